What follows belongs to an exercise in optimizing a design on an open flow for small area, a short achievable clock period and few clock cycles; a production flow would make more cautious choices. At most, simulation tests tie the RTL to the original design; equivalence was not proved. Order is by start time. A run may have started before the one above it ended, and the first run may already hold edits. Not every run is shown, and edits may drop behaviour that the tests do not exercise. Only the layout flow was run in runs 3 to 7, 10 and 11; the RTL was not checked for function there.

==> design.v <==
module cost_min (
    input CLK,
    input RST,
    input Last,
    input [6:0] cost,
    output reg [9:0] MinCost,
    output reg [3:0] MatchCount,
    output reg Valid
);
    reg [9:0] Accumulator;
    reg [2:0] CheckCounter;
    reg RST_delay_0;
    reg RST_delay_1;
    reg RST_delay_2;
    reg RST_delay_3;
    wire Period_1;
    wire Period_5;
    assign Period_1 = (CheckCounter == 1);
    assign Period_5 = (CheckCounter == 5);
    always @(posedge CLK) begin
        RST_delay_0 <= RST;
        RST_delay_1 <= RST_delay_0;
        RST_delay_2 <= RST_delay_1;
        RST_delay_3 <= RST_delay_2;
    end
    always @(posedge CLK) begin
        if (RST_delay_1) begin
            Accumulator <= 0;
        end else begin
            if (Period_1) Accumulator <= cost;
            else Accumulator <= Accumulator + cost;
        end
    end
    always @(posedge CLK) begin
        if (RST_delay_1) begin
            CheckCounter <= 0;
        end else begin
            if (CheckCounter == 7) CheckCounter <= 0;
            else begin
                CheckCounter <= CheckCounter + 1;
            end
        end
    end
    reg [7:0] last_propagate;
    integer i;
    always @(posedge CLK) begin
        if (RST_delay_1) begin
            for (i = 0; i < 8; i = i + 1) last_propagate[i] <= 0;
            Valid <= 0;
        end else begin
            last_propagate[0] <= Last;
            for (i = 0; i < 7; i = i + 1) last_propagate[i+1] <= last_propagate[i];
            Valid <= last_propagate[7];
        end
    end
    reg [9:0] PreviousAcc;
    always @(posedge CLK) begin
        if (RST_delay_3)
            PreviousAcc <= {10{1'b1}}; 
        else begin
            if (Period_1) PreviousAcc <= Accumulator;
            else;   
        end
    end
    always @(posedge CLK) begin
        if (RST_delay_1) MinCost <= {10{1'b1}};
        else begin
            if (Period_1) begin
                MinCost <= (PreviousAcc < MinCost) ? PreviousAcc : MinCost;
            end else begin
                MinCost <= MinCost;   
            end
        end
    end
    always @(posedge CLK) begin
        if (RST) MatchCount <= 0;
        else begin
            if ((Period_5)) begin
                case ({
                    PreviousAcc < MinCost, PreviousAcc == MinCost
                })
                    2'b10:   MatchCount <= 1;
                    2'b01:   MatchCount <= MatchCount + 1;
                    default: MatchCount <= MatchCount;
                endcase
            end else begin
                MatchCount <= MatchCount;   
            end
        end
    end
endmodule
module order_output (
    input CLK,
    input RST,
    input [3*8-1:0] list,
    input enable,
    output reg [2:0] job,
    output reg [2:0] work,
    output reg last
);
    reg [2:0] worker_counter;
    reg [2:0] sequential_list[0:7];
    reg RST_delay;
    always @(posedge CLK) RST_delay <= RST;
    integer i;
    always @(posedge CLK) begin
        if (RST_delay) begin
            for (i = 0; i < 8; i = i + 1) sequential_list[i] <= i;
        end else if (enable) begin
            for (i = 0; i < 8; i = i + 1) sequential_list[i] <= list[i*3+:3];
        end else begin
            sequential_list[7] <= 3'd0;
            for (i = 0; i < 7; i = i + 1) sequential_list[i] <= sequential_list[i+1];
        end
    end
    always @(posedge CLK) begin
        if (RST_delay) begin
            job  <= 0;
            work <= 0;
        end else begin
            job  <= sequential_list[0];
            work <= worker_counter;
        end
    end
    always @(posedge CLK) begin
        if (RST_delay) begin
            worker_counter <= 0;
        end else begin
            if (enable) worker_counter <= 0;
            else worker_counter <= worker_counter + 1;
        end
    end
    wire last_one;
    assign last_one = (  (sequential_list[0]==7)&(sequential_list[1]==6)
                        &(sequential_list[2]==5)&(sequential_list[3]==4)
                        &(sequential_list[4]==3)&(sequential_list[5]==2)
                        &(sequential_list[6]==1)&(sequential_list[7]==0)
        &(worker_counter ==0) 
        ) ? 1'b1 : 1'b0;
    reg [2:0] last_one_propagte[0:7];
    always @(posedge CLK) begin   
        if (RST_delay) begin
            for (i = 0; i < 8; i = i + 1) last_one_propagte[i] <= 0;
            last <= 0;
        end else begin
            last_one_propagte[0] <= last_one;
            last <= last_one_propagte[7];
            for (i = 0; i < 7; i = i + 1) begin
                last_one_propagte[i+1] <= last_one_propagte[i];
            end
        end
    end
endmodule
module all_sort (
    input CLK,
    input RST,
    output [2:0] work,
    output [2:0] job,
    output all_sort_last
);
    localparam NUMBER_OF_WORK = 8;
    localparam COST_BIT = 7;
    localparam INDEX_BIT = 3;
    localparam COM_0 = 4;
    localparam COM_1 = 2;
    localparam ENABLE_CNT_NUM = 7;
    wire grt[0:NUMBER_OF_WORK-2];
    wire [2:0] switch_number_index;
    wire [COST_BIT-1:0] switch_value;
    wire [2:0] switch_point;
    reg [3*8-1:0] order_list;
    reg [2:0] list[0:NUMBER_OF_WORK-1];
    reg [2:0] list_0[0:NUMBER_OF_WORK-1];
    reg [2:0] list_1[0:NUMBER_OF_WORK-1];
    reg [2:0] list_2[0:NUMBER_OF_WORK-1];
    reg [2:0] list_3[0:NUMBER_OF_WORK-1];
    reg [2:0] switch_number_index_propagate[0:4];
    reg enable;
    reg [3:0] enable_cnt;
    reg [COST_BIT-1:0] list_switch_value[0:NUMBER_OF_WORK-1];
    reg [INDEX_BIT+COST_BIT-1:0] list_find_small_0[0:COM_0-1];
    reg [INDEX_BIT+COST_BIT-1:0] list_find_small_1[0:COM_1-1];
    reg [INDEX_BIT+COST_BIT-1:0] list_find_small_2;
    reg [2:0] list_switch[0:NUMBER_OF_WORK-1];
    reg [2:0] list_out[0:NUMBER_OF_WORK-1];
    reg [2:0] list_out_delay_0[0:NUMBER_OF_WORK-1];
    integer j;
    assign switch_value = list[(switch_number_index-1)];
    always @(posedge CLK) begin
        if (RST) begin
            for (j = 0; j < NUMBER_OF_WORK; j = j + 1) begin
                list[j]   <= 7 - j;
                list_0[j] <= 7 - j;
                list_1[j] <= 7 - j;
                list_2[j] <= 7 - j;
                list_3[j] <= 7 - j;
            end
        end else begin
            for (j = 0; j < NUMBER_OF_WORK; j = j + 1) begin
                list_0[j] <= list[j];
                list_1[j] <= list_0[j];
                list_2[j] <= list_1[j];
                list_3[j] <= list_2[j];
                if (enable) list[j] <= list_out_delay_0[j];
                else list[j] <= j;   
            end
        end
    end
    always @(posedge CLK) begin
        if (RST) begin
            for (j = 0; j < NUMBER_OF_WORK; j = j + 1) list_switch_value[j] <= j;
        end else begin
            for (j = 0; j < NUMBER_OF_WORK; j = j + 1)
            list_switch_value[j] <= (j > (switch_number_index - 1)) ? list[j] - switch_value : 7;  
        end
    end
    genvar t;
    generate
        for (t = 0; t < NUMBER_OF_WORK - 1; t = t + 1)
        begin : Greater_Than_Right
            assign grt[t] = list[t] < list[t+1];
        end
    endgenerate
    assign switch_number_index = 
                            grt[6] ? 4'd7   :
                            grt[5] ? 4'd6   :
                            grt[4] ? 4'd5   :
                            grt[3] ? 4'd4   :
                            grt[2] ? 4'd3   :
                            grt[1] ? 4'd2   :
                            grt[0] ? 4'd1   :   4'd0;
    always @(posedge CLK) begin
        if (RST) begin
            for (j = 0; j < COM_0; j = j + 1) list_find_small_0[j] <= 0;
        end else begin
            list_find_small_0[0] <= (list_switch_value[0] < list_switch_value[1]) ?  {{3'd0},{list_switch_value[0]}} : {{3'd1},{list_switch_value[1]}} ;
            list_find_small_0[1] <= (list_switch_value[2] < list_switch_value[3]) ?  {{3'd2},{list_switch_value[2]}} : {{3'd3},{list_switch_value[3]}} ;
            list_find_small_0[2] <= (list_switch_value[4] < list_switch_value[5]) ?  {{3'd4},{list_switch_value[4]}} : {{3'd5},{list_switch_value[5]}} ;
            list_find_small_0[3] <= (list_switch_value[6] < list_switch_value[7]) ?  {{3'd6},{list_switch_value[6]}} : {{3'd7},{list_switch_value[7]}} ;
        end
    end
    always @(posedge CLK) begin
        if (RST) begin
            for (j = 0; j < COM_1; j = j + 1) list_find_small_1[j] <= 0;
        end else begin
            list_find_small_1[0] <= list_find_small_0[0][COST_BIT-1:0] < list_find_small_0[1][COST_BIT-1:0] ? list_find_small_0[0]:list_find_small_0[1];
            list_find_small_1[1] <= list_find_small_0[2][COST_BIT-1:0] < list_find_small_0[3][COST_BIT-1:0] ? list_find_small_0[2]:list_find_small_0[3];
        end
    end
    always @(posedge CLK) begin
        if (RST) list_find_small_2 <= 0;
        else
            list_find_small_2 <=  list_find_small_1[0][COST_BIT-1:0]<list_find_small_1[1][COST_BIT-1:0] ? list_find_small_1[0]:list_find_small_1[1];
    end
    assign switch_point = list_find_small_2[INDEX_BIT+COST_BIT-1:INDEX_BIT+COST_BIT-3];
    always @(posedge CLK) begin
        if (RST) begin
            for (j = 0; j < 5; j = j + 1) switch_number_index_propagate[j] <= 7;
        end else begin
            switch_number_index_propagate[0] <= switch_number_index - 1;
            switch_number_index_propagate[1] <= switch_number_index_propagate[0];
            switch_number_index_propagate[2] <= switch_number_index_propagate[1];
            switch_number_index_propagate[3] <= switch_number_index_propagate[2];
            switch_number_index_propagate[4] <= switch_number_index_propagate[3];
        end
    end
    wire [2:0] reversed_point_switch;
    wire [2:0] reversed_point_reversed;
    assign reversed_point_switch = switch_number_index_propagate[3];
    assign reversed_point_reversed = (switch_number_index_propagate[3] == 7 ) ? 3'd6:switch_number_index_propagate[4];
    generate
        genvar k;
        for (k = 0; k < 8; k = k + 1) begin : SWITCH_TWO_NUMBER
            always @(posedge CLK) begin
                if (RST) begin
                    list_switch[k] <= k;
                end else begin   
                    if (reversed_point_switch == 7) begin   
                        list_switch[k] <= list_3[k];
                    end else begin
                        if (switch_point == k) list_switch[k] <= list_3[reversed_point_switch];
                        else if (reversed_point_switch == k) list_switch[k] <= list_3[switch_point];
                        else list_switch[k] <= list_3[k];
                    end
                end
            end
        end
    endgenerate
    always @(posedge CLK) begin
        if (RST) begin
            for (j = 0; j < NUMBER_OF_WORK; j = j + 1) begin
                list_out[j] <= j;
            end
        end else begin
            case (reversed_point_reversed)
                3'd0: begin
                    list_out[0] <= list_switch[0];
                    list_out[1] <= list_switch[7];
                    list_out[2] <= list_switch[6];
                    list_out[3] <= list_switch[5];
                    list_out[4] <= list_switch[4];
                    list_out[5] <= list_switch[3];
                    list_out[6] <= list_switch[2];
                    list_out[7] <= list_switch[1];
                end
                3'd1: begin
                    list_out[0] <= list_switch[0];
                    list_out[1] <= list_switch[1];
                    list_out[2] <= list_switch[7];
                    list_out[3] <= list_switch[6];
                    list_out[4] <= list_switch[5];
                    list_out[5] <= list_switch[4];
                    list_out[6] <= list_switch[3];
                    list_out[7] <= list_switch[2];
                end
                3'd2: begin
                    list_out[0] <= list_switch[0];
                    list_out[1] <= list_switch[1];
                    list_out[2] <= list_switch[2];
                    list_out[3] <= list_switch[7];
                    list_out[4] <= list_switch[6];
                    list_out[5] <= list_switch[5];
                    list_out[6] <= list_switch[4];
                    list_out[7] <= list_switch[3];
                end
                3'd3: begin
                    list_out[0] <= list_switch[0];
                    list_out[1] <= list_switch[1];
                    list_out[2] <= list_switch[2];
                    list_out[3] <= list_switch[3];
                    list_out[4] <= list_switch[7];
                    list_out[5] <= list_switch[6];
                    list_out[6] <= list_switch[5];
                    list_out[7] <= list_switch[4];
                end
                3'd4: begin
                    list_out[0] <= list_switch[0];
                    list_out[1] <= list_switch[1];
                    list_out[2] <= list_switch[2];
                    list_out[3] <= list_switch[3];
                    list_out[4] <= list_switch[4];
                    list_out[5] <= list_switch[7];
                    list_out[6] <= list_switch[6];
                    list_out[7] <= list_switch[5];
                end
                3'd5: begin
                    list_out[0] <= list_switch[0];
                    list_out[1] <= list_switch[1];
                    list_out[2] <= list_switch[2];
                    list_out[3] <= list_switch[3];
                    list_out[4] <= list_switch[4];
                    list_out[5] <= list_switch[5];
                    list_out[6] <= list_switch[7];
                    list_out[7] <= list_switch[6];
                end
                default: begin
                    list_out[0] <= list_switch[0];
                    list_out[1] <= list_switch[1];
                    list_out[2] <= list_switch[2];
                    list_out[3] <= list_switch[3];
                    list_out[4] <= list_switch[4];
                    list_out[5] <= list_switch[5];
                    list_out[6] <= list_switch[6];
                    list_out[7] <= list_switch[7];
                end
            endcase
        end
    end
    always @(posedge CLK) begin
        if (RST) begin
            for (j = 0; j < NUMBER_OF_WORK; j = j + 1) begin
                list_out_delay_0[j] <= 0;
            end
        end else begin
            for (j = 0; j < NUMBER_OF_WORK; j = j + 1) begin
                list_out_delay_0[j] <= list_out[j];
            end
        end
    end
    always @(posedge CLK) begin
        if (RST) begin
            enable_cnt <= 0;
        end else begin
            if (enable_cnt == ENABLE_CNT_NUM) begin
                enable_cnt <= 0;
            end else begin
                enable_cnt <= enable_cnt + 1'b1;
            end
        end
    end
    always @(posedge CLK) begin
        if (RST) begin
            enable <= 0;
        end else begin
            if (enable_cnt == ENABLE_CNT_NUM) begin
                enable <= 1;
            end else begin
                enable <= 0;
            end
        end
    end
    wire all_sort_enable;
    assign all_sort_enable = enable;
    always @(*) begin
        if (enable)
            order_list <= {
                list_out_delay_0[7],
                list_out_delay_0[6],
                list_out_delay_0[5],
                list_out_delay_0[4],
                list_out_delay_0[3],
                list_out_delay_0[2],
                list_out_delay_0[1],
                list_out_delay_0[0]
            };
        else order_list <= 24'b0;
    end
    wire ORDER_OUTPUT_last;
    order_output order_output_dut (
        .CLK(CLK),
        .RST(RST),
        .list(order_list),
        .enable(enable),
        .job(job),
        .work(work),
        .last(ORDER_OUTPUT_last)
    );
    assign all_sort_last = ORDER_OUTPUT_last;
endmodule
module JAM (
    input CLK,
    input RST,
    output [2:0] W,
    output [2:0] J,
    input [6:0] Cost,
    output [3:0] MatchCount,
    output [9:0] MinCost,
    output Valid
);
    wire Last_signal;
    cost_min cost_min_dut (
        .CLK(CLK),
        .RST(RST),
        .Last(Last_signal),
        .cost(Cost),
        .MinCost(MinCost),
        .MatchCount(MatchCount),
        .Valid(Valid)
    );
    all_sort all_sort_dut (
        .CLK(CLK),
        .RST(RST),
        .work(W),
        .job(J),
        .all_sort_last(Last_signal)
    );
endmodule
==> run.sh <==
#!/bin/bash
# synth_recipe.tcl (not shown) runs the flow's synth.tcl, then flattens the netlist and writes it again
# the make line also repeats each setting of config.mk as NAME=value (left out here)
make -C /OpenROAD-flow-scripts/flow DESIGN_CONFIG=/design/flow/config.mk WORK_HOME=/design/flow/orfs CLKGATE_MAP_FILE= SYNTH_SCRIPT=/design/flow/synth_recipe.tcl finish
==> config.mk <==
export PLATFORM = sky130hd
export DESIGN_NAME = JAM
export DESIGN_NICKNAME = JAM
export VERILOG_FILES = /design/flow/design.v
export SDC_FILE = /design/flow/constraint.sdc
export NUM_CORES = 4
export LEC_CHECK = 0
export CAP_MARGIN = 20
export CORE_MARGIN = 2
export CORE_UTILIZATION = 40
export SLEW_MARGIN = 20
==> constraint.sdc <==
create_clock -name core_clock -period 10.0 [get_ports {CLK}]
set_input_delay 2.0000 -clock core_clock [delete_from_list [all_inputs] [get_ports {CLK}]]
set_output_delay 2.0000 -clock core_clock [all_outputs]
set_load 0.01 [all_outputs]
==> flow_results.org, run 1 <==
** Job
- # Max-Cap Violations :: 0

** Critical path
- Number of buffers and inverters on the critical path :: 2
- STA puts the critical path data required time at between 10 and 15 ns.
- Slowest cell on crit path :: sky130_fd_sc_hd__xnor2_1
- Max incr delay on CP :: between 0.5 and 0.6 ns
- Critical path type :: reg -> reg
- Critical Path End Type :: flip-flop
- Data on the critical path arrives at its endpoint at 4.94 ns.
- Of all nets on the critical path, the largest fanout is 11.
- Cell breakdown of the critical path :: inv_1 > ha_1 > a21o_1 > o21ba_2 > a211oi_1 > o21ai_1 > inv_2 > ha_1 > xnor2_1 > a21oi_1 > or3_1 > ha_1 > fa_1 > nor3b_1 > a211oi_1
- Launching element type of the critical path :: flip-flop
- Cell seen most often among critical-path stages :: sky130_fd_sc_hd__ha_1
- Largest delay contributor family on the critical path :: adder cells

** Yosys
- Yosys printed 17 warnings.
- The number of nets handed over by synthesis was 1709.
- Synthesis produced a netlist whose cell count is approximately 1600.
- Synthesis inferred between 300 and 400 register bits.
- Avg Synthesized Cell Area :: roughly 9.4 um2
- The mapped netlist covers 0.0152 mm2.
- Yosys mapped a number of flops with a built-in enable equal to 0.
- In the post-synthesis netlist, the biggest area contributors are sky130_fd_sc_hd__dfxtp_1, sky130_fd_sc_hd__ha_1, sky130_fd_sc_hd__nor2b_1, sky130_fd_sc_hd__a21oi_1, sky130_fd_sc_hd__nor2_1.
- Largest area contributor in the netlist :: sky130_fd_sc_hd__dfxtp_1
- Post-synthesis cell type count :: 74
- Fraction of post-synthesis cell area in the top cell type by area :: 0.484
- Counting flops with an async set or reset pin after synthesis yields a share of 0.
- Sequential cell area fraction in the yosys report :: 0.484
- Among all flip-flop cells after synthesis, the most frequent one is sky130_fd_sc_hd__dfxtp_1.

** Clock network
- Total number of H-tree levels :: 2
- Clock-pin slew was measured on the worst setup and hold paths at 0.06 ns.
- In this run, CTS created clock tree buffers numbering 39.
- TritonCTS built the clock tree.
- Number of buffers on the longest clock path :: 3
- Number of buffers inserted to repair setup after CTS :: 0
- Gates resized during post-CTS repair numbered 0.
- Clock latency on the worst-skew pair :: around 0.54 ns
- CTS saw between 300 and 400 sinks.
- CTS hold repair buffers :: 0
- Buffer type at the clock tree root :: sky130_fd_sc_hd__clkbuf_16

** Outcome
- Result of the run :: no timing/DRC/antenna violations

** Routing
- In this run the remaining antenna-violating nets after routing total 0.
- The routed design has between 30000 and 40000 um of wire.
- The final route contains roughly 11000 vias.
- Detailed-route DRC error count :: 0
- Average detailed-routed wire length per instance :: 17.7 um
- Dividing the detail-routed via count by the number of cells gives 5.20.
- Detailed Route Iter0 Violations :: 860
- The pre-antenna-repair detailed-routing pass consisted of 7 iterations.

** STA
- Headroom to the max-slew limit came out at 0.331.
- Static timing analysis puts the maximum clock frequency at about 0.22 GHz.
- Total Negative Setup Slacks :: 0 ns
- Setup repair after global routing left no endpoint under its margin.
- Worst Skew :: ~0.021 ns
- Hold violation count in the final report :: 0
- The total count of max-transition violations in the final report came to 0.
- At the pin with the least slew margin, the transition time is between 1 and 1.5 ns.
- The worst path in the final design needs a cycle of between 4 and 5 ns, including I/O delays and setup.
- Fin crit share :: 0.457
- Setup violation total in the final timing report :: 0
- Post-route setup slack :: around 5.4 ns

** Finish
- In the layout the commonest cells are sky130_fd_sc_hd__dfxtp_1, sky130_fd_sc_hd__nor2_1, sky130_fd_sc_hd__nor2b_1, sky130_fd_sc_hd__nand2_1, sky130_fd_sc_hd__a21oi_1.
- Proportion of layout cells with a drive suffix above 1 :: 0.0912
- From synthesis to final layout, the design area changed by 13.3%.
- The final layout contains approximately 1700 nets.
- Number of fill cells :: roughly 3600
- The repair_antennas step left the layout with diodes totalling 0.
- Most frequent standard cell in the layout excluding fill and tap cells :: sky130_fd_sc_hd__dfxtp_1

** GRT
- Sum of overflow across all layers after global routing :: 0
- The first global-routing pass estimated 60100 um of wire.
- Number of antenna violations at the first check in global routing :: 1
- Via count of the first global-routing pass :: roughly 11000
- Entering global routing, the biggest net connects 120 pins.
- Gr usage total :: 0.193

** Floorplan
- Chip Width :: approximately 200 um
- Number of core rows :: between 70 and 80
- Number of top-level pins :: 30
- For this configuration, the core starts out at a cell density of 0.405.
- Die H :: 199 um
- Placeable core region :: roughly 0.037 mm2
- Die area :: between 0.03 and 0.04 mm2

** Placement
- Input and output buffers added on the ports amount to 29.
- OpenSTA, run right after detailed placement, puts the worst setup slack at between 5 and 6 ns.
- Global placer's final weighted congestion :: about 0.95
- Sum of net half-perimeters after detailed placement :: between 20000 and 30000 um

** Min path
- In this run the worst hold path is classified as reg -> reg.
-- path summary, 6_finish.rpt --
path	start	endpoint	slack [ns]	cells after the start
max	all_sort_dut.list[3][2]$_SDFF_PP1_	all_sort_dut.list_switch_value[5][1]$_SDFF_PP0_	5.43	15
min	cost_min_dut.RST_delay_2$_DFF_P_	cost_min_dut.RST_delay_3$_DFF_P_	0.33	0
max reg2reg	all_sort_dut.list[3][2]$_SDFF_PP1_	all_sort_dut.list_switch_value[5][1]$_SDFF_PP0_	5.43	15
min reg2reg	cost_min_dut.RST_delay_2$_DFF_P_	cost_min_dut.RST_delay_3$_DFF_P_	0.33	0
-- synth_stat cells (all sizes together) (4+ instances only) --
cell,instances
and4b,4
and2,4
clkbuf,55
a22o,8
o211ai,16
a311oi,4
nand2,117
mux2i,36
o21a,5
a22oi,9
nand3,32
mux2,6
and3,11
nor2,129
dfxtp,367
nand3b,5
xor2,8
o21ai,59
xnor2,9
nor2b,123
a221oi,8
ha,87
nor3,38
fa,8
a221o,6
nand2b,35
buf,29
a211oi,21
o21bai,11
a21o,29
or2,52
o22ai,6
or3,4
a32oi,5
a21oi,98
mux4,7
nor3b,7
inv,79
and3b,5
a31oi,21
nand4,10
-- kinds of logic after synthesis --
family | after synthesis | share of synthesized area
simple gates | 583 | 0.199
flops | 367 | 0.484
mux | 49 | 0.0404
compound gates | 329 | 0.141
xor+xnor | 17 | 0.0103
buf+inv | 165 | 0.0427
fa+ha+maj | 95 | 0.0823
-- flip-flops by register name (all words and copies together) (netlist names), 12 cells and up --
signal	flops
all_sort_dut.list_find_small_0	19
all_sort_dut.list_3	24
all_sort_dut.list_1	24
all_sort_dut.order_output_dut.sequential_list	24
all_sort_dut.list_out_delay_0	24
all_sort_dut.list_switch_value	29
all_sort_dut.list_find_small_1	12
all_sort_dut.list_2	24
all_sort_dut.switch_number_index_propagate	15
all_sort_dut.list	24
all_sort_dut.list_0	24
all_sort_dut.list_out	24
all_sort_dut.list_switch	24
-- through the flow --
| step | instances | hold WS [ns] | util | area [um2] |
|---|---|---|---|---|
| final | 2145 | 0.330 | 0.458 | 17200 |
| after global routing | 2145 | 0.343 | 0.458 | 17200 |
| after CTS | 2145 | 0.334 | 0.458 | 17200 |
| after detailed placement | 2075 | 0.319 | 0.423 | 15900 |
| after global placement | 2075 | 0.312 | 0.423 | 15900 |
| after floorplan | 1605 | 0.310 | - | 15200 |
-- metal layers --
| metal | global-route usage | vias to the layer above | routed length (um) |
|---|---|---|---|
| li1 | - | 5515 | - |
| met2 | 0.310 | 330 | 17200 |
| met3 | 0.0324 | 90 | 2030 |
| met1 | 0.262 | 5212 | 17500 |
| met4 | 0.0708 | 0 | 1210 |
| met5 | 0 | - | 0 |
-- final cells by class --
cell class | count | area [um2] | area share
clock buffer | 53 | 1110 | 0.0646
timing repair buffer | 43 | 397 | 0.0231
sequential | 367 | 7350 | 0.428
multi-input combinational | 1073 | 7170 | 0.418
inverter | 81 | 304 | 0.0177
clock inverter | 17 | 209 | 0.0122
tap | 511 | 639 | 0.0372
-- worst reg2reg max path, cell delays in order (launching register included) --
cell	delay (ns)
sky130_fd_sc_hd__dfxtp_1	0.41
sky130_fd_sc_hd__inv_1	0.08
sky130_fd_sc_hd__ha_1	0.31
sky130_fd_sc_hd__a21o_1	0.19
sky130_fd_sc_hd__o21ba_2	0.22
sky130_fd_sc_hd__a211oi_1	0.05
sky130_fd_sc_hd__o21ai_1	0.33
sky130_fd_sc_hd__inv_2	0.19
sky130_fd_sc_hd__ha_1	0.34
sky130_fd_sc_hd__xnor2_1	0.57
sky130_fd_sc_hd__a21oi_1	0.07
sky130_fd_sc_hd__or3_1	0.57
sky130_fd_sc_hd__ha_1	0.31
sky130_fd_sc_hd__fa_1	0.50
sky130_fd_sc_hd__nor3b_1	0.20
sky130_fd_sc_hd__a211oi_1	0.07
Testbench counts, summed over its fixed seeds: cycles 5,806,278.
Power of run 1 is not shown: the default activity estimate is doubtful for this run.
==> run 2: changes to the inputs <==
==> design.v (replaced) <==
module jam_cmb (
    input  [13:0] a,
    input  [13:0] b,
    output [13:0] y
);
    wire lt = a[9:0] < b[9:0];
    wire eq = a[9:0] == b[9:0];
    assign y[9:0] = lt ? a[9:0] : b[9:0];
    assign y[13:10] = eq ? a[13:10] + b[13:10] : (lt ? a[13:10] : b[13:10]);
endmodule
module jam_order (
    input  [5:0] k,
    output reg [5:0] a
);
    always @(*) begin
        case (k)
            6'd0: a = 6'd0;
            6'd1: a = 6'd1;
            6'd2: a = 6'd2;
            6'd3: a = 6'd6;
            6'd4: a = 6'd7;
            6'd5: a = 6'd9;
            6'd6: a = 6'd10;
            6'd7: a = 6'd14;
            6'd8: a = 6'd15;
            6'd9: a = 6'd8;
            6'd10: a = 6'd18;
            6'd11: a = 6'd22;
            6'd12: a = 6'd23;
            6'd13: a = 6'd3;
            6'd14: a = 6'd11;
            6'd15: a = 6'd17;
            6'd16: a = 6'd16;
            6'd17: a = 6'd19;
            6'd18: a = 6'd26;
            6'd19: a = 6'd30;
            6'd20: a = 6'd31;
            6'd21: a = 6'd25;
            6'd22: a = 6'd24;
            6'd23: a = 6'd27;
            6'd24: a = 6'd34;
            6'd25: a = 6'd38;
            6'd26: a = 6'd39;
            6'd27: a = 6'd4;
            6'd28: a = 6'd12;
            6'd29: a = 6'd33;
            6'd30: a = 6'd32;
            6'd31: a = 6'd20;
            6'd32: a = 6'd35;
            6'd33: a = 6'd28;
            6'd34: a = 6'd42;
            6'd35: a = 6'd43;
            6'd36: a = 6'd46;
            6'd37: a = 6'd47;
            6'd38: a = 6'd41;
            6'd39: a = 6'd40;
            6'd40: a = 6'd36;
            6'd41: a = 6'd44;
            6'd42: a = 6'd5;
            6'd43: a = 6'd13;
            6'd44: a = 6'd21;
            6'd45: a = 6'd29;
            6'd46: a = 6'd50;
            6'd47: a = 6'd51;
            6'd48: a = 6'd52;
            6'd49: a = 6'd54;
            6'd50: a = 6'd55;
            6'd51: a = 6'd49;
            6'd52: a = 6'd48;
            6'd53: a = 6'd37;
            6'd54: a = 6'd45;
            6'd55: a = 6'd53;
            6'd56: a = 6'd58;
            6'd57: a = 6'd59;
            6'd58: a = 6'd60;
            6'd59: a = 6'd61;
            6'd60: a = 6'd62;
            6'd61: a = 6'd63;
            6'd62: a = 6'd57;
            6'd63: a = 6'd56;
            default: a = 6'd0;
        endcase
    end
endmodule
module jam_cand (
    input  [13:0] v,
    input  [6:0]  c,
    input         ok,
    output [13:0] y
);
    wire [9:0] s = v[9:0] + {3'd0, c};
    assign y[9:0] = s | {10{~ok}};
    assign y[13:10] = v[13:10] & {4{ok}};
endmodule
module JAM (
    input CLK,
    input RST,
    output [2:0] W,
    output [2:0] J,
    input [6:0] Cost,
    output reg [3:0] MatchCount,
    output reg [9:0] MinCost,
    output reg Valid
);
    reg [5:0] rk;
    reg [5:0] wj;
    wire [5:0] rk_inc = (rk == 6'd63) ? 6'd63 : rk + 6'd1;
    wire [5:0] nxt_addr;
    jam_order u_ord (.k(RST ? 6'd0 : rk_inc), .a(nxt_addr));
    assign W = wj[5:3];
    assign J = wj[2:0];
    reg [5:0] a1, a2;
    reg [6:0] cin;
    always @(posedge CLK) begin
        if (RST) rk <= 6'd0; else rk <= rk_inc;
        wj <= nxt_addr;
        a1 <= wj;
        a2 <= a1;
        cin <= Cost;
    end
    reg [6:0] tab [0:63];
    integer ti;
    always @(posedge CLK) begin
        for (ti = 0; ti < 64; ti = ti + 1) if (a2 == ti) tab[ti] <= cin;
    end
    reg [7:0] g0_um2, g0_um1, g0_u0, g0_u1, g0_u2, g0_u3;
    reg [2:0] g0_rm1, g0_r0, g0_r1, g0_r2;
    wire [2:0] g0_pc = {2'd0, g0_um2[0]} + {2'd0, g0_um2[1]} + {2'd0, g0_um2[2]} + {2'd0, g0_um2[3]} + {2'd0, g0_um2[4]} + {2'd0, g0_um2[5]} + 3'd7;
    always @(posedge CLK) begin
        if (RST) g0_um2 <= 8'd240; else g0_um2 <= g0_um2 + 8'd1;
        g0_um1 <= g0_um2; g0_u0 <= g0_um1; g0_u1 <= g0_u0; g0_u2 <= g0_u1; g0_u3 <= g0_u2;
        g0_rm1 <= g0_pc; g0_r0 <= g0_rm1; g0_r1 <= g0_r0; g0_r2 <= g0_r1;
    end
    reg [6:0] g0_c0;
    always @(posedge CLK) g0_c0 <= tab[{g0_r2, 3'd0}];
    reg [6:0] g0_c1;
    always @(posedge CLK) g0_c1 <= tab[{g0_r1, 3'd1}];
    reg [6:0] g0_c2;
    always @(posedge CLK) g0_c2 <= tab[{g0_rm1, 3'd2}];
    reg [6:0] g0_c3;
    always @(posedge CLK) g0_c3 <= tab[{g0_rm1, 3'd3}];
    reg [6:0] g0_c4;
    always @(posedge CLK) g0_c4 <= tab[{g0_rm1, 3'd4}];
    reg [6:0] g0_c5;
    always @(posedge CLK) g0_c5 <= tab[{g0_rm1, 3'd5}];
    reg [7:0] g1_um2, g1_um1, g1_u0, g1_u1, g1_u2, g1_u3;
    reg [2:0] g1_rm1, g1_r0, g1_r1, g1_r2;
    wire [2:0] g1_pc = {2'd0, g1_um2[0]} + {2'd0, g1_um2[1]} + {2'd0, g1_um2[2]} + {2'd0, g1_um2[3]} + {2'd0, g1_um2[4]} + {2'd0, g1_um2[5]} + 3'd0;
    always @(posedge CLK) begin
        if (RST) g1_um2 <= 8'd236; else g1_um2 <= g1_um2 + 8'd1;
        g1_um1 <= g1_um2; g1_u0 <= g1_um1; g1_u1 <= g1_u0; g1_u2 <= g1_u1; g1_u3 <= g1_u2;
        g1_rm1 <= g1_pc; g1_r0 <= g1_rm1; g1_r1 <= g1_r0; g1_r2 <= g1_r1;
    end
    reg [6:0] g1_c0;
    always @(posedge CLK) g1_c0 <= tab[{g1_r2, 3'd0}];
    reg [6:0] g1_c1;
    always @(posedge CLK) g1_c1 <= tab[{g1_r1, 3'd1}];
    reg [6:0] g1_c2;
    always @(posedge CLK) g1_c2 <= tab[{g1_rm1, 3'd2}];
    reg [6:0] g1_c3;
    always @(posedge CLK) g1_c3 <= tab[{g1_rm1, 3'd3}];
    reg [6:0] g1_c4;
    always @(posedge CLK) g1_c4 <= tab[{g1_rm1, 3'd4}];
    reg [6:0] g1_c5;
    always @(posedge CLK) g1_c5 <= tab[{g1_rm1, 3'd5}];
    reg [6:0] g1_c6;
    always @(posedge CLK) g1_c6 <= tab[{g1_rm1, 3'd6}];
    reg [6:0] g1_c7;
    always @(posedge CLK) g1_c7 <= tab[{g1_rm1, 3'd7}];
    reg [7:0] g2_um2, g2_um1, g2_u0, g2_u1, g2_u2, g2_u3;
    reg [2:0] g2_rm1, g2_r0, g2_r1, g2_r2;
    wire [2:0] g2_pc = {2'd0, g2_um2[0]} + {2'd0, g2_um2[1]} + {2'd0, g2_um2[2]} + {2'd0, g2_um2[3]} + {2'd0, g2_um2[4]} + {2'd0, g2_um2[5]} + 3'd1;
    always @(posedge CLK) begin
        if (RST) g2_um2 <= 8'd232; else g2_um2 <= g2_um2 + 8'd1;
        g2_um1 <= g2_um2; g2_u0 <= g2_um1; g2_u1 <= g2_u0; g2_u2 <= g2_u1; g2_u3 <= g2_u2;
        g2_rm1 <= g2_pc; g2_r0 <= g2_rm1; g2_r1 <= g2_r0; g2_r2 <= g2_r1;
    end
    reg [6:0] g2_c0;
    always @(posedge CLK) g2_c0 <= tab[{g2_r2, 3'd0}];
    reg [6:0] g2_c1;
    always @(posedge CLK) g2_c1 <= tab[{g2_r1, 3'd1}];
    reg [6:0] g2_c2;
    always @(posedge CLK) g2_c2 <= tab[{g2_rm1, 3'd2}];
    reg [6:0] g2_c3;
    always @(posedge CLK) g2_c3 <= tab[{g2_rm1, 3'd3}];
    reg [6:0] g2_c4;
    always @(posedge CLK) g2_c4 <= tab[{g2_rm1, 3'd4}];
    reg [6:0] g2_c5;
    always @(posedge CLK) g2_c5 <= tab[{g2_rm1, 3'd5}];
    reg [6:0] g2_c6;
    always @(posedge CLK) g2_c6 <= tab[{g2_rm1, 3'd6}];
    reg [6:0] g2_c7;
    always @(posedge CLK) g2_c7 <= tab[{g2_rm1, 3'd7}];
    reg [13:0] q0 [0:28];
    wire [13:0] l0_x0;
    jam_cand l0_cx0 (.v(q0[0]), .c(g0_c2), .ok(g0_u0[2]), .y(l0_x0));
    wire [13:0] l0_x1;
    jam_cand l0_cx1 (.v(q0[4]), .c(g0_c3), .ok(g0_u0[3]), .y(l0_x1));
    wire [13:0] l0_x2;
    jam_cand l0_cx2 (.v(q0[12]), .c(g0_c4), .ok(g0_u0[4]), .y(l0_x2));
    wire [13:0] l0_x3;
    jam_cand l0_cx3 (.v(q0[28]), .c(g0_c5), .ok(g0_u0[5]), .y(l0_x3));
    wire [13:0] l0_y0;
    jam_cmb l0_cy0 (.a(l0_x0), .b(l0_x1), .y(l0_y0));
    wire [13:0] l0_y1;
    jam_cmb l0_cy1 (.a(l0_x2), .b(l0_x3), .y(l0_y1));
    reg [13:0] l0_p0 [0:1];
    always @(posedge CLK) begin
        l0_p0[0] <= l0_y0;
        l0_p0[1] <= l0_y1;
    end
    wire [13:0] l0_z0_0;
    jam_cmb l0_cz0_0 (.a(l0_p0[0]), .b(l0_p0[1]), .y(l0_z0_0));
    reg [13:0] l0_p1, l0_p2;
    always @(posedge CLK) l0_p1 <= l0_z0_0;
    wire [13:0] l0_t2, l0_s2;
    jam_cand l0_ct2 (.v(q0[0]), .c(g0_c1), .ok(g0_u2[1]), .y(l0_t2));
    jam_cmb l0_cs2 (.a(l0_t2), .b(l0_p1), .y(l0_s2));
    always @(posedge CLK) l0_p2 <= l0_s2;
    wire [13:0] l0_t1, l0_s3, l0_r;
    jam_cand l0_ct1 (.v(q0[0]), .c(g0_c0), .ok(g0_u3[0]), .y(l0_t1));
    jam_cmb l0_cs3 (.a(l0_t1), .b(l0_p2), .y(l0_s3));
    assign l0_r = (g0_u3 == 8'd0) ? 14'h0400 : l0_s3;
    integer qi0;
    always @(posedge CLK) begin
        q0[0] <= l0_r;
        for (qi0 = 1; qi0 < 29; qi0 = qi0 + 1) q0[qi0] <= q0[qi0-1];
    end
    reg [13:0] q1 [0:28];
    wire [13:0] l1_x0;
    jam_cand l1_cx0 (.v(q1[0]), .c(g1_c2), .ok(g1_u0[2]), .y(l1_x0));
    wire [13:0] l1_x1;
    jam_cand l1_cx1 (.v(q1[4]), .c(g1_c3), .ok(g1_u0[3]), .y(l1_x1));
    wire [13:0] l1_x2;
    jam_cand l1_cx2 (.v(q1[12]), .c(g1_c4), .ok(g1_u0[4]), .y(l1_x2));
    wire [13:0] l1_x3;
    jam_cand l1_cx3 (.v(q1[28]), .c(g1_c5), .ok(g1_u0[5]), .y(l1_x3));
    wire [13:0] l1_x4;
    jam_cand l1_cx4 (.v(q0[0]), .c(g1_c6), .ok(1'b1), .y(l1_x4));
    wire [13:0] l1_y0;
    jam_cmb l1_cy0 (.a(l1_x0), .b(l1_x1), .y(l1_y0));
    wire [13:0] l1_y1;
    jam_cmb l1_cy1 (.a(l1_x2), .b(l1_x3), .y(l1_y1));
    reg [13:0] l1_p0 [0:2];
    always @(posedge CLK) begin
        l1_p0[0] <= l1_y0;
        l1_p0[1] <= l1_y1;
        l1_p0[2] <= l1_x4;
    end
    wire [13:0] l1_z0_0;
    jam_cmb l1_cz0_0 (.a(l1_p0[0]), .b(l1_p0[1]), .y(l1_z0_0));
    wire [13:0] l1_z1_0;
    jam_cmb l1_cz1_0 (.a(l1_z0_0), .b(l1_p0[2]), .y(l1_z1_0));
    reg [13:0] l1_p1, l1_p2;
    always @(posedge CLK) l1_p1 <= l1_z1_0;
    wire [13:0] l1_t2, l1_s2;
    jam_cand l1_ct2 (.v(q1[0]), .c(g1_c1), .ok(g1_u2[1]), .y(l1_t2));
    jam_cmb l1_cs2 (.a(l1_t2), .b(l1_p1), .y(l1_s2));
    always @(posedge CLK) l1_p2 <= l1_s2;
    wire [13:0] l1_t1, l1_s3, l1_r;
    jam_cand l1_ct1 (.v(q1[0]), .c(g1_c0), .ok(g1_u3[0]), .y(l1_t1));
    jam_cmb l1_cs3 (.a(l1_t1), .b(l1_p2), .y(l1_s3));
    assign l1_r = l1_s3;
    integer qi1;
    always @(posedge CLK) begin
        q1[0] <= l1_r;
        for (qi1 = 1; qi1 < 29; qi1 = qi1 + 1) q1[qi1] <= q1[qi1-1];
    end
    reg [13:0] q2 [0:28];
    wire [13:0] l2_x0;
    jam_cand l2_cx0 (.v(q2[0]), .c(g1_c2), .ok(g1_u0[2]), .y(l2_x0));
    wire [13:0] l2_x1;
    jam_cand l2_cx1 (.v(q2[4]), .c(g1_c3), .ok(g1_u0[3]), .y(l2_x1));
    wire [13:0] l2_x2;
    jam_cand l2_cx2 (.v(q2[12]), .c(g1_c4), .ok(g1_u0[4]), .y(l2_x2));
    wire [13:0] l2_x3;
    jam_cand l2_cx3 (.v(q2[28]), .c(g1_c5), .ok(g1_u0[5]), .y(l2_x3));
    wire [13:0] l2_x4;
    jam_cand l2_cx4 (.v(q0[0]), .c(g1_c7), .ok(1'b1), .y(l2_x4));
    wire [13:0] l2_y0;
    jam_cmb l2_cy0 (.a(l2_x0), .b(l2_x1), .y(l2_y0));
    wire [13:0] l2_y1;
    jam_cmb l2_cy1 (.a(l2_x2), .b(l2_x3), .y(l2_y1));
    reg [13:0] l2_p0 [0:2];
    always @(posedge CLK) begin
        l2_p0[0] <= l2_y0;
        l2_p0[1] <= l2_y1;
        l2_p0[2] <= l2_x4;
    end
    wire [13:0] l2_z0_0;
    jam_cmb l2_cz0_0 (.a(l2_p0[0]), .b(l2_p0[1]), .y(l2_z0_0));
    wire [13:0] l2_z1_0;
    jam_cmb l2_cz1_0 (.a(l2_z0_0), .b(l2_p0[2]), .y(l2_z1_0));
    reg [13:0] l2_p1, l2_p2;
    always @(posedge CLK) l2_p1 <= l2_z1_0;
    wire [13:0] l2_t2, l2_s2;
    jam_cand l2_ct2 (.v(q2[0]), .c(g1_c1), .ok(g1_u2[1]), .y(l2_t2));
    jam_cmb l2_cs2 (.a(l2_t2), .b(l2_p1), .y(l2_s2));
    always @(posedge CLK) l2_p2 <= l2_s2;
    wire [13:0] l2_t1, l2_s3, l2_r;
    jam_cand l2_ct1 (.v(q2[0]), .c(g1_c0), .ok(g1_u3[0]), .y(l2_t1));
    jam_cmb l2_cs3 (.a(l2_t1), .b(l2_p2), .y(l2_s3));
    assign l2_r = l2_s3;
    integer qi2;
    always @(posedge CLK) begin
        q2[0] <= l2_r;
        for (qi2 = 1; qi2 < 29; qi2 = qi2 + 1) q2[qi2] <= q2[qi2-1];
    end
    reg [13:0] q3 [0:28];
    wire [13:0] l3_x0;
    jam_cand l3_cx0 (.v(q3[0]), .c(g2_c2), .ok(g2_u0[2]), .y(l3_x0));
    wire [13:0] l3_x1;
    jam_cand l3_cx1 (.v(q3[4]), .c(g2_c3), .ok(g2_u0[3]), .y(l3_x1));
    wire [13:0] l3_x2;
    jam_cand l3_cx2 (.v(q3[12]), .c(g2_c4), .ok(g2_u0[4]), .y(l3_x2));
    wire [13:0] l3_x3;
    jam_cand l3_cx3 (.v(q3[28]), .c(g2_c5), .ok(g2_u0[5]), .y(l3_x3));
    wire [13:0] l3_x4;
    jam_cand l3_cx4 (.v(q2[0]), .c(g2_c6), .ok(1'b1), .y(l3_x4));
    wire [13:0] l3_x5;
    jam_cand l3_cx5 (.v(q1[0]), .c(g2_c7), .ok(1'b1), .y(l3_x5));
    wire [13:0] l3_y0;
    jam_cmb l3_cy0 (.a(l3_x0), .b(l3_x1), .y(l3_y0));
    wire [13:0] l3_y1;
    jam_cmb l3_cy1 (.a(l3_x2), .b(l3_x3), .y(l3_y1));
    wire [13:0] l3_y2;
    jam_cmb l3_cy2 (.a(l3_x4), .b(l3_x5), .y(l3_y2));
    reg [13:0] l3_p0 [0:2];
    always @(posedge CLK) begin
        l3_p0[0] <= l3_y0;
        l3_p0[1] <= l3_y1;
        l3_p0[2] <= l3_y2;
    end
    wire [13:0] l3_z0_0;
    jam_cmb l3_cz0_0 (.a(l3_p0[0]), .b(l3_p0[1]), .y(l3_z0_0));
    wire [13:0] l3_z1_0;
    jam_cmb l3_cz1_0 (.a(l3_z0_0), .b(l3_p0[2]), .y(l3_z1_0));
    reg [13:0] l3_p1, l3_p2;
    always @(posedge CLK) l3_p1 <= l3_z1_0;
    wire [13:0] l3_t2, l3_s2;
    jam_cand l3_ct2 (.v(q3[0]), .c(g2_c1), .ok(g2_u2[1]), .y(l3_t2));
    jam_cmb l3_cs2 (.a(l3_t2), .b(l3_p1), .y(l3_s2));
    always @(posedge CLK) l3_p2 <= l3_s2;
    wire [13:0] l3_t1, l3_s3, l3_r;
    jam_cand l3_ct1 (.v(q3[0]), .c(g2_c0), .ok(g2_u3[0]), .y(l3_t1));
    jam_cmb l3_cs3 (.a(l3_t1), .b(l3_p2), .y(l3_s3));
    assign l3_r = l3_s3;
    integer qi3;
    always @(posedge CLK) begin
        q3[0] <= l3_r;
        for (qi3 = 1; qi3 < 29; qi3 = qi3 + 1) q3[qi3] <= q3[qi3-1];
    end
    always @(posedge CLK) begin
        if (RST) Valid <= 1'b0;
        else if (g2_u3 == 8'd63) begin
            Valid <= 1'b1;
            MinCost <= l3_r[9:0];
            MatchCount <= l3_r[13:10];
        end
    end
endmodule
==> flow_results.org, run 2 <==
** Min path
- Type of the most critical hold path :: reg -> reg

** STA
- The clock tree skew after final layout was 0.0818 ns (+0.0609 ns).
- Setup violation total in the final timing report :: 0 (unchanged)
- Least-Margin Pin Slew :: 1.23 ns (+0.227 ns)
- The minimum period implied by the final worst setup slack came to 4.62 ns (+0.0448 ns).
- The final-layout worst hold slack came to 0.274 ns (-0.0563 ns).
- Fin crit share :: 0.462 (+0.00448)
- Unrepaired setup endpoints after global routing :: false
- The headroom to the max-slew limit is 0.171 (-0.160).
- Max-slew violations :: 0 (unchanged)
- Total Negative Setup Slacks :: 0 ns (unchanged)
- The number of hold violations in the final report is 0 (unchanged).
- The top achievable clock speed came to 0.216 GHz (-0.97%).

** GRT
- Via count of the first global-routing pass :: 56500 (+420%)
- The total congestion overflow after global routing was 0 (unchanged).
- First-pass GRT wire length :: 350000 um (+480%)
- Gr usage total :: 0.195 (+0.00205)
- Number of antenna violations at the first check in global routing :: 34 (+33)
- The pin count of the biggest net entering global routing came to 65 (-46%).

** Finish
- The area growth from synthesis to layout is 14.5%.
- Highest-count cells in the layout ignoring fill and taps :: sky130_fd_sc_hd__dfxtp_1, sky130_fd_sc_hd__nor2_1, sky130_fd_sc_hd__ha_1, sky130_fd_sc_hd__a21oi_1, sky130_fd_sc_hd__nand2_1
- Proportion of layout cells with a drive suffix above 1 :: 0.0934 (+0.00219)
- Leaving out fill and tap cells, the most frequent cell in the layout is sky130_fd_sc_hd__dfxtp_1.
- The final net count came to 8414 (+390%).
- Flip-flop count of the largest register after layout :: 448 (+1400%)
- Ranked by flip-flop count, first place goes to tab.

** Critical path
- The arrival time reported for the critical path endpoint is 5.40 ns (+0.46 ns).
- Reg2Reg Setup Slack :: 5.38 ns (-0.04 ns)
- STA classifies the critical path startpoint as a flip-flop.
- By startpoint and endpoint, the worst setup path is classified as reg -> reg.
- The slowest stage of the critical path is the sky130_fd_sc_hd__a211oi_2 cell.
- Max incr delay on CP :: 0.62 ns (+0.05 ns)
- The peak fanout along the critical path is 19 (+8).
- The sum of buffers and inverters on the critical path was 3 (+1).
- Walking the worst path, the cells encountered are inv_1 > ha_1 > and3_1 > o21ai_0 > a21boi_0 > nor2_1 > buf_4 > nand2_1 > o21ai_0 > ha_1 > and3b_1 > o21a_1 > o21ai_0 > a21oi_1 > a211oi_2 > buf_4 > a2bb2oi_1 > o21ai_0 > a21oi_1.
- Cell seen most often among critical-path stages :: sky130_fd_sc_hd__o21ai_0
- Grouping stages by cell kind, the critical path spends the most delay in compound AO/OA/AOI/OAI gates.
- Critical Path End Type :: flip-flop
- The critical path required time came to 10.79 ns (+0.42 ns).

** Routing
- Average detailed-routed wire length per instance :: 21.3 um (+21%)
- Routed vias/inst :: 5.19 (-0.16%)
- Post-detailed-route count of antenna-violating nets :: 0 (unchanged)
- The overall via count from detail_route came to 57400 (+420%).
- Final routed wirelength across all metal layers :: 236000 um (+520%)
- The remaining routing DRC violations was 0 (unchanged).
- The number of detailed-routing iterations run before antenna repair came to 6 (-1).
- The initial detailed-routing violation count came to 5186 (+500%).

** Job
- The max capacitance violation total was 0 (unchanged).

** Clock network
- CTS hold repair buffers :: 0 (unchanged)
- Number of buffers on the longest clock path :: 4 (+1)
- The number of clock sinks was 2685 (+630%).
- Clock latency on the worst-skew pair :: 0.95 ns (+0.41 ns)
- The number of levels the H-tree was split into came to 5 (+3).
- Number of buffers inserted to repair setup after CTS :: 0 (unchanged)
- Buffer type at the clock tree root :: sky130_fd_sc_hd__clkbuf_16
- Quantity of gates resized following cts :: 0 (unchanged)
- Clock slew at reported path FFs :: 0.06 ns (about the same)
- The number of buffers created by CTS was 288 (+640%).
- TritonCTS clock tree :: done

** Outcome
- Result of the run :: no timing/DRC/antenna violations

** Floorplan
- The horizontal die dimension came to 486 um (+140%).
- The starting density of the core is 0.403 (-0.00152).
- The I/O pin count was 30 (unchanged).
- The area of the die was 0.236 mm2 (+500%).
- Die H :: 486 um (+140%)
- Number of core rows :: 176 (+150%)
- Placeable core region :: 0.231 mm2 (+520%)

** Yosys
- Counting instances in the post-synthesis netlist gives the leading cell types as sky130_fd_sc_hd__dfxtp_1, sky130_fd_sc_hd__nor2_1, sky130_fd_sc_hd__ha_1.
- Syn Std Cell Area :: 0.0929 mm2 (+510%)
- Dominant cell by count in the synthesized netlist :: sky130_fd_sc_hd__dfxtp_1
- Gate count after technology mapping :: 7681 (+380%)
- The most used flip-flop cell after synthesis is sky130_fd_sc_hd__dfxtp_1.
- The number of distinct library cell variants in the gate-level netlist after synthesis is 76 (+2.7%).
- Fraction of post-synthesis cell area in the top cell type by area :: 0.479 (-0.00552)
- The post-synthesis async set-or-reset flop share came to 0 (unchanged).
- The number of nets in the synthesized netlist is 8278 (+380%).
- The largest total area in the synthesized netlist belongs to sky130_fd_sc_hd__dfxtp_1.
- Sequential cell area fraction in the yosys report :: 0.628 (+0.144)
- Avg Synthesized Cell Area :: 12.1 um2 (+28%)
- Post-synthesis register bit count :: 2685 (+630%)
- The warning count from the yosys run is 20 (+3).
- Area contributors post-synth :: sky130_fd_sc_hd__dfxtp_1, sky130_fd_sc_hd__edfxtp_1, sky130_fd_sc_hd__ha_1, sky130_fd_sc_hd__a21oi_1, sky130_fd_sc_hd__mux4_2
- Number of flops mapped to enable cells by yosys :: 462 (+462)

** Placement
- Sum of net half-perimeters after detailed placement :: 165000 um (+530%)
- Global placer's final weighted congestion :: 0.925 (-2.8%)
- The count of buffers inserted at the top-level ports is 29 (unchanged).
[run 2: logic make-up after synthesis]
logic type               Yosys count  synth area share
adder cells (fa/ha/maj)          588            0.0841
AO/OA/AOI/OAI                   1527             0.103
multiplexers                     366            0.0541
AND/OR/NAND/NOR                 1617            0.0801
buffers and inverters            646            0.0264
flip-flops                      2685             0.628
XOR/XNOR                         252            0.0238
[run 2: worst paths after layout]
check / from / end / depth (start not counted)
max: l1_p0[1][4]$_DFF_P_ / l1_p1[13]$_DFF_P_ / 19
min: q0[6][5]$_DFF_P_ / q0[7][5]$_DFF_P_ / 0
max reg2reg: l1_p0[1][4]$_DFF_P_ / l1_p1[13]$_DFF_P_ / 19
min reg2reg: q0[6][5]$_DFF_P_ / q0[7][5]$_DFF_P_ / 0
[run 2: layer usage]
metal / share of wire / wire length [um] / GRT usage / up-vias
li1: - / - / - / 27100
met1: 0.43 / 102000 / 0.260 / 27500
met2: 0.44 / 103000 / 0.302 / 2198
met3: 0.077 / 18000 / 0.0388 / 585
met4: 0.054 / 12800 / 0.101 / 12
met5: 0.00032 / 76 / 0 / -
[run 2: worst reg2reg max path, stage by stage (launching register included)]
cell and delay [ns]:
sky130_fd_sc_hd__dfxtp_1 0.31, sky130_fd_sc_hd__inv_1 0.06, sky130_fd_sc_hd__ha_1 0.32, sky130_fd_sc_hd__and3_1 0.17
sky130_fd_sc_hd__o21ai_0 0.20, sky130_fd_sc_hd__a21boi_0 0.18, sky130_fd_sc_hd__nor2_1 0.47, sky130_fd_sc_hd__buf_4 0.31
sky130_fd_sc_hd__nand2_1 0.07, sky130_fd_sc_hd__o21ai_0 0.14, sky130_fd_sc_hd__ha_1 0.30, sky130_fd_sc_hd__and3b_1 0.17
sky130_fd_sc_hd__o21a_1 0.16, sky130_fd_sc_hd__o21ai_0 0.19, sky130_fd_sc_hd__a21oi_1 0.12, sky130_fd_sc_hd__a211oi_2 0.62
sky130_fd_sc_hd__buf_4 0.33, sky130_fd_sc_hd__a2bb2oi_1 0.18, sky130_fd_sc_hd__o21ai_0 0.09, sky130_fd_sc_hd__a21oi_1 0.14
[run 2: final cells by class]
| class | count | area [um2] |
|---|---|---|
| fillers | 20400 | 124000 |
| repair buffers | 106 | 868 |
| well taps | 3026 | 3790 |
| flip-flops and latches | 2685 | 58400 |
| clock inverters | 113 | 1460 |
| clock buffers | 381 | 8250 |
| multi-input cells | 4350 | 32100 |
| inverters | 386 | 1450 |
| diodes | 24 | 60.1 |
[run 2: stage by stage]
step,util,instances,setup slack (ns),area [um2]
floorplan,-,7681,5.77,92900
global placement,0.419,10600,4.57,96600
CTS,0.461,11000,5.38,106000
finish,0.462,11100,5.38,106000
detailed placement,0.419,10600,4.59,96600
global route,0.461,11100,4.98,106000
Testbench counts for the RTL of run 2, summed over its fixed seeds: cycles 1,674.
Power of run 2 is not shown: the default activity estimate is doubtful for this run.
==> run 3: changes to the inputs <==
--- a/design.v
+++ b/design.v
@@ -4,6 +4,44 @@
     output [13:0] y
 );
-    wire lt = a[9:0] < b[9:0];
-    wire eq = a[9:0] == b[9:0];
+    wire l0_0 = ~a[0] & b[0];
+    wire e0_0 = ~(a[0] ^ b[0]);
+    wire l0_1 = ~a[1] & b[1];
+    wire e0_1 = ~(a[1] ^ b[1]);
+    wire l0_2 = ~a[2] & b[2];
+    wire e0_2 = ~(a[2] ^ b[2]);
+    wire l0_3 = ~a[3] & b[3];
+    wire e0_3 = ~(a[3] ^ b[3]);
+    wire l0_4 = ~a[4] & b[4];
+    wire e0_4 = ~(a[4] ^ b[4]);
+    wire l0_5 = ~a[5] & b[5];
+    wire e0_5 = ~(a[5] ^ b[5]);
+    wire l0_6 = ~a[6] & b[6];
+    wire e0_6 = ~(a[6] ^ b[6]);
+    wire l0_7 = ~a[7] & b[7];
+    wire e0_7 = ~(a[7] ^ b[7]);
+    wire l0_8 = ~a[8] & b[8];
+    wire e0_8 = ~(a[8] ^ b[8]);
+    wire l0_9 = ~a[9] & b[9];
+    wire e0_9 = ~(a[9] ^ b[9]);
+    wire l1_0 = l0_1 | (e0_1 & l0_0);
+    wire e1_0 = e0_1 & e0_0;
+    wire l1_1 = l0_3 | (e0_3 & l0_2);
+    wire e1_1 = e0_3 & e0_2;
+    wire l1_2 = l0_5 | (e0_5 & l0_4);
+    wire e1_2 = e0_5 & e0_4;
+    wire l1_3 = l0_7 | (e0_7 & l0_6);
+    wire e1_3 = e0_7 & e0_6;
+    wire l1_4 = l0_9 | (e0_9 & l0_8);
+    wire e1_4 = e0_9 & e0_8;
+    wire l2_0 = l1_1 | (e1_1 & l1_0);
+    wire e2_0 = e1_1 & e1_0;
+    wire l2_1 = l1_3 | (e1_3 & l1_2);
+    wire e2_1 = e1_3 & e1_2;
+    wire l3_0 = l2_1 | (e2_1 & l2_0);
+    wire e3_0 = e2_1 & e2_0;
+    wire l4_0 = l1_4 | (e1_4 & l3_0);
+    wire e4_0 = e1_4 & e3_0;
+    wire lt = l4_0;
+    wire eq = e4_0;
     assign y[9:0] = lt ? a[9:0] : b[9:0];
     assign y[13:10] = eq ? a[13:10] + b[13:10] : (lt ? a[13:10] : b[13:10]);
@@ -20,9 +58,9 @@
             6'd3: a = 6'd6;
             6'd4: a = 6'd7;
-            6'd5: a = 6'd9;
-            6'd6: a = 6'd10;
-            6'd7: a = 6'd14;
-            6'd8: a = 6'd15;
-            6'd9: a = 6'd8;
+            6'd5: a = 6'd8;
+            6'd6: a = 6'd9;
+            6'd7: a = 6'd10;
+            6'd8: a = 6'd14;
+            6'd9: a = 6'd15;
             6'd10: a = 6'd18;
             6'd11: a = 6'd22;
@@ -30,12 +68,12 @@
             6'd13: a = 6'd3;
             6'd14: a = 6'd11;
-            6'd15: a = 6'd17;
-            6'd16: a = 6'd16;
+            6'd15: a = 6'd16;
+            6'd16: a = 6'd17;
             6'd17: a = 6'd19;
             6'd18: a = 6'd26;
             6'd19: a = 6'd30;
             6'd20: a = 6'd31;
-            6'd21: a = 6'd25;
-            6'd22: a = 6'd24;
+            6'd21: a = 6'd24;
+            6'd22: a = 6'd25;
             6'd23: a = 6'd27;
             6'd24: a = 6'd34;
@@ -44,6 +82,6 @@
             6'd27: a = 6'd4;
             6'd28: a = 6'd12;
-            6'd29: a = 6'd33;
-            6'd30: a = 6'd32;
+            6'd29: a = 6'd32;
+            6'd30: a = 6'd33;
             6'd31: a = 6'd20;
             6'd32: a = 6'd35;
@@ -53,6 +91,6 @@
             6'd36: a = 6'd46;
             6'd37: a = 6'd47;
-            6'd38: a = 6'd41;
-            6'd39: a = 6'd40;
+            6'd38: a = 6'd40;
+            6'd39: a = 6'd41;
             6'd40: a = 6'd36;
             6'd41: a = 6'd44;
@@ -66,6 +104,6 @@
             6'd49: a = 6'd54;
             6'd50: a = 6'd55;
-            6'd51: a = 6'd49;
-            6'd52: a = 6'd48;
+            6'd51: a = 6'd48;
+            6'd52: a = 6'd49;
             6'd53: a = 6'd37;
             6'd54: a = 6'd45;
@@ -77,6 +115,6 @@
             6'd60: a = 6'd62;
             6'd61: a = 6'd63;
-            6'd62: a = 6'd57;
-            6'd63: a = 6'd56;
+            6'd62: a = 6'd56;
+            6'd63: a = 6'd57;
             default: a = 6'd0;
         endcase
@@ -89,5 +127,115 @@
     output [13:0] y
 );
-    wire [9:0] s = v[9:0] + {3'd0, c};
+    wire g0_0 = v[0] & c[0];
+    wire p0_0 = v[0] ^ c[0];
+    wire g0_1 = v[1] & c[1];
+    wire p0_1 = v[1] ^ c[1];
+    wire g0_2 = v[2] & c[2];
+    wire p0_2 = v[2] ^ c[2];
+    wire g0_3 = v[3] & c[3];
+    wire p0_3 = v[3] ^ c[3];
+    wire g0_4 = v[4] & c[4];
+    wire p0_4 = v[4] ^ c[4];
+    wire g0_5 = v[5] & c[5];
+    wire p0_5 = v[5] ^ c[5];
+    wire g0_6 = v[6] & c[6];
+    wire p0_6 = v[6] ^ c[6];
+    wire g0_7 = 1'b0;
+    wire p0_7 = v[7];
+    wire g0_8 = 1'b0;
+    wire p0_8 = v[8];
+    wire g0_9 = 1'b0;
+    wire p0_9 = v[9];
+    wire g1_0 = g0_0;
+    wire p1_0 = p0_0;
+    wire g1_1 = g0_1 | (p0_1 & g0_0);
+    wire p1_1 = p0_1 & p0_0;
+    wire g1_2 = g0_2 | (p0_2 & g0_1);
+    wire p1_2 = p0_2 & p0_1;
+    wire g1_3 = g0_3 | (p0_3 & g0_2);
+    wire p1_3 = p0_3 & p0_2;
+    wire g1_4 = g0_4 | (p0_4 & g0_3);
+    wire p1_4 = p0_4 & p0_3;
+    wire g1_5 = g0_5 | (p0_5 & g0_4);
+    wire p1_5 = p0_5 & p0_4;
+    wire g1_6 = g0_6 | (p0_6 & g0_5);
+    wire p1_6 = p0_6 & p0_5;
+    wire g1_7 = g0_7 | (p0_7 & g0_6);
+    wire p1_7 = p0_7 & p0_6;
+    wire g1_8 = g0_8 | (p0_8 & g0_7);
+    wire p1_8 = p0_8 & p0_7;
+    wire g1_9 = g0_9 | (p0_9 & g0_8);
+    wire p1_9 = p0_9 & p0_8;
+    wire g2_0 = g1_0;
+    wire p2_0 = p1_0;
+    wire g2_1 = g1_1;
+    wire p2_1 = p1_1;
+    wire g2_2 = g1_2 | (p1_2 & g1_0);
+    wire p2_2 = p1_2 & p1_0;
+    wire g2_3 = g1_3 | (p1_3 & g1_1);
+    wire p2_3 = p1_3 & p1_1;
+    wire g2_4 = g1_4 | (p1_4 & g1_2);
+    wire p2_4 = p1_4 & p1_2;
+    wire g2_5 = g1_5 | (p1_5 & g1_3);
+    wire p2_5 = p1_5 & p1_3;
+    wire g2_6 = g1_6 | (p1_6 & g1_4);
+    wire p2_6 = p1_6 & p1_4;
+    wire g2_7 = g1_7 | (p1_7 & g1_5);
+    wire p2_7 = p1_7 & p1_5;
+    wire g2_8 = g1_8 | (p1_8 & g1_6);
+    wire p2_8 = p1_8 & p1_6;
+    wire g2_9 = g1_9 | (p1_9 & g1_7);
+    wire p2_9 = p1_9 & p1_7;
+    wire g3_0 = g2_0;
+    wire p3_0 = p2_0;
+    wire g3_1 = g2_1;
+    wire p3_1 = p2_1;
+    wire g3_2 = g2_2;
+    wire p3_2 = p2_2;
+    wire g3_3 = g2_3;
+    wire p3_3 = p2_3;
+    wire g3_4 = g2_4 | (p2_4 & g2_0);
+    wire p3_4 = p2_4 & p2_0;
+    wire g3_5 = g2_5 | (p2_5 & g2_1);
+    wire p3_5 = p2_5 & p2_1;
+    wire g3_6 = g2_6 | (p2_6 & g2_2);
+    wire p3_6 = p2_6 & p2_2;
+    wire g3_7 = g2_7 | (p2_7 & g2_3);
+    wire p3_7 = p2_7 & p2_3;
+    wire g3_8 = g2_8 | (p2_8 & g2_4);
+    wire p3_8 = p2_8 & p2_4;
+    wire g3_9 = g2_9 | (p2_9 & g2_5);
+    wire p3_9 = p2_9 & p2_5;
+    wire g4_0 = g3_0;
+    wire p4_0 = p3_0;
+    wire g4_1 = g3_1;
+    wire p4_1 = p3_1;
+    wire g4_2 = g3_2;
+    wire p4_2 = p3_2;
+    wire g4_3 = g3_3;
+    wire p4_3 = p3_3;
+    wire g4_4 = g3_4;
+    wire p4_4 = p3_4;
+    wire g4_5 = g3_5;
+    wire p4_5 = p3_5;
+    wire g4_6 = g3_6;
+    wire p4_6 = p3_6;
+    wire g4_7 = g3_7;
+    wire p4_7 = p3_7;
+    wire g4_8 = g3_8 | (p3_8 & g3_0);
+    wire p4_8 = p3_8 & p3_0;
+    wire g4_9 = g3_9 | (p3_9 & g3_1);
+    wire p4_9 = p3_9 & p3_1;
+    wire [9:0] s;
+    assign s[0] = p0_0;
+    assign s[1] = p0_1 ^ g4_0;
+    assign s[2] = p0_2 ^ g4_1;
+    assign s[3] = p0_3 ^ g4_2;
+    assign s[4] = p0_4 ^ g4_3;
+    assign s[5] = p0_5 ^ g4_4;
+    assign s[6] = p0_6 ^ g4_5;
+    assign s[7] = p0_7 ^ g4_6;
+    assign s[8] = p0_8 ^ g4_7;
+    assign s[9] = p0_9 ^ g4_8;
     assign y[9:0] = s | {10{~ok}};
     assign y[13:10] = v[13:10] & {4{ok}};
@@ -107,5 +255,5 @@
     wire [5:0] rk_inc = (rk == 6'd63) ? 6'd63 : rk + 6'd1;
     wire [5:0] nxt_addr;
-    jam_order u_ord (.k(RST ? 6'd0 : rk_inc), .a(nxt_addr));
+    jam_order u_ord (.k(rk_inc), .a(nxt_addr));
     assign W = wj[5:3];
     assign J = wj[2:0];
@@ -114,5 +262,5 @@
     always @(posedge CLK) begin
         if (RST) rk <= 6'd0; else rk <= rk_inc;
-        wj <= nxt_addr;
+        wj <= RST ? 6'd0 : nxt_addr;
         a1 <= wj;
         a2 <= a1;
@@ -133,5 +281,5 @@
     end
     reg [6:0] g0_c0;
-    always @(posedge CLK) g0_c0 <= tab[{g0_r2, 3'd0}];
+    always @(posedge CLK) g0_c0 <= tab[{g0_r1, 3'd0}];
     reg [6:0] g0_c1;
     always @(posedge CLK) g0_c1 <= tab[{g0_r1, 3'd1}];
@@ -153,5 +301,5 @@
     end
     reg [6:0] g1_c0;
-    always @(posedge CLK) g1_c0 <= tab[{g1_r2, 3'd0}];
+    always @(posedge CLK) g1_c0 <= tab[{g1_r1, 3'd0}];
     reg [6:0] g1_c1;
     always @(posedge CLK) g1_c1 <= tab[{g1_r1, 3'd1}];
@@ -177,5 +325,5 @@
     end
     reg [6:0] g2_c0;
-    always @(posedge CLK) g2_c0 <= tab[{g2_r2, 3'd0}];
+    always @(posedge CLK) g2_c0 <= tab[{g2_r1, 3'd0}];
     reg [6:0] g2_c1;
     always @(posedge CLK) g2_c1 <= tab[{g2_r1, 3'd1}];
@@ -210,16 +358,21 @@
         l0_p0[1] <= l0_y1;
     end
-    wire [13:0] l0_z0_0;
-    jam_cmb l0_cz0_0 (.a(l0_p0[0]), .b(l0_p0[1]), .y(l0_z0_0));
-    reg [13:0] l0_p1, l0_p2;
-    always @(posedge CLK) l0_p1 <= l0_z0_0;
-    wire [13:0] l0_t2, l0_s2;
-    jam_cand l0_ct2 (.v(q0[0]), .c(g0_c1), .ok(g0_u2[1]), .y(l0_t2));
-    jam_cmb l0_cs2 (.a(l0_t2), .b(l0_p1), .y(l0_s2));
-    always @(posedge CLK) l0_p2 <= l0_s2;
-    wire [13:0] l0_t1, l0_s3, l0_r;
-    jam_cand l0_ct1 (.v(q0[0]), .c(g0_c0), .ok(g0_u3[0]), .y(l0_t1));
-    jam_cmb l0_cs3 (.a(l0_t1), .b(l0_p2), .y(l0_s3));
-    assign l0_r = (g0_u3 == 8'd0) ? 14'h0400 : l0_s3;
+    reg [13:0] l0_a1, l0_b1;
+    wire [13:0] l0_z1;
+    jam_cmb l0_cz1 (.a(l0_p0[0]), .b(l0_p0[1]), .y(l0_z1));
+    always @(posedge CLK) l0_a1 <= l0_z1;
+    reg [13:0] l0_pr, l0_t2, l0_t1;
+    wire [13:0] l0_t2s, l0_prv, l0_t1s;
+    jam_cand l0_ct2 (.v(q0[0]), .c(g0_c1), .ok(g0_u2[1]), .y(l0_t2s));
+    jam_cmb l0_cpv (.a(l0_pr), .b(l0_t2), .y(l0_prv));
+    jam_cand l0_ct1 (.v(l0_prv), .c(g0_c0), .ok(g0_u2[0]), .y(l0_t1s));
+    always @(posedge CLK) begin
+        l0_pr <= ((g0_u2 == 8'd0) ? 14'h0400 : l0_a1);
+        l0_t2 <= l0_t2s;
+        l0_t1 <= l0_t1s;
+    end
+    wire [13:0] l0_m3, l0_r;
+    jam_cmb l0_cm3 (.a(l0_t1), .b(l0_t2), .y(l0_m3));
+    jam_cmb l0_cr3 (.a(l0_m3), .b(l0_pr), .y(l0_r));
     integer qi0;
     always @(posedge CLK) begin
@@ -248,18 +401,24 @@
         l1_p0[2] <= l1_x4;
     end
-    wire [13:0] l1_z0_0;
-    jam_cmb l1_cz0_0 (.a(l1_p0[0]), .b(l1_p0[1]), .y(l1_z0_0));
-    wire [13:0] l1_z1_0;
-    jam_cmb l1_cz1_0 (.a(l1_z0_0), .b(l1_p0[2]), .y(l1_z1_0));
-    reg [13:0] l1_p1, l1_p2;
-    always @(posedge CLK) l1_p1 <= l1_z1_0;
-    wire [13:0] l1_t2, l1_s2;
-    jam_cand l1_ct2 (.v(q1[0]), .c(g1_c1), .ok(g1_u2[1]), .y(l1_t2));
-    jam_cmb l1_cs2 (.a(l1_t2), .b(l1_p1), .y(l1_s2));
-    always @(posedge CLK) l1_p2 <= l1_s2;
-    wire [13:0] l1_t1, l1_s3, l1_r;
-    jam_cand l1_ct1 (.v(q1[0]), .c(g1_c0), .ok(g1_u3[0]), .y(l1_t1));
-    jam_cmb l1_cs3 (.a(l1_t1), .b(l1_p2), .y(l1_s3));
-    assign l1_r = l1_s3;
+    reg [13:0] l1_a1, l1_b1;
+    wire [13:0] l1_z1;
+    jam_cmb l1_cz1 (.a(l1_p0[0]), .b(l1_p0[1]), .y(l1_z1));
+    always @(posedge CLK) l1_a1 <= l1_z1;
+    reg [13:0] l1_pr, l1_t2, l1_t1;
+    always @(posedge CLK) l1_b1 <= l1_p0[2];
+    wire [13:0] l1_z2;
+    jam_cmb l1_cz2 (.a(l1_a1), .b(l1_b1), .y(l1_z2));
+    wire [13:0] l1_t2s, l1_prv, l1_t1s;
+    jam_cand l1_ct2 (.v(q1[0]), .c(g1_c1), .ok(g1_u2[1]), .y(l1_t2s));
+    jam_cmb l1_cpv (.a(l1_pr), .b(l1_t2), .y(l1_prv));
+    jam_cand l1_ct1 (.v(l1_prv), .c(g1_c0), .ok(g1_u2[0]), .y(l1_t1s));
+    always @(posedge CLK) begin
+        l1_pr <= l1_z2;
+        l1_t2 <= l1_t2s;
+        l1_t1 <= l1_t1s;
+    end
+    wire [13:0] l1_m3, l1_r;
+    jam_cmb l1_cm3 (.a(l1_t1), .b(l1_t2), .y(l1_m3));
+    jam_cmb l1_cr3 (.a(l1_m3), .b(l1_pr), .y(l1_r));
     integer qi1;
     always @(posedge CLK) begin
@@ -288,18 +447,24 @@
         l2_p0[2] <= l2_x4;
     end
-    wire [13:0] l2_z0_0;
-    jam_cmb l2_cz0_0 (.a(l2_p0[0]), .b(l2_p0[1]), .y(l2_z0_0));
-    wire [13:0] l2_z1_0;
-    jam_cmb l2_cz1_0 (.a(l2_z0_0), .b(l2_p0[2]), .y(l2_z1_0));
-    reg [13:0] l2_p1, l2_p2;
-    always @(posedge CLK) l2_p1 <= l2_z1_0;
-    wire [13:0] l2_t2, l2_s2;
-    jam_cand l2_ct2 (.v(q2[0]), .c(g1_c1), .ok(g1_u2[1]), .y(l2_t2));
-    jam_cmb l2_cs2 (.a(l2_t2), .b(l2_p1), .y(l2_s2));
-    always @(posedge CLK) l2_p2 <= l2_s2;
-    wire [13:0] l2_t1, l2_s3, l2_r;
-    jam_cand l2_ct1 (.v(q2[0]), .c(g1_c0), .ok(g1_u3[0]), .y(l2_t1));
-    jam_cmb l2_cs3 (.a(l2_t1), .b(l2_p2), .y(l2_s3));
-    assign l2_r = l2_s3;
+    reg [13:0] l2_a1, l2_b1;
+    wire [13:0] l2_z1;
+    jam_cmb l2_cz1 (.a(l2_p0[0]), .b(l2_p0[1]), .y(l2_z1));
+    always @(posedge CLK) l2_a1 <= l2_z1;
+    reg [13:0] l2_pr, l2_t2, l2_t1;
+    always @(posedge CLK) l2_b1 <= l2_p0[2];
+    wire [13:0] l2_z2;
+    jam_cmb l2_cz2 (.a(l2_a1), .b(l2_b1), .y(l2_z2));
+    wire [13:0] l2_t2s, l2_prv, l2_t1s;
+    jam_cand l2_ct2 (.v(q2[0]), .c(g1_c1), .ok(g1_u2[1]), .y(l2_t2s));
+    jam_cmb l2_cpv (.a(l2_pr), .b(l2_t2), .y(l2_prv));
+    jam_cand l2_ct1 (.v(l2_prv), .c(g1_c0), .ok(g1_u2[0]), .y(l2_t1s));
+    always @(posedge CLK) begin
+        l2_pr <= l2_z2;
+        l2_t2 <= l2_t2s;
+        l2_t1 <= l2_t1s;
+    end
+    wire [13:0] l2_m3, l2_r;
+    jam_cmb l2_cm3 (.a(l2_t1), .b(l2_t2), .y(l2_m3));
+    jam_cmb l2_cr3 (.a(l2_m3), .b(l2_pr), .y(l2_r));
     integer qi2;
     always @(posedge CLK) begin
@@ -332,18 +497,24 @@
         l3_p0[2] <= l3_y2;
     end
-    wire [13:0] l3_z0_0;
-    jam_cmb l3_cz0_0 (.a(l3_p0[0]), .b(l3_p0[1]), .y(l3_z0_0));
-    wire [13:0] l3_z1_0;
-    jam_cmb l3_cz1_0 (.a(l3_z0_0), .b(l3_p0[2]), .y(l3_z1_0));
-    reg [13:0] l3_p1, l3_p2;
-    always @(posedge CLK) l3_p1 <= l3_z1_0;
-    wire [13:0] l3_t2, l3_s2;
-    jam_cand l3_ct2 (.v(q3[0]), .c(g2_c1), .ok(g2_u2[1]), .y(l3_t2));
-    jam_cmb l3_cs2 (.a(l3_t2), .b(l3_p1), .y(l3_s2));
-    always @(posedge CLK) l3_p2 <= l3_s2;
-    wire [13:0] l3_t1, l3_s3, l3_r;
-    jam_cand l3_ct1 (.v(q3[0]), .c(g2_c0), .ok(g2_u3[0]), .y(l3_t1));
-    jam_cmb l3_cs3 (.a(l3_t1), .b(l3_p2), .y(l3_s3));
-    assign l3_r = l3_s3;
+    reg [13:0] l3_a1, l3_b1;
+    wire [13:0] l3_z1;
+    jam_cmb l3_cz1 (.a(l3_p0[0]), .b(l3_p0[1]), .y(l3_z1));
+    always @(posedge CLK) l3_a1 <= l3_z1;
+    reg [13:0] l3_pr, l3_t2, l3_t1;
+    always @(posedge CLK) l3_b1 <= l3_p0[2];
+    wire [13:0] l3_z2;
+    jam_cmb l3_cz2 (.a(l3_a1), .b(l3_b1), .y(l3_z2));
+    wire [13:0] l3_t2s, l3_prv, l3_t1s;
+    jam_cand l3_ct2 (.v(q3[0]), .c(g2_c1), .ok(g2_u2[1]), .y(l3_t2s));
+    jam_cmb l3_cpv (.a(l3_pr), .b(l3_t2), .y(l3_prv));
+    jam_cand l3_ct1 (.v(l3_prv), .c(g2_c0), .ok(g2_u2[0]), .y(l3_t1s));
+    always @(posedge CLK) begin
+        l3_pr <= l3_z2;
+        l3_t2 <= l3_t2s;
+        l3_t1 <= l3_t1s;
+    end
+    wire [13:0] l3_m3, l3_r;
+    jam_cmb l3_cm3 (.a(l3_t1), .b(l3_t2), .y(l3_m3));
+    jam_cmb l3_cr3 (.a(l3_m3), .b(l3_pr), .y(l3_r));
     integer qi3;
     always @(posedge CLK) begin
==> flow_results.org, run 3 <==
** Critical path
- Launching element type of the critical path :: flip-flop
- Slowest cell on crit path :: sky130_fd_sc_hd__nand2_1
- Worst setup path start :: l3_t1[5]$_DFF_P_
- Worst-path fanout max :: 17 (-2)
- The sum of buffers and inverters on the critical path came to 1 (-2).
- The depth of the most critical reg-to-reg path is 15 (-4).
- The most critical setup path has its endpoint at MatchCount[3]$_DFFE_PP_.
- Largest delay contributor family on the critical path :: simple AND/OR/NAND/NOR gates
- The startpoint identified for the worst register-to-register timing path is l3_t1[5]$_DFF_P_.
- The critical path required time came to 10.69 ns (-0.10 ns).
- The maximum cell stage delay along the critical path is 0.72 ns (+0.10 ns).
- Number of logic stages on the critical path including buffering :: 15 (-4)
- The arrival time reported for the critical path endpoint was 5.20 ns (-0.20 ns).
- Reg-to-Reg End :: MatchCount[3]$_DFFE_PP_
- Reg2Reg Setup Slack :: 5.48 ns (+0.10 ns)
- The setup path with the least slack is of type reg -> reg.
- Cell breakdown of the critical path :: inv_1 > ha_1 > a211o_1 > o211ai_1 > o21ai_0 > or2_2 > mux2i_1 > ha_1 > a21o_1 > a21o_1 > a21oi_1 > o21ai_0 > nand2_1 > nor3b_1 > nor4_1
- STA classifies the critical path endpoint as a flip-flop.

** Yosys
- Number of flops mapped to enable cells by yosys :: 462 (unchanged)
- By instance count, the leading cell after synthesis is sky130_fd_sc_hd__dfxtp_1.
- In the synthesized netlist the dominant register cell turns out to be sky130_fd_sc_hd__dfxtp_1.
- The synthesized instance count was 8314 (+8.2%).
- After synthesis, the largest family of logic cells by area is compound AO/OA/AOI/OAI gates.
- The fraction of the mapped netlist area in compound gates is 0.106 (+0.00259).
- The area share of the largest cell type after synthesis came to 0.478 (-0.000620).
- The number of distinct library cell variants in the gate-level netlist after synthesis is 76 (unchanged).
- Of all cell types, the one taking the most synthesized area is sky130_fd_sc_hd__dfxtp_1.
- Area contributors post-synth :: sky130_fd_sc_hd__dfxtp_1, sky130_fd_sc_hd__edfxtp_1, sky130_fd_sc_hd__ha_1, sky130_fd_sc_hd__mux2i_1, sky130_fd_sc_hd__a21oi_1
- Sequential cell area fraction in the yosys report :: 0.619 (-0.00893)
- The area fraction in and, or, nand and nor cells after synthesis came to 0.0854 (+0.00531).
- The number of nets in the synthesized netlist was 8967 (+8.3%).
- Proportion of synthesized flip-flops having asynchronous set or reset :: 0 (unchanged)
- Post-Synth XOR/XNOR Area :: 0.0192 (-0.00453)
- Top cells by count, synth :: sky130_fd_sc_hd__dfxtp_1, sky130_fd_sc_hd__nor2_1, sky130_fd_sc_hd__nand2_1
- Avg Synthesized Cell Area :: 11.8 um2 (-2.2%)
- The warning count from the yosys run came to 20 (unchanged).
- Adder-cell area share of the yosys netlist :: 0.0868 (+0.00274)
- Post-synthesis register bit count :: 2813 (+4.8%)
- The area of the mapped netlist was 0.0984 mm2 (+5.9%).
- Fraction of synthesized area in multiplexers :: 0.0549 (+0.000804)

** Placement
- The count of buffers inserted at the top-level ports came to 29 (unchanged).
- Placed standard-cell area :: 0.102 mm2 (+6.0%)
- The final RePlAce weighted congestion came to 0.932 (+0.71%).
- The post-detailed-placement half-perimeter wirelength came to 177000 um (+7.5%).

** Floorplan
- Die H :: 500 um (+2.9%)
- Chip Width :: 500 um (+2.9%)
- The core region area came to 0.245 mm2 (+6.4%).
- Initial Utilization :: 0.401 (-0.00181)
- Number of core rows :: 182 (+3.4%)
- Die area :: 0.250 mm2 (+5.8%)
- Number of top-level pins :: 30 (unchanged)

** GRT
- First-pass GRT wire length :: 377000 um (+7.8%)
- The total congestion overflow after global routing came to 0 (unchanged).
- The pin count of the biggest net entering global routing was 65 (unchanged).
- Gr usage total :: 0.199 (+0.00344)
- Via count of the first global-routing pass :: 60600 (+7.1%)
- The initial antenna violation count came to 33 (-2.9%).

** Clock network
- TritonCTS built the clock tree.
- The number of gates resized after CTS came to 0 (unchanged).
- Num Clock Sinks :: 2813 (+4.8%)
- Clock tree synthesis selected as its root buffer the cell sky130_fd_sc_hd__clkbuf_16.
- Clock slew at reported path FFs :: 0.06 ns (about the same)
- The number of buffers inserted for hold repair after clock tree synthesis came to 0 (unchanged).
- The number of buffers created by CTS is 301 (+4.5%).
- Total number of H-tree levels :: 5 (unchanged)
- Number of buffers inserted to repair setup after CTS :: 0 (unchanged)
- Clock latency on the worst-skew pair :: 0.94 ns (about the same)
- Number of buffers on the longest clock path :: 4 (unchanged)

** STA
- Shortest clock period the worst path allows after layout :: 4.52 ns (-0.104 ns)
- The final number of setup-violating endpoints was 0 (unchanged).
- Max-Slew Margin vs Limit :: 0.178 (+0.00702)
- Hold violation count in the final report :: 0 (unchanged)
- Unrepaired setup endpoints after global routing :: false
- The actual transition at the worst max-transition pin is 1.23 ns (-0.00207 ns).
- Fmax :: 0.221 GHz (+2.3%)
- The clock tree skew after final layout came to 0.0672 ns (-0.0146 ns).
- Total Negative Setup Slacks :: 0 ns (unchanged)
- Max-slew violations :: 0 (unchanged)
- The final clock period utilization by the worst path was 0.452 (-0.0104).

** Finish
- The design area is 0.112 mm2 (+5.6%).
- The number of flip-flops under the largest register name came to 448 (unchanged).
- Highest-count cells in the layout ignoring fill and taps :: sky130_fd_sc_hd__dfxtp_1, sky130_fd_sc_hd__nor2_1, sky130_fd_sc_hd__nand2_1, sky130_fd_sc_hd__ha_1, sky130_fd_sc_hd__a21oi_1
- Nets :: 9114 (+8.3%)
- The register with the most flip-flops in the final layout is tab.
- Proportion of layout cells with a drive suffix above 1 :: 0.0888 (-0.00462)
- Most frequent standard cell in the layout excluding fill and tap cells :: sky130_fd_sc_hd__dfxtp_1
- The area growth from synthesis to layout is 14.2%.

** Routing
- The mean routed wirelength per cell came to 21.3 um (about the same).
- The initial detailed-routing violation count came to 5257 (+1.4%).
- Post-detailed-route count of antenna-violating nets :: 0 (unchanged)
- Final routed wirelength across all metal layers :: 253000 um (+7.5%)
- Routed vias/inst :: 5.19 (about the same)
- Vias post-DR :: 61800 (+7.6%)
- The number of detailed-routing iterations run before antenna repair is 7 (+1).
- Detailed-route DRC error count :: 0 (unchanged)

** Outcome
- Result of the run :: no timing/DRC/antenna violations

** Min path
- The tightest min-delay check is of the reg -> reg type.

** Job
- The max capacitance violation total came to 0 (unchanged).
run 3: changes by cell type after synthesis, moves of 30 or more:
cell	change
sky130_fd_sc_hd__nand3_1	-30
sky130_fd_sc_hd__dfxtp_1	+128
sky130_fd_sc_hd__nand2_1	+128
sky130_fd_sc_hd__mux2i_1	+78
sky130_fd_sc_hd__inv_1	+83
sky130_fd_sc_hd__nand2b_1	+39
sky130_fd_sc_hd__ha_1	+52
sky130_fd_sc_hd__nor2_1	+86
sky130_fd_sc_hd__nor2b_1	-75
sky130_fd_sc_hd__o21ai_0	+79
run 3: worst min-delay path by stage:
stage	from	to	slack (ns)	cells past startpoint
after floorplan	a1[0]$_DFF_P_	a2[0]$_DFF_P_	0.31	0
after global placement	q1[19][2]$_DFF_P_	q1[20][2]$_DFF_P_	0.31	0
after CTS	q1[3][6]$_DFF_P_	q1[4][6]$_DFF_P_	0.28	0
final	q1[3][6]$_DFF_P_	q1[4][6]$_DFF_P_	0.29	0
after global routing	q3[8][5]$_DFF_P_	q3[9][5]$_DFF_P_	0.29	0
after detailed placement	g1_r0[2]$_DFF_P_	g1_r1[2]$_DFF_P_	0.31	0
run 3: cells by family (layout without fill, tap and decap cells):
logic type      after synthesis  count (layout)
compound gates             1639            1639
xor+xnor                    216             216
fa+ha+maj                   644             644
buf+inv                     737            1098
flops                      2813            2813
mux                         414             414
other cells                   0              16
simple gates               1851            1851
run 3: final cells by class:
class / count / area (um2)
Fill cell: 21900 / 133000
Sequential cell: 2813 / 61000
Clock buffer: 401 / 8550
Timing Repair Buffer: 114 / 928
Clock inverter: 116 / 1300
Antenna cell: 16 / 40.0
Inverter: 467 / 1750
Multi-Input combinational cell: 4764 / 34800
Tap cell: 3220 / 4030
run 3: through the flow:
stage / instances / util / worst slack (ns) / hold WS [ns]
after floorplan: 8314 / - / 5.99 / 0.310
after global placement: 11400 / 0.418 / 5.68 / 0.310
after detailed placement: 11400 / 0.418 / 5.63 / 0.312
after CTS: 11900 / 0.458 / 5.55 / 0.280
after global routing: 11900 / 0.458 / 5.11 / 0.289
final: 11900 / 0.458 / 5.48 / 0.287
run 3: worst reg2reg max path: cells and delay by family (launching register included):
kind	cells	cell delay [ns]
AO/OA/AOI/OAI	7	1.30
adder cells (fa/ha/maj)	2	0.56
buffers and inverters	1	0.05
flip-flops	1	0.33
multiplexers	1	0.29
AND/OR/NAND/NOR	4	1.77
run 3: layer usage:
metal	share of wire	GRT usage	vias up
met3	0.070	0.0360	632
met4	0.053	0.100	12
met5	0.00038	0	-
met2	0.44	0.312	2225
met1	0.43	0.263	29700
li1	-	-	29300
Power of run 3 is not shown: the default activity estimate is doubtful for this run.
==> run 4: changes to the inputs <==
==> flow/run.sh (new file) <==
#!/bin/bash
# Standard layout, but the port buffers use a normal buffer cell (buf_4) instead of
# the default pick, so the output ports are driven with a normal buffer.
set -euo pipefail
export BUFFER_PORTS_ARGS="-buffer_cell sky130_fd_sc_hd__buf_4"
bash standard.sh finish > standard_flow.log 2>&1
==> standard.sh (new file) <==
#!/bin/bash
# synth_recipe.tcl (not shown) runs the flow's synth.tcl, then flattens the netlist and writes it again
# the make line also repeats each setting of config.mk as NAME=value (left out here)
make -C /OpenROAD-flow-scripts/flow DESIGN_CONFIG=/design/flow/config.mk WORK_HOME=/design/flow/orfs CLKGATE_MAP_FILE= SYNTH_SCRIPT=/design/flow/synth_recipe.tcl "${@:-finish}"
removed: run.sh
==> flow_results.org, run 4 <==
** Outcome
- The flow ran to the end and the layout has no timing, DRC or antenna violations.

** GRT
- The global-route wire length before repair is 376000 um (-0.14%).
- The overall fraction of global-route tracks in use is 0.198 (-0.000633).
- Number of antenna violations at the first check in global routing :: 28 (-15%)
- The pin count of the biggest net entering global routing is 65 (unchanged).
- The total congestion overflow after global routing came to 0 (unchanged).
- Via count of the first global-routing pass :: 61000 (+0.78%)

** Min path
- Type of the most critical hold path :: reg -> reg

** Yosys
- The post-synthesis async set-or-reset flop share is 0 (unchanged).
- Area contributors post-synth :: sky130_fd_sc_hd__dfxtp_1, sky130_fd_sc_hd__edfxtp_1, sky130_fd_sc_hd__ha_1, sky130_fd_sc_hd__mux2i_1, sky130_fd_sc_hd__a21oi_1
- Fraction of post-synthesis cell area in the top cell type by area :: 0.478 (unchanged)
- The register bit total from synthesis came to 2813 (unchanged).
- Number of flops mapped to enable cells by yosys :: 462 (unchanged)
- Ranked by instance count, the synthesized netlist is headed by sky130_fd_sc_hd__dfxtp_1, sky130_fd_sc_hd__nor2_1, sky130_fd_sc_hd__nand2_1.
- Largest area contributor in the netlist :: sky130_fd_sc_hd__dfxtp_1
- Among all flip-flop cells after synthesis, the most frequent one is sky130_fd_sc_hd__dfxtp_1.
- The warning count from the yosys run was 20 (unchanged).
- The mean instance size in the synthesized netlist is 11.8 um2 (unchanged).
- The number of nets in the synthesized netlist was 8967 (unchanged).
- Post-synthesis cell type count :: 76 (unchanged)
- The area of the mapped netlist is 0.0984 mm2 (unchanged).
- The synthesized instance count came to 8314 (unchanged).
- The portion of the post-synthesis area used by sequential elements is 0.619 (unchanged).
- sky130_fd_sc_hd__dfxtp_1 is the most common cell in the netlist.

** Placement
- Placed standard-cell area :: 0.102 mm2 (about the same)
- IO buf count :: 29 (unchanged)
- The final RePlAce weighted congestion was 0.928 (-0.36%).
- The post-detailed-placement half-perimeter wirelength came to 177000 um (+0.28%).

** STA
- The top achievable clock speed is 0.219 GHz (-0.89%).
- Hold violation count in the final report :: 0 (unchanged)
- Setup repair after global routing left no endpoint under its margin.
- The total count of max-transition violations in the final report is 0 (unchanged).
- The final number of setup-violating endpoints came to 0 (unchanged).
- The headroom to the max-slew limit was 0.222 (+0.0434).
- The final sum of negative setup slack is 0 ns (unchanged).
- Final hold slack :: 0.271 ns (-0.0160 ns)
- The clock tree skew after final layout is 0.0993 ns (+0.0321 ns).
- Least-Margin Pin Slew :: 1.16 ns (-0.0649 ns)
- Shortest clock period the worst path allows after layout :: 4.56 ns (+0.0404 ns)
- The final clock period utilization by the worst path came to 0.456 (+0.00404).

** Finish
- The final-layout fill cell count was 21900 (-0.10%).
- Leaving out fill and tap cells, the most frequent cells in the layout are sky130_fd_sc_hd__dfxtp_1, sky130_fd_sc_hd__nor2_1, sky130_fd_sc_hd__nand2_1, sky130_fd_sc_hd__ha_1, sky130_fd_sc_hd__a21oi_1.
- The number of flip-flops under the largest register name was 448 (unchanged).
- Relative to the synthesized area, the layout overhead comes to 14.3%.
- Multi-input logic area :: 0.0348 mm2 (about the same)
- Cell area after layout :: 0.112 mm2 (+0.10%)
- The library cell used most frequently in the layout, excluding fill and tap cells, is sky130_fd_sc_hd__dfxtp_1.
- Nets :: 9118 (+0.044%)
- Register with the most flip-flops :: tab
- The flip-flop and latch area came to 0.0610 mm2 (about the same).
- Proportion of layout cells with a drive suffix above 1 :: 0.0946 (+0.00589)

** Critical path
- Launching element type of the critical path :: flip-flop
- The peak fanout along the critical path was 17 (unchanged).
- Critical Path End Type :: flip-flop
- Critical path type :: reg -> reg
- The critical path required time was 10.71 ns (+0.02 ns).
- Endpoint arrival time on the critical path :: 5.26 ns (+0.06 ns)

** Floorplan
- The area of the die came to 0.250 mm2 (unchanged).
- The horizontal die dimension is 500 um (unchanged).
- Number of core rows :: 182 (unchanged)
- Die H :: 500 um (unchanged)
- Initial Utilization :: 0.401 (unchanged)
- The I/O pin count is 30 (unchanged).
- The core region area is 0.245 mm2 (unchanged).

** Clock network
- The number of setup buffers added after CTS came to 0 (unchanged).
- The number of levels the H-tree was split into is 5 (unchanged).
- Num Clock Sinks :: 2813 (unchanged)
- The root buffer cell chosen for the clock tree is sky130_fd_sc_hd__clkbuf_16.
- Num CTS Buffers :: 302 (+0.33%)
- Number of buffers on the longest clock path :: 4 (unchanged)
- The clock latency on the worst-skew pair came to 0.95 ns (about the same).
- The clock-pin slew on the worst setup and hold paths is 0.06 ns (about the same).
- The number of buffers inserted for hold repair after clock tree synthesis was 0 (unchanged).
- TritonCTS clock tree :: done
- The number of gates resized after CTS is 0 (unchanged).

** Routing
- Post-detailed-route count of antenna-violating nets :: 0 (unchanged)
- Vias post-DR :: 61500 (-0.56%)
- The remaining routing DRC violations came to 0 (unchanged).
- Final routed wirelength across all metal layers :: 253000 um (-0.37%)
- Average detailed-routed wire length per instance :: 21.2 um (-0.45%)
- The number of vias per cell came to 5.16 (-0.64%).
- The number of detailed-routing iterations run before antenna repair was 5 (-2).
- Detailed Route Iter0 Violations :: 4899 (-6.8%)

** Job
- The max capacitance violation total is 0 (unchanged).
[run 4: changes by cell type in the layout (fill, tap and decap cells not counted), moves of 3 or more]
| cell | change |
|---|---|
| sky130_fd_sc_hd__buf_4 | +31 |
| sky130_fd_sc_hd__clkdlybuf4s50_1 | -29 |
| sky130_fd_sc_hd__clkinvlp_4 | +9 |
| sky130_fd_sc_hd__clkbuf_16 | +8 |
| sky130_fd_sc_hd__clkbuf_8 | -8 |
| sky130_fd_sc_hd__clkinv_2 | +8 |
| sky130_fd_sc_hd__clkbuf_1 | -7 |
| sky130_fd_sc_hd__inv_6 | -6 |
| sky130_fd_sc_hd__clkinv_4 | +3 |
| sky130_fd_sc_hd__inv_4 | +3 |
[run 4: worst paths after layout]
path	startpoint	to	slack, ns	cells after the start
worst max-delay path	l3_t2[5]$_DFF_P_	MatchCount[3]$_DFFE_PP_	5.44	14
worst max register to register	l3_t2[5]$_DFF_P_	MatchCount[3]$_DFFE_PP_	5.44	14
worst min register to register	q1[18][5]$_DFF_P_	q1[19][5]$_DFF_P_	0.27	0
worst min-delay path	q1[18][5]$_DFF_P_	q1[19][5]$_DFF_P_	0.27	0
[run 4: kinds of logic after synthesis]
family,count (synthesis),synth area share
compound gates,1639,0.106
xor+xnor,216,0.0192
fa+ha+maj,644,0.0868
buf+inv,737,0.0284
flops,2813,0.619
mux,414,0.0549
simple gates,1851,0.0854
[run 4: cell type report]
class / instances / area share
Clock inverter: 129 / 0.0123
Inverter: 467 / 0.0156
Timing Repair Buffer: 117 / 0.00788
Multi-Input combinational cell: 4764 / 0.309
Antenna cell: 16 / 0.000356
Clock buffer: 395 / 0.0766
Tap cell: 3220 / 0.0358
Sequential cell: 2813 / 0.542
[run 4: critical path, cell delays in order (launching register included)]
cell	delay, ns
sky130_fd_sc_hd__dfxtp_1	0.34
sky130_fd_sc_hd__ha_1	0.32
sky130_fd_sc_hd__a211o_1	0.27
sky130_fd_sc_hd__o211ai_1	0.13
sky130_fd_sc_hd__o21ai_0	0.19
sky130_fd_sc_hd__or2_2	0.51
sky130_fd_sc_hd__mux2i_1	0.29
sky130_fd_sc_hd__ha_1	0.29
sky130_fd_sc_hd__a21o_1	0.19
sky130_fd_sc_hd__a21o_1	0.17
sky130_fd_sc_hd__a21oi_1	0.22
sky130_fd_sc_hd__o21ai_0	0.14
sky130_fd_sc_hd__nand2_1	0.72
sky130_fd_sc_hd__nor3b_1	0.12
sky130_fd_sc_hd__nor4_1	0.41
[run 4: routing by layer]
| metal | vias to the layer above | wire, um | track usage |
|---|---|---|---|
| li1 | 29300 | - | - |
| met1 | 29400 | 109000 | 0.259 |
| met2 | 2140 | 113000 | 0.312 |
| met3 | 621 | 16900 | 0.0378 |
| met4 | 10 | 13500 | 0.105 |
| met5 | - | 66 | 0 |
[run 4: stage by stage]
stage	std cells	utilization	setup WS (ns)
floorplan	8314	-	5.99
global placement	11400	0.417	5.58
detailed placement	11400	0.417	5.55
CTS	11900	0.458	5.47
global route	11900	0.458	5.12
finish	11900	0.458	5.44
Power of run 4 is not shown: the default activity estimate is doubtful for this run.
==> run 5: changes to the inputs <==
--- a/design.v
+++ b/design.v
@@ -1,6 +1,7 @@
-module jam_cmb (
-    input  [13:0] a,
-    input  [13:0] b,
-    output [13:0] y
+module jam_cmp (
+    input  [9:0] a,
+    input  [9:0] b,
+    output lt,
+    output eq
 );
     wire l0_0 = ~a[0] & b[0];
@@ -42,9 +43,53 @@
     wire l4_0 = l1_4 | (e1_4 & l3_0);
     wire e4_0 = e1_4 & e3_0;
-    wire lt = l4_0;
-    wire eq = e4_0;
+    assign lt = l4_0;
+    assign eq = e4_0;
+endmodule
+module jam_cmb (
+    input  [13:0] a,
+    input  [13:0] b,
+    output [13:0] y
+);
+    wire lt, eq;
+    jam_cmp u_c (.a(a[9:0]), .b(b[9:0]), .lt(lt), .eq(eq));
     assign y[9:0] = lt ? a[9:0] : b[9:0];
     assign y[13:10] = eq ? a[13:10] + b[13:10] : (lt ? a[13:10] : b[13:10]);
 endmodule
+module jam_min3 (
+    input  [13:0] a,
+    input  [13:0] b,
+    input  [13:0] c,
+    output [13:0] y
+);
+    wire lab, eab, lac, eac, lbc, ebc;
+    jam_cmp u_ab (.a(a[9:0]), .b(b[9:0]), .lt(lab), .eq(eab));
+    jam_cmp u_ac (.a(a[9:0]), .b(c[9:0]), .lt(lac), .eq(eac));
+    jam_cmp u_bc (.a(b[9:0]), .b(c[9:0]), .lt(lbc), .eq(ebc));
+    wire am = (lab | eab) & (lac | eac);
+    wire bm = ~lab & (lbc | ebc);
+    wire cm = ~lac & ~lbc;
+    assign y[9:0] = am ? a[9:0] : (bm ? b[9:0] : c[9:0]);
+    wire [3:0] sab = a[13:10] + b[13:10];
+    wire [3:0] sac = a[13:10] + c[13:10];
+    wire [3:0] sbc = b[13:10] + c[13:10];
+    wire [3:0] sabc = sab + c[13:10];
+    assign y[13:10] = am ? (bm ? (cm ? sabc : sab) : (cm ? sac : a[13:10]))
+                         : (bm ? (cm ? sbc : b[13:10]) : c[13:10]);
+endmodule
+module jam_cand2 (
+    input  [13:0] a,
+    input  [13:0] b,
+    input  [6:0]  c,
+    input         ok,
+    output [13:0] y
+);
+    wire lt, eq;
+    jam_cmp u_c (.a(a[9:0]), .b(b[9:0]), .lt(lt), .eq(eq));
+    wire [13:0] sa, sb;
+    jam_cand u_a (.v(a), .c(c), .ok(ok), .y(sa));
+    jam_cand u_b (.v(b), .c(c), .ok(ok), .y(sb));
+    assign y[9:0] = lt ? sa[9:0] : sb[9:0];
+    assign y[13:10] = {4{ok}} & (eq ? a[13:10] + b[13:10] : (lt ? a[13:10] : b[13:10]));
+endmodule
 module jam_order (
     input  [5:0] k,
@@ -251,4 +296,5 @@
     output reg Valid
 );
+    reg rst_q;   
     reg [5:0] rk;
     reg [5:0] wj;
@@ -258,17 +304,15 @@
     assign W = wj[5:3];
     assign J = wj[2:0];
-    reg [5:0] a1, a2;
-    reg [6:0] cin;
+    reg [5:0] a1;
     always @(posedge CLK) begin
+        rst_q <= RST;
         if (RST) rk <= 6'd0; else rk <= rk_inc;
         wj <= RST ? 6'd0 : nxt_addr;
         a1 <= wj;
-        a2 <= a1;
-        cin <= Cost;
     end
     reg [6:0] tab [0:63];
     integer ti;
     always @(posedge CLK) begin
-        for (ti = 0; ti < 64; ti = ti + 1) if (a2 == ti) tab[ti] <= cin;
+        for (ti = 0; ti < 64; ti = ti + 1) if (a1 == ti) tab[ti] <= Cost;
     end
     reg [7:0] g0_um2, g0_um1, g0_u0, g0_u1, g0_u2, g0_u3;
@@ -276,5 +320,5 @@
     wire [2:0] g0_pc = {2'd0, g0_um2[0]} + {2'd0, g0_um2[1]} + {2'd0, g0_um2[2]} + {2'd0, g0_um2[3]} + {2'd0, g0_um2[4]} + {2'd0, g0_um2[5]} + 3'd7;
     always @(posedge CLK) begin
-        if (RST) g0_um2 <= 8'd240; else g0_um2 <= g0_um2 + 8'd1;
+        if (rst_q) g0_um2 <= 8'd242; else g0_um2 <= g0_um2 + 8'd1;
         g0_um1 <= g0_um2; g0_u0 <= g0_um1; g0_u1 <= g0_u0; g0_u2 <= g0_u1; g0_u3 <= g0_u2;
         g0_rm1 <= g0_pc; g0_r0 <= g0_rm1; g0_r1 <= g0_r0; g0_r2 <= g0_r1;
@@ -296,5 +340,5 @@
     wire [2:0] g1_pc = {2'd0, g1_um2[0]} + {2'd0, g1_um2[1]} + {2'd0, g1_um2[2]} + {2'd0, g1_um2[3]} + {2'd0, g1_um2[4]} + {2'd0, g1_um2[5]} + 3'd0;
     always @(posedge CLK) begin
-        if (RST) g1_um2 <= 8'd236; else g1_um2 <= g1_um2 + 8'd1;
+        if (rst_q) g1_um2 <= 8'd238; else g1_um2 <= g1_um2 + 8'd1;
         g1_um1 <= g1_um2; g1_u0 <= g1_um1; g1_u1 <= g1_u0; g1_u2 <= g1_u1; g1_u3 <= g1_u2;
         g1_rm1 <= g1_pc; g1_r0 <= g1_rm1; g1_r1 <= g1_r0; g1_r2 <= g1_r1;
@@ -320,5 +364,5 @@
     wire [2:0] g2_pc = {2'd0, g2_um2[0]} + {2'd0, g2_um2[1]} + {2'd0, g2_um2[2]} + {2'd0, g2_um2[3]} + {2'd0, g2_um2[4]} + {2'd0, g2_um2[5]} + 3'd1;
     always @(posedge CLK) begin
-        if (RST) g2_um2 <= 8'd232; else g2_um2 <= g2_um2 + 8'd1;
+        if (rst_q) g2_um2 <= 8'd234; else g2_um2 <= g2_um2 + 8'd1;
         g2_um1 <= g2_um2; g2_u0 <= g2_um1; g2_u1 <= g2_u0; g2_u2 <= g2_u1; g2_u3 <= g2_u2;
         g2_rm1 <= g2_pc; g2_r0 <= g2_rm1; g2_r1 <= g2_r0; g2_r2 <= g2_r1;
@@ -341,4 +385,5 @@
     always @(posedge CLK) g2_c7 <= tab[{g2_rm1, 3'd7}];
     reg [13:0] q0 [0:28];
+    reg [13:0] l0_e [0:3];
     wire [13:0] l0_x0;
     jam_cand l0_cx0 (.v(q0[0]), .c(g0_c2), .ok(g0_u0[2]), .y(l0_x0));
@@ -349,30 +394,32 @@
     wire [13:0] l0_x3;
     jam_cand l0_cx3 (.v(q0[28]), .c(g0_c5), .ok(g0_u0[5]), .y(l0_x3));
-    wire [13:0] l0_y0;
-    jam_cmb l0_cy0 (.a(l0_x0), .b(l0_x1), .y(l0_y0));
-    wire [13:0] l0_y1;
-    jam_cmb l0_cy1 (.a(l0_x2), .b(l0_x3), .y(l0_y1));
-    reg [13:0] l0_p0 [0:1];
     always @(posedge CLK) begin
-        l0_p0[0] <= l0_y0;
-        l0_p0[1] <= l0_y1;
-    end
+        l0_e[0] <= l0_x0;
+        l0_e[1] <= l0_x1;
+        l0_e[2] <= l0_x2;
+        l0_e[3] <= l0_x3;
+    end
+    wire [13:0] l0_g0;
+    jam_min3 l0_cg0 (.a(l0_e[0]), .b(l0_e[1]), .c(l0_e[2]), .y(l0_g0));
+    wire [13:0] l0_g1;
+    assign l0_g1 = l0_e[3];
     reg [13:0] l0_a1, l0_b1;
-    wire [13:0] l0_z1;
-    jam_cmb l0_cz1 (.a(l0_p0[0]), .b(l0_p0[1]), .y(l0_z1));
-    always @(posedge CLK) l0_a1 <= l0_z1;
+    always @(posedge CLK) begin
+        l0_a1 <= l0_g0;
+        l0_b1 <= l0_g1;
+    end
     reg [13:0] l0_pr, l0_t2, l0_t1;
-    wire [13:0] l0_t2s, l0_prv, l0_t1s;
+    wire [13:0] l0_z2;
+    jam_cmb l0_cz2 (.a(l0_a1), .b(l0_b1), .y(l0_z2));
+    wire [13:0] l0_t2s, l0_t1s;
     jam_cand l0_ct2 (.v(q0[0]), .c(g0_c1), .ok(g0_u2[1]), .y(l0_t2s));
-    jam_cmb l0_cpv (.a(l0_pr), .b(l0_t2), .y(l0_prv));
-    jam_cand l0_ct1 (.v(l0_prv), .c(g0_c0), .ok(g0_u2[0]), .y(l0_t1s));
+    jam_cand2 l0_ct1 (.a(l0_pr), .b(l0_t2), .c(g0_c0), .ok(g0_u2[0]), .y(l0_t1s));
     always @(posedge CLK) begin
-        l0_pr <= ((g0_u2 == 8'd0) ? 14'h0400 : l0_a1);
+        l0_pr <= ((g0_u2 == 8'd0) ? 14'h0400 : l0_z2);
         l0_t2 <= l0_t2s;
         l0_t1 <= l0_t1s;
     end
-    wire [13:0] l0_m3, l0_r;
-    jam_cmb l0_cm3 (.a(l0_t1), .b(l0_t2), .y(l0_m3));
-    jam_cmb l0_cr3 (.a(l0_m3), .b(l0_pr), .y(l0_r));
+    wire [13:0] l0_r;
+    jam_min3 l0_cr3 (.a(l0_t1), .b(l0_t2), .c(l0_pr), .y(l0_r));
     integer qi0;
     always @(posedge CLK) begin
@@ -381,4 +428,5 @@
     end
     reg [13:0] q1 [0:28];
+    reg [13:0] l1_e [0:4];
     wire [13:0] l1_x0;
     jam_cand l1_cx0 (.v(q1[0]), .c(g1_c2), .ok(g1_u0[2]), .y(l1_x0));
@@ -391,26 +439,26 @@
     wire [13:0] l1_x4;
     jam_cand l1_cx4 (.v(q0[0]), .c(g1_c6), .ok(1'b1), .y(l1_x4));
-    wire [13:0] l1_y0;
-    jam_cmb l1_cy0 (.a(l1_x0), .b(l1_x1), .y(l1_y0));
-    wire [13:0] l1_y1;
-    jam_cmb l1_cy1 (.a(l1_x2), .b(l1_x3), .y(l1_y1));
-    reg [13:0] l1_p0 [0:2];
-    always @(posedge CLK) begin
-        l1_p0[0] <= l1_y0;
-        l1_p0[1] <= l1_y1;
-        l1_p0[2] <= l1_x4;
-    end
+    always @(posedge CLK) begin
+        l1_e[0] <= l1_x0;
+        l1_e[1] <= l1_x1;
+        l1_e[2] <= l1_x2;
+        l1_e[3] <= l1_x3;
+        l1_e[4] <= l1_x4;
+    end
+    wire [13:0] l1_g0;
+    jam_min3 l1_cg0 (.a(l1_e[0]), .b(l1_e[1]), .c(l1_e[2]), .y(l1_g0));
+    wire [13:0] l1_g1;
+    jam_cmb l1_cg1 (.a(l1_e[3]), .b(l1_e[4]), .y(l1_g1));
     reg [13:0] l1_a1, l1_b1;
-    wire [13:0] l1_z1;
-    jam_cmb l1_cz1 (.a(l1_p0[0]), .b(l1_p0[1]), .y(l1_z1));
-    always @(posedge CLK) l1_a1 <= l1_z1;
+    always @(posedge CLK) begin
+        l1_a1 <= l1_g0;
+        l1_b1 <= l1_g1;
+    end
     reg [13:0] l1_pr, l1_t2, l1_t1;
-    always @(posedge CLK) l1_b1 <= l1_p0[2];
     wire [13:0] l1_z2;
     jam_cmb l1_cz2 (.a(l1_a1), .b(l1_b1), .y(l1_z2));
-    wire [13:0] l1_t2s, l1_prv, l1_t1s;
+    wire [13:0] l1_t2s, l1_t1s;
     jam_cand l1_ct2 (.v(q1[0]), .c(g1_c1), .ok(g1_u2[1]), .y(l1_t2s));
-    jam_cmb l1_cpv (.a(l1_pr), .b(l1_t2), .y(l1_prv));
-    jam_cand l1_ct1 (.v(l1_prv), .c(g1_c0), .ok(g1_u2[0]), .y(l1_t1s));
+    jam_cand2 l1_ct1 (.a(l1_pr), .b(l1_t2), .c(g1_c0), .ok(g1_u2[0]), .y(l1_t1s));
     always @(posedge CLK) begin
         l1_pr <= l1_z2;
@@ -418,7 +466,6 @@
         l1_t1 <= l1_t1s;
     end
-    wire [13:0] l1_m3, l1_r;
-    jam_cmb l1_cm3 (.a(l1_t1), .b(l1_t2), .y(l1_m3));
-    jam_cmb l1_cr3 (.a(l1_m3), .b(l1_pr), .y(l1_r));
+    wire [13:0] l1_r;
+    jam_min3 l1_cr3 (.a(l1_t1), .b(l1_t2), .c(l1_pr), .y(l1_r));
     integer qi1;
     always @(posedge CLK) begin
@@ -427,4 +474,5 @@
     end
     reg [13:0] q2 [0:28];
+    reg [13:0] l2_e [0:4];
     wire [13:0] l2_x0;
     jam_cand l2_cx0 (.v(q2[0]), .c(g1_c2), .ok(g1_u0[2]), .y(l2_x0));
@@ -437,26 +485,26 @@
     wire [13:0] l2_x4;
     jam_cand l2_cx4 (.v(q0[0]), .c(g1_c7), .ok(1'b1), .y(l2_x4));
-    wire [13:0] l2_y0;
-    jam_cmb l2_cy0 (.a(l2_x0), .b(l2_x1), .y(l2_y0));
-    wire [13:0] l2_y1;
-    jam_cmb l2_cy1 (.a(l2_x2), .b(l2_x3), .y(l2_y1));
-    reg [13:0] l2_p0 [0:2];
-    always @(posedge CLK) begin
-        l2_p0[0] <= l2_y0;
-        l2_p0[1] <= l2_y1;
-        l2_p0[2] <= l2_x4;
-    end
+    always @(posedge CLK) begin
+        l2_e[0] <= l2_x0;
+        l2_e[1] <= l2_x1;
+        l2_e[2] <= l2_x2;
+        l2_e[3] <= l2_x3;
+        l2_e[4] <= l2_x4;
+    end
+    wire [13:0] l2_g0;
+    jam_min3 l2_cg0 (.a(l2_e[0]), .b(l2_e[1]), .c(l2_e[2]), .y(l2_g0));
+    wire [13:0] l2_g1;
+    jam_cmb l2_cg1 (.a(l2_e[3]), .b(l2_e[4]), .y(l2_g1));
     reg [13:0] l2_a1, l2_b1;
-    wire [13:0] l2_z1;
-    jam_cmb l2_cz1 (.a(l2_p0[0]), .b(l2_p0[1]), .y(l2_z1));
-    always @(posedge CLK) l2_a1 <= l2_z1;
+    always @(posedge CLK) begin
+        l2_a1 <= l2_g0;
+        l2_b1 <= l2_g1;
+    end
     reg [13:0] l2_pr, l2_t2, l2_t1;
-    always @(posedge CLK) l2_b1 <= l2_p0[2];
     wire [13:0] l2_z2;
     jam_cmb l2_cz2 (.a(l2_a1), .b(l2_b1), .y(l2_z2));
-    wire [13:0] l2_t2s, l2_prv, l2_t1s;
+    wire [13:0] l2_t2s, l2_t1s;
     jam_cand l2_ct2 (.v(q2[0]), .c(g1_c1), .ok(g1_u2[1]), .y(l2_t2s));
-    jam_cmb l2_cpv (.a(l2_pr), .b(l2_t2), .y(l2_prv));
-    jam_cand l2_ct1 (.v(l2_prv), .c(g1_c0), .ok(g1_u2[0]), .y(l2_t1s));
+    jam_cand2 l2_ct1 (.a(l2_pr), .b(l2_t2), .c(g1_c0), .ok(g1_u2[0]), .y(l2_t1s));
     always @(posedge CLK) begin
         l2_pr <= l2_z2;
@@ -464,7 +512,6 @@
         l2_t1 <= l2_t1s;
     end
-    wire [13:0] l2_m3, l2_r;
-    jam_cmb l2_cm3 (.a(l2_t1), .b(l2_t2), .y(l2_m3));
-    jam_cmb l2_cr3 (.a(l2_m3), .b(l2_pr), .y(l2_r));
+    wire [13:0] l2_r;
+    jam_min3 l2_cr3 (.a(l2_t1), .b(l2_t2), .c(l2_pr), .y(l2_r));
     integer qi2;
     always @(posedge CLK) begin
@@ -473,4 +520,5 @@
     end
     reg [13:0] q3 [0:28];
+    reg [13:0] l3_e [0:5];
     wire [13:0] l3_x0;
     jam_cand l3_cx0 (.v(q3[0]), .c(g2_c2), .ok(g2_u0[2]), .y(l3_x0));
@@ -485,28 +533,27 @@
     wire [13:0] l3_x5;
     jam_cand l3_cx5 (.v(q1[0]), .c(g2_c7), .ok(1'b1), .y(l3_x5));
-    wire [13:0] l3_y0;
-    jam_cmb l3_cy0 (.a(l3_x0), .b(l3_x1), .y(l3_y0));
-    wire [13:0] l3_y1;
-    jam_cmb l3_cy1 (.a(l3_x2), .b(l3_x3), .y(l3_y1));
-    wire [13:0] l3_y2;
-    jam_cmb l3_cy2 (.a(l3_x4), .b(l3_x5), .y(l3_y2));
-    reg [13:0] l3_p0 [0:2];
-    always @(posedge CLK) begin
-        l3_p0[0] <= l3_y0;
-        l3_p0[1] <= l3_y1;
-        l3_p0[2] <= l3_y2;
-    end
+    always @(posedge CLK) begin
+        l3_e[0] <= l3_x0;
+        l3_e[1] <= l3_x1;
+        l3_e[2] <= l3_x2;
+        l3_e[3] <= l3_x3;
+        l3_e[4] <= l3_x4;
+        l3_e[5] <= l3_x5;
+    end
+    wire [13:0] l3_g0;
+    jam_min3 l3_cg0 (.a(l3_e[0]), .b(l3_e[1]), .c(l3_e[2]), .y(l3_g0));
+    wire [13:0] l3_g1;
+    jam_min3 l3_cg1 (.a(l3_e[3]), .b(l3_e[4]), .c(l3_e[5]), .y(l3_g1));
     reg [13:0] l3_a1, l3_b1;
-    wire [13:0] l3_z1;
-    jam_cmb l3_cz1 (.a(l3_p0[0]), .b(l3_p0[1]), .y(l3_z1));
-    always @(posedge CLK) l3_a1 <= l3_z1;
+    always @(posedge CLK) begin
+        l3_a1 <= l3_g0;
+        l3_b1 <= l3_g1;
+    end
     reg [13:0] l3_pr, l3_t2, l3_t1;
-    always @(posedge CLK) l3_b1 <= l3_p0[2];
     wire [13:0] l3_z2;
     jam_cmb l3_cz2 (.a(l3_a1), .b(l3_b1), .y(l3_z2));
-    wire [13:0] l3_t2s, l3_prv, l3_t1s;
+    wire [13:0] l3_t2s, l3_t1s;
     jam_cand l3_ct2 (.v(q3[0]), .c(g2_c1), .ok(g2_u2[1]), .y(l3_t2s));
-    jam_cmb l3_cpv (.a(l3_pr), .b(l3_t2), .y(l3_prv));
-    jam_cand l3_ct1 (.v(l3_prv), .c(g2_c0), .ok(g2_u2[0]), .y(l3_t1s));
+    jam_cand2 l3_ct1 (.a(l3_pr), .b(l3_t2), .c(g2_c0), .ok(g2_u2[0]), .y(l3_t1s));
     always @(posedge CLK) begin
         l3_pr <= l3_z2;
@@ -514,7 +561,6 @@
         l3_t1 <= l3_t1s;
     end
-    wire [13:0] l3_m3, l3_r;
-    jam_cmb l3_cm3 (.a(l3_t1), .b(l3_t2), .y(l3_m3));
-    jam_cmb l3_cr3 (.a(l3_m3), .b(l3_pr), .y(l3_r));
+    wire [13:0] l3_r;
+    jam_min3 l3_cr3 (.a(l3_t1), .b(l3_t2), .c(l3_pr), .y(l3_r));
     integer qi3;
     always @(posedge CLK) begin
@@ -523,7 +569,9 @@
     end
     always @(posedge CLK) begin
-        if (RST) Valid <= 1'b0;
-        else if (g2_u3 == 8'd63) begin
-            Valid <= 1'b1;
+        if (rst_q) Valid <= 1'b0;
+        else if (g2_u3 == 8'd63) Valid <= 1'b1;
+    end
+    always @(posedge CLK) begin
+        if (g2_u3 == 8'd63) begin
             MinCost <= l3_r[9:0];
             MatchCount <= l3_r[13:10];
==> flow_results.org, run 5 <==
** STA
- The total count of max-transition violations in the final report is 0 (unchanged).
- Fin crit share :: 0.350 (-0.106)
- The number of hold violations in the final report is 0 (unchanged).
- Least-Margin Pin Slew :: 1.20 ns (+0.0406 ns)
- Setup repair after global routing left no endpoint under its margin.
- The final number of setup-violating endpoints was 0 (unchanged).
- The setup slack after layout came to 6.50 ns (+1.06 ns).
- The final sum of negative setup slack was 0 ns (unchanged).
- Worst Skew :: 0.0905 ns (-0.00875 ns)
- Final hold slack :: 0.264 ns (-0.00696 ns)
- Shortest clock period the worst path allows after layout :: 3.50 ns (-1.06 ns)
- The top achievable clock speed is 0.286 GHz (+30%).
- The headroom to the max-slew limit is 0.195 (-0.0272).

** GRT
- The overall fraction of global-route tracks in use came to 0.197 (-0.00169).
- First-pass GRT wire length :: 400000 um (+6.3%)
- The pin count of the biggest net entering global routing came to 65 (unchanged).
- The number of global-route vias before repair came to 64900 (+6.3%).
- The total congestion overflow after global routing is 0 (unchanged).
- The initial antenna violation count was 22 (-21%).

** Floorplan
- The starting density of the core was 0.401 (about the same).
- Number of core rows :: 188 (+3.3%)
- Number of top-level pins :: 30 (unchanged)
- Die H :: 517 um (+3.3%)
- Die area :: 0.267 mm2 (+6.7%)
- Chip Width :: 517 um (+3.3%)
- Placeable core region :: 0.262 mm2 (+6.7%)

** Critical path
- Largest delay contributor family on the critical path :: flip-flops
- Launching element type of the critical path :: flip-flop
- The maximum cell stage delay along the critical path is 0.46 ns (-0.26 ns).
- Launch instance of the worst register-to-register path :: l3_pr[7]$_DFF_P_
- The critical path required time was 8.00 ns (-2.71 ns).
- Critical path type :: reg -> out
- The worst reg-to-reg setup slack was 6.75 ns (+1.31 ns).
- Number of buffers and inverters on the critical path :: 1 (+1)
- The endpoint identified for the worst register-to-register timing path is MatchCount[3]$_DFFE_PN_.
- The signal on the critical path passes through buf_4.
- Critical Path End Type :: output pin
- The depth of the most critical reg-to-reg path is 9 (-5).
- The arrival time reported for the critical path endpoint came to 1.50 ns (-3.76 ns).
- Slowest cell on crit path :: sky130_fd_sc_hd__edfxtp_1
- The peak fanout along the critical path came to 1 (-16).

** Routing
- The number of nets still failing antenna checks after routing was 0 (unchanged).
- Final routed wirelength across all metal layers :: 266000 um (+5.2%)
- Vias post-DR :: 65100 (+6.0%)
- The initial detailed-routing violation count is 5367 (+9.6%).
- The number of detailed-routing iterations run before antenna repair was 7 (+2).
- The remaining routing DRC violations was 0 (unchanged).
- The mean routed wirelength per cell was 21.0 um (-0.99%).
- The number of vias per cell was 5.14 (-0.31%).

** Clock network
- The number of buffers created by CTS was 303 (+0.33%).
- Clock latency on the worst-skew pair :: 0.87 ns (-0.08 ns)
- CTS hold repair buffers :: 0 (unchanged)
- Buffer type at the clock tree root :: sky130_fd_sc_hd__clkbuf_16
- The clock-pin slew on the worst setup and hold paths is 0.06 ns (about the same).
- Total number of H-tree levels :: 5 (unchanged)
- Number of buffers inserted to repair setup after CTS :: 0 (unchanged)
- Number of buffers on the longest clock path :: 4 (unchanged)
- TritonCTS clock tree :: done
- The number of gates resized after CTS came to 0 (unchanged).
- The number of clock sinks is 2941 (+4.6%).

** Placement
- The post-detailed-placement half-perimeter wirelength is 189000 um (+6.4%).
- The count of buffers inserted at the top-level ports came to 29 (unchanged).
- Pre-CTS setup slack :: 6.76 ns (+1.21 ns)
- Global placer's final weighted congestion :: 0.902 (-2.8%)

** Yosys
- The portion of the post-synthesis area used by sequential elements is 0.604 (-0.0150).
- Avg Synthesized Cell Area :: 12.0 um2 (+1.0%)
- The area share of the largest cell type after synthesis is 0.472 (-0.00604).
- Syn Std Cell Area :: 0.105 mm2 (+6.8%)
- The synthesized design spends more area on one cell type than any other, namely sky130_fd_sc_hd__dfxtp_1.
- Gate count after technology mapping :: 8789 (+5.7%)
- Dominant cell by count in the synthesized netlist :: sky130_fd_sc_hd__dfxtp_1
- Post-synthesis cell type count :: 84 (+11%)
- Number of warnings issued by yosys :: 20 (unchanged)
- Number of flops mapped to enable cells by yosys :: 462 (unchanged)
- For this run, the leading register cell type out of synthesis is sky130_fd_sc_hd__dfxtp_1.
- The commonest cells after synthesis are sky130_fd_sc_hd__dfxtp_1, sky130_fd_sc_hd__ha_1, sky130_fd_sc_hd__nor2_1.
- Area contributors post-synth :: sky130_fd_sc_hd__dfxtp_1, sky130_fd_sc_hd__edfxtp_1, sky130_fd_sc_hd__ha_1, sky130_fd_sc_hd__a21oi_1, sky130_fd_sc_hd__mux4_2
- The register bit total from synthesis came to 2941 (+4.6%).
- Post-Synthesis Net Count :: 9613 (+7.2%)
- The post-synthesis async set-or-reset flop share was 0 (unchanged).

** Min path
- Worst Hold End :: q1[16][4]$_DFF_P_
- The worst hold path depth came to 0 (unchanged).
- Type of the most critical hold path :: reg -> reg
- In this run the most critical hold path is launched from q1[15][4]$_DFF_P_.

** Finish
- Counting flops per register, the top entry is tab.
- The final design utilization came to 0.456 (-0.00266).
- The largest registers in the layout are tab x448, q3 x406.
- Highest-count cells in the layout ignoring fill and taps :: sky130_fd_sc_hd__dfxtp_1, sky130_fd_sc_hd__ha_1, sky130_fd_sc_hd__nor2_1, sky130_fd_sc_hd__a21oi_1, sky130_fd_sc_hd__inv_1
- The library cell used most frequently in the layout, excluding fill and tap cells, is sky130_fd_sc_hd__dfxtp_1.
- Proportion of layout cells with a drive suffix above 1 :: 0.0989 (+0.00421)
- Flip-flop count of the largest register after layout :: 448 (unchanged)
- Nets :: 9731 (+6.7%)
- Layout overhead on the synthesized area :: 13.6%

** Job
- The max capacitance violation total is 0 (unchanged).

** Outcome
- Result of the run :: no timing/DRC/antenna violations
-- run 5: how the worst max path moves through the flow --
stage | end | cells after the start | from | slack, ns
floorplan | MatchCount[3]$_DFFE_PN_ | 10 | l3_pr[7]$_DFF_P_ | 7.33
global placement | q2[0][13]$_DFF_P_ | 10 | l2_pr[5]$_DFF_P_ | 6.59
finish | MinCost[6] | 1 | MinCost[6]$_DFFE_PN_ | 6.50
global route | MinCost[6] | 1 | MinCost[6]$_DFFE_PN_ | 6.41
CTS | MinCost[6] | 1 | MinCost[6]$_DFFE_PN_ | 6.41
detailed placement | MatchCount[3]$_DFFE_PN_ | 9 | l3_pr[7]$_DFF_P_ | 6.76
-- run 5: logic make-up after synthesis --
group / Yosys count / synth area share
AOI/OAI and AO/OA: 1774 / 0.107
buffers and inverters: 835 / 0.0305
and+or+nand+nor: 1651 / 0.0716
DFF: 2941 / 0.604
xor gates and xnor gates: 313 / 0.0261
muxes: 460 / 0.0580
adders and majority gates: 815 / 0.103
-- run 5: layer usage --
metal  routed length, um  share of wire  up-vias  global-route usage
met5                 108        0.00041        -             0.00198
met3               18900          0.071      579              0.0384
met4               12400          0.047        8              0.0898
met1              116000           0.44    31400               0.261
met2              118000           0.45     2233               0.309
li1                    -              -    31000                   -
-- run 5: per-stage QoR --
stage          cells  cell area, um2
2_1_floorplan   8789          105000
3_3_place_gp   12100          109000
3_5_place_dp   12100          109000
4_1_cts        12700          119000
5_1_grt        12700          119000
6_report       12700          119000
-- run 5: area by class of cell --
cell class	count	area (um2)
fill	23600	142000
clock buffer	405	8600
sequential	2941	63500
timing repair buffer	97	743
multi-input combinational	5013	38500
clock inverter	138	1480
antenna	10	25.0
tap	3515	4400
inverter	551	2070
Power of run 5 is not shown: the default activity estimate is doubtful for this run.
==> run 6: changes to the inputs <==
--- a/design.v
+++ b/design.v
@@ -572,9 +572,7 @@
         else if (g2_u3 == 8'd63) Valid <= 1'b1;
     end
-    always @(posedge CLK) begin
-        if (g2_u3 == 8'd63) begin
-            MinCost <= l3_r[9:0];
-            MatchCount <= l3_r[13:10];
-        end
+    always @(*) begin
+        MinCost = q3[0][9:0];
+        MatchCount = q3[0][13:10];
     end
 endmodule
==> flow_results.org, run 6 <==
** Yosys
- Ys flop type :: sky130_fd_sc_hd__dfxtp_1
- The post-synthesis async set-or-reset flop share came to 0 (unchanged).
- Fraction of post-synthesis cell area in the top cell type by area :: 0.474 (+0.00191)
- The register bit total from synthesis was 2927 (-0.48%).
- The largest total area in the synthesized netlist belongs to sky130_fd_sc_hd__dfxtp_1.
- In the synthesized netlist, the cells that appear most often are sky130_fd_sc_hd__dfxtp_1, sky130_fd_sc_hd__ha_1, sky130_fd_sc_hd__nor2_1.
- The synthesized instance count is 8832 (+0.49%).
- The portion of the post-synthesis area used by sequential elements was 0.603 (-0.00158).
- Number of flops mapped to enable cells by yosys :: 448 (-3.0%)
- The area of the mapped netlist was 0.105 mm2 (-0.40%).
- Dominant cell by count in the synthesized netlist :: sky130_fd_sc_hd__dfxtp_1
- The warning count from the yosys run was 20 (unchanged).
- Post-Synthesis Net Count :: 9655 (+0.44%)
- Post-synthesis cell type count :: 83 (-1.2%)
- The mean instance size in the synthesized netlist came to 11.9 um2 (-0.89%).
- Area contributors post-synth :: sky130_fd_sc_hd__dfxtp_1, sky130_fd_sc_hd__edfxtp_1, sky130_fd_sc_hd__ha_1, sky130_fd_sc_hd__a21oi_1, sky130_fd_sc_hd__mux2i_1

** STA
- The total count of max-transition violations in the final report came to 0 (unchanged).
- The final clock period utilization by the worst path came to 0.375 (+0.0258).
- Shortest clock period the worst path allows after layout :: 3.75 ns (+0.258 ns)
- Least-Margin Pin Slew :: 1.15 ns (-0.0545 ns)
- Fmax :: 0.266 GHz (-6.9%)
- The final sum of negative setup slack is 0 ns (unchanged).
- Post-route setup slack :: 6.25 ns (-0.258 ns)
- Max-Slew Margin vs Limit :: 0.231 (+0.0365)
- Setup repair after global routing left no endpoint under its margin.
- Hold violation count in the final report :: 0 (unchanged)
- Setup violation total in the final timing report :: 0 (unchanged)
- Worst Skew :: 0.0681 ns (-0.0225 ns)

** Routing
- First-pass iteration count of the detailed router :: 6 (-1)
- Vias post-DR :: 65600 (+0.67%)
- Average detailed-routed wire length per instance :: 21.2 um (+0.99%)
- Detailed Route Iter0 Violations :: 5594 (+4.2%)
- The number of nets still failing antenna checks after routing came to 0 (unchanged).
- The final wirelength is 269000 um (+1.2%).
- Detailed-route DRC error count :: 0 (unchanged)
- The number of vias per cell was 5.16 (+0.42%).

** GRT
- The global-route wire length before repair came to 402000 um (+0.54%).
- Gr usage total :: 0.199 (+0.00227)
- Number of antenna violations at the first check in global routing :: 21 (-4.5%)
- The pin count of the biggest net entering global routing is 65 (unchanged).
- The number of global-route vias before repair was 64900 (+0.077%).
- The total congestion overflow after global routing came to 0 (unchanged).

** Finish
- The synthesis-to-layout area growth is 13.6% (about the same).
- Register with the most flip-flops :: tab
- The share of post-route cells with drive strength above 1 is 0.0940 (-0.00484).
- Highest-count cells in the layout ignoring fill and taps :: sky130_fd_sc_hd__dfxtp_1, sky130_fd_sc_hd__ha_1, sky130_fd_sc_hd__nor2_1, sky130_fd_sc_hd__a21oi_1, sky130_fd_sc_hd__inv_1
- The number of flip-flops under the largest register name was 448 (unchanged).
- The final design utilization was 0.458 (+0.00177).
- Biggest regs :: tab x448, q3 x406
- Most frequent standard cell in the layout excluding fill and tap cells :: sky130_fd_sc_hd__dfxtp_1
- The final net count was 9769 (+0.39%).
- Number of fill cells :: 23300 (-1.1%)

** Clock network
- The maximum count of clock buffers along a single path is 4 (unchanged).
- CTS placed an instance of sky130_fd_sc_hd__clkbuf_16 at the clock tree root.
- Clock slew at reported path FFs :: 0.06 ns (about the same)
- The number of gates resized after CTS came to 0 (unchanged).
- The clock latency on the worst-skew pair is 0.88 ns (about the same).
- Num Clock Sinks :: 2927 (-0.48%)
- Total number of H-tree levels :: 5 (unchanged)
- The number of buffers inserted for hold repair after clock tree synthesis came to 0 (unchanged).
- Number of buffers inserted to repair setup after CTS :: 0 (unchanged)
- The number of buffers created by CTS is 305 (+0.66%).
- TritonCTS clock tree :: done

** Floorplan
- The area of the die was 0.266 mm2 (-0.40%).
- Number of top-level pins :: 30 (unchanged)
- Number of core rows :: 187 (-0.53%)
- Placeable core region :: 0.260 mm2 (-0.71%)
- Chip Width :: 516 um (-0.20%)
- Initial Utilization :: 0.403 (+0.00125)
- The vertical extent of the die is 516 um (-0.20%).

** Critical path
- The worst setup path is launched from a flip-flop.
- Launch instance of the worst register-to-register path :: g1_rm1[1]$_DFF_P_
- The peak fanout along the critical path was 6 (+5).
- The most critical setup path has its endpoint at MinCost[1].
- Tracing the worst setup path back leads to its startpoint at q3[0][1]$_DFF_P_.
- The sum of buffers and inverters on the critical path is 1 (unchanged).
- The cell family contributing the most delay on the critical path is flip-flops.
- The maximum cell stage delay along the critical path is 0.67 ns (+0.21 ns).
- Critical path type :: reg -> out
- The depth of the most critical reg-to-reg path was 8 (-1).
- Cell breakdown of the critical path :: buf_4
- The critical path required time was 8.00 ns (about the same).
- The worst reg-to-reg setup slack was 6.71 ns (-0.04 ns).
- Reg-to-Reg End :: g1_c7[3]$_DFF_P_
- The arrival time reported for the critical path endpoint is 1.75 ns (+0.25 ns).
- Critical Path End Type :: output pin
- Slowest cell on crit path :: sky130_fd_sc_hd__dfxtp_1
- Number of logic stages on the critical path including buffering :: 1 (unchanged)

** Outcome
- The flow ran to the end and the layout has no timing, DRC or antenna violations.

** Placement
- The count of buffers inserted at the top-level ports came to 29 (unchanged).
- The post-detailed-placement half-perimeter wirelength is 191000 um (+1.1%).
- Pre-CTS setup slack :: 6.68 ns (-0.0821 ns)
- Global placer's final weighted congestion :: 0.909 (+0.79%)

** Min path
- Cell depth of the worst min-delay path :: 0 (unchanged)
- Type of the most critical hold path :: reg -> reg

** Job
- # Max-Cap Violations :: 0 (unchanged)
run 6: cell count changes after synthesis, moves of 20 or more:
cell,delta
sky130_fd_sc_hd__mux4_2,-24
sky130_fd_sc_hd__a221oi_1,+21
sky130_fd_sc_hd__mux2_2,-20
sky130_fd_sc_hd__mux2i_1,+20
sky130_fd_sc_hd__buf_2,+20
run 6: cell families after synthesis:
| logic type | after synthesis | share of synthesized area |
|---|---|---|
| compound gates | 1838 | 0.112 |
| xor+xnor | 313 | 0.0262 |
| fa+ha+maj | 814 | 0.103 |
| buf+inv | 840 | 0.0309 |
| flops | 2927 | 0.603 |
| mux | 436 | 0.0528 |
| simple gates | 1664 | 0.0723 |
run 6: worst min path at each step:
stage / end / from / slack, ns
5_1_grt: q1[9][5]$_DFF_P_ / q1[8][5]$_DFF_P_ / 0.27
6_report: q1[21][3]$_DFF_P_ / q1[20][3]$_DFF_P_ / 0.27
3_5_place_dp: q0[25][11]$_DFF_P_ / q0[24][11]$_DFF_P_ / 0.31
4_1_cts: q2[9][3]$_DFF_P_ / q2[8][3]$_DFF_P_ / 0.26
3_3_place_gp: q3[7][13]$_DFF_P_ / q3[6][13]$_DFF_P_ / 0.31
2_1_floorplan: g0_r1[0]$_DFF_P_ / g0_r0[0]$_DFF_P_ / 0.31
run 6: through the flow:
step | instances | cell area (um2) | hold slack, ns
after CTS | 12700 | 119000 | 0.260
final | 12700 | 119000 | 0.272
after floorplan | 8832 | 105000 | 0.310
after global routing | 12700 | 119000 | 0.265
after global placement | 12100 | 109000 | 0.310
after detailed placement | 12100 | 109000 | 0.312
run 6: cell type report:
class	count	area (um2)	area share
tap	3496	4370	0.0368
inverter	548	2060	0.0173
antenna	16	40.0	0.000337
clock inverter	150	1740	0.0146
sequential	2927	63100	0.531
clock buffer	401	8400	0.0707
multi-input combinational	5065	38500	0.323
timing repair buffer	99	752	0.00632
run 6: routing by layer:
| layer | track usage | vias to the layer above | part of all wire | wire (um) |
|---|---|---|---|---|
| li1 | - | 31100 | - | - |
| met1 | 0.267 | 31600 | 0.44 | 119000 |
| met3 | 0.0357 | 603 | 0.067 | 18100 |
| met2 | 0.313 | 2273 | 0.44 | 119000 |
| met4 | 0.0870 | 6 | 0.045 | 12200 |
| met5 | 0 | - | 0.00014 | 37 |
Power of run 6 is not shown: the default activity estimate is doubtful for this run.
==> run 7: changes to the inputs <==
==> flow/run.sh (replaced) <==
#!/bin/bash
# Standard layout with two changes: the port buffers use a normal buffer cell (buf_4)
# instead of the default pick, and clock tree synthesis builds its tree from clkbuf_8
# without dummy loads.
set -euo pipefail
export BUFFER_PORTS_ARGS="-buffer_cell sky130_fd_sc_hd__buf_4"
export CTS_ARGS="-sink_clustering_enable -repair_clock_nets -dont_use_dummy_load -buf_list sky130_fd_sc_hd__clkbuf_8"
bash standard.sh finish > standard_flow.log 2>&1
==> flow_results.org, run 7 <==
** Routing
- Final routed wirelength across all metal layers :: 268000 um (-0.27%)
- Detailed Route Iter0 Violations :: 5331 (-4.7%)
- Vias post-DR :: 65300 (-0.46%)
- Routed vias/inst :: 5.18 (+0.41%)
- The remaining routing DRC violations came to 0 (unchanged).
- The number of detailed-routing iterations run before antenna repair is 6 (unchanged).
- Average detailed-routed wire length per instance :: 21.3 um (+0.61%)
- The number of nets still failing antenna checks after routing came to 0 (unchanged).

** Clock network
- The number of buffers inserted for hold repair after clock tree synthesis was 0 (unchanged).
- Clock latency on the worst-skew pair :: 1.04 ns (+0.16 ns)
- Number of buffers inserted to repair setup after CTS :: 0 (unchanged)
- Clock slew at reported path FFs :: 0.06 ns (about the same)
- Clock tree synthesis selected as its root buffer the cell sky130_fd_sc_hd__clkbuf_8.
- Num Clock Sinks :: 2927 (unchanged)
- The number of buffers created by CTS is 447 (+47%).
- The maximum count of clock buffers along a single path was 4 (unchanged).
- TritonCTS clock tree :: done
- Total number of H-tree levels :: 5 (unchanged)
- The number of gates resized after CTS is 0 (unchanged).

** Finish
- Nets :: 9909 (+1.4%)
- The largest registers in the layout are tab x448, q3 x406.
- The top cell types in the final layout, fill and taps aside, are sky130_fd_sc_hd__dfxtp_1, sky130_fd_sc_hd__ha_1, sky130_fd_sc_hd__nor2_1, sky130_fd_sc_hd__a21oi_1, sky130_fd_sc_hd__inv_1.
- The final design utilization came to 0.442 (-0.0155).
- Number of fill cells :: 23700 (+1.7%)
- Register with the most flip-flops :: tab
- Proportion of layout cells with a drive suffix above 1 :: 0.0908 (-0.00320)
- The number of flip-flops under the largest register name came to 448 (unchanged).
- Relative to the synthesized area, the layout overhead comes to 9.79%.
- Most frequent standard cell in the layout excluding fill and tap cells :: sky130_fd_sc_hd__dfxtp_1

** Critical path
- The number of logic stages on the critical path including buffering was 1 (unchanged).
- Worst-path fanout max :: 6 (unchanged)
- Walking the worst path, the cells encountered are buf_4.
- Max incr delay on CP :: 0.69 ns (+0.02 ns)
- The arrival time reported for the critical path endpoint came to 1.90 ns (+0.15 ns).
- Number of buffers and inverters on the critical path :: 1 (unchanged)
- Critical Path End Type :: output pin
- Critical path type :: reg -> out
- The largest individual stage delay along the critical path comes from the cell sky130_fd_sc_hd__dfxtp_1.
- The worst setup path is launched from a flip-flop.
- The critical path required time is 8.00 ns (about the same).
- The depth of the most critical reg-to-reg path is 7 (-1).
- Largest delay contributor family on the critical path :: flip-flops

** STA
- Fmax :: 0.256 GHz (-3.7%)
- Max-slew violations :: 0 (unchanged)
- The headroom to the max-slew limit came to 0.170 (-0.0613).
- The final number of setup-violating endpoints was 0 (unchanged).
- The actual transition at the worst max-transition pin is 1.24 ns (+0.0916 ns).
- Worst Skew :: 0.142 ns (+0.0742 ns)
- Hold violation count in the final report :: 0 (unchanged)
- Final hold slack :: 0.198 ns (-0.0746 ns)
- The final clock period utilization by the worst path came to 0.390 (+0.0144).
- Setup repair after global routing left no endpoint under its margin.
- Shortest clock period the worst path allows after layout :: 3.90 ns (+0.144 ns)
- The final sum of negative setup slack came to 0 ns (unchanged).

** Floorplan
- The I/O pin count was 30 (unchanged).
- Die area :: 0.266 mm2 (unchanged)
- Placeable core region :: 0.260 mm2 (unchanged)
- The vertical extent of the die is 516 um (unchanged).
- Initial Utilization :: 0.403 (unchanged)
- The horizontal die dimension is 516 um (unchanged).
- The count of standard-cell rows came to 187 (unchanged).

** Yosys
- Proportion of synthesized flip-flops having asynchronous set or reset :: 0 (unchanged)
- Sequential cell area fraction in the yosys report :: 0.603 (unchanged)
- Dominant cell by count in the synthesized netlist :: sky130_fd_sc_hd__dfxtp_1
- The number of nets in the synthesized netlist came to 9655 (unchanged).
- Syn Std Cell Area :: 0.105 mm2 (unchanged)
- The area share of the largest cell type after synthesis was 0.474 (unchanged).
- Area contributors post-synth :: sky130_fd_sc_hd__dfxtp_1, sky130_fd_sc_hd__edfxtp_1, sky130_fd_sc_hd__ha_1, sky130_fd_sc_hd__a21oi_1, sky130_fd_sc_hd__mux2i_1
- The mean instance size in the synthesized netlist came to 11.9 um2 (unchanged).
- Ys flop type :: sky130_fd_sc_hd__dfxtp_1
- Number of warnings issued by yosys :: 20 (unchanged)
- Gate count after technology mapping :: 8832 (unchanged)
- The number of synthesized flops with an enable pin was 448 (unchanged).
- sky130_fd_sc_hd__dfxtp_1 takes more of the synthesized area than any other cell.
- The register bit total from synthesis is 2927 (unchanged).
- The number of distinct library cell variants in the gate-level netlist after synthesis came to 83 (unchanged).
- Top cells by count, synth :: sky130_fd_sc_hd__dfxtp_1, sky130_fd_sc_hd__ha_1, sky130_fd_sc_hd__nor2_1

** GRT
- The overall fraction of global-route tracks in use was 0.198 (-0.000636).
- The global-route wire length before repair is 401000 um (-0.22%).
- Number of antenna violations at the first check in global routing :: 26 (+24%)
- Maximum number of pins on one net before global-route repair :: 65 (unchanged)
- The total congestion overflow after global routing came to 0 (unchanged).
- The number of global-route vias before repair came to 65500 (+0.87%).

** Min path
- In this run the worst hold path is classified as reg -> reg.
- Cell depth of the worst min-delay path :: 0 (unchanged)

** Job
- # Max-Cap Violations :: 0 (unchanged)

** Placement
- The post-detailed-placement half-perimeter wirelength is 191000 um (unchanged).
- IO buf count :: 29 (unchanged)
- Global placer's final weighted congestion :: 0.909 (unchanged)

** Outcome
- Result of the run :: no timing/DRC/antenna violations
[run 7: cell counts after synthesis]
No cell type changed its count.
[run 7: area by class of cell]
cell class,instances,area [um2],area share
clock buffer,447,6150,0.0535
multi-input combinational,5065,38500,0.335
timing repair buffer,97,726,0.00632
antenna,12,30.0,0.000261
inverter,548,2060,0.0179
tap,3496,4370,0.0381
sequential,2927,63100,0.549
[run 7: logic make-up after synthesis]
| family | synth area share |
|---|---|
| and+or+nand+nor | 0.0723 |
| adders and majority gates | 0.103 |
| buffers and inverters | 0.0309 |
| DFF | 0.603 |
| muxes | 0.0528 |
| xor gates and xnor gates | 0.0262 |
| AOI/OAI and AO/OA | 0.112 |
[run 7: path summary, 6_finish.rpt]
path | endpoint | slack (ns) | from
max | MinCost[1] | 6.10 | q3[0][1]$_DFF_P_
min | q1[24][3]$_DFF_P_ | 0.20 | q1[23][3]$_DFF_P_
max reg2reg | g2_c7[1]$_DFF_P_ | 6.76 | g2_rm1[1]$_DFF_P_
min reg2reg | q1[24][3]$_DFF_P_ | 0.20 | q1[23][3]$_DFF_P_
[run 7: layer usage]
layer	GRT usage	vias to the layer above	routed length [um]
li1	-	31100	-
met2	0.311	2294	119000
met4	0.0894	16	12300
met3	0.0429	612	19400
met5	0	-	116
met1	0.262	31300	118000
[run 7: stage by stage]
| step | instance area, um2 | setup WS (ns) | std cells |
|---|---|---|---|
| final | 115000 | 6.10 | 12600 |
| after detailed placement | 109000 | 6.68 | 12100 |
| after floorplan | 105000 | 7.42 | 8832 |
| after CTS | 115000 | 5.99 | 12600 |
| after global routing | 115000 | 6.01 | 12600 |
| after global placement | 109000 | 6.73 | 12100 |
Power of run 7 is not shown: the default activity estimate is doubtful for this run.
==> run 8: changes to the inputs <==
--- a/design.v
+++ b/design.v
@@ -316,10 +316,16 @@
         for (ti = 0; ti < 64; ti = ti + 1) if (a1 == ti) tab[ti] <= Cost;
     end
-    reg [7:0] g0_um2, g0_um1, g0_u0, g0_u1, g0_u2, g0_u3;
+    reg [7:0] g0_um2;
+    reg [5:0] g0_um1, g0_u0;
+    reg [1:0] g0_u1, g0_u2;
+    reg g0_zm1, g0_z0, g0_z1, g0_z2;       
+    reg g0_lm1, g0_l0, g0_l1, g0_l2, g0_l3;   
     reg [2:0] g0_rm1, g0_r0, g0_r1, g0_r2;
     wire [2:0] g0_pc = {2'd0, g0_um2[0]} + {2'd0, g0_um2[1]} + {2'd0, g0_um2[2]} + {2'd0, g0_um2[3]} + {2'd0, g0_um2[4]} + {2'd0, g0_um2[5]} + 3'd7;
     always @(posedge CLK) begin
         if (rst_q) g0_um2 <= 8'd242; else g0_um2 <= g0_um2 + 8'd1;
-        g0_um1 <= g0_um2; g0_u0 <= g0_um1; g0_u1 <= g0_u0; g0_u2 <= g0_u1; g0_u3 <= g0_u2;
+        g0_um1 <= g0_um2[5:0]; g0_u0 <= g0_um1; g0_u1 <= g0_u0[1:0]; g0_u2 <= g0_u1;
+        g0_zm1 <= (g0_um2 == 8'd0); g0_z0 <= g0_zm1; g0_z1 <= g0_z0; g0_z2 <= g0_z1;
+        g0_lm1 <= (g0_um2 == 8'd63); g0_l0 <= g0_lm1; g0_l1 <= g0_l0; g0_l2 <= g0_l1; g0_l3 <= g0_l2;
         g0_rm1 <= g0_pc; g0_r0 <= g0_rm1; g0_r1 <= g0_r0; g0_r2 <= g0_r1;
     end
@@ -336,10 +342,16 @@
     reg [6:0] g0_c5;
     always @(posedge CLK) g0_c5 <= tab[{g0_rm1, 3'd5}];
-    reg [7:0] g1_um2, g1_um1, g1_u0, g1_u1, g1_u2, g1_u3;
+    reg [7:0] g1_um2;
+    reg [5:0] g1_um1, g1_u0;
+    reg [1:0] g1_u1, g1_u2;
+    reg g1_zm1, g1_z0, g1_z1, g1_z2;       
+    reg g1_lm1, g1_l0, g1_l1, g1_l2, g1_l3;   
     reg [2:0] g1_rm1, g1_r0, g1_r1, g1_r2;
     wire [2:0] g1_pc = {2'd0, g1_um2[0]} + {2'd0, g1_um2[1]} + {2'd0, g1_um2[2]} + {2'd0, g1_um2[3]} + {2'd0, g1_um2[4]} + {2'd0, g1_um2[5]} + 3'd0;
     always @(posedge CLK) begin
         if (rst_q) g1_um2 <= 8'd238; else g1_um2 <= g1_um2 + 8'd1;
-        g1_um1 <= g1_um2; g1_u0 <= g1_um1; g1_u1 <= g1_u0; g1_u2 <= g1_u1; g1_u3 <= g1_u2;
+        g1_um1 <= g1_um2[5:0]; g1_u0 <= g1_um1; g1_u1 <= g1_u0[1:0]; g1_u2 <= g1_u1;
+        g1_zm1 <= (g1_um2 == 8'd0); g1_z0 <= g1_zm1; g1_z1 <= g1_z0; g1_z2 <= g1_z1;
+        g1_lm1 <= (g1_um2 == 8'd63); g1_l0 <= g1_lm1; g1_l1 <= g1_l0; g1_l2 <= g1_l1; g1_l3 <= g1_l2;
         g1_rm1 <= g1_pc; g1_r0 <= g1_rm1; g1_r1 <= g1_r0; g1_r2 <= g1_r1;
     end
@@ -360,10 +372,16 @@
     reg [6:0] g1_c7;
     always @(posedge CLK) g1_c7 <= tab[{g1_rm1, 3'd7}];
-    reg [7:0] g2_um2, g2_um1, g2_u0, g2_u1, g2_u2, g2_u3;
+    reg [7:0] g2_um2;
+    reg [5:0] g2_um1, g2_u0;
+    reg [1:0] g2_u1, g2_u2;
+    reg g2_zm1, g2_z0, g2_z1, g2_z2;       
+    reg g2_lm1, g2_l0, g2_l1, g2_l2, g2_l3;   
     reg [2:0] g2_rm1, g2_r0, g2_r1, g2_r2;
     wire [2:0] g2_pc = {2'd0, g2_um2[0]} + {2'd0, g2_um2[1]} + {2'd0, g2_um2[2]} + {2'd0, g2_um2[3]} + {2'd0, g2_um2[4]} + {2'd0, g2_um2[5]} + 3'd1;
     always @(posedge CLK) begin
         if (rst_q) g2_um2 <= 8'd234; else g2_um2 <= g2_um2 + 8'd1;
-        g2_um1 <= g2_um2; g2_u0 <= g2_um1; g2_u1 <= g2_u0; g2_u2 <= g2_u1; g2_u3 <= g2_u2;
+        g2_um1 <= g2_um2[5:0]; g2_u0 <= g2_um1; g2_u1 <= g2_u0[1:0]; g2_u2 <= g2_u1;
+        g2_zm1 <= (g2_um2 == 8'd0); g2_z0 <= g2_zm1; g2_z1 <= g2_z0; g2_z2 <= g2_z1;
+        g2_lm1 <= (g2_um2 == 8'd63); g2_l0 <= g2_lm1; g2_l1 <= g2_l0; g2_l2 <= g2_l1; g2_l3 <= g2_l2;
         g2_rm1 <= g2_pc; g2_r0 <= g2_rm1; g2_r1 <= g2_r0; g2_r2 <= g2_r1;
     end
@@ -416,5 +434,5 @@
     jam_cand2 l0_ct1 (.a(l0_pr), .b(l0_t2), .c(g0_c0), .ok(g0_u2[0]), .y(l0_t1s));
     always @(posedge CLK) begin
-        l0_pr <= ((g0_u2 == 8'd0) ? 14'h0400 : l0_z2);
+        l0_pr <= (g0_z2 ? 14'h0400 : l0_z2);
         l0_t2 <= l0_t2s;
         l0_t1 <= l0_t1s;
@@ -570,9 +588,9 @@
     always @(posedge CLK) begin
         if (rst_q) Valid <= 1'b0;
-        else if (g2_u3 == 8'd63) Valid <= 1'b1;
+        else if (g2_l3) Valid <= 1'b1;
     end
-    always @(*) begin
-        MinCost = q3[0][9:0];
-        MatchCount = q3[0][13:10];
+    always @(posedge CLK) begin
+        MinCost <= l3_r[9:0];
+        MatchCount <= l3_r[13:10];
     end
 endmodule
==> flow_results.org, run 8 <==
** Outcome
- The flow ran to the end and the layout has no timing, DRC or antenna violations.

** Floorplan
- The horizontal die dimension came to 514 um (-0.27%).
- Number of core rows :: 187 (unchanged)
- Placeable core region :: 0.259 mm2 (-0.27%)
- The starting density of the core was 0.401 (-0.00113).
- Die H :: 514 um (-0.27%)
- Die area :: 0.264 mm2 (-0.55%)
- Number of top-level pins :: 30 (unchanged)

** Yosys
- The post-synthesis async set-or-reset flop share came to 0 (unchanged).
- Area contributors post-synth :: sky130_fd_sc_hd__dfxtp_1, sky130_fd_sc_hd__edfxtp_1, sky130_fd_sc_hd__ha_1, sky130_fd_sc_hd__a21oi_1, sky130_fd_sc_hd__mux2i_1
- The number of distinct library cell variants in the gate-level netlist after synthesis was 84 (+1.2%).
- The area of the mapped netlist was 0.104 mm2 (-0.55%).
- Dominant cell by count in the synthesized netlist :: sky130_fd_sc_hd__dfxtp_1
- The warning count from the yosys run is 20 (unchanged).
- Number of flops mapped to enable cells by yosys :: 448 (unchanged)
- Post-synthesis register bit count :: 2896 (-1.1%)
- The portion of the post-synthesis area used by sequential elements is 0.600 (-0.00263).
- The area share of the largest cell type after synthesis came to 0.471 (-0.00334).
- The synthesized design spends more area on one cell type than any other, namely sky130_fd_sc_hd__dfxtp_1.
- The synthesized instance count was 8775 (-0.65%).
- Avg Synthesized Cell Area :: 11.9 um2 (about the same)
- In the synthesized netlist the dominant register cell turns out to be sky130_fd_sc_hd__dfxtp_1.
- The number of nets in the synthesized netlist was 9600 (-0.57%).
- After synthesis, the most frequently instantiated cells are sky130_fd_sc_hd__dfxtp_1, sky130_fd_sc_hd__ha_1, sky130_fd_sc_hd__a21oi_1.

** Critical path
- Critical Path End Type :: output pin
- Cell depth of the worst flop-to-flop path :: 6 (-1)
- The slowest stage of the critical path is the sky130_fd_sc_hd__dfxtp_1 cell.
- The critical path required time was 8.00 ns (about the same).
- Number of buffers and inverters on the critical path :: 1 (unchanged)
- Launching element type of the critical path :: flip-flop
- The worst reg-to-reg setup slack came to 6.66 ns (-0.10 ns).
- Reg-to-Reg End :: g2_c3[0]$_DFF_P_
- Endpoint arrival time on the critical path :: 1.84 ns (-0.06 ns)
- The worst register-to-register path begins at g2_rm1[2]$_DFF_P_.
- The signal on the critical path passes through buf_4.
- The maximum cell stage delay along the critical path is 0.66 ns (-0.03 ns).
- The peak fanout along the critical path came to 6 (unchanged).
- The setup path with the least slack is of type reg -> out.
- Among cell families on the critical path, the largest total delay comes from flip-flops.

** Min path
- Type of the most critical hold path :: reg -> reg
- The worst hold path depth was 0 (unchanged).
- In this run the most critical hold path is launched from q1[9][7]$_DFF_P_.
- Worst Hold End :: q1[10][7]$_DFF_P_

** Finish
- Most frequent standard cell in the layout excluding fill and tap cells :: sky130_fd_sc_hd__dfxtp_1
- Ranked by flip-flop count, first place goes to tab.
- Layout overhead on the synthesized area :: 9.81% (about the same)
- The number of flip-flops under the largest register name came to 448 (unchanged).
- Proportion of layout cells with a drive suffix above 1 :: 0.0946 (+0.00379)
- The final net count was 9864 (-0.45%).
- In the layout the commonest cells are sky130_fd_sc_hd__dfxtp_1, sky130_fd_sc_hd__ha_1, sky130_fd_sc_hd__a21oi_1, sky130_fd_sc_hd__nor2_1, sky130_fd_sc_hd__inv_1.
- Core Util, Final :: 0.441 (-0.00114)
- The count of non-filler cells in the finished layout came to 12500 (-1.1%).

** Placement
- The post-detailed-placement half-perimeter wirelength was 188000 um (-1.5%).
- Global placer's final weighted congestion :: 0.912 (+0.33%)
- Cell total after placement :: 12000 (-1.2%)
- IO buf count :: 29 (unchanged)

** STA
- The final clock period utilization by the worst path was 0.384 (-0.00573).
- Total Negative Setup Slacks :: 0 ns (unchanged)
- The clock tree skew after final layout came to 0.140 ns (-0.00273 ns).
- The top achievable clock speed was 0.260 GHz (+1.5%).
- Max-Slew Margin vs Limit :: 0.155 (-0.0149)
- The minimum period implied by the final worst setup slack came to 3.84 ns (-0.0573 ns).
- Max-slew violations :: 0 (unchanged)
- Least-Margin Pin Slew :: 1.27 ns (+0.0243 ns)
- Hold violation count in the final report :: 0 (unchanged)
- Setup violation total in the final timing report :: 0 (unchanged)
- The final-layout worst hold slack was 0.241 ns (+0.0434 ns).
- Unrepaired setup endpoints after global routing :: false

** Clock network
- Buffer type at the clock tree root :: sky130_fd_sc_hd__clkbuf_8
- The number of levels the H-tree was split into was 5 (unchanged).
- The clock latency on the worst-skew pair was 1.03 ns (about the same).
- The number of gates resized after CTS was 0 (unchanged).
- CTS hold repair buffers :: 0 (unchanged)
- The number of buffers created by CTS is 453 (+1.3%).
- The number of setup buffers added after CTS was 0 (unchanged).
- Clock slew at reported path FFs :: 0.05 ns (about the same)
- Num Clock Sinks :: 2896 (-1.1%)
- Number of buffers on the longest clock path :: 4 (unchanged)
- TritonCTS clock tree :: done

** Routing
- Final routed wirelength across all metal layers :: 266000 um (-0.98%)
- Average detailed-routed wire length per instance :: 21.3 um (+0.11%)
- Detailed Route Iter0 Violations :: 5289 (-0.79%)
- Vias post-DR :: 65600 (+0.46%)
- The number of nets still failing antenna checks after routing was 0 (unchanged).
- The number of detailed-routing iterations run before antenna repair was 6 (unchanged).
- Detailed-route DRC error count :: 0 (unchanged)
- Routed vias/inst :: 5.26 (+1.6%)

** GRT
- The number of global-route vias before repair is 65600 (+0.073%).
- Sum of overflow across all layers after global routing :: 0 (unchanged)
- Gr usage total :: 0.197 (-0.00140)
- Maximum number of pins on one net before global-route repair :: 65 (unchanged)
- The global-route wire length before repair came to 398000 um (-0.90%).
- The initial antenna violation count was 26 (unchanged).

** Job
- # Max-Cap Violations :: 0 (unchanged)
run 8: area by class of cell:
| class | count | area (um2) |
|---|---|---|
| Fill cell | 23900 | 145000 |
| Clock buffer | 453 | 6230 |
| Sequential cell | 2896 | 62500 |
| Multi-Input combinational cell | 5028 | 38400 |
| Antenna cell | 16 | 40.0 |
| Inverter | 559 | 2100 |
| Timing Repair Buffer | 101 | 758 |
| Tap cell | 3402 | 4260 |
run 8: routing by layer:
layer / track usage / share of wire / vias to the layer above
met1: 0.262 / 0.44 / 31400
li1: - / - / 31000
met5: 0 / 0.000094 / -
met3: 0.0399 / 0.073 / 668
met4: 0.0888 / 0.046 / 6
met2: 0.309 / 0.44 / 2496
run 8: worst max path at each step:
stage                     startpoint                end  slack, ns  cells past startpoint
detailed placement  l3_pr[1]$_DFF_P_   l3_t1[0]$_DFF_P_       6.73                     11
global route        q3[0][1]$_DFF_P_         MinCost[1]       6.04                      1
CTS                 q3[0][1]$_DFF_P_         MinCost[1]       6.02                      1
global placement    l2_t2[7]$_DFF_P_  q2[0][13]$_DFF_P_       6.64                     10
finish              q3[0][1]$_DFF_P_         MinCost[1]       6.16                      1
floorplan                        RST   wj[5]$_SDFF_PP0_       7.34                      4
run 8: cells by family after synthesis:
logic type | synth area share
compound gates | 0.113
xor+xnor | 0.0261
fa+ha+maj | 0.104
buf+inv | 0.0314
flops | 0.600
mux | 0.0541
simple gates | 0.0708
run 8: metrics by stage:
stage                     setup WS [ns]  instance area [um2]
after floorplan                    7.34               104000
after global placement             6.64               108000
after detailed placement           6.73               108000
after CTS                          6.02               114000
after global routing               6.04               114000
final                              6.16               114000
Testbench counts for the RTL of run 8, summed over its fixed seeds: cycles 1,656.
Power of run 8 is not shown: the default activity estimate is doubtful for this run.
==> run 9: changes to the inputs <==
--- a/config.mk
+++ b/config.mk
@@ -8,4 +8,4 @@
 export CAP_MARGIN = 20
 export CORE_MARGIN = 2
-export CORE_UTILIZATION = 40
+export CORE_UTILIZATION = 60
 export SLEW_MARGIN = 20
==> flow_results.org, run 9 <==
** Finish
- Number of fill cells :: 13200 (-45%)
- Highest-count cells in the layout ignoring fill and taps :: sky130_fd_sc_hd__dfxtp_1, sky130_fd_sc_hd__ha_1, sky130_fd_sc_hd__a21oi_1, sky130_fd_sc_hd__inv_1, sky130_fd_sc_hd__nor2_1
- The final net count is 9843 (-0.21%).
- Core Util, Final :: 0.655 (+0.214)
- Flip-flop count of the largest register after layout :: 448 (unchanged)
- Register with the most flip-flops :: tab
- The count of non-filler cells in the finished layout is 11300 (-9.0%).
- The share of post-route cells with drive strength above 1 came to 0.0925 (-0.00211).
- Layout overhead on the synthesized area :: 8.24%
- Leaving out fill and tap cells, the most frequent cell in the layout is sky130_fd_sc_hd__dfxtp_1.

** GRT
- The overall fraction of global-route tracks in use is 0.297 (+0.0999).
- Met1 track demand over resource in global routing :: 0.399 (+0.137)
- Via count of the first global-routing pass :: 64700 (-1.3%)
- Met3 track utilization from global routing :: 0.0762 (+0.0364)
- Met2 track demand over resource in global routing :: 0.449 (+0.140)
- Maximum number of pins on one net before global-route repair :: 65 (unchanged)
- The initial antenna violation count is 23 (-12%).
- The global-route wire length before repair is 393000 um (-1.2%).
- Most Crowded Layer GR :: met2
- Sum of overflow across all layers after global routing :: 0 (unchanged)

** Floorplan
- The I/O pin count is 30 (unchanged).
- The area of the die was 0.177 mm2 (-33%).
- Number of core rows :: 152 (-19%)
- Die H :: 421 um (-18%)
- The starting density of the core was 0.605 (+0.204).
- The core region area is 0.172 mm2 (-34%).
- The horizontal die dimension came to 421 um (-18%).

** STA
- The final number of setup-violating endpoints is 0 (unchanged).
- Post-route setup slack :: 6.08 ns (-0.0830 ns)
- Fmax :: 0.255 GHz (-2.1%)
- Shortest clock period the worst path allows after layout :: 3.92 ns (+0.0830 ns)
- The headroom to the max-slew limit is 0.159 (+0.00434).
- The clock tree skew after final layout is 0.0942 ns (-0.0453 ns).
- Setup repair after global routing left no endpoint under its margin.
- Total Negative Setup Slacks :: 0 ns (unchanged)
- The number of hold violations in the final report was 0 (unchanged).
- Least-Margin Pin Slew :: 1.26 ns (-0.00391 ns)
- The total count of max-transition violations in the final report is 0 (unchanged).
- The final clock period utilization by the worst path came to 0.392 (+0.00830).

** Yosys
- The area of the mapped netlist is 0.104 mm2 (unchanged).
- Sorting the synthesized cells by how often they occur yields sky130_fd_sc_hd__dfxtp_1, sky130_fd_sc_hd__ha_1, sky130_fd_sc_hd__a21oi_1.
- The number of distinct library cell variants in the gate-level netlist after synthesis came to 84 (unchanged).
- sky130_fd_sc_hd__dfxtp_1 is the most common cell in the netlist.
- Area contributors post-synth :: sky130_fd_sc_hd__dfxtp_1, sky130_fd_sc_hd__edfxtp_1, sky130_fd_sc_hd__ha_1, sky130_fd_sc_hd__a21oi_1, sky130_fd_sc_hd__mux2i_1
- Number of warnings issued by yosys :: 20 (unchanged)
- Post-synthesis register bit count :: 2896 (unchanged)
- The post-synthesis async set-or-reset flop share was 0 (unchanged).
- The area share of the largest cell type after synthesis is 0.471 (unchanged).
- Avg Synthesized Cell Area :: 11.9 um2 (unchanged)
- Largest area contributor in the netlist :: sky130_fd_sc_hd__dfxtp_1
- Post-Synthesis Net Count :: 9600 (unchanged)
- Sequential cell area fraction in the yosys report :: 0.600 (unchanged)
- The number of synthesized flops with an enable pin came to 448 (unchanged).
- Gate count after technology mapping :: 8775 (unchanged)
- Ys flop type :: sky130_fd_sc_hd__dfxtp_1

** Critical path
- The peak fanout along the critical path was 4 (-2).
- Cell breakdown of the critical path :: buf_4
- STA classifies the critical path startpoint as a flip-flop.
- In this run the critical register-to-register path is captured at q1[0][3]$_DFF_P_.
- The arrival time reported for the critical path endpoint was 1.92 ns (+0.08 ns).
- In this run the critical register-to-register path is launched from l1_pr[5]$_DFF_P_.
- Data required time of the worst path :: 8.00 ns (about the same)
- Critical path type :: reg -> out
- Destination of the critical timing path :: MinCost[0]
- The worst setup path is captured at an output pin.
- On the critical path, the stage with the largest delay is an instance of sky130_fd_sc_hd__dfxtp_1.
- Max incr delay on CP :: 0.67 ns (about the same)
- On the critical path the largest part of the delay comes from flip-flops.
- The number of logic stages on the critical path including buffering is 1 (unchanged).
- Tracing the worst setup path back leads to its startpoint at q3[0][0]$_DFF_P_.
- Number of buffers and inverters on the critical path :: 1 (unchanged)
- The depth of the most critical reg-to-reg path was 10 (+4).
- Reg2Reg Setup Slack :: 6.66 ns (about the same)

** Routing
- Vias post-DR :: 65800 (+0.41%)
- The number of detailed-routing iterations run before antenna repair was 8 (+2).
- Final routed wirelength across all metal layers :: 263000 um (-1.1%)
- The initial detailed-routing violation count is 6327 (+20%).
- Post-detailed-route count of antenna-violating nets :: 0 (unchanged)
- Average detailed-routed wire length per instance :: 23.2 um (+8.7%)
- The remaining routing DRC violations came to 0 (unchanged).
- Routed vias/inst :: 5.81 (+10%)

** Clock network
- The clock-pin slew on the worst setup and hold paths is 0.06 ns (about the same).
- The number of buffers created by CTS is 437 (-3.5%).
- The number of levels the H-tree was split into came to 5 (unchanged).
- Clock latency on the worst-skew pair :: 1.06 ns (+0.03 ns)
- The number of setup buffers added after CTS is 0 (unchanged).
- Number of buffers on the longest clock path :: 4 (unchanged)
- The number of gates resized after CTS came to 0 (unchanged).
- Num Clock Sinks :: 2896 (unchanged)
- TritonCTS clock tree :: done
- Buffer type at the clock tree root :: sky130_fd_sc_hd__clkbuf_8
- CTS hold repair buffers :: 0 (unchanged)

** Placement
- The post-detailed-placement half-perimeter wirelength was 188000 um (about the same).
- Global placer's final weighted congestion :: 0.948 (+3.9%)
- Cell total after placement :: 10900 (-9.2%)
- The count of buffers inserted at the top-level ports is 29 (unchanged).
- The pre-CTS setup slack is 6.75 ns (+0.0149 ns).

** Outcome
- Result of the run :: no timing/DRC/antenna violations

** Job
- The max capacitance violation total is 0 (unchanged).

** Min path
- Type of the most critical hold path :: reg -> reg
[run 9: worst min-delay path by stage]
stage / cells after the start / end / slack (ns) / from
4_1_cts: 0 / q2[16][10]$_DFF_P_ / 0.26 / q2[15][10]$_DFF_P_
3_3_place_gp: 0 / q3[9][10]$_DFF_P_ / 0.31 / q3[8][10]$_DFF_P_
3_5_place_dp: 0 / q1[12][9]$_DFF_P_ / 0.31 / q1[11][9]$_DFF_P_
6_report: 0 / q1[2][7]$_DFF_P_ / 0.26 / q1[1][7]$_DFF_P_
2_1_floorplan: 0 / g0_r1[0]$_DFF_P_ / 0.31 / g0_r0[0]$_DFF_P_
5_1_grt: 0 / q1[2][7]$_DFF_P_ / 0.25 / q1[1][7]$_DFF_P_
[run 9: logic make-up after synthesis]
kind of cell,after synthesis,synth area share
AOI/OAI and AO/OA,1850,0.113
xor gates and xnor gates,310,0.0261
adders and majority gates,816,0.104
buffers and inverters,851,0.0314
DFF,2896,0.600
muxes,438,0.0541
and+or+nand+nor,1614,0.0708
[run 9: per-stage QoR]
stage	area (um2)	hold WS, ns
floorplan	104000	0.310
global placement	107000	0.310
detailed placement	107000	0.312
CTS	113000	0.263
global route	113000	0.250
finish	113000	0.257
[run 9: cell type report]
cell class | count | area [um2] | share of cell area
timing repair buffer | 96 | 721 | 0.00640
antenna | 10 | 25.0 | 0.000222
tap | 2310 | 2890 | 0.0257
clock buffer | 437 | 6010 | 0.0534
inverter | 559 | 2100 | 0.0186
sequential | 2896 | 62500 | 0.555
multi-input combinational | 5028 | 38400 | 0.341
[run 9: layer usage]
layer / vias to the layer above / routed length (um)
met4: 12 / 12400
li1: 31000 / -
met3: 634 / 23800
met2: 2798 / 114000
met5: - / 129
met1: 31400 / 113000
Power of run 9 is not shown: the default activity estimate is doubtful for this run.
==> run 10: changes to the inputs <==
--- a/design.v
+++ b/design.v
@@ -192,95 +192,37 @@
     wire g0_9 = 1'b0;
     wire p0_9 = v[9];
-    wire g1_0 = g0_0;
-    wire p1_0 = p0_0;
-    wire g1_1 = g0_1 | (p0_1 & g0_0);
-    wire p1_1 = p0_1 & p0_0;
-    wire g1_2 = g0_2 | (p0_2 & g0_1);
-    wire p1_2 = p0_2 & p0_1;
-    wire g1_3 = g0_3 | (p0_3 & g0_2);
-    wire p1_3 = p0_3 & p0_2;
-    wire g1_4 = g0_4 | (p0_4 & g0_3);
-    wire p1_4 = p0_4 & p0_3;
-    wire g1_5 = g0_5 | (p0_5 & g0_4);
-    wire p1_5 = p0_5 & p0_4;
-    wire g1_6 = g0_6 | (p0_6 & g0_5);
-    wire p1_6 = p0_6 & p0_5;
-    wire g1_7 = g0_7 | (p0_7 & g0_6);
-    wire p1_7 = p0_7 & p0_6;
-    wire g1_8 = g0_8 | (p0_8 & g0_7);
-    wire p1_8 = p0_8 & p0_7;
-    wire g1_9 = g0_9 | (p0_9 & g0_8);
-    wire p1_9 = p0_9 & p0_8;
-    wire g2_0 = g1_0;
-    wire p2_0 = p1_0;
-    wire g2_1 = g1_1;
-    wire p2_1 = p1_1;
-    wire g2_2 = g1_2 | (p1_2 & g1_0);
-    wire p2_2 = p1_2 & p1_0;
-    wire g2_3 = g1_3 | (p1_3 & g1_1);
-    wire p2_3 = p1_3 & p1_1;
-    wire g2_4 = g1_4 | (p1_4 & g1_2);
-    wire p2_4 = p1_4 & p1_2;
-    wire g2_5 = g1_5 | (p1_5 & g1_3);
-    wire p2_5 = p1_5 & p1_3;
-    wire g2_6 = g1_6 | (p1_6 & g1_4);
-    wire p2_6 = p1_6 & p1_4;
-    wire g2_7 = g1_7 | (p1_7 & g1_5);
-    wire p2_7 = p1_7 & p1_5;
-    wire g2_8 = g1_8 | (p1_8 & g1_6);
-    wire p2_8 = p1_8 & p1_6;
-    wire g2_9 = g1_9 | (p1_9 & g1_7);
-    wire p2_9 = p1_9 & p1_7;
-    wire g3_0 = g2_0;
-    wire p3_0 = p2_0;
-    wire g3_1 = g2_1;
-    wire p3_1 = p2_1;
-    wire g3_2 = g2_2;
-    wire p3_2 = p2_2;
-    wire g3_3 = g2_3;
-    wire p3_3 = p2_3;
-    wire g3_4 = g2_4 | (p2_4 & g2_0);
-    wire p3_4 = p2_4 & p2_0;
-    wire g3_5 = g2_5 | (p2_5 & g2_1);
-    wire p3_5 = p2_5 & p2_1;
-    wire g3_6 = g2_6 | (p2_6 & g2_2);
-    wire p3_6 = p2_6 & p2_2;
-    wire g3_7 = g2_7 | (p2_7 & g2_3);
-    wire p3_7 = p2_7 & p2_3;
-    wire g3_8 = g2_8 | (p2_8 & g2_4);
-    wire p3_8 = p2_8 & p2_4;
-    wire g3_9 = g2_9 | (p2_9 & g2_5);
-    wire p3_9 = p2_9 & p2_5;
-    wire g4_0 = g3_0;
-    wire p4_0 = p3_0;
-    wire g4_1 = g3_1;
-    wire p4_1 = p3_1;
-    wire g4_2 = g3_2;
-    wire p4_2 = p3_2;
-    wire g4_3 = g3_3;
-    wire p4_3 = p3_3;
-    wire g4_4 = g3_4;
-    wire p4_4 = p3_4;
-    wire g4_5 = g3_5;
-    wire p4_5 = p3_5;
-    wire g4_6 = g3_6;
-    wire p4_6 = p3_6;
-    wire g4_7 = g3_7;
-    wire p4_7 = p3_7;
-    wire g4_8 = g3_8 | (p3_8 & g3_0);
-    wire p4_8 = p3_8 & p3_0;
-    wire g4_9 = g3_9 | (p3_9 & g3_1);
-    wire p4_9 = p3_9 & p3_1;
+    wire gx1 = g0_1 | (p0_1 & g0_0);
+    wire px1 = p0_1 & p0_0;
+    wire gx2 = g0_3 | (p0_3 & g0_2);
+    wire px2 = p0_3 & p0_2;
+    wire gx3 = g0_5 | (p0_5 & g0_4);
+    wire px3 = p0_5 & p0_4;
+    wire gx4 = g0_7 | (p0_7 & g0_6);
+    wire px4 = p0_7 & p0_6;
+    wire gx5 = g0_9 | (p0_9 & g0_8);
+    wire px5 = p0_9 & p0_8;
+    wire gx6 = gx2 | (px2 & gx1);
+    wire px6 = px2 & px1;
+    wire gx7 = gx4 | (px4 & gx3);
+    wire px7 = px4 & px3;
+    wire gx8 = gx7 | (px7 & gx6);
+    wire px8 = px7 & px6;
+    wire gx9 = gx3 | (px3 & gx6);
+    wire gx10 = gx5 | (px5 & gx8);
+    wire gx11 = g0_2 | (p0_2 & gx1);
+    wire gx12 = g0_4 | (p0_4 & gx6);
+    wire gx13 = g0_6 | (p0_6 & gx9);
+    wire gx14 = g0_8 | (p0_8 & gx8);
     wire [9:0] s;
     assign s[0] = p0_0;
-    assign s[1] = p0_1 ^ g4_0;
-    assign s[2] = p0_2 ^ g4_1;
-    assign s[3] = p0_3 ^ g4_2;
-    assign s[4] = p0_4 ^ g4_3;
-    assign s[5] = p0_5 ^ g4_4;
-    assign s[6] = p0_6 ^ g4_5;
-    assign s[7] = p0_7 ^ g4_6;
-    assign s[8] = p0_8 ^ g4_7;
-    assign s[9] = p0_9 ^ g4_8;
+    assign s[1] = p0_1 ^ g0_0;
+    assign s[2] = p0_2 ^ gx1;
+    assign s[3] = p0_3 ^ gx11;
+    assign s[4] = p0_4 ^ gx6;
+    assign s[5] = p0_5 ^ gx12;
+    assign s[6] = p0_6 ^ gx9;
+    assign s[7] = p0_7 ^ gx13;
+    assign s[8] = p0_8 ^ gx8;
+    assign s[9] = p0_9 ^ gx14;
     assign y[9:0] = s | {10{~ok}};
     assign y[13:10] = v[13:10] & {4{ok}};
@@ -321,25 +263,21 @@
     reg g0_zm1, g0_z0, g0_z1, g0_z2;       
     reg g0_lm1, g0_l0, g0_l1, g0_l2, g0_l3;   
-    reg [2:0] g0_rm1, g0_r0, g0_r1, g0_r2;
-    wire [2:0] g0_pc = {2'd0, g0_um2[0]} + {2'd0, g0_um2[1]} + {2'd0, g0_um2[2]} + {2'd0, g0_um2[3]} + {2'd0, g0_um2[4]} + {2'd0, g0_um2[5]} + 3'd7;
+    reg [2:0] g0_r0, g0_r1;
+    reg [7:0] g0_oh0, g0_oh2;   
+    wire [2:0] g0_pc = {2'd0, g0_um1[0]} + {2'd0, g0_um1[1]} + {2'd0, g0_um1[2]} + {2'd0, g0_um1[3]} + {2'd0, g0_um1[4]} + {2'd0, g0_um1[5]} + 3'd7;
     always @(posedge CLK) begin
-        if (rst_q) g0_um2 <= 8'd242; else g0_um2 <= g0_um2 + 8'd1;
+        if (rst_q) g0_um2 <= 8'd243; else g0_um2 <= g0_um2 + 8'd1;
         g0_um1 <= g0_um2[5:0]; g0_u0 <= g0_um1; g0_u1 <= g0_u0[1:0]; g0_u2 <= g0_u1;
         g0_zm1 <= (g0_um2 == 8'd0); g0_z0 <= g0_zm1; g0_z1 <= g0_z0; g0_z2 <= g0_z1;
         g0_lm1 <= (g0_um2 == 8'd63); g0_l0 <= g0_lm1; g0_l1 <= g0_l0; g0_l2 <= g0_l1; g0_l3 <= g0_l2;
-        g0_rm1 <= g0_pc; g0_r0 <= g0_rm1; g0_r1 <= g0_r0; g0_r2 <= g0_r1;
+        g0_r0 <= g0_pc; g0_r1 <= g0_r0;
+        g0_oh0 <= 8'd1 << g0_pc; g0_oh2 <= 8'd1 << g0_r1;
     end
-    reg [6:0] g0_c0;
-    always @(posedge CLK) g0_c0 <= tab[{g0_r1, 3'd0}];
-    reg [6:0] g0_c1;
-    always @(posedge CLK) g0_c1 <= tab[{g0_r1, 3'd1}];
-    reg [6:0] g0_c2;
-    always @(posedge CLK) g0_c2 <= tab[{g0_rm1, 3'd2}];
-    reg [6:0] g0_c3;
-    always @(posedge CLK) g0_c3 <= tab[{g0_rm1, 3'd3}];
-    reg [6:0] g0_c4;
-    always @(posedge CLK) g0_c4 <= tab[{g0_rm1, 3'd4}];
-    reg [6:0] g0_c5;
-    always @(posedge CLK) g0_c5 <= tab[{g0_rm1, 3'd5}];
+    wire [6:0] g0_c0 = ({7{g0_oh2[0]}} & tab[0]) | ({7{g0_oh2[1]}} & tab[8]) | ({7{g0_oh2[2]}} & tab[16]) | ({7{g0_oh2[3]}} & tab[24]) | ({7{g0_oh2[4]}} & tab[32]) | ({7{g0_oh2[5]}} & tab[40]);
+    wire [6:0] g0_c1 = ({7{g0_oh2[0]}} & tab[1]) | ({7{g0_oh2[1]}} & tab[9]) | ({7{g0_oh2[2]}} & tab[17]) | ({7{g0_oh2[3]}} & tab[25]) | ({7{g0_oh2[4]}} & tab[33]) | ({7{g0_oh2[5]}} & tab[41]);
+    wire [6:0] g0_c2 = ({7{g0_oh0[0]}} & tab[2]) | ({7{g0_oh0[1]}} & tab[10]) | ({7{g0_oh0[2]}} & tab[18]) | ({7{g0_oh0[3]}} & tab[26]) | ({7{g0_oh0[4]}} & tab[34]) | ({7{g0_oh0[5]}} & tab[42]);
+    wire [6:0] g0_c3 = ({7{g0_oh0[0]}} & tab[3]) | ({7{g0_oh0[1]}} & tab[11]) | ({7{g0_oh0[2]}} & tab[19]) | ({7{g0_oh0[3]}} & tab[27]) | ({7{g0_oh0[4]}} & tab[35]) | ({7{g0_oh0[5]}} & tab[43]);
+    wire [6:0] g0_c4 = ({7{g0_oh0[0]}} & tab[4]) | ({7{g0_oh0[1]}} & tab[12]) | ({7{g0_oh0[2]}} & tab[20]) | ({7{g0_oh0[3]}} & tab[28]) | ({7{g0_oh0[4]}} & tab[36]) | ({7{g0_oh0[5]}} & tab[44]);
+    wire [6:0] g0_c5 = ({7{g0_oh0[0]}} & tab[5]) | ({7{g0_oh0[1]}} & tab[13]) | ({7{g0_oh0[2]}} & tab[21]) | ({7{g0_oh0[3]}} & tab[29]) | ({7{g0_oh0[4]}} & tab[37]) | ({7{g0_oh0[5]}} & tab[45]);
     reg [7:0] g1_um2;
     reg [5:0] g1_um1, g1_u0;
@@ -347,29 +285,23 @@
     reg g1_zm1, g1_z0, g1_z1, g1_z2;       
     reg g1_lm1, g1_l0, g1_l1, g1_l2, g1_l3;   
-    reg [2:0] g1_rm1, g1_r0, g1_r1, g1_r2;
-    wire [2:0] g1_pc = {2'd0, g1_um2[0]} + {2'd0, g1_um2[1]} + {2'd0, g1_um2[2]} + {2'd0, g1_um2[3]} + {2'd0, g1_um2[4]} + {2'd0, g1_um2[5]} + 3'd0;
+    reg [2:0] g1_r0, g1_r1;
+    reg [7:0] g1_oh0, g1_oh2;   
+    wire [2:0] g1_pc = {2'd0, g1_um1[0]} + {2'd0, g1_um1[1]} + {2'd0, g1_um1[2]} + {2'd0, g1_um1[3]} + {2'd0, g1_um1[4]} + {2'd0, g1_um1[5]} + 3'd0;
     always @(posedge CLK) begin
-        if (rst_q) g1_um2 <= 8'd238; else g1_um2 <= g1_um2 + 8'd1;
+        if (rst_q) g1_um2 <= 8'd239; else g1_um2 <= g1_um2 + 8'd1;
         g1_um1 <= g1_um2[5:0]; g1_u0 <= g1_um1; g1_u1 <= g1_u0[1:0]; g1_u2 <= g1_u1;
         g1_zm1 <= (g1_um2 == 8'd0); g1_z0 <= g1_zm1; g1_z1 <= g1_z0; g1_z2 <= g1_z1;
         g1_lm1 <= (g1_um2 == 8'd63); g1_l0 <= g1_lm1; g1_l1 <= g1_l0; g1_l2 <= g1_l1; g1_l3 <= g1_l2;
-        g1_rm1 <= g1_pc; g1_r0 <= g1_rm1; g1_r1 <= g1_r0; g1_r2 <= g1_r1;
+        g1_r0 <= g1_pc; g1_r1 <= g1_r0;
+        g1_oh0 <= 8'd1 << g1_pc; g1_oh2 <= 8'd1 << g1_r1;
     end
-    reg [6:0] g1_c0;
-    always @(posedge CLK) g1_c0 <= tab[{g1_r1, 3'd0}];
-    reg [6:0] g1_c1;
-    always @(posedge CLK) g1_c1 <= tab[{g1_r1, 3'd1}];
-    reg [6:0] g1_c2;
-    always @(posedge CLK) g1_c2 <= tab[{g1_rm1, 3'd2}];
-    reg [6:0] g1_c3;
-    always @(posedge CLK) g1_c3 <= tab[{g1_rm1, 3'd3}];
-    reg [6:0] g1_c4;
-    always @(posedge CLK) g1_c4 <= tab[{g1_rm1, 3'd4}];
-    reg [6:0] g1_c5;
-    always @(posedge CLK) g1_c5 <= tab[{g1_rm1, 3'd5}];
-    reg [6:0] g1_c6;
-    always @(posedge CLK) g1_c6 <= tab[{g1_rm1, 3'd6}];
-    reg [6:0] g1_c7;
-    always @(posedge CLK) g1_c7 <= tab[{g1_rm1, 3'd7}];
+    wire [6:0] g1_c0 = ({7{g1_oh2[1]}} & tab[8]) | ({7{g1_oh2[2]}} & tab[16]) | ({7{g1_oh2[3]}} & tab[24]) | ({7{g1_oh2[4]}} & tab[32]) | ({7{g1_oh2[5]}} & tab[40]) | ({7{g1_oh2[6]}} & tab[48]);
+    wire [6:0] g1_c1 = ({7{g1_oh2[1]}} & tab[9]) | ({7{g1_oh2[2]}} & tab[17]) | ({7{g1_oh2[3]}} & tab[25]) | ({7{g1_oh2[4]}} & tab[33]) | ({7{g1_oh2[5]}} & tab[41]) | ({7{g1_oh2[6]}} & tab[49]);
+    wire [6:0] g1_c2 = ({7{g1_oh0[1]}} & tab[10]) | ({7{g1_oh0[2]}} & tab[18]) | ({7{g1_oh0[3]}} & tab[26]) | ({7{g1_oh0[4]}} & tab[34]) | ({7{g1_oh0[5]}} & tab[42]) | ({7{g1_oh0[6]}} & tab[50]);
+    wire [6:0] g1_c3 = ({7{g1_oh0[1]}} & tab[11]) | ({7{g1_oh0[2]}} & tab[19]) | ({7{g1_oh0[3]}} & tab[27]) | ({7{g1_oh0[4]}} & tab[35]) | ({7{g1_oh0[5]}} & tab[43]) | ({7{g1_oh0[6]}} & tab[51]);
+    wire [6:0] g1_c4 = ({7{g1_oh0[1]}} & tab[12]) | ({7{g1_oh0[2]}} & tab[20]) | ({7{g1_oh0[3]}} & tab[28]) | ({7{g1_oh0[4]}} & tab[36]) | ({7{g1_oh0[5]}} & tab[44]) | ({7{g1_oh0[6]}} & tab[52]);
+    wire [6:0] g1_c5 = ({7{g1_oh0[1]}} & tab[13]) | ({7{g1_oh0[2]}} & tab[21]) | ({7{g1_oh0[3]}} & tab[29]) | ({7{g1_oh0[4]}} & tab[37]) | ({7{g1_oh0[5]}} & tab[45]) | ({7{g1_oh0[6]}} & tab[53]);
+    wire [6:0] g1_c6 = ({7{g1_oh0[0]}} & tab[6]) | ({7{g1_oh0[1]}} & tab[14]) | ({7{g1_oh0[2]}} & tab[22]) | ({7{g1_oh0[3]}} & tab[30]) | ({7{g1_oh0[4]}} & tab[38]) | ({7{g1_oh0[5]}} & tab[46]) | ({7{g1_oh0[6]}} & tab[54]);
+    wire [6:0] g1_c7 = ({7{g1_oh0[0]}} & tab[7]) | ({7{g1_oh0[1]}} & tab[15]) | ({7{g1_oh0[2]}} & tab[23]) | ({7{g1_oh0[3]}} & tab[31]) | ({7{g1_oh0[4]}} & tab[39]) | ({7{g1_oh0[5]}} & tab[47]) | ({7{g1_oh0[6]}} & tab[55]);
     reg [7:0] g2_um2;
     reg [5:0] g2_um1, g2_u0;
@@ -377,29 +309,23 @@
     reg g2_zm1, g2_z0, g2_z1, g2_z2;       
     reg g2_lm1, g2_l0, g2_l1, g2_l2, g2_l3;   
-    reg [2:0] g2_rm1, g2_r0, g2_r1, g2_r2;
-    wire [2:0] g2_pc = {2'd0, g2_um2[0]} + {2'd0, g2_um2[1]} + {2'd0, g2_um2[2]} + {2'd0, g2_um2[3]} + {2'd0, g2_um2[4]} + {2'd0, g2_um2[5]} + 3'd1;
+    reg [2:0] g2_r0, g2_r1;
+    reg [7:0] g2_oh0, g2_oh2;   
+    wire [2:0] g2_pc = {2'd0, g2_um1[0]} + {2'd0, g2_um1[1]} + {2'd0, g2_um1[2]} + {2'd0, g2_um1[3]} + {2'd0, g2_um1[4]} + {2'd0, g2_um1[5]} + 3'd1;
     always @(posedge CLK) begin
-        if (rst_q) g2_um2 <= 8'd234; else g2_um2 <= g2_um2 + 8'd1;
+        if (rst_q) g2_um2 <= 8'd235; else g2_um2 <= g2_um2 + 8'd1;
         g2_um1 <= g2_um2[5:0]; g2_u0 <= g2_um1; g2_u1 <= g2_u0[1:0]; g2_u2 <= g2_u1;
         g2_zm1 <= (g2_um2 == 8'd0); g2_z0 <= g2_zm1; g2_z1 <= g2_z0; g2_z2 <= g2_z1;
         g2_lm1 <= (g2_um2 == 8'd63); g2_l0 <= g2_lm1; g2_l1 <= g2_l0; g2_l2 <= g2_l1; g2_l3 <= g2_l2;
-        g2_rm1 <= g2_pc; g2_r0 <= g2_rm1; g2_r1 <= g2_r0; g2_r2 <= g2_r1;
+        g2_r0 <= g2_pc; g2_r1 <= g2_r0;
+        g2_oh0 <= 8'd1 << g2_pc; g2_oh2 <= 8'd1 << g2_r1;
     end
-    reg [6:0] g2_c0;
-    always @(posedge CLK) g2_c0 <= tab[{g2_r1, 3'd0}];
-    reg [6:0] g2_c1;
-    always @(posedge CLK) g2_c1 <= tab[{g2_r1, 3'd1}];
-    reg [6:0] g2_c2;
-    always @(posedge CLK) g2_c2 <= tab[{g2_rm1, 3'd2}];
-    reg [6:0] g2_c3;
-    always @(posedge CLK) g2_c3 <= tab[{g2_rm1, 3'd3}];
-    reg [6:0] g2_c4;
-    always @(posedge CLK) g2_c4 <= tab[{g2_rm1, 3'd4}];
-    reg [6:0] g2_c5;
-    always @(posedge CLK) g2_c5 <= tab[{g2_rm1, 3'd5}];
-    reg [6:0] g2_c6;
-    always @(posedge CLK) g2_c6 <= tab[{g2_rm1, 3'd6}];
-    reg [6:0] g2_c7;
-    always @(posedge CLK) g2_c7 <= tab[{g2_rm1, 3'd7}];
+    wire [6:0] g2_c0 = ({7{g2_oh2[2]}} & tab[16]) | ({7{g2_oh2[3]}} & tab[24]) | ({7{g2_oh2[4]}} & tab[32]) | ({7{g2_oh2[5]}} & tab[40]) | ({7{g2_oh2[6]}} & tab[48]) | ({7{g2_oh2[7]}} & tab[56]);
+    wire [6:0] g2_c1 = ({7{g2_oh2[2]}} & tab[17]) | ({7{g2_oh2[3]}} & tab[25]) | ({7{g2_oh2[4]}} & tab[33]) | ({7{g2_oh2[5]}} & tab[41]) | ({7{g2_oh2[6]}} & tab[49]) | ({7{g2_oh2[7]}} & tab[57]);
+    wire [6:0] g2_c2 = ({7{g2_oh0[2]}} & tab[18]) | ({7{g2_oh0[3]}} & tab[26]) | ({7{g2_oh0[4]}} & tab[34]) | ({7{g2_oh0[5]}} & tab[42]) | ({7{g2_oh0[6]}} & tab[50]) | ({7{g2_oh0[7]}} & tab[58]);
+    wire [6:0] g2_c3 = ({7{g2_oh0[2]}} & tab[19]) | ({7{g2_oh0[3]}} & tab[27]) | ({7{g2_oh0[4]}} & tab[35]) | ({7{g2_oh0[5]}} & tab[43]) | ({7{g2_oh0[6]}} & tab[51]) | ({7{g2_oh0[7]}} & tab[59]);
+    wire [6:0] g2_c4 = ({7{g2_oh0[2]}} & tab[20]) | ({7{g2_oh0[3]}} & tab[28]) | ({7{g2_oh0[4]}} & tab[36]) | ({7{g2_oh0[5]}} & tab[44]) | ({7{g2_oh0[6]}} & tab[52]) | ({7{g2_oh0[7]}} & tab[60]);
+    wire [6:0] g2_c5 = ({7{g2_oh0[2]}} & tab[21]) | ({7{g2_oh0[3]}} & tab[29]) | ({7{g2_oh0[4]}} & tab[37]) | ({7{g2_oh0[5]}} & tab[45]) | ({7{g2_oh0[6]}} & tab[53]) | ({7{g2_oh0[7]}} & tab[61]);
+    wire [6:0] g2_c6 = ({7{g2_oh0[1]}} & tab[14]) | ({7{g2_oh0[2]}} & tab[22]) | ({7{g2_oh0[3]}} & tab[30]) | ({7{g2_oh0[4]}} & tab[38]) | ({7{g2_oh0[5]}} & tab[46]) | ({7{g2_oh0[6]}} & tab[54]) | ({7{g2_oh0[7]}} & tab[62]);
+    wire [6:0] g2_c7 = ({7{g2_oh0[1]}} & tab[15]) | ({7{g2_oh0[2]}} & tab[23]) | ({7{g2_oh0[3]}} & tab[31]) | ({7{g2_oh0[4]}} & tab[39]) | ({7{g2_oh0[5]}} & tab[47]) | ({7{g2_oh0[6]}} & tab[55]) | ({7{g2_oh0[7]}} & tab[63]);
     reg [13:0] q0 [0:28];
     reg [13:0] l0_e [0:3];
==> flow/run.sh (replaced) <==
#!/bin/bash
# Standard layout with two changes: the port buffers use a normal buffer cell (buf_4)
# instead of the default pick, and clock tree synthesis builds its tree from clkbuf_16,
# without dummy loads, in clusters of up to 20 flip-flops.
set -euo pipefail
export BUFFER_PORTS_ARGS="-buffer_cell sky130_fd_sc_hd__buf_4"
export CTS_ARGS="-sink_clustering_enable -repair_clock_nets -dont_use_dummy_load -buf_list sky130_fd_sc_hd__clkbuf_16 -sink_clustering_size 20 -sink_clustering_max_diameter 150"
bash standard.sh finish > standard_flow.log 2>&1
--- a/config.mk
+++ b/config.mk
@@ -8,4 +8,4 @@
 export CAP_MARGIN = 20
 export CORE_MARGIN = 2
-export CORE_UTILIZATION = 60
+export CORE_UTILIZATION = 40
 export SLEW_MARGIN = 20
==> flow_results.org, run 10 <==
** Clock network
- The number of setup buffers added after CTS is 0 (unchanged).
- Quantity of gates resized following cts :: 0 (unchanged)
- Total number of H-tree levels :: 4 (-1)
- CTS hold repair buffers :: 0 (unchanged)
- The number of buffers created by CTS came to 157 (-64%).
- The number of clock sinks is 2771 (-4.3%).
- The maximum count of clock buffers along a single path came to 3 (-1).
- TritonCTS built the clock tree.
- The clock-pin slew on the worst setup and hold paths is 0.08 ns (+0.02 ns).
- Clock latency on the worst-skew pair :: 0.83 ns (-0.23 ns)
- In this run the clock root is driven by a sky130_fd_sc_hd__clkbuf_16.

** GRT
- The initial antenna violation count was 13 (-43%).
- Sum of overflow across all layers after global routing :: 0 (unchanged)
- The global-route wire length before repair was 347000 um (-12%).
- The pin count of the biggest net entering global routing came to 65 (unchanged).
- Via count of the first global-routing pass :: 56300 (-13%)
- The overall fraction of global-route tracks in use was 0.186 (-0.110).

** Routing
- Routed vias/inst :: 5.11 (-12%)
- The mean routed wirelength per cell is 20.9 um (-9.7%).
- The initial detailed-routing violation count is 4935 (-22%).
- First-pass iteration count of the detailed router :: 9 (+1)
- Vias post-DR :: 55700 (-15%)
- Post-detailed-route count of antenna-violating nets :: 0 (unchanged)
- Final routed wirelength across all metal layers :: 229000 um (-13%)
- The remaining routing DRC violations was 0 (unchanged).

** Yosys
- By count the netlist is led by sky130_fd_sc_hd__dfxtp_1, sky130_fd_sc_hd__ha_1, sky130_fd_sc_hd__inv_1.
- Post-synthesis register bit count :: 2771 (-4.3%)
- Avg Synthesized Cell Area :: 12.5 um2 (+5.2%)
- The post-synthesis async set-or-reset flop share came to 0 (unchanged).
- The number of synthesized flops with an enable pin was 448 (unchanged).
- Largest area contributor in the netlist :: sky130_fd_sc_hd__dfxtp_1
- Post-Synthesis Net Count :: 8631 (-10%)
- Dominant cell by count in the synthesized netlist :: sky130_fd_sc_hd__dfxtp_1
- The portion of the post-synthesis area used by sequential elements is 0.623 (+0.0227).
- The area of the mapped netlist came to 0.0963 mm2 (-7.5%).
- The area share of the largest cell type after synthesis came to 0.483 (+0.0122).
- The number of distinct library cell variants in the gate-level netlist after synthesis is 74 (-12%).
- In the synthesized netlist the dominant register cell turns out to be sky130_fd_sc_hd__dfxtp_1.
- Number of warnings issued by yosys :: 20 (unchanged)
- In the post-synthesis netlist, the biggest area contributors are sky130_fd_sc_hd__dfxtp_1, sky130_fd_sc_hd__edfxtp_1, sky130_fd_sc_hd__ha_1, sky130_fd_sc_hd__fa_1, sky130_fd_sc_hd__a22oi_1.
- The synthesized instance count came to 7713 (-12%).

** Finish
- Most frequent standard cell in the layout excluding fill and tap cells :: sky130_fd_sc_hd__dfxtp_1
- The share of post-route cells with drive strength above 1 is 0.0486 (-0.0439).
- Flip-flop count of the largest register after layout :: 448 (unchanged)
- In the layout the commonest cells are sky130_fd_sc_hd__dfxtp_1, sky130_fd_sc_hd__ha_1, sky130_fd_sc_hd__inv_1, sky130_fd_sc_hd__edfxtp_1, sky130_fd_sc_hd__a22oi_1.
- Nets :: 8639 (-12%)
- tab holds more flip-flops than any other register.
- Layout overhead on the synthesized area :: 8.05%
- Number of fill cells :: 21900 (+66%)

** Critical path
- The worst setup path is captured at a flip-flop.
- Reg-to-Reg End :: l2_e[2][7]$_DFF_P_
- The peak fanout along the critical path was 42 (+38).
- Cell depth of the worst flop-to-flop path :: 15 (+5)
- Reg2Reg Setup Slack :: 6.17 ns (-0.49 ns)
- Data required time of the worst path :: 10.65 ns (+2.65 ns)
- Launch instance of the worst register-to-register path :: g1_oh0[1]$_SDFF_PP0_
- In this run the worst setup path begins at g1_oh0[1]$_SDFF_PP0_.
- STA classifies the critical path startpoint as a flip-flop.
- Critical path type :: reg -> reg
- Endpoint arrival time on the critical path :: 4.49 ns (+2.57 ns)

** Min path
- For hold timing, the worst endpoint is q2[27][12]$_DFF_P_.
- Cell depth of the worst min-delay path :: 0 (unchanged)
- Type of the most critical hold path :: reg -> reg
- In this run the most critical hold path is launched from q2[26][12]$_DFF_P_.

** Floorplan
- Chip Width :: 495 um (+18%)
- The count of standard-cell rows was 180 (+18%).
- The vertical extent of the die came to 495 um (+18%).
- Number of top-level pins :: 30 (unchanged)
- The starting density of the core was 0.401 (-0.204).
- Die area :: 0.245 mm2 (+38%)
- The core region area came to 0.240 mm2 (+40%).

** STA
- Total Negative Setup Slacks :: 0 ns (unchanged)
- The final number of setup-violating endpoints was 0 (unchanged).
- Worst Skew :: 0.0833 ns (-0.0109 ns)
- The top achievable clock speed is 0.261 GHz (+2.3%).
- Max-Slew Margin vs Limit :: 0.253 (+0.0940)
- The minimum period implied by the final worst setup slack was 3.83 ns (-0.0899 ns).
- The actual transition at the worst max-transition pin came to 1.12 ns (-0.141 ns).
- Fin crit share :: 0.383 (-0.00899)
- The total count of max-transition violations in the final report was 0 (unchanged).
- Hold violation count in the final report :: 0 (unchanged)
- Setup repair after global routing left no endpoint under its margin.

** Placement
- Global placer's final weighted congestion :: 0.915 (-3.5%)
- The count of buffers inserted at the top-level ports came to 29 (unchanged).
- The post-detailed-placement half-perimeter wirelength came to 167000 um (-11%).

** Job
- # Max-Cap Violations :: 0 (unchanged)

** Outcome
- Result of the run :: no timing/DRC/antenna violations
-- run 10: cell types whose count changed after synthesis, moves of 96 or more --
cell	change
sky130_fd_sc_hd__mux2i_1	-104
sky130_fd_sc_hd__a21oi_1	-246
sky130_fd_sc_hd__a221oi_1	-98
sky130_fd_sc_hd__fa_1	+96
sky130_fd_sc_hd__o21ai_0	-176
sky130_fd_sc_hd__a22oi_1	+394
sky130_fd_sc_hd__dfxtp_1	-125
sky130_fd_sc_hd__nor2_1	-259
-- run 10: worst max-delay path by stage --
stage                                    end  cells after the start
after global routing        l2_t1[9]$_DFF_P_                     17
after floorplan           l3_e[5][9]$_DFF_P_                     14
after detailed placement  l2_e[2][7]$_DFF_P_                     15
after CTS                   l1_t1[9]$_DFF_P_                     16
after global placement      l2_t1[9]$_DFF_P_                     18
final                     l2_e[2][7]$_DFF_P_                     15
-- run 10: area by class of cell --
type | instances | area, um2 | share of cell area
inverter | 540 | 2030 | 0.0195
timing repair buffer | 81 | 616 | 0.00592
antenna | 9 | 22.5 | 0.000217
multi-input combinational | 4170 | 33500 | 0.322
tap | 3185 | 3990 | 0.0383
clock buffer | 157 | 3930 | 0.0378
sequential | 2771 | 60000 | 0.576
-- run 10: cells by family after synthesis --
kind of cell / synth area share
xor+xnor: 0.0212
buf+inv: 0.0304
simple gates: 0.0690
flops: 0.623
mux: 0.0249
fa+ha+maj: 0.132
compound gates: 0.0996
-- run 10: per-layer routing --
layer,vias up,share of wire,routed length [um],global-route usage
met5,-,0,0,0
met1,27000,0.44,102000,0.250
met4,0,0.035,8010,0.0655
met2,1671,0.46,104000,0.299
met3,374,0.064,14600,0.0376
li1,26700,-,-,-
-- run 10: through the flow --
step | hold slack, ns | area [um2] | worst slack, ns | cells | utilization
after detailed placement | 0.312 | 100000 | 6.30 | 10700 | 0.417
after global placement | 0.310 | 100000 | 6.31 | 10700 | 0.417
final | 0.273 | 104000 | 6.17 | 10900 | 0.434
after floorplan | 0.310 | 96300 | 6.96 | 7713 | -
after CTS | 0.273 | 104000 | 6.25 | 10900 | 0.434
after global routing | 0.281 | 104000 | 5.92 | 10900 | 0.434
-- run 10: critical path: stages (launching register included) --
cell	delay, ns
sky130_fd_sc_hd__dfxtp_1	0.32
sky130_fd_sc_hd__buf_4	0.51
sky130_fd_sc_hd__a22oi_1	0.19
sky130_fd_sc_hd__nand3_1	0.52
sky130_fd_sc_hd__ha_1	0.26
sky130_fd_sc_hd__inv_1	0.06
sky130_fd_sc_hd__fa_1	0.37
sky130_fd_sc_hd__inv_1	0.11
sky130_fd_sc_hd__a21o_1	0.12
sky130_fd_sc_hd__a21o_1	0.17
sky130_fd_sc_hd__a21o_1	0.13
sky130_fd_sc_hd__a21o_1	0.18
sky130_fd_sc_hd__inv_1	0.07
sky130_fd_sc_hd__fa_1	0.41
sky130_fd_sc_hd__xor2_1	0.16
sky130_fd_sc_hd__nand2_1	0.07
Power of run 10 is not shown: the default activity estimate is doubtful for this run.
==> run 11: changes to the inputs <==
==> flow/run.sh (replaced) <==
#!/bin/bash
# Standard layout with two changes: the port buffers use a normal buffer cell (buf_4)
# instead of the default pick, and clock tree synthesis builds its tree from clkbuf_8,
# without dummy loads, in clusters of up to 15 flip-flops.
set -euo pipefail
export BUFFER_PORTS_ARGS="-buffer_cell sky130_fd_sc_hd__buf_4"
export CTS_ARGS="-sink_clustering_enable -repair_clock_nets -dont_use_dummy_load -buf_list sky130_fd_sc_hd__clkbuf_8 -sink_clustering_size 15 -sink_clustering_max_diameter 100"
bash standard.sh finish > standard_flow.log 2>&1
==> flow_results.org, run 11 <==
** Job
- The max capacitance violation total is 0 (unchanged).

** Yosys
- Fraction of post-synthesis cell area in the top cell type by area :: 0.483 (unchanged)
- Avg Synthesized Cell Area :: 12.5 um2 (unchanged)
- Number of warnings issued by yosys :: 20 (unchanged)
- The register bit total from synthesis is 2771 (unchanged).
- Number of flops mapped to enable cells by yosys :: 448 (unchanged)
- Summed over all instances, the cell type with the most area after synthesis is sky130_fd_sc_hd__dfxtp_1.
- The portion of the post-synthesis area used by sequential elements came to 0.623 (unchanged).
- For this run, the leading register cell type out of synthesis is sky130_fd_sc_hd__dfxtp_1.
- The number of nets in the synthesized netlist came to 8631 (unchanged).
- Gate count after technology mapping :: 7713 (unchanged)
- The number of distinct library cell variants in the gate-level netlist after synthesis came to 74 (unchanged).
- Proportion of synthesized flip-flops having asynchronous set or reset :: 0 (unchanged)
- The area of the mapped netlist came to 0.0963 mm2 (unchanged).
- In the synthesized netlist, the cells that appear most often are sky130_fd_sc_hd__dfxtp_1, sky130_fd_sc_hd__ha_1, sky130_fd_sc_hd__inv_1.
- Yosys attributes the largest share of cell area to sky130_fd_sc_hd__dfxtp_1, sky130_fd_sc_hd__edfxtp_1, sky130_fd_sc_hd__ha_1, sky130_fd_sc_hd__fa_1, sky130_fd_sc_hd__a22oi_1.
- Among all cell types in the netlist, the one instantiated most often is sky130_fd_sc_hd__dfxtp_1.

** Clock network
- CTS hold repair buffers :: 0 (unchanged)
- TritonCTS clock tree :: done
- Total number of H-tree levels :: 4 (unchanged)
- The maximum count of clock buffers along a single path came to 3 (unchanged).
- The number of clock sinks is 2771 (unchanged).
- Number of buffers inserted to repair setup after CTS :: 0 (unchanged)
- Buffer type at the clock tree root :: sky130_fd_sc_hd__clkbuf_8
- The clock latency on the worst-skew pair came to 0.99 ns (+0.16 ns).
- Clock slew at reported path FFs :: 0.10 ns (+0.02 ns)
- The number of buffers created by CTS is 205 (+31%).
- The number of gates resized after CTS came to 0 (unchanged).

** GRT
- The initial antenna violation count came to 12 (-1).
- The number of global-route vias before repair was 56700 (+0.69%).
- The total congestion overflow after global routing was 0 (unchanged).
- Maximum number of pins on one net before global-route repair :: 65 (unchanged)
- The overall fraction of global-route tracks in use is 0.187 (+0.000602).
- First-pass GRT wire length :: 349000 um (+0.38%)

** Routing
- The remaining routing DRC violations was 0 (unchanged).
- The initial detailed-routing violation count came to 4866 (-1.4%).
- The mean routed wirelength per cell was 20.9 um (about the same).
- The number of detailed-routing iterations run before antenna repair was 9 (unchanged).
- Vias post-DR :: 55900 (+0.32%)
- The number of nets still failing antenna checks after routing came to 0 (unchanged).
- The final wirelength was 229000 um (+0.36%).
- The number of vias per cell is 5.10 (-0.11%).

** STA
- Total Negative Setup Slacks :: 0 ns (unchanged)
- The actual transition at the worst max-transition pin was 1.12 ns (-0.00214 ns).
- The final clock period utilization by the worst path came to 0.383 (-0.000750).
- Worst Skew :: 0.130 ns (+0.0463 ns)
- Unrepaired setup endpoints after global routing :: false
- Fmax :: 0.261 GHz (+0.20%)
- The minimum period implied by the final worst setup slack is 3.83 ns (-0.00750 ns).
- Max-Slew Margin vs Limit :: 0.255 (+0.00142)
- The number of hold violations in the final report came to 0 (unchanged).
- The final number of setup-violating endpoints was 0 (unchanged).
- The total count of max-transition violations in the final report is 0 (unchanged).

** Critical path
- Launching element type of the critical path :: flip-flop
- The critical path is of the reg -> reg type.
- Critical Path End Type :: flip-flop
- The worst reg-to-reg setup slack was 6.17 ns (about the same).
- Reg-to-Reg End :: l1_t1[9]$_DFF_P_
- The critical path required time was 10.74 ns (+0.09 ns).
- The arrival time reported for the critical path endpoint was 4.57 ns (+0.08 ns).
- In this run the critical register-to-register path is launched from g1_oh2[2]$_SDFF_PP0_.
- Worst-path fanout max :: 14 (-67%)
- Cell depth of the worst flop-to-flop path :: 16 (+1)

** Finish
- Nets :: 8687 (+0.56%)
- Flip-flop count of the largest register after layout :: 448 (unchanged)
- Highest-count cells in the layout ignoring fill and taps :: sky130_fd_sc_hd__dfxtp_1, sky130_fd_sc_hd__ha_1, sky130_fd_sc_hd__inv_1, sky130_fd_sc_hd__edfxtp_1, sky130_fd_sc_hd__a22oi_1
- Proportion of layout cells with a drive suffix above 1 :: 0.0545 (+0.00588)
- Register with the most flip-flops :: tab
- Compared with the post-synthesis result, the final layout area differs by 6.90%.
- The library cell used most frequently in the layout, excluding fill and tap cells, is sky130_fd_sc_hd__dfxtp_1.

** Floorplan
- Placeable core region :: 0.240 mm2 (unchanged)
- The vertical extent of the die is 495 um (unchanged).
- Initial Utilization :: 0.401 (unchanged)
- The count of standard-cell rows came to 180 (unchanged).
- Die area :: 0.245 mm2 (unchanged)
- The I/O pin count came to 30 (unchanged).
- Chip Width :: 495 um (unchanged)

** Placement
- Global placer's final weighted congestion :: 0.915 (unchanged)
- IO buf count :: 29 (unchanged)
- The post-detailed-placement half-perimeter wirelength was 167000 um (unchanged).

** Min path
- The min-delay analysis places its worst path in the category reg -> reg.
- In this run the most critical hold path is launched from q1[3][9]$_DFF_P_.
- Cell depth of the worst min-delay path :: 0 (unchanged)
- The path with the worst hold slack has its endpoint at q1[4][9]$_DFF_P_.

** Outcome
- The run finished with no timing, DRC or antenna violations.
## run 11: cell families after synthesis
group	Yosys count	share of synthesized area
compound gates	1434	0.0996
xor+xnor	233	0.0212
mux	214	0.0249
fa+ha+maj	909	0.132
simple gates	1380	0.0690
flops	2771	0.623
buf+inv	772	0.0304
## run 11: critical path, cell delays in order, from the launching register on
cell and delay [ns]:
sky130_fd_sc_hd__dfxtp_1 0.54, sky130_fd_sc_hd__a22oi_1 0.25, sky130_fd_sc_hd__nand2_1 0.07, sky130_fd_sc_hd__a221oi_1 0.61, sky130_fd_sc_hd__buf_4 0.28, sky130_fd_sc_hd__fa_1 0.17, sky130_fd_sc_hd__inv_1 0.06, sky130_fd_sc_hd__a21o_1 0.16
sky130_fd_sc_hd__a21o_1 0.21, sky130_fd_sc_hd__a21o_1 0.19, sky130_fd_sc_hd__a21o_1 0.22, sky130_fd_sc_hd__a21oi_1 0.18, sky130_fd_sc_hd__nor2_1 0.07, sky130_fd_sc_hd__ha_1 0.19, sky130_fd_sc_hd__xor2_1 0.13, sky130_fd_sc_hd__o21ai_0 0.15
sky130_fd_sc_hd__nand2_1 0.07
## run 11: worst max-delay path by stage
| stage | start | end | slack, ns | cells past startpoint |
|---|---|---|---|---|
| after detailed placement | g1_oh0[1]$_SDFF_PP0_ | l2_e[2][7]$_DFF_P_ | 6.30 | 15 |
| final | g1_oh2[2]$_SDFF_PP0_ | l1_t1[9]$_DFF_P_ | 6.17 | 16 |
| after global routing | g1_oh2[2]$_SDFF_PP0_ | l2_t1[9]$_DFF_P_ | 5.90 | 17 |
| after global placement | g1_oh2[5]$_SDFF_PN0_ | l2_t1[9]$_DFF_P_ | 6.31 | 18 |
| after floorplan | g2_oh0[4]$_SDFF_PP0_ | l3_e[5][9]$_DFF_P_ | 6.96 | 14 |
| after CTS | q3[0][7]$_DFF_P_ | MinCost[7] | 6.08 | 1 |
## run 11: per-layer routing
metal | track usage | part of all wire
met2 | 0.298 | 0.45
met5 | 0 | 0
met4 | 0.0714 | 0.039
met1 | 0.250 | 0.44
met3 | 0.0386 | 0.067
## run 11: final cells by class
type,instances,area (um2)
Fill cell,22100,137000
Sequential cell,2771,60000
Multi-Input combinational cell,4170,33500
Tap cell,3185,3990
Clock buffer,205,2820
Inverter,540,2030
Timing Repair Buffer,81,616
Antenna cell,8,20.0
## run 11: per-stage QoR
step           utilization  std cells  area (um2)  hold slack [ns]  setup slack, ns
4_1_cts              0.429      11000      103000            0.235             6.08
5_1_grt              0.429      11000      103000            0.247             5.90
6_report             0.429      11000      103000            0.245             6.17
3_3_place_gp         0.417      10700      100000            0.310             6.31
3_5_place_dp         0.417      10700      100000            0.312             6.30
2_1_floorplan            -       7713       96300            0.310             6.96
Power of run 11 is not shown: the default activity estimate is doubtful for this run.
==> run 12: changes to the inputs <==
--- a/design.v
+++ b/design.v
@@ -263,21 +263,27 @@
     reg g0_zm1, g0_z0, g0_z1, g0_z2;       
     reg g0_lm1, g0_l0, g0_l1, g0_l2, g0_l3;   
-    reg [2:0] g0_r0, g0_r1;
-    reg [7:0] g0_oh0, g0_oh2;   
-    wire [2:0] g0_pc = {2'd0, g0_um1[0]} + {2'd0, g0_um1[1]} + {2'd0, g0_um1[2]} + {2'd0, g0_um1[3]} + {2'd0, g0_um1[4]} + {2'd0, g0_um1[5]} + 3'd7;
+    reg [2:0] g0_rm1, g0_r0;
+    reg [7:0] g0_ohm1, g0_oh1;   
+    wire [2:0] g0_pc = {2'd0, g0_um2[0]} + {2'd0, g0_um2[1]} + {2'd0, g0_um2[2]} + {2'd0, g0_um2[3]} + {2'd0, g0_um2[4]} + {2'd0, g0_um2[5]} + 3'd7;
     always @(posedge CLK) begin
-        if (rst_q) g0_um2 <= 8'd243; else g0_um2 <= g0_um2 + 8'd1;
+        if (rst_q) g0_um2 <= 8'd242; else g0_um2 <= g0_um2 + 8'd1;
         g0_um1 <= g0_um2[5:0]; g0_u0 <= g0_um1; g0_u1 <= g0_u0[1:0]; g0_u2 <= g0_u1;
         g0_zm1 <= (g0_um2 == 8'd0); g0_z0 <= g0_zm1; g0_z1 <= g0_z0; g0_z2 <= g0_z1;
         g0_lm1 <= (g0_um2 == 8'd63); g0_l0 <= g0_lm1; g0_l1 <= g0_l0; g0_l2 <= g0_l1; g0_l3 <= g0_l2;
-        g0_r0 <= g0_pc; g0_r1 <= g0_r0;
-        g0_oh0 <= 8'd1 << g0_pc; g0_oh2 <= 8'd1 << g0_r1;
+        g0_rm1 <= g0_pc; g0_r0 <= g0_rm1;
+        g0_ohm1 <= 8'd1 << g0_pc; g0_oh1 <= 8'd1 << g0_r0;
     end
-    wire [6:0] g0_c0 = ({7{g0_oh2[0]}} & tab[0]) | ({7{g0_oh2[1]}} & tab[8]) | ({7{g0_oh2[2]}} & tab[16]) | ({7{g0_oh2[3]}} & tab[24]) | ({7{g0_oh2[4]}} & tab[32]) | ({7{g0_oh2[5]}} & tab[40]);
-    wire [6:0] g0_c1 = ({7{g0_oh2[0]}} & tab[1]) | ({7{g0_oh2[1]}} & tab[9]) | ({7{g0_oh2[2]}} & tab[17]) | ({7{g0_oh2[3]}} & tab[25]) | ({7{g0_oh2[4]}} & tab[33]) | ({7{g0_oh2[5]}} & tab[41]);
-    wire [6:0] g0_c2 = ({7{g0_oh0[0]}} & tab[2]) | ({7{g0_oh0[1]}} & tab[10]) | ({7{g0_oh0[2]}} & tab[18]) | ({7{g0_oh0[3]}} & tab[26]) | ({7{g0_oh0[4]}} & tab[34]) | ({7{g0_oh0[5]}} & tab[42]);
-    wire [6:0] g0_c3 = ({7{g0_oh0[0]}} & tab[3]) | ({7{g0_oh0[1]}} & tab[11]) | ({7{g0_oh0[2]}} & tab[19]) | ({7{g0_oh0[3]}} & tab[27]) | ({7{g0_oh0[4]}} & tab[35]) | ({7{g0_oh0[5]}} & tab[43]);
-    wire [6:0] g0_c4 = ({7{g0_oh0[0]}} & tab[4]) | ({7{g0_oh0[1]}} & tab[12]) | ({7{g0_oh0[2]}} & tab[20]) | ({7{g0_oh0[3]}} & tab[28]) | ({7{g0_oh0[4]}} & tab[36]) | ({7{g0_oh0[5]}} & tab[44]);
-    wire [6:0] g0_c5 = ({7{g0_oh0[0]}} & tab[5]) | ({7{g0_oh0[1]}} & tab[13]) | ({7{g0_oh0[2]}} & tab[21]) | ({7{g0_oh0[3]}} & tab[29]) | ({7{g0_oh0[4]}} & tab[37]) | ({7{g0_oh0[5]}} & tab[45]);
+    reg [6:0] g0_c0;
+    always @(posedge CLK) g0_c0 <= ({7{g0_oh1[0]}} & tab[0]) | ({7{g0_oh1[1]}} & tab[8]) | ({7{g0_oh1[2]}} & tab[16]) | ({7{g0_oh1[3]}} & tab[24]) | ({7{g0_oh1[4]}} & tab[32]) | ({7{g0_oh1[5]}} & tab[40]);
+    reg [6:0] g0_c1;
+    always @(posedge CLK) g0_c1 <= ({7{g0_oh1[0]}} & tab[1]) | ({7{g0_oh1[1]}} & tab[9]) | ({7{g0_oh1[2]}} & tab[17]) | ({7{g0_oh1[3]}} & tab[25]) | ({7{g0_oh1[4]}} & tab[33]) | ({7{g0_oh1[5]}} & tab[41]);
+    reg [6:0] g0_c2;
+    always @(posedge CLK) g0_c2 <= ({7{g0_ohm1[0]}} & tab[2]) | ({7{g0_ohm1[1]}} & tab[10]) | ({7{g0_ohm1[2]}} & tab[18]) | ({7{g0_ohm1[3]}} & tab[26]) | ({7{g0_ohm1[4]}} & tab[34]) | ({7{g0_ohm1[5]}} & tab[42]);
+    reg [6:0] g0_c3;
+    always @(posedge CLK) g0_c3 <= ({7{g0_ohm1[0]}} & tab[3]) | ({7{g0_ohm1[1]}} & tab[11]) | ({7{g0_ohm1[2]}} & tab[19]) | ({7{g0_ohm1[3]}} & tab[27]) | ({7{g0_ohm1[4]}} & tab[35]) | ({7{g0_ohm1[5]}} & tab[43]);
+    reg [6:0] g0_c4;
+    always @(posedge CLK) g0_c4 <= ({7{g0_ohm1[0]}} & tab[4]) | ({7{g0_ohm1[1]}} & tab[12]) | ({7{g0_ohm1[2]}} & tab[20]) | ({7{g0_ohm1[3]}} & tab[28]) | ({7{g0_ohm1[4]}} & tab[36]) | ({7{g0_ohm1[5]}} & tab[44]);
+    reg [6:0] g0_c5;
+    always @(posedge CLK) g0_c5 <= ({7{g0_ohm1[0]}} & tab[5]) | ({7{g0_ohm1[1]}} & tab[13]) | ({7{g0_ohm1[2]}} & tab[21]) | ({7{g0_ohm1[3]}} & tab[29]) | ({7{g0_ohm1[4]}} & tab[37]) | ({7{g0_ohm1[5]}} & tab[45]);
     reg [7:0] g1_um2;
     reg [5:0] g1_um1, g1_u0;
@@ -285,23 +291,31 @@
     reg g1_zm1, g1_z0, g1_z1, g1_z2;       
     reg g1_lm1, g1_l0, g1_l1, g1_l2, g1_l3;   
-    reg [2:0] g1_r0, g1_r1;
-    reg [7:0] g1_oh0, g1_oh2;   
-    wire [2:0] g1_pc = {2'd0, g1_um1[0]} + {2'd0, g1_um1[1]} + {2'd0, g1_um1[2]} + {2'd0, g1_um1[3]} + {2'd0, g1_um1[4]} + {2'd0, g1_um1[5]} + 3'd0;
+    reg [2:0] g1_rm1, g1_r0;
+    reg [7:0] g1_ohm1, g1_oh1;   
+    wire [2:0] g1_pc = {2'd0, g1_um2[0]} + {2'd0, g1_um2[1]} + {2'd0, g1_um2[2]} + {2'd0, g1_um2[3]} + {2'd0, g1_um2[4]} + {2'd0, g1_um2[5]} + 3'd0;
     always @(posedge CLK) begin
-        if (rst_q) g1_um2 <= 8'd239; else g1_um2 <= g1_um2 + 8'd1;
+        if (rst_q) g1_um2 <= 8'd238; else g1_um2 <= g1_um2 + 8'd1;
         g1_um1 <= g1_um2[5:0]; g1_u0 <= g1_um1; g1_u1 <= g1_u0[1:0]; g1_u2 <= g1_u1;
         g1_zm1 <= (g1_um2 == 8'd0); g1_z0 <= g1_zm1; g1_z1 <= g1_z0; g1_z2 <= g1_z1;
         g1_lm1 <= (g1_um2 == 8'd63); g1_l0 <= g1_lm1; g1_l1 <= g1_l0; g1_l2 <= g1_l1; g1_l3 <= g1_l2;
-        g1_r0 <= g1_pc; g1_r1 <= g1_r0;
-        g1_oh0 <= 8'd1 << g1_pc; g1_oh2 <= 8'd1 << g1_r1;
+        g1_rm1 <= g1_pc; g1_r0 <= g1_rm1;
+        g1_ohm1 <= 8'd1 << g1_pc; g1_oh1 <= 8'd1 << g1_r0;
     end
-    wire [6:0] g1_c0 = ({7{g1_oh2[1]}} & tab[8]) | ({7{g1_oh2[2]}} & tab[16]) | ({7{g1_oh2[3]}} & tab[24]) | ({7{g1_oh2[4]}} & tab[32]) | ({7{g1_oh2[5]}} & tab[40]) | ({7{g1_oh2[6]}} & tab[48]);
-    wire [6:0] g1_c1 = ({7{g1_oh2[1]}} & tab[9]) | ({7{g1_oh2[2]}} & tab[17]) | ({7{g1_oh2[3]}} & tab[25]) | ({7{g1_oh2[4]}} & tab[33]) | ({7{g1_oh2[5]}} & tab[41]) | ({7{g1_oh2[6]}} & tab[49]);
-    wire [6:0] g1_c2 = ({7{g1_oh0[1]}} & tab[10]) | ({7{g1_oh0[2]}} & tab[18]) | ({7{g1_oh0[3]}} & tab[26]) | ({7{g1_oh0[4]}} & tab[34]) | ({7{g1_oh0[5]}} & tab[42]) | ({7{g1_oh0[6]}} & tab[50]);
-    wire [6:0] g1_c3 = ({7{g1_oh0[1]}} & tab[11]) | ({7{g1_oh0[2]}} & tab[19]) | ({7{g1_oh0[3]}} & tab[27]) | ({7{g1_oh0[4]}} & tab[35]) | ({7{g1_oh0[5]}} & tab[43]) | ({7{g1_oh0[6]}} & tab[51]);
-    wire [6:0] g1_c4 = ({7{g1_oh0[1]}} & tab[12]) | ({7{g1_oh0[2]}} & tab[20]) | ({7{g1_oh0[3]}} & tab[28]) | ({7{g1_oh0[4]}} & tab[36]) | ({7{g1_oh0[5]}} & tab[44]) | ({7{g1_oh0[6]}} & tab[52]);
-    wire [6:0] g1_c5 = ({7{g1_oh0[1]}} & tab[13]) | ({7{g1_oh0[2]}} & tab[21]) | ({7{g1_oh0[3]}} & tab[29]) | ({7{g1_oh0[4]}} & tab[37]) | ({7{g1_oh0[5]}} & tab[45]) | ({7{g1_oh0[6]}} & tab[53]);
-    wire [6:0] g1_c6 = ({7{g1_oh0[0]}} & tab[6]) | ({7{g1_oh0[1]}} & tab[14]) | ({7{g1_oh0[2]}} & tab[22]) | ({7{g1_oh0[3]}} & tab[30]) | ({7{g1_oh0[4]}} & tab[38]) | ({7{g1_oh0[5]}} & tab[46]) | ({7{g1_oh0[6]}} & tab[54]);
-    wire [6:0] g1_c7 = ({7{g1_oh0[0]}} & tab[7]) | ({7{g1_oh0[1]}} & tab[15]) | ({7{g1_oh0[2]}} & tab[23]) | ({7{g1_oh0[3]}} & tab[31]) | ({7{g1_oh0[4]}} & tab[39]) | ({7{g1_oh0[5]}} & tab[47]) | ({7{g1_oh0[6]}} & tab[55]);
+    reg [6:0] g1_c0;
+    always @(posedge CLK) g1_c0 <= ({7{g1_oh1[1]}} & tab[8]) | ({7{g1_oh1[2]}} & tab[16]) | ({7{g1_oh1[3]}} & tab[24]) | ({7{g1_oh1[4]}} & tab[32]) | ({7{g1_oh1[5]}} & tab[40]) | ({7{g1_oh1[6]}} & tab[48]);
+    reg [6:0] g1_c1;
+    always @(posedge CLK) g1_c1 <= ({7{g1_oh1[1]}} & tab[9]) | ({7{g1_oh1[2]}} & tab[17]) | ({7{g1_oh1[3]}} & tab[25]) | ({7{g1_oh1[4]}} & tab[33]) | ({7{g1_oh1[5]}} & tab[41]) | ({7{g1_oh1[6]}} & tab[49]);
+    reg [6:0] g1_c2;
+    always @(posedge CLK) g1_c2 <= ({7{g1_ohm1[1]}} & tab[10]) | ({7{g1_ohm1[2]}} & tab[18]) | ({7{g1_ohm1[3]}} & tab[26]) | ({7{g1_ohm1[4]}} & tab[34]) | ({7{g1_ohm1[5]}} & tab[42]) | ({7{g1_ohm1[6]}} & tab[50]);
+    reg [6:0] g1_c3;
+    always @(posedge CLK) g1_c3 <= ({7{g1_ohm1[1]}} & tab[11]) | ({7{g1_ohm1[2]}} & tab[19]) | ({7{g1_ohm1[3]}} & tab[27]) | ({7{g1_ohm1[4]}} & tab[35]) | ({7{g1_ohm1[5]}} & tab[43]) | ({7{g1_ohm1[6]}} & tab[51]);
+    reg [6:0] g1_c4;
+    always @(posedge CLK) g1_c4 <= ({7{g1_ohm1[1]}} & tab[12]) | ({7{g1_ohm1[2]}} & tab[20]) | ({7{g1_ohm1[3]}} & tab[28]) | ({7{g1_ohm1[4]}} & tab[36]) | ({7{g1_ohm1[5]}} & tab[44]) | ({7{g1_ohm1[6]}} & tab[52]);
+    reg [6:0] g1_c5;
+    always @(posedge CLK) g1_c5 <= ({7{g1_ohm1[1]}} & tab[13]) | ({7{g1_ohm1[2]}} & tab[21]) | ({7{g1_ohm1[3]}} & tab[29]) | ({7{g1_ohm1[4]}} & tab[37]) | ({7{g1_ohm1[5]}} & tab[45]) | ({7{g1_ohm1[6]}} & tab[53]);
+    reg [6:0] g1_c6;
+    always @(posedge CLK) g1_c6 <= ({7{g1_ohm1[0]}} & tab[6]) | ({7{g1_ohm1[1]}} & tab[14]) | ({7{g1_ohm1[2]}} & tab[22]) | ({7{g1_ohm1[3]}} & tab[30]) | ({7{g1_ohm1[4]}} & tab[38]) | ({7{g1_ohm1[5]}} & tab[46]) | ({7{g1_ohm1[6]}} & tab[54]);
+    reg [6:0] g1_c7;
+    always @(posedge CLK) g1_c7 <= ({7{g1_ohm1[0]}} & tab[7]) | ({7{g1_ohm1[1]}} & tab[15]) | ({7{g1_ohm1[2]}} & tab[23]) | ({7{g1_ohm1[3]}} & tab[31]) | ({7{g1_ohm1[4]}} & tab[39]) | ({7{g1_ohm1[5]}} & tab[47]) | ({7{g1_ohm1[6]}} & tab[55]);
     reg [7:0] g2_um2;
     reg [5:0] g2_um1, g2_u0;
@@ -309,23 +323,31 @@
     reg g2_zm1, g2_z0, g2_z1, g2_z2;       
     reg g2_lm1, g2_l0, g2_l1, g2_l2, g2_l3;   
-    reg [2:0] g2_r0, g2_r1;
-    reg [7:0] g2_oh0, g2_oh2;   
-    wire [2:0] g2_pc = {2'd0, g2_um1[0]} + {2'd0, g2_um1[1]} + {2'd0, g2_um1[2]} + {2'd0, g2_um1[3]} + {2'd0, g2_um1[4]} + {2'd0, g2_um1[5]} + 3'd1;
+    reg [2:0] g2_rm1, g2_r0;
+    reg [7:0] g2_ohm1, g2_oh1;   
+    wire [2:0] g2_pc = {2'd0, g2_um2[0]} + {2'd0, g2_um2[1]} + {2'd0, g2_um2[2]} + {2'd0, g2_um2[3]} + {2'd0, g2_um2[4]} + {2'd0, g2_um2[5]} + 3'd1;
     always @(posedge CLK) begin
-        if (rst_q) g2_um2 <= 8'd235; else g2_um2 <= g2_um2 + 8'd1;
+        if (rst_q) g2_um2 <= 8'd234; else g2_um2 <= g2_um2 + 8'd1;
         g2_um1 <= g2_um2[5:0]; g2_u0 <= g2_um1; g2_u1 <= g2_u0[1:0]; g2_u2 <= g2_u1;
         g2_zm1 <= (g2_um2 == 8'd0); g2_z0 <= g2_zm1; g2_z1 <= g2_z0; g2_z2 <= g2_z1;
         g2_lm1 <= (g2_um2 == 8'd63); g2_l0 <= g2_lm1; g2_l1 <= g2_l0; g2_l2 <= g2_l1; g2_l3 <= g2_l2;
-        g2_r0 <= g2_pc; g2_r1 <= g2_r0;
-        g2_oh0 <= 8'd1 << g2_pc; g2_oh2 <= 8'd1 << g2_r1;
+        g2_rm1 <= g2_pc; g2_r0 <= g2_rm1;
+        g2_ohm1 <= 8'd1 << g2_pc; g2_oh1 <= 8'd1 << g2_r0;
     end
-    wire [6:0] g2_c0 = ({7{g2_oh2[2]}} & tab[16]) | ({7{g2_oh2[3]}} & tab[24]) | ({7{g2_oh2[4]}} & tab[32]) | ({7{g2_oh2[5]}} & tab[40]) | ({7{g2_oh2[6]}} & tab[48]) | ({7{g2_oh2[7]}} & tab[56]);
-    wire [6:0] g2_c1 = ({7{g2_oh2[2]}} & tab[17]) | ({7{g2_oh2[3]}} & tab[25]) | ({7{g2_oh2[4]}} & tab[33]) | ({7{g2_oh2[5]}} & tab[41]) | ({7{g2_oh2[6]}} & tab[49]) | ({7{g2_oh2[7]}} & tab[57]);
-    wire [6:0] g2_c2 = ({7{g2_oh0[2]}} & tab[18]) | ({7{g2_oh0[3]}} & tab[26]) | ({7{g2_oh0[4]}} & tab[34]) | ({7{g2_oh0[5]}} & tab[42]) | ({7{g2_oh0[6]}} & tab[50]) | ({7{g2_oh0[7]}} & tab[58]);
-    wire [6:0] g2_c3 = ({7{g2_oh0[2]}} & tab[19]) | ({7{g2_oh0[3]}} & tab[27]) | ({7{g2_oh0[4]}} & tab[35]) | ({7{g2_oh0[5]}} & tab[43]) | ({7{g2_oh0[6]}} & tab[51]) | ({7{g2_oh0[7]}} & tab[59]);
-    wire [6:0] g2_c4 = ({7{g2_oh0[2]}} & tab[20]) | ({7{g2_oh0[3]}} & tab[28]) | ({7{g2_oh0[4]}} & tab[36]) | ({7{g2_oh0[5]}} & tab[44]) | ({7{g2_oh0[6]}} & tab[52]) | ({7{g2_oh0[7]}} & tab[60]);
-    wire [6:0] g2_c5 = ({7{g2_oh0[2]}} & tab[21]) | ({7{g2_oh0[3]}} & tab[29]) | ({7{g2_oh0[4]}} & tab[37]) | ({7{g2_oh0[5]}} & tab[45]) | ({7{g2_oh0[6]}} & tab[53]) | ({7{g2_oh0[7]}} & tab[61]);
-    wire [6:0] g2_c6 = ({7{g2_oh0[1]}} & tab[14]) | ({7{g2_oh0[2]}} & tab[22]) | ({7{g2_oh0[3]}} & tab[30]) | ({7{g2_oh0[4]}} & tab[38]) | ({7{g2_oh0[5]}} & tab[46]) | ({7{g2_oh0[6]}} & tab[54]) | ({7{g2_oh0[7]}} & tab[62]);
-    wire [6:0] g2_c7 = ({7{g2_oh0[1]}} & tab[15]) | ({7{g2_oh0[2]}} & tab[23]) | ({7{g2_oh0[3]}} & tab[31]) | ({7{g2_oh0[4]}} & tab[39]) | ({7{g2_oh0[5]}} & tab[47]) | ({7{g2_oh0[6]}} & tab[55]) | ({7{g2_oh0[7]}} & tab[63]);
+    reg [6:0] g2_c0;
+    always @(posedge CLK) g2_c0 <= ({7{g2_oh1[2]}} & tab[16]) | ({7{g2_oh1[3]}} & tab[24]) | ({7{g2_oh1[4]}} & tab[32]) | ({7{g2_oh1[5]}} & tab[40]) | ({7{g2_oh1[6]}} & tab[48]) | ({7{g2_oh1[7]}} & tab[56]);
+    reg [6:0] g2_c1;
+    always @(posedge CLK) g2_c1 <= ({7{g2_oh1[2]}} & tab[17]) | ({7{g2_oh1[3]}} & tab[25]) | ({7{g2_oh1[4]}} & tab[33]) | ({7{g2_oh1[5]}} & tab[41]) | ({7{g2_oh1[6]}} & tab[49]) | ({7{g2_oh1[7]}} & tab[57]);
+    reg [6:0] g2_c2;
+    always @(posedge CLK) g2_c2 <= ({7{g2_ohm1[2]}} & tab[18]) | ({7{g2_ohm1[3]}} & tab[26]) | ({7{g2_ohm1[4]}} & tab[34]) | ({7{g2_ohm1[5]}} & tab[42]) | ({7{g2_ohm1[6]}} & tab[50]) | ({7{g2_ohm1[7]}} & tab[58]);
+    reg [6:0] g2_c3;
+    always @(posedge CLK) g2_c3 <= ({7{g2_ohm1[2]}} & tab[19]) | ({7{g2_ohm1[3]}} & tab[27]) | ({7{g2_ohm1[4]}} & tab[35]) | ({7{g2_ohm1[5]}} & tab[43]) | ({7{g2_ohm1[6]}} & tab[51]) | ({7{g2_ohm1[7]}} & tab[59]);
+    reg [6:0] g2_c4;
+    always @(posedge CLK) g2_c4 <= ({7{g2_ohm1[2]}} & tab[20]) | ({7{g2_ohm1[3]}} & tab[28]) | ({7{g2_ohm1[4]}} & tab[36]) | ({7{g2_ohm1[5]}} & tab[44]) | ({7{g2_ohm1[6]}} & tab[52]) | ({7{g2_ohm1[7]}} & tab[60]);
+    reg [6:0] g2_c5;
+    always @(posedge CLK) g2_c5 <= ({7{g2_ohm1[2]}} & tab[21]) | ({7{g2_ohm1[3]}} & tab[29]) | ({7{g2_ohm1[4]}} & tab[37]) | ({7{g2_ohm1[5]}} & tab[45]) | ({7{g2_ohm1[6]}} & tab[53]) | ({7{g2_ohm1[7]}} & tab[61]);
+    reg [6:0] g2_c6;
+    always @(posedge CLK) g2_c6 <= ({7{g2_ohm1[1]}} & tab[14]) | ({7{g2_ohm1[2]}} & tab[22]) | ({7{g2_ohm1[3]}} & tab[30]) | ({7{g2_ohm1[4]}} & tab[38]) | ({7{g2_ohm1[5]}} & tab[46]) | ({7{g2_ohm1[6]}} & tab[54]) | ({7{g2_ohm1[7]}} & tab[62]);
+    reg [6:0] g2_c7;
+    always @(posedge CLK) g2_c7 <= ({7{g2_ohm1[1]}} & tab[15]) | ({7{g2_ohm1[2]}} & tab[23]) | ({7{g2_ohm1[3]}} & tab[31]) | ({7{g2_ohm1[4]}} & tab[39]) | ({7{g2_ohm1[5]}} & tab[47]) | ({7{g2_ohm1[6]}} & tab[55]) | ({7{g2_ohm1[7]}} & tab[63]);
     reg [13:0] q0 [0:28];
     reg [13:0] l0_e [0:3];
@@ -517,6 +539,6 @@
     end
     always @(posedge CLK) begin
-        MinCost <= l3_r[9:0];
-        MatchCount <= l3_r[13:10];
+        MinCost <= l3_r[9:0] & {10{g2_l3}};
+        MatchCount <= l3_r[13:10] & {4{g2_l3}};
     end
 endmodule
==> flow/run.sh (replaced) <==
#!/bin/bash
# Standard layout with two changes: the port buffers use a normal buffer cell (buf_4)
# instead of the default pick, and clock tree synthesis builds its tree from clkbuf_16,
# without dummy loads, in clusters of up to 20 flip-flops.
set -euo pipefail
export BUFFER_PORTS_ARGS="-buffer_cell sky130_fd_sc_hd__buf_4"
export CTS_ARGS="-sink_clustering_enable -repair_clock_nets -dont_use_dummy_load -buf_list sky130_fd_sc_hd__clkbuf_16 -sink_clustering_size 20 -sink_clustering_max_diameter 150"
bash standard.sh finish > standard_flow.log 2>&1
==> flow_results.org, run 12 <==
** Routing
- Post-detailed-route count of antenna-violating nets :: 0 (unchanged)
- The number of detailed-routing iterations run before antenna repair came to 6 (-3).
- The initial detailed-routing violation count was 4841 (-0.51%).
- Vias post-DR :: 56700 (+1.3%)
- The mean routed wirelength per cell came to 20.5 um (-2.1%).
- Detailed-route DRC error count :: 0 (unchanged)
- The number of vias per cell is 5.05 (-0.94%).
- The final wirelength was 230000 um (+0.16%).

** Yosys
- The area of the mapped netlist was 0.0997 mm2 (+3.6%).
- The xor and xnor fraction of the mapped netlist area was 0.0192 (-0.00205).
- The biggest area contributor in the post-synthesis netlist is sky130_fd_sc_hd__dfxtp_1.
- Post-synthesis cell type count :: 71 (-4.1%)
- The proportion of synthesized area in mux cells was 0.0226 (-0.00231).
- The area fraction in and, or, nand and nor cells after synthesis is 0.0674 (-0.00163).
- In the post-synthesis netlist, the cell with the most instances is sky130_fd_sc_hd__dfxtp_1.
- Number of flops mapped to enable cells by yosys :: 448 (unchanged)
- Number of warnings issued by yosys :: 20 (unchanged)
- The number of nets in the synthesized netlist came to 8788 (+1.8%).
- The area share of the largest cell type after synthesis was 0.500 (+0.0171).
- The register bit total from synthesis came to 2939 (+6.1%).
- By area, the combinational part of the netlist is dominated by adder cells.
- The post-synthesis async set-or-reset flop share was 0 (unchanged).
- The fraction of the mapped netlist area in compound gates was 0.0992 (-0.000422).
- In the synthesized netlist, the cells that appear most often are sky130_fd_sc_hd__dfxtp_1, sky130_fd_sc_hd__ha_1, sky130_fd_sc_hd__inv_1.
- The portion of the post-synthesis area used by sequential elements is 0.635 (+0.0123).
- The post-synthesis adder-cell area fraction was 0.128 (-0.00454).
- The synthesized instance count came to 7870 (+2.0%).
- In the post-synthesis netlist, the biggest area contributors are sky130_fd_sc_hd__dfxtp_1, sky130_fd_sc_hd__edfxtp_1, sky130_fd_sc_hd__ha_1, sky130_fd_sc_hd__fa_1, sky130_fd_sc_hd__a22oi_1.
- The mean instance size in the synthesized netlist is 12.7 um2 (+1.5%).
- Ys flop type :: sky130_fd_sc_hd__dfxtp_1

** GRT
- The overall fraction of global-route tracks in use came to 0.180 (-0.00708).
- Sum of overflow across all layers after global routing :: 0 (unchanged)
- The initial antenna violation count was 28 (+16).
- Maximum number of pins on one net before global-route repair :: 65 (unchanged)
- Via count of the first global-routing pass :: 56800 (+0.078%)
- The global-route wire length before repair came to 347000 um (-0.50%).

** Critical path
- Critical path type :: reg -> reg
- The peak fanout along the critical path came to 27 (+13).
- The worst register-to-register path ends at MatchCount[3]$_DFF_P_.
- The worst setup path is launched from a flip-flop.
- Cell seen most often among critical-path stages :: sky130_fd_sc_hd__o21ai_0
- Endpoint arrival time on the critical path :: 4.24 ns (-0.33 ns)
- Cell breakdown of the critical path :: inv_1 > ha_1 > a2111oi_0 > o21ai_0 > a22oi_1 > a21o_1 > buf_4 > nor2_1 > o21ai_0 > nor4bb_1 > nor4b_1
- Data required time of the worst path :: 10.68 ns (-0.06 ns)
- Reg2Reg Setup Slack :: 6.44 ns (+0.27 ns)
- Critical Path End Type :: flip-flop
- Largest delay contributor family on the critical path :: compound AO/OA/AOI/OAI gates
- Cell depth of the worst flop-to-flop path :: 11 (-5)
- The sum of buffers and inverters on the critical path is 2 (unchanged).
- In this run the worst setup path begins at l3_pr[7]$_DFF_P_.
- The startpoint identified for the worst register-to-register timing path is l3_pr[7]$_DFF_P_.
- The slowest stage of the critical path is the sky130_fd_sc_hd__dfxtp_1 cell.
- The maximum cell stage delay along the critical path is 0.46 ns (-0.15 ns).

** STA
- The clock tree skew after final layout is 0.0946 ns (-0.0350 ns).
- Max-slew violations :: 0 (unchanged)
- The final number of setup-violating endpoints is 0 (unchanged).
- The final clock period utilization by the worst path is 0.356 (-0.0270).
- Unrepaired setup endpoints after global routing :: false
- The headroom to the max-slew limit came to 0.284 (+0.0298).
- Least-Margin Pin Slew :: 1.04 ns (-0.0745 ns)
- Hold violation count in the final report :: 0 (unchanged)
- The final sum of negative setup slack is 0 ns (unchanged).
- Fmax :: 0.281 GHz (+7.6%)
- Shortest clock period the worst path allows after layout :: 3.56 ns (-0.270 ns)

** Clock network
- Total number of H-tree levels :: 4 (unchanged)
- The number of clock sinks is 2939 (+6.1%).
- Clock slew at reported path FFs :: 0.09 ns (about the same)
- Buffer type at the clock tree root :: sky130_fd_sc_hd__clkbuf_16
- The maximum count of clock buffers along a single path was 3 (unchanged).
- The number of buffers created by CTS was 165 (-20%).
- TritonCTS built the clock tree.
- Number of buffers inserted to repair setup after CTS :: 0 (unchanged)
- The number of gates resized after CTS was 0 (unchanged).
- Clock latency on the worst-skew pair :: 0.82 ns (-0.17 ns)
- CTS hold repair buffers :: 0 (unchanged)

** Min path
- The worst hold path terminates at q1[27][10]$_DFF_P_.
- Type of the most critical hold path :: reg -> reg
- Cell depth of the worst min-delay path :: 0 (unchanged)
- The worst hold path begins at q1[26][10]$_DFF_P_.

** Finish
- Register with the most flip-flops :: tab
- Biggest regs :: tab x448, q3 x406
- Flip-flop count of the largest register after layout :: 448 (unchanged)
- The library cell used most frequently in the layout, excluding fill and tap cells, is sky130_fd_sc_hd__dfxtp_1.
- Highest-count cells in the layout ignoring fill and taps :: sky130_fd_sc_hd__dfxtp_1, sky130_fd_sc_hd__ha_1, sky130_fd_sc_hd__inv_1, sky130_fd_sc_hd__edfxtp_1, sky130_fd_sc_hd__a22oi_1
- Nets :: 8796 (+1.3%)
- Relative to the synthesized area, the layout overhead comes to 8.09%.
- Proportion of layout cells with a drive suffix above 1 :: 0.0484 (-0.00609)

** Outcome
- Result of the run :: no timing/DRC/antenna violations

** Floorplan
- Number of top-level pins :: 30 (unchanged)
- Initial Utilization :: 0.402 (about the same)
- Die area :: 0.253 mm2 (+3.5%)
- Die H :: 503 um (+1.7%)
- Number of core rows :: 183 (+1.7%)
- Placeable core region :: 0.248 mm2 (+3.5%)
- Chip Width :: 503 um (+1.7%)

** Placement
- The count of buffers inserted at the top-level ports is 29 (unchanged).
- Sum of net half-perimeters after detailed placement :: 162000 um (-2.5%)
- Global placer's final weighted congestion :: 0.875 (-4.4%)

** Job
- The max capacitance violation total was 0 (unchanged).
## run 12: changes by cell type in the layout (fill, tap and decap cells not counted), sizes merged, moves of 22 or more
cell	delta
clkbuf	-40
a21oi	-35
a211oi	+22
o21ai	-35
a21o	+42
and2	+22
dfxtp	+168
nand2	-34
## run 12: layer usage
layer / part of all wire / vias to the layer above / track usage
li1: - / 27200 / -
met1: 0.45 / 27300 / 0.245
met2: 0.45 / 1717 / 0.284
met3: 0.062 / 425 / 0.0328
met4: 0.039 / 10 / 0.0690
met5: 0.00031 / - / 0
## run 12: area by class of cell
cell class	instances	area, um2
flip-flops and latches	2939	63300
multi-input cells	4165	33500
clock buffers	165	4130
inverters	532	2000
diodes	4	10.0
repair buffers	75	571
well taps	3330	4170
fillers	22700	140000
## run 12: worst max path at each step
stage	to	slack [ns]	cells after the start
after floorplan	MatchCount[2]$_DFF_P_	7.29	11
after global placement	q3[0][13]$_DFF_P_	6.34	11
after detailed placement	MatchCount[3]$_DFF_P_	6.46	11
after CTS	W[1]	6.38	1
after global routing	MatchCount[3]$_DFF_P_	6.06	11
final	MatchCount[3]$_DFF_P_	6.44	11
## run 12: through the flow
step            util  worst slack (ns)  cells  hold WS (ns)  area, um2
2_1_floorplan      -              7.29   7870         0.310      99700
3_3_place_gp   0.417              6.34  11000         0.310     104000
3_5_place_dp   0.417              6.46  11000         0.312     104000
4_1_cts        0.434              6.38  11200         0.228     108000
5_1_grt        0.434              6.06  11200         0.234     108000
6_report       0.434              6.44  11200         0.231     108000
## run 12: logic make-up after synthesis
family	after synthesis
xor gates and xnor gates	218
buffers and inverters	766
and+or+nand+nor	1384
AOI/OAI and AO/OA	1448
DFF	2939
adders and majority gates	909
muxes	206
Testbench counts for the RTL of run 12, summed over its fixed seeds: cycles 1,656.
Power of run 12 is not shown: the default activity estimate is doubtful for this run.
==> run 13: changes to the inputs <==
--- a/config.mk
+++ b/config.mk
@@ -6,6 +6,6 @@
 export NUM_CORES = 4
 export LEC_CHECK = 0
-export CAP_MARGIN = 20
+export CAP_MARGIN = 50
 export CORE_MARGIN = 2
 export CORE_UTILIZATION = 40
-export SLEW_MARGIN = 20
+export SLEW_MARGIN = 60
==> flow_results.org, run 13 <==
** Outcome
- The run finished with no timing, DRC or antenna violations.

** Critical path
- The peak fanout along the critical path was 27 (unchanged).
- Critical path type :: reg -> reg
- Reg2Reg Setup Slack :: 6.44 ns (about the same)
- Critical Path End Type :: flip-flop
- Data required time of the worst path :: 10.68 ns (about the same)
- The arrival time reported for the critical path endpoint was 4.24 ns (about the same).
- In this run the critical register-to-register path is launched from l3_pr[7]$_DFF_P_.
- The most critical setup path has its startpoint at l3_pr[7]$_DFF_P_.
- Launching element type of the critical path :: flip-flop
- The worst register-to-register path ends at MatchCount[3]$_DFF_P_.
- In this run the worst setup path terminates at MatchCount[3]$_DFF_P_.
- Cell depth of the worst flop-to-flop path :: 11 (unchanged)

** Routing
- The number of detailed-routing iterations run before antenna repair is 8 (+2).
- The overall via count from detail_route was 56900 (+0.36%).
- Final routed wirelength across all metal layers :: 230000 um (about the same)
- The number of vias per cell is 5.07 (+0.27%).
- The remaining routing DRC violations is 0 (unchanged).
- The mean routed wirelength per cell was 20.5 um (-0.19%).
- Post-detailed-route count of antenna-violating nets :: 0 (unchanged)
- The initial detailed-routing violation count was 4596 (-5.1%).

** Floorplan
- Die H :: 503 um (unchanged)
- Die area :: 0.253 mm2 (unchanged)
- The horizontal die dimension was 503 um (unchanged).
- Number of top-level pins :: 30 (unchanged)
- The core region area is 0.248 mm2 (unchanged).
- The count of standard-cell rows was 183 (unchanged).
- Initial Utilization :: 0.402 (unchanged)

** STA
- Shortest clock period the worst path allows after layout :: 3.56 ns (-0.00191 ns)
- The top achievable clock speed is 0.281 GHz (about the same).
- The final number of setup-violating endpoints was 0 (unchanged).
- Max-slew violations :: 0 (unchanged)
- Total Negative Setup Slacks :: 0 ns (unchanged)
- Unrepaired setup endpoints after global routing :: false
- Post-route setup slack :: 6.44 ns (+0.00191 ns)
- The final clock period utilization by the worst path was 0.356 (about the same).
- The headroom to the max-slew limit is 0.567 (+0.282).
- Least-Margin Pin Slew :: 0.643 ns (-0.400 ns)
- Hold violation count in the final report :: 0 (unchanged)
- The clock tree skew after final layout is 0.0854 ns (-0.00923 ns).

** Finish
- Proportion of layout cells with a drive suffix above 1 :: 0.0667 (+0.0183)
- The design area was 0.108 mm2 (+0.59%).
- More flip-flops sit in one register than any other, and that register is tab.
- Highest-count cells in the layout ignoring fill and taps :: sky130_fd_sc_hd__dfxtp_1, sky130_fd_sc_hd__ha_1, sky130_fd_sc_hd__inv_1, sky130_fd_sc_hd__edfxtp_1, sky130_fd_sc_hd__a22oi_1
- Layout overhead on the synthesized area :: 8.72%
- Nets :: 8804 (+0.091%)
- The number of flip-flops under the largest register name came to 448 (unchanged).
- The largest registers in the layout are tab x448, q3 x406.
- Leaving out fill and tap cells, the most frequent cell in the layout is sky130_fd_sc_hd__dfxtp_1.

** Yosys
- Number of warnings issued by yosys :: 20 (unchanged)
- Sorting the synthesized cells by area gives the leading types as sky130_fd_sc_hd__dfxtp_1, sky130_fd_sc_hd__edfxtp_1, sky130_fd_sc_hd__ha_1, sky130_fd_sc_hd__fa_1, sky130_fd_sc_hd__a22oi_1.
- The synthesized instance count came to 7870 (unchanged).
- Avg Synthesized Cell Area :: 12.7 um2 (unchanged)
- By count the netlist is led by sky130_fd_sc_hd__dfxtp_1, sky130_fd_sc_hd__ha_1, sky130_fd_sc_hd__inv_1.
- The post-synthesis async set-or-reset flop share came to 0 (unchanged).
- Ys flop type :: sky130_fd_sc_hd__dfxtp_1
- sky130_fd_sc_hd__dfxtp_1 takes more of the synthesized area than any other cell.
- Post-Synth XOR/XNOR Area :: 0.0192 (unchanged)
- The fraction of the mapped netlist area in compound gates is 0.0992 (unchanged).
- The register bit total from synthesis came to 2939 (unchanged).
- Number of flops mapped to enable cells by yosys :: 448 (unchanged)
- The proportion of synthesized area in mux cells came to 0.0226 (unchanged).
- The area fraction in and, or, nand and nor cells after synthesis was 0.0674 (unchanged).
- The number of nets in the synthesized netlist was 8788 (unchanged).
- The number of distinct library cell variants in the gate-level netlist after synthesis was 71 (unchanged).
- After synthesis, the largest family of logic cells by area is adder cells.
- The area share of the largest cell type after synthesis is 0.500 (unchanged).
- Sequential cell area fraction in the yosys report :: 0.635 (unchanged)
- Adder-cell area share of the yosys netlist :: 0.128 (unchanged)
- The area of the mapped netlist is 0.0997 mm2 (unchanged).
- sky130_fd_sc_hd__dfxtp_1 is the most common cell in the netlist.

** GRT
- The overall fraction of global-route tracks in use came to 0.180 (-0.000383).
- Maximum number of pins on one net before global-route repair :: 65 (unchanged)
- The total congestion overflow after global routing is 0 (unchanged).
- Via count of the first global-routing pass :: 56700 (-0.18%)
- First-pass GRT wire length :: 347000 um (about the same)
- Number of antenna violations at the first check in global routing :: 29 (+3.6%)

** Clock network
- Number of buffers inserted to repair setup after CTS :: 0 (unchanged)
- The number of levels the H-tree was split into was 4 (unchanged).
- Clock slew at reported path FFs :: 0.09 ns (about the same)
- Num Clock Sinks :: 2939 (unchanged)
- CTS hold repair buffers :: 0 (unchanged)
- The maximum count of clock buffers along a single path is 3 (unchanged).
- The number of buffers created by CTS was 165 (unchanged).
- The number of gates resized after CTS is 0 (unchanged).
- The tree is rooted in a sky130_fd_sc_hd__clkbuf_16.
- Clock latency on the worst-skew pair :: 0.84 ns (+0.02 ns)
- TritonCTS built the clock tree.

** Min path
- Cell depth of the worst min-delay path :: 0 (unchanged)
- The tightest min-delay check is of the reg -> reg type.

** Placement
- Placed standard-cell area :: 0.104 mm2 (+0.55%)
- The pre-CTS setup slack was 6.40 ns (-0.0674 ns).
- The count of buffers inserted at the top-level ports is 29 (unchanged).
- Global placer's final weighted congestion :: 0.875 (unchanged)
- The post-detailed-placement half-perimeter wirelength is 163000 um (+0.11%).

** Job
- # Max-Cap Violations :: 0 (unchanged)
-- run 13: cell counts after synthesis --
Identical to the previous run, type by type.
-- run 13: worst max-delay path: stages (launching register included) --
cell and delay (ns):
sky130_fd_sc_hd__dfxtp_1 0.46, sky130_fd_sc_hd__inv_1 0.09, sky130_fd_sc_hd__ha_1 0.35, sky130_fd_sc_hd__a2111oi_0 0.40
sky130_fd_sc_hd__o21ai_0 0.18, sky130_fd_sc_hd__a22oi_1 0.43, sky130_fd_sc_hd__a21o_1 0.39, sky130_fd_sc_hd__buf_4 0.37
sky130_fd_sc_hd__nor2_1 0.08, sky130_fd_sc_hd__o21ai_0 0.12, sky130_fd_sc_hd__nor4bb_1 0.44, sky130_fd_sc_hd__nor4b_1 0.11
-- run 13: cells by family (layout without fill, tap and decap cells) --
kind of cell | count (synthesis) | in the layout
AO/OA/AOI/OAI | 1448 | 1448
XOR/XNOR | 218 | 218
adder cells (fa/ha/maj) | 909 | 909
buffers and inverters | 766 | 780
flip-flops | 2939 | 2939
multiplexers | 206 | 206
other | 0 | 6
AND/OR/NAND/NOR | 1384 | 1384
-- run 13: layout make-up --
cell class / count / area (um2)
antenna: 6 / 15.0
clock buffer: 165 / 4130
fill: 22600 / 140000
inverter: 532 / 2000
multi-input combinational: 4165 / 34000
sequential: 2939 / 63400
tap: 3330 / 4170
timing repair buffer: 83 / 678
-- run 13: layer usage --
metal / routed length [um] / up-vias / global-route usage
li1: - / 27200 / -
met1: 105000 / 27600 / 0.248
met2: 103000 / 1712 / 0.284
met3: 13300 / 405 / 0.0278
met4: 8560 / 6 / 0.0661
met5: 36 / - / 0
-- run 13: through the flow --
stage,utilization,instances,hold WS [ns]
floorplan,-,7870,0.310
global placement,0.417,11000,0.310
detailed placement,0.420,11000,0.312
CTS,0.436,11200,0.279
global route,0.437,11200,0.290
finish,0.437,11200,0.289
-- run 13: worst min path at each step --
stage / from / to / slack (ns)
2_1_floorplan: g0_rm1[0]$_DFF_P_ / g0_r0[0]$_DFF_P_ / 0.31
5_1_grt: q0[25][9]$_DFF_P_ / q0[26][9]$_DFF_P_ / 0.29
3_3_place_gp: q0[17][4]$_DFF_P_ / q0[18][4]$_DFF_P_ / 0.31
6_report: q0[25][9]$_DFF_P_ / q0[26][9]$_DFF_P_ / 0.29
4_1_cts: q3[9][7]$_DFF_P_ / q3[10][7]$_DFF_P_ / 0.28
3_5_place_dp: q0[15][10]$_DFF_P_ / q0[16][10]$_DFF_P_ / 0.31
Power of run 13 is not shown: the default activity estimate is doubtful for this run.
==> run 14: changes to the inputs <==
--- a/design.v
+++ b/design.v
@@ -90,5 +90,5 @@
     jam_cand u_b (.v(b), .c(c), .ok(ok), .y(sb));
     assign y[9:0] = lt ? sa[9:0] : sb[9:0];
-    assign y[13:10] = {4{ok}} & (eq ? a[13:10] + b[13:10] : (lt ? a[13:10] : b[13:10]));
+    assign y[13:10] = eq ? a[13:10] + b[13:10] : (lt ? a[13:10] : b[13:10]);
 endmodule
 module jam_order (
@@ -226,5 +226,5 @@
     assign s[9] = p0_9 ^ gx14;
     assign y[9:0] = s | {10{~ok}};
-    assign y[13:10] = v[13:10] & {4{ok}};
+    assign y[13:10] = v[13:10];
 endmodule
 module JAM (
@@ -270,5 +270,6 @@
         g0_um1 <= g0_um2[5:0]; g0_u0 <= g0_um1; g0_u1 <= g0_u0[1:0]; g0_u2 <= g0_u1;
         g0_zm1 <= (g0_um2 == 8'd0); g0_z0 <= g0_zm1; g0_z1 <= g0_z0; g0_z2 <= g0_z1;
-        g0_lm1 <= (g0_um2 == 8'd63); g0_l0 <= g0_lm1; g0_l1 <= g0_l0; g0_l2 <= g0_l1; g0_l3 <= g0_l2;
+        if (rst_q) begin g0_lm1 <= 1'b0; g0_l0 <= 1'b0; g0_l1 <= 1'b0; g0_l2 <= 1'b0; g0_l3 <= 1'b0; end
+        else begin g0_lm1 <= (g0_um2 == 8'd63); g0_l0 <= g0_lm1; g0_l1 <= g0_l0; g0_l2 <= g0_l1; g0_l3 <= g0_l2; end
         g0_rm1 <= g0_pc; g0_r0 <= g0_rm1;
         g0_ohm1 <= 8'd1 << g0_pc; g0_oh1 <= 8'd1 << g0_r0;
@@ -298,5 +299,6 @@
         g1_um1 <= g1_um2[5:0]; g1_u0 <= g1_um1; g1_u1 <= g1_u0[1:0]; g1_u2 <= g1_u1;
         g1_zm1 <= (g1_um2 == 8'd0); g1_z0 <= g1_zm1; g1_z1 <= g1_z0; g1_z2 <= g1_z1;
-        g1_lm1 <= (g1_um2 == 8'd63); g1_l0 <= g1_lm1; g1_l1 <= g1_l0; g1_l2 <= g1_l1; g1_l3 <= g1_l2;
+        if (rst_q) begin g1_lm1 <= 1'b0; g1_l0 <= 1'b0; g1_l1 <= 1'b0; g1_l2 <= 1'b0; g1_l3 <= 1'b0; end
+        else begin g1_lm1 <= (g1_um2 == 8'd63); g1_l0 <= g1_lm1; g1_l1 <= g1_l0; g1_l2 <= g1_l1; g1_l3 <= g1_l2; end
         g1_rm1 <= g1_pc; g1_r0 <= g1_rm1;
         g1_ohm1 <= 8'd1 << g1_pc; g1_oh1 <= 8'd1 << g1_r0;
@@ -330,5 +332,6 @@
         g2_um1 <= g2_um2[5:0]; g2_u0 <= g2_um1; g2_u1 <= g2_u0[1:0]; g2_u2 <= g2_u1;
         g2_zm1 <= (g2_um2 == 8'd0); g2_z0 <= g2_zm1; g2_z1 <= g2_z0; g2_z2 <= g2_z1;
-        g2_lm1 <= (g2_um2 == 8'd63); g2_l0 <= g2_lm1; g2_l1 <= g2_l0; g2_l2 <= g2_l1; g2_l3 <= g2_l2;
+        if (rst_q) begin g2_lm1 <= 1'b0; g2_l0 <= 1'b0; g2_l1 <= 1'b0; g2_l2 <= 1'b0; g2_l3 <= 1'b0; end
+        else begin g2_lm1 <= (g2_um2 == 8'd63); g2_l0 <= g2_lm1; g2_l1 <= g2_l0; g2_l2 <= g2_l1; g2_l3 <= g2_l2; end
         g2_rm1 <= g2_pc; g2_r0 <= g2_rm1;
         g2_ohm1 <= 8'd1 << g2_pc; g2_oh1 <= 8'd1 << g2_r0;
@@ -350,6 +353,6 @@
     reg [6:0] g2_c7;
     always @(posedge CLK) g2_c7 <= ({7{g2_ohm1[1]}} & tab[15]) | ({7{g2_ohm1[2]}} & tab[23]) | ({7{g2_ohm1[3]}} & tab[31]) | ({7{g2_ohm1[4]}} & tab[39]) | ({7{g2_ohm1[5]}} & tab[47]) | ({7{g2_ohm1[6]}} & tab[55]) | ({7{g2_ohm1[7]}} & tab[63]);
-    reg [13:0] q0 [0:28];
-    reg [13:0] l0_e [0:3];
+    reg [13:0] q0 [0:29];
+    reg [9:0] l0_e [0:3];
     wire [13:0] l0_x0;
     jam_cand l0_cx0 (.v(q0[0]), .c(g0_c2), .ok(g0_u0[2]), .y(l0_x0));
@@ -361,13 +364,17 @@
     jam_cand l0_cx3 (.v(q0[28]), .c(g0_c5), .ok(g0_u0[5]), .y(l0_x3));
     always @(posedge CLK) begin
-        l0_e[0] <= l0_x0;
-        l0_e[1] <= l0_x1;
-        l0_e[2] <= l0_x2;
-        l0_e[3] <= l0_x3;
-    end
+        l0_e[0] <= l0_x0[9:0];
+        l0_e[1] <= l0_x1[9:0];
+        l0_e[2] <= l0_x2[9:0];
+        l0_e[3] <= l0_x3[9:0];
+    end
+    wire [13:0] l0_f0 = {q0[1][13:10], l0_e[0]};
+    wire [13:0] l0_f1 = {q0[5][13:10], l0_e[1]};
+    wire [13:0] l0_f2 = {q0[13][13:10], l0_e[2]};
+    wire [13:0] l0_f3 = {q0[29][13:10], l0_e[3]};
     wire [13:0] l0_g0;
-    jam_min3 l0_cg0 (.a(l0_e[0]), .b(l0_e[1]), .c(l0_e[2]), .y(l0_g0));
+    jam_min3 l0_cg0 (.a(l0_f0), .b(l0_f1), .c(l0_f2), .y(l0_g0));
     wire [13:0] l0_g1;
-    assign l0_g1 = l0_e[3];
+    assign l0_g1 = l0_f3;
     reg [13:0] l0_a1, l0_b1;
     always @(posedge CLK) begin
@@ -375,5 +382,7 @@
         l0_b1 <= l0_g1;
     end
-    reg [13:0] l0_pr, l0_t2, l0_t1;
+    reg [13:0] l0_pr, l0_t1;
+    reg [9:0] l0_t2c;
+    wire [13:0] l0_t2 = {q0[1][13:10], l0_t2c};   
     wire [13:0] l0_z2;
     jam_cmb l0_cz2 (.a(l0_a1), .b(l0_b1), .y(l0_z2));
@@ -383,5 +392,5 @@
     always @(posedge CLK) begin
         l0_pr <= (g0_z2 ? 14'h0400 : l0_z2);
-        l0_t2 <= l0_t2s;
+        l0_t2c <= l0_t2s[9:0];
         l0_t1 <= l0_t1s;
     end
@@ -391,8 +400,8 @@
     always @(posedge CLK) begin
         q0[0] <= l0_r;
-        for (qi0 = 1; qi0 < 29; qi0 = qi0 + 1) q0[qi0] <= q0[qi0-1];
+        for (qi0 = 1; qi0 < 30; qi0 = qi0 + 1) q0[qi0] <= q0[qi0-1];
     end
-    reg [13:0] q1 [0:28];
-    reg [13:0] l1_e [0:4];
+    reg [13:0] q1 [0:29];
+    reg [9:0] l1_e [0:4];
     wire [13:0] l1_x0;
     jam_cand l1_cx0 (.v(q1[0]), .c(g1_c2), .ok(g1_u0[2]), .y(l1_x0));
@@ -406,14 +415,19 @@
     jam_cand l1_cx4 (.v(q0[0]), .c(g1_c6), .ok(1'b1), .y(l1_x4));
     always @(posedge CLK) begin
-        l1_e[0] <= l1_x0;
-        l1_e[1] <= l1_x1;
-        l1_e[2] <= l1_x2;
-        l1_e[3] <= l1_x3;
-        l1_e[4] <= l1_x4;
-    end
+        l1_e[0] <= l1_x0[9:0];
+        l1_e[1] <= l1_x1[9:0];
+        l1_e[2] <= l1_x2[9:0];
+        l1_e[3] <= l1_x3[9:0];
+        l1_e[4] <= l1_x4[9:0];
+    end
+    wire [13:0] l1_f0 = {q1[1][13:10], l1_e[0]};
+    wire [13:0] l1_f1 = {q1[5][13:10], l1_e[1]};
+    wire [13:0] l1_f2 = {q1[13][13:10], l1_e[2]};
+    wire [13:0] l1_f3 = {q1[29][13:10], l1_e[3]};
+    wire [13:0] l1_f4 = {q0[1][13:10], l1_e[4]};
     wire [13:0] l1_g0;
-    jam_min3 l1_cg0 (.a(l1_e[0]), .b(l1_e[1]), .c(l1_e[2]), .y(l1_g0));
+    jam_min3 l1_cg0 (.a(l1_f0), .b(l1_f1), .c(l1_f2), .y(l1_g0));
     wire [13:0] l1_g1;
-    jam_cmb l1_cg1 (.a(l1_e[3]), .b(l1_e[4]), .y(l1_g1));
+    jam_cmb l1_cg1 (.a(l1_f3), .b(l1_f4), .y(l1_g1));
     reg [13:0] l1_a1, l1_b1;
     always @(posedge CLK) begin
@@ -421,5 +435,7 @@
         l1_b1 <= l1_g1;
     end
-    reg [13:0] l1_pr, l1_t2, l1_t1;
+    reg [13:0] l1_pr, l1_t1;
+    reg [9:0] l1_t2c;
+    wire [13:0] l1_t2 = {q1[1][13:10], l1_t2c};   
     wire [13:0] l1_z2;
     jam_cmb l1_cz2 (.a(l1_a1), .b(l1_b1), .y(l1_z2));
@@ -429,5 +445,5 @@
     always @(posedge CLK) begin
         l1_pr <= l1_z2;
-        l1_t2 <= l1_t2s;
+        l1_t2c <= l1_t2s[9:0];
         l1_t1 <= l1_t1s;
     end
@@ -437,8 +453,8 @@
     always @(posedge CLK) begin
         q1[0] <= l1_r;
-        for (qi1 = 1; qi1 < 29; qi1 = qi1 + 1) q1[qi1] <= q1[qi1-1];
+        for (qi1 = 1; qi1 < 30; qi1 = qi1 + 1) q1[qi1] <= q1[qi1-1];
     end
-    reg [13:0] q2 [0:28];
-    reg [13:0] l2_e [0:4];
+    reg [13:0] q2 [0:29];
+    reg [9:0] l2_e [0:4];
     wire [13:0] l2_x0;
     jam_cand l2_cx0 (.v(q2[0]), .c(g1_c2), .ok(g1_u0[2]), .y(l2_x0));
@@ -452,14 +468,19 @@
     jam_cand l2_cx4 (.v(q0[0]), .c(g1_c7), .ok(1'b1), .y(l2_x4));
     always @(posedge CLK) begin
-        l2_e[0] <= l2_x0;
-        l2_e[1] <= l2_x1;
-        l2_e[2] <= l2_x2;
-        l2_e[3] <= l2_x3;
-        l2_e[4] <= l2_x4;
-    end
+        l2_e[0] <= l2_x0[9:0];
+        l2_e[1] <= l2_x1[9:0];
+        l2_e[2] <= l2_x2[9:0];
+        l2_e[3] <= l2_x3[9:0];
+        l2_e[4] <= l2_x4[9:0];
+    end
+    wire [13:0] l2_f0 = {q2[1][13:10], l2_e[0]};
+    wire [13:0] l2_f1 = {q2[5][13:10], l2_e[1]};
+    wire [13:0] l2_f2 = {q2[13][13:10], l2_e[2]};
+    wire [13:0] l2_f3 = {q2[29][13:10], l2_e[3]};
+    wire [13:0] l2_f4 = {q0[1][13:10], l2_e[4]};
     wire [13:0] l2_g0;
-    jam_min3 l2_cg0 (.a(l2_e[0]), .b(l2_e[1]), .c(l2_e[2]), .y(l2_g0));
+    jam_min3 l2_cg0 (.a(l2_f0), .b(l2_f1), .c(l2_f2), .y(l2_g0));
     wire [13:0] l2_g1;
-    jam_cmb l2_cg1 (.a(l2_e[3]), .b(l2_e[4]), .y(l2_g1));
+    jam_cmb l2_cg1 (.a(l2_f3), .b(l2_f4), .y(l2_g1));
     reg [13:0] l2_a1, l2_b1;
     always @(posedge CLK) begin
@@ -467,5 +488,7 @@
         l2_b1 <= l2_g1;
     end
-    reg [13:0] l2_pr, l2_t2, l2_t1;
+    reg [13:0] l2_pr, l2_t1;
+    reg [9:0] l2_t2c;
+    wire [13:0] l2_t2 = {q2[1][13:10], l2_t2c};   
     wire [13:0] l2_z2;
     jam_cmb l2_cz2 (.a(l2_a1), .b(l2_b1), .y(l2_z2));
@@ -475,5 +498,5 @@
     always @(posedge CLK) begin
         l2_pr <= l2_z2;
-        l2_t2 <= l2_t2s;
+        l2_t2c <= l2_t2s[9:0];
         l2_t1 <= l2_t1s;
     end
@@ -483,8 +506,8 @@
     always @(posedge CLK) begin
         q2[0] <= l2_r;
-        for (qi2 = 1; qi2 < 29; qi2 = qi2 + 1) q2[qi2] <= q2[qi2-1];
+        for (qi2 = 1; qi2 < 30; qi2 = qi2 + 1) q2[qi2] <= q2[qi2-1];
     end
-    reg [13:0] q3 [0:28];
-    reg [13:0] l3_e [0:5];
+    reg [13:0] q3 [0:29];
+    reg [9:0] l3_e [0:5];
     wire [13:0] l3_x0;
     jam_cand l3_cx0 (.v(q3[0]), .c(g2_c2), .ok(g2_u0[2]), .y(l3_x0));
@@ -500,15 +523,21 @@
     jam_cand l3_cx5 (.v(q1[0]), .c(g2_c7), .ok(1'b1), .y(l3_x5));
     always @(posedge CLK) begin
-        l3_e[0] <= l3_x0;
-        l3_e[1] <= l3_x1;
-        l3_e[2] <= l3_x2;
-        l3_e[3] <= l3_x3;
-        l3_e[4] <= l3_x4;
-        l3_e[5] <= l3_x5;
-    end
+        l3_e[0] <= l3_x0[9:0];
+        l3_e[1] <= l3_x1[9:0];
+        l3_e[2] <= l3_x2[9:0];
+        l3_e[3] <= l3_x3[9:0];
+        l3_e[4] <= l3_x4[9:0];
+        l3_e[5] <= l3_x5[9:0];
+    end
+    wire [13:0] l3_f0 = {q3[1][13:10], l3_e[0]};
+    wire [13:0] l3_f1 = {q3[5][13:10], l3_e[1]};
+    wire [13:0] l3_f2 = {q3[13][13:10], l3_e[2]};
+    wire [13:0] l3_f3 = {q3[29][13:10], l3_e[3]};
+    wire [13:0] l3_f4 = {q2[1][13:10], l3_e[4]};
+    wire [13:0] l3_f5 = {q1[1][13:10], l3_e[5]};
     wire [13:0] l3_g0;
-    jam_min3 l3_cg0 (.a(l3_e[0]), .b(l3_e[1]), .c(l3_e[2]), .y(l3_g0));
+    jam_min3 l3_cg0 (.a(l3_f0), .b(l3_f1), .c(l3_f2), .y(l3_g0));
     wire [13:0] l3_g1;
-    jam_min3 l3_cg1 (.a(l3_e[3]), .b(l3_e[4]), .c(l3_e[5]), .y(l3_g1));
+    jam_min3 l3_cg1 (.a(l3_f3), .b(l3_f4), .c(l3_f5), .y(l3_g1));
     reg [13:0] l3_a1, l3_b1;
     always @(posedge CLK) begin
@@ -516,5 +545,7 @@
         l3_b1 <= l3_g1;
     end
-    reg [13:0] l3_pr, l3_t2, l3_t1;
+    reg [13:0] l3_pr, l3_t1;
+    reg [9:0] l3_t2c;
+    wire [13:0] l3_t2 = {q3[1][13:10], l3_t2c};   
     wire [13:0] l3_z2;
     jam_cmb l3_cz2 (.a(l3_a1), .b(l3_b1), .y(l3_z2));
@@ -524,5 +555,5 @@
     always @(posedge CLK) begin
         l3_pr <= l3_z2;
-        l3_t2 <= l3_t2s;
+        l3_t2c <= l3_t2s[9:0];
         l3_t1 <= l3_t1s;
     end
@@ -532,5 +563,5 @@
     always @(posedge CLK) begin
         q3[0] <= l3_r;
-        for (qi3 = 1; qi3 < 29; qi3 = qi3 + 1) q3[qi3] <= q3[qi3-1];
+        for (qi3 = 1; qi3 < 30; qi3 = qi3 + 1) q3[qi3] <= q3[qi3-1];
     end
     always @(posedge CLK) begin
==> flow/run.sh (replaced) <==
#!/bin/bash
# Standard layout with three changes: the port buffers use a normal buffer cell (buf_4)
# instead of the default pick; clock tree synthesis builds its tree from clkbuf_16,
# without dummy loads, in clusters of up to 20 flip-flops; and timing repair aims for a
# setup slack of 6.9 ns on the 10 ns clock, so it sizes up the slowest paths. The
# constraints (constraint.sdc) are not changed.
set -euo pipefail
export BUFFER_PORTS_ARGS="-buffer_cell sky130_fd_sc_hd__buf_4"
export CTS_ARGS="-sink_clustering_enable -repair_clock_nets -dont_use_dummy_load -buf_list sky130_fd_sc_hd__clkbuf_16 -sink_clustering_size 20 -sink_clustering_max_diameter 150"
export SETUP_SLACK_MARGIN=6.9
bash standard.sh finish > standard_flow.log 2>&1
--- a/config.mk
+++ b/config.mk
@@ -6,6 +6,6 @@
 export NUM_CORES = 4
 export LEC_CHECK = 0
-export CAP_MARGIN = 50
+export CAP_MARGIN = 20
 export CORE_MARGIN = 2
 export CORE_UTILIZATION = 40
-export SLEW_MARGIN = 60
+export SLEW_MARGIN = 20
==> flow_results.org, run 14 <==
** Outcome
- Result of the run :: no timing/DRC/antenna violations

** GRT
- Gr usage total :: 0.179 (-0.000425)
- The initial antenna violation count is 17 (-41%).
- Maximum number of pins on one net before global-route repair :: 65 (unchanged)
- The total congestion overflow after global routing was 0 (unchanged).
- The number of global-route vias before repair was 56000 (-1.2%).
- First-pass GRT wire length :: 343000 um (-1.2%)

** Finish
- More flip-flops sit in one register than any other, and that register is tab.
- Highest-count cells in the layout ignoring fill and taps :: sky130_fd_sc_hd__dfxtp_1, sky130_fd_sc_hd__ha_1, sky130_fd_sc_hd__inv_1, sky130_fd_sc_hd__edfxtp_1, sky130_fd_sc_hd__a22oi_1
- Number of fill cells :: 22300 (-1.3%)
- Layout overhead on the synthesized area :: 8.75% (about the same)
- Flip-flop count of the largest register after layout :: 448 (unchanged)
- The area of the multi-input gates is 0.0336 mm2 (-1.3%).
- Most frequent standard cell in the layout excluding fill and tap cells :: sky130_fd_sc_hd__dfxtp_1
- The share of post-route cells with drive strength above 1 was 0.0632 (-0.00351).
- Nets :: 8720 (-0.95%)
- The flip-flop and latch area came to 0.0621 mm2 (-2.0%).

** Critical path
- Largest delay contributor family on the critical path :: flip-flops
- Number of buffers and inverters on the critical path :: 1 (-1)
- Endpoint arrival time on the critical path :: 1.34 ns (-2.90 ns)
- The worst register-to-register path begins at l2_e[0][6]$_DFF_P_.
- The worst setup path is of the reg -> out kind.
- The critical path required time came to 8.00 ns (-2.68 ns).
- The largest individual stage delay along the critical path comes from the cell sky130_fd_sc_hd__dfxtp_4.
- The critical path starts at MinCost[4]$_DFF_P_.
- Launching element type of the critical path :: flip-flop
- The maximum cell stage delay along the critical path came to 0.37 ns (-0.09 ns).
- Cell depth of the worst flop-to-flop path :: 9 (-2)
- Cell breakdown of the critical path :: buf_6
- Number of logic stages on the critical path including buffering :: 1 (-10)
- Critical Path End Type :: output pin
- The peak fanout along the critical path is 1 (-96%).

** Placement
- IO buf count :: 29 (unchanged)
- The pre-CTS setup slack was 6.51 ns (+0.118 ns).
- Global placer's final weighted congestion :: 0.890 (+1.7%)
- Sum of net half-perimeters after detailed placement :: 160000 um (-1.6%)

** Min path
- The worst hold path depth was 0 (unchanged).
- The path class of the tightest hold or removal check is reg -> reg.
- The startpoint identified for the worst hold timing path is q2[20][2]$_DFF_P_.

** Clock network
- The maximum count of clock buffers along a single path was 3 (unchanged).
- Total number of H-tree levels :: 4 (unchanged)
- In this run the clock root is driven by a sky130_fd_sc_hd__clkbuf_16.
- TritonCTS built the clock tree.
- The clock latency on the worst-skew pair is 0.85 ns (about the same).
- The number of buffers inserted for hold repair after clock tree synthesis came to 0 (unchanged).
- Clock slew at reported path FFs :: 0.09 ns (about the same)
- Num CTS Buffers :: 161 (-2.4%)
- Num Clock Sinks :: 2875 (-2.2%)

** Yosys
- Post-Synthesis Net Count :: 8668 (-1.4%)
- Dominant cell by count in the synthesized netlist :: sky130_fd_sc_hd__dfxtp_1
- The register bit total from synthesis came to 2875 (-2.2%).
- Ys flop type :: sky130_fd_sc_hd__dfxtp_1
- The area of the mapped netlist came to 0.0981 mm2 (-1.6%).
- Area contributors post-synth :: sky130_fd_sc_hd__dfxtp_1, sky130_fd_sc_hd__edfxtp_1, sky130_fd_sc_hd__ha_1, sky130_fd_sc_hd__fa_1, sky130_fd_sc_hd__a22oi_1
- Proportion of synthesized flip-flops having asynchronous set or reset :: 0 (unchanged)
- The number of distinct library cell variants in the gate-level netlist after synthesis was 90 (+27%).
- The warning count from the yosys run came to 20 (unchanged).
- Sequential cell area fraction in the yosys report :: 0.632 (-0.00299)
- The mean instance size in the synthesized netlist was 12.7 um2 (about the same).
- Largest area contributor in the netlist :: sky130_fd_sc_hd__dfxtp_1
- Fraction of post-synthesis cell area in the top cell type by area :: 0.495 (-0.00513)
- The synthesized instance count came to 7750 (-1.5%).
- Number of flops mapped to enable cells by yosys :: 448 (unchanged)
- By count the netlist is led by sky130_fd_sc_hd__dfxtp_1, sky130_fd_sc_hd__ha_1, sky130_fd_sc_hd__inv_1.

** Routing
- Detailed Route Iter0 Violations :: 4909 (+6.8%)
- Average detailed-routed wire length per instance :: 20.5 um (+0.27%)
- The final wirelength is 226000 um (-1.6%).
- The number of vias per cell is 5.07 (+0.12%).
- The overall via count from detail_route is 55900 (-1.8%).
- Detailed-route DRC error count :: 0 (unchanged)
- The number of detailed-routing iterations run before antenna repair is 6 (-2).
- Post-detailed-route count of antenna-violating nets :: 0 (unchanged)

** STA
- Least-Margin Pin Slew :: 1.15 ns (+0.507 ns)
- Shortest clock period the worst path allows after layout :: 3.34 ns (-0.214 ns)
- Worst Skew :: 0.0946 ns (+0.00926 ns)
- Setup repair after global routing could not meet its margin everywhere.
- The final number of setup-violating endpoints came to 0 (unchanged).
- Max-slew violations :: 0 (unchanged)
- Total Negative Setup Slacks :: 0 ns (unchanged)
- The top achievable clock speed came to 0.299 GHz (+6.4%).
- Max-Slew Margin vs Limit :: 0.233 (-0.334)
- Post-route setup slack :: 6.66 ns (+0.214 ns)
- The final clock period utilization by the worst path came to 0.334 (-0.0214).
- The number of hold violations in the final report was 0 (unchanged).

** Floorplan
- The starting density of the core came to 0.403 (+0.00108).
- Placeable core region :: 0.244 mm2 (-1.8%)
- The horizontal die dimension is 499 um (-0.78%).
- Number of core rows :: 181 (-1.1%)
- The vertical extent of the die was 499 um (-0.78%).
- Number of top-level pins :: 30 (unchanged)
- Die area :: 0.249 mm2 (-1.5%)

** Job
- # Max-Cap Violations :: 0 (unchanged)
-- run 14: changes by cell type after synthesis, moves of 14 or more --
cell                       before   now
sky130_fd_sc_hd__nand4_1       48    32
sky130_fd_sc_hd__nand2_1      374   390
sky130_fd_sc_hd__mux2i_1      116   130
sky130_fd_sc_hd__a211oi_1      81    57
sky130_fd_sc_hd__and2_1       112    34
sky130_fd_sc_hd__clkbuf_1     215   189
sky130_fd_sc_hd__dfxtp_1     2491  2427
sky130_fd_sc_hd__buf_2         11    25
sky130_fd_sc_hd__nand3_1      207   234
-- run 14: cell families (layout without fill, tap and decap cells) --
logic type,count (synthesis),after routing,synth area share
fa+ha+maj,909,909,0.130
simple gates,1339,1339,0.0651
other cells,0,7,0
mux,219,219,0.0243
xor+xnor,220,220,0.0196
buf+inv,765,812,0.0299
flops,2875,2875,0.632
compound gates,1423,1426,0.0994
-- run 14: area by class of cell --
| cell class | instances | share of cell area |
|---|---|---|
| Sequential cell | 2875 | 0.582 |
| Multi-Input combinational cell | 4113 | 0.314 |
| Clock buffer | 161 | 0.0377 |
| Tap cell | 3202 | 0.0375 |
| Inverter | 537 | 0.0189 |
| Timing Repair Buffer | 114 | 0.00924 |
| Antenna cell | 7 | 0.000164 |
-- run 14: repair_timing --
| action | in CTS | in global routing |
|---|---|---|
| pin swaps | 7 | 9 |
| setup buffers | 9 | 28 |
| setup endpoints to repair | 107 | 110 |
| resized for setup | 79 | 49 |
| cloned | 3 | 0 |
-- run 14: worst paths after layout --
check,endpoint,slack [ns]
worst max-delay path,MinCost[4],6.66
worst min register to register,q2[21][2]$_DFF_P_,0.24
worst max register to register,l2_a1[12]$_DFF_P_,7.02
worst min-delay path,q2[21][2]$_DFF_P_,0.24
-- run 14: metal layers --
layer | track usage | up-vias | wire length (um)
li1 | - | 26900 | -
met1 | 0.247 | 27100 | 103000
met2 | 0.283 | 1566 | 101000
met3 | 0.0318 | 341 | 14000
met4 | 0.0633 | 6 | 7820
met5 | 0 | - | 41
-- run 14: through the flow --
step / instance area (um2) / instances / util / hold WS (ns)
5_1_grt: 107000 / 11000 / 0.438 / 0.244
2_1_floorplan: 98100 / 7750 / - / 0.310
3_5_place_dp: 102000 / 10800 / 0.418 / 0.312
6_report: 107000 / 11000 / 0.438 / 0.237
3_3_place_gp: 102000 / 10800 / 0.418 / 0.310
4_1_cts: 106000 / 11000 / 0.436 / 0.235
Testbench counts for the RTL of run 14, summed over its fixed seeds: cycles 1,656.
Power of run 14 is not shown: the default activity estimate is doubtful for this run.
==> run 15: changes to the inputs <==
==> flow/run.sh (replaced) <==
#!/bin/bash
# Standard layout with three changes: the port buffers use a normal buffer cell (buf_4)
# instead of the default pick; clock tree synthesis builds its tree from clkbuf_16,
# without dummy loads, in clusters of up to 20 flip-flops; and timing repair aims for a
# setup slack of 7.4 ns on the 10 ns clock, so it sizes up the slowest paths. The
# constraints (constraint.sdc) are not changed.
set -euo pipefail
export BUFFER_PORTS_ARGS="-buffer_cell sky130_fd_sc_hd__buf_4"
export CTS_ARGS="-sink_clustering_enable -repair_clock_nets -dont_use_dummy_load -buf_list sky130_fd_sc_hd__clkbuf_16 -sink_clustering_size 20 -sink_clustering_max_diameter 150"
export SETUP_SLACK_MARGIN=7.4
bash standard.sh finish > standard_flow.log 2>&1
==> flow_results.org, run 15 <==
** Critical path
- Cell breakdown of the critical path :: buf_6
- The worst setup path is captured at an output pin.
- STA classifies the critical path startpoint as a flip-flop.
- Grouping stages by cell kind, the critical path spends the most delay in flip-flops.
- Worst-path fanout max :: 1 (unchanged)
- The arrival time reported for the critical path endpoint was 1.35 ns (about the same).
- The worst setup path is of the reg -> out kind.
- Max incr delay on CP :: 0.39 ns (+0.02 ns)
- The slowest stage of the critical path belongs to the cell sky130_fd_sc_hd__dfxtp_4.
- The critical path required time was 8.00 ns (about the same).
- The sum of buffers and inverters on the critical path is 1 (unchanged).

** GRT
- The total congestion overflow after global routing came to 0 (unchanged).
- First-pass GRT wire length :: 351000 um (+2.3%)
- Maximum number of pins on one net before global-route repair :: 65 (unchanged)
- The initial antenna violation count came to 16 (-1).
- Gr usage total :: 0.184 (+0.00459)
- The number of global-route vias before repair was 56900 (+1.7%).

** Clock network
- Num CTS Buffers :: 161 (unchanged)
- TritonCTS clock tree :: done
- Clock latency on the worst-skew pair :: 0.85 ns (about the same)
- Number of buffers on the longest clock path :: 3 (unchanged)
- The number of levels the H-tree was split into was 4 (unchanged).
- The tree is rooted in a sky130_fd_sc_hd__clkbuf_16.
- Num Clock Sinks :: 2875 (unchanged)
- The clock-pin slew on the worst setup and hold paths was 0.08 ns (about the same).

** Yosys
- Fraction of synthesized area in multiplexers :: 0.0243 (unchanged)
- Synth Area in Compound Gates :: 0.0994 (unchanged)
- For this run, the leading register cell type out of synthesis is sky130_fd_sc_hd__dfxtp_1.
- Fraction of post-synthesis cell area in the top cell type by area :: 0.495 (unchanged)
- After synthesis, the largest family of logic cells by area is adder cells.
- Summed over all instances, the cell type with the most area after synthesis is sky130_fd_sc_hd__dfxtp_1.
- Gate count after technology mapping :: 7750 (unchanged)
- The portion of the post-synthesis area used by sequential elements came to 0.632 (unchanged).
- The post-synthesis adder-cell area fraction was 0.130 (unchanged).
- The number of nets in the synthesized netlist came to 8668 (unchanged).
- Post-synthesis share of cell area spent on and, or, nand and nor gates :: 0.0651 (unchanged)
- Post-Synth XOR/XNOR Area :: 0.0196 (unchanged)
- Dominant cell by count in the synthesized netlist :: sky130_fd_sc_hd__dfxtp_1
- Syn Std Cell Area :: 0.0981 mm2 (unchanged)
- Post-synthesis cell type count :: 90 (unchanged)
- Area contributors post-synth :: sky130_fd_sc_hd__dfxtp_1, sky130_fd_sc_hd__edfxtp_1, sky130_fd_sc_hd__ha_1, sky130_fd_sc_hd__fa_1, sky130_fd_sc_hd__a22oi_1
- Post-synthesis register bit count :: 2875 (unchanged)
- Number of flops mapped to enable cells by yosys :: 448 (unchanged)
- Avg Synthesized Cell Area :: 12.7 um2 (unchanged)
- The warning count from the yosys run is 20 (unchanged).
- Top cells by count, synth :: sky130_fd_sc_hd__dfxtp_1, sky130_fd_sc_hd__ha_1, sky130_fd_sc_hd__inv_1
- The post-synthesis async set-or-reset flop share came to 0 (unchanged).

** Routing
- Average detailed-routed wire length per instance :: 21.0 um (+2.2%)
- The number of detailed-routing iterations run before antenna repair is 6 (unchanged).
- Detailed Route Iter0 Violations :: 4536 (-7.6%)
- Final routed wirelength across all metal layers :: 234000 um (+3.8%)
- Routed vias/inst :: 5.10 (+0.53%)
- The remaining routing DRC violations was 0 (unchanged).
- The overall via count from detail_route is 57100 (+2.1%).
- The number of nets still failing antenna checks after routing came to 0 (unchanged).

** Job
- The max capacitance violation total was 0 (unchanged).

** Placement
- Sum of net half-perimeters after detailed placement :: 161000 um (+0.75%)
- Placed standard-cell area :: 0.102 mm2 (about the same)
- The final RePlAce weighted congestion came to 0.880 (-1.0%).
- IO buf count :: 29 (unchanged)

** STA
- The total count of max-transition violations in the final report came to 0 (unchanged).
- Worst Skew :: 0.0860 ns (-0.00859 ns)
- Hold violation count in the final report :: 0 (unchanged)
- The final sum of negative setup slack came to 0 ns (unchanged).
- The final number of setup-violating endpoints is 0 (unchanged).
- The top achievable clock speed was 0.298 GHz (-0.30%).
- Setup repair after global routing could not meet its margin everywhere.
- Final hold slack :: 0.276 ns (+0.0391 ns)
- Max-Slew Margin vs Limit :: 0.240 (+0.00669)
- The actual transition at the worst max-transition pin is 1.14 ns (-0.0100 ns).
- Fin crit share :: 0.335 (+0.00101)
- Shortest clock period the worst path allows after layout :: 3.35 ns (+0.0101 ns)

** Finish
- The design area came to 0.111 mm2 (+3.7%).
- Register with the most flip-flops :: tab
- Highest-count cells in the layout ignoring fill and taps :: sky130_fd_sc_hd__dfxtp_1, sky130_fd_sc_hd__ha_1, sky130_fd_sc_hd__inv_1, sky130_fd_sc_hd__edfxtp_1, sky130_fd_sc_hd__a22oi_1
- Most frequent standard cell in the layout excluding fill and tap cells :: sky130_fd_sc_hd__dfxtp_1
- The final design utilization came to 0.454 (+0.0160).
- The final net count came to 8896 (+2.0%).
- Flip-flop count of the largest register after layout :: 448 (unchanged)
- Proportion of layout cells with a drive suffix above 1 :: 0.138 (+0.0751)
- From synthesis to final layout, the design area changed by 12.7%.

** Outcome
- Result of the run :: no timing/DRC/antenna violations

** Floorplan
- The starting density of the core was 0.403 (unchanged).
- Die area :: 0.249 mm2 (unchanged)
- The horizontal die dimension came to 499 um (unchanged).
- Number of top-level pins :: 30 (unchanged)
- Number of core rows :: 181 (unchanged)
- The vertical extent of the die came to 499 um (unchanged).
- Placeable core region :: 0.244 mm2 (unchanged)

** Min path
- Type of the most critical hold path :: reg -> reg
-- run 15: kinds of logic after synthesis --
logic type / after synthesis
xor gates and xnor gates: 220
and+or+nand+nor: 1339
muxes: 219
adders and majority gates: 909
buffers and inverters: 765
DFF: 2875
AOI/OAI and AO/OA: 1423
-- run 15: metal layers --
| metal | up-vias | track usage | routed length [um] |
|---|---|---|---|
| li1 | 27200 | - | - |
| met1 | 27800 | 0.252 | 106000 |
| met2 | 1642 | 0.290 | 105000 |
| met3 | 385 | 0.0347 | 15300 |
| met4 | 16 | 0.0642 | 8140 |
| met5 | - | 0 | 106 |
-- run 15: layout make-up --
type	instances	area (um2)
fillers	21800	133000
inverters	537	2040
multi-input cells	4120	35600
clock buffers	161	4030
flip-flops and latches	2875	62300
well taps	3202	4010
diodes	6	15.0
repair buffers	283	2580
-- run 15: final timing paths --
kind | start | endpoint | slack [ns] | cells past startpoint
worst max-delay path | MinCost[2]$_DFF_P_ | MinCost[2] | 6.65 | 1
worst min-delay path | q1[13][5]$_DFF_P_ | q1[14][5]$_DFF_P_ | 0.28 | 0
worst max register to register | l3_e[0][1]$_DFF_P_ | l3_a1[13]$_DFF_P_ | 7.18 | 13
worst min register to register | q1[13][5]$_DFF_P_ | q1[14][5]$_DFF_P_ | 0.28 | 0
-- run 15: what timing repair did --
action | CTS | global route
resized for setup | 413 | 320
setup buffers | 133 | 66
hold buffers | 0 | 0
pin swaps | 130 | 161
cloned | 9 | 8
setup endpoints to repair | 297 | 271
-- run 15: metrics by stage --
step,worst slack [ns],cells
after global routing,6.59,11200
after floorplan,7.35,7750
after CTS,6.57,11100
after detailed placement,6.50,10800
final,6.65,11200
after global placement,6.55,10800
Power of run 15 is not shown: the default activity estimate is doubtful for this run.
==> run 16: changes to the inputs <==
==> flow/run.sh (replaced) <==
#!/bin/bash
# Standard layout with two changes: the port buffers use a normal buffer cell (buf_4)
# instead of the default pick, and clock tree synthesis builds its tree from clkbuf_16,
# without dummy loads, in clusters of up to 20 flip-flops.
set -euo pipefail
export BUFFER_PORTS_ARGS="-buffer_cell sky130_fd_sc_hd__buf_4"
export CTS_ARGS="-sink_clustering_enable -repair_clock_nets -dont_use_dummy_load -buf_list sky130_fd_sc_hd__clkbuf_16 -sink_clustering_size 20 -sink_clustering_max_diameter 150"
bash standard.sh finish > standard_flow.log 2>&1
==> flow_results.org, run 16 <==
** Clock network
- The number of gates resized after CTS came to 0 (-100%).
- Number of buffers on the longest clock path :: 3 (unchanged)
- The clock-pin slew on the worst setup and hold paths came to 0.09 ns (about the same).
- Number of buffers inserted to repair setup after CTS :: 0 (-100%)
- Num CTS Buffers :: 161 (unchanged)
- The number of clock sinks is 2875 (unchanged).
- The number of buffers inserted for hold repair after clock tree synthesis was 0 (unchanged).
- Clock latency on the worst-skew pair :: 0.84 ns (about the same)
- TritonCTS clock tree :: done
- Buffer type at the clock tree root :: sky130_fd_sc_hd__clkbuf_16
- Total number of H-tree levels :: 4 (unchanged)

** Yosys
- Number of warnings issued by yosys :: 20 (unchanged)
- Ranked by total cell area, the synthesized netlist is headed by sky130_fd_sc_hd__dfxtp_1, sky130_fd_sc_hd__edfxtp_1, sky130_fd_sc_hd__ha_1, sky130_fd_sc_hd__fa_1, sky130_fd_sc_hd__a22oi_1.
- Ys flop type :: sky130_fd_sc_hd__dfxtp_1
- Gate count after technology mapping :: 7750 (unchanged)
- The number of synthesized flops with an enable pin was 448 (unchanged).
- The post-synthesis async set-or-reset flop share came to 0 (unchanged).
- The number of distinct library cell variants in the gate-level netlist after synthesis was 90 (unchanged).
- Top cells by count, synth :: sky130_fd_sc_hd__dfxtp_1, sky130_fd_sc_hd__ha_1, sky130_fd_sc_hd__inv_1
- The area of the mapped netlist was 0.0981 mm2 (unchanged).
- Summed over all instances, the cell type with the most area after synthesis is sky130_fd_sc_hd__dfxtp_1.
- Sequential cell area fraction in the yosys report :: 0.632 (unchanged)
- The area share of the largest cell type after synthesis is 0.495 (unchanged).
- The mean instance size in the synthesized netlist was 12.7 um2 (unchanged).
- The number of nets in the synthesized netlist was 8668 (unchanged).
- The most common cell in the synthesized netlist is sky130_fd_sc_hd__dfxtp_1.
- Post-synthesis register bit count :: 2875 (unchanged)

** Placement
- Sum of net half-perimeters after detailed placement :: 160000 um (-0.74%)
- The final RePlAce weighted congestion came to 0.890 (+1.0%).
- The count of placed standard cells including taps came to 10800 (unchanged).
- The count of buffers inserted at the top-level ports is 29 (unchanged).
- The total placed instance area came to 0.102 mm2 (about the same).
- The pre-CTS setup slack was 6.51 ns (+0.0188 ns).

** Critical path
- Data required time of the worst path :: 10.66 ns (+2.66 ns)
- Slowest cell on crit path :: sky130_fd_sc_hd__a21oi_4
- Max incr delay on CP :: 0.82 ns (+0.43 ns)
- The arrival time reported for the critical path endpoint came to 4.23 ns (+2.88 ns).
- Cell depth of the worst flop-to-flop path :: 9 (-4)
- Worst-path fanout max :: 38 (+37)
- Critical path type :: reg -> reg
- The critical path goes through inv_1 > ha_1 > nand4_1 > nor3_1 > inv_1 > a21oi_4 > mux2_2 > o21ai_0 > o21ai_0.
- The number of logic stages on the critical path including buffering is 9 (+8).
- The sum of buffers and inverters on the critical path was 2 (+1).
- The worst reg-to-reg setup slack came to 6.43 ns (-0.75 ns).
- Launching element type of the critical path :: flip-flop
- On the critical path the largest part of the delay comes from compound AO/OA/AOI/OAI gates.
- In this run the critical register-to-register path is captured at q2[0][10]$_DFF_P_.
- Launch instance of the worst register-to-register path :: l2_pr[4]$_DFF_P_
- Critical Path End Type :: flip-flop

** Routing
- Detailed Route Iter0 Violations :: 4659 (+2.7%)
- Routed metal-1 wire length :: 102000 um (-3.3%)
- Vias post-DR :: 55600 (-2.5%)
- Average detailed-routed wire length per instance :: 20.5 um (-2.4%)
- The number of detailed-routing iterations run before antenna repair was 8 (+2).
- Final routed wirelength across all metal layers :: 224000 um (-4.3%)
- Signal routing reaches up to met5.
- The number of vias per cell was 5.07 (-0.54%).
- Detailed-route DRC error count :: 0 (unchanged)
- Met3 wire length :: 14100 um (-7.6%)
- Post-detailed-route count of antenna-violating nets :: 0 (unchanged)
- The met2 wire length came to 100000 um (-4.7%).

** STA
- Setup repair after global routing left no endpoint under its margin.
- The final clock period utilization by the worst path is 0.357 (+0.0215).
- The top achievable clock speed came to 0.280 GHz (-6.0%).
- The clock tree skew after final layout is 0.0944 ns (+0.00834 ns).
- Total Negative Setup Slacks :: 0 ns (unchanged)
- The actual transition at the worst max-transition pin is 1.12 ns (-0.0173 ns).
- Shortest clock period the worst path allows after layout :: 3.57 ns (+0.215 ns)
- Max-Slew Margin vs Limit :: 0.251 (+0.0115)
- The setup slack after layout is 6.43 ns (-0.215 ns).
- Max-slew violations :: 0 (unchanged)
- Setup violation total in the final timing report :: 0 (unchanged)
- Hold violation count in the final report :: 0 (unchanged)

** Min path
- Type of the most critical hold path :: reg -> reg
- Hold Path Origin :: q2[20][2]$_DFF_P_
- The worst hold path depth was 0 (unchanged).
- For hold timing, the worst endpoint is q2[21][2]$_DFF_P_.

** Floorplan
- The horizontal die dimension was 499 um (unchanged).
- Initial Utilization :: 0.403 (unchanged)
- The I/O pin count was 30 (unchanged).
- The count of standard-cell rows came to 181 (unchanged).
- Die H :: 499 um (unchanged)
- The core region area is 0.244 mm2 (unchanged).
- Die area :: 0.249 mm2 (unchanged)

** GRT
- Gr usage total :: 0.179 (-0.00525)
- Sum of overflow across all layers after global routing :: 0 (unchanged)
- Number of antenna violations at the first check in global routing :: 16 (unchanged)
- The number of global-route vias before repair came to 55900 (-1.9%).
- First-pass GRT wire length :: 341000 um (-2.7%)
- Maximum number of pins on one net before global-route repair :: 65 (unchanged)

** Finish
- Final cell count without fillers :: 11000 (-1.9%)
- Layout overhead on the synthesized area :: 7.96%
- The share of post-route cells with drive strength above 1 is 0.0500 (-0.0883).
- Flip-flop count of the largest register after layout :: 448 (unchanged)
- Nets :: 8681 (-2.4%)
- Register with the most flip-flops :: tab
- Highest-count cells in the layout ignoring fill and taps :: sky130_fd_sc_hd__dfxtp_1, sky130_fd_sc_hd__ha_1, sky130_fd_sc_hd__inv_1, sky130_fd_sc_hd__edfxtp_1, sky130_fd_sc_hd__a22oi_1
- The design area was 0.106 mm2 (-4.2%).
- Most frequent standard cell in the layout excluding fill and tap cells :: sky130_fd_sc_hd__dfxtp_1

** Outcome
- The flow ran to the end and the layout has no timing, DRC or antenna violations.

** Job
- # Max-Cap Violations :: 0 (unchanged)
[run 16: cell counts after synthesis]
Identical to the previous run, type by type.
[run 16: cell families (layout without fill, tap and decap cells)]
family,after synthesis,after routing,share of synthesized area
adder cells (fa/ha/maj),909,909,0.130
flip-flops,2875,2875,0.632
multiplexers,219,219,0.0243
buffers and inverters,765,776,0.0299
XOR/XNOR,220,220,0.0196
other,0,4,0
AND/OR/NAND/NOR,1339,1339,0.0651
AO/OA/AOI/OAI,1423,1423,0.0994
[run 16: final cells by class]
type	count	area [um2]
timing repair buffer	78	608
fill	22300	138000
antenna	4	10.0
clock buffer	161	4030
tap	3202	4010
inverter	537	2020
multi-input combinational	4110	33200
sequential	2875	62000
[run 16: worst max path at each step]
stage,start,endpoint,slack (ns)
6_report,l2_pr[4]$_DFF_P_,q2[0][10]$_DFF_P_,6.43
5_1_grt,l2_pr[7]$_DFF_P_,q2[0][10]$_DFF_P_,6.06
4_1_cts,l2_pr[4]$_DFF_P_,q2[0][10]$_DFF_P_,6.46
3_5_place_dp,l2_pr[6]$_DFF_P_,q2[0][10]$_DFF_P_,6.51
3_3_place_gp,l2_pr[6]$_DFF_P_,q2[0][13]$_DFF_P_,6.53
2_1_floorplan,q2[1][10]$_DFF_P_,l3_b1[13]$_DFF_P_,7.18
[run 16: stage by stage]
step                      hold WS, ns  utilization
after detailed placement        0.312        0.418
after floorplan                 0.310            -
final                           0.239        0.435
after global placement          0.310        0.418
after global routing            0.244        0.435
after CTS                       0.235        0.435
[run 16: metal layers]
metal | up-vias | GRT usage
li1 | 26800 | -
met1 | 26900 | 0.246
met2 | 1621 | 0.282
met3 | 374 | 0.0317
met4 | 6 | 0.0633
met5 | - | 0
Power of run 16 is not shown: the default activity estimate is doubtful for this run.
==> run 17: changes to the inputs <==
==> flow/run.sh (replaced) <==
#!/bin/bash
# Standard layout with three changes: the port buffers use a normal buffer cell (buf_4)
# instead of the default pick; clock tree synthesis builds its tree from clkbuf_8,
# without dummy loads, in clusters of up to 15 flip-flops; and timing repair aims for a
# setup slack of 6.9 ns on the 10 ns clock, so it sizes up the slowest paths. The
# constraints (constraint.sdc) are not changed.
set -euo pipefail
export BUFFER_PORTS_ARGS="-buffer_cell sky130_fd_sc_hd__buf_4"
export CTS_ARGS="-sink_clustering_enable -repair_clock_nets -dont_use_dummy_load -buf_list sky130_fd_sc_hd__clkbuf_8 -sink_clustering_size 15 -sink_clustering_max_diameter 100"
export SETUP_SLACK_MARGIN=6.9
bash standard.sh finish > standard_flow.log 2>&1
==> flow_results.org, run 17 <==
** Critical path
- The maximum cell stage delay along the critical path was 0.38 ns (-0.44 ns).
- Data required time of the worst path :: 8.00 ns (-2.66 ns)
- Slowest cell on crit path :: sky130_fd_sc_hd__dfxtp_4
- The arrival time reported for the critical path endpoint came to 1.55 ns (-2.68 ns).
- The worst reg-to-reg setup slack was 7.00 ns (+0.57 ns).
- Number of buffers and inverters on the critical path :: 1 (-1)
- Broken down by cell family, the worst path's largest delay share belongs to flip-flops.
- Cell depth of the worst flop-to-flop path :: 10 (+1)
- The critical path is of the reg -> out type.
- Critical Path End Type :: output pin
- STA classifies the critical path startpoint as a flip-flop.
- Cell breakdown of the critical path :: buf_6
- The worst register-to-register path ends at l2_a1[12]$_DFF_P_.
- The peak fanout along the critical path is 1 (-97%).
- Launch instance of the worst register-to-register path :: l2_e[0][6]$_DFF_P_

** Placement
- IO buf count :: 29 (unchanged)
- The final RePlAce weighted congestion came to 0.890 (unchanged).
- The count of placed standard cells including taps was 10800 (unchanged).
- The post-detailed-placement half-perimeter wirelength was 160000 um (unchanged).

** Floorplan
- Chip Width :: 499 um (unchanged)
- Die area :: 0.249 mm2 (unchanged)
- The I/O pin count was 30 (unchanged).
- The starting density of the core came to 0.403 (unchanged).
- The vertical extent of the die is 499 um (unchanged).
- Placeable core region :: 0.244 mm2 (unchanged)
- The count of standard-cell rows was 181 (unchanged).

** Min path
- Worst Hold End :: q2[26][1]$_DFF_P_
- Hold Path Origin :: q2[25][1]$_DFF_P_
- Type of the most critical hold path :: reg -> reg
- The worst hold path depth is 0 (unchanged).

** Yosys
- Ys flop type :: sky130_fd_sc_hd__dfxtp_1
- Post-synthesis cell type count :: 90 (unchanged)
- Number of flops mapped to enable cells by yosys :: 448 (unchanged)
- Avg Synthesized Cell Area :: 12.7 um2 (unchanged)
- sky130_fd_sc_hd__dfxtp_1 takes more of the synthesized area than any other cell.
- The most common cell in the synthesized netlist is sky130_fd_sc_hd__dfxtp_1.
- Post-Synthesis Net Count :: 8668 (unchanged)
- The warning count from the yosys run came to 20 (unchanged).
- The area share of the largest cell type after synthesis came to 0.495 (unchanged).
- The post-synthesis async set-or-reset flop share was 0 (unchanged).
- Top cells by count, synth :: sky130_fd_sc_hd__dfxtp_1, sky130_fd_sc_hd__ha_1, sky130_fd_sc_hd__inv_1
- The portion of the post-synthesis area used by sequential elements came to 0.632 (unchanged).
- Gate count after technology mapping :: 7750 (unchanged)
- Syn Std Cell Area :: 0.0981 mm2 (unchanged)
- Post-synthesis register bit count :: 2875 (unchanged)
- Area contributors post-synth :: sky130_fd_sc_hd__dfxtp_1, sky130_fd_sc_hd__edfxtp_1, sky130_fd_sc_hd__ha_1, sky130_fd_sc_hd__fa_1, sky130_fd_sc_hd__a22oi_1

** STA
- The clock tree skew after final layout was 0.143 ns (+0.0482 ns).
- The number of hold violations in the final report is 0 (unchanged).
- Total Negative Setup Slacks :: 0 ns (unchanged)
- Least-Margin Pin Slew :: 1.12 ns (-0.00677 ns)
- The final number of setup-violating endpoints is 0 (unchanged).
- Shortest clock period the worst path allows after layout :: 3.55 ns (-0.0202 ns)
- The total count of max-transition violations in the final report was 0 (unchanged).
- The top achievable clock speed was 0.282 GHz (+0.57%).
- The final clock period utilization by the worst path came to 0.355 (-0.00202).
- Max-Slew Margin vs Limit :: 0.256 (+0.00451)
- Setup repair after global routing could not meet its margin everywhere.

** Clock network
- TritonCTS built the clock tree.
- Num CTS Buffers :: 210 (+30%)
- Clock latency on the worst-skew pair :: 1.06 ns (+0.22 ns)
- The cell sitting at the root of the clock tree is a sky130_fd_sc_hd__clkbuf_8.
- The number of levels the H-tree was split into was 4 (unchanged).
- The maximum count of clock buffers along a single path was 3 (unchanged).
- Num Clock Sinks :: 2875 (unchanged)
- Clock slew at reported path FFs :: 0.09 ns (about the same)

** Routing
- The number of vias per cell was 5.08 (about the same).
- Post-detailed-route count of antenna-violating nets :: 0 (unchanged)
- Vias post-DR :: 56100 (+0.88%)
- Detailed Route Iter0 Violations :: 4757 (+2.1%)
- The number of detailed-routing iterations run before antenna repair was 9 (+1).
- Detailed-route DRC error count :: 0 (unchanged)
- The final wirelength is 227000 um (+1.1%).
- The mean routed wirelength per cell is 20.5 um (+0.35%).

** Finish
- The library cell used most frequently in the layout, excluding fill and tap cells, is sky130_fd_sc_hd__dfxtp_1.
- Register with the most flip-flops :: tab
- In the layout the commonest cells are sky130_fd_sc_hd__dfxtp_1, sky130_fd_sc_hd__ha_1, sky130_fd_sc_hd__inv_1, sky130_fd_sc_hd__edfxtp_1, sky130_fd_sc_hd__a22oi_1.
- Proportion of layout cells with a drive suffix above 1 :: 0.0692 (+0.0192)
- Flip-flop count of the largest register after layout :: 448 (unchanged)
- Nets :: 8768 (+1.0%)
- Layout overhead on the synthesized area :: 7.55%
- The count of non-filler cells in the finished layout was 11100 (+0.78%).

** GRT
- After global routing, the most crowded layer is met2.
- Met2 track demand over resource in global routing :: 0.286 (+0.00442)
- Gr usage total :: 0.180 (+0.00178)
- The number of global-route vias before repair is 56500 (+1.2%).
- The pin count of the biggest net entering global routing came to 65 (unchanged).
- The initial antenna violation count came to 20 (+4).
- Met1 track demand over resource in global routing :: 0.246 (about the same)
- Sum of overflow across all layers after global routing :: 0 (unchanged)
- Met3 track utilization from global routing :: 0.0349 (+0.00318)
- The global-route wire length before repair is 345000 um (+0.97%).

** Job
- The max capacitance violation total was 0 (unchanged).

** Outcome
- Result of the run :: no timing/DRC/antenna violations
run 17: cell counts after synthesis:
No cell type changed its count.
run 17: area by class of cell:
class	instances	area (um2)
Fill cell	22400	138000
Sequential cell	2875	62100
Multi-Input combinational cell	4113	33500
Tap cell	3202	4010
Clock buffer	210	2890
Inverter	537	2020
Timing Repair Buffer	113	962
Antenna cell	3	7.51
run 17: worst max-delay path by stage:
stage | from | end | slack (ns) | depth (start not counted)
finish | MinCost[3]$_DFF_P_ | MinCost[3] | 6.45 | 1
global route | MinCost[3]$_DFF_P_ | MinCost[3] | 6.37 | 1
CTS | MinCost[3]$_DFF_P_ | MinCost[3] | 6.33 | 1
detailed placement | l2_pr[6]$_DFF_P_ | q2[0][10]$_DFF_P_ | 6.51 | 9
global placement | l2_pr[6]$_DFF_P_ | q2[0][13]$_DFF_P_ | 6.53 | 10
floorplan | q2[1][10]$_DFF_P_ | l3_b1[13]$_DFF_P_ | 7.18 | 11
run 17: stage by stage:
| stage | hold WS [ns] | instance area [um2] | setup WS (ns) | utilization |
|---|---|---|---|---|
| after floorplan | 0.310 | 98100 | 7.18 | - |
| after CTS | 0.218 | 105000 | 6.33 | 0.432 |
| after global routing | 0.229 | 106000 | 6.37 | 0.433 |
| after detailed placement | 0.312 | 102000 | 6.51 | 0.418 |
| after global placement | 0.310 | 102000 | 6.53 | 0.418 |
| final | 0.240 | 106000 | 6.45 | 0.433 |
run 17: cell families (layout without fill, tap and decap cells):
kind of cell | after synthesis | count (layout) | share of synthesized area
DFF | 2875 | 2875 | 0.632
other | 0 | 3 | 0
adders and majority gates | 909 | 909 | 0.130
xor gates and xnor gates | 220 | 220 | 0.0196
muxes | 219 | 219 | 0.0243
AOI/OAI and AO/OA | 1423 | 1426 | 0.0994
buffers and inverters | 765 | 860 | 0.0299
and+or+nand+nor | 1339 | 1339 | 0.0651
run 17: worst register-to-register path, delay by kind of cell, from the launching register on:
family,cells,cell delay (ns)
mux,2,0.59
compound gates,5,1.29
buf+inv,2,0.31
fa+ha+maj,1,0.29
flops,1,0.36
run 17: repair_timing:
| item | in CTS | in global routing |
|---|---|---|
| endpoints found under the setup margin | 105 | 121 |
| pin swaps | 7 | 8 |
| cloned | 3 | 0 |
| buffers inserted | 15 | 21 |
| hold buffers | 0 | 0 |
| resized for setup | 75 | 55 |
| endpoints found under the hold margin | 0 | 0 |
run 17: metal layers:
| metal | wire length (um) | up-vias |
|---|---|---|
| met3 | 14800 | 381 |
| met5 | 69 | - |
| met2 | 102000 | 1689 |
| met4 | 7280 | 10 |
| met1 | 103000 | 27100 |
| li1 | - | 26900 |
Power of run 17 is not shown: the default activity estimate is doubtful for this run.
==> run 18: changes to the inputs <==
--- a/design.v
+++ b/design.v
@@ -263,28 +263,22 @@
     reg g0_zm1, g0_z0, g0_z1, g0_z2;       
     reg g0_lm1, g0_l0, g0_l1, g0_l2, g0_l3;   
-    reg [2:0] g0_rm1, g0_r0;
-    reg [7:0] g0_ohm1, g0_oh1;   
-    wire [2:0] g0_pc = {2'd0, g0_um2[0]} + {2'd0, g0_um2[1]} + {2'd0, g0_um2[2]} + {2'd0, g0_um2[3]} + {2'd0, g0_um2[4]} + {2'd0, g0_um2[5]} + 3'd7;
+    reg [2:0] g0_r0, g0_r1;
+    reg [7:0] g0_oh0, g0_oh2;   
+    wire [2:0] g0_pc = {2'd0, g0_um1[0]} + {2'd0, g0_um1[1]} + {2'd0, g0_um1[2]} + {2'd0, g0_um1[3]} + {2'd0, g0_um1[4]} + {2'd0, g0_um1[5]} + 3'd7;
     always @(posedge CLK) begin
-        if (rst_q) g0_um2 <= 8'd242; else g0_um2 <= g0_um2 + 8'd1;
+        if (rst_q) g0_um2 <= 8'd243; else g0_um2 <= g0_um2 + 8'd1;
         g0_um1 <= g0_um2[5:0]; g0_u0 <= g0_um1; g0_u1 <= g0_u0[1:0]; g0_u2 <= g0_u1;
         g0_zm1 <= (g0_um2 == 8'd0); g0_z0 <= g0_zm1; g0_z1 <= g0_z0; g0_z2 <= g0_z1;
         if (rst_q) begin g0_lm1 <= 1'b0; g0_l0 <= 1'b0; g0_l1 <= 1'b0; g0_l2 <= 1'b0; g0_l3 <= 1'b0; end
         else begin g0_lm1 <= (g0_um2 == 8'd63); g0_l0 <= g0_lm1; g0_l1 <= g0_l0; g0_l2 <= g0_l1; g0_l3 <= g0_l2; end
-        g0_rm1 <= g0_pc; g0_r0 <= g0_rm1;
-        g0_ohm1 <= 8'd1 << g0_pc; g0_oh1 <= 8'd1 << g0_r0;
+        g0_r0 <= g0_pc; g0_r1 <= g0_r0;
+        g0_oh0 <= 8'd1 << g0_pc; g0_oh2 <= 8'd1 << g0_r1;
     end
-    reg [6:0] g0_c0;
-    always @(posedge CLK) g0_c0 <= ({7{g0_oh1[0]}} & tab[0]) | ({7{g0_oh1[1]}} & tab[8]) | ({7{g0_oh1[2]}} & tab[16]) | ({7{g0_oh1[3]}} & tab[24]) | ({7{g0_oh1[4]}} & tab[32]) | ({7{g0_oh1[5]}} & tab[40]);
-    reg [6:0] g0_c1;
-    always @(posedge CLK) g0_c1 <= ({7{g0_oh1[0]}} & tab[1]) | ({7{g0_oh1[1]}} & tab[9]) | ({7{g0_oh1[2]}} & tab[17]) | ({7{g0_oh1[3]}} & tab[25]) | ({7{g0_oh1[4]}} & tab[33]) | ({7{g0_oh1[5]}} & tab[41]);
-    reg [6:0] g0_c2;
-    always @(posedge CLK) g0_c2 <= ({7{g0_ohm1[0]}} & tab[2]) | ({7{g0_ohm1[1]}} & tab[10]) | ({7{g0_ohm1[2]}} & tab[18]) | ({7{g0_ohm1[3]}} & tab[26]) | ({7{g0_ohm1[4]}} & tab[34]) | ({7{g0_ohm1[5]}} & tab[42]);
-    reg [6:0] g0_c3;
-    always @(posedge CLK) g0_c3 <= ({7{g0_ohm1[0]}} & tab[3]) | ({7{g0_ohm1[1]}} & tab[11]) | ({7{g0_ohm1[2]}} & tab[19]) | ({7{g0_ohm1[3]}} & tab[27]) | ({7{g0_ohm1[4]}} & tab[35]) | ({7{g0_ohm1[5]}} & tab[43]);
-    reg [6:0] g0_c4;
-    always @(posedge CLK) g0_c4 <= ({7{g0_ohm1[0]}} & tab[4]) | ({7{g0_ohm1[1]}} & tab[12]) | ({7{g0_ohm1[2]}} & tab[20]) | ({7{g0_ohm1[3]}} & tab[28]) | ({7{g0_ohm1[4]}} & tab[36]) | ({7{g0_ohm1[5]}} & tab[44]);
-    reg [6:0] g0_c5;
-    always @(posedge CLK) g0_c5 <= ({7{g0_ohm1[0]}} & tab[5]) | ({7{g0_ohm1[1]}} & tab[13]) | ({7{g0_ohm1[2]}} & tab[21]) | ({7{g0_ohm1[3]}} & tab[29]) | ({7{g0_ohm1[4]}} & tab[37]) | ({7{g0_ohm1[5]}} & tab[45]);
+    wire [6:0] g0_c0 = ({7{g0_oh2[0]}} & tab[0]) | ({7{g0_oh2[1]}} & tab[8]) | ({7{g0_oh2[2]}} & tab[16]) | ({7{g0_oh2[3]}} & tab[24]) | ({7{g0_oh2[4]}} & tab[32]) | ({7{g0_oh2[5]}} & tab[40]);
+    wire [6:0] g0_c1 = ({7{g0_oh2[0]}} & tab[1]) | ({7{g0_oh2[1]}} & tab[9]) | ({7{g0_oh2[2]}} & tab[17]) | ({7{g0_oh2[3]}} & tab[25]) | ({7{g0_oh2[4]}} & tab[33]) | ({7{g0_oh2[5]}} & tab[41]);
+    wire [6:0] g0_c2 = ({7{g0_oh0[0]}} & tab[2]) | ({7{g0_oh0[1]}} & tab[10]) | ({7{g0_oh0[2]}} & tab[18]) | ({7{g0_oh0[3]}} & tab[26]) | ({7{g0_oh0[4]}} & tab[34]) | ({7{g0_oh0[5]}} & tab[42]);
+    wire [6:0] g0_c3 = ({7{g0_oh0[0]}} & tab[3]) | ({7{g0_oh0[1]}} & tab[11]) | ({7{g0_oh0[2]}} & tab[19]) | ({7{g0_oh0[3]}} & tab[27]) | ({7{g0_oh0[4]}} & tab[35]) | ({7{g0_oh0[5]}} & tab[43]);
+    wire [6:0] g0_c4 = ({7{g0_oh0[0]}} & tab[4]) | ({7{g0_oh0[1]}} & tab[12]) | ({7{g0_oh0[2]}} & tab[20]) | ({7{g0_oh0[3]}} & tab[28]) | ({7{g0_oh0[4]}} & tab[36]) | ({7{g0_oh0[5]}} & tab[44]);
+    wire [6:0] g0_c5 = ({7{g0_oh0[0]}} & tab[5]) | ({7{g0_oh0[1]}} & tab[13]) | ({7{g0_oh0[2]}} & tab[21]) | ({7{g0_oh0[3]}} & tab[29]) | ({7{g0_oh0[4]}} & tab[37]) | ({7{g0_oh0[5]}} & tab[45]);
     reg [7:0] g1_um2;
     reg [5:0] g1_um1, g1_u0;
@@ -292,32 +286,24 @@
     reg g1_zm1, g1_z0, g1_z1, g1_z2;       
     reg g1_lm1, g1_l0, g1_l1, g1_l2, g1_l3;   
-    reg [2:0] g1_rm1, g1_r0;
-    reg [7:0] g1_ohm1, g1_oh1;   
-    wire [2:0] g1_pc = {2'd0, g1_um2[0]} + {2'd0, g1_um2[1]} + {2'd0, g1_um2[2]} + {2'd0, g1_um2[3]} + {2'd0, g1_um2[4]} + {2'd0, g1_um2[5]} + 3'd0;
+    reg [2:0] g1_r0, g1_r1;
+    reg [7:0] g1_oh0, g1_oh2;   
+    wire [2:0] g1_pc = {2'd0, g1_um1[0]} + {2'd0, g1_um1[1]} + {2'd0, g1_um1[2]} + {2'd0, g1_um1[3]} + {2'd0, g1_um1[4]} + {2'd0, g1_um1[5]} + 3'd0;
     always @(posedge CLK) begin
-        if (rst_q) g1_um2 <= 8'd238; else g1_um2 <= g1_um2 + 8'd1;
+        if (rst_q) g1_um2 <= 8'd239; else g1_um2 <= g1_um2 + 8'd1;
         g1_um1 <= g1_um2[5:0]; g1_u0 <= g1_um1; g1_u1 <= g1_u0[1:0]; g1_u2 <= g1_u1;
         g1_zm1 <= (g1_um2 == 8'd0); g1_z0 <= g1_zm1; g1_z1 <= g1_z0; g1_z2 <= g1_z1;
         if (rst_q) begin g1_lm1 <= 1'b0; g1_l0 <= 1'b0; g1_l1 <= 1'b0; g1_l2 <= 1'b0; g1_l3 <= 1'b0; end
         else begin g1_lm1 <= (g1_um2 == 8'd63); g1_l0 <= g1_lm1; g1_l1 <= g1_l0; g1_l2 <= g1_l1; g1_l3 <= g1_l2; end
-        g1_rm1 <= g1_pc; g1_r0 <= g1_rm1;
-        g1_ohm1 <= 8'd1 << g1_pc; g1_oh1 <= 8'd1 << g1_r0;
+        g1_r0 <= g1_pc; g1_r1 <= g1_r0;
+        g1_oh0 <= 8'd1 << g1_pc; g1_oh2 <= 8'd1 << g1_r1;
     end
-    reg [6:0] g1_c0;
-    always @(posedge CLK) g1_c0 <= ({7{g1_oh1[1]}} & tab[8]) | ({7{g1_oh1[2]}} & tab[16]) | ({7{g1_oh1[3]}} & tab[24]) | ({7{g1_oh1[4]}} & tab[32]) | ({7{g1_oh1[5]}} & tab[40]) | ({7{g1_oh1[6]}} & tab[48]);
-    reg [6:0] g1_c1;
-    always @(posedge CLK) g1_c1 <= ({7{g1_oh1[1]}} & tab[9]) | ({7{g1_oh1[2]}} & tab[17]) | ({7{g1_oh1[3]}} & tab[25]) | ({7{g1_oh1[4]}} & tab[33]) | ({7{g1_oh1[5]}} & tab[41]) | ({7{g1_oh1[6]}} & tab[49]);
-    reg [6:0] g1_c2;
-    always @(posedge CLK) g1_c2 <= ({7{g1_ohm1[1]}} & tab[10]) | ({7{g1_ohm1[2]}} & tab[18]) | ({7{g1_ohm1[3]}} & tab[26]) | ({7{g1_ohm1[4]}} & tab[34]) | ({7{g1_ohm1[5]}} & tab[42]) | ({7{g1_ohm1[6]}} & tab[50]);
-    reg [6:0] g1_c3;
-    always @(posedge CLK) g1_c3 <= ({7{g1_ohm1[1]}} & tab[11]) | ({7{g1_ohm1[2]}} & tab[19]) | ({7{g1_ohm1[3]}} & tab[27]) | ({7{g1_ohm1[4]}} & tab[35]) | ({7{g1_ohm1[5]}} & tab[43]) | ({7{g1_ohm1[6]}} & tab[51]);
-    reg [6:0] g1_c4;
-    always @(posedge CLK) g1_c4 <= ({7{g1_ohm1[1]}} & tab[12]) | ({7{g1_ohm1[2]}} & tab[20]) | ({7{g1_ohm1[3]}} & tab[28]) | ({7{g1_ohm1[4]}} & tab[36]) | ({7{g1_ohm1[5]}} & tab[44]) | ({7{g1_ohm1[6]}} & tab[52]);
-    reg [6:0] g1_c5;
-    always @(posedge CLK) g1_c5 <= ({7{g1_ohm1[1]}} & tab[13]) | ({7{g1_ohm1[2]}} & tab[21]) | ({7{g1_ohm1[3]}} & tab[29]) | ({7{g1_ohm1[4]}} & tab[37]) | ({7{g1_ohm1[5]}} & tab[45]) | ({7{g1_ohm1[6]}} & tab[53]);
-    reg [6:0] g1_c6;
-    always @(posedge CLK) g1_c6 <= ({7{g1_ohm1[0]}} & tab[6]) | ({7{g1_ohm1[1]}} & tab[14]) | ({7{g1_ohm1[2]}} & tab[22]) | ({7{g1_ohm1[3]}} & tab[30]) | ({7{g1_ohm1[4]}} & tab[38]) | ({7{g1_ohm1[5]}} & tab[46]) | ({7{g1_ohm1[6]}} & tab[54]);
-    reg [6:0] g1_c7;
-    always @(posedge CLK) g1_c7 <= ({7{g1_ohm1[0]}} & tab[7]) | ({7{g1_ohm1[1]}} & tab[15]) | ({7{g1_ohm1[2]}} & tab[23]) | ({7{g1_ohm1[3]}} & tab[31]) | ({7{g1_ohm1[4]}} & tab[39]) | ({7{g1_ohm1[5]}} & tab[47]) | ({7{g1_ohm1[6]}} & tab[55]);
+    wire [6:0] g1_c0 = ({7{g1_oh2[1]}} & tab[8]) | ({7{g1_oh2[2]}} & tab[16]) | ({7{g1_oh2[3]}} & tab[24]) | ({7{g1_oh2[4]}} & tab[32]) | ({7{g1_oh2[5]}} & tab[40]) | ({7{g1_oh2[6]}} & tab[48]);
+    wire [6:0] g1_c1 = ({7{g1_oh2[1]}} & tab[9]) | ({7{g1_oh2[2]}} & tab[17]) | ({7{g1_oh2[3]}} & tab[25]) | ({7{g1_oh2[4]}} & tab[33]) | ({7{g1_oh2[5]}} & tab[41]) | ({7{g1_oh2[6]}} & tab[49]);
+    wire [6:0] g1_c2 = ({7{g1_oh0[1]}} & tab[10]) | ({7{g1_oh0[2]}} & tab[18]) | ({7{g1_oh0[3]}} & tab[26]) | ({7{g1_oh0[4]}} & tab[34]) | ({7{g1_oh0[5]}} & tab[42]) | ({7{g1_oh0[6]}} & tab[50]);
+    wire [6:0] g1_c3 = ({7{g1_oh0[1]}} & tab[11]) | ({7{g1_oh0[2]}} & tab[19]) | ({7{g1_oh0[3]}} & tab[27]) | ({7{g1_oh0[4]}} & tab[35]) | ({7{g1_oh0[5]}} & tab[43]) | ({7{g1_oh0[6]}} & tab[51]);
+    wire [6:0] g1_c4 = ({7{g1_oh0[1]}} & tab[12]) | ({7{g1_oh0[2]}} & tab[20]) | ({7{g1_oh0[3]}} & tab[28]) | ({7{g1_oh0[4]}} & tab[36]) | ({7{g1_oh0[5]}} & tab[44]) | ({7{g1_oh0[6]}} & tab[52]);
+    wire [6:0] g1_c5 = ({7{g1_oh0[1]}} & tab[13]) | ({7{g1_oh0[2]}} & tab[21]) | ({7{g1_oh0[3]}} & tab[29]) | ({7{g1_oh0[4]}} & tab[37]) | ({7{g1_oh0[5]}} & tab[45]) | ({7{g1_oh0[6]}} & tab[53]);
+    wire [6:0] g1_c6 = ({7{g1_oh0[0]}} & tab[6]) | ({7{g1_oh0[1]}} & tab[14]) | ({7{g1_oh0[2]}} & tab[22]) | ({7{g1_oh0[3]}} & tab[30]) | ({7{g1_oh0[4]}} & tab[38]) | ({7{g1_oh0[5]}} & tab[46]) | ({7{g1_oh0[6]}} & tab[54]);
+    wire [6:0] g1_c7 = ({7{g1_oh0[0]}} & tab[7]) | ({7{g1_oh0[1]}} & tab[15]) | ({7{g1_oh0[2]}} & tab[23]) | ({7{g1_oh0[3]}} & tab[31]) | ({7{g1_oh0[4]}} & tab[39]) | ({7{g1_oh0[5]}} & tab[47]) | ({7{g1_oh0[6]}} & tab[55]);
     reg [7:0] g2_um2;
     reg [5:0] g2_um1, g2_u0;
@@ -325,32 +311,24 @@
     reg g2_zm1, g2_z0, g2_z1, g2_z2;       
     reg g2_lm1, g2_l0, g2_l1, g2_l2, g2_l3;   
-    reg [2:0] g2_rm1, g2_r0;
-    reg [7:0] g2_ohm1, g2_oh1;   
-    wire [2:0] g2_pc = {2'd0, g2_um2[0]} + {2'd0, g2_um2[1]} + {2'd0, g2_um2[2]} + {2'd0, g2_um2[3]} + {2'd0, g2_um2[4]} + {2'd0, g2_um2[5]} + 3'd1;
+    reg [2:0] g2_r0, g2_r1;
+    reg [7:0] g2_oh0, g2_oh2;   
+    wire [2:0] g2_pc = {2'd0, g2_um1[0]} + {2'd0, g2_um1[1]} + {2'd0, g2_um1[2]} + {2'd0, g2_um1[3]} + {2'd0, g2_um1[4]} + {2'd0, g2_um1[5]} + 3'd1;
     always @(posedge CLK) begin
-        if (rst_q) g2_um2 <= 8'd234; else g2_um2 <= g2_um2 + 8'd1;
+        if (rst_q) g2_um2 <= 8'd235; else g2_um2 <= g2_um2 + 8'd1;
         g2_um1 <= g2_um2[5:0]; g2_u0 <= g2_um1; g2_u1 <= g2_u0[1:0]; g2_u2 <= g2_u1;
         g2_zm1 <= (g2_um2 == 8'd0); g2_z0 <= g2_zm1; g2_z1 <= g2_z0; g2_z2 <= g2_z1;
         if (rst_q) begin g2_lm1 <= 1'b0; g2_l0 <= 1'b0; g2_l1 <= 1'b0; g2_l2 <= 1'b0; g2_l3 <= 1'b0; end
         else begin g2_lm1 <= (g2_um2 == 8'd63); g2_l0 <= g2_lm1; g2_l1 <= g2_l0; g2_l2 <= g2_l1; g2_l3 <= g2_l2; end
-        g2_rm1 <= g2_pc; g2_r0 <= g2_rm1;
-        g2_ohm1 <= 8'd1 << g2_pc; g2_oh1 <= 8'd1 << g2_r0;
+        g2_r0 <= g2_pc; g2_r1 <= g2_r0;
+        g2_oh0 <= 8'd1 << g2_pc; g2_oh2 <= 8'd1 << g2_r1;
     end
-    reg [6:0] g2_c0;
-    always @(posedge CLK) g2_c0 <= ({7{g2_oh1[2]}} & tab[16]) | ({7{g2_oh1[3]}} & tab[24]) | ({7{g2_oh1[4]}} & tab[32]) | ({7{g2_oh1[5]}} & tab[40]) | ({7{g2_oh1[6]}} & tab[48]) | ({7{g2_oh1[7]}} & tab[56]);
-    reg [6:0] g2_c1;
-    always @(posedge CLK) g2_c1 <= ({7{g2_oh1[2]}} & tab[17]) | ({7{g2_oh1[3]}} & tab[25]) | ({7{g2_oh1[4]}} & tab[33]) | ({7{g2_oh1[5]}} & tab[41]) | ({7{g2_oh1[6]}} & tab[49]) | ({7{g2_oh1[7]}} & tab[57]);
-    reg [6:0] g2_c2;
-    always @(posedge CLK) g2_c2 <= ({7{g2_ohm1[2]}} & tab[18]) | ({7{g2_ohm1[3]}} & tab[26]) | ({7{g2_ohm1[4]}} & tab[34]) | ({7{g2_ohm1[5]}} & tab[42]) | ({7{g2_ohm1[6]}} & tab[50]) | ({7{g2_ohm1[7]}} & tab[58]);
-    reg [6:0] g2_c3;
-    always @(posedge CLK) g2_c3 <= ({7{g2_ohm1[2]}} & tab[19]) | ({7{g2_ohm1[3]}} & tab[27]) | ({7{g2_ohm1[4]}} & tab[35]) | ({7{g2_ohm1[5]}} & tab[43]) | ({7{g2_ohm1[6]}} & tab[51]) | ({7{g2_ohm1[7]}} & tab[59]);
-    reg [6:0] g2_c4;
-    always @(posedge CLK) g2_c4 <= ({7{g2_ohm1[2]}} & tab[20]) | ({7{g2_ohm1[3]}} & tab[28]) | ({7{g2_ohm1[4]}} & tab[36]) | ({7{g2_ohm1[5]}} & tab[44]) | ({7{g2_ohm1[6]}} & tab[52]) | ({7{g2_ohm1[7]}} & tab[60]);
-    reg [6:0] g2_c5;
-    always @(posedge CLK) g2_c5 <= ({7{g2_ohm1[2]}} & tab[21]) | ({7{g2_ohm1[3]}} & tab[29]) | ({7{g2_ohm1[4]}} & tab[37]) | ({7{g2_ohm1[5]}} & tab[45]) | ({7{g2_ohm1[6]}} & tab[53]) | ({7{g2_ohm1[7]}} & tab[61]);
-    reg [6:0] g2_c6;
-    always @(posedge CLK) g2_c6 <= ({7{g2_ohm1[1]}} & tab[14]) | ({7{g2_ohm1[2]}} & tab[22]) | ({7{g2_ohm1[3]}} & tab[30]) | ({7{g2_ohm1[4]}} & tab[38]) | ({7{g2_ohm1[5]}} & tab[46]) | ({7{g2_ohm1[6]}} & tab[54]) | ({7{g2_ohm1[7]}} & tab[62]);
-    reg [6:0] g2_c7;
-    always @(posedge CLK) g2_c7 <= ({7{g2_ohm1[1]}} & tab[15]) | ({7{g2_ohm1[2]}} & tab[23]) | ({7{g2_ohm1[3]}} & tab[31]) | ({7{g2_ohm1[4]}} & tab[39]) | ({7{g2_ohm1[5]}} & tab[47]) | ({7{g2_ohm1[6]}} & tab[55]) | ({7{g2_ohm1[7]}} & tab[63]);
+    wire [6:0] g2_c0 = ({7{g2_oh2[2]}} & tab[16]) | ({7{g2_oh2[3]}} & tab[24]) | ({7{g2_oh2[4]}} & tab[32]) | ({7{g2_oh2[5]}} & tab[40]) | ({7{g2_oh2[6]}} & tab[48]) | ({7{g2_oh2[7]}} & tab[56]);
+    wire [6:0] g2_c1 = ({7{g2_oh2[2]}} & tab[17]) | ({7{g2_oh2[3]}} & tab[25]) | ({7{g2_oh2[4]}} & tab[33]) | ({7{g2_oh2[5]}} & tab[41]) | ({7{g2_oh2[6]}} & tab[49]) | ({7{g2_oh2[7]}} & tab[57]);
+    wire [6:0] g2_c2 = ({7{g2_oh0[2]}} & tab[18]) | ({7{g2_oh0[3]}} & tab[26]) | ({7{g2_oh0[4]}} & tab[34]) | ({7{g2_oh0[5]}} & tab[42]) | ({7{g2_oh0[6]}} & tab[50]) | ({7{g2_oh0[7]}} & tab[58]);
+    wire [6:0] g2_c3 = ({7{g2_oh0[2]}} & tab[19]) | ({7{g2_oh0[3]}} & tab[27]) | ({7{g2_oh0[4]}} & tab[35]) | ({7{g2_oh0[5]}} & tab[43]) | ({7{g2_oh0[6]}} & tab[51]) | ({7{g2_oh0[7]}} & tab[59]);
+    wire [6:0] g2_c4 = ({7{g2_oh0[2]}} & tab[20]) | ({7{g2_oh0[3]}} & tab[28]) | ({7{g2_oh0[4]}} & tab[36]) | ({7{g2_oh0[5]}} & tab[44]) | ({7{g2_oh0[6]}} & tab[52]) | ({7{g2_oh0[7]}} & tab[60]);
+    wire [6:0] g2_c5 = ({7{g2_oh0[2]}} & tab[21]) | ({7{g2_oh0[3]}} & tab[29]) | ({7{g2_oh0[4]}} & tab[37]) | ({7{g2_oh0[5]}} & tab[45]) | ({7{g2_oh0[6]}} & tab[53]) | ({7{g2_oh0[7]}} & tab[61]);
+    wire [6:0] g2_c6 = ({7{g2_oh0[1]}} & tab[14]) | ({7{g2_oh0[2]}} & tab[22]) | ({7{g2_oh0[3]}} & tab[30]) | ({7{g2_oh0[4]}} & tab[38]) | ({7{g2_oh0[5]}} & tab[46]) | ({7{g2_oh0[6]}} & tab[54]) | ({7{g2_oh0[7]}} & tab[62]);
+    wire [6:0] g2_c7 = ({7{g2_oh0[1]}} & tab[15]) | ({7{g2_oh0[2]}} & tab[23]) | ({7{g2_oh0[3]}} & tab[31]) | ({7{g2_oh0[4]}} & tab[39]) | ({7{g2_oh0[5]}} & tab[47]) | ({7{g2_oh0[6]}} & tab[55]) | ({7{g2_oh0[7]}} & tab[63]);
     reg [13:0] q0 [0:29];
     reg [9:0] l0_e [0:3];
==> flow/run.sh (replaced) <==
#!/bin/bash
# Standard layout with three changes: the port buffers use a normal buffer cell (buf_4)
# instead of the default pick; clock tree synthesis builds its tree from clkbuf_16,
# without dummy loads, in clusters of up to 20 flip-flops; and timing repair aims for a
# setup slack of 6.9 ns on the 10 ns clock, so it sizes up the slowest paths. The
# constraints (constraint.sdc) are not changed.
set -euo pipefail
export BUFFER_PORTS_ARGS="-buffer_cell sky130_fd_sc_hd__buf_4"
export CTS_ARGS="-sink_clustering_enable -repair_clock_nets -dont_use_dummy_load -buf_list sky130_fd_sc_hd__clkbuf_16 -sink_clustering_size 20 -sink_clustering_max_diameter 150"
export SETUP_SLACK_MARGIN=6.9
bash standard.sh finish > standard_flow.log 2>&1
==> flow_results.org, run 18 <==
** Placement
- The final RePlAce weighted congestion came to 0.916 (+3.0%).
- The post-detailed-placement half-perimeter wirelength was 164000 um (+2.6%).
- The count of buffers inserted at the top-level ports is 29 (unchanged).

** STA
- Unrepaired setup endpoints after global routing :: true
- The minimum period implied by the final worst setup slack was 3.33 ns (-0.221 ns).
- Total Negative Setup Slacks :: 0 ns (unchanged)
- Max-Slew Margin vs Limit :: 0.256 (+0.000587)
- The number of hold violations in the final report was 0 (unchanged).
- The top achievable clock speed was 0.301 GHz (+6.6%).
- Worst Skew :: 0.0907 ns (-0.0520 ns)
- The actual transition at the worst max-transition pin is 1.11 ns (-0.00240 ns).
- The final clock period utilization by the worst path came to 0.333 (-0.0221).
- Max-slew violations :: 0 (unchanged)
- Setup violation total in the final timing report :: 0 (unchanged)

** GRT
- The global-route met3 utilization is 0.0299 (-0.00506).
- Maximum number of pins on one net before global-route repair :: 65 (unchanged)
- Met1 track demand over resource in global routing :: 0.252 (+0.00572)
- Most Crowded Layer GR :: met2
- The number of global-route vias before repair was 55200 (-2.4%).
- Gr usage total :: 0.187 (+0.00660)
- Sum of overflow across all layers after global routing :: 0 (unchanged)
- The routing usage on met2 was 0.298 (+0.0116).
- The initial antenna violation count is 14 (-30%).
- First-pass GRT wire length :: 344000 um (-0.10%)

** Critical path
- Among cell families on the critical path, the largest total delay comes from flip-flops.
- The arrival time reported for the critical path endpoint is 1.33 ns (-0.22 ns).
- The sum of buffers and inverters on the critical path was 1 (unchanged).
- In this run the critical register-to-register path is launched from tab[40][1]$_DFFE_PN_.
- Reg2Reg Setup Slack :: 6.84 ns (-0.16 ns)
- Worst-path fanout max :: 2 (+1)
- Cell depth of the worst flop-to-flop path :: 15 (+5)
- The signal on the critical path passes through buf_6.
- The maximum cell stage delay along the critical path was 0.35 ns (-0.03 ns).
- Data required time of the worst path :: 8.00 ns (about the same)
- Launching element type of the critical path :: flip-flop
- Critical Path End Type :: output pin
- The worst setup path is of the reg -> out kind.
- Reg-to-Reg End :: l1_t1[6]$_DFF_P_
- Slowest cell on crit path :: sky130_fd_sc_hd__dfxtp_2

** Floorplan
- Chip Width :: 492 um (-1.5%)
- Number of core rows :: 179 (-1.1%)
- Placeable core region :: 0.237 mm2 (-2.7%)
- The area of the die is 0.242 mm2 (-3.0%).
- Number of top-level pins :: 30 (unchanged)
- Die H :: 492 um (-1.5%)
- Initial Utilization :: 0.401 (-0.00164)

** Yosys
- The biggest area contributor in the post-synthesis netlist is sky130_fd_sc_hd__dfxtp_1.
- The number of distinct library cell variants in the gate-level netlist after synthesis is 87 (-3.3%).
- Proportion of synthesized flip-flops having asynchronous set or reset :: 0 (unchanged)
- Post-synthesis register bit count :: 2721 (-5.4%)
- Fraction of post-synthesis cell area in the top cell type by area :: 0.478 (-0.0168)
- After synthesis, the most frequently instantiated cells are sky130_fd_sc_hd__dfxtp_1, sky130_fd_sc_hd__ha_1, sky130_fd_sc_hd__inv_1.
- The portion of the post-synthesis area used by sequential elements was 0.620 (-0.0124).
- The number of nets in the synthesized netlist was 8596 (-0.83%).
- Avg Synthesized Cell Area :: 12.4 um2 (-2.2%)
- Gate count after technology mapping :: 7678 (-0.93%)
- Dominant cell by count in the synthesized netlist :: sky130_fd_sc_hd__dfxtp_1
- The number of synthesized flops with an enable pin came to 448 (unchanged).
- Ys flop type :: sky130_fd_sc_hd__dfxtp_1
- Number of warnings issued by yosys :: 20 (unchanged)
- Syn Std Cell Area :: 0.0951 mm2 (-3.1%)
- Area contributors post-synth :: sky130_fd_sc_hd__dfxtp_1, sky130_fd_sc_hd__edfxtp_1, sky130_fd_sc_hd__ha_1, sky130_fd_sc_hd__fa_1, sky130_fd_sc_hd__a22oi_1

** Outcome
- The run finished with no timing, DRC or antenna violations.

** Routing
- Vias post-DR :: 57100 (+1.7%)
- Detailed Route Iter0 Violations :: 5385 (+13%)
- Post-detailed-route count of antenna-violating nets :: 0 (unchanged)
- Average detailed-routed wire length per instance :: 21.5 um (+4.5%)
- Final routed wirelength across all metal layers :: 237000 um (+4.4%)
- Routed vias/inst :: 5.17 (+1.8%)
- Detailed-route DRC error count :: 0 (unchanged)
- The number of detailed-routing iterations run before antenna repair was 8 (-1).

** Clock network
- Num Clock Sinks :: 2721 (-5.4%)
- Clock slew at reported path FFs :: 0.08 ns (about the same)
- The cell sitting at the root of the clock tree is a sky130_fd_sc_hd__clkbuf_16.
- The number of buffers created by CTS is 154 (-27%).
- TritonCTS built the clock tree.
- Total number of H-tree levels :: 4 (unchanged)
- Number of buffers on the longest clock path :: 3 (unchanged)
- CTS hold repair buffers :: 0 (unchanged)
- The clock latency on the worst-skew pair is 0.87 ns (-0.19 ns).

** Finish
- The final design utilization is 0.450 (+0.0172).
- Most frequent standard cell in the layout excluding fill and tap cells :: sky130_fd_sc_hd__dfxtp_1
- Flip-flop count of the largest register after layout :: 448 (unchanged)
- Register with the most flip-flops :: tab
- The final-layout fill cell count was 21200 (-5.1%).
- Nets :: 8787 (+0.22%)
- Highest-count cells in the layout ignoring fill and taps :: sky130_fd_sc_hd__dfxtp_1, sky130_fd_sc_hd__ha_1, sky130_fd_sc_hd__inv_1, sky130_fd_sc_hd__nand2_1, sky130_fd_sc_hd__edfxtp_1
- The share of post-route cells with drive strength above 1 came to 0.116 (+0.0464).
- The area growth from synthesis to layout is 12.3%.

** Min path
- Cell depth of the worst min-delay path :: 0 (unchanged)
- The path class of the tightest hold or removal check is reg -> reg.
- Worst Hold End :: q3[6][8]$_DFF_P_
- Hold Path Origin :: q3[5][8]$_DFF_P_

** Job
- # Max-Cap Violations :: 0 (unchanged)
[run 18: cell types whose count changed in the layout (fill, tap and decap cells not counted), sizes merged, moves of 29 or more]
cell / delta
a21oi: -42
o21ai: +51
dfxtp: -154
nand2: +126
clkbuf: -37
buf: +131
mux2: -29
[run 18: cell families after synthesis]
kind of cell | synth area share
xor gates and xnor gates | 0.0194
DFF | 0.620
adders and majority gates | 0.134
muxes | 0.0232
AOI/OAI and AO/OA | 0.102
buffers and inverters | 0.0320
and+or+nand+nor | 0.0696
[run 18: what timing repair did]
item / in CTS / in global routing
gates resized for setup: 234 / 315
pin swaps: 34 / 199
cloned: 8 / 16
setup buffers: 37 / 130
setup endpoints to repair: 239 / 171
[run 18: per-layer routing]
layer  part of all wire  vias to the layer above
li1                   -                    26900
met1               0.43                    27700
met2               0.45                     2066
met3              0.071                      463
met4              0.049                       10
met5            0.00029                        -
[run 18: cell type report]
cell class / count / area [um2] / area share
Timing Repair Buffer: 268 / 2920 / 0.0273
Multi-Input combinational cell: 4161 / 34800 / 0.326
Antenna cell: 4 / 10.0 / 0.0000937
Tap cell: 3167 / 3960 / 0.0371
Inverter: 563 / 2120 / 0.0198
Clock buffer: 154 / 3850 / 0.0361
Sequential cell: 2721 / 59100 / 0.554
[run 18: how the worst max path moves through the flow]
stage,startpoint,end,slack (ns),cells past startpoint
after floorplan,g1_oh0[3]$_SDFF_PP0_,l2_e[4][9]$_DFF_P_,6.96,14
after global placement,g1_oh0[4]$_SDFF_PN0_,l2_e[2][7]$_DFF_P_,6.32,15
after detailed placement,g1_oh0[3]$_SDFF_PP0_,l2_e[2][7]$_DFF_P_,6.29,15
after CTS,wj[5]$_SDFF_PP0_,W[2],6.59,1
after global routing,wj[5]$_SDFF_PP0_,W[2],6.59,1
final,wj[5]$_SDFF_PP0_,W[2],6.67,1
[run 18: stage by stage]
stage               setup slack (ns)  instances  hold slack [ns]  area [um2]
global route                    6.59      11000            0.277      107000
floorplan                       6.96       7678            0.310       95100
finish                          6.67      11000            0.274      107000
global placement                6.32      10700            0.310       98800
CTS                             6.59      10900            0.266      104000
detailed placement              6.29      10700            0.312       98800
Testbench counts for the RTL of run 18, summed over its fixed seeds: cycles 1,638.
Power of run 18 is not shown: the default activity estimate is doubtful for this run.
==> run 19: changes to the inputs <==
--- a/config.mk
+++ b/config.mk
@@ -8,4 +8,4 @@
 export CAP_MARGIN = 20
 export CORE_MARGIN = 2
-export CORE_UTILIZATION = 40
+export CORE_UTILIZATION = 60
 export SLEW_MARGIN = 20
==> flow_results.org, run 19 <==
** Outcome
- The flow ran to the end and the layout has no timing, DRC or antenna violations.

** Routing
- Routed vias/inst :: 5.73 (+11%)
- Final routed wirelength across all metal layers :: 231000 um (-2.5%)
- Average detailed-routed wire length per instance :: 23.3 um (+8.7%)
- First-pass iteration count of the detailed router :: 8 (unchanged)
- The number of nets still failing antenna checks after routing was 0 (unchanged).
- The remaining routing DRC violations was 0 (unchanged).
- Detailed Route Iter0 Violations :: 5404 (+0.35%)
- The overall via count from detail_route is 56700 (-0.74%).

** Floorplan
- The count of standard-cell rows came to 146 (-18%).
- Initial Utilization :: 0.603 (+0.202)
- The horizontal die dimension was 402 um (-18%).
- Placeable core region :: 0.158 mm2 (-33%)
- Number of top-level pins :: 30 (unchanged)
- The area of the die is 0.162 mm2 (-33%).
- Die H :: 402 um (-18%)

** Clock network
- Number of buffers on the longest clock path :: 3 (unchanged)
- Total number of H-tree levels :: 4 (unchanged)
- TritonCTS built the clock tree.
- The number of clock sinks came to 2721 (unchanged).
- Buffer type at the clock tree root :: sky130_fd_sc_hd__clkbuf_16
- Clock slew at reported path FFs :: 0.08 ns (about the same)
- The clock latency on the worst-skew pair is 0.83 ns (-0.04 ns).
- Num CTS Buffers :: 154 (unchanged)

** Finish
- The flip-flop and latch area is 0.0591 mm2 (about the same).
- The library cell used most frequently in the layout, excluding fill and tap cells, is sky130_fd_sc_hd__dfxtp_1.
- Layout overhead on the synthesized area :: 9.97%
- The top cell types in the final layout, fill and taps aside, are sky130_fd_sc_hd__dfxtp_1, sky130_fd_sc_hd__ha_1, sky130_fd_sc_hd__inv_1, sky130_fd_sc_hd__nand2_1, sky130_fd_sc_hd__edfxtp_1.
- The final net count is 8742 (-0.51%).
- Flip-flop count of the largest register after layout :: 448 (unchanged)
- Register with the most flip-flops :: tab
- The area of the multi-input gates was 0.0344 mm2 (-1.1%).
- The final-layout fill cell count came to 11900 (-44%).
- Proportion of layout cells with a drive suffix above 1 :: 0.102 (-0.0137)

** STA
- The top achievable clock speed is 0.303 GHz (+0.72%).
- The headroom to the max-slew limit came to 0.202 (-0.0544).
- Shortest clock period the worst path allows after layout :: 3.30 ns (-0.0239 ns)
- Least-Margin Pin Slew :: 1.20 ns (+0.0832 ns)
- Worst Skew :: 0.0702 ns (-0.0205 ns)
- Total Negative Setup Slacks :: 0 ns (unchanged)
- Setup repair after global routing could not meet its margin everywhere.
- The final number of setup-violating endpoints is 0 (unchanged).
- The total count of max-transition violations in the final report was 0 (unchanged).
- Fin crit share :: 0.330 (-0.00239)
- The number of hold violations in the final report was 0 (unchanged).

** Job
- The max capacitance violation total is 0 (unchanged).

** Yosys
- The number of distinct library cell variants in the gate-level netlist after synthesis is 87 (unchanged).
- Sequential cell area fraction in the yosys report :: 0.620 (unchanged)
- Avg Synthesized Cell Area :: 12.4 um2 (unchanged)
- Dominant cell by count in the synthesized netlist :: sky130_fd_sc_hd__dfxtp_1
- Proportion of synthesized flip-flops having asynchronous set or reset :: 0 (unchanged)
- The register bit total from synthesis was 2721 (unchanged).
- Top cells by count, synth :: sky130_fd_sc_hd__dfxtp_1, sky130_fd_sc_hd__ha_1, sky130_fd_sc_hd__inv_1
- In the post-synthesis netlist, the biggest area contributors are sky130_fd_sc_hd__dfxtp_1, sky130_fd_sc_hd__edfxtp_1, sky130_fd_sc_hd__ha_1, sky130_fd_sc_hd__fa_1, sky130_fd_sc_hd__a22oi_1.
- Fraction of post-synthesis cell area in the top cell type by area :: 0.478 (unchanged)
- The most used flip-flop cell after synthesis is sky130_fd_sc_hd__dfxtp_1.
- Number of flops mapped to enable cells by yosys :: 448 (unchanged)
- The synthesized instance count came to 7678 (unchanged).
- Largest area contributor in the netlist :: sky130_fd_sc_hd__dfxtp_1
- Syn Std Cell Area :: 0.0951 mm2 (unchanged)
- The warning count from the yosys run came to 20 (unchanged).
- The number of nets in the synthesized netlist came to 8596 (unchanged).

** Min path
- Type of the most critical hold path :: reg -> reg

** GRT
- The global-route wire length before repair is 339000 um (-1.4%).
- The pin count of the biggest net entering global routing was 65 (unchanged).
- Gr usage total :: 0.277 (+0.0902)
- The total congestion overflow after global routing came to 0 (unchanged).
- Via count of the first global-routing pass :: 55200 (+0.076%)
- The initial antenna violation count came to 5 (-9).

** Placement
- Sum of net half-perimeters after detailed placement :: 160000 um (-2.3%)
- IO buf count :: 29 (unchanged)
- The final RePlAce weighted congestion came to 0.914 (-0.24%).

** Critical path
- The worst setup path is captured at an output pin.
- The sum of buffers and inverters on the critical path came to 1 (unchanged).
- The arrival time reported for the critical path endpoint is 1.30 ns (-0.03 ns).
- Worst-path fanout max :: 2 (unchanged)
- Broken down by cell family, the worst path's largest delay share belongs to flip-flops.
- Launching element type of the critical path :: flip-flop
- The maximum cell stage delay along the critical path was 0.36 ns (about the same).
- Data required time of the worst path :: 8.00 ns (about the same)
- Critical path type :: reg -> out
- Slowest cell on crit path :: sky130_fd_sc_hd__dfxtp_4
- Cell breakdown of the critical path :: buf_6
run 19: changes by cell type in the layout (fill, tap and decap cells not counted), sizes merged:
cell / change
clkbuf: -8
buf: -40
bufbuf: +3
run 19: routing by layer:
layer | vias up | GRT usage | part of all wire
met1 | 27300 | 0.387 | 0.44
met2 | 2080 | 0.429 | 0.44
met5 | - | 0 | 0.00011
li1 | 26800 | - | -
met3 | 487 | 0.0454 | 0.075
met4 | 4 | 0.119 | 0.049
run 19: cells by family (layout without fill, tap and decap cells):
kind of cell,Yosys count,count (layout),share of synthesized area
other cells,0,4,0
xor+xnor,211,211,0.0194
compound gates,1418,1419,0.102
mux,205,205,0.0232
fa+ha+maj,909,909,0.134
buf+inv,797,940,0.0320
flops,2721,2721,0.620
simple gates,1417,1417,0.0696
run 19: stage by stage:
stage | utilization | instances | setup WS (ns) | area, um2 | hold slack [ns]
finish | 0.663 | 9898 | 6.70 | 105000 | 0.274
global route | 0.663 | 9894 | 6.64 | 105000 | 0.286
CTS | 0.649 | 9770 | 6.63 | 102000 | 0.277
detailed placement | 0.617 | 9590 | 6.36 | 97400 | 0.312
global placement | 0.617 | 9590 | 6.35 | 97400 | 0.310
floorplan | - | 7678 | 6.96 | 95100 | 0.310
run 19: final timing paths:
path	endpoint	slack, ns	startpoint	cells after the start
worst max register to register	l1_t1[6]$_DFF_P_	6.84	tab[16][1]$_DFFE_PN_	15
worst min-delay path	q0[12][2]$_DFF_P_	0.27	q0[11][2]$_DFF_P_	0
worst max-delay path	J[0]	6.70	wj[0]$_SDFF_PP0_	1
worst min register to register	q0[12][2]$_DFF_P_	0.27	q0[11][2]$_DFF_P_	0
run 19: layout make-up:
type,count,share of cell area
multi-input cells,4161,0.329
diodes,4,0.0000957
repair buffers,223,0.0240
clock buffers,154,0.0368
well taps,2072,0.0248
flip-flops and latches,2721,0.565
inverters,563,0.0202
run 19: repair_timing:
action	4_1_cts	5_1_grt
hold buffers	0	0
buffers inserted	17	111
hold endpoints to repair	0	0
gates resized for setup	206	250
setup endpoints to repair	203	172
cloned	9	13
pin swaps	28	163
Power of run 19 is not shown: the default activity estimate is doubtful for this run.
==> run 20: changes to the inputs <==
==> design.v: back to that of run 14 <==
==> flow_results.org, run 20 <==
** STA
- The top achievable clock speed came to 0.303 GHz (about the same).
- Worst Skew :: 0.0671 ns (-0.00309 ns)
- The number of hold violations in the final report is 0 (unchanged).
- Setup repair after global routing could not meet its margin everywhere.
- The minimum period implied by the final worst setup slack was 3.30 ns (-0.000360 ns).
- Total Negative Setup Slacks :: 0 ns (unchanged)
- Final hold slack :: 0.273 ns (-0.00110 ns)
- The final number of setup-violating endpoints is 0 (unchanged).
- The headroom to the max-slew limit came to 0.308 (+0.107).
- Least-Margin Pin Slew :: 1.04 ns (-0.160 ns)
- Fin crit share :: 0.330 (about the same)
- Max-slew violations :: 0 (unchanged)

** Yosys
- Proportion of synthesized flip-flops having asynchronous set or reset :: 0 (unchanged)
- Top cells by count, synth :: sky130_fd_sc_hd__dfxtp_1, sky130_fd_sc_hd__ha_1, sky130_fd_sc_hd__inv_1
- The area of the mapped netlist was 0.0981 mm2 (+3.2%).
- Avg Synthesized Cell Area :: 12.7 um2 (+2.2%)
- The warning count from the yosys run was 20 (unchanged).
- The number of synthesized flops with an enable pin came to 448 (unchanged).
- Post-Synthesis Net Count :: 8668 (+0.84%)
- Yosys instantiated no cell more often than sky130_fd_sc_hd__dfxtp_1.
- Ranked by total cell area, the synthesized netlist is headed by sky130_fd_sc_hd__dfxtp_1, sky130_fd_sc_hd__edfxtp_1, sky130_fd_sc_hd__ha_1, sky130_fd_sc_hd__fa_1, sky130_fd_sc_hd__a22oi_1.
- Ys flop type :: sky130_fd_sc_hd__dfxtp_1
- The portion of the post-synthesis area used by sequential elements was 0.632 (+0.0124).
- The register bit total from synthesis is 2875 (+5.7%).
- Largest area contributor in the netlist :: sky130_fd_sc_hd__dfxtp_1
- The synthesized instance count is 7750 (+0.94%).
- Fraction of post-synthesis cell area in the top cell type by area :: 0.495 (+0.0168)
- Post-synthesis cell type count :: 90 (+3.4%)

** Critical path
- Data required time of the worst path :: 8.00 ns (about the same)
- Critical Path End Type :: output pin
- The signal on the critical path passes through buf_6.
- Endpoint arrival time on the critical path :: 1.30 ns (about the same)
- The worst setup path is launched from a flip-flop.
- Largest delay contributor family on the critical path :: flip-flops
- The maximum cell stage delay along the critical path was 0.37 ns (about the same).
- The peak fanout along the critical path is 1 (-1).
- Critical path type :: reg -> out
- The slowest stage of the critical path is the sky130_fd_sc_hd__dfxtp_4 cell.
- Number of buffers and inverters on the critical path :: 1 (unchanged)

** Placement
- The final RePlAce weighted congestion is 0.922 (+0.92%).
- The post-detailed-placement half-perimeter wirelength came to 155000 um (-3.4%).
- The count of buffers inserted at the top-level ports came to 29 (unchanged).

** Finish
- The final net count is 8707 (-0.40%).
- Layout overhead on the synthesized area :: 7.22%
- Register with the most flip-flops :: tab
- The final-layout fill cell count is 12400 (+4.8%).
- Highest-count cells in the layout ignoring fill and taps :: sky130_fd_sc_hd__dfxtp_1, sky130_fd_sc_hd__ha_1, sky130_fd_sc_hd__inv_1, sky130_fd_sc_hd__edfxtp_1, sky130_fd_sc_hd__a22oi_1
- The share of post-route cells with drive strength above 1 came to 0.0605 (-0.0414).
- Most frequent standard cell in the layout excluding fill and tap cells :: sky130_fd_sc_hd__dfxtp_1
- The number of flip-flops under the largest register name was 448 (unchanged).

** GRT
- Gr usage total :: 0.263 (-0.0143)
- The total congestion overflow after global routing was 0 (unchanged).
- The number of global-route vias before repair is 54800 (-0.73%).
- The global-route wire length before repair was 334000 um (-1.6%).
- Maximum number of pins on one net before global-route repair :: 65 (unchanged)
- The initial antenna violation count came to 16 (+11).

** Job
- # Max-Cap Violations :: 0 (unchanged)

** Clock network
- The maximum count of clock buffers along a single path is 3 (unchanged).
- Total number of H-tree levels :: 4 (unchanged)
- In this run the clock root is driven by a sky130_fd_sc_hd__clkbuf_16.
- CTS hold repair buffers :: 0 (unchanged)
- The number of buffers created by CTS is 161 (+4.5%).
- The clock latency on the worst-skew pair was 0.84 ns (about the same).
- The clock-pin slew on the worst setup and hold paths came to 0.08 ns (about the same).
- The number of clock sinks is 2875 (+5.7%).
- TritonCTS built the clock tree.

** Routing
- The number of detailed-routing iterations run before antenna repair came to 9 (+1).
- Final routed wirelength across all metal layers :: 221000 um (-4.3%)
- Routed vias/inst :: 5.63 (-1.7%)
- The number of nets still failing antenna checks after routing is 0 (unchanged).
- Detailed Route Iter0 Violations :: 5192 (-3.9%)
- Average detailed-routed wire length per instance :: 22.2 um (-5.0%)
- The overall via count from detail_route came to 56100 (-0.98%).
- The remaining routing DRC violations came to 0 (unchanged).

** Floorplan
- Initial Utilization :: 0.604 (+0.000866)
- Number of core rows :: 148 (+1.4%)
- The I/O pin count came to 30 (unchanged).
- The horizontal die dimension came to 408 um (+1.6%).
- Die area :: 0.167 mm2 (+3.1%)
- The vertical extent of the die is 408 um (+1.6%).
- Placeable core region :: 0.163 mm2 (+3.0%)

** Min path
- Type of the most critical hold path :: reg -> reg

** Outcome
- Result of the run :: no timing/DRC/antenna violations
==> run 20: timing repair <==
| action | 4_1_cts | 5_1_grt |
|---|---|---|
| buffers inserted | 14 | 13 |
| resized for setup | 72 | 32 |
| cloned | 2 | 0 |
| setup endpoints to repair | 70 | 126 |
| pin swaps | 6 | 4 |
==> run 20: through the flow <==
step | cell area (um2) | utilization | setup slack [ns] | std cells
4_1_cts | 105000 | 0.646 | 6.64 | 9949
2_1_floorplan | 98100 | - | 7.18 | 7750
6_report | 105000 | 0.647 | 6.70 | 9966
3_3_place_gp | 101000 | 0.619 | 6.66 | 9772
3_5_place_dp | 101000 | 0.619 | 6.56 | 9772
5_1_grt | 105000 | 0.647 | 6.65 | 9962
==> run 20: cells by family (layout without fill, tap and decap cells) <==
kind of cell / Yosys count / count (layout) / synth area share
flops: 2875 / 2875 / 0.632
buf+inv: 765 / 800 / 0.0299
fa+ha+maj: 909 / 909 / 0.130
mux: 219 / 219 / 0.0243
simple gates: 1339 / 1339 / 0.0651
xor+xnor: 220 / 220 / 0.0196
other cells: 0 / 4 / 0
compound gates: 1423 / 1425 / 0.0994
==> run 20: worst paths after layout <==
| check | start | depth (start not counted) | to | slack [ns] |
|---|---|---|---|---|
| worst min register to register | q1[2][13]$_DFF_P_ | 0 | q1[3][13]$_DFF_P_ | 0.27 |
| worst max register to register | l2_t1[7]$_DFF_P_ | 11 | q2[0][13]$_DFF_P_ | 6.93 |
| worst max-delay path | MinCost[5]$_DFF_P_ | 1 | MinCost[5] | 6.70 |
| worst min-delay path | q1[2][13]$_DFF_P_ | 0 | q1[3][13]$_DFF_P_ | 0.27 |
==> run 20: cell type report <==
| type | instances | area, um2 | area share |
|---|---|---|---|
| Antenna cell | 4 | 10.0 | 0.0000951 |
| Inverter | 537 | 2020 | 0.0192 |
| Sequential cell | 2875 | 62100 | 0.590 |
| Tap cell | 2175 | 2720 | 0.0259 |
| Clock buffer | 161 | 4030 | 0.0383 |
| Multi-Input combinational cell | 4112 | 33500 | 0.318 |
| Timing Repair Buffer | 102 | 885 | 0.00841 |
==> run 20: per-layer routing <==
layer,vias up,share of wire,GRT usage
li1,26800,-,-
met1,26900,0.45,0.375
met2,1968,0.44,0.406
met3,364,0.075,0.0486
met4,8,0.034,0.0859
met5,-,0.00027,0
Testbench counts for the RTL of run 20, summed over its fixed seeds: cycles 1,656.
Power of run 20 is not shown: the default activity estimate is doubtful for this run.
==> run 21: changes to the inputs <==
==> design.v: back to that of run 18 <==
--- a/config.mk
+++ b/config.mk
@@ -8,4 +8,4 @@
 export CAP_MARGIN = 20
 export CORE_MARGIN = 2
-export CORE_UTILIZATION = 60
+export CORE_UTILIZATION = 70
 export SLEW_MARGIN = 20
==> flow_results.org, run 21 <==
** Outcome
- Result of the run :: no timing/DRC/antenna violations

** Finish
- Highest-count cells in the layout ignoring fill and taps :: sky130_fd_sc_hd__dfxtp_1, sky130_fd_sc_hd__ha_1, sky130_fd_sc_hd__inv_1, sky130_fd_sc_hd__nand2_1, sky130_fd_sc_hd__edfxtp_1
- The final net count was 8724 (+0.20%).
- Register with the most flip-flops :: tab
- Layout overhead on the synthesized area :: 9.36%
- Most frequent standard cell in the layout excluding fill and tap cells :: sky130_fd_sc_hd__dfxtp_1
- The final-layout fill cell count is 8380 (-33%).
- Proportion of layout cells with a drive suffix above 1 :: 0.0996 (+0.0391)
- Flip-flop count of the largest register after layout :: 448 (unchanged)

** Yosys
- Ys flop type :: sky130_fd_sc_hd__dfxtp_1
- The mean instance size in the synthesized netlist was 12.4 um2 (-2.2%).
- Post-synthesis register bit count :: 2721 (-5.4%)
- Number of flops mapped to enable cells by yosys :: 448 (unchanged)
- Post-synthesis share of cell area spent on and, or, nand and nor gates :: 0.0696 (+0.00452)
- Post-Synth XOR/XNOR Area :: 0.0194 (-0.000208)
- The post-synthesis async set-or-reset flop share is 0 (unchanged).
- The synthesized instance count is 7678 (-0.93%).
- After synthesis, the most frequently instantiated cells are sky130_fd_sc_hd__dfxtp_1, sky130_fd_sc_hd__ha_1, sky130_fd_sc_hd__inv_1.
- Dominant cell by count in the synthesized netlist :: sky130_fd_sc_hd__dfxtp_1
- Area contributors post-synth :: sky130_fd_sc_hd__dfxtp_1, sky130_fd_sc_hd__edfxtp_1, sky130_fd_sc_hd__ha_1, sky130_fd_sc_hd__fa_1, sky130_fd_sc_hd__a22oi_1
- Combinational family with the most area after synthesis :: adder cells
- The fraction of the mapped netlist area in compound gates is 0.102 (+0.00304).
- Syn Std Cell Area :: 0.0951 mm2 (-3.1%)
- The number of distinct library cell variants in the gate-level netlist after synthesis is 87 (-3.3%).
- The warning count from the yosys run was 20 (unchanged).
- The number of nets in the synthesized netlist is 8596 (-0.83%).
- The area share of the largest cell type after synthesis is 0.478 (-0.0168).
- The proportion of synthesized area in mux cells came to 0.0232 (-0.00109).
- Summed over all instances, the cell type with the most area after synthesis is sky130_fd_sc_hd__dfxtp_1.
- Sequential cell area fraction in the yosys report :: 0.620 (-0.0124)
- The post-synthesis adder-cell area fraction is 0.134 (+0.00410).

** Placement
- The count of buffers inserted at the top-level ports was 29 (unchanged).
- The post-detailed-placement half-perimeter wirelength came to 159000 um (+2.6%).
- The final RePlAce weighted congestion was 0.966 (+4.7%).

** Critical path
- Launching element type of the critical path :: flip-flop
- Data required time of the worst path :: 8.00 ns (about the same)
- The arrival time reported for the critical path endpoint is 1.29 ns (about the same).
- Reg-to-Reg End :: l2_e[2][9]$_DFF_P_
- Number of buffers and inverters on the critical path :: 1 (unchanged)
- Largest delay contributor family on the critical path :: flip-flops
- Worst-path fanout max :: 2 (+1)
- The maximum cell stage delay along the critical path is 0.37 ns (about the same).
- The worst setup path is captured at an output pin.
- The worst setup path is of the reg -> out kind.
- Reg2Reg Setup Slack :: 6.82 ns (-0.11 ns)
- The slowest stage of the critical path belongs to the cell sky130_fd_sc_hd__dfxtp_4.
- Cell breakdown of the critical path :: buf_6
- Launch instance of the worst register-to-register path :: g1_oh0[4]$_SDFF_PN0_
- The depth of the most critical reg-to-reg path came to 17 (+6).

** Clock network
- Clock slew at reported path FFs :: 0.08 ns (about the same)
- TritonCTS clock tree :: done
- The number of clock sinks came to 2721 (-5.4%).
- Num CTS Buffers :: 154 (-4.3%)
- Buffer type at the clock tree root :: sky130_fd_sc_hd__clkbuf_16
- Number of buffers on the longest clock path :: 3 (unchanged)
- The clock latency on the worst-skew pair was 0.81 ns (-0.03 ns).
- Total number of H-tree levels :: 4 (unchanged)

** STA
- The final-layout worst hold slack came to 0.268 ns (-0.00478 ns).
- Max-Slew Margin vs Limit :: 0.160 (-0.148)
- Hold violation count in the final report :: 0 (unchanged)
- The final sum of negative setup slack is 0 ns (unchanged).
- The minimum period implied by the final worst setup slack is 3.29 ns (-0.0130 ns).
- The final number of setup-violating endpoints was 0 (unchanged).
- Max-slew violations :: 0 (unchanged)
- The clock tree skew after final layout is 0.0797 ns (+0.0126 ns).
- Least-Margin Pin Slew :: 1.26 ns (+0.223 ns)
- The final clock period utilization by the worst path was 0.329 (-0.00130).
- The top achievable clock speed is 0.304 GHz (+0.39%).
- Unrepaired setup endpoints after global routing :: true

** Min path
- The worst hold path terminates at q1[12][4]$_DFF_P_.
- The worst hold path depth came to 0 (unchanged).
- Type of the most critical hold path :: reg -> reg
- The startpoint identified for the worst hold timing path is q1[11][4]$_DFF_P_.

** Routing
- Post-detailed-route count of antenna-violating nets :: 0 (unchanged)
- The overall via count from detail_route was 58100 (+3.5%).
- Routed vias/inst :: 6.06 (+7.6%)
- Average detailed-routed wire length per instance :: 24.4 um (+9.8%)
- First-pass iteration count of the detailed router :: 13 (+4)
- The initial detailed-routing violation count was 6992 (+35%).
- The final wirelength came to 234000 um (+5.7%).
- The remaining routing DRC violations is 0 (unchanged).

** GRT
- The number of global-route vias before repair came to 56800 (+3.7%).
- Number of antenna violations at the first check in global routing :: 10 (-6)
- First-pass GRT wire length :: 342000 um (+2.4%)
- Maximum number of pins on one net before global-route repair :: 65 (unchanged)
- Gr usage total :: 0.325 (+0.0618)
- The total congestion overflow after global routing came to 0 (unchanged).

** Floorplan
- The area of the die was 0.139 mm2 (-17%).
- The I/O pin count came to 30 (unchanged).
- Number of core rows :: 135 (-8.8%)
- The starting density of the core is 0.704 (+0.100).
- The vertical extent of the die is 373 um (-8.8%).
- The horizontal die dimension is 373 um (-8.8%).
- Placeable core region :: 0.135 mm2 (-17%)

** Job
- # Max-Cap Violations :: 0 (unchanged)
-- run 21: cell count changes after synthesis, sizes merged, moves of 16 or more --
cell / delta
a211oi: -27
a21oi: -40
a221oi: +21
a22oi: -17
dfxtp: -154
inv: +29
mux2: -29
nand2: +126
nand2b: -16
o21ai: +51
-- run 21: final cells by class --
class	count	area, um2	share of cell area
antenna	4	10.0	0.0000962
clock buffer	154	3850	0.0370
inverter	563	2110	0.0203
multi-input combinational	4161	34400	0.330
sequential	2721	59100	0.568
tap	1781	2230	0.0214
timing repair buffer	205	2330	0.0224
-- run 21: metal layers --
metal / up-vias / GRT usage / share of wire
met5: - / 0 / 0.00015
met4: 4 / 0.158 / 0.059
met3: 703 / 0.0614 / 0.091
met2: 2861 / 0.513 / 0.45
met1: 27800 / 0.433 / 0.40
li1: 26800 / - / -
-- run 21: through the flow --
step	std cells	utilization	setup slack [ns]	area [um2]
after floorplan	7678	-	6.96	95100
after global placement	9299	0.718	6.20	97000
after detailed placement	9300	0.718	6.13	97000
after CTS	9479	0.755	6.66	102000
after global routing	9586	0.770	6.67	104000
final	9589	0.770	6.71	104000
-- run 21: repair_timing --
action                                  4_1_cts  5_1_grt
resized for setup                           217      246
hold buffers                                  0        0
setup buffers                                19       92
pin swaps                                    27      142
cloned                                        6       14
endpoints found under the setup margin      206      195
-- run 21: worst max path at each step --
stage,from,endpoint,slack [ns],cells past startpoint
floorplan,g1_oh0[3]$_SDFF_PP0_,l2_e[4][9]$_DFF_P_,6.96,14
global placement,g1_oh2[5]$_SDFF_PN0_,l2_t1[9]$_DFF_P_,6.20,15
detailed placement,g1_oh0[5]$_SDFF_PN0_,l1_e[1][9]$_DFF_P_,6.13,15
CTS,wj[2]$_SDFF_PP0_,J[2],6.66,1
global route,wj[2]$_SDFF_PP0_,J[2],6.67,1
finish,wj[2]$_SDFF_PP0_,J[2],6.71,1
-- run 21: cells by family (layout without fill, tap and decap cells) --
group / count (synthesis) / in the layout
XOR/XNOR: 211 / 211
multiplexers: 205 / 205
buffers and inverters: 797 / 922
AND/OR/NAND/NOR: 1417 / 1417
AO/OA/AOI/OAI: 1418 / 1419
other: 0 / 4
flip-flops: 2721 / 2721
adder cells (fa/ha/maj): 909 / 909
Testbench counts for the RTL of run 21, summed over its fixed seeds: cycles 1,638.
Power of run 21 is not shown: the default activity estimate is doubtful for this run.
==> run 22: changes to the inputs <==
==> flow/run.sh (replaced) <==
#!/bin/bash
# Standard layout with three changes: the port buffers use a normal buffer cell (buf_4)
# instead of the default pick; clock tree synthesis builds its tree from clkbuf_16,
# without dummy loads, in clusters of up to 24 flip-flops; and timing repair aims for a
# setup slack of 6.9 ns on the 10 ns clock, so it sizes up the slowest paths. The
# constraints (constraint.sdc) are not changed.
set -euo pipefail
export BUFFER_PORTS_ARGS="-buffer_cell sky130_fd_sc_hd__buf_4"
export CTS_ARGS="-sink_clustering_enable -repair_clock_nets -dont_use_dummy_load -buf_list sky130_fd_sc_hd__clkbuf_16 -sink_clustering_size 24 -sink_clustering_max_diameter 150"
export SETUP_SLACK_MARGIN=6.9
bash standard.sh finish > standard_flow.log 2>&1
--- a/config.mk
+++ b/config.mk
@@ -8,4 +8,4 @@
 export CAP_MARGIN = 20
 export CORE_MARGIN = 2
-export CORE_UTILIZATION = 70
+export CORE_UTILIZATION = 60
 export SLEW_MARGIN = 20
==> flow_results.org, run 22 <==
** Outcome
- The run finished with no timing, DRC or antenna violations.

** STA
- Hold violation count in the final report :: 0 (unchanged)
- Fin crit share :: 0.325 (-0.00391)
- Max-Slew Margin vs Limit :: 0.218 (+0.0578)
- Final hold slack :: 0.284 ns (+0.0156 ns)
- Least-Margin Pin Slew :: 1.17 ns (-0.0866 ns)
- The final number of setup-violating endpoints was 0 (unchanged).
- Post-route setup slack :: 6.75 ns (+0.0391 ns)
- The total count of max-transition violations in the final report came to 0 (unchanged).
- The minimum period implied by the final worst setup slack came to 3.25 ns (-0.0391 ns).
- The top achievable clock speed is 0.308 GHz (+1.2%).
- The clock tree skew after final layout is 0.0762 ns (-0.00346 ns).
- Total Negative Setup Slacks :: 0 ns (unchanged)
- Unrepaired setup endpoints after global routing :: true

** Min path
- In this run the worst hold path is classified as reg -> reg.
- Cell depth of the worst min-delay path :: 0 (unchanged)

** Critical path
- Critical path type :: reg -> out
- Slowest cell on crit path :: sky130_fd_sc_hd__dfxtp_2
- The maximum cell stage delay along the critical path is 0.36 ns (about the same).
- STA classifies the critical path startpoint as a flip-flop.
- Cell depth of the worst flop-to-flop path :: 12 (-5)
- The sum of buffers and inverters on the critical path is 1 (unchanged).
- The peak fanout along the critical path was 2 (unchanged).
- The kind of cell with the highest combined delay along the critical path is flip-flops.
- Endpoint arrival time on the critical path :: 1.25 ns (-0.04 ns)
- The worst setup path is captured at an output pin.
- The critical path required time came to 8.00 ns (about the same).
- The number of logic stages on the critical path including buffering came to 1 (unchanged).
- Cell breakdown of the critical path :: buf_6

** Floorplan
- Chip Width :: 402 um (+7.9%)
- The vertical extent of the die is 402 um (+7.9%).
- The starting density of the core came to 0.603 (-0.101).
- Die area :: 0.162 mm2 (+16%)
- The core region area was 0.158 mm2 (+17%).
- Number of core rows :: 146 (+8.1%)
- The I/O pin count is 30 (unchanged).

** Placement
- The pre-CTS setup slack was 6.36 ns (+0.227 ns).
- The count of buffers inserted at the top-level ports was 29 (unchanged).
- The total placed instance area was 0.0974 mm2 (+0.37%).
- Global placer's final weighted congestion :: 0.914 (-5.4%)
- Sum of net half-perimeters after detailed placement :: 160000 um (+0.92%)

** Yosys
- Number of warnings issued by yosys :: 20 (unchanged)
- Number of flops mapped to enable cells by yosys :: 448 (unchanged)
- Top cells by count, synth :: sky130_fd_sc_hd__dfxtp_1, sky130_fd_sc_hd__ha_1, sky130_fd_sc_hd__inv_1
- The register bit total from synthesis came to 2721 (unchanged).
- The area share of the largest cell type after synthesis came to 0.478 (unchanged).
- The post-synthesis async set-or-reset flop share came to 0 (unchanged).
- Post-synthesis cell type count :: 87 (unchanged)
- Ys flop type :: sky130_fd_sc_hd__dfxtp_1
- The number of nets in the synthesized netlist came to 8596 (unchanged).
- Largest area contributor in the netlist :: sky130_fd_sc_hd__dfxtp_1
- Dominant cell by count in the synthesized netlist :: sky130_fd_sc_hd__dfxtp_1
- Sequential cell area fraction in the yosys report :: 0.620 (unchanged)
- Syn Std Cell Area :: 0.0951 mm2 (unchanged)
- Gate count after technology mapping :: 7678 (unchanged)
- Area contributors post-synth :: sky130_fd_sc_hd__dfxtp_1, sky130_fd_sc_hd__edfxtp_1, sky130_fd_sc_hd__ha_1, sky130_fd_sc_hd__fa_1, sky130_fd_sc_hd__a22oi_1
- The mean instance size in the synthesized netlist is 12.4 um2 (unchanged).

** Finish
- Most frequent standard cell in the layout excluding fill and tap cells :: sky130_fd_sc_hd__dfxtp_1
- Layout overhead on the synthesized area :: 9.35% (about the same)
- Number of fill cells :: 11900 (+42%)
- Cell area after layout :: 0.104 mm2 (about the same)
- Proportion of layout cells with a drive suffix above 1 :: 0.101 (+0.00194)
- The top cell types in the final layout, fill and taps aside, are sky130_fd_sc_hd__dfxtp_1, sky130_fd_sc_hd__ha_1, sky130_fd_sc_hd__inv_1, sky130_fd_sc_hd__nand2_1, sky130_fd_sc_hd__edfxtp_1.
- The final net count was 8723 (-0.011%).
- The number of flip-flops under the largest register name is 448 (unchanged).
- tab holds more flip-flops than any other register.

** GRT
- The global-route wire length before repair was 336000 um (-1.7%).
- Sum of overflow across all layers after global routing :: 0 (unchanged)
- The overall fraction of global-route tracks in use was 0.274 (-0.0503).
- The initial antenna violation count is 6 (-4).
- The number of global-route vias before repair came to 54600 (-4.0%).
- Maximum number of pins on one net before global-route repair :: 65 (unchanged)

** Clock network
- The number of buffers inserted for hold repair after clock tree synthesis was 0 (unchanged).
- The number of levels the H-tree was split into was 4 (unchanged).
- Clock latency on the worst-skew pair :: 0.83 ns (+0.02 ns)
- The tree is rooted in a sky130_fd_sc_hd__clkbuf_16.
- The number of buffers created by CTS came to 131 (-15%).
- Clock slew at reported path FFs :: 0.09 ns (about the same)
- TritonCTS clock tree :: done
- Number of buffers on the longest clock path :: 3 (unchanged)
- The number of clock sinks is 2721 (unchanged).

** Routing
- The final wirelength came to 230000 um (-1.4%).
- The number of detailed-routing iterations run before antenna repair was 9 (-4).
- Average detailed-routed wire length per instance :: 23.3 um (-4.3%)
- The number of vias per cell came to 5.72 (-5.6%).
- The number of nets still failing antenna checks after routing was 0 (unchanged).
- Detailed-route DRC error count :: 0 (unchanged)
- The initial detailed-routing violation count is 5449 (-22%).
- Vias post-DR :: 56500 (-2.7%)

** Job
- The max capacitance violation total was 0 (unchanged).
-- run 22: cell counts after synthesis --
Identical to the previous run, type by type.
-- run 22: repair_timing --
item                       in CTS  in global routing
gates cloned                    5                 17
buffers inserted               19                113
pin swaps                      42                161
setup endpoints to repair     200                176
resized for setup             209                263
-- run 22: stage by stage --
stage,utilization,cells
2_1_floorplan,-,7678
3_5_place_dp,0.617,9590
3_3_place_gp,0.617,9590
5_1_grt,0.659,9875
6_report,0.659,9878
4_1_cts,0.645,9745
-- run 22: logic make-up (layout without fill, tap and decap cells) --
logic type      count (synthesis)  in the layout  synth area share
mux                           205            205            0.0232
compound gates               1418           1419             0.102
buf+inv                       797            921            0.0320
fa+ha+maj                     909            909             0.134
flops                        2721           2721             0.620
other cells                     0              3                 0
simple gates                 1417           1417            0.0696
xor+xnor                      211            211            0.0194
-- run 22: worst paths after layout --
path | startpoint | to | slack [ns]
worst min-delay path | q3[20][8]$_DFF_P_ | q3[21][8]$_DFF_P_ | 0.28
worst max register to register | g1_oh0[6]$_SDFF_PN0_ | l1_e[4][7]$_DFF_P_ | 6.85
worst max-delay path | wj[3]$_SDFF_PP0_ | W[0] | 6.75
worst min register to register | q3[20][8]$_DFF_P_ | q3[21][8]$_DFF_P_ | 0.28
-- run 22: worst reg2reg max path, cell delays in order (launching register included) --
cell and delay [ns]:
sky130_fd_sc_hd__dfxtp_4 0.39, sky130_fd_sc_hd__buf_6 0.13, sky130_fd_sc_hd__clkbuf_16 0.15, sky130_fd_sc_hd__buf_4 0.13, sky130_fd_sc_hd__a222oi_1 0.40, sky130_fd_sc_hd__nand3_1 0.38, sky130_fd_sc_hd__ha_1 0.41, sky130_fd_sc_hd__inv_1 0.04
sky130_fd_sc_hd__o21bai_1 0.16, sky130_fd_sc_hd__a21oi_2 0.10, sky130_fd_sc_hd__buf_4 0.14, sky130_fd_sc_hd__fa_1 0.41, sky130_fd_sc_hd__xnor2_1 0.15
-- run 22: layer usage --
| metal | vias up | GRT usage | wire length, um |
|---|---|---|---|
| met1 | 27200 | 0.388 | 101000 |
| met5 | - | 0 | 13 |
| met2 | 2049 | 0.425 | 101000 |
| met4 | 2 | 0.112 | 11000 |
| li1 | 26700 | - | - |
| met3 | 498 | 0.0413 | 17300 |
-- run 22: area by class of cell --
type	instances	area, um2	share of cell area
antenna	3	7.51	0.0000722
clock buffer	131	3280	0.0315
multi-input combinational	4161	34500	0.331
timing repair buffer	227	2480	0.0238
inverter	563	2120	0.0203
sequential	2721	59100	0.568
tap	2072	2590	0.0249
Power of run 22 is not shown: the default activity estimate is doubtful for this run.
==> run 23: changes to the inputs <==
--- a/config.mk
+++ b/config.mk
@@ -8,4 +8,4 @@
 export CAP_MARGIN = 20
 export CORE_MARGIN = 2
-export CORE_UTILIZATION = 60
+export CORE_UTILIZATION = 70
 export SLEW_MARGIN = 20
==> flow_results.org, run 23 <==
** Yosys
- Top cells by count, synth :: sky130_fd_sc_hd__dfxtp_1, sky130_fd_sc_hd__ha_1, sky130_fd_sc_hd__inv_1
- The number of distinct library cell variants in the gate-level netlist after synthesis was 87 (unchanged).
- The register bit total from synthesis came to 2721 (unchanged).
- Synth Area in Compound Gates :: 0.102 (unchanged)
- Number of flops mapped to enable cells by yosys :: 448 (unchanged)
- Area contributors post-synth :: sky130_fd_sc_hd__dfxtp_1, sky130_fd_sc_hd__edfxtp_1, sky130_fd_sc_hd__ha_1, sky130_fd_sc_hd__fa_1, sky130_fd_sc_hd__a22oi_1
- Dominant cell by count in the synthesized netlist :: sky130_fd_sc_hd__dfxtp_1
- Gate count after technology mapping :: 7678 (unchanged)
- Sequential cell area fraction in the yosys report :: 0.620 (unchanged)
- Proportion of synthesized flip-flops having asynchronous set or reset :: 0 (unchanged)
- Largest area contributor in the netlist :: sky130_fd_sc_hd__dfxtp_1
- The warning count from the yosys run was 20 (unchanged).
- For this run, the leading register cell type out of synthesis is sky130_fd_sc_hd__dfxtp_1.
- Combinational family with the most area after synthesis :: adder cells
- The area fraction in and, or, nand and nor cells after synthesis is 0.0696 (unchanged).
- Fraction of post-synthesis cell area in the top cell type by area :: 0.478 (unchanged)
- Fraction of synthesized area in multiplexers :: 0.0232 (unchanged)
- Post-Synth XOR/XNOR Area :: 0.0194 (unchanged)
- The number of nets in the synthesized netlist was 8596 (unchanged).
- Avg Synthesized Cell Area :: 12.4 um2 (unchanged)
- The area of the mapped netlist was 0.0951 mm2 (unchanged).
- The post-synthesis adder-cell area fraction came to 0.134 (unchanged).

** GRT
- Maximum number of pins on one net before global-route repair :: 65 (unchanged)
- The global-route wire length before repair is 338000 um (+0.51%).
- Number of antenna violations at the first check in global routing :: 8 (+2)
- Gr usage total :: 0.320 (+0.0459)
- Via count of the first global-routing pass :: 56200 (+3.0%)
- Sum of overflow across all layers after global routing :: 0 (unchanged)

** STA
- Least-Margin Pin Slew :: 1.24 ns (+0.0641 ns)
- The number of hold violations in the final report came to 0 (unchanged).
- The top achievable clock speed was 0.306 GHz (-0.67%).
- Unrepaired setup endpoints after global routing :: true
- The final sum of negative setup slack came to 0 ns (unchanged).
- The final number of setup-violating endpoints is 0 (unchanged).
- The minimum period implied by the final worst setup slack is 3.27 ns (+0.0220 ns).
- Max-slew violations :: 0 (unchanged)
- Worst Skew :: 0.0675 ns (-0.00867 ns)
- The final clock period utilization by the worst path is 0.327 (+0.00220).
- Max-Slew Margin vs Limit :: 0.175 (-0.0427)

** Critical path
- Cell breakdown of the critical path :: buf_6
- The sum of buffers and inverters on the critical path was 1 (unchanged).
- Max incr delay on CP :: 0.37 ns (about the same)
- The slowest stage of the critical path belongs to the cell sky130_fd_sc_hd__dfxtp_4.
- The worst setup path is captured at an output pin.
- STA classifies the critical path startpoint as a flip-flop.
- Largest delay contributor family on the critical path :: flip-flops
- Critical path type :: reg -> out
- Endpoint arrival time on the critical path :: 1.27 ns (+0.02 ns)
- The critical path required time came to 8.00 ns (about the same).
- Worst-path fanout max :: 2 (unchanged)

** Routing
- Vias post-DR :: 57400 (+1.7%)
- Average detailed-routed wire length per instance :: 24.1 um (+3.4%)
- Post-detailed-route count of antenna-violating nets :: 0 (unchanged)
- First-pass iteration count of the detailed router :: 11 (+2)
- Detailed-route DRC error count :: 0 (unchanged)
- The number of vias per cell was 6.02 (+5.2%).
- The initial detailed-routing violation count was 6609 (+21%).
- Final routed wirelength across all metal layers :: 230000 um (about the same)

** Placement
- The post-detailed-placement half-perimeter wirelength came to 159000 um (-0.91%).
- The total placed instance area is 0.0970 mm2 (-0.37%).
- Global placer's final weighted congestion :: 0.966 (+5.7%)
- IO buf count :: 29 (unchanged)

** Finish
- Nets :: 8685 (-0.44%)
- The area growth from synthesis to layout is 8.56%.
- Flip-flop count of the largest register after layout :: 448 (unchanged)
- Leaving out fill and tap cells, the most frequent cell in the layout is sky130_fd_sc_hd__dfxtp_1.
- Highest-count cells in the layout ignoring fill and taps :: sky130_fd_sc_hd__dfxtp_1, sky130_fd_sc_hd__ha_1, sky130_fd_sc_hd__inv_1, sky130_fd_sc_hd__nand2_1, sky130_fd_sc_hd__edfxtp_1
- Multi-input logic area :: 0.0344 mm2 (-0.18%)
- Register with the most flip-flops :: tab
- Number of fill cells :: 8464 (-29%)
- Cell area after layout :: 0.103 mm2 (-0.72%)
- Proportion of layout cells with a drive suffix above 1 :: 0.0943 (-0.00723)
- The flip-flop and latch area came to 0.0591 mm2 (about the same).

** Floorplan
- The area of the die is 0.139 mm2 (-14%).
- The I/O pin count came to 30 (unchanged).
- The core region area came to 0.135 mm2 (-14%).
- The starting density of the core is 0.704 (+0.101).
- The count of standard-cell rows is 135 (-7.5%).
- The horizontal die dimension was 373 um (-7.3%).
- Die H :: 373 um (-7.3%)

** Min path
- The path class of the tightest hold or removal check is reg -> reg.

** Clock network
- Clock slew at reported path FFs :: 0.09 ns (about the same)
- Buffer type at the clock tree root :: sky130_fd_sc_hd__clkbuf_16
- The number of buffers created by CTS was 131 (unchanged).
- TritonCTS clock tree :: done
- Total number of H-tree levels :: 4 (unchanged)
- The maximum count of clock buffers along a single path is 3 (unchanged).
- The clock latency on the worst-skew pair is 0.81 ns (-0.02 ns).
- The number of clock sinks was 2721 (unchanged).
- The number of buffers inserted for hold repair after clock tree synthesis came to 0 (unchanged).

** Outcome
- Result of the run :: no timing/DRC/antenna violations

** Job
- The max capacitance violation total is 0 (unchanged).
run 23: layout make-up:
cell class	instances	area share
sequential	2721	0.572
multi-input combinational	4161	0.333
clock buffer	131	0.0317
tap	1781	0.0216
timing repair buffer	189	0.0208
inverter	563	0.0205
antenna	2	0.0000485
run 23: what timing repair did:
action,4_1_cts,5_1_grt
setup endpoints to repair,205,179
pin swaps,33,147
buffers inserted,22,75
resized for setup,215,240
gates cloned,4,14
run 23: path summary, 6_finish.rpt:
| check | from | endpoint | slack, ns | cells past startpoint |
|---|---|---|---|---|
| max | wj[2]$_SDFF_PP0_ | J[2] | 6.73 | 1 |
| min | q0[13][0]$_DFF_P_ | q0[14][0]$_DFF_P_ | 0.29 | 0 |
| max reg2reg | g1_oh0[1]$_SDFF_PP0_ | l2_e[4][7]$_DFF_P_ | 6.78 | 12 |
| min reg2reg | q0[13][0]$_DFF_P_ | q0[14][0]$_DFF_P_ | 0.29 | 0 |
run 23: cell families (layout without fill, tap and decap cells):
group                    after synthesis  after routing
AO/OA/AOI/OAI                       1418           1419
other                                  0              2
flip-flops                          2721           2721
buffers and inverters                797            883
XOR/XNOR                             211            211
adder cells (fa/ha/maj)              909            909
multiplexers                         205            205
AND/OR/NAND/NOR                     1417           1417
run 23: per-layer routing:
| metal | wire length (um) | track usage |
|---|---|---|
| met1 | 93300 | 0.429 |
| met2 | 104000 | 0.507 |
| met3 | 20300 | 0.0599 |
| met4 | 12600 | 0.151 |
| met5 | 13 | 0 |
run 23: through the flow:
step                cells  hold slack [ns]  setup WS, ns  utilization
floorplan            7678            0.310          6.96            -
global placement     9299            0.310          6.20        0.718
detailed placement   9300            0.312          6.13        0.718
CTS                  9457            0.290          6.67        0.750
global route         9547            0.294          6.67        0.764
finish               9548            0.292          6.73        0.764
Power of run 23 is not shown: the default activity estimate is doubtful for this run.

static timing again, ports no longer ideal:
The flow's constraints put no driver on any port. The routed layouts listed below were extracted and timed again, unchanged, in two steps.
Step 1 (the two cells are an assumption about what drives the block):
set clk [get_ports {CLK}]
set_driving_cell -lib_cell sky130_fd_sc_hd__clkbuf_16 $clk
set_driving_cell -lib_cell sky130_fd_sc_hd__buf_2 [delete_from_list [all_inputs] $clk]
Step 2 times the ports against the registers' clock, not the clock port: input delays grow and output delays shrink by t, the midpoint of the rising clock arrivals with the driver on.
Slacks: no drivers / after step 1 / after step 2; pairs: no drivers / after step 1.
| run | t (ns) | setup WS [ns] | hold WS [ns] | slew at the worst register clock pin (ns) |
|---|---|---|---|---|
| run 1 | 0.577 | 5.425 / 5.425 / 5.425 | 0.330 / 0.330 / 0.330 | 0.07 / 0.07 |
| run 2 | 0.982 | 5.380 / 5.380 / 4.702 | 0.274 / 0.274 / 0.274 | 0.07 / 0.07 |
| run 3 | 1.006 | 5.485 / 5.485 / 5.485 | 0.287 / 0.287 / 0.287 | 0.07 / 0.07 |
| run 4 | 1.002 | 5.444 / 5.444 / 5.444 | 0.271 / 0.271 / 0.271 | 0.07 / 0.07 |
| run 5 | 0.925 | 6.503 / 6.406 / 6.745 | 0.264 / 0.264 / 0.264 | 0.07 / 0.07 |
| run 6 | 0.945 | 6.245 / 6.147 / 6.711 | 0.272 / 0.272 / 0.272 | 0.07 / 0.07 |
| run 7 | 1.076 | 6.101 / 6.008 / 6.763 | 0.198 / 0.198 / 0.198 | 0.07 / 0.07 |
| run 8 | 1.044 | 6.158 / 6.072 / 6.656 | 0.241 / 0.241 / 0.241 | 0.07 / 0.07 |
| run 9 | 1.105 | 6.075 / 5.985 / 6.663 | 0.257 / 0.257 / 0.257 | 0.07 / 0.07 |
| run 10 | 0.880 | 6.165 / 6.165 / 6.165 | 0.273 / 0.273 / 0.273 | 0.09 / 0.09 |
| run 11 | 1.021 | 6.173 / 6.121 / 6.173 | 0.245 / 0.245 / 0.245 | 0.12 / 0.12 |
| run 12 | 0.875 | 6.442 / 6.430 / 6.442 | 0.231 / 0.231 / 0.231 | 0.09 / 0.09 |
| run 13 | 0.879 | 6.444 / 6.435 / 6.444 | 0.289 / 0.289 / 0.289 | 0.10 / 0.10 |
| run 14 | 0.887 | 6.658 / 6.572 / 7.017 | 0.237 / 0.237 / 0.237 | 0.09 / 0.09 |
| run 15 | 0.891 | 6.648 / 6.564 / 6.984 | 0.276 / 0.276 / 0.276 | 0.09 / 0.09 |
| run 16 | 0.885 | 6.432 / 6.432 / 6.432 | 0.239 / 0.239 / 0.239 | 0.09 / 0.09 |
| run 17 | 1.065 | 6.453 / 6.369 / 6.998 | 0.240 / 0.240 / 0.240 | 0.11 / 0.11 |
| run 18 | 0.923 | 6.673 / 6.576 / 6.816 | 0.274 / 0.274 / 0.274 | 0.10 / 0.10 |
| run 19 | 0.881 | 6.697 / 6.611 / 6.843 | 0.274 / 0.274 / 0.274 | 0.10 / 0.10 |
| run 20 | 0.873 | 6.698 / 6.614 / 6.933 | 0.273 / 0.273 / 0.273 | 0.10 / 0.10 |
| run 21 | 0.861 | 6.710 / 6.624 / 6.824 | 0.268 / 0.268 / 0.268 | 0.09 / 0.09 |
| run 22 | 0.880 | 6.750 / 6.658 / 6.848 | 0.284 / 0.284 / 0.284 | 0.11 / 0.11 |
| run 23 | 0.851 | 6.728 / 6.644 / 6.781 | 0.292 / 0.292 / 0.292 | 0.11 / 0.11 |
After both steps setup and hold are still met in every run listed. For run 2, which loses most, drivers alone change the setup slack by 0.000 ns; drivers and shift together by -0.678 ns.
